What follows belongs to an exercise in optimizing a design on an open flow for small area, a short achievable clock period and few clock cycles; a production flow would make more cautious choices. RTL that was checked went through simulation tests only; none was proved equivalent to the original. The runs stand in the order in which they began. Some may have run side by side, so a run need not build on the results above it, and the first need not be the original design. Some runs may be left out. An edit can pass the tests and still lose a function that they never use. The RTL of runs 1 to 9, 14 to 18, 27 and 29 was laid out without a check of its function. Power and IR drop assume default switching activity.

===== config.mk =====
export PLATFORM = sky130hd
export DESIGN_NAME = signed_right_shift_mplier
export DESIGN_NICKNAME = signed_right_shift_mplier
export VERILOG_FILES = /design/flow/design.v
export SDC_FILE = /design/flow/constraint.sdc
export NUM_CORES = 4
export LEC_CHECK = 0
export CAP_MARGIN = 20
export CORE_MARGIN = 2
export CORE_UTILIZATION = 40
export SLEW_MARGIN = 20

===== constraint.sdc =====
create_clock -name core_clock -period 5.0 [get_ports {clk}]
set_input_delay 1.0000 -clock core_clock [delete_from_list [all_inputs] [get_ports {clk}]]
set_output_delay 1.0000 -clock core_clock [all_outputs]
set_load 0.01 [all_outputs]

===== design.v =====
module signed_right_shift_mplier #(
    parameter N = 32
)(
    input                 clk,
    input                 rst_n,       
    input    [N-1:0]      mcand,
    input    [N-1:0]      mplier,
    output   [2*N-1:0]    product,
    output                done 
);
    reg signed  [2*N-1:0]         partial_product;
    reg signed  [N:0]             mcand_reg;
    reg signed  [N:0]             mplier_reg;
    reg         [$clog2(N):0]     counter;
    reg  [N:0]  mux_out;
    reg  [N:0]  sum;
    reg         cout;
    always @(*) begin
        case (mplier_reg[1:0])   
          2'b00 , 2'b11 :   mux_out = 0;
          2'b01         :   mux_out = mcand_reg;
          default       :   mux_out = ~mcand_reg + 1;   
        endcase
        {cout,sum} = partial_product[2*N-1:N-1] + mux_out;
    end
    reg LSB;
    always @(posedge clk) begin
        if (!rst_n) begin
            partial_product <= 0;
            counter         <= 0;
            LSB             <= 0;
            mcand_reg       <= {mcand[N-1],mcand};
            mplier_reg      <= {mplier,1'b0};
        end else begin
            partial_product <= {sum[N], sum, partial_product[N-2:1]};
            LSB             <= (counter== N-1) ? partial_product[0] : LSB;
            counter         <= counter + 1;
            mplier_reg      <= mplier_reg >>> 1;
        end
    end
        assign done = (counter == N);
        assign product = {partial_product[2*N-2:0],LSB};
endmodule

===== run.sh =====
#!/bin/bash
# synth_recipe.tcl (not shown) runs the flow's synth.tcl, then flattens the netlist and writes it again
# the make line also repeats each setting of config.mk as NAME=value (left out here)
make -C /OpenROAD-flow-scripts/flow DESIGN_CONFIG=/design/flow/config.mk WORK_HOME=/design/flow/orfs CLKGATE_MAP_FILE= SYNTH_SCRIPT=/design/flow/synth_recipe.tcl finish

==> impl_metrics.csv, run 1 <==
group,metric,value,unit
status,status,"timing/DRC/antenna clean",
pwr,p_seq_frac,0.370,
synth,postSynthCellCount,726,
sta,hold_ws,0.453,ns
synth,post_synth.cell_area_avg,9.31,µm²
synth,synth_async_sr_flop_share,0,
sta,rsz0062_at_grt,"false",
sta,post-route-period-util,0.877,
grt,first_global_vias,5605,
synth,count_of_flip_flops_with_a_built_in_enable_after_synthesis,33,
pwr,power.share.combinational,0.298,
critical_path,critical_path_required,5.36,ns
critical_path,worst_r2r_startpoint,"mcand_reg[10]",
pwr,power.density_cell_area,419,mW/mm²
drt,num_vias,5771,
drt,drt-vias-per-instance,5.35,
floorplanning,floorplan.initialDensity,0.409,
clock_tree,clock_latency,0.42,ns
synth,synth.ff_latch_count,135,
critical_path,critical_path_arrival,4.74,ns
clock_tree,cts_tree,"done",
sta,fin_skew,0.0143,ns
place,routabilityCongestion,0.912,
drt,avgRoutedWirePerCell,16.1,µm
floorplanning,rows,47,
synth,synthTopCellsByArea,"dfxtp_1 30%, edfxtp_1 15%, ha_1 6.7%",
pwr,p_clk_frac,0.332,
final_layout,number_of_nets_in_the_finished_design,948,
drt,drtAntennaViolNets,0,
drt,drtPass1Iterations,5,
place,placed_area,0.00824,mm²
sta,hold_viol,0,
sta,final-max-slew-violation-count,0,
worst_hold_path,holdPathStages,1,
pwr,power_switching,1250,µW
clock_tree,postCtsResizedCells,0,
place,dpl.hpwl,13000,µm
floorplanning,num_io_pins,131,
synth,post_synth_num_cell_types,56,
grt,grt-ovfl-total,0,
floorplanning,design.die.area,0.0180,mm²
final_layout,p_r_area_growth_vs_syn,30.8,%
worst_hold_path,min_from,"mplier_reg[31]",
final_layout,final_core_util,0.535,
synth,synth_top_cell_area_share,0.302,
final_layout,layout-drive-gt1-share,0.0944,
drt,route.final.wire_length,17400,µm
synth,yosysSeqAreaShare,0.449,
worst_hold_path,hold-path-endpoint,"mplier_reg[30]",
clock_tree,worst_setup_hold_path_clk_slew,0.06,ns
critical_path,r2r_setup_slack,0.62,ns
final_layout,n_antenna_cell,0,
sta,final-setup-viol-count,0,
critical_path,setup.worst_path.class,"flip-flop to flip-flop",
sta,totalNegativeSetupSlack,0,ns
final_layout,largest_reg_flops,63,
clock_tree,post-cts-setup-buffers,0,
synth,synth_area,0.00676,mm²
critical_path,endpoint_kind,"flip-flop",
critical_path,r2r-end,"partial_product[60]",
clock_tree,clock_buffers_created_by_tritoncts,17,
drt,dr.first_iter.drc_count,275,
pwr,p_int,2450,µW
clock_tree,postCtsHoldBufs,0,
clock_tree,clkSinkCount,135,
grt,total_grt_usage,0.194,
sta,top_achievable_clock_speed,0.228,GHz
synth,synth_area_leader_cell,"dfxtp_1",
pwr,power.leakage,0.00337,µW
grt,antenna_found_initial,0,
floorplanning,core,0.0165,mm²
critical_path,highest_net_fanout_along_the_worst_path,7,
final_layout,final_standard_cell_area_without_fillers,0.00884,mm²
synth,yosys_most_used_dff,"dfxtp_1",
grt,first_pass_grt_wire_length,27600,µm
drt,post_route_drc,0,
pwr,switching_part_of_the_total_power,0.339,
place,portBuffers,130,
pwr,ir_drop,0.280,mV
sta,worst_slew_pin_slew,0.965,ns
clock_tree,clk_root_buffer_cell,"clkbuf_16",
floorplanning,chipHeight,134,µm
job,max-cap-violations,0,
clock_tree,htree_levels,4,
critical_path,start_kind,"flip-flop",
sta,slew_headroom,0.356,
pwr,finalPower,3700,µW
sta,post-route-min-period,4.38,ns
floorplanning,die_boundary_width,134,µm
worst_hold_path,hp-class,"flip-flop to flip-flop",
clock_tree,cts_max_path_buffers,2,
critical_path,worstRegToRegCells,14,
grt,grt_start_max_net_pins,84,
synth,yosys_warnings,1,
==> worst max-delay path by stage <==
stage                   from                   to  slack (ns)  cells past startpoint
2_1_floorplan  mcand_reg[10]  partial_product[60]        0.93                     17
3_3_place_gp   mcand_reg[10]  partial_product[60]        0.80                     14
3_5_place_dp   mcand_reg[10]  partial_product[60]        0.67                     14
4_1_cts        mcand_reg[10]  partial_product[60]        0.63                     14
5_1_grt        mcand_reg[10]  partial_product[60]        0.28                     14
6_report       mcand_reg[10]  partial_product[60]        0.62                     14
==> kinds of logic (layout without fill, tap and decap cells) <==
kind of cell | Yosys count | count (layout) | synth area share
xor gates and xnor gates | 23 | 23 | 0.0298
adders and majority gates | 37 | 37 | 0.0696
DFF | 135 | 135 | 0.449
AOI/OAI and AO/OA | 180 | 180 | 0.164
muxes | 40 | 40 | 0.0650
buffers and inverters | 56 | 188 | 0.0320
and+or+nand+nor | 255 | 255 | 0.191
==> power by group through the flow <==
stage	sequential [µW]	combinational, µW	clock (µW)
after floorplan	1400	651	0
after global placement	1390	1090	0
after detailed placement	1390	1100	0
after CTS	1370	1100	1260
after global routing	1390	1220	1320
final	1370	1100	1230
==> cells in the mapped netlist, types with 2 or more instances <==
cell type	n
o31ai_1	14
edfxtp_1	33
or4_1	2
ha_1	36
a21o_1	3
o21a_1	7
nor2_1	49
and3_1	4
buf_2	2
or2_2	2
nand2_1	70
o21bai_1	8
mux2i_1	9
xnor2_1	9
nor3_1	22
dfxtp_1	102
a22o_1	2
inv_1	19
buf_1	3
a211o_1	3
a211oi_1	5
o41ai_1	2
nand4_1	13
o211ai_1	11
xor2_1	14
or3_1	6
nand3_1	17
o21ai_0	70
nand2b_1	9
clkbuf_1	31
nor4_1	10
mux2_2	31
a21oi_1	37
and2_1	37
a31oi_1	8
and4_1	2
nor2b_1	5
==> final cells by class <==
type                    count  area (µm²)
flip-flops and latches    135        3030
fillers                  1516        7680
well taps                 220         275
repair buffers            137        1350
multi-input cells         535        3510
inverters                  19        71.3
clock buffers              17         425
clock inverters            15         178
==> critical path, stage by stage, from the launching register on <==
cell	delay, ns
edfxtp_1	0.47
or3_1	0.47
or3b_1	0.50
or2_4	0.32
or3_4	0.38
o31ai_4	0.24
o21ai_0	0.14
ha_1	0.42
nand2_1	0.11
o21ai_0	0.37
a21oi_1	0.12
o211ai_1	0.25
o2111ai_1	0.18
a211o_1	0.32
nand2_1	0.06
==> metal layers <==
| layer | up-vias | global-route usage | part of all wire |
|---|---|---|---|
| met4 | 0 | 0.0674 | 0.012 |
| li1 | 2868 | - | - |
| met1 | 2691 | 0.241 | 0.44 |
| met3 | 16 | 0.0703 | 0.083 |
| met2 | 196 | 0.313 | 0.46 |
| met5 | - | 0 | 0 |
==> per-stage QoR <==
step / setup WS, ns / std cells
after global routing: 0.284 / 1078
after detailed placement: 0.669 / 1046
after CTS: 0.634 / 1078
after global placement: 0.798 / 1046
after floorplan: 0.930 / 726
final: 0.615 / 1078
==> cell usage in the layout, fill, tap and decap left out, types with 2 or more instances in the layout <==
master | Yosys | routed
edfxtp_1 | 33 | 33
inv_6 | 0 | 3
nand4_1 | 13 | 13
and4_1 | 2 | 2
clkinv_8 | 0 | 5
a211oi_1 | 5 | 5
nor2b_1 | 5 | 5
inv_8 | 0 | 5
o41ai_1 | 2 | 2
o21ai_0 | 70 | 70
or3_1 | 6 | 6
or2_2 | 2 | 2
mux2i_1 | 9 | 9
dfxtp_1 | 102 | 102
o21a_1 | 7 | 7
and2_1 | 37 | 37
inv_1 | 19 | 18
buf_4 | 1 | 7
nor4_1 | 10 | 10
o211ai_1 | 11 | 11
nor3_1 | 22 | 22
mux2_2 | 31 | 31
nor2_1 | 49 | 49
a22o_1 | 2 | 2
clkbuf_16 | 0 | 17
a31oi_1 | 8 | 8
xnor2_1 | 9 | 9
a21oi_1 | 37 | 37
or4_1 | 2 | 2
nand2b_1 | 9 | 9
and3_1 | 4 | 4
nand3_1 | 17 | 17
clkdlybuf4s50_1 | 0 | 129
o31ai_1 | 14 | 14
nand2_1 | 70 | 70
a211o_1 | 3 | 3
o21bai_1 | 8 | 8
a21o_1 | 3 | 3
ha_1 | 36 | 36
xor2_1 | 14 | 14
==> inputs of run 2 (changes only) <==
==> design.v (replaced) <==
module signed_right_shift_mplier #(
    parameter N = 32
)(
    input                 clk,
    input                 rst_n,       
    input    [N-1:0]      mcand,
    input    [N-1:0]      mplier,
    output   [2*N-1:0]    product,
    output                done
);
    reg  [31:0] mc;           
    reg  [31:0] pl;           
    reg  [3:0]  e_one, e_two, e_neg;   
    reg  [32:0] S, C;         
    reg  [7:0]  sl, cl;       
    reg         cin;          
    reg  [31:0] ph;           
    reg         first;        
    reg  [2:0]  cnt;
    function [11:0] benc(input [8:0] b);
        integer k;
        reg x2, x1, x0;
        begin
            for (k = 0; k < 4; k = k + 1) begin
                x2 = b[2*k+2]; x1 = b[2*k+1]; x0 = b[2*k];
                benc[k]     = x1 ^ x0;                               
                benc[4+k]   = (x2 & ~x1 & ~x0) | (~x2 & x1 & x0);    
                benc[8+k]   = x2;                                    
            end
        end
    endfunction
    wire [11:0] enc_start = benc({mplier[7:0], 1'b0});
    wire [11:0] enc_next  = benc(pl[15:7]);
    wire [32:0] mx  = {mc[31], mc};
    wire [32:0] mx2 = {mc, 1'b0};
    wire [32:0] pp0, pp1, pp2, pp3;
    wire [32:0] sel0 = ({33{e_one[0]}} & mx) | ({33{e_two[0]}} & mx2);
    wire [32:0] sel1 = ({33{e_one[1]}} & mx) | ({33{e_two[1]}} & mx2);
    wire [32:0] sel2 = ({33{e_one[2]}} & mx) | ({33{e_two[2]}} & mx2);
    wire [32:0] sel3 = ({33{e_one[3]}} & mx) | ({33{e_two[3]}} & mx2);
    assign pp0 = (sel0 ^ {33{e_neg[0]}}) ^ {1'b1, 32'b0};
    assign pp1 = (sel1 ^ {33{e_neg[1]}}) ^ {1'b1, 32'b0};
    assign pp2 = (sel2 ^ {33{e_neg[2]}}) ^ {1'b1, 32'b0};
    assign pp3 = (sel3 ^ {33{e_neg[3]}}) ^ {1'b1, 32'b0};
    wire [32:0] negs;
    genvar g;
    generate
        for (g = 0; g < 33; g = g + 1) begin : g_negs
            if (g % 2 == 0 && g < 31) begin : g_e
                assign negs[g] = pl[g+1];
            end else begin : g_o
                assign negs[g] = 1'b0;
            end
        end
    endgenerate
    wire [32:0] hs = first ? negs : S;
    wire [32:0] hc = first ? {1'b1, 32'b0} : C;
    wire hs0_ = hs[4] ^ hc[4];
    wire hc0_ = hs[4] & hc[4];
    wire fs0 = hs[5] ^ hc[5] ^ pp0[5];
    wire fc0 = (hs[5] & hc[5]) | (hs[5] & pp0[5]) | (hc[5] & pp0[5]);
    wire fs1 = hs[6] ^ hc[6] ^ pp0[6];
    wire fc1 = (hs[6] & hc[6]) | (hs[6] & pp0[6]) | (hc[6] & pp0[6]);
    wire hs1_ = pp1[4] ^ pp2[2];
    wire hc1_ = pp1[4] & pp2[2];
    wire fs2 = hs[7] ^ hc[7] ^ pp0[7];
    wire fc2 = (hs[7] & hc[7]) | (hs[7] & pp0[7]) | (hc[7] & pp0[7]);
    wire fs3 = pp1[5] ^ pp2[3] ^ pp3[1];
    wire fc3 = (pp1[5] & pp2[3]) | (pp1[5] & pp3[1]) | (pp2[3] & pp3[1]);
    wire fs4 = hs[8] ^ hc[8] ^ pp0[8];
    wire fc4 = (hs[8] & hc[8]) | (hs[8] & pp0[8]) | (hc[8] & pp0[8]);
    wire fs5 = pp1[6] ^ pp2[4] ^ pp3[2];
    wire fc5 = (pp1[6] & pp2[4]) | (pp1[6] & pp3[2]) | (pp2[4] & pp3[2]);
    wire fs6 = hs[9] ^ hc[9] ^ pp0[9];
    wire fc6 = (hs[9] & hc[9]) | (hs[9] & pp0[9]) | (hc[9] & pp0[9]);
    wire fs7 = pp1[7] ^ pp2[5] ^ pp3[3];
    wire fc7 = (pp1[7] & pp2[5]) | (pp1[7] & pp3[3]) | (pp2[5] & pp3[3]);
    wire fs8 = hs[10] ^ hc[10] ^ pp0[10];
    wire fc8 = (hs[10] & hc[10]) | (hs[10] & pp0[10]) | (hc[10] & pp0[10]);
    wire fs9 = pp1[8] ^ pp2[6] ^ pp3[4];
    wire fc9 = (pp1[8] & pp2[6]) | (pp1[8] & pp3[4]) | (pp2[6] & pp3[4]);
    wire fs10 = hs[11] ^ hc[11] ^ pp0[11];
    wire fc10 = (hs[11] & hc[11]) | (hs[11] & pp0[11]) | (hc[11] & pp0[11]);
    wire fs11 = pp1[9] ^ pp2[7] ^ pp3[5];
    wire fc11 = (pp1[9] & pp2[7]) | (pp1[9] & pp3[5]) | (pp2[7] & pp3[5]);
    wire fs12 = hs[12] ^ hc[12] ^ pp0[12];
    wire fc12 = (hs[12] & hc[12]) | (hs[12] & pp0[12]) | (hc[12] & pp0[12]);
    wire fs13 = pp1[10] ^ pp2[8] ^ pp3[6];
    wire fc13 = (pp1[10] & pp2[8]) | (pp1[10] & pp3[6]) | (pp2[8] & pp3[6]);
    wire fs14 = hs[13] ^ hc[13] ^ pp0[13];
    wire fc14 = (hs[13] & hc[13]) | (hs[13] & pp0[13]) | (hc[13] & pp0[13]);
    wire fs15 = pp1[11] ^ pp2[9] ^ pp3[7];
    wire fc15 = (pp1[11] & pp2[9]) | (pp1[11] & pp3[7]) | (pp2[9] & pp3[7]);
    wire fs16 = hs[14] ^ hc[14] ^ pp0[14];
    wire fc16 = (hs[14] & hc[14]) | (hs[14] & pp0[14]) | (hc[14] & pp0[14]);
    wire fs17 = pp1[12] ^ pp2[10] ^ pp3[8];
    wire fc17 = (pp1[12] & pp2[10]) | (pp1[12] & pp3[8]) | (pp2[10] & pp3[8]);
    wire fs18 = hs[15] ^ hc[15] ^ pp0[15];
    wire fc18 = (hs[15] & hc[15]) | (hs[15] & pp0[15]) | (hc[15] & pp0[15]);
    wire fs19 = pp1[13] ^ pp2[11] ^ pp3[9];
    wire fc19 = (pp1[13] & pp2[11]) | (pp1[13] & pp3[9]) | (pp2[11] & pp3[9]);
    wire fs20 = hs[16] ^ hc[16] ^ pp0[16];
    wire fc20 = (hs[16] & hc[16]) | (hs[16] & pp0[16]) | (hc[16] & pp0[16]);
    wire fs21 = pp1[14] ^ pp2[12] ^ pp3[10];
    wire fc21 = (pp1[14] & pp2[12]) | (pp1[14] & pp3[10]) | (pp2[12] & pp3[10]);
    wire fs22 = hs[17] ^ hc[17] ^ pp0[17];
    wire fc22 = (hs[17] & hc[17]) | (hs[17] & pp0[17]) | (hc[17] & pp0[17]);
    wire fs23 = pp1[15] ^ pp2[13] ^ pp3[11];
    wire fc23 = (pp1[15] & pp2[13]) | (pp1[15] & pp3[11]) | (pp2[13] & pp3[11]);
    wire fs24 = hs[18] ^ hc[18] ^ pp0[18];
    wire fc24 = (hs[18] & hc[18]) | (hs[18] & pp0[18]) | (hc[18] & pp0[18]);
    wire fs25 = pp1[16] ^ pp2[14] ^ pp3[12];
    wire fc25 = (pp1[16] & pp2[14]) | (pp1[16] & pp3[12]) | (pp2[14] & pp3[12]);
    wire fs26 = hs[19] ^ hc[19] ^ pp0[19];
    wire fc26 = (hs[19] & hc[19]) | (hs[19] & pp0[19]) | (hc[19] & pp0[19]);
    wire fs27 = pp1[17] ^ pp2[15] ^ pp3[13];
    wire fc27 = (pp1[17] & pp2[15]) | (pp1[17] & pp3[13]) | (pp2[15] & pp3[13]);
    wire fs28 = hs[20] ^ hc[20] ^ pp0[20];
    wire fc28 = (hs[20] & hc[20]) | (hs[20] & pp0[20]) | (hc[20] & pp0[20]);
    wire fs29 = pp1[18] ^ pp2[16] ^ pp3[14];
    wire fc29 = (pp1[18] & pp2[16]) | (pp1[18] & pp3[14]) | (pp2[16] & pp3[14]);
    wire fs30 = hs[21] ^ hc[21] ^ pp0[21];
    wire fc30 = (hs[21] & hc[21]) | (hs[21] & pp0[21]) | (hc[21] & pp0[21]);
    wire fs31 = pp1[19] ^ pp2[17] ^ pp3[15];
    wire fc31 = (pp1[19] & pp2[17]) | (pp1[19] & pp3[15]) | (pp2[17] & pp3[15]);
    wire fs32 = hs[22] ^ hc[22] ^ pp0[22];
    wire fc32 = (hs[22] & hc[22]) | (hs[22] & pp0[22]) | (hc[22] & pp0[22]);
    wire fs33 = pp1[20] ^ pp2[18] ^ pp3[16];
    wire fc33 = (pp1[20] & pp2[18]) | (pp1[20] & pp3[16]) | (pp2[18] & pp3[16]);
    wire fs34 = hs[23] ^ hc[23] ^ pp0[23];
    wire fc34 = (hs[23] & hc[23]) | (hs[23] & pp0[23]) | (hc[23] & pp0[23]);
    wire fs35 = pp1[21] ^ pp2[19] ^ pp3[17];
    wire fc35 = (pp1[21] & pp2[19]) | (pp1[21] & pp3[17]) | (pp2[19] & pp3[17]);
    wire fs36 = hs[24] ^ hc[24] ^ pp0[24];
    wire fc36 = (hs[24] & hc[24]) | (hs[24] & pp0[24]) | (hc[24] & pp0[24]);
    wire fs37 = pp1[22] ^ pp2[20] ^ pp3[18];
    wire fc37 = (pp1[22] & pp2[20]) | (pp1[22] & pp3[18]) | (pp2[20] & pp3[18]);
    wire fs38 = hs[25] ^ hc[25] ^ pp0[25];
    wire fc38 = (hs[25] & hc[25]) | (hs[25] & pp0[25]) | (hc[25] & pp0[25]);
    wire fs39 = pp1[23] ^ pp2[21] ^ pp3[19];
    wire fc39 = (pp1[23] & pp2[21]) | (pp1[23] & pp3[19]) | (pp2[21] & pp3[19]);
    wire fs40 = hs[26] ^ hc[26] ^ pp0[26];
    wire fc40 = (hs[26] & hc[26]) | (hs[26] & pp0[26]) | (hc[26] & pp0[26]);
    wire fs41 = pp1[24] ^ pp2[22] ^ pp3[20];
    wire fc41 = (pp1[24] & pp2[22]) | (pp1[24] & pp3[20]) | (pp2[22] & pp3[20]);
    wire fs42 = hs[27] ^ hc[27] ^ pp0[27];
    wire fc42 = (hs[27] & hc[27]) | (hs[27] & pp0[27]) | (hc[27] & pp0[27]);
    wire fs43 = pp1[25] ^ pp2[23] ^ pp3[21];
    wire fc43 = (pp1[25] & pp2[23]) | (pp1[25] & pp3[21]) | (pp2[23] & pp3[21]);
    wire fs44 = hs[28] ^ hc[28] ^ pp0[28];
    wire fc44 = (hs[28] & hc[28]) | (hs[28] & pp0[28]) | (hc[28] & pp0[28]);
    wire fs45 = pp1[26] ^ pp2[24] ^ pp3[22];
    wire fc45 = (pp1[26] & pp2[24]) | (pp1[26] & pp3[22]) | (pp2[24] & pp3[22]);
    wire fs46 = hs[29] ^ hc[29] ^ pp0[29];
    wire fc46 = (hs[29] & hc[29]) | (hs[29] & pp0[29]) | (hc[29] & pp0[29]);
    wire fs47 = pp1[27] ^ pp2[25] ^ pp3[23];
    wire fc47 = (pp1[27] & pp2[25]) | (pp1[27] & pp3[23]) | (pp2[25] & pp3[23]);
    wire fs48 = hs[30] ^ hc[30] ^ pp0[30];
    wire fc48 = (hs[30] & hc[30]) | (hs[30] & pp0[30]) | (hc[30] & pp0[30]);
    wire fs49 = pp1[28] ^ pp2[26] ^ pp3[24];
    wire fc49 = (pp1[28] & pp2[26]) | (pp1[28] & pp3[24]) | (pp2[26] & pp3[24]);
    wire fs50 = hs[31] ^ hc[31] ^ pp0[31];
    wire fc50 = (hs[31] & hc[31]) | (hs[31] & pp0[31]) | (hc[31] & pp0[31]);
    wire fs51 = pp1[29] ^ pp2[27] ^ pp3[25];
    wire fc51 = (pp1[29] & pp2[27]) | (pp1[29] & pp3[25]) | (pp2[27] & pp3[25]);
    wire fs52 = hs[32] ^ hc[32] ^ pp0[32];
    wire fc52 = (hs[32] & hc[32]) | (hs[32] & pp0[32]) | (hc[32] & pp0[32]);
    wire fs53 = pp1[30] ^ pp2[28] ^ pp3[26];
    wire fc53 = (pp1[30] & pp2[28]) | (pp1[30] & pp3[26]) | (pp2[28] & pp3[26]);
    wire fs54 = 1'b1 ^ pp1[31] ^ pp2[29];
    wire fc54 = (1'b1 & pp1[31]) | (1'b1 & pp2[29]) | (pp1[31] & pp2[29]);
    wire hs2_ = hs[2] ^ hc[2];
    wire hc2_ = hs[2] & hc[2];
    wire fs55 = hs[3] ^ hc[3] ^ pp0[3];
    wire fc55 = (hs[3] & hc[3]) | (hs[3] & pp0[3]) | (hc[3] & pp0[3]);
    wire fs56 = hs0_ ^ pp0[4] ^ pp1[2];
    wire fc56 = (hs0_ & pp0[4]) | (hs0_ & pp1[2]) | (pp0[4] & pp1[2]);
    wire fs57 = hc0_ ^ pp1[3] ^ pp2[1];
    wire fc57 = (hc0_ & pp1[3]) | (hc0_ & pp2[1]) | (pp1[3] & pp2[1]);
    wire fs58 = pp3[0] ^ hs1_ ^ fc0;
    wire fc58 = (pp3[0] & hs1_) | (pp3[0] & fc0) | (hs1_ & fc0);
    wire fs59 = hc1_ ^ fc1 ^ fs2;
    wire fc59 = (hc1_ & fc1) | (hc1_ & fs2) | (fc1 & fs2);
    wire fs60 = fc2 ^ fc3 ^ fs4;
    wire fc60 = (fc2 & fc3) | (fc2 & fs4) | (fc3 & fs4);
    wire fs61 = fc4 ^ fc5 ^ fs6;
    wire fc61 = (fc4 & fc5) | (fc4 & fs6) | (fc5 & fs6);
    wire fs62 = fc6 ^ fc7 ^ fs8;
    wire fc62 = (fc6 & fc7) | (fc6 & fs8) | (fc7 & fs8);
    wire fs63 = fc8 ^ fc9 ^ fs10;
    wire fc63 = (fc8 & fc9) | (fc8 & fs10) | (fc9 & fs10);
    wire fs64 = fc10 ^ fc11 ^ fs12;
    wire fc64 = (fc10 & fc11) | (fc10 & fs12) | (fc11 & fs12);
    wire fs65 = fc12 ^ fc13 ^ fs14;
    wire fc65 = (fc12 & fc13) | (fc12 & fs14) | (fc13 & fs14);
    wire fs66 = fc14 ^ fc15 ^ fs16;
    wire fc66 = (fc14 & fc15) | (fc14 & fs16) | (fc15 & fs16);
    wire fs67 = fc16 ^ fc17 ^ fs18;
    wire fc67 = (fc16 & fc17) | (fc16 & fs18) | (fc17 & fs18);
    wire fs68 = fc18 ^ fc19 ^ fs20;
    wire fc68 = (fc18 & fc19) | (fc18 & fs20) | (fc19 & fs20);
    wire fs69 = fc20 ^ fc21 ^ fs22;
    wire fc69 = (fc20 & fc21) | (fc20 & fs22) | (fc21 & fs22);
    wire fs70 = fc22 ^ fc23 ^ fs24;
    wire fc70 = (fc22 & fc23) | (fc22 & fs24) | (fc23 & fs24);
    wire fs71 = fc24 ^ fc25 ^ fs26;
    wire fc71 = (fc24 & fc25) | (fc24 & fs26) | (fc25 & fs26);
    wire fs72 = fc26 ^ fc27 ^ fs28;
    wire fc72 = (fc26 & fc27) | (fc26 & fs28) | (fc27 & fs28);
    wire fs73 = fc28 ^ fc29 ^ fs30;
    wire fc73 = (fc28 & fc29) | (fc28 & fs30) | (fc29 & fs30);
    wire fs74 = fc30 ^ fc31 ^ fs32;
    wire fc74 = (fc30 & fc31) | (fc30 & fs32) | (fc31 & fs32);
    wire fs75 = fc32 ^ fc33 ^ fs34;
    wire fc75 = (fc32 & fc33) | (fc32 & fs34) | (fc33 & fs34);
    wire fs76 = fc34 ^ fc35 ^ fs36;
    wire fc76 = (fc34 & fc35) | (fc34 & fs36) | (fc35 & fs36);
    wire fs77 = fc36 ^ fc37 ^ fs38;
    wire fc77 = (fc36 & fc37) | (fc36 & fs38) | (fc37 & fs38);
    wire fs78 = fc38 ^ fc39 ^ fs40;
    wire fc78 = (fc38 & fc39) | (fc38 & fs40) | (fc39 & fs40);
    wire fs79 = fc40 ^ fc41 ^ fs42;
    wire fc79 = (fc40 & fc41) | (fc40 & fs42) | (fc41 & fs42);
    wire fs80 = fc42 ^ fc43 ^ fs44;
    wire fc80 = (fc42 & fc43) | (fc42 & fs44) | (fc43 & fs44);
    wire fs81 = fc44 ^ fc45 ^ fs46;
    wire fc81 = (fc44 & fc45) | (fc44 & fs46) | (fc45 & fs46);
    wire fs82 = fc46 ^ fc47 ^ fs48;
    wire fc82 = (fc46 & fc47) | (fc46 & fs48) | (fc47 & fs48);
    wire fs83 = fc48 ^ fc49 ^ fs50;
    wire fc83 = (fc48 & fc49) | (fc48 & fs50) | (fc49 & fs50);
    wire fs84 = fc50 ^ fc51 ^ fs52;
    wire fc84 = (fc50 & fc51) | (fc50 & fs52) | (fc51 & fs52);
    wire fs85 = pp3[27] ^ fc52 ^ fc53;
    wire fc85 = (pp3[27] & fc52) | (pp3[27] & fc53) | (fc52 & fc53);
    wire fs86 = pp1[32] ^ pp2[30] ^ pp3[28];
    wire fc86 = (pp1[32] & pp2[30]) | (pp1[32] & pp3[28]) | (pp2[30] & pp3[28]);
    wire hs3_ = 1'b1 ^ pp2[31];
    wire hc3_ = 1'b1 & pp2[31];
    wire hs4_ = hs[0] ^ hc[0];
    wire hc4_ = hs[0] & hc[0];
    wire fs87 = hs[1] ^ hc[1] ^ pp0[1];
    wire fc87 = (hs[1] & hc[1]) | (hs[1] & pp0[1]) | (hc[1] & pp0[1]);
    wire fs88 = hs2_ ^ pp0[2] ^ pp1[0];
    wire fc88 = (hs2_ & pp0[2]) | (hs2_ & pp1[0]) | (pp0[2] & pp1[0]);
    wire fs89 = hc2_ ^ pp1[1] ^ fs55;
    wire fc89 = (hc2_ & pp1[1]) | (hc2_ & fs55) | (pp1[1] & fs55);
    wire fs90 = pp2[0] ^ fc55 ^ fs56;
    wire fc90 = (pp2[0] & fc55) | (pp2[0] & fs56) | (fc55 & fs56);
    wire fs91 = fc56 ^ fs0 ^ fs57;
    wire fc91 = (fc56 & fs0) | (fc56 & fs57) | (fs0 & fs57);
    wire fs92 = fc57 ^ fs1 ^ fs58;
    wire fc92 = (fc57 & fs1) | (fc57 & fs58) | (fs1 & fs58);
    wire fs93 = fs3 ^ fc58 ^ fs59;
    wire fc93 = (fs3 & fc58) | (fs3 & fs59) | (fc58 & fs59);
    wire fs94 = fs5 ^ fc59 ^ fs60;
    wire fc94 = (fs5 & fc59) | (fs5 & fs60) | (fc59 & fs60);
    wire fs95 = fs7 ^ fc60 ^ fs61;
    wire fc95 = (fs7 & fc60) | (fs7 & fs61) | (fc60 & fs61);
    wire fs96 = fs9 ^ fc61 ^ fs62;
    wire fc96 = (fs9 & fc61) | (fs9 & fs62) | (fc61 & fs62);
    wire fs97 = fs11 ^ fc62 ^ fs63;
    wire fc97 = (fs11 & fc62) | (fs11 & fs63) | (fc62 & fs63);
    wire fs98 = fs13 ^ fc63 ^ fs64;
    wire fc98 = (fs13 & fc63) | (fs13 & fs64) | (fc63 & fs64);
    wire fs99 = fs15 ^ fc64 ^ fs65;
    wire fc99 = (fs15 & fc64) | (fs15 & fs65) | (fc64 & fs65);
    wire fs100 = fs17 ^ fc65 ^ fs66;
    wire fc100 = (fs17 & fc65) | (fs17 & fs66) | (fc65 & fs66);
    wire fs101 = fs19 ^ fc66 ^ fs67;
    wire fc101 = (fs19 & fc66) | (fs19 & fs67) | (fc66 & fs67);
    wire fs102 = fs21 ^ fc67 ^ fs68;
    wire fc102 = (fs21 & fc67) | (fs21 & fs68) | (fc67 & fs68);
    wire fs103 = fs23 ^ fc68 ^ fs69;
    wire fc103 = (fs23 & fc68) | (fs23 & fs69) | (fc68 & fs69);
    wire fs104 = fs25 ^ fc69 ^ fs70;
    wire fc104 = (fs25 & fc69) | (fs25 & fs70) | (fc69 & fs70);
    wire fs105 = fs27 ^ fc70 ^ fs71;
    wire fc105 = (fs27 & fc70) | (fs27 & fs71) | (fc70 & fs71);
    wire fs106 = fs29 ^ fc71 ^ fs72;
    wire fc106 = (fs29 & fc71) | (fs29 & fs72) | (fc71 & fs72);
    wire fs107 = fs31 ^ fc72 ^ fs73;
    wire fc107 = (fs31 & fc72) | (fs31 & fs73) | (fc72 & fs73);
    wire fs108 = fs33 ^ fc73 ^ fs74;
    wire fc108 = (fs33 & fc73) | (fs33 & fs74) | (fc73 & fs74);
    wire fs109 = fs35 ^ fc74 ^ fs75;
    wire fc109 = (fs35 & fc74) | (fs35 & fs75) | (fc74 & fs75);
    wire fs110 = fs37 ^ fc75 ^ fs76;
    wire fc110 = (fs37 & fc75) | (fs37 & fs76) | (fc75 & fs76);
    wire fs111 = fs39 ^ fc76 ^ fs77;
    wire fc111 = (fs39 & fc76) | (fs39 & fs77) | (fc76 & fs77);
    wire fs112 = fs41 ^ fc77 ^ fs78;
    wire fc112 = (fs41 & fc77) | (fs41 & fs78) | (fc77 & fs78);
    wire fs113 = fs43 ^ fc78 ^ fs79;
    wire fc113 = (fs43 & fc78) | (fs43 & fs79) | (fc78 & fs79);
    wire fs114 = fs45 ^ fc79 ^ fs80;
    wire fc114 = (fs45 & fc79) | (fs45 & fs80) | (fc79 & fs80);
    wire fs115 = fs47 ^ fc80 ^ fs81;
    wire fc115 = (fs47 & fc80) | (fs47 & fs81) | (fc80 & fs81);
    wire fs116 = fs49 ^ fc81 ^ fs82;
    wire fc116 = (fs49 & fc81) | (fs49 & fs82) | (fc81 & fs82);
    wire fs117 = fs51 ^ fc82 ^ fs83;
    wire fc117 = (fs51 & fc82) | (fs51 & fs83) | (fc82 & fs83);
    wire fs118 = fs53 ^ fc83 ^ fs84;
    wire fc118 = (fs53 & fc83) | (fs53 & fs84) | (fc83 & fs84);
    wire fs119 = fs54 ^ fs85 ^ fc84;
    wire fc119 = (fs54 & fs85) | (fs54 & fc84) | (fs85 & fc84);
    wire fs120 = fc54 ^ fs86 ^ fc85;
    wire fc120 = (fc54 & fs86) | (fc54 & fc85) | (fs86 & fc85);
    wire fs121 = pp3[29] ^ hs3_ ^ fc86;
    wire fc121 = (pp3[29] & hs3_) | (pp3[29] & fc86) | (hs3_ & fc86);
    wire fs122 = pp2[32] ^ pp3[30] ^ hc3_;
    wire fc122 = (pp2[32] & pp3[30]) | (pp2[32] & hc3_) | (pp3[30] & hc3_);
    wire hs5_ = 1'b1 ^ pp3[31];
    wire hc5_ = 1'b1 & pp3[31];
    wire [40:0] cs_s = {1'b0, 1'b1, pp3[32], hs5_, fs122, fs121, fs120, fs119, fs118, fs117, fs116, fs115, fs114, fs113, fs112, fs111, fs110, fs109, fs108, fs107, fs106, fs105, fs104, fs103, fs102, fs101, fs100, fs99, fs98, fs97, fs96, fs95, fs94, fs93, fs92, fs91, fs90, fs89, fs88, fs87, pp0[0]};
    wire [40:0] cs_c = {1'b0, 1'b0, hc5_, fc122, fc121, fc120, fc119, fc118, fc117, fc116, fc115, fc114, fc113, fc112, fc111, fc110, fc109, fc108, fc107, fc106, fc105, fc104, fc103, fc102, fc101, fc100, fc99, fc98, fc97, fc96, fc95, fc94, fc93, fc92, fc91, fc90, fc89, fc88, fc87, hc4_, hs4_};
    wire [39:0] fsum = {S[31:0], sl} + {C[31:0], cl} + {39'b0, cin};
    wire        cout = fsum[8] ^ S[0] ^ C[0];
    always @(posedge clk) begin
        first <= ~rst_n;
        if (!rst_n) begin
            mc    <= mcand;
            pl    <= mplier;
            e_one <= enc_start[3:0];
            e_two <= enc_start[7:4];
            e_neg <= enc_start[11:8];
            cnt   <= 3'd0;
        end else begin
            pl    <= {fsum[7:0], pl[31:8]};
            e_one <= enc_next[3:0];
            e_two <= enc_next[7:4];
            e_neg <= enc_next[11:8];
            cnt   <= cnt + 3'd1;
        end
        S   <= cs_s[40:8];
        C   <= cs_c[40:8];
        sl  <= cs_s[7:0];
        cl  <= cs_c[7:0];
        cin <= first ? 1'b0 : cout;
        ph  <= fsum[39:8];
    end
    assign product = {ph, pl};
    assign done    = (cnt == 3'd5);
endmodule
==> impl_metrics.csv, run 2 <==
group,metric,value,unit
synth,ys_top_cells_by_count,"155 x dfxtp_1, 130 x inv_1, 124 x a22oi_1",
synth,post_synth.cell_area_avg,10.3,µm²
clock_tree,post-cts-setup-buffers,0,
floorplanning,chipHeight,183,µm
synth,yosys_most_used_dff,"dfxtp_1",
synth,synthTopCellsByArea,"dfxtp_1 24%, fa_1 19%, xor2_1 8.1%",
worst_hold_path,hp-class,"flip-flop to flip-flop",
critical_path,r2r-end,"S[1]",
clock_tree,htree_levels,4,
grt,busiest_layer,"met2",
clock_tree,clkSinkCount,187,
worst_hold_path,min_from,"cnt[0]",
sta,post-route-period-util,0.651,
sta,totalNegativeSetupSlack,0,ns
grt,grt_start_max_net_pins,49,
synth,synth_async_sr_flop_share,0,
clock_tree,cts_max_path_buffers,2,
place,portBuffers,130,
critical_path,start_kind,"flip-flop",
synth,post-synth-top-count-cell,"dfxtp_1",
critical_path,setup.worst_path.class,"flip-flop to flip-flop",
floorplanning,die_boundary_width,183,µm
critical_path,critical_path_required,5.32,ns
final_layout,p_r_area_growth_vs_syn,16.5,%
grt,gr-usage-met1,0.298,
floorplanning,core,0.0316,mm²
drt,post_route_drc,0,
grt,met2_demand_to_capacity_share_in_global_routing,0.332,
grt,grt-ovfl-total,0,
drt,num_vias,9072,
worst_hold_path,hold-path-endpoint,"cnt[0]",
floorplanning,floorplan.initialDensity,0.406,
sta,final-setup-viol-count,0,
critical_path,endpoint_kind,"flip-flop",
floorplanning,rows,65,
grt,gr-usage-met3,0.0359,
synth,yosysSeqAreaShare,0.317,
pwr,power.density_cell_area,789,mW/mm²
critical_path,critical_path_arrival,3.57,ns
drt,avgRoutedWirePerCell,20.2,µm
critical_path,highest_net_fanout_along_the_worst_path,26,
floorplanning,num_io_pins,131,
critical_path,worst_r2r_startpoint,"e_one[0]",
synth,synth_top_cell_area_share,0.242,
sta,rsz0062_at_grt,"false",
clock_tree,postCtsHoldBufs,0,
critical_path,worst_setup_sp,"e_one[0]",
final_layout,layout.cells.most_common,"dfxtp_1",
critical_path,worstRegToRegCells,7,
sta,top_achievable_clock_speed,0.307,GHz
clock_tree,clk_root_buffer_cell,"clkbuf_16",
status,status,"timing/DRC/antenna clean",
clock_tree,clock_latency,0.46,ns
final_layout,layout-drive-gt1-share,0.0819,
grt,first_pass_grt_wire_length,53800,µm
grt,total_grt_usage,0.211,
final_layout,number_of_nets_in_the_finished_design,1541,
place,routabilityCongestion,0.884,
sta,post-route-min-period,3.25,ns
sta,final-max-slew-violation-count,0,
drt,dr.first_iter.drc_count,628,
drt,route.final.wire_length,34700,µm
final_layout,most-common-layout-cells,"150 x dfxtp_1, 130 x inv_1, 129 x clkdlybuf4s50_1, 124 x a22oi_1, 122 x fa_1",
synth,synth_area_leader_cell,"dfxtp_1",
job,max-cap-violations,0,
clock_tree,cts_tree,"done",
place,dpl.hpwl,26500,µm
synth,synth.ff_latch_count,187,
grt,antenna_found_initial,1,
synth,count_of_flip_flops_with_a_built_in_enable_after_synthesis,32,
synth,yosys_warnings,1,
drt,drt-vias-per-instance,5.27,
pwr,power.leakage,0.00630,µW
grt,first_global_vias,9283,
clock_tree,clock_buffers_created_by_tritoncts,17,
drt,drtPass1Iterations,7,
drt,drtAntennaViolNets,0,
sta,hold_viol,0,
clock_tree,worst_setup_hold_path_clk_slew,0.08,ns
synth,synth_area,0.0128,mm²
critical_path,r2r_setup_slack,1.75,ns
sta,slew_headroom,0.255,
pwr,ir_drop,0.365,mV
floorplanning,design.die.area,0.0335,mm²
final_layout,final_cell_count_no_fill,1722,
synth,postSynthCellCount,1241,
sta,worst_slew_pin_slew,1.12,ns
sta,fin_skew,0.0169,ns
worst_hold_path,holdPathStages,1,
place,place.detailed.instances,1689,
synth,post_synth_num_cell_types,67,
clock_tree,postCtsResizedCells,0,
-- run 2: through the flow --
stage          cell area, µm²  hold slack, ns  worst slack, ns  utilization  power [µW]
2_1_floorplan           12800           0.406             2.00            -        7860
3_3_place_gp            14300           0.422             1.87        0.453       10100
3_5_place_dp            14300           0.424             1.80        0.453       10300
4_1_cts                 14900           0.444             1.47        0.473       11800
5_1_grt                 14900           0.470             1.59        0.473       12900
6_report                14900           0.441             1.75        0.474       11800
-- run 2: critical path, cell delays in order, from the launching register on --
cell and delay [ns]:
dfxtp_1 1.01, a22oi_1 0.20, xnor2_1 0.20, fa_1 0.57, inv_1 0.06, fa_1 0.53
inv_1 0.05, fa_1 0.49
-- run 2: cell families after synthesis --
group / after synthesis / share of synthesized area
AOI/OAI and AO/OA: 263 / 0.148
buffers and inverters: 230 / 0.0730
DFF: 187 / 0.317
xor gates and xnor gates: 177 / 0.121
adders and majority gates: 169 / 0.236
and+or+nand+nor: 169 / 0.0654
muxes: 46 / 0.0391
-- run 2: metal layers --
layer | vias to the layer above | wire (µm)
met4 | 0 | 842
met2 | 285 | 15900
met3 | 43 | 1710
met5 | - | 0
li1 | 4267 | -
met1 | 4477 | 16300
-- run 2: power breakdown --
part / leakage, µW / switching [µW] / internal (µW)
registers: 0.00162 / 592 / 2300
clock network: 0.000310 / 721 / 737
logic: 0.00437 / 4190 / 3240
total: 0.00630 / 5510 / 6280
-- run 2: final cells by class --
cell class,count,area [µm²]
repair buffers,145,1410
inverters,131,492
diodes,1,2.50
flip-flops and latches,187,4070
clock buffers,17,425
clock inverters,15,213
fillers,3026,16600
multi-input cells,824,7830
well taps,402,503
-- run 2: worst max path at each step --
stage / endpoint / slack [ns]
finish: S[1] / 1.75
global route: S[3] / 1.59
CTS: product[7] / 1.47
detailed placement: S[3] / 1.80
global placement: S[1] / 1.87
floorplan: S[11] / 2.00
==> inputs of run 3 (changes only) <==
--- a/config.mk
+++ b/config.mk
@@ -5,7 +5,9 @@
 export SDC_FILE = /design/flow/constraint.sdc
 export NUM_CORES = 4
 export LEC_CHECK = 0
+export ABC_CLOCK_PERIOD_IN_PS = 2000
 export CAP_MARGIN = 20
 export CORE_MARGIN = 2
 export CORE_UTILIZATION = 40
+export SETUP_SLACK_MARGIN = 2.8
 export SLEW_MARGIN = 20
==> impl_metrics.csv, run 3 <==
group,metric,value,unit
drt,drtAntennaViolNets,0,
place,dpl.hpwl,25300,µm
clock_tree,postCtsHoldBufs,0,
final_layout,number_of_nets_in_the_finished_design,1697,
clock_tree,clkSinkCount,187,
sta,post-route-period-util,0.550,
grt,total_grt_usage,0.230,
pwr,ir_drop,0.337,mV
sta,hold_viol,0,
sta,fin_skew,0.0100,ns
final_layout,layout.cells.most_common,"dfxtp_1",
synth,synth_top_cell_area_share,0.242,
synth,post_synth_num_cell_types,67,
final_layout,layout-drive-gt1-share,0.340,
synth,yosys_warnings,1,
critical_path,setup.worst_path.class,"flip-flop to flip-flop",
critical_path,start_kind,"flip-flop",
place,portBuffers,130,
synth,synthTopCellsByArea,"dfxtp_1 24%, fa_1 19%, xor2_1 8.1%",
critical_path,critical_path_arrival,3.13,ns
grt,met2_demand_to_capacity_share_in_global_routing,0.353,
critical_path,highest_net_fanout_along_the_worst_path,3,
grt,first_global_vias,10200,
grt,gr-usage-met3,0.0485,
floorplanning,rows,65,
pwr,finalPower,13300,µW
floorplanning,num_io_pins,131,
sta,post-route-min-period,2.75,ns
pwr,power_switching,5950,µW
pwr,p_int,7360,µW
sta,final-setup-viol-count,0,
clock_tree,clock_latency,0.45,ns
sta,rsz0062_at_grt,"true",
synth,count_of_flip_flops_with_a_built_in_enable_after_synthesis,32,
grt,antenna_found_initial,0,
job,max-cap-violations,0,
pwr,p_seq_frac,0.210,
critical_path,worst_r2r_startpoint,"sl[0]",
synth,synth_area_leader_cell,"dfxtp_1",
clock_tree,cts_max_path_buffers,2,
place,routabilityCongestion,0.870,
sta,totalNegativeSetupSlack,0,ns
grt,busiest_layer,"met2",
critical_path,critical_path_required,5.38,ns
synth,yosysSeqAreaShare,0.317,
synth,ys_top_cells_by_count,"155 x dfxtp_1, 130 x inv_1, 124 x a22oi_1",
sta,slew_headroom,0.587,
pwr,power.share.combinational,0.671,
status,status,"timing/DRC/antenna clean",
floorplanning,die_boundary_width,183,µm
clock_tree,clk_root_buffer_cell,"clkbuf_16",
pwr,switching_part_of_the_total_power,0.447,
clock_tree,htree_levels,4,
grt,grt_start_max_net_pins,50,
final_layout,most-common-layout-cells,"126 x dfxtp_1, 106 x xor2_1, 97 x buf_4, 95 x inv_1, 69 x a22oi_1",
synth,post_synth.cell_area_avg,10.3,µm²
synth,synth.ff_latch_count,187,
drt,avgRoutedWirePerCell,20.5,µm
floorplanning,core,0.0316,mm²
synth,yosys_most_used_dff,"dfxtp_1",
sta,worst_slew_pin_slew,0.619,ns
pwr,power.leakage,0.00743,µW
worst_hold_path,min_from,"cnt[0]",
worst_hold_path,holdPathStages,1,
final_layout,final_core_util,0.555,
drt,drtPass1Iterations,6,
pwr,power.density_cell_area,760,mW/mm²
synth,synth_async_sr_flop_share,0,
critical_path,worstRegToRegCells,11,
clock_tree,worst_setup_hold_path_clk_slew,0.08,ns
grt,grt-ovfl-total,0,
floorplanning,design.die.area,0.0335,mm²
grt,gr-usage-met1,0.325,
critical_path,endpoint_kind,"flip-flop",
floorplanning,floorplan.initialDensity,0.406,
drt,num_vias,10000,
clock_tree,cts_tree,"done",
final_layout,p_r_area_growth_vs_syn,36.7,%
critical_path,r2r-end,"ph[30]",
floorplanning,chipHeight,183,µm
final_layout,n_antenna_cell,0,
pwr,p_clk_frac,0.119,
drt,route.final.wire_length,38500,µm
drt,dr.first_iter.drc_count,834,
sta,top_achievable_clock_speed,0.363,GHz
clock_tree,clock_buffers_created_by_tritoncts,17,
synth,synth_area,0.0128,mm²
drt,drt-vias-per-instance,5.34,
grt,first_pass_grt_wire_length,58800,µm
synth,post-synth-top-count-cell,"dfxtp_1",
sta,final-max-slew-violation-count,0,
synth,postSynthCellCount,1241,
critical_path,r2r_setup_slack,2.25,ns
worst_hold_path,hp-class,"flip-flop to flip-flop",
worst_hold_path,hold-path-endpoint,"cnt[0]",
drt,post_route_drc,0,
==> run 3: changes by cell type in the layout (fill, tap and decap cells not counted), moves of 49 or more <==
cell             delta
fa_1               -65
buf_4              +82
a22oi_1            -55
buf_6              +49
a22oi_2            +55
dlygate4sd2_1      +63
fa_2               +65
clkdlybuf4s50_1    -65
==> run 3: metal layers <==
| metal | routed length (µm) | vias up |
|---|---|---|
| met5 | 0 | - |
| met4 | 1080 | 0 |
| met3 | 2830 | 65 |
| met2 | 17300 | 403 |
| met1 | 17300 | 4977 |
| li1 | - | 4581 |
==> run 3: final cells by class <==
| type | count | area [µm²] |
|---|---|---|
| Timing Repair inverter | 1 | 7.51 |
| Inverter | 131 | 500 |
| Tap cell | 402 | 503 |
| Multi-Input combinational cell | 824 | 8710 |
| Sequential cell | 187 | 4140 |
| Clock inverter | 13 | 221 |
| Fill cell | 2668 | 14000 |
| Clock buffer | 19 | 455 |
| Timing Repair Buffer | 300 | 2990 |
==> run 3: power by group through the flow <==
stage	Sequential (µW)	Combinational (µW)	Clock [µW]
CTS	2790	8220	1610
global route	2850	9890	1670
finish	2800	8930	1590
global placement	2930	7150	0
detailed placement	2930	7340	0
floorplan	2660	5350	0
==> run 3: kinds of logic (layout without fill, tap and decap cells) <==
family / Yosys count / after routing / share of synthesized area
AO/OA/AOI/OAI: 263 / 263 / 0.148
XOR/XNOR: 177 / 177 / 0.121
adder cells (fa/ha/maj): 169 / 169 / 0.236
buffers and inverters: 230 / 464 / 0.0730
flip-flops: 187 / 187 / 0.317
multiplexers: 46 / 46 / 0.0391
AND/OR/NAND/NOR: 169 / 169 / 0.0654
==> run 3: through the flow <==
step	hold WS [ns]	cell area (µm²)	cells	worst slack, ns
detailed placement	0.429	14400	1687	1.72
finish	0.448	17500	1877	2.25
global route	0.478	17500	1877	2.10
global placement	0.420	14400	1687	1.79
CTS	0.449	16900	1844	2.22
floorplan	0.406	13300	1241	2.42
==> run 3: repair_timing <==
item                       in CTS  in global routing
pin swaps                     135                109
resized for setup             303                 91
cloned                          4                  1
setup endpoints to repair     200                112
buffers inserted              121                 32
hold endpoints to repair        0                  0
==> run 3: critical path: stages (launching register included) <==
cell and delay (ns):
dfxtp_2 0.32, fa_2 0.39, fa_2 0.35, a21o_1 0.20, a221oi_4 0.33, or3_4 0.20
a21oi_4 0.07, buf_6 0.14, o21ai_4 0.20, o21bai_4 0.09, a221oi_2 0.25, xnor2_1 0.14
==> run 3: worst max path at each step <==
stage,startpoint,to,slack (ns),cells after the start
after floorplan,e_one[0],S[7],2.42,9
after global placement,e_one[0],S[15],1.79,8
after detailed placement,e_two[1],S[19],1.72,6
after CTS,cin,ph[20],2.22,10
after global routing,sl[0],ph[20],2.10,10
final,sl[0],ph[30],2.25,11
==> inputs of run 4 (changes only) <==
==> design.v (replaced) <==
module signed_right_shift_mplier #(
    parameter N = 32
)(
    input                 clk,
    input                 rst_n,       
    input    [N-1:0]      mcand,
    input    [N-1:0]      mplier,
    output   [2*N-1:0]    product,
    output                done
);
    reg  [31:0] mc;           
    reg  [31:0] pl;           
    reg  [3:0]  e_one, e_two, e_neg;   
    reg  [32:0] S, C;         
    reg  [7:0]  sl, cl;       
    reg         cin;          
    reg  [31:0] ph;           
    reg         first;        
    reg  [2:0]  cnt;
    function [11:0] benc(input [8:0] b);
        integer k;
        reg x2, x1, x0;
        begin
            for (k = 0; k < 4; k = k + 1) begin
                x2 = b[2*k+2]; x1 = b[2*k+1]; x0 = b[2*k];
                benc[k]     = x1 ^ x0;                               
                benc[4+k]   = (x2 & ~x1 & ~x0) | (~x2 & x1 & x0);    
                benc[8+k]   = x2;                                    
            end
        end
    endfunction
    wire [11:0] enc_start = benc({mplier[7:0], 1'b0});
    wire [11:0] enc_next  = benc(pl[15:7]);
    wire [32:0] mx  = {mc[31], mc};
    wire [32:0] mx2 = {mc, 1'b0};
    wire [32:0] pp0, pp1, pp2, pp3;
    wire [32:0] sel0 = ({33{e_one[0]}} & mx) | ({33{e_two[0]}} & mx2);
    wire [32:0] sel1 = ({33{e_one[1]}} & mx) | ({33{e_two[1]}} & mx2);
    wire [32:0] sel2 = ({33{e_one[2]}} & mx) | ({33{e_two[2]}} & mx2);
    wire [32:0] sel3 = ({33{e_one[3]}} & mx) | ({33{e_two[3]}} & mx2);
    assign pp0 = (sel0 ^ {33{e_neg[0]}}) ^ {1'b1, 32'b0};
    assign pp1 = (sel1 ^ {33{e_neg[1]}}) ^ {1'b1, 32'b0};
    assign pp2 = (sel2 ^ {33{e_neg[2]}}) ^ {1'b1, 32'b0};
    assign pp3 = (sel3 ^ {33{e_neg[3]}}) ^ {1'b1, 32'b0};
    wire [32:0] negs;
    genvar g;
    generate
        for (g = 0; g < 33; g = g + 1) begin : g_negs
            if (g % 2 == 0 && g < 31) begin : g_e
                assign negs[g] = pl[g+1];
            end else begin : g_o
                assign negs[g] = 1'b0;
            end
        end
    endgenerate
    wire [32:0] hs = first ? negs : S;
    wire [32:0] hc = first ? {1'b1, 32'b0} : C;
    wire hs0_ = hs[4] ^ hc[4];
    wire hc0_ = hs[4] & hc[4];
    wire fs0, fc0;
    csa_fa u_fa0 (.a(hs[5]), .b(hc[5]), .c(pp0[5]), .s(fs0), .co(fc0));
    wire fs1, fc1;
    csa_fa u_fa1 (.a(hs[6]), .b(hc[6]), .c(pp0[6]), .s(fs1), .co(fc1));
    wire hs1_ = pp1[4] ^ pp2[2];
    wire hc1_ = pp1[4] & pp2[2];
    wire fs2, fc2;
    csa_fa u_fa2 (.a(hs[7]), .b(hc[7]), .c(pp0[7]), .s(fs2), .co(fc2));
    wire fs3, fc3;
    csa_fa u_fa3 (.a(pp1[5]), .b(pp2[3]), .c(pp3[1]), .s(fs3), .co(fc3));
    wire fs4, fc4;
    csa_fa u_fa4 (.a(hs[8]), .b(hc[8]), .c(pp0[8]), .s(fs4), .co(fc4));
    wire fs5, fc5;
    csa_fa u_fa5 (.a(pp1[6]), .b(pp2[4]), .c(pp3[2]), .s(fs5), .co(fc5));
    wire fs6, fc6;
    csa_fa u_fa6 (.a(hs[9]), .b(hc[9]), .c(pp0[9]), .s(fs6), .co(fc6));
    wire fs7, fc7;
    csa_fa u_fa7 (.a(pp1[7]), .b(pp2[5]), .c(pp3[3]), .s(fs7), .co(fc7));
    wire fs8, fc8;
    csa_fa u_fa8 (.a(hs[10]), .b(hc[10]), .c(pp0[10]), .s(fs8), .co(fc8));
    wire fs9, fc9;
    csa_fa u_fa9 (.a(pp1[8]), .b(pp2[6]), .c(pp3[4]), .s(fs9), .co(fc9));
    wire fs10, fc10;
    csa_fa u_fa10 (.a(hs[11]), .b(hc[11]), .c(pp0[11]), .s(fs10), .co(fc10));
    wire fs11, fc11;
    csa_fa u_fa11 (.a(pp1[9]), .b(pp2[7]), .c(pp3[5]), .s(fs11), .co(fc11));
    wire fs12, fc12;
    csa_fa u_fa12 (.a(hs[12]), .b(hc[12]), .c(pp0[12]), .s(fs12), .co(fc12));
    wire fs13, fc13;
    csa_fa u_fa13 (.a(pp1[10]), .b(pp2[8]), .c(pp3[6]), .s(fs13), .co(fc13));
    wire fs14, fc14;
    csa_fa u_fa14 (.a(hs[13]), .b(hc[13]), .c(pp0[13]), .s(fs14), .co(fc14));
    wire fs15, fc15;
    csa_fa u_fa15 (.a(pp1[11]), .b(pp2[9]), .c(pp3[7]), .s(fs15), .co(fc15));
    wire fs16, fc16;
    csa_fa u_fa16 (.a(hs[14]), .b(hc[14]), .c(pp0[14]), .s(fs16), .co(fc16));
    wire fs17, fc17;
    csa_fa u_fa17 (.a(pp1[12]), .b(pp2[10]), .c(pp3[8]), .s(fs17), .co(fc17));
    wire fs18, fc18;
    csa_fa u_fa18 (.a(hs[15]), .b(hc[15]), .c(pp0[15]), .s(fs18), .co(fc18));
    wire fs19, fc19;
    csa_fa u_fa19 (.a(pp1[13]), .b(pp2[11]), .c(pp3[9]), .s(fs19), .co(fc19));
    wire fs20, fc20;
    csa_fa u_fa20 (.a(hs[16]), .b(hc[16]), .c(pp0[16]), .s(fs20), .co(fc20));
    wire fs21, fc21;
    csa_fa u_fa21 (.a(pp1[14]), .b(pp2[12]), .c(pp3[10]), .s(fs21), .co(fc21));
    wire fs22, fc22;
    csa_fa u_fa22 (.a(hs[17]), .b(hc[17]), .c(pp0[17]), .s(fs22), .co(fc22));
    wire fs23, fc23;
    csa_fa u_fa23 (.a(pp1[15]), .b(pp2[13]), .c(pp3[11]), .s(fs23), .co(fc23));
    wire fs24, fc24;
    csa_fa u_fa24 (.a(hs[18]), .b(hc[18]), .c(pp0[18]), .s(fs24), .co(fc24));
    wire fs25, fc25;
    csa_fa u_fa25 (.a(pp1[16]), .b(pp2[14]), .c(pp3[12]), .s(fs25), .co(fc25));
    wire fs26, fc26;
    csa_fa u_fa26 (.a(hs[19]), .b(hc[19]), .c(pp0[19]), .s(fs26), .co(fc26));
    wire fs27, fc27;
    csa_fa u_fa27 (.a(pp1[17]), .b(pp2[15]), .c(pp3[13]), .s(fs27), .co(fc27));
    wire fs28, fc28;
    csa_fa u_fa28 (.a(hs[20]), .b(hc[20]), .c(pp0[20]), .s(fs28), .co(fc28));
    wire fs29, fc29;
    csa_fa u_fa29 (.a(pp1[18]), .b(pp2[16]), .c(pp3[14]), .s(fs29), .co(fc29));
    wire fs30, fc30;
    csa_fa u_fa30 (.a(hs[21]), .b(hc[21]), .c(pp0[21]), .s(fs30), .co(fc30));
    wire fs31, fc31;
    csa_fa u_fa31 (.a(pp1[19]), .b(pp2[17]), .c(pp3[15]), .s(fs31), .co(fc31));
    wire fs32, fc32;
    csa_fa u_fa32 (.a(hs[22]), .b(hc[22]), .c(pp0[22]), .s(fs32), .co(fc32));
    wire fs33, fc33;
    csa_fa u_fa33 (.a(pp1[20]), .b(pp2[18]), .c(pp3[16]), .s(fs33), .co(fc33));
    wire fs34, fc34;
    csa_fa u_fa34 (.a(hs[23]), .b(hc[23]), .c(pp0[23]), .s(fs34), .co(fc34));
    wire fs35, fc35;
    csa_fa u_fa35 (.a(pp1[21]), .b(pp2[19]), .c(pp3[17]), .s(fs35), .co(fc35));
    wire fs36, fc36;
    csa_fa u_fa36 (.a(hs[24]), .b(hc[24]), .c(pp0[24]), .s(fs36), .co(fc36));
    wire fs37, fc37;
    csa_fa u_fa37 (.a(pp1[22]), .b(pp2[20]), .c(pp3[18]), .s(fs37), .co(fc37));
    wire fs38, fc38;
    csa_fa u_fa38 (.a(hs[25]), .b(hc[25]), .c(pp0[25]), .s(fs38), .co(fc38));
    wire fs39, fc39;
    csa_fa u_fa39 (.a(pp1[23]), .b(pp2[21]), .c(pp3[19]), .s(fs39), .co(fc39));
    wire fs40, fc40;
    csa_fa u_fa40 (.a(hs[26]), .b(hc[26]), .c(pp0[26]), .s(fs40), .co(fc40));
    wire fs41, fc41;
    csa_fa u_fa41 (.a(pp1[24]), .b(pp2[22]), .c(pp3[20]), .s(fs41), .co(fc41));
    wire fs42, fc42;
    csa_fa u_fa42 (.a(hs[27]), .b(hc[27]), .c(pp0[27]), .s(fs42), .co(fc42));
    wire fs43, fc43;
    csa_fa u_fa43 (.a(pp1[25]), .b(pp2[23]), .c(pp3[21]), .s(fs43), .co(fc43));
    wire fs44, fc44;
    csa_fa u_fa44 (.a(hs[28]), .b(hc[28]), .c(pp0[28]), .s(fs44), .co(fc44));
    wire fs45, fc45;
    csa_fa u_fa45 (.a(pp1[26]), .b(pp2[24]), .c(pp3[22]), .s(fs45), .co(fc45));
    wire fs46, fc46;
    csa_fa u_fa46 (.a(hs[29]), .b(hc[29]), .c(pp0[29]), .s(fs46), .co(fc46));
    wire fs47, fc47;
    csa_fa u_fa47 (.a(pp1[27]), .b(pp2[25]), .c(pp3[23]), .s(fs47), .co(fc47));
    wire fs48, fc48;
    csa_fa u_fa48 (.a(hs[30]), .b(hc[30]), .c(pp0[30]), .s(fs48), .co(fc48));
    wire fs49, fc49;
    csa_fa u_fa49 (.a(pp1[28]), .b(pp2[26]), .c(pp3[24]), .s(fs49), .co(fc49));
    wire fs50, fc50;
    csa_fa u_fa50 (.a(hs[31]), .b(hc[31]), .c(pp0[31]), .s(fs50), .co(fc50));
    wire fs51, fc51;
    csa_fa u_fa51 (.a(pp1[29]), .b(pp2[27]), .c(pp3[25]), .s(fs51), .co(fc51));
    wire fs52, fc52;
    csa_fa u_fa52 (.a(hs[32]), .b(hc[32]), .c(pp0[32]), .s(fs52), .co(fc52));
    wire fs53, fc53;
    csa_fa u_fa53 (.a(pp1[30]), .b(pp2[28]), .c(pp3[26]), .s(fs53), .co(fc53));
    wire fs54 = ~(pp1[31] ^ pp2[29]);
    wire fc54 = pp1[31] | pp2[29];
    wire hs2_ = hs[2] ^ hc[2];
    wire hc2_ = hs[2] & hc[2];
    wire fs55, fc55;
    csa_fa u_fa55 (.a(hs[3]), .b(hc[3]), .c(pp0[3]), .s(fs55), .co(fc55));
    wire fs56, fc56;
    csa_fa u_fa56 (.a(hs0_), .b(pp0[4]), .c(pp1[2]), .s(fs56), .co(fc56));
    wire fs57, fc57;
    csa_fa u_fa57 (.a(hc0_), .b(pp1[3]), .c(pp2[1]), .s(fs57), .co(fc57));
    wire fs58, fc58;
    csa_fa u_fa58 (.a(pp3[0]), .b(hs1_), .c(fc0), .s(fs58), .co(fc58));
    wire fs59, fc59;
    csa_fa u_fa59 (.a(hc1_), .b(fc1), .c(fs2), .s(fs59), .co(fc59));
    wire fs60, fc60;
    csa_fa u_fa60 (.a(fc2), .b(fc3), .c(fs4), .s(fs60), .co(fc60));
    wire fs61, fc61;
    csa_fa u_fa61 (.a(fc4), .b(fc5), .c(fs6), .s(fs61), .co(fc61));
    wire fs62, fc62;
    csa_fa u_fa62 (.a(fc6), .b(fc7), .c(fs8), .s(fs62), .co(fc62));
    wire fs63, fc63;
    csa_fa u_fa63 (.a(fc8), .b(fc9), .c(fs10), .s(fs63), .co(fc63));
    wire fs64, fc64;
    csa_fa u_fa64 (.a(fc10), .b(fc11), .c(fs12), .s(fs64), .co(fc64));
    wire fs65, fc65;
    csa_fa u_fa65 (.a(fc12), .b(fc13), .c(fs14), .s(fs65), .co(fc65));
    wire fs66, fc66;
    csa_fa u_fa66 (.a(fc14), .b(fc15), .c(fs16), .s(fs66), .co(fc66));
    wire fs67, fc67;
    csa_fa u_fa67 (.a(fc16), .b(fc17), .c(fs18), .s(fs67), .co(fc67));
    wire fs68, fc68;
    csa_fa u_fa68 (.a(fc18), .b(fc19), .c(fs20), .s(fs68), .co(fc68));
    wire fs69, fc69;
    csa_fa u_fa69 (.a(fc20), .b(fc21), .c(fs22), .s(fs69), .co(fc69));
    wire fs70, fc70;
    csa_fa u_fa70 (.a(fc22), .b(fc23), .c(fs24), .s(fs70), .co(fc70));
    wire fs71, fc71;
    csa_fa u_fa71 (.a(fc24), .b(fc25), .c(fs26), .s(fs71), .co(fc71));
    wire fs72, fc72;
    csa_fa u_fa72 (.a(fc26), .b(fc27), .c(fs28), .s(fs72), .co(fc72));
    wire fs73, fc73;
    csa_fa u_fa73 (.a(fc28), .b(fc29), .c(fs30), .s(fs73), .co(fc73));
    wire fs74, fc74;
    csa_fa u_fa74 (.a(fc30), .b(fc31), .c(fs32), .s(fs74), .co(fc74));
    wire fs75, fc75;
    csa_fa u_fa75 (.a(fc32), .b(fc33), .c(fs34), .s(fs75), .co(fc75));
    wire fs76, fc76;
    csa_fa u_fa76 (.a(fc34), .b(fc35), .c(fs36), .s(fs76), .co(fc76));
    wire fs77, fc77;
    csa_fa u_fa77 (.a(fc36), .b(fc37), .c(fs38), .s(fs77), .co(fc77));
    wire fs78, fc78;
    csa_fa u_fa78 (.a(fc38), .b(fc39), .c(fs40), .s(fs78), .co(fc78));
    wire fs79, fc79;
    csa_fa u_fa79 (.a(fc40), .b(fc41), .c(fs42), .s(fs79), .co(fc79));
    wire fs80, fc80;
    csa_fa u_fa80 (.a(fc42), .b(fc43), .c(fs44), .s(fs80), .co(fc80));
    wire fs81, fc81;
    csa_fa u_fa81 (.a(fc44), .b(fc45), .c(fs46), .s(fs81), .co(fc81));
    wire fs82, fc82;
    csa_fa u_fa82 (.a(fc46), .b(fc47), .c(fs48), .s(fs82), .co(fc82));
    wire fs83, fc83;
    csa_fa u_fa83 (.a(fc48), .b(fc49), .c(fs50), .s(fs83), .co(fc83));
    wire fs84, fc84;
    csa_fa u_fa84 (.a(fc50), .b(fc51), .c(fs52), .s(fs84), .co(fc84));
    wire fs85, fc85;
    csa_fa u_fa85 (.a(pp3[27]), .b(fc52), .c(fc53), .s(fs85), .co(fc85));
    wire fs86, fc86;
    csa_fa u_fa86 (.a(pp1[32]), .b(pp2[30]), .c(pp3[28]), .s(fs86), .co(fc86));
    wire hs3_ = 1'b1 ^ pp2[31];
    wire hc3_ = 1'b1 & pp2[31];
    wire hs4_ = hs[0] ^ hc[0];
    wire hc4_ = hs[0] & hc[0];
    wire fs87, fc87;
    csa_fa u_fa87 (.a(hs[1]), .b(hc[1]), .c(pp0[1]), .s(fs87), .co(fc87));
    wire fs88, fc88;
    csa_fa u_fa88 (.a(hs2_), .b(pp0[2]), .c(pp1[0]), .s(fs88), .co(fc88));
    wire fs89, fc89;
    csa_fa u_fa89 (.a(hc2_), .b(pp1[1]), .c(fs55), .s(fs89), .co(fc89));
    wire fs90, fc90;
    csa_fa u_fa90 (.a(pp2[0]), .b(fc55), .c(fs56), .s(fs90), .co(fc90));
    wire fs91, fc91;
    csa_fa u_fa91 (.a(fc56), .b(fs0), .c(fs57), .s(fs91), .co(fc91));
    wire fs92, fc92;
    csa_fa u_fa92 (.a(fc57), .b(fs1), .c(fs58), .s(fs92), .co(fc92));
    wire fs93, fc93;
    csa_fa u_fa93 (.a(fs3), .b(fc58), .c(fs59), .s(fs93), .co(fc93));
    wire fs94, fc94;
    csa_fa u_fa94 (.a(fs5), .b(fc59), .c(fs60), .s(fs94), .co(fc94));
    wire fs95, fc95;
    csa_fa u_fa95 (.a(fs7), .b(fc60), .c(fs61), .s(fs95), .co(fc95));
    wire fs96, fc96;
    csa_fa u_fa96 (.a(fs9), .b(fc61), .c(fs62), .s(fs96), .co(fc96));
    wire fs97, fc97;
    csa_fa u_fa97 (.a(fs11), .b(fc62), .c(fs63), .s(fs97), .co(fc97));
    wire fs98, fc98;
    csa_fa u_fa98 (.a(fs13), .b(fc63), .c(fs64), .s(fs98), .co(fc98));
    wire fs99, fc99;
    csa_fa u_fa99 (.a(fs15), .b(fc64), .c(fs65), .s(fs99), .co(fc99));
    wire fs100, fc100;
    csa_fa u_fa100 (.a(fs17), .b(fc65), .c(fs66), .s(fs100), .co(fc100));
    wire fs101, fc101;
    csa_fa u_fa101 (.a(fs19), .b(fc66), .c(fs67), .s(fs101), .co(fc101));
    wire fs102, fc102;
    csa_fa u_fa102 (.a(fs21), .b(fc67), .c(fs68), .s(fs102), .co(fc102));
    wire fs103, fc103;
    csa_fa u_fa103 (.a(fs23), .b(fc68), .c(fs69), .s(fs103), .co(fc103));
    wire fs104, fc104;
    csa_fa u_fa104 (.a(fs25), .b(fc69), .c(fs70), .s(fs104), .co(fc104));
    wire fs105, fc105;
    csa_fa u_fa105 (.a(fs27), .b(fc70), .c(fs71), .s(fs105), .co(fc105));
    wire fs106, fc106;
    csa_fa u_fa106 (.a(fs29), .b(fc71), .c(fs72), .s(fs106), .co(fc106));
    wire fs107, fc107;
    csa_fa u_fa107 (.a(fs31), .b(fc72), .c(fs73), .s(fs107), .co(fc107));
    wire fs108, fc108;
    csa_fa u_fa108 (.a(fs33), .b(fc73), .c(fs74), .s(fs108), .co(fc108));
    wire fs109, fc109;
    csa_fa u_fa109 (.a(fs35), .b(fc74), .c(fs75), .s(fs109), .co(fc109));
    wire fs110, fc110;
    csa_fa u_fa110 (.a(fs37), .b(fc75), .c(fs76), .s(fs110), .co(fc110));
    wire fs111, fc111;
    csa_fa u_fa111 (.a(fs39), .b(fc76), .c(fs77), .s(fs111), .co(fc111));
    wire fs112, fc112;
    csa_fa u_fa112 (.a(fs41), .b(fc77), .c(fs78), .s(fs112), .co(fc112));
    wire fs113, fc113;
    csa_fa u_fa113 (.a(fs43), .b(fc78), .c(fs79), .s(fs113), .co(fc113));
    wire fs114, fc114;
    csa_fa u_fa114 (.a(fs45), .b(fc79), .c(fs80), .s(fs114), .co(fc114));
    wire fs115, fc115;
    csa_fa u_fa115 (.a(fs47), .b(fc80), .c(fs81), .s(fs115), .co(fc115));
    wire fs116, fc116;
    csa_fa u_fa116 (.a(fs49), .b(fc81), .c(fs82), .s(fs116), .co(fc116));
    wire fs117, fc117;
    csa_fa u_fa117 (.a(fs51), .b(fc82), .c(fs83), .s(fs117), .co(fc117));
    wire fs118, fc118;
    csa_fa u_fa118 (.a(fs53), .b(fc83), .c(fs84), .s(fs118), .co(fc118));
    wire fs119, fc119;
    csa_fa u_fa119 (.a(fs54), .b(fs85), .c(fc84), .s(fs119), .co(fc119));
    wire fs120, fc120;
    csa_fa u_fa120 (.a(fc54), .b(fs86), .c(fc85), .s(fs120), .co(fc120));
    wire fs121, fc121;
    csa_fa u_fa121 (.a(pp3[29]), .b(hs3_), .c(fc86), .s(fs121), .co(fc121));
    wire fs122, fc122;
    csa_fa u_fa122 (.a(pp2[32]), .b(pp3[30]), .c(hc3_), .s(fs122), .co(fc122));
    wire hs5_ = 1'b1 ^ pp3[31];
    wire hc5_ = 1'b1 & pp3[31];
    wire [40:0] cs_s = {1'b0, 1'b1, pp3[32], hs5_, fs122, fs121, fs120, fs119, fs118, fs117, fs116, fs115, fs114, fs113, fs112, fs111, fs110, fs109, fs108, fs107, fs106, fs105, fs104, fs103, fs102, fs101, fs100, fs99, fs98, fs97, fs96, fs95, fs94, fs93, fs92, fs91, fs90, fs89, fs88, fs87, pp0[0]};
    wire [40:0] cs_c = {1'b0, 1'b0, hc5_, fc122, fc121, fc120, fc119, fc118, fc117, fc116, fc115, fc114, fc113, fc112, fc111, fc110, fc109, fc108, fc107, fc106, fc105, fc104, fc103, fc102, fc101, fc100, fc99, fc98, fc97, fc96, fc95, fc94, fc93, fc92, fc91, fc90, fc89, fc88, fc87, hc4_, hs4_};
    wire [39:0] fsum = {S[31:0], sl} + {C[31:0], cl} + {39'b0, cin};
    wire        cout = fsum[8] ^ S[0] ^ C[0];
    always @(posedge clk) begin
        first <= ~rst_n;
        if (!rst_n) begin
            mc    <= mcand;
            pl    <= mplier;
            e_one <= enc_start[3:0];
            e_two <= enc_start[7:4];
            e_neg <= enc_start[11:8];
            cnt   <= 3'd0;
        end else begin
            pl    <= {fsum[7:0], pl[31:8]};
            e_one <= enc_next[3:0];
            e_two <= enc_next[7:4];
            e_neg <= enc_next[11:8];
            cnt   <= cnt + 3'd1;
        end
        S   <= cs_s[40:8];
        C   <= cs_c[40:8];
        sl  <= cs_s[7:0];
        cl  <= cs_c[7:0];
        cin <= first ? 1'b0 : cout;
        ph  <= fsum[39:8];
    end
    assign product = {ph, pl};
    assign done    = (cnt == 3'd5);
endmodule
module csa_fa (
    input  a,
    input  b,
    input  c,
    output s,
    output co
);
    assign s  = a ^ b ^ c;
    assign co = (a & b) | (a & c) | (b & c);
endmodule
--- a/config.mk
+++ b/config.mk
@@ -5,9 +5,9 @@
 export SDC_FILE = /design/flow/constraint.sdc
 export NUM_CORES = 4
 export LEC_CHECK = 0
-export ABC_CLOCK_PERIOD_IN_PS = 2000
 export CAP_MARGIN = 20
 export CORE_MARGIN = 2
 export CORE_UTILIZATION = 40
-export SETUP_SLACK_MARGIN = 2.8
+export SETUP_SLACK_MARGIN = 2.5
 export SLEW_MARGIN = 20
+export SYNTH_HIERARCHICAL = 1
==> impl_metrics.csv, run 4 <==
group,metric,value,unit
place,routabilityCongestion,0.843,
floorplanning,chipHeight,180,µm
floorplanning,design.die.area,0.0326,mm²
critical_path,critical_path_required,5.36,ns
synth,ys_top_cells_by_count,"155 x dfxtp_1, 153 x xnor2_1, 126 x a22oi_1",
grt,grt_start_max_net_pins,49,
job,max-cap-violations,0,
grt,first_global_vias,9538,
synth,synth_area,0.0125,mm²
drt,drtPass1Iterations,5,
final_layout,p_r_area_growth_vs_syn,33.2,%
synth,postSynthCellCount,1135,
place,portBuffers,130,
grt,total_grt_usage,0.218,
place,place.detailed.instances,1580,
worst_hold_path,hp-class,"flip-flop to flip-flop",
final_layout,number_of_nets_in_the_finished_design,1552,
clock_tree,clkSinkCount,187,
synth,synth_area_leader_cell,"dfxtp_1",
drt,drt-vias-per-instance,5.43,
critical_path,setup.worst_path.class,"flip-flop to flip-flop",
place,dpl.hpwl,24600,µm
status,status,"timing/DRC/antenna clean",
sta,final-max-slew-violation-count,0,
pwr,finalPower,12600,µW
floorplanning,floorplan.initialDensity,0.407,
clock_tree,clk_root_buffer_cell,"clkbuf_16",
floorplanning,num_io_pins,131,
drt,avgRoutedWirePerCell,21.0,µm
drt,num_vias,9370,
drt,drtAntennaViolNets,0,
synth,yosysSeqAreaShare,0.326,
critical_path,worstPathCellList,"fa_2 > fa_2 > a21o_1 > a221oi_4 > o21ai_4 > a31oi_4 > o21a_1 > o21ai_2 > a211oi_2",
critical_path,worst_path_max_delay_cell,"fa_2",
sta,slew_headroom,0.362,
clock_tree,clock_latency,0.45,ns
critical_path,cp_slowest_stage_delay,0.40,ns
drt,post_route_drc,0,
critical_path,endpoint_kind,"flip-flop",
sta,fin_skew,0.0111,ns
sta,totalNegativeSetupSlack,0,ns
critical_path,critical-path-top-cell-by-count,"fa_2",
floorplanning,die_boundary_width,180,µm
worst_hold_path,min_from,"cnt[0]",
final_layout,n_antenna_cell,0,
critical_path,worst_r2r_startpoint,"sl[0]",
clock_tree,cts_max_path_buffers,2,
synth,synth_async_sr_flop_share,0,
sta,hold_viol,0,
synth,post_synth.cell_area_avg,11.0,µm²
drt,route.final.wire_length,36200,µm
grt,antenna_found_initial,0,
pwr,power.leakage,0.00642,µW
final_layout,most-common-layout-cells,"139 x xnor2_1, 126 x clkdlybuf4s50_1, 123 x dfxtp_1, 88 x buf_4, 82 x fa_1",
clock_tree,cts_tree,"done",
final_layout,layout.cells.most_common,"xnor2_1",
critical_path,cp_num_buf_inv,0,
sta,post-route-period-util,0.520,
final_layout,final_core_util,0.542,
clock_tree,postCtsHoldBufs,0,
synth,post_synth_num_cell_types,60,
synth,count_of_flip_flops_with_a_built_in_enable_after_synthesis,32,
sta,post-route-min-period,2.60,ns
sta,hold_ws,0.431,ns
synth,synth.ff_latch_count,187,
synth,synth_top_cell_area_share,0.249,
critical_path,start_kind,"flip-flop",
sta,rsz0062_at_grt,"true",
sta,worst_slew_pin_slew,0.958,ns
pwr,power.density_cell_area,758,mW/mm²
critical_path,worst_setup_sp,"sl[0]",
synth,synthTopCellsByArea,"dfxtp_1 25%, fa_1 20%, xnor2_1 11%",
critical_path,critical_path_arrival,2.96,ns
floorplanning,rows,64,
grt,first_pass_grt_wire_length,55300,µm
clock_tree,clock_buffers_created_by_tritoncts,17,
synth,yosys_warnings,7,
pwr,ir_drop,0.269,mV
critical_path,critical-path-top-delay-family,"compound AO/OA/AOI/OAI gates",
sta,top_achievable_clock_speed,0.385,GHz
clock_tree,worst_setup_hold_path_clk_slew,0.08,ns
floorplanning,core,0.0306,mm²
clock_tree,htree_levels,4,
final_layout,layout-drive-gt1-share,0.298,
final_layout,final_cell_count_no_fill,1726,
grt,grt-ovfl-total,0,
drt,dr.first_iter.drc_count,559,
critical_path,highest_net_fanout_along_the_worst_path,3,
synth,yosys_most_used_dff,"dfxtp_1",
sta,final-setup-viol-count,0,
synth,post-synth-top-count-cell,"dfxtp_1",
==> run 4: cell count changes after synthesis, sizes merged, moves of 4 or more <==
cell   delta
mux2     +14
nand3     +4
nor2b    +16
nand4     -4
mux2i    -13
inv     -111
a31oi     +6
nor2      -5
xnor2    +94
xor2     -93
nand2    -12
==> run 4: routing by layer <==
metal | global-route usage | vias up | routed length (µm)
met5 | 0 | - | 0
met4 | 0.0671 | 0 | 1020
met3 | 0.0519 | 70 | 2770
met2 | 0.325 | 402 | 15800
met1 | 0.314 | 4582 | 16700
li1 | - | 4316 | -
==> run 4: report_power, final <==
part	internal, µW	total, µW	switching, µW
Combinational	4030	8400	4370
Clock	706	1370	664
Sequential	2320	2810	486
==> run 4: path summary, 6_finish.rpt <==
check        cells past startpoint      to  slack, ns
min reg2reg                      1  cnt[0]       0.43
max                              9  ph[24]       2.40
max reg2reg                      9  ph[24]       2.40
min                              1  cnt[0]       0.43
==> run 4: final cells by class <==
cell class              instances  area [µm²]
flip-flops and latches        187        4140
well taps                     396         495
multi-input cells             835        8690
fillers                      2605       14000
repair buffers                257        2610
clock inverters                15         150
clock buffers                  17         425
inverters                      19        71.3
==> run 4: repair_timing <==
item,in CTS,in global routing
cloned,0,2
gates resized for setup,102,135
pin swaps,32,60
buffers inserted,67,45
endpoints found under the setup margin,99,75
==> run 4: stage by stage <==
stage | setup slack [ns] | instance area (µm²)
after detailed placement | 1.82 | 14000
after CTS | 2.34 | 15600
after global placement | 1.78 | 14000
after floorplan | 2.50 | 12600
final | 2.40 | 16600
after global routing | 2.29 | 16600
==> run 4: cells by family (layout without fill, tap and decap cells) <==
group / count (synthesis) / after routing / share of synthesized area
muxes: 47 / 47 / 0.0425
and+or+nand+nor: 166 / 166 / 0.0688
AOI/OAI and AO/OA: 273 / 273 / 0.154
adders and majority gates: 169 / 169 / 0.245
buffers and inverters: 114 / 308 / 0.0382
xor gates and xnor gates: 178 / 178 / 0.125
DFF: 187 / 187 / 0.326
other: 1 / 2 / 0.000301
==> run 4: Yosys stat by module, one instance, submodules excluded <==
| module | cells | flops+latches |
|---|---|---|
| csa_fa | 1 | 0 |
| signed_right_shift_mplier | 1013 | 187 |
==> inputs of run 5 (changes only) <==
--- a/config.mk
+++ b/config.mk
@@ -8,6 +8,5 @@
 export CAP_MARGIN = 20
 export CORE_MARGIN = 2
 export CORE_UTILIZATION = 40
-export SETUP_SLACK_MARGIN = 2.5
 export SLEW_MARGIN = 20
 export SYNTH_HIERARCHICAL = 1
==> impl_metrics.csv, run 5 <==
group,metric,value,unit
status,status,"timing/DRC/antenna clean",
synth,yosys_warnings,7,
sta,final-setup-viol-count,0,
floorplanning,rows,64,
drt,route.final.wire_length,32600,µm
sta,hold_viol,0,
floorplanning,chipHeight,180,µm
grt,grt_start_max_net_pins,51,
synth,count_of_flip_flops_with_a_built_in_enable_after_synthesis,32,
worst_hold_path,min_from,"cnt[0]",
final_layout,most-common-layout-cells,"153 x xnor2_1, 143 x dfxtp_1, 129 x clkdlybuf4s50_1, 126 x a22oi_1, 124 x fa_1",
synth,synth_area,0.0125,mm²
sta,post-route-period-util,0.603,
drt,post_route_drc,0,
final_layout,final-seq-area,0.00409,mm²
synth,synthTopCellsByArea,"dfxtp_1 25%, fa_1 20%, xnor2_1 11%",
synth,post_synthesis_share_of_cell_area_spent_on_full_adders_half_adders_and_majority_gates,0.245,
synth,yosys_most_used_dff,"dfxtp_1",
worst_hold_path,hp-class,"flip-flop to flip-flop",
clock_tree,clk_root_buffer_cell,"clkbuf_16",
sta,final.setup.worst_slack,1.99,ns
final_layout,number_of_nets_in_the_finished_design,1437,
sta,worst_slew_pin_slew,0.960,ns
floorplanning,design.die.area,0.0326,mm²
final_layout,n_antenna_cell,0,
clock_tree,post-cts-setup-buffers,0,
synth,post-synth-top-count-cell,"dfxtp_1",
clock_tree,clock_buffers_created_by_tritoncts,17,
clock_tree,worst_setup_hold_path_clk_slew,0.07,ns
synth,postSynthCellCount,1135,
synth,synth.ff_latch_count,187,
critical_path,highest_net_fanout_along_the_worst_path,4,
grt,first_pass_grt_wire_length,51700,µm
sta,rsz0062_at_grt,"false",
critical_path,worst_r2r_startpoint,"sl[0]",
clock_tree,clkSinkCount,187,
place,dpl.hpwl,24700,µm
critical_path,critical_path_arrival,3.37,ns
place,place_ws,1.87,ns
floorplanning,num_io_pins,131,
critical_path,worstRegToRegCells,9,
synth,largest_family_of_logic_cells_by_synthesized_area,"adder cells",
final_layout,multi_input_area,0.00792,mm²
critical_path,critical_path_required,5.36,ns
sta,slew_headroom,0.360,
grt,grt-ovfl-total,0,
drt,drtAntennaViolNets,0,
worst_hold_path,holdPathStages,1,
place,portBuffers,130,
critical_path,endpoint_kind,"flip-flop",
final_layout,final_core_util,0.474,
floorplanning,die_boundary_width,180,µm
job,max-cap-violations,0,
synth,synth_area_leader_cell,"dfxtp_1",
synth,synth_compound_area_frac,0.154,
place,routabilityCongestion,0.831,
drt,drtPass1Iterations,7,
floorplanning,floorplan.initialDensity,0.407,
sta,fin_skew,0.0140,ns
clock_tree,htree_levels,4,
sta,hold_ws,0.460,ns
sta,post-route-min-period,3.01,ns
grt,antenna_found_initial,0,
pwr,power.density_cell_area,780,mW/mm²
synth,post_synth_num_cell_types,60,
floorplanning,core,0.0306,mm²
synth,yosysSeqAreaShare,0.326,
clock_tree,postCtsHoldBufs,0,
worst_hold_path,hold-path-endpoint,"cnt[0]",
pwr,power.leakage,0.00555,µW
synth,ys_top_cells_by_count,"155 x dfxtp_1, 153 x xnor2_1, 126 x a22oi_1",
clock_tree,cts_tree,"done",
grt,first_global_vias,9002,
sta,final-max-slew-violation-count,0,
critical_path,start_kind,"flip-flop",
synth,post_synth_xor_area_fraction,0.125,
critical_path,r2r_setup_slack,1.99,ns
critical_path,r2r-end,"ph[24]",
sta,totalNegativeSetupSlack,0,ns
synth,synth_top_cell_area_share,0.249,
drt,avgRoutedWirePerCell,20.3,µm
clock_tree,cts_max_path_buffers,2,
sta,top_achievable_clock_speed,0.332,GHz
final_layout,layout-drive-gt1-share,0.0947,
grt,total_grt_usage,0.204,
clock_tree,postCtsResizedCells,0,
synth,post_synth.cell_area_avg,11.0,µm²
synth,yosys.area_share.simple,0.0688,
final_layout,p_r_area_growth_vs_syn,16.5,%
drt,drt-vias-per-instance,5.41,
critical_path,setup.worst_path.class,"flip-flop to flip-flop",
drt,dr.first_iter.drc_count,598,
synth,synth_async_sr_flop_share,0,
final_layout,layout.filler_cells,2838,
pwr,ir_drop,0.301,mV
final_layout,layout.cells.most_common,"xnor2_1",
synth,synthMuxAreaShare,0.0425,
clock_tree,clock_latency,0.45,ns
drt,num_vias,8711,
[run 5: cell families after synthesis]
family,after synthesis
simple gates,166
flops,187
compound gates,273
fa+ha+maj,169
buf+inv,114
xor+xnor,178
other cells,1
mux,47
[run 5: where the power goes]
group / switching, µW / internal (µW) / total [µW]
registers: 647 / 2310 / 2950
clock network: 621 / 655 / 1280
logic: 3740 / 3340 / 7080
[run 5: critical path, cell delays in order (launching register included)]
cell,delay [ns]
dfxtp_1,0.32
fa_1,0.46
fa_1,0.42
a21o_1,0.24
a221oi_2,0.35
o21ai_2,0.15
a31oi_2,0.34
o21a_1,0.24
o21ai_0,0.15
a211oi_1,0.26
[run 5: metrics by stage]
step                total power, µW  instances  instance area [µm²]
global route                  12400       1611                14500
detailed placement            10000       1579                14000
global placement               9880       1578                13900
floorplan                      7750       1136                12500
CTS                           11400       1611                14500
finish                        11300       1611                14500
[run 5: worst max-delay path by stage]
stage	start	end	slack, ns	depth (start not counted)
after floorplan	first	S[11]	2.10	6
after global routing	sl[0]	ph[24]	1.83	9
after global placement	e_one[0]	S[8]	1.73	5
after CTS	e_neg[2]	product[5]	1.67	1
after detailed placement	first	S[20]	1.87	4
final	sl[0]	ph[24]	1.99	9
[run 5: modules after synthesis (local to each module, per instance)]
module,times used,cells
csa_fa,122,1
signed_right_shift_mplier,1,1013
[run 5: area by class of cell]
class | count | share of cell area
Multi-Input combinational cell | 835 | 0.546
Tap cell | 396 | 0.0342
Timing Repair Buffer | 142 | 0.0961
Clock buffer | 21 | 0.0311
Clock inverter | 11 | 0.00612
Inverter | 19 | 0.00492
Sequential cell | 187 | 0.282
[run 5: layer usage]
layer / up-vias / GRT usage / wire length, µm
met5: - / 0 / 0
met4: 0 / 0.0629 / 646
met3: 34 / 0.0473 / 2300
met2: 327 / 0.289 / 13600
met1: 4269 / 0.307 / 16100
li1: 4081 / - / -
==> inputs of run 6 (changes only) <==
--- a/design.v
+++ b/design.v
@@ -237,85 +237,85 @@
     csa_fa u_fa86 (.a(pp1[32]), .b(pp2[30]), .c(pp3[28]), .s(fs86), .co(fc86));
     wire hs3_ = 1'b1 ^ pp2[31];
     wire hc3_ = 1'b1 & pp2[31];
-    wire hs4_ = hs[0] ^ hc[0];
-    wire hc4_ = hs[0] & hc[0];
     wire fs87, fc87;
-    csa_fa u_fa87 (.a(hs[1]), .b(hc[1]), .c(pp0[1]), .s(fs87), .co(fc87));
+    csa_fa u_fa87 (.a(hs[0]), .b(hc[0]), .c(pp0[0]), .s(fs87), .co(fc87));
     wire fs88, fc88;
-    csa_fa u_fa88 (.a(hs2_), .b(pp0[2]), .c(pp1[0]), .s(fs88), .co(fc88));
+    csa_fa u_fa88 (.a(hs[1]), .b(hc[1]), .c(pp0[1]), .s(fs88), .co(fc88));
     wire fs89, fc89;
-    csa_fa u_fa89 (.a(hc2_), .b(pp1[1]), .c(fs55), .s(fs89), .co(fc89));
+    csa_fa u_fa89 (.a(hs2_), .b(pp0[2]), .c(pp1[0]), .s(fs89), .co(fc89));
     wire fs90, fc90;
-    csa_fa u_fa90 (.a(pp2[0]), .b(fc55), .c(fs56), .s(fs90), .co(fc90));
+    csa_fa u_fa90 (.a(hc2_), .b(pp1[1]), .c(fs55), .s(fs90), .co(fc90));
     wire fs91, fc91;
-    csa_fa u_fa91 (.a(fc56), .b(fs0), .c(fs57), .s(fs91), .co(fc91));
+    csa_fa u_fa91 (.a(pp2[0]), .b(fc55), .c(fs56), .s(fs91), .co(fc91));
     wire fs92, fc92;
-    csa_fa u_fa92 (.a(fc57), .b(fs1), .c(fs58), .s(fs92), .co(fc92));
+    csa_fa u_fa92 (.a(fc56), .b(fs0), .c(fs57), .s(fs92), .co(fc92));
     wire fs93, fc93;
-    csa_fa u_fa93 (.a(fs3), .b(fc58), .c(fs59), .s(fs93), .co(fc93));
+    csa_fa u_fa93 (.a(fc57), .b(fs1), .c(fs58), .s(fs93), .co(fc93));
     wire fs94, fc94;
-    csa_fa u_fa94 (.a(fs5), .b(fc59), .c(fs60), .s(fs94), .co(fc94));
+    csa_fa u_fa94 (.a(fs3), .b(fc58), .c(fs59), .s(fs94), .co(fc94));
     wire fs95, fc95;
-    csa_fa u_fa95 (.a(fs7), .b(fc60), .c(fs61), .s(fs95), .co(fc95));
+    csa_fa u_fa95 (.a(fs5), .b(fc59), .c(fs60), .s(fs95), .co(fc95));
     wire fs96, fc96;
-    csa_fa u_fa96 (.a(fs9), .b(fc61), .c(fs62), .s(fs96), .co(fc96));
+    csa_fa u_fa96 (.a(fs7), .b(fc60), .c(fs61), .s(fs96), .co(fc96));
     wire fs97, fc97;
-    csa_fa u_fa97 (.a(fs11), .b(fc62), .c(fs63), .s(fs97), .co(fc97));
+    csa_fa u_fa97 (.a(fs9), .b(fc61), .c(fs62), .s(fs97), .co(fc97));
     wire fs98, fc98;
-    csa_fa u_fa98 (.a(fs13), .b(fc63), .c(fs64), .s(fs98), .co(fc98));
+    csa_fa u_fa98 (.a(fs11), .b(fc62), .c(fs63), .s(fs98), .co(fc98));
     wire fs99, fc99;
-    csa_fa u_fa99 (.a(fs15), .b(fc64), .c(fs65), .s(fs99), .co(fc99));
+    csa_fa u_fa99 (.a(fs13), .b(fc63), .c(fs64), .s(fs99), .co(fc99));
     wire fs100, fc100;
-    csa_fa u_fa100 (.a(fs17), .b(fc65), .c(fs66), .s(fs100), .co(fc100));
+    csa_fa u_fa100 (.a(fs15), .b(fc64), .c(fs65), .s(fs100), .co(fc100));
     wire fs101, fc101;
-    csa_fa u_fa101 (.a(fs19), .b(fc66), .c(fs67), .s(fs101), .co(fc101));
+    csa_fa u_fa101 (.a(fs17), .b(fc65), .c(fs66), .s(fs101), .co(fc101));
     wire fs102, fc102;
-    csa_fa u_fa102 (.a(fs21), .b(fc67), .c(fs68), .s(fs102), .co(fc102));
+    csa_fa u_fa102 (.a(fs19), .b(fc66), .c(fs67), .s(fs102), .co(fc102));
     wire fs103, fc103;
-    csa_fa u_fa103 (.a(fs23), .b(fc68), .c(fs69), .s(fs103), .co(fc103));
+    csa_fa u_fa103 (.a(fs21), .b(fc67), .c(fs68), .s(fs103), .co(fc103));
     wire fs104, fc104;
-    csa_fa u_fa104 (.a(fs25), .b(fc69), .c(fs70), .s(fs104), .co(fc104));
+    csa_fa u_fa104 (.a(fs23), .b(fc68), .c(fs69), .s(fs104), .co(fc104));
     wire fs105, fc105;
-    csa_fa u_fa105 (.a(fs27), .b(fc70), .c(fs71), .s(fs105), .co(fc105));
+    csa_fa u_fa105 (.a(fs25), .b(fc69), .c(fs70), .s(fs105), .co(fc105));
     wire fs106, fc106;
-    csa_fa u_fa106 (.a(fs29), .b(fc71), .c(fs72), .s(fs106), .co(fc106));
+    csa_fa u_fa106 (.a(fs27), .b(fc70), .c(fs71), .s(fs106), .co(fc106));
     wire fs107, fc107;
-    csa_fa u_fa107 (.a(fs31), .b(fc72), .c(fs73), .s(fs107), .co(fc107));
+    csa_fa u_fa107 (.a(fs29), .b(fc71), .c(fs72), .s(fs107), .co(fc107));
     wire fs108, fc108;
-    csa_fa u_fa108 (.a(fs33), .b(fc73), .c(fs74), .s(fs108), .co(fc108));
+    csa_fa u_fa108 (.a(fs31), .b(fc72), .c(fs73), .s(fs108), .co(fc108));
     wire fs109, fc109;
-    csa_fa u_fa109 (.a(fs35), .b(fc74), .c(fs75), .s(fs109), .co(fc109));
+    csa_fa u_fa109 (.a(fs33), .b(fc73), .c(fs74), .s(fs109), .co(fc109));
     wire fs110, fc110;
-    csa_fa u_fa110 (.a(fs37), .b(fc75), .c(fs76), .s(fs110), .co(fc110));
+    csa_fa u_fa110 (.a(fs35), .b(fc74), .c(fs75), .s(fs110), .co(fc110));
     wire fs111, fc111;
-    csa_fa u_fa111 (.a(fs39), .b(fc76), .c(fs77), .s(fs111), .co(fc111));
+    csa_fa u_fa111 (.a(fs37), .b(fc75), .c(fs76), .s(fs111), .co(fc111));
     wire fs112, fc112;
-    csa_fa u_fa112 (.a(fs41), .b(fc77), .c(fs78), .s(fs112), .co(fc112));
+    csa_fa u_fa112 (.a(fs39), .b(fc76), .c(fs77), .s(fs112), .co(fc112));
     wire fs113, fc113;
-    csa_fa u_fa113 (.a(fs43), .b(fc78), .c(fs79), .s(fs113), .co(fc113));
+    csa_fa u_fa113 (.a(fs41), .b(fc77), .c(fs78), .s(fs113), .co(fc113));
     wire fs114, fc114;
-    csa_fa u_fa114 (.a(fs45), .b(fc79), .c(fs80), .s(fs114), .co(fc114));
+    csa_fa u_fa114 (.a(fs43), .b(fc78), .c(fs79), .s(fs114), .co(fc114));
     wire fs115, fc115;
-    csa_fa u_fa115 (.a(fs47), .b(fc80), .c(fs81), .s(fs115), .co(fc115));
+    csa_fa u_fa115 (.a(fs45), .b(fc79), .c(fs80), .s(fs115), .co(fc115));
     wire fs116, fc116;
-    csa_fa u_fa116 (.a(fs49), .b(fc81), .c(fs82), .s(fs116), .co(fc116));
+    csa_fa u_fa116 (.a(fs47), .b(fc80), .c(fs81), .s(fs116), .co(fc116));
     wire fs117, fc117;
-    csa_fa u_fa117 (.a(fs51), .b(fc82), .c(fs83), .s(fs117), .co(fc117));
+    csa_fa u_fa117 (.a(fs49), .b(fc81), .c(fs82), .s(fs117), .co(fc117));
     wire fs118, fc118;
-    csa_fa u_fa118 (.a(fs53), .b(fc83), .c(fs84), .s(fs118), .co(fc118));
+    csa_fa u_fa118 (.a(fs51), .b(fc82), .c(fs83), .s(fs118), .co(fc118));
     wire fs119, fc119;
-    csa_fa u_fa119 (.a(fs54), .b(fs85), .c(fc84), .s(fs119), .co(fc119));
+    csa_fa u_fa119 (.a(fs53), .b(fc83), .c(fs84), .s(fs119), .co(fc119));
     wire fs120, fc120;
-    csa_fa u_fa120 (.a(fc54), .b(fs86), .c(fc85), .s(fs120), .co(fc120));
+    csa_fa u_fa120 (.a(fs54), .b(fs85), .c(fc84), .s(fs120), .co(fc120));
     wire fs121, fc121;
-    csa_fa u_fa121 (.a(pp3[29]), .b(hs3_), .c(fc86), .s(fs121), .co(fc121));
+    csa_fa u_fa121 (.a(fc54), .b(fs86), .c(fc85), .s(fs121), .co(fc121));
     wire fs122, fc122;
-    csa_fa u_fa122 (.a(pp2[32]), .b(pp3[30]), .c(hc3_), .s(fs122), .co(fc122));
-    wire hs5_ = 1'b1 ^ pp3[31];
-    wire hc5_ = 1'b1 & pp3[31];
-    wire [40:0] cs_s = {1'b0, 1'b1, pp3[32], hs5_, fs122, fs121, fs120, fs119, fs118, fs117, fs116, fs115, fs114, fs113, fs112, fs111, fs110, fs109, fs108, fs107, fs106, fs105, fs104, fs103, fs102, fs101, fs100, fs99, fs98, fs97, fs96, fs95, fs94, fs93, fs92, fs91, fs90, fs89, fs88, fs87, pp0[0]};
-    wire [40:0] cs_c = {1'b0, 1'b0, hc5_, fc122, fc121, fc120, fc119, fc118, fc117, fc116, fc115, fc114, fc113, fc112, fc111, fc110, fc109, fc108, fc107, fc106, fc105, fc104, fc103, fc102, fc101, fc100, fc99, fc98, fc97, fc96, fc95, fc94, fc93, fc92, fc91, fc90, fc89, fc88, fc87, hc4_, hs4_};
-    wire [39:0] fsum = {S[31:0], sl} + {C[31:0], cl} + {39'b0, cin};
+    csa_fa u_fa122 (.a(pp3[29]), .b(hs3_), .c(fc86), .s(fs122), .co(fc122));
+    wire fs123, fc123;
+    csa_fa u_fa123 (.a(pp2[32]), .b(pp3[30]), .c(hc3_), .s(fs123), .co(fc123));
+    wire hs4_ = 1'b1 ^ pp3[31];
+    wire hc4_ = 1'b1 & pp3[31];
+    wire [40:0] cs_s = {1'b0, 1'b1, pp3[32], hs4_, fs123, fs122, fs121, fs120, fs119, fs118, fs117, fs116, fs115, fs114, fs113, fs112, fs111, fs110, fs109, fs108, fs107, fs106, fs105, fs104, fs103, fs102, fs101, fs100, fs99, fs98, fs97, fs96, fs95, fs94, fs93, fs92, fs91, fs90, fs89, fs88, fs87};
+    wire [40:0] cs_c = {1'b0, 1'b0, hc4_, fc123, fc122, fc121, fc120, fc119, fc118, fc117, fc116, fc115, fc114, fc113, fc112, fc111, fc110, fc109, fc108, fc107, fc106, fc105, fc104, fc103, fc102, fc101, fc100, fc99, fc98, fc97, fc96, fc95, fc94, fc93, fc92, fc91, fc90, fc89, fc88, fc87, 1'b0};
+    wire [39:0] fsum = {S[31:0], sl} + {C[31:0], cl[7:1], cin};
     wire        cout = fsum[8] ^ S[0] ^ C[0];
     always @(posedge clk) begin
         first <= ~rst_n;
==> flow/run.sh (new file) <==
#!/bin/bash
# Standard ORFS layout, but with small buffers on the ports instead of the
# delay cells buffer_ports picks by default.  Each tool's output is logged
# by ORFS under orfs/logs; make's own output goes to flow_make.log.
set -euo pipefail
export BUFFER_PORTS_ARGS="-buffer_cell sky130_fd_sc_hd__buf_1"
bash standard.sh > flow_make.log 2>&1
==> standard.sh (new file) <==
#!/bin/bash
# synth_recipe.tcl (not shown) runs the flow's synth.tcl, then flattens the netlist and writes it again
# the make line also repeats each setting of config.mk as NAME=value (left out here)
make -C /OpenROAD-flow-scripts/flow DESIGN_CONFIG=/design/flow/config.mk WORK_HOME=/design/flow/orfs CLKGATE_MAP_FILE= SYNTH_SCRIPT=/design/flow/synth_recipe.tcl "${@:-finish}"
--- a/config.mk
+++ b/config.mk
@@ -8,5 +8,6 @@
 export CAP_MARGIN = 20
 export CORE_MARGIN = 2
 export CORE_UTILIZATION = 40
+export SETUP_SLACK_MARGIN = 2.5
 export SLEW_MARGIN = 20
 export SYNTH_HIERARCHICAL = 1
removed: run.sh
==> impl_metrics.csv, run 6 <==
group,metric,value,unit
sta,hold_viol,0,
final_layout,most-common-layout-cells,"147 x xnor2_1, 139 x dfxtp_1, 129 x buf_1, 109 x fa_1, 89 x a22oi_1",
sta,final-max-slew-violation-count,0,
critical_path,highest_net_fanout_along_the_worst_path,7,
pwr,p_seq_frac,0.229,
grt,total_grt_usage,0.223,
clock_tree,cts_tree,"done",
grt,first_pass_grt_wire_length,55500,µm
final_layout,n_antenna_cell,0,
place,placed_area,0.0131,mm²
synth,synth_area,0.0125,mm²
clock_tree,clkSinkCount,186,
critical_path,start_kind,"flip-flop",
pwr,p_int,6650,µW
sta,top_achievable_clock_speed,0.391,GHz
critical_path,r2r-end,"S[16]",
pwr,power_switching,5530,µW
drt,post_route_drc,0,
clock_tree,htree_levels,4,
floorplanning,die_boundary_width,181,µm
sta,final-setup-viol-count,0,
clock_tree,clk_root_buffer_cell,"clkbuf_16",
synth,synth.ff_latch_count,186,
status,status,"timing/DRC/antenna clean",
synth,post_synth.cell_area_avg,10.8,µm²
place,dpl.hpwl,25300,µm
synth,synth_area_leader_cell,"dfxtp_1",
grt,first_global_vias,9443,
drt,route.final.wire_length,36300,µm
pwr,p_clk_frac,0.114,
worst_hold_path,holdPathStages,1,
synth,post_synth_num_cell_types,60,
grt,grt-ovfl-total,0,
final_layout,p_r_area_growth_vs_syn,21.8,%
sta,fin_skew,0.0120,ns
final_layout,layout.cells.most_common,"xnor2_1",
synth,postSynthCellCount,1150,
pwr,power.leakage,0.00577,µW
final_layout,layout-drive-gt1-share,0.223,
pwr,switching_part_of_the_total_power,0.454,
floorplanning,chipHeight,181,µm
critical_path,r2r_setup_slack,2.44,ns
grt,antenna_found_initial,0,
synth,synthTopCellsByArea,"dfxtp_1 25%, fa_1 20%, xnor2_1 11%",
sta,rsz0062_at_grt,"true",
clock_tree,cts_max_path_buffers,2,
clock_tree,worst_setup_hold_path_clk_slew,0.08,ns
drt,num_vias,9461,
synth,yosysSeqAreaShare,0.324,
final_layout,final_standard_cell_area_without_fillers,0.0152,mm²
pwr,power.share.combinational,0.657,
drt,drtAntennaViolNets,0,
floorplanning,num_io_pins,131,
drt,drtPass1Iterations,5,
drt,dr.first_iter.drc_count,812,
pwr,ir_drop,0.252,mV
sta,slew_headroom,0.625,
synth,yosys_most_used_dff,"dfxtp_1",
synth,synth_async_sr_flop_share,0,
critical_path,setup.worst_path.class,"flip-flop to flip-flop",
sta,totalNegativeSetupSlack,0,ns
drt,avgRoutedWirePerCell,21.2,µm
critical_path,worstRegToRegCells,6,
critical_path,worst_r2r_startpoint,"mc[17]",
sta,post-route-period-util,0.512,
place,portBuffers,130,
floorplanning,design.die.area,0.0326,mm²
job,max-cap-violations,0,
clock_tree,clock_latency,0.45,ns
final_layout,number_of_nets_in_the_finished_design,1536,
synth,synth_top_cell_area_share,0.247,
place,routabilityCongestion,0.899,
synth,ys_top_cells_by_count,"154 x dfxtp_1, 154 x xnor2_1, 125 x a22oi_1",
synth,yosys_warnings,7,
drt,drt-vias-per-instance,5.53,
worst_hold_path,hp-class,"flip-flop to flip-flop",
critical_path,critical_path_arrival,2.88,ns
grt,grt_start_max_net_pins,48,
worst_hold_path,hold-path-endpoint,"cnt[0]",
critical_path,endpoint_kind,"flip-flop",
pwr,power.density_cell_area,802,mW/mm²
floorplanning,floorplan.initialDensity,0.406,
clock_tree,postCtsHoldBufs,0,
critical_path,critical_path_required,5.32,ns
synth,count_of_flip_flops_with_a_built_in_enable_after_synthesis,32,
clock_tree,clock_buffers_created_by_tritoncts,17,
floorplanning,rows,64,
worst_hold_path,min_from,"cnt[0]",
sta,post-route-min-period,2.56,ns
sta,worst_slew_pin_slew,0.554,ns
floorplanning,core,0.0307,mm²
run 6: cell count changes in the layout (fill, tap and decap cells not counted), moves of 15 or more:
cell,delta
buf_1,+129
clkdlybuf4s50_1,-129
buf_4,+66
a22oi_1,-37
a22oi_2,+36
fa_1,-15
fa_2,+15
run 6: worst max path at each step:
stage               depth (start not counted)  endpoint     start
floorplan                                   7      S[0]  e_one[2]
global placement                            5     S[21]  e_one[2]
detailed placement                          6      S[1]  e_one[3]
CTS                                         9    ph[30]      S[3]
global route                                6     S[16]    mc[17]
finish                                      6     S[16]    mc[17]
run 6: modules after synthesis (local to each module, per instance):
module,area [µm²],times used
csa_fa,20.0,123
signed_right_shift_mplier,10000,1
run 6: per-layer routing:
layer	vias up	GRT usage	wire [µm]
li1	4308	-	-
met3	63	0.0598	2900
met4	0	0.0810	1250
met2	415	0.343	16300
met5	-	0	0
met1	4675	0.303	15800
run 6: cell families (layout without fill, tap and decap cells):
group | count (synthesis) | after routing | share of synthesized area
buf+inv | 120 | 283 | 0.0401
fa+ha+maj | 169 | 169 | 0.244
other cells | 1 | 2 | 0.000301
mux | 44 | 44 | 0.0397
compound gates | 281 | 281 | 0.155
xor+xnor | 173 | 173 | 0.123
simple gates | 176 | 176 | 0.0733
flops | 186 | 186 | 0.324
run 6: stage by stage:
step / util / worst slack [ns] / hold WS [ns] / cells / total power (µW)
global route: 0.495 / 2.39 / 0.503 / 1710 / 13200
floorplan: - / 2.50 / 0.421 / 1151 / 7830
detailed placement: 0.428 / 1.84 / 0.443 / 1587 / 9980
CTS: 0.478 / 2.48 / 0.461 / 1682 / 11900
finish: 0.495 / 2.44 / 0.454 / 1710 / 12200
global placement: 0.428 / 1.85 / 0.434 / 1587 / 9840
run 6: power by group through the flow:
stage / logic [µW] / clock network (µW) / registers [µW]
floorplan: 5190 / 0 / 2640
global placement: 6890 / 0 / 2950
detailed placement: 7030 / 0 / 2950
CTS: 7670 / 1430 / 2810
global route: 8890 / 1480 / 2850
finish: 8000 / 1390 / 2790
run 6: layout make-up:
cell class              instances  area (µm²)
fillers                      2787       15500
inverters                      17        63.8
clock buffers                  18         450
repair buffers                234        1510
flip-flops and latches        186        4100
well taps                     396         495
clock inverters                14         145
multi-input cells             845        8430
run 6: critical path, cell delays in order (launching register included):
cell and delay [ns]:
edfxtp_1 0.54, buf_4 0.20, a22oi_2 0.19, xnor2_1 0.12
fa_1 0.41, fa_1 0.53, fa_1 0.44
run 6: timing repair:
item                                   4_1_cts  5_1_grt
pin swaps                                   13       21
setup endpoints to repair                   89       58
endpoints found under the hold margin        0        0
setup buffers                               63       28
resized for setup                           78       62
==> inputs of run 7 (changes only) <==
==> run.sh (new file) <==
#!/bin/bash
# synth_recipe.tcl (not shown) runs the flow's synth.tcl, then flattens the netlist and writes it again
# the make line also repeats each setting of config.mk as NAME=value (left out here)
make -C /OpenROAD-flow-scripts/flow DESIGN_CONFIG=/design/flow/config.mk WORK_HOME=/design/flow/orfs CLKGATE_MAP_FILE= SYNTH_SCRIPT=/design/flow/synth_recipe.tcl finish
removed: flow/run.sh
removed: standard.sh
==> impl_metrics.csv, run 7 <==
group,metric,value,unit
sta,final-setup-viol-count,0,
synth,synth_top_cell_area_share,0.247,
sta,totalNegativeSetupSlack,0,ns
sta,top_achievable_clock_speed,0.382,GHz
job,max-cap-violations,0,
sta,final-max-slew-violation-count,0,
pwr,ir_drop,0.274,mV
clock_tree,clkSinkCount,186,
pwr,power.density_cell_area,762,mW/mm²
critical_path,r2r-end,"S[8]",
floorplanning,floorplan.initialDensity,0.406,
grt,gr-usage-met1,0.320,
grt,first_global_vias,9665,
drt,dr.first_iter.drc_count,959,
grt,grt-ovfl-total,0,
clock_tree,cts_tree,"done",
clock_tree,clock_buffers_created_by_tritoncts,17,
sta,fin_skew,0.0111,ns
clock_tree,worst_setup_hold_path_clk_slew,0.08,ns
drt,route.final.wire_length,38400,µm
critical_path,worst_r2r_startpoint,"first",
place,dpl.hpwl,25400,µm
sta,post-route-min-period,2.62,ns
final_layout,p_r_area_growth_vs_syn,33.6,%
final_layout,layout.cells.most_common,"xnor2_1",
worst_hold_path,min_from,"cnt[0]",
floorplanning,die_boundary_width,181,µm
drt,avgRoutedWirePerCell,22.2,µm
sta,rsz0062_at_grt,"true",
synth,synthTopCellsByArea,"dfxtp_1 25%, fa_1 20%, xnor2_1 11%",
final_layout,most-common-layout-cells,"135 x xnor2_1, 127 x clkdlybuf4s50_1, 115 x dfxtp_1, 85 x buf_4, 81 x a22oi_1",
sta,worst_slew_pin_slew,0.558,ns
critical_path,critical_path_required,5.39,ns
grt,first_pass_grt_wire_length,57200,µm
place,portBuffers,130,
pwr,finalPower,12700,µW
drt,num_vias,9640,
worst_hold_path,hp-class,"flip-flop to flip-flop",
grt,met2_demand_to_capacity_share_in_global_routing,0.360,
synth,synth.ff_latch_count,186,
status,status,"timing/DRC/antenna clean",
place,routabilityCongestion,0.894,
floorplanning,chipHeight,181,µm
worst_hold_path,hold-path-endpoint,"cnt[0]",
clock_tree,postCtsHoldBufs,0,
grt,busiest_layer,"met2",
clock_tree,clk_root_buffer_cell,"clkbuf_16",
drt,drtAntennaViolNets,0,
synth,yosysSeqAreaShare,0.324,
worst_hold_path,holdPathStages,1,
synth,post_synth_num_cell_types,60,
critical_path,worstRegToRegCells,6,
critical_path,start_kind,"flip-flop",
final_layout,layout-drive-gt1-share,0.309,
grt,total_grt_usage,0.231,
clock_tree,clock_latency,0.45,ns
grt,gr-usage-met3,0.0420,
clock_tree,cts_max_path_buffers,2,
critical_path,r2r_setup_slack,2.38,ns
floorplanning,rows,64,
floorplanning,design.die.area,0.0326,mm²
synth,post_synth.cell_area_avg,10.8,µm²
sta,post-route-period-util,0.524,
sta,hold_viol,0,
grt,antenna_found_initial,1,
critical_path,endpoint_kind,"flip-flop",
synth,synth_async_sr_flop_share,0,
drt,drt-vias-per-instance,5.57,
synth,postSynthCellCount,1150,
critical_path,critical_path_arrival,3.01,ns
synth,synth_area_leader_cell,"dfxtp_1",
synth,count_of_flip_flops_with_a_built_in_enable_after_synthesis,32,
grt,grt_start_max_net_pins,48,
synth,synth_area,0.0125,mm²
pwr,power.leakage,0.00641,µW
final_layout,n_antenna_cell,0,
synth,yosys_warnings,7,
synth,ys_top_cells_by_count,"154 x dfxtp_1, 154 x xnor2_1, 125 x a22oi_1",
floorplanning,core,0.0307,mm²
critical_path,setup.worst_path.class,"flip-flop to flip-flop",
floorplanning,num_io_pins,131,
sta,slew_headroom,0.628,
synth,yosys_most_used_dff,"dfxtp_1",
clock_tree,htree_levels,4,
drt,post_route_drc,0,
final_layout,number_of_nets_in_the_finished_design,1558,
drt,drtPass1Iterations,6,
critical_path,highest_net_fanout_along_the_worst_path,5,
[run 7: worst max-delay path: stages (launching register included)]
cell,delay (ns)
dfxtp_4,0.43
buf_6,0.13
buf_16,0.11
mux2_4,0.30
fa_2,0.60
fa_2,0.45
fa_2,0.52
[run 7: per-module statistics from Yosys (local to each module, per instance)]
module	flops+latches	cells
csa_fa	0	1
signed_right_shift_mplier	186	1027
[run 7: per-stage QoR]
step,util,hold slack [ns],instance area [µm²],setup slack [ns],cells
3_3_place_gp,0.454,0.433,13900,1.83,1586
4_1_cts,0.515,0.427,15800,2.42,1691
6_report,0.543,0.424,16700,2.38,1732
3_5_place_dp,0.454,0.445,13900,1.75,1586
5_1_grt,0.543,0.431,16700,2.35,1732
2_1_floorplan,-,0.421,12500,2.50,1151
[run 7: area by class of cell]
| cell class | instances | area [µm²] |
|---|---|---|
| fill | 2549 | 14000 |
| multi-input combinational | 845 | 8760 |
| sequential | 186 | 4140 |
| timing repair buffer | 256 | 2640 |
| tap | 396 | 495 |
| clock buffer | 19 | 453 |
| clock inverter | 13 | 106 |
| inverter | 17 | 66.3 |
[run 7: report_power, final]
part	switching (µW)	internal, µW
Clock	648	675
Sequential	508	2320
Combinational	4400	4150
[run 7: worst max path at each step]
stage | from | to | slack, ns
global placement | e_one[0] | S[19] | 1.83
global route | S[8] | ph[30] | 2.35
CTS | first | S[22] | 2.42
finish | first | S[8] | 2.38
detailed placement | e_one[0] | S[8] | 1.75
floorplan | e_one[2] | S[0] | 2.50
[run 7: layer usage]
metal / vias to the layer above / wire (µm)
met2: 430 / 17600
li1: 4349 / -
met3: 84 / 2920
met1: 4777 / 16500
met4: 0 / 1350
met5: - / 0
[run 7: cells by family after synthesis]
kind of cell	Yosys count	synth area share
xor gates and xnor gates	173	0.123
buffers and inverters	120	0.0401
other	1	0.000301
muxes	44	0.0397
adders and majority gates	169	0.244
DFF	186	0.324
AOI/OAI and AO/OA	281	0.155
and+or+nand+nor	176	0.0733
[run 7: timing repair]
action                     CTS  global route
setup endpoints to repair  103            68
pin swaps                   48            69
cloned                       3             1
buffers inserted            70            40
resized for setup          144           130
hold endpoints to repair     0             0
==> inputs of run 8 (changes only) <==
==> flow/run.sh (new file) <==
#!/bin/bash
# Standard ORFS layout, but with small buffers on the ports instead of the
# delay cells buffer_ports picks by default.  Each tool's output is logged
# by ORFS under orfs/logs; make's own output goes to flow_make.log.
set -euo pipefail
export BUFFER_PORTS_ARGS="-buffer_cell sky130_fd_sc_hd__buf_1"
bash standard.sh > flow_make.log 2>&1
==> standard.sh (new file) <==
#!/bin/bash
# synth_recipe.tcl (not shown) runs the flow's synth.tcl, then flattens the netlist and writes it again
# the make line also repeats each setting of config.mk as NAME=value (left out here)
make -C /OpenROAD-flow-scripts/flow DESIGN_CONFIG=/design/flow/config.mk WORK_HOME=/design/flow/orfs CLKGATE_MAP_FILE= SYNTH_SCRIPT=/design/flow/synth_recipe.tcl "${@:-finish}"
--- a/config.mk
+++ b/config.mk
@@ -8,6 +8,6 @@
 export CAP_MARGIN = 20
 export CORE_MARGIN = 2
 export CORE_UTILIZATION = 40
-export SETUP_SLACK_MARGIN = 2.5
+export SETUP_SLACK_MARGIN = 3.0
 export SLEW_MARGIN = 20
 export SYNTH_HIERARCHICAL = 1
removed: run.sh
==> impl_metrics.csv, run 8 <==
group,metric,value,unit
synth,postSynthCellCount,1150,
drt,drtPass1Iterations,6,
floorplanning,chipHeight,181,µm
place,dpl.hpwl,25400,µm
sta,final.setup.worst_slack,2.43,ns
place,place.detailed.instances,1588,
critical_path,critical_path_arrival,2.90,ns
final_layout,number_of_nets_in_the_finished_design,1594,
sta,slew_headroom,0.627,
clock_tree,clk_root_buffer_cell,"clkbuf_16",
sta,worst_slew_pin_slew,0.559,ns
pwr,finalPower,13700,µW
status,status,"timing/DRC/antenna clean",
synth,synth_area_leader_cell,"dfxtp_1",
final_layout,layout.cells.most_common,"xnor2_1",
synth,synthTopCellsByArea,"dfxtp_1 25%, fa_1 20%, xnor2_1 11%",
clock_tree,clock_buffers_created_by_tritoncts,17,
grt,first_global_vias,10100,
critical_path,setup.worst_path.class,"flip-flop to flip-flop",
place,portBuffers,130,
synth,synth_area,0.0125,mm²
floorplanning,design.die.area,0.0326,mm²
sta,hold_viol,0,
critical_path,start_kind,"flip-flop",
synth,synth.ff_latch_count,186,
synth,post_synth.cell_area_avg,10.8,µm²
floorplanning,die_boundary_width,181,µm
final_layout,final_cell_count_no_fill,1768,
critical_path,endpoint_kind,"flip-flop",
synth,synth_top_cell_area_share,0.247,
grt,gr-usage-met3,0.0546,
pwr,ir_drop,0.286,mV
drt,drtAntennaViolNets,0,
drt,num_vias,10100,
clock_tree,worst_setup_hold_path_clk_slew,0.08,ns
sta,final-max-slew-violation-count,0,
critical_path,highest_net_fanout_along_the_worst_path,8,
grt,total_grt_usage,0.243,
drt,drt-vias-per-instance,5.68,
drt,avgRoutedWirePerCell,22.9,µm
clock_tree,postCtsHoldBufs,0,
synth,post_synth_num_cell_types,60,
synth,synth_async_sr_flop_share,0,
place,routabilityCongestion,0.879,
final_layout,most-common-layout-cells,"122 x xnor2_1, 110 x buf_1, 105 x dfxtp_1, 98 x buf_4, 80 x fa_2",
synth,ys_top_cells_by_count,"154 x dfxtp_1, 154 x xnor2_1, 125 x a22oi_1",
clock_tree,clkSinkCount,186,
worst_hold_path,hp-class,"flip-flop to flip-flop",
clock_tree,clock_latency,0.45,ns
grt,grt-ovfl-total,0,
critical_path,r2r_setup_slack,2.43,ns
sta,fin_skew,0.0122,ns
sta,rsz0062_at_grt,"true",
final_layout,final_core_util,0.556,
synth,yosysSeqAreaShare,0.324,
sta,post-route-min-period,2.57,ns
grt,met2_demand_to_capacity_share_in_global_routing,0.377,
grt,first_pass_grt_wire_length,60200,µm
drt,dr.first_iter.drc_count,745,
synth,yosys_warnings,7,
sta,totalNegativeSetupSlack,0,ns
job,max-cap-violations,0,
grt,grt_start_max_net_pins,48,
floorplanning,num_io_pins,131,
drt,post_route_drc,0,
floorplanning,floorplan.initialDensity,0.406,
clock_tree,cts_max_path_buffers,2,
clock_tree,cts_tree,"done",
critical_path,critical_path_required,5.33,ns
pwr,power.density_cell_area,803,mW/mm²
pwr,power.leakage,0.00650,µW
sta,post-route-period-util,0.514,
final_layout,layout-drive-gt1-share,0.418,
clock_tree,htree_levels,4,
sta,final-setup-viol-count,0,
final_layout,n_antenna_cell,0,
floorplanning,rows,64,
synth,count_of_flip_flops_with_a_built_in_enable_after_synthesis,32,
floorplanning,core,0.0307,mm²
grt,antenna_found_initial,0,
grt,busiest_layer,"met2",
sta,top_achievable_clock_speed,0.389,GHz
grt,gr-usage-met1,0.323,
drt,route.final.wire_length,40500,µm
final_layout,p_r_area_growth_vs_syn,36.7,%
place,place_ws,1.76,ns
synth,yosys_most_used_dff,"dfxtp_1",
==> run 8: layout make-up <==
| type | instances | area, µm² |
|---|---|---|
| fillers | 2551 | 13600 |
| multi-input cells | 845 | 9320 |
| flip-flops and latches | 186 | 4180 |
| repair buffers | 292 | 2390 |
| well taps | 396 | 495 |
| clock buffers | 19 | 443 |
| clock inverters | 13 | 150 |
| inverters | 17 | 66.3 |
==> run 8: power by group <==
| group | switching (µW) | total [µW] | internal [µW] |
|---|---|---|---|
| Combinational | 4850 | 9420 | 4570 |
| Sequential | 526 | 2870 | 2340 |
| Clock | 672 | 1400 | 725 |
==> run 8: per-module statistics from Yosys (local to each module, per instance) <==
module                     cell area, µm²  copies in the design  cells inside
signed_right_shift_mplier           10000                     1          1027
csa_fa                               20.0                   123             1
==> run 8: logic make-up after synthesis <==
family,Yosys count,synth area share
AO/OA/AOI/OAI,281,0.155
flip-flops,186,0.324
AND/OR/NAND/NOR,176,0.0733
XOR/XNOR,173,0.123
adder cells (fa/ha/maj),169,0.244
buffers and inverters,120,0.0401
multiplexers,44,0.0397
other,1,0.000301
==> run 8: what timing repair did <==
item | CTS | global route
setup endpoints to repair | 165 | 123
pin swaps | 77 | 66
cloned | 6 | 4
gates resized for setup | 293 | 122
setup buffers | 106 | 32
==> run 8: per-layer routing <==
layer,vias up,part of all wire
met4,0,0.042
met1,5009,0.41
li1,4427,-
met3,93,0.087
met2,522,0.46
met5,-,0
==> run 8: critical path: stages (launching register included) <==
cell,delay (ns)
dfxtp_4,0.47
buf_12,0.18
a22oi_2,0.08
xnor2_2,0.16
fa_2,0.63
fa_2,0.47
fa_1,0.45
==> run 8: path summary, 6_finish.rpt <==
kind | startpoint | to | depth (start not counted)
hold reg to reg | cnt[0] | cnt[0] | 1
setup reg to reg | e_two[0] | S[1] | 6
setup / recovery | e_two[0] | S[1] | 6
hold / removal | cnt[0] | cnt[0] | 1
==> run 8: stage by stage <==
step | hold WS [ns] | area [µm²]
floorplan | 0.421 | 12900
global placement | 0.432 | 13400
detailed placement | 0.444 | 13400
CTS | 0.461 | 16200
global route | 0.473 | 17000
finish | 0.454 | 17000
==> inputs of run 9 (changes only) <==
==> flow/run.sh (replaced) <==
#!/bin/bash
# Standard ORFS layout with two cell choices changed: small buffers on the
# ports instead of the delay cells buffer_ports picks by default, and no
# full/half-adder cells (ADDER_MAP_FILE empty), so abc maps the carry-save
# tree to XOR gates.  ORFS logs each tool under orfs/logs; make's own output
# goes to flow_make.log.
set -euo pipefail
export BUFFER_PORTS_ARGS="-buffer_cell sky130_fd_sc_hd__buf_1"
export ADDER_MAP_FILE=
bash standard.sh > flow_make.log 2>&1
--- a/config.mk
+++ b/config.mk
@@ -8,6 +8,6 @@
 export CAP_MARGIN = 20
 export CORE_MARGIN = 2
 export CORE_UTILIZATION = 40
-export SETUP_SLACK_MARGIN = 3.0
+export SETUP_SLACK_MARGIN = 2.5
 export SLEW_MARGIN = 20
-export SYNTH_HIERARCHICAL = 1
+export SYNTH_HIERARCHICAL = 0
==> impl_metrics.csv, run 9 <==
group,metric,value,unit
critical_path,cp_slowest_stage_delay,0.33,ns
floorplanning,die_boundary_width,184,µm
critical_path,endpoint_kind,"flip-flop",
clock_tree,htree_levels,4,
critical_path,critical-path-top-delay-family,"adder cells",
synth,post-synth-top-count-cell,"xnor2_1",
grt,grt-ovfl-total,0,
synth,yosys_most_used_dff,"dfxtp_1",
final_layout,n_antenna_cell,0,
sta,final-setup-viol-count,0,
sta,totalNegativeSetupSlack,0,ns
sta,post-route-period-util,0.518,
sta,hold_viol,0,
grt,first_global_vias,9914,
place,place_ws,1.87,ns
pwr,p_int,7090,µW
grt,total_grt_usage,0.215,
final_layout,final-seq-area,0.00412,mm²
drt,route.final.wire_length,37000,µm
synth,synth_area_leader_cell,"xnor2_1",
synth,synth_area,0.0130,mm²
floorplanning,design.die.area,0.0340,mm²
synth,postSynthCellCount,1481,
critical_path,critical-path-top-cell-by-count,"maj3_2",
status,status,"timing/DRC/antenna clean",
place,portBuffers,130,
sta,hold_ws,0.476,ns
critical_path,wp_depth,10,
drt,avgRoutedWirePerCell,18.4,µm
drt,drtPass1Iterations,5,
grt,grt_start_max_net_pins,49,
worst_hold_path,holdPathStages,1,
pwr,power.density_cell_area,893,mW/mm²
pwr,power.leakage,0.00511,µW
sta,rsz0062_at_grt,"true",
synth,ys_top_cells_by_count,"353 x xnor2_1, 154 x dfxtp_1, 126 x a22oi_1",
sta,top_achievable_clock_speed,0.386,GHz
pwr,power.share.combinational,0.651,
sta,final-max-slew-violation-count,0,
sta,fin_skew,0.0139,ns
clock_tree,cts_max_path_buffers,2,
clock_tree,postCtsHoldBufs,0,
final_layout,p_r_area_growth_vs_syn,14.9,%
synth,synth_async_sr_flop_share,0,
synth,yosys_warnings,1,
clock_tree,clock_latency,0.47,ns
floorplanning,chipHeight,184,µm
critical_path,worstPathCellList,"and2_4 > maj3_2 > maj3_2 > maj3_2 > and2_1 > o21a_1 > a311oi_2 > o21ai_2 > maj3_2 > xnor2_1",
clock_tree,worst_setup_hold_path_clk_slew,0.07,ns
pwr,p_clk_frac,0.102,
final_layout,layout.filler_cells,3108,
synth,post_synth_num_cell_types,65,
sta,slew_headroom,0.387,
floorplanning,rows,66,
sta,worst_slew_pin_slew,0.920,ns
place,routabilityCongestion,0.894,
final_layout,layout.cells.most_common,"xnor2_1",
drt,post_route_drc,0,
critical_path,start_kind,"flip-flop",
pwr,switching_part_of_the_total_power,0.469,
floorplanning,floorplan.initialDensity,0.403,
synth,yosysSeqAreaShare,0.311,
grt,first_pass_grt_wire_length,55900,µm
sta,final.setup.worst_slack,2.41,ns
drt,drt-vias-per-instance,5.37,
pwr,ir_drop,0.345,mV
synth,count_of_flip_flops_with_a_built_in_enable_after_synthesis,32,
final_layout,layout-drive-gt1-share,0.129,
critical_path,worst_path_max_delay_cell,"dfxtp_2",
place,dpl.hpwl,27300,µm
synth,synth_top_cell_area_share,0.238,
synth,synthTopCellsByArea,"xnor2_1 24%, dfxtp_1 24%, edfxtp_1 7.4%",
sta,post-route-min-period,2.59,ns
critical_path,setup.worst_path.class,"flip-flop to flip-flop",
synth,post_synth.cell_area_avg,8.79,µm²
floorplanning,num_io_pins,131,
critical_path,cp_num_buf_inv,0,
critical_path,critical_path_required,5.34,ns
pwr,power_switching,6250,µW
critical_path,worstRegToRegCells,10,
drt,dr.first_iter.drc_count,922,
grt,antenna_found_initial,0,
critical_path,highest_net_fanout_along_the_worst_path,4,
synth,synth.ff_latch_count,186,
final_layout,number_of_nets_in_the_finished_design,1619,
worst_hold_path,hp-class,"flip-flop to flip-flop",
clock_tree,clk_root_buffer_cell,"clkbuf_16",
drt,num_vias,10800,
clock_tree,clkSinkCount,186,
drt,drtAntennaViolNets,0,
job,max-cap-violations,0,
floorplanning,core,0.0323,mm²
clock_tree,cts_tree,"done",
final_layout,most-common-layout-cells,"336 x xnor2_1, 129 x buf_1, 125 x a22oi_1, 111 x dfxtp_1, 111 x nor2_1",
clock_tree,clock_buffers_created_by_tritoncts,17,
pwr,p_seq_frac,0.247,
final_layout,multi_input_area,0.00890,mm²
critical_path,critical_path_arrival,2.93,ns
-- run 9: cell count changes in the layout (fill, tap and decap cells not counted), moves of 44 or more --
cell,previous run,this run
xnor2_1,122,336
maj3_1,0,87
fa_2,80,0
buf_4,98,21
nor2_1,36,111
nand2_1,36,102
a22oi_1,69,125
a22oi_2,56,1
a21oi_1,35,85
xor2_1,18,68
fa_1,44,0
-- run 9: worst paths after layout --
kind / start / to / slack, ns
setup / recovery: S[15] / ph[29] / 2.41
hold / removal: cnt[0] / cnt[0] / 0.48
setup reg to reg: S[15] / ph[29] / 2.41
hold reg to reg: cnt[0] / cnt[0] / 0.48
-- run 9: layer usage --
layer  vias to the layer above  global-route usage  routed length (µm)
met4                         0              0.0694                 694
li1                       5269                   -                   -
met1                      5104               0.330               18300
met2                       382               0.297               15000
met3                        33              0.0411                2970
met5                         -                   0                   0
-- run 9: area by class of cell --
| cell class | count | area share |
|---|---|---|
| multi-input combinational | 1176 | 0.595 |
| sequential | 186 | 0.276 |
| timing repair buffer | 158 | 0.0494 |
| tap | 442 | 0.0370 |
| clock buffer | 17 | 0.0284 |
| clock inverter | 15 | 0.0105 |
| inverter | 14 | 0.00368 |
-- run 9: timing repair --
item / 4_1_cts / 5_1_grt
pin swaps: 14 / 6
setup endpoints to repair: 75 / 33
buffers inserted: 11 / 4
gates resized for setup: 70 / 54
-- run 9: power groups by stage --
stage	Clock, µW	Sequential (µW)	Combinational [µW]
5_1_grt	1450	3390	9450
3_5_place_dp	0	3180	8000
6_report	1360	3300	8690
2_1_floorplan	0	2830	6520
4_1_cts	1390	3220	8420
3_3_place_gp	0	3170	7940
-- run 9: worst register-to-register path: stages (launching register included) --
cell      delay, ns
dfxtp_2        0.33
and2_4         0.16
maj3_2         0.30
maj3_2         0.30
maj3_2         0.30
and2_1         0.14
o21a_1         0.18
a311oi_2       0.20
o21ai_2        0.12
maj3_2         0.31
xnor2_1        0.12
-- run 9: cells by family (layout without fill, tap and decap cells) --
family / count (synthesis) / count (layout) / synth area share
xor+xnor: 423 / 423 / 0.285
compound gates: 336 / 336 / 0.166
simple gates: 287 / 287 / 0.0969
flops: 186 / 186 / 0.311
buf+inv: 119 / 204 / 0.0387
fa+ha+maj: 97 / 97 / 0.0752
mux: 33 / 33 / 0.0280
-- run 9: through the flow --
step	util	cells	power [µW]	area, µm²
floorplan	-	1481	9350	13000
global placement	0.425	1961	11100	13700
detailed placement	0.425	1961	11200	13700
CTS	0.456	2004	13000	14700
global route	0.463	2008	14300	15000
finish	0.463	2008	13300	15000
==> inputs of run 10 (changes only) <==
--- a/design.v
+++ b/design.v
@@ -315,8 +315,252 @@
     wire hc4_ = 1'b1 & pp3[31];
     wire [40:0] cs_s = {1'b0, 1'b1, pp3[32], hs4_, fs123, fs122, fs121, fs120, fs119, fs118, fs117, fs116, fs115, fs114, fs113, fs112, fs111, fs110, fs109, fs108, fs107, fs106, fs105, fs104, fs103, fs102, fs101, fs100, fs99, fs98, fs97, fs96, fs95, fs94, fs93, fs92, fs91, fs90, fs89, fs88, fs87};
     wire [40:0] cs_c = {1'b0, 1'b0, hc4_, fc123, fc122, fc121, fc120, fc119, fc118, fc117, fc116, fc115, fc114, fc113, fc112, fc111, fc110, fc109, fc108, fc107, fc106, fc105, fc104, fc103, fc102, fc101, fc100, fc99, fc98, fc97, fc96, fc95, fc94, fc93, fc92, fc91, fc90, fc89, fc88, fc87, 1'b0};
-    wire [39:0] fsum = {S[31:0], sl} + {C[31:0], cl[7:1], cin};
-    wire        cout = fsum[8] ^ S[0] ^ C[0];
+    wire [39:0] fa_a = {S[31:0], sl};
+    wire [39:0] fa_b = {C[31:0], cl[7:1], cin};
+    wire [39:0] pg_g = fa_a & fa_b;
+    wire [39:0] pg_p = fa_a ^ fa_b;
+    wire sk_g0_1;
+    pfx_gray u_sk0 (.gh(pg_g[1]), .ph(pg_p[1]), .gl(pg_g[0]), .g(sk_g0_1));
+    wire sk_g0_3, sk_p0_3;
+    pfx_black u_sk1 (.gh(pg_g[3]), .ph(pg_p[3]), .gl(pg_g[2]), .pl(pg_p[2]), .g(sk_g0_3), .p(sk_p0_3));
+    wire sk_g0_5, sk_p0_5;
+    pfx_black u_sk2 (.gh(pg_g[5]), .ph(pg_p[5]), .gl(pg_g[4]), .pl(pg_p[4]), .g(sk_g0_5), .p(sk_p0_5));
+    wire sk_g0_7, sk_p0_7;
+    pfx_black u_sk3 (.gh(pg_g[7]), .ph(pg_p[7]), .gl(pg_g[6]), .pl(pg_p[6]), .g(sk_g0_7), .p(sk_p0_7));
+    wire sk_g0_9, sk_p0_9;
+    pfx_black u_sk4 (.gh(pg_g[9]), .ph(pg_p[9]), .gl(pg_g[8]), .pl(pg_p[8]), .g(sk_g0_9), .p(sk_p0_9));
+    wire sk_g0_11, sk_p0_11;
+    pfx_black u_sk5 (.gh(pg_g[11]), .ph(pg_p[11]), .gl(pg_g[10]), .pl(pg_p[10]), .g(sk_g0_11), .p(sk_p0_11));
+    wire sk_g0_13, sk_p0_13;
+    pfx_black u_sk6 (.gh(pg_g[13]), .ph(pg_p[13]), .gl(pg_g[12]), .pl(pg_p[12]), .g(sk_g0_13), .p(sk_p0_13));
+    wire sk_g0_15, sk_p0_15;
+    pfx_black u_sk7 (.gh(pg_g[15]), .ph(pg_p[15]), .gl(pg_g[14]), .pl(pg_p[14]), .g(sk_g0_15), .p(sk_p0_15));
+    wire sk_g0_17, sk_p0_17;
+    pfx_black u_sk8 (.gh(pg_g[17]), .ph(pg_p[17]), .gl(pg_g[16]), .pl(pg_p[16]), .g(sk_g0_17), .p(sk_p0_17));
+    wire sk_g0_19, sk_p0_19;
+    pfx_black u_sk9 (.gh(pg_g[19]), .ph(pg_p[19]), .gl(pg_g[18]), .pl(pg_p[18]), .g(sk_g0_19), .p(sk_p0_19));
+    wire sk_g0_21, sk_p0_21;
+    pfx_black u_sk10 (.gh(pg_g[21]), .ph(pg_p[21]), .gl(pg_g[20]), .pl(pg_p[20]), .g(sk_g0_21), .p(sk_p0_21));
+    wire sk_g0_23, sk_p0_23;
+    pfx_black u_sk11 (.gh(pg_g[23]), .ph(pg_p[23]), .gl(pg_g[22]), .pl(pg_p[22]), .g(sk_g0_23), .p(sk_p0_23));
+    wire sk_g0_25, sk_p0_25;
+    pfx_black u_sk12 (.gh(pg_g[25]), .ph(pg_p[25]), .gl(pg_g[24]), .pl(pg_p[24]), .g(sk_g0_25), .p(sk_p0_25));
+    wire sk_g0_27, sk_p0_27;
+    pfx_black u_sk13 (.gh(pg_g[27]), .ph(pg_p[27]), .gl(pg_g[26]), .pl(pg_p[26]), .g(sk_g0_27), .p(sk_p0_27));
+    wire sk_g0_29, sk_p0_29;
+    pfx_black u_sk14 (.gh(pg_g[29]), .ph(pg_p[29]), .gl(pg_g[28]), .pl(pg_p[28]), .g(sk_g0_29), .p(sk_p0_29));
+    wire sk_g0_31, sk_p0_31;
+    pfx_black u_sk15 (.gh(pg_g[31]), .ph(pg_p[31]), .gl(pg_g[30]), .pl(pg_p[30]), .g(sk_g0_31), .p(sk_p0_31));
+    wire sk_g0_33, sk_p0_33;
+    pfx_black u_sk16 (.gh(pg_g[33]), .ph(pg_p[33]), .gl(pg_g[32]), .pl(pg_p[32]), .g(sk_g0_33), .p(sk_p0_33));
+    wire sk_g0_35, sk_p0_35;
+    pfx_black u_sk17 (.gh(pg_g[35]), .ph(pg_p[35]), .gl(pg_g[34]), .pl(pg_p[34]), .g(sk_g0_35), .p(sk_p0_35));
+    wire sk_g0_37, sk_p0_37;
+    pfx_black u_sk18 (.gh(pg_g[37]), .ph(pg_p[37]), .gl(pg_g[36]), .pl(pg_p[36]), .g(sk_g0_37), .p(sk_p0_37));
+    wire sk_g0_39, sk_p0_39;
+    pfx_black u_sk19 (.gh(pg_g[39]), .ph(pg_p[39]), .gl(pg_g[38]), .pl(pg_p[38]), .g(sk_g0_39), .p(sk_p0_39));
+    wire sk_g1_2;
+    pfx_gray u_sk20 (.gh(pg_g[2]), .ph(pg_p[2]), .gl(sk_g0_1), .g(sk_g1_2));
+    wire sk_g1_3;
+    pfx_gray u_sk21 (.gh(sk_g0_3), .ph(sk_p0_3), .gl(sk_g0_1), .g(sk_g1_3));
+    wire sk_g1_6, sk_p1_6;
+    pfx_black u_sk22 (.gh(pg_g[6]), .ph(pg_p[6]), .gl(sk_g0_5), .pl(sk_p0_5), .g(sk_g1_6), .p(sk_p1_6));
+    wire sk_g1_7, sk_p1_7;
+    pfx_black u_sk23 (.gh(sk_g0_7), .ph(sk_p0_7), .gl(sk_g0_5), .pl(sk_p0_5), .g(sk_g1_7), .p(sk_p1_7));
+    wire sk_g1_10, sk_p1_10;
+    pfx_black u_sk24 (.gh(pg_g[10]), .ph(pg_p[10]), .gl(sk_g0_9), .pl(sk_p0_9), .g(sk_g1_10), .p(sk_p1_10));
+    wire sk_g1_11, sk_p1_11;
+    pfx_black u_sk25 (.gh(sk_g0_11), .ph(sk_p0_11), .gl(sk_g0_9), .pl(sk_p0_9), .g(sk_g1_11), .p(sk_p1_11));
+    wire sk_g1_14, sk_p1_14;
+    pfx_black u_sk26 (.gh(pg_g[14]), .ph(pg_p[14]), .gl(sk_g0_13), .pl(sk_p0_13), .g(sk_g1_14), .p(sk_p1_14));
+    wire sk_g1_15, sk_p1_15;
+    pfx_black u_sk27 (.gh(sk_g0_15), .ph(sk_p0_15), .gl(sk_g0_13), .pl(sk_p0_13), .g(sk_g1_15), .p(sk_p1_15));
+    wire sk_g1_18, sk_p1_18;
+    pfx_black u_sk28 (.gh(pg_g[18]), .ph(pg_p[18]), .gl(sk_g0_17), .pl(sk_p0_17), .g(sk_g1_18), .p(sk_p1_18));
+    wire sk_g1_19, sk_p1_19;
+    pfx_black u_sk29 (.gh(sk_g0_19), .ph(sk_p0_19), .gl(sk_g0_17), .pl(sk_p0_17), .g(sk_g1_19), .p(sk_p1_19));
+    wire sk_g1_22, sk_p1_22;
+    pfx_black u_sk30 (.gh(pg_g[22]), .ph(pg_p[22]), .gl(sk_g0_21), .pl(sk_p0_21), .g(sk_g1_22), .p(sk_p1_22));
+    wire sk_g1_23, sk_p1_23;
+    pfx_black u_sk31 (.gh(sk_g0_23), .ph(sk_p0_23), .gl(sk_g0_21), .pl(sk_p0_21), .g(sk_g1_23), .p(sk_p1_23));
+    wire sk_g1_26, sk_p1_26;
+    pfx_black u_sk32 (.gh(pg_g[26]), .ph(pg_p[26]), .gl(sk_g0_25), .pl(sk_p0_25), .g(sk_g1_26), .p(sk_p1_26));
+    wire sk_g1_27, sk_p1_27;
+    pfx_black u_sk33 (.gh(sk_g0_27), .ph(sk_p0_27), .gl(sk_g0_25), .pl(sk_p0_25), .g(sk_g1_27), .p(sk_p1_27));
+    wire sk_g1_30, sk_p1_30;
+    pfx_black u_sk34 (.gh(pg_g[30]), .ph(pg_p[30]), .gl(sk_g0_29), .pl(sk_p0_29), .g(sk_g1_30), .p(sk_p1_30));
+    wire sk_g1_31, sk_p1_31;
+    pfx_black u_sk35 (.gh(sk_g0_31), .ph(sk_p0_31), .gl(sk_g0_29), .pl(sk_p0_29), .g(sk_g1_31), .p(sk_p1_31));
+    wire sk_g1_34, sk_p1_34;
+    pfx_black u_sk36 (.gh(pg_g[34]), .ph(pg_p[34]), .gl(sk_g0_33), .pl(sk_p0_33), .g(sk_g1_34), .p(sk_p1_34));
+    wire sk_g1_35, sk_p1_35;
+    pfx_black u_sk37 (.gh(sk_g0_35), .ph(sk_p0_35), .gl(sk_g0_33), .pl(sk_p0_33), .g(sk_g1_35), .p(sk_p1_35));
+    wire sk_g1_38, sk_p1_38;
+    pfx_black u_sk38 (.gh(pg_g[38]), .ph(pg_p[38]), .gl(sk_g0_37), .pl(sk_p0_37), .g(sk_g1_38), .p(sk_p1_38));
+    wire sk_g1_39, sk_p1_39;
+    pfx_black u_sk39 (.gh(sk_g0_39), .ph(sk_p0_39), .gl(sk_g0_37), .pl(sk_p0_37), .g(sk_g1_39), .p(sk_p1_39));
+    wire sk_g2_4;
+    pfx_gray u_sk40 (.gh(pg_g[4]), .ph(pg_p[4]), .gl(sk_g1_3), .g(sk_g2_4));
+    wire sk_g2_5;
+    pfx_gray u_sk41 (.gh(sk_g0_5), .ph(sk_p0_5), .gl(sk_g1_3), .g(sk_g2_5));
+    wire sk_g2_6;
+    pfx_gray u_sk42 (.gh(sk_g1_6), .ph(sk_p1_6), .gl(sk_g1_3), .g(sk_g2_6));
+    wire sk_g2_7;
+    pfx_gray u_sk43 (.gh(sk_g1_7), .ph(sk_p1_7), .gl(sk_g1_3), .g(sk_g2_7));
+    wire sk_g2_12, sk_p2_12;
+    pfx_black u_sk44 (.gh(pg_g[12]), .ph(pg_p[12]), .gl(sk_g1_11), .pl(sk_p1_11), .g(sk_g2_12), .p(sk_p2_12));
+    wire sk_g2_13, sk_p2_13;
+    pfx_black u_sk45 (.gh(sk_g0_13), .ph(sk_p0_13), .gl(sk_g1_11), .pl(sk_p1_11), .g(sk_g2_13), .p(sk_p2_13));
+    wire sk_g2_14, sk_p2_14;
+    pfx_black u_sk46 (.gh(sk_g1_14), .ph(sk_p1_14), .gl(sk_g1_11), .pl(sk_p1_11), .g(sk_g2_14), .p(sk_p2_14));
+    wire sk_g2_15, sk_p2_15;
+    pfx_black u_sk47 (.gh(sk_g1_15), .ph(sk_p1_15), .gl(sk_g1_11), .pl(sk_p1_11), .g(sk_g2_15), .p(sk_p2_15));
+    wire sk_g2_20, sk_p2_20;
+    pfx_black u_sk48 (.gh(pg_g[20]), .ph(pg_p[20]), .gl(sk_g1_19), .pl(sk_p1_19), .g(sk_g2_20), .p(sk_p2_20));
+    wire sk_g2_21, sk_p2_21;
+    pfx_black u_sk49 (.gh(sk_g0_21), .ph(sk_p0_21), .gl(sk_g1_19), .pl(sk_p1_19), .g(sk_g2_21), .p(sk_p2_21));
+    wire sk_g2_22, sk_p2_22;
+    pfx_black u_sk50 (.gh(sk_g1_22), .ph(sk_p1_22), .gl(sk_g1_19), .pl(sk_p1_19), .g(sk_g2_22), .p(sk_p2_22));
+    wire sk_g2_23, sk_p2_23;
+    pfx_black u_sk51 (.gh(sk_g1_23), .ph(sk_p1_23), .gl(sk_g1_19), .pl(sk_p1_19), .g(sk_g2_23), .p(sk_p2_23));
+    wire sk_g2_28, sk_p2_28;
+    pfx_black u_sk52 (.gh(pg_g[28]), .ph(pg_p[28]), .gl(sk_g1_27), .pl(sk_p1_27), .g(sk_g2_28), .p(sk_p2_28));
+    wire sk_g2_29, sk_p2_29;
+    pfx_black u_sk53 (.gh(sk_g0_29), .ph(sk_p0_29), .gl(sk_g1_27), .pl(sk_p1_27), .g(sk_g2_29), .p(sk_p2_29));
+    wire sk_g2_30, sk_p2_30;
+    pfx_black u_sk54 (.gh(sk_g1_30), .ph(sk_p1_30), .gl(sk_g1_27), .pl(sk_p1_27), .g(sk_g2_30), .p(sk_p2_30));
+    wire sk_g2_31, sk_p2_31;
+    pfx_black u_sk55 (.gh(sk_g1_31), .ph(sk_p1_31), .gl(sk_g1_27), .pl(sk_p1_27), .g(sk_g2_31), .p(sk_p2_31));
+    wire sk_g2_36, sk_p2_36;
+    pfx_black u_sk56 (.gh(pg_g[36]), .ph(pg_p[36]), .gl(sk_g1_35), .pl(sk_p1_35), .g(sk_g2_36), .p(sk_p2_36));
+    wire sk_g2_37, sk_p2_37;
+    pfx_black u_sk57 (.gh(sk_g0_37), .ph(sk_p0_37), .gl(sk_g1_35), .pl(sk_p1_35), .g(sk_g2_37), .p(sk_p2_37));
+    wire sk_g2_38, sk_p2_38;
+    pfx_black u_sk58 (.gh(sk_g1_38), .ph(sk_p1_38), .gl(sk_g1_35), .pl(sk_p1_35), .g(sk_g2_38), .p(sk_p2_38));
+    wire sk_g2_39, sk_p2_39;
+    pfx_black u_sk59 (.gh(sk_g1_39), .ph(sk_p1_39), .gl(sk_g1_35), .pl(sk_p1_35), .g(sk_g2_39), .p(sk_p2_39));
+    wire sk_g3_8;
+    pfx_gray u_sk60 (.gh(pg_g[8]), .ph(pg_p[8]), .gl(sk_g2_7), .g(sk_g3_8));
+    wire sk_g3_9;
+    pfx_gray u_sk61 (.gh(sk_g0_9), .ph(sk_p0_9), .gl(sk_g2_7), .g(sk_g3_9));
+    wire sk_g3_10;
+    pfx_gray u_sk62 (.gh(sk_g1_10), .ph(sk_p1_10), .gl(sk_g2_7), .g(sk_g3_10));
+    wire sk_g3_11;
+    pfx_gray u_sk63 (.gh(sk_g1_11), .ph(sk_p1_11), .gl(sk_g2_7), .g(sk_g3_11));
+    wire sk_g3_12;
+    pfx_gray u_sk64 (.gh(sk_g2_12), .ph(sk_p2_12), .gl(sk_g2_7), .g(sk_g3_12));
+    wire sk_g3_13;
+    pfx_gray u_sk65 (.gh(sk_g2_13), .ph(sk_p2_13), .gl(sk_g2_7), .g(sk_g3_13));
+    wire sk_g3_14;
+    pfx_gray u_sk66 (.gh(sk_g2_14), .ph(sk_p2_14), .gl(sk_g2_7), .g(sk_g3_14));
+    wire sk_g3_15;
+    pfx_gray u_sk67 (.gh(sk_g2_15), .ph(sk_p2_15), .gl(sk_g2_7), .g(sk_g3_15));
+    wire sk_g3_24, sk_p3_24;
+    pfx_black u_sk68 (.gh(pg_g[24]), .ph(pg_p[24]), .gl(sk_g2_23), .pl(sk_p2_23), .g(sk_g3_24), .p(sk_p3_24));
+    wire sk_g3_25, sk_p3_25;
+    pfx_black u_sk69 (.gh(sk_g0_25), .ph(sk_p0_25), .gl(sk_g2_23), .pl(sk_p2_23), .g(sk_g3_25), .p(sk_p3_25));
+    wire sk_g3_26, sk_p3_26;
+    pfx_black u_sk70 (.gh(sk_g1_26), .ph(sk_p1_26), .gl(sk_g2_23), .pl(sk_p2_23), .g(sk_g3_26), .p(sk_p3_26));
+    wire sk_g3_27, sk_p3_27;
+    pfx_black u_sk71 (.gh(sk_g1_27), .ph(sk_p1_27), .gl(sk_g2_23), .pl(sk_p2_23), .g(sk_g3_27), .p(sk_p3_27));
+    wire sk_g3_28, sk_p3_28;
+    pfx_black u_sk72 (.gh(sk_g2_28), .ph(sk_p2_28), .gl(sk_g2_23), .pl(sk_p2_23), .g(sk_g3_28), .p(sk_p3_28));
+    wire sk_g3_29, sk_p3_29;
+    pfx_black u_sk73 (.gh(sk_g2_29), .ph(sk_p2_29), .gl(sk_g2_23), .pl(sk_p2_23), .g(sk_g3_29), .p(sk_p3_29));
+    wire sk_g3_30, sk_p3_30;
+    pfx_black u_sk74 (.gh(sk_g2_30), .ph(sk_p2_30), .gl(sk_g2_23), .pl(sk_p2_23), .g(sk_g3_30), .p(sk_p3_30));
+    wire sk_g3_31, sk_p3_31;
+    pfx_black u_sk75 (.gh(sk_g2_31), .ph(sk_p2_31), .gl(sk_g2_23), .pl(sk_p2_23), .g(sk_g3_31), .p(sk_p3_31));
+    wire sk_g4_16;
+    pfx_gray u_sk76 (.gh(pg_g[16]), .ph(pg_p[16]), .gl(sk_g3_15), .g(sk_g4_16));
+    wire sk_g4_17;
+    pfx_gray u_sk77 (.gh(sk_g0_17), .ph(sk_p0_17), .gl(sk_g3_15), .g(sk_g4_17));
+    wire sk_g4_18;
+    pfx_gray u_sk78 (.gh(sk_g1_18), .ph(sk_p1_18), .gl(sk_g3_15), .g(sk_g4_18));
+    wire sk_g4_19;
+    pfx_gray u_sk79 (.gh(sk_g1_19), .ph(sk_p1_19), .gl(sk_g3_15), .g(sk_g4_19));
+    wire sk_g4_20;
+    pfx_gray u_sk80 (.gh(sk_g2_20), .ph(sk_p2_20), .gl(sk_g3_15), .g(sk_g4_20));
+    wire sk_g4_21;
+    pfx_gray u_sk81 (.gh(sk_g2_21), .ph(sk_p2_21), .gl(sk_g3_15), .g(sk_g4_21));
+    wire sk_g4_22;
+    pfx_gray u_sk82 (.gh(sk_g2_22), .ph(sk_p2_22), .gl(sk_g3_15), .g(sk_g4_22));
+    wire sk_g4_23;
+    pfx_gray u_sk83 (.gh(sk_g2_23), .ph(sk_p2_23), .gl(sk_g3_15), .g(sk_g4_23));
+    wire sk_g4_24;
+    pfx_gray u_sk84 (.gh(sk_g3_24), .ph(sk_p3_24), .gl(sk_g3_15), .g(sk_g4_24));
+    wire sk_g4_25;
+    pfx_gray u_sk85 (.gh(sk_g3_25), .ph(sk_p3_25), .gl(sk_g3_15), .g(sk_g4_25));
+    wire sk_g4_26;
+    pfx_gray u_sk86 (.gh(sk_g3_26), .ph(sk_p3_26), .gl(sk_g3_15), .g(sk_g4_26));
+    wire sk_g4_27;
+    pfx_gray u_sk87 (.gh(sk_g3_27), .ph(sk_p3_27), .gl(sk_g3_15), .g(sk_g4_27));
+    wire sk_g4_28;
+    pfx_gray u_sk88 (.gh(sk_g3_28), .ph(sk_p3_28), .gl(sk_g3_15), .g(sk_g4_28));
+    wire sk_g4_29;
+    pfx_gray u_sk89 (.gh(sk_g3_29), .ph(sk_p3_29), .gl(sk_g3_15), .g(sk_g4_29));
+    wire sk_g4_30;
+    pfx_gray u_sk90 (.gh(sk_g3_30), .ph(sk_p3_30), .gl(sk_g3_15), .g(sk_g4_30));
+    wire sk_g4_31;
+    pfx_gray u_sk91 (.gh(sk_g3_31), .ph(sk_p3_31), .gl(sk_g3_15), .g(sk_g4_31));
+    wire sk_g5_32;
+    pfx_gray u_sk92 (.gh(pg_g[32]), .ph(pg_p[32]), .gl(sk_g4_31), .g(sk_g5_32));
+    wire sk_g5_33;
+    pfx_gray u_sk93 (.gh(sk_g0_33), .ph(sk_p0_33), .gl(sk_g4_31), .g(sk_g5_33));
+    wire sk_g5_34;
+    pfx_gray u_sk94 (.gh(sk_g1_34), .ph(sk_p1_34), .gl(sk_g4_31), .g(sk_g5_34));
+    wire sk_g5_35;
+    pfx_gray u_sk95 (.gh(sk_g1_35), .ph(sk_p1_35), .gl(sk_g4_31), .g(sk_g5_35));
+    wire sk_g5_36;
+    pfx_gray u_sk96 (.gh(sk_g2_36), .ph(sk_p2_36), .gl(sk_g4_31), .g(sk_g5_36));
+    wire sk_g5_37;
+    pfx_gray u_sk97 (.gh(sk_g2_37), .ph(sk_p2_37), .gl(sk_g4_31), .g(sk_g5_37));
+    wire sk_g5_38;
+    pfx_gray u_sk98 (.gh(sk_g2_38), .ph(sk_p2_38), .gl(sk_g4_31), .g(sk_g5_38));
+    wire sk_g5_39;
+    pfx_gray u_sk99 (.gh(sk_g2_39), .ph(sk_p2_39), .gl(sk_g4_31), .g(sk_g5_39));
+    wire [39:0] fsum;
+    assign fsum[0] = pg_p[0];
+    assign fsum[1] = pg_p[1] ^ pg_g[0];
+    assign fsum[2] = pg_p[2] ^ sk_g0_1;
+    assign fsum[3] = pg_p[3] ^ sk_g1_2;
+    assign fsum[4] = pg_p[4] ^ sk_g1_3;
+    assign fsum[5] = pg_p[5] ^ sk_g2_4;
+    assign fsum[6] = pg_p[6] ^ sk_g2_5;
+    assign fsum[7] = pg_p[7] ^ sk_g2_6;
+    assign fsum[8] = pg_p[8] ^ sk_g2_7;
+    assign fsum[9] = pg_p[9] ^ sk_g3_8;
+    assign fsum[10] = pg_p[10] ^ sk_g3_9;
+    assign fsum[11] = pg_p[11] ^ sk_g3_10;
+    assign fsum[12] = pg_p[12] ^ sk_g3_11;
+    assign fsum[13] = pg_p[13] ^ sk_g3_12;
+    assign fsum[14] = pg_p[14] ^ sk_g3_13;
+    assign fsum[15] = pg_p[15] ^ sk_g3_14;
+    assign fsum[16] = pg_p[16] ^ sk_g3_15;
+    assign fsum[17] = pg_p[17] ^ sk_g4_16;
+    assign fsum[18] = pg_p[18] ^ sk_g4_17;
+    assign fsum[19] = pg_p[19] ^ sk_g4_18;
+    assign fsum[20] = pg_p[20] ^ sk_g4_19;
+    assign fsum[21] = pg_p[21] ^ sk_g4_20;
+    assign fsum[22] = pg_p[22] ^ sk_g4_21;
+    assign fsum[23] = pg_p[23] ^ sk_g4_22;
+    assign fsum[24] = pg_p[24] ^ sk_g4_23;
+    assign fsum[25] = pg_p[25] ^ sk_g4_24;
+    assign fsum[26] = pg_p[26] ^ sk_g4_25;
+    assign fsum[27] = pg_p[27] ^ sk_g4_26;
+    assign fsum[28] = pg_p[28] ^ sk_g4_27;
+    assign fsum[29] = pg_p[29] ^ sk_g4_28;
+    assign fsum[30] = pg_p[30] ^ sk_g4_29;
+    assign fsum[31] = pg_p[31] ^ sk_g4_30;
+    assign fsum[32] = pg_p[32] ^ sk_g4_31;
+    assign fsum[33] = pg_p[33] ^ sk_g5_32;
+    assign fsum[34] = pg_p[34] ^ sk_g5_33;
+    assign fsum[35] = pg_p[35] ^ sk_g5_34;
+    assign fsum[36] = pg_p[36] ^ sk_g5_35;
+    assign fsum[37] = pg_p[37] ^ sk_g5_36;
+    assign fsum[38] = pg_p[38] ^ sk_g5_37;
+    assign fsum[39] = pg_p[39] ^ sk_g5_38;
+    wire cout = sk_g2_7;
     always @(posedge clk) begin
         first <= ~rst_n;
         if (!rst_n) begin
@@ -343,6 +587,25 @@
     assign product = {ph, pl};
     assign done    = (cnt == 3'd5);
 endmodule
+module pfx_black (
+    input  gh,
+    input  ph,
+    input  gl,
+    input  pl,
+    output g,
+    output p
+);
+    assign g = gh | (ph & gl);
+    assign p = ph & pl;
+endmodule
+module pfx_gray (
+    input  gh,
+    input  ph,
+    input  gl,
+    output g
+);
+    assign g = gh | (ph & gl);
+endmodule
 module csa_fa (
     input  a,
     input  b,
--- a/config.mk
+++ b/config.mk
@@ -10,4 +10,4 @@
 export CORE_UTILIZATION = 40
 export SETUP_SLACK_MARGIN = 2.5
 export SLEW_MARGIN = 20
-export SYNTH_HIERARCHICAL = 0
+export SYNTH_HIERARCHICAL = 1
==> impl_metrics.csv, run 10 <==
group,metric,value,unit
worst_hold_path,hp-class,"flip-flop to flip-flop",
place,portBuffers,130,
synth,synth_top_cell_area_share,0.221,
synth,count_of_flip_flops_with_a_built_in_enable_after_synthesis,32,
synth,synthTopCellsByArea,"dfxtp_1 22%, xor3_1 21%, maj3_1 8.8%",
floorplanning,rows,68,
floorplanning,chipHeight,191,µm
clock_tree,cts_max_path_buffers,2,
synth,postSynthCellCount,1206,
final_layout,layout-drive-gt1-share,0.0909,
clock_tree,postCtsHoldBufs,0,
drt,drt-vias-per-instance,5.27,
floorplanning,core,0.0345,mm²
pwr,p_int,8060,µW
synth,yosys.area_share.simple,0.0780,
final_layout,p_r_area_growth_vs_syn,10.8,%
floorplanning,design.die.area,0.0364,mm²
grt,antenna_found_initial,0,
place,placed_area,0.0147,mm²
critical_path,setup.worst_path.class,"flip-flop to flip-flop",
pwr,power.leakage,0.00670,µW
final_layout,final_cell_count_no_fill,1764,
pwr,p_seq_frac,0.226,
grt,first_global_vias,9182,
sta,top_achievable_clock_speed,0.406,GHz
synth,synth_compound_area_frac,0.127,
synth,post-synth-top-count-cell,"dfxtp_1",
synth,post_synth.cell_area_avg,11.6,µm²
critical_path,worst_path_max_delay_cell,"dfxtp_4",
sta,final-setup-viol-count,0,
clock_tree,clock_buffers_created_by_tritoncts,17,
pwr,ir_drop,0.427,mV
final_layout,most-common-layout-cells,"144 x dfxtp_1, 134 x xnor2_1, 129 x buf_1, 123 x maj3_1, 123 x xor3_1",
grt,grt-ovfl-total,0,
synth,yosys_most_used_dff,"dfxtp_1",
clock_tree,clkSinkCount,186,
final_layout,final_core_util,0.448,
critical_path,worstPathCellList,"buf_6 > mux2_2 > xor3_1 > maj3_1 > xor3_1",
critical_path,critical_path_arrival,2.78,ns
pwr,power_switching,4850,µW
drt,drtPass1Iterations,5,
sta,final-max-slew-violation-count,0,
drt,route.final.wire_length,35300,µm
clock_tree,htree_levels,4,
synth,post_synth_xor_area_fraction,0.348,
synth,yosys_warnings,7,
sta,worst_slew_pin_slew,1.05,ns
place,routabilityCongestion,0.799,
critical_path,highest_net_fanout_along_the_worst_path,18,
synth,synth.ff_latch_count,186,
sta,post-route-period-util,0.493,
status,status,"timing/DRC/antenna clean",
place,dpl.hpwl,25700,µm
sta,post-route-min-period,2.46,ns
job,max-cap-violations,0,
drt,post_route_drc,0,
final_layout,final_standard_cell_area_without_fillers,0.0154,mm²
synth,synth_async_sr_flop_share,0,
sta,fin_skew,0.0118,ns
place,place.detailed.instances,1723,
grt,grt_start_max_net_pins,48,
critical_path,endpoint_kind,"flip-flop",
synth,synth_area,0.0139,mm²
drt,dr.first_iter.drc_count,536,
pwr,power.share.combinational,0.670,
synth,post_synthesis_share_of_cell_area_spent_on_full_adders_half_adders_and_majority_gates,0.0883,
pwr,power.density_cell_area,836,mW/mm²
final_layout,n_antenna_cell,0,
synth,synth_area_leader_cell,"dfxtp_1",
sta,slew_headroom,0.299,
synth,yosysSeqAreaShare,0.290,
sta,hold_viol,0,
synth,largest_family_of_logic_cells_by_synthesized_area,"XOR/XNOR gates",
pwr,switching_part_of_the_total_power,0.376,
grt,total_grt_usage,0.196,
drt,num_vias,9299,
critical_path,start_kind,"flip-flop",
final_layout,layout.cells.most_common,"dfxtp_1",
critical_path,critical-path-top-cell-by-count,"xor3_1",
final_layout,number_of_nets_in_the_finished_design,1362,
floorplanning,num_io_pins,131,
synth,ys_top_cells_by_count,"154 x dfxtp_1, 134 x xnor2_1, 123 x maj3_1, 123 x xor3_1, 121 x a22oi_1",
floorplanning,floorplan.initialDensity,0.405,
synth,synthMuxAreaShare,0.0364,
clock_tree,cts_tree,"done",
grt,first_pass_grt_wire_length,53700,µm
critical_path,critical_path_required,5.31,ns
synth,post_synth_num_cell_types,34,
sta,totalNegativeSetupSlack,0,ns
floorplanning,die_boundary_width,191,µm
clock_tree,clock_latency,0.45,ns
drt,drtAntennaViolNets,0,
clock_tree,worst_setup_hold_path_clk_slew,0.08,ns
pwr,p_clk_frac,0.104,
drt,avgRoutedWirePerCell,20.0,µm
sta,rsz0062_at_grt,"true",
clock_tree,clk_root_buffer_cell,"clkbuf_16",
critical_path,cp_slowest_stage_delay,0.45,ns
## run 10: Yosys stat by module (local to each module, per instance)
module / cells inside / cell area (µm²)
pfx_black: 2 / 13.8
signed_right_shift_mplier: 806 / 8700
csa_fa: 2 / 33.8
pfx_gray: 1 / 7.51
## run 10: area by class of cell
class,count,area (µm²)
flip-flops and latches,186,4080
repair buffers,154,734
fillers,3270,19000
well taps,455,569
multi-input cells,932,9470
clock buffers,19,443
clock inverters,13,129
inverters,5,18.8
## run 10: through the flow
stage	hold slack (ns)	setup slack (ns)	power (µW)
after detailed placement	0.444	2.07	11500
after global placement	0.431	2.10	11400
after CTS	0.461	2.47	13000
after floorplan	0.418	2.54	9860
final	0.458	2.54	12900
after global routing	0.505	2.46	13800
## run 10: final timing paths
kind	startpoint	to	slack [ns]	cells past startpoint
hold reg to reg	cnt[0]	cnt[0]	0.46	1
setup / recovery	first	S[17]	2.54	5
hold / removal	cnt[0]	cnt[0]	0.46	1
setup reg to reg	first	S[17]	2.54	5
## run 10: worst max-delay path: cells and delay by family, from the launching register on
| family | cells | cell delay, ns |
|---|---|---|
| mux | 1 | 0.38 |
| fa+ha+maj | 1 | 0.41 |
| buf+inv | 1 | 0.22 |
| flops | 1 | 0.45 |
| xor+xnor | 2 | 0.86 |
## run 10: cell families after synthesis
group | count (synthesis)
AOI/OAI and AO/OA | 237
xor gates and xnor gates | 343
adders and majority gates | 123
buffers and inverters | 91
DFF | 186
muxes | 45
other | 1
and+or+nand+nor | 180
## run 10: layer usage
metal	wire length [µm]	global-route usage	part of all wire
met5	0	0	0
met4	1040	0.0763	0.029
met3	1660	0.0337	0.047
met2	16700	0.323	0.47
met1	15900	0.256	0.45
## run 10: power groups by stage
| stage | clock (µW) | sequential, µW | combinational [µW] |
|---|---|---|---|
| finish | 1350 | 2910 | 8650 |
| global route | 1450 | 2990 | 9380 |
| CTS | 1390 | 2940 | 8660 |
| detailed placement | 0 | 2970 | 8570 |
| global placement | 0 | 2970 | 8480 |
| floorplan | 0 | 2700 | 7160 |
## run 10: what timing repair did
item | in CTS | in global routing
endpoints found under the setup margin | 81 | 62
cloned | 0 | 0
buffers inserted | 4 | 5
resized for setup | 20 | 9
Testbench counts for the RTL of run 10, summed over its fixed seeds: cycles 48,000.
==> inputs of run 11 (changes only) <==
--- a/config.mk
+++ b/config.mk
@@ -8,6 +8,6 @@
 export CAP_MARGIN = 20
 export CORE_MARGIN = 2
 export CORE_UTILIZATION = 40
-export SETUP_SLACK_MARGIN = 2.5
+export SETUP_SLACK_MARGIN = 3.0
 export SLEW_MARGIN = 20
 export SYNTH_HIERARCHICAL = 1
==> impl_metrics.csv, run 11 <==
group,metric,value,unit
synth,yosys_warnings,7,
clock_tree,clkSinkCount,186,
worst_hold_path,hold-path-endpoint,"pl[22]",
critical_path,worstPathCellList,"buf_4 > a22oi_2 > xnor2_2 > maj3_2 > maj3_2 > xor3_1",
drt,drtAntennaViolNets,0,
synth,synth_top_cell_area_share,0.221,
synth,post-synth-top-count-cell,"dfxtp_1",
clock_tree,cts_tree,"done",
place,portBuffers,130,
sta,post-route-min-period,2.28,ns
pwr,power.density_cell_area,793,mW/mm²
critical_path,start_kind,"flip-flop",
critical_path,highest_net_fanout_along_the_worst_path,6,
job,max-cap-violations,0,
drt,num_vias,10100,
drt,avgRoutedWirePerCell,21.4,µm
worst_hold_path,holdPathStages,1,
sta,worst_slew_pin_slew,0.584,ns
grt,grt_start_max_net_pins,48,
grt,grt-ovfl-total,0,
synth,yosys_most_used_dff,"dfxtp_1",
synth,count_of_flip_flops_with_a_built_in_enable_after_synthesis,32,
synth,synth_async_sr_flop_share,0,
grt,antenna_found_initial,0,
final_layout,final_core_util,0.552,
critical_path,worst_path_max_delay_cell,"edfxtp_1",
worst_hold_path,hp-class,"flip-flop to flip-flop",
sta,top_achievable_clock_speed,0.438,GHz
floorplanning,chipHeight,191,µm
floorplanning,rows,68,
floorplanning,floorplan.initialDensity,0.405,
grt,first_global_vias,10200,
place,dpl.hpwl,26200,µm
synth,synth_area,0.0139,mm²
place,routabilityCongestion,0.827,
synth,post_synth_num_cell_types,34,
final_layout,most-common-layout-cells,"120 x buf_4, 116 x xor3_1, 111 x maj3_2, 110 x dfxtp_1, 102 x buf_1",
critical_path,worstRegToRegCells,6,
floorplanning,num_io_pins,131,
critical_path,cp_slowest_stage_delay,0.57,ns
sta,post-route-period-util,0.456,
drt,post_route_drc,0,
final_layout,layout.filler_cells,2907,
clock_tree,clk_root_buffer_cell,"clkbuf_16",
final_layout,number_of_nets_in_the_finished_design,1533,
sta,final-setup-viol-count,0,
critical_path,critical_path_required,5.33,ns
critical_path,worst_r2r_startpoint,"mc[27]",
drt,route.final.wire_length,41400,µm
critical_path,critical-path-top-cell-by-count,"maj3_2",
drt,drt-vias-per-instance,5.24,
synth,post_synth.cell_area_avg,11.6,µm²
sta,hold_viol,0,
critical_path,endpoint_kind,"flip-flop",
sta,fin_skew,0.0194,ns
grt,first_pass_grt_wire_length,61600,µm
clock_tree,htree_levels,4,
final_layout,multi_input_area,0.0109,mm²
sta,totalNegativeSetupSlack,0,ns
clock_tree,clock_latency,0.47,ns
sta,final-max-slew-violation-count,0,
status,status,"timing/DRC/antenna clean",
synth,postSynthCellCount,1206,
floorplanning,die_boundary_width,191,µm
drt,dr.first_iter.drc_count,578,
sta,slew_headroom,0.611,
clock_tree,worst_setup_hold_path_clk_slew,0.08,ns
synth,yosysSeqAreaShare,0.290,
critical_path,setup.worst_path.class,"flip-flop to flip-flop",
clock_tree,clock_buffers_created_by_tritoncts,17,
final_layout,layout-drive-gt1-share,0.461,
final_layout,final-seq-area,0.00417,mm²
critical_path,r2r_setup_slack,2.72,ns
clock_tree,cts_max_path_buffers,2,
synth,synthTopCellsByArea,"dfxtp_1 22%, xor3_1 21%, maj3_1 8.8%",
final_layout,layout.cells.most_common,"buf_4",
drt,drtPass1Iterations,7,
grt,total_grt_usage,0.227,
sta,rsz0062_at_grt,"true",
final_layout,n_antenna_cell,0,
pwr,ir_drop,0.478,mV
critical_path,r2r-end,"S[24]",
synth,synth.ff_latch_count,186,
floorplanning,design.die.area,0.0364,mm²
synth,ys_top_cells_by_count,"154 x dfxtp_1, 134 x xnor2_1, 123 x maj3_1, 123 x xor3_1, 121 x a22oi_1",
pwr,finalPower,15100,µW
floorplanning,core,0.0345,mm²
synth,synth_area_leader_cell,"dfxtp_1",
final_layout,p_r_area_growth_vs_syn,36.5,%
pwr,power.leakage,0.00854,µW
worst_hold_path,min_from,"pl[30]",
critical_path,critical_path_arrival,2.61,ns
run 11: repair_timing:
item / in CTS / in global routing
hold buffers: 0 / 0
pin swaps: 105 / 75
gates resized for setup: 250 / 103
setup buffers: 147 / 29
gates cloned: 7 / 2
endpoints found under the setup margin: 158 / 106
run 11: Yosys stat by module, one instance, submodules excluded:
| module | flops+latches | times used |
|---|---|---|
| signed_right_shift_mplier | 186 | 1 |
| csa_fa | 0 | 123 |
| pfx_black | 0 | 58 |
| pfx_gray | 0 | 38 |
run 11: logic make-up (layout without fill, tap and decap cells):
logic type / Yosys count / count (layout) / synth area share
other: 1 / 4 / 0.000269
flip-flops: 186 / 186 / 0.290
adder cells (fa/ha/maj): 123 / 123 / 0.0883
multiplexers: 45 / 45 / 0.0364
XOR/XNOR: 343 / 343 / 0.348
buffers and inverters: 91 / 362 / 0.0324
AND/OR/NAND/NOR: 180 / 180 / 0.0780
AO/OA/AOI/OAI: 237 / 237 / 0.127
run 11: layout make-up:
| class | count | area share |
|---|---|---|
| inverter | 5 | 0.00164 |
| tap | 455 | 0.0299 |
| clock inverter | 14 | 0.00894 |
| clock buffer | 18 | 0.0226 |
| sequential | 186 | 0.219 |
| timing repair buffer | 325 | 0.146 |
| multi-input combinational | 932 | 0.571 |
run 11: per-layer routing:
layer	GRT usage	vias to the layer above	part of all wire
met5	0	-	0
met4	0.0689	0	0.024
met3	0.0324	50	0.045
met2	0.393	241	0.49
met1	0.292	5059	0.44
li1	-	4792	-
run 11: worst max-delay path by stage:
stage          startpoint     to  slack, ns  cells past startpoint
5_1_grt            mc[27]  S[24]       2.69                      6
4_1_cts             first  C[14]       2.77                      6
3_3_place_gp     e_two[0]  sl[7]       1.92                      6
3_5_place_dp     e_two[0]  sl[7]       1.88                      6
6_report           mc[27]  S[24]       2.72                      6
2_1_floorplan    e_one[0]   C[0]       2.89                      7
run 11: critical path, delay by kind of cell (launching register included):
kind,cells,cell delay (ns)
fa+ha+maj,2,0.66
xor+xnor,2,0.53
flops,1,0.57
compound gates,1,0.16
buf+inv,1,0.22
run 11: power breakdown:
group	internal, µW	switching [µW]
clock network	720	708
logic	6520	4220
registers	2330	583
total	9570	5510
run 11: through the flow:
stage,worst slack [ns],hold slack [ns],instances,instance area [µm²]
floorplan,2.89,0.418,1209,14800
global placement,1.92,0.430,1718,15300
detailed placement,1.88,0.438,1718,15300
CTS,2.77,0.498,1904,18300
global route,2.69,0.523,1935,19000
finish,2.72,0.498,1935,19000
==> inputs of run 12 (changes only) <==
==> flow/run.sh (replaced) <==
#!/bin/bash
# Standard ORFS layout, but with small buffers on the ports instead of the
# delay cells buffer_ports picks by default.  Each tool's output is logged
# by ORFS under orfs/logs; make's own output goes to flow_make.log.
set -euo pipefail
export BUFFER_PORTS_ARGS="-buffer_cell sky130_fd_sc_hd__buf_1"
bash standard.sh > flow_make.log 2>&1
--- a/config.mk
+++ b/config.mk
@@ -8,6 +8,5 @@
 export CAP_MARGIN = 20
 export CORE_MARGIN = 2
 export CORE_UTILIZATION = 40
-export SETUP_SLACK_MARGIN = 3.0
 export SLEW_MARGIN = 20
 export SYNTH_HIERARCHICAL = 1
==> impl_metrics.csv, run 12 <==
group,metric,value,unit
status,status,"timing/DRC/antenna clean",
pwr,p_seq_frac,0.272,
critical_path,worstRegToRegCells,4,
synth,yosysSeqAreaShare,0.328,
synth,synth_area_leader_cell,"dfxtp_1",
pwr,ir_drop,0.382,mV
floorplanning,chipHeight,180,µm
sta,final-setup-viol-count,0,
critical_path,highest_net_fanout_along_the_worst_path,49,
final_layout,final-seq-area,0.00405,mm²
clock_tree,htree_levels,4,
pwr,power_switching,4500,µW
clock_tree,cts_tree,"done",
critical_path,r2r-end,"S[7]",
sta,top_achievable_clock_speed,0.328,GHz
synth,synthTopCellsByArea,"dfxtp_1 25%, fa_1 20%, xnor2_1 9.7%",
worst_hold_path,hp-class,"flip-flop to flip-flop",
place,routabilityCongestion,0.862,
critical_path,critical_path_required,5.33,ns
floorplanning,floorplan.initialDensity,0.405,
pwr,power.density_cell_area,770,mW/mm²
final_layout,layout-drive-gt1-share,0.0911,
drt,num_vias,8093,
final_layout,layout.filler_cells,2874,
pwr,switching_part_of_the_total_power,0.432,
synth,yosys_most_used_dff,"dfxtp_1",
critical_path,r2r_setup_slack,1.95,ns
sta,post-route-min-period,3.05,ns
synth,count_of_flip_flops_with_a_built_in_enable_after_synthesis,32,
clock_tree,clock_latency,0.47,ns
drt,post_route_drc,0,
sta,post-route-period-util,0.610,
drt,route.final.wire_length,31000,µm
floorplanning,design.die.area,0.0322,mm²
drt,drtPass1Iterations,6,
final_layout,layout.cells.most_common,"dfxtp_1",
drt,drtAntennaViolNets,0,
synth,synth_top_cell_area_share,0.250,
grt,first_pass_grt_wire_length,48900,µm
pwr,power.leakage,0.00559,µW
clock_tree,postCtsResizedCells,0,
pwr,p_int,5910,µW
grt,antenna_found_initial,0,
critical_path,critical_path_arrival,3.38,ns
synth,postSynthCellCount,1052,
synth,synth_async_sr_flop_share,0,
job,max-cap-violations,0,
floorplanning,core,0.0304,mm²
grt,grt-ovfl-total,0,
synth,post-synth-top-count-cell,"dfxtp_1",
clock_tree,post-cts-setup-buffers,0,
critical_path,worst_r2r_startpoint,"first",
floorplanning,die_boundary_width,180,µm
grt,total_grt_usage,0.196,
worst_hold_path,min_from,"cnt[0]",
sta,slew_headroom,0.240,
final_layout,most-common-layout-cells,"148 x dfxtp_1, 136 x xnor2_1, 129 x buf_1, 123 x fa_1, 114 x a22oi_1",
final_layout,number_of_nets_in_the_finished_design,1362,
grt,first_global_vias,8519,
clock_tree,postCtsHoldBufs,0,
sta,final-max-slew-violation-count,0,
synth,synth.ff_latch_count,186,
clock_tree,clock_buffers_created_by_tritoncts,17,
drt,avgRoutedWirePerCell,20.1,µm
pwr,power.share.combinational,0.591,
drt,drt-vias-per-instance,5.27,
final_layout,final_core_util,0.444,
synth,yosys_warnings,7,
final_layout,p_r_area_growth_vs_syn,9.67,%
floorplanning,rows,64,
synth,post_synth_num_cell_types,34,
critical_path,setup.worst_path.class,"flip-flop to flip-flop",
synth,ys_top_cells_by_count,"154 x dfxtp_1, 136 x xnor2_1, 123 x fa_1",
synth,synth_area,0.0123,mm²
sta,worst_slew_pin_slew,1.14,ns
floorplanning,num_io_pins,131,
sta,fin_skew,0.0187,ns
grt,grt_start_max_net_pins,54,
drt,dr.first_iter.drc_count,631,
clock_tree,cts_max_path_buffers,2,
clock_tree,clkSinkCount,186,
clock_tree,worst_setup_hold_path_clk_slew,0.08,ns
sta,hold_viol,0,
pwr,p_clk_frac,0.137,
final_layout,n_antenna_cell,0,
clock_tree,clk_root_buffer_cell,"clkbuf_16",
worst_hold_path,hold-path-endpoint,"cnt[0]",
place,portBuffers,130,
worst_hold_path,holdPathStages,1,
critical_path,start_kind,"flip-flop",
sta,hold_ws,0.449,ns
critical_path,endpoint_kind,"flip-flop",
final_layout,multi_input_area,0.00771,mm²
place,dpl.hpwl,22600,µm
synth,post_synth.cell_area_avg,11.7,µm²
sta,rsz0062_at_grt,"false",
sta,totalNegativeSetupSlack,0,ns
## run 12: changes by cell type in the layout (fill, tap and decap cells not counted), moves of 90 or more
cell     delta
buf_4     -106
a22oi_2    -90
maj3_2    -111
a22oi_1    +90
fa_1      +123
xor3_1    -116
## run 12: power groups by stage
stage	sequential [µW]	combinational (µW)	clock, µW
floorplan	2630	4660	0
global placement	2880	5980	0
detailed placement	2870	6160	0
CTS	2840	6230	1460
global route	2900	7000	1510
finish	2830	6150	1420
## run 12: critical path: stages, from the launching register on
cell	delay (ns)
dfxtp_2	1.01
mux2_2	0.45
fa_1	0.45
fa_1	0.57
fa_1	0.44
## run 12: worst max-delay path by stage
stage          startpoint    end  slack, ns  cells past startpoint
3_5_place_dp        first   S[7]       1.94                      4
3_3_place_gp        first  S[20]       1.96                      4
6_report            first   S[7]       1.95                      4
4_1_cts             first   S[7]       1.94                      4
5_1_grt             first  S[13]       1.83                      4
2_1_floorplan       first  S[21]       2.43                      6
## run 12: routing by layer
layer / vias to the layer above / GRT usage / part of all wire
li1: 3752 / - / -
met4: 0 / 0.0657 / 0.021
met1: 4065 / 0.258 / 0.45
met5: - / 0 / 0
met2: 231 / 0.329 / 0.49
met3: 45 / 0.0292 / 0.043
## run 12: cell families (layout without fill, tap and decap cells)
kind of cell | count (synthesis) | in the layout | share of synthesized area
AO/OA/AOI/OAI | 241 | 241 | 0.148
flip-flops | 186 | 186 | 0.328
XOR/XNOR | 178 | 178 | 0.126
adder cells (fa/ha/maj) | 168 | 168 | 0.245
AND/OR/NAND/NOR | 142 | 142 | 0.0691
buffers and inverters | 96 | 184 | 0.0463
multiplexers | 40 | 40 | 0.0365
other | 1 | 2 | 0.000304
## run 12: per-module statistics from Yosys (local to each module, per instance)
module	cells	flops+latches
csa_fa	1	0
pfx_black	2	0
pfx_gray	1	0
signed_right_shift_mplier	775	186
## run 12: stage by stage
step / cells / total power, µW / setup WS, ns / cell area (µm²)
finish: 1537 / 10400 / 1.95 / 13500
global route: 1537 / 11400 / 1.83 / 13500
floorplan: 1053 / 7290 / 2.43 / 12300
detailed placement: 1505 / 9030 / 1.94 / 12900
global placement: 1505 / 8860 / 1.96 / 12900
CTS: 1537 / 10500 / 1.94 / 13500
## run 12: area by class of cell
cell class | instances | share of cell area
tap | 396 | 0.0367
clock inverter | 15 | 0.0151
multi-input combinational | 771 | 0.571
clock buffer | 17 | 0.0315
inverter | 8 | 0.00222
timing repair buffer | 144 | 0.0440
sequential | 186 | 0.300
==> inputs of run 13 (changes only) <==
--- a/config.mk
+++ b/config.mk
@@ -8,5 +8,6 @@
 export CAP_MARGIN = 20
 export CORE_MARGIN = 2
 export CORE_UTILIZATION = 40
+export SETUP_SLACK_MARGIN = 2.5
 export SLEW_MARGIN = 20
 export SYNTH_HIERARCHICAL = 1
==> impl_metrics.csv, run 13 <==
group,metric,value,unit
status,status,"timing/DRC/antenna clean",
synth,post_synth_num_cell_types,34,
final_layout,n_antenna_cell,0,
floorplanning,rows,64,
clock_tree,clk_root_buffer_cell,"clkbuf_16",
clock_tree,clock_buffers_created_by_tritoncts,17,
place,routabilityCongestion,0.845,
worst_hold_path,min_from,"cnt[0]",
sta,fin_skew,0.0173,ns
drt,post_route_drc,0,
synth,ys_top_cells_by_count,"154 x dfxtp_1, 136 x xnor2_1, 123 x fa_1",
synth,yosys_warnings,7,
critical_path,critical_path_required,5.33,ns
critical_path,endpoint_kind,"flip-flop",
floorplanning,die_boundary_width,180,µm
final_layout,final_core_util,0.486,
sta,rsz0062_at_grt,"true",
job,max-cap-violations,0,
pwr,power.leakage,0.00613,µW
synth,synthTopCellsByArea,"dfxtp_1 25%, fa_1 20%, xnor2_1 9.7%",
sta,slew_headroom,0.571,
pwr,power.density_cell_area,738,mW/mm²
final_layout,most-common-layout-cells,"144 x dfxtp_1, 129 x buf_1, 125 x xnor2_1, 101 x fa_1, 94 x a21o_1",
final_layout,layout.cells.most_common,"dfxtp_1",
sta,totalNegativeSetupSlack,0,ns
final_layout,number_of_nets_in_the_finished_design,1430,
synth,post_synth.cell_area_avg,11.7,µm²
sta,post-route-min-period,2.57,ns
critical_path,worst_r2r_startpoint,"mc[28]",
floorplanning,chipHeight,180,µm
critical_path,r2r_setup_slack,2.43,ns
clock_tree,cts_max_path_buffers,2,
clock_tree,htree_levels,4,
worst_hold_path,holdPathStages,1,
sta,hold_viol,0,
synth,postSynthCellCount,1052,
grt,first_global_vias,8914,
worst_hold_path,hold-path-endpoint,"cnt[0]",
drt,num_vias,8490,
floorplanning,design.die.area,0.0322,mm²
clock_tree,worst_setup_hold_path_clk_slew,0.08,ns
pwr,ir_drop,0.367,mV
critical_path,critical_path_arrival,2.91,ns
synth,yosys_most_used_dff,"dfxtp_1",
grt,antenna_found_initial,0,
critical_path,start_kind,"flip-flop",
drt,drt-vias-per-instance,5.29,
drt,dr.first_iter.drc_count,672,
synth,post-synth-top-count-cell,"dfxtp_1",
final_layout,final_cell_count_no_fill,1605,
grt,first_pass_grt_wire_length,51500,µm
critical_path,r2r-end,"S[20]",
synth,synth_top_cell_area_share,0.250,
place,portBuffers,130,
synth,yosysSeqAreaShare,0.328,
grt,total_grt_usage,0.206,
drt,drtAntennaViolNets,0,
place,dpl.hpwl,22600,µm
clock_tree,clock_latency,0.46,ns
pwr,finalPower,10900,µW
drt,drtPass1Iterations,5,
final_layout,layout-drive-gt1-share,0.221,
place,place_ws,1.87,ns
floorplanning,floorplan.initialDensity,0.405,
synth,synth_area,0.0123,mm²
synth,synth_area_leader_cell,"dfxtp_1",
synth,count_of_flip_flops_with_a_built_in_enable_after_synthesis,32,
final_layout,p_r_area_growth_vs_syn,20.0,%
critical_path,highest_net_fanout_along_the_worst_path,7,
drt,route.final.wire_length,33300,µm
place,place.detailed.instances,1505,
sta,top_achievable_clock_speed,0.389,GHz
sta,worst_slew_pin_slew,0.644,ns
sta,final-max-slew-violation-count,0,
floorplanning,num_io_pins,131,
clock_tree,clkSinkCount,186,
clock_tree,postCtsHoldBufs,0,
drt,avgRoutedWirePerCell,20.8,µm
synth,synth.ff_latch_count,186,
grt,grt-ovfl-total,0,
grt,grt_start_max_net_pins,41,
synth,synth_async_sr_flop_share,0,
sta,final-setup-viol-count,0,
sta,final.setup.worst_slack,2.43,ns
sta,post-route-period-util,0.514,
critical_path,worstRegToRegCells,5,
clock_tree,cts_tree,"done",
worst_hold_path,hp-class,"flip-flop to flip-flop",
critical_path,setup.worst_path.class,"flip-flop to flip-flop",
floorplanning,core,0.0304,mm²
[run 13: modules after synthesis (local to each module, per instance)]
module | cells | flops+latches | cell area [µm²]
signed_right_shift_mplier | 775 | 186 | 8780
csa_fa | 1 | 0 | 20.0
pfx_black | 2 | 0 | 13.8
pfx_gray | 1 | 0 | 7.51
[run 13: area by class of cell]
type                       count  area (µm²)
fill                        2786       15600
clock buffer                  17         425
tap                          396         495
clock inverter                15         189
multi-input combinational    771        8150
timing repair buffer         212        1420
sequential                   186        4070
inverter                       8        32.5
[run 13: kinds of logic after synthesis]
kind of cell / share of synthesized area
flip-flops: 0.328
other: 0.000304
AO/OA/AOI/OAI: 0.148
XOR/XNOR: 0.126
multiplexers: 0.0365
adder cells (fa/ha/maj): 0.245
AND/OR/NAND/NOR: 0.0691
buffers and inverters: 0.0463
[run 13: stage by stage]
step / hold slack [ns] / cell area, µm²
final: 0.439 / 14800
after floorplan: 0.406 / 12300
after detailed placement: 0.426 / 12900
after global routing: 0.483 / 14800
after global placement: 0.420 / 12900
after CTS: 0.444 / 14100
[run 13: worst max path at each step]
stage | endpoint | depth (start not counted) | startpoint | slack [ns]
final | S[20] | 5 | mc[28] | 2.43
after global routing | S[18] | 5 | mc[23] | 2.36
after CTS | S[16] | 5 | mc[23] | 2.46
after detailed placement | S[16] | 5 | first | 1.87
after global placement | S[20] | 5 | first | 1.88
after floorplan | S[11] | 6 | first | 2.51
[run 13: worst max-delay path, stage by stage (launching register included)]
cell      delay (ns)
edfxtp_1        0.54
a22oi_2         0.29
xnor2_2         0.15
fa_1            0.47
fa_1            0.56
fa_2            0.44
[run 13: report_power, final]
group	switching [µW]	internal, µW
Clock	728	686
Sequential	435	2290
Combinational	3500	3270
Total	4660	6250
[run 13: per-layer routing]
| layer | wire (µm) | vias to the layer above | global-route usage |
|---|---|---|---|
| met5 | 0 | - | 0 |
| met4 | 686 | 0 | 0.0680 |
| met3 | 1880 | 46 | 0.0405 |
| met2 | 16300 | 265 | 0.345 |
| met1 | 14500 | 4276 | 0.269 |
| li1 | - | 3903 | - |
[run 13: repair_timing]
| item | in CTS | in global routing |
|---|---|---|
| endpoints found under the setup margin | 71 | 86 |
| gates cloned | 2 | 2 |
| buffers inserted | 33 | 31 |
| pin swaps | 8 | 32 |
| gates resized for setup | 60 | 93 |
==> inputs of run 14 (changes only) <==
--- a/design.v
+++ b/design.v
@@ -15,7 +15,9 @@
     reg  [7:0]  sl, cl;       
     reg         cin;          
     reg  [31:0] ph;           
+    reg  [3:0]  e_onen, e_twon, e_negn;   
     reg         first;        
+    reg         firstn;       
     reg  [2:0]  cnt;
     function [11:0] benc(input [8:0] b);
         integer k;
@@ -33,15 +35,20 @@
     wire [11:0] enc_next  = benc(pl[15:7]);
     wire [32:0] mx  = {mc[31], mc};
     wire [32:0] mx2 = {mc, 1'b0};
+    wire [3:0]  one_h = ~e_onen, two_h = ~e_twon, neg_h = ~e_negn;
     wire [32:0] pp0, pp1, pp2, pp3;
-    wire [32:0] sel0 = ({33{e_one[0]}} & mx) | ({33{e_two[0]}} & mx2);
-    wire [32:0] sel1 = ({33{e_one[1]}} & mx) | ({33{e_two[1]}} & mx2);
-    wire [32:0] sel2 = ({33{e_one[2]}} & mx) | ({33{e_two[2]}} & mx2);
-    wire [32:0] sel3 = ({33{e_one[3]}} & mx) | ({33{e_two[3]}} & mx2);
-    assign pp0 = (sel0 ^ {33{e_neg[0]}}) ^ {1'b1, 32'b0};
-    assign pp1 = (sel1 ^ {33{e_neg[1]}}) ^ {1'b1, 32'b0};
-    assign pp2 = (sel2 ^ {33{e_neg[2]}}) ^ {1'b1, 32'b0};
-    assign pp3 = (sel3 ^ {33{e_neg[3]}}) ^ {1'b1, 32'b0};
+    wire [32:0] sel0 = {({16{one_h[0]}} & mx[32:17]) | ({16{two_h[0]}} & mx2[32:17]),
+                        ({17{e_one[0]}} & mx[16:0]) | ({17{e_two[0]}} & mx2[16:0])};
+    wire [32:0] sel1 = {({16{one_h[1]}} & mx[32:17]) | ({16{two_h[1]}} & mx2[32:17]),
+                        ({17{e_one[1]}} & mx[16:0]) | ({17{e_two[1]}} & mx2[16:0])};
+    wire [32:0] sel2 = {({16{one_h[2]}} & mx[32:17]) | ({16{two_h[2]}} & mx2[32:17]),
+                        ({17{e_one[2]}} & mx[16:0]) | ({17{e_two[2]}} & mx2[16:0])};
+    wire [32:0] sel3 = {({16{one_h[3]}} & mx[32:17]) | ({16{two_h[3]}} & mx2[32:17]),
+                        ({17{e_one[3]}} & mx[16:0]) | ({17{e_two[3]}} & mx2[16:0])};
+    assign pp0 = (sel0 ^ {{16{neg_h[0]}}, {17{e_neg[0]}}}) ^ {1'b1, 32'b0};
+    assign pp1 = (sel1 ^ {{16{neg_h[1]}}, {17{e_neg[1]}}}) ^ {1'b1, 32'b0};
+    assign pp2 = (sel2 ^ {{16{neg_h[2]}}, {17{e_neg[2]}}}) ^ {1'b1, 32'b0};
+    assign pp3 = (sel3 ^ {{16{neg_h[3]}}, {17{e_neg[3]}}}) ^ {1'b1, 32'b0};
     wire [32:0] negs;
     genvar g;
     generate
@@ -53,8 +60,9 @@
             end
         end
     endgenerate
-    wire [32:0] hs = first ? negs : S;
-    wire [32:0] hc = first ? {1'b1, 32'b0} : C;
+    wire        first_h = ~firstn;
+    wire [32:0] hs = {first_h ? negs[32:17] : S[32:17], first ? negs[16:0] : S[16:0]};
+    wire [32:0] hc = {first_h ? {1'b1, 15'b0} : C[32:17], first ? 17'b0 : C[16:0]};
     wire hs0_ = hs[4] ^ hc[4];
     wire hc0_ = hs[4] & hc[4];
     wire fs0, fc0;
@@ -562,19 +570,26 @@
     assign fsum[39] = pg_p[39] ^ sk_g5_38;
     wire cout = sk_g2_7;
     always @(posedge clk) begin
-        first <= ~rst_n;
+        first  <= ~rst_n;
+        firstn <= rst_n;
         if (!rst_n) begin
             mc    <= mcand;
             pl    <= mplier;
             e_one <= enc_start[3:0];
             e_two <= enc_start[7:4];
             e_neg <= enc_start[11:8];
+            e_onen <= ~enc_start[3:0];
+            e_twon <= ~enc_start[7:4];
+            e_negn <= ~enc_start[11:8];
             cnt   <= 3'd0;
         end else begin
             pl    <= {fsum[7:0], pl[31:8]};
             e_one <= enc_next[3:0];
             e_two <= enc_next[7:4];
             e_neg <= enc_next[11:8];
+            e_onen <= ~enc_next[3:0];
+            e_twon <= ~enc_next[7:4];
+            e_negn <= ~enc_next[11:8];
             cnt   <= cnt + 3'd1;
         end
         S   <= cs_s[40:8];
==> impl_metrics.csv, run 14 <==
group,metric,value,unit
status,status,"timing/DRC/antenna clean",
critical_path,highest_net_fanout_along_the_worst_path,8,
synth,synth_async_sr_flop_share,0,
sta,hold_ws,0.454,ns
clock_tree,htree_levels,4,
clock_tree,cts_tree,"done",
drt,avgRoutedWirePerCell,19.0,µm
drt,drt-vias-per-instance,5.11,
grt,antenna_found_initial,0,
synth,synth_top_cell_area_share,0.267,
final_layout,layout.cells.most_common,"dfxtp_1",
pwr,power.density_cell_area,748,mW/mm²
drt,dr.first_iter.drc_count,610,
final_layout,most-common-layout-cells,"144 x dfxtp_1, 140 x xnor2_1, 129 x buf_1, 117 x fa_1, 94 x a21o_1",
sta,fin_skew,0.0122,ns
drt,route.final.wire_length,30900,µm
pwr,power.leakage,0.00595,µW
critical_path,worst_path_max_delay_cell,"edfxtp_1",
synth,yosys_warnings,7,
floorplanning,rows,64,
synth,synth_area_leader_cell,"dfxtp_1",
critical_path,critical_path_required,5.34,ns
synth,post-synth-top-count-cell,"dfxtp_1",
floorplanning,num_io_pins,131,
sta,top_achievable_clock_speed,0.400,GHz
clock_tree,postCtsHoldBufs,0,
grt,first_global_vias,8470,
final_layout,layout-drive-gt1-share,0.155,
worst_hold_path,hp-class,"flip-flop to flip-flop",
sta,post-route-min-period,2.50,ns
final_layout,final-seq-area,0.00437,mm²
floorplanning,chipHeight,181,µm
sta,slew_headroom,0.540,
synth,yosys_most_used_dff,"dfxtp_1",
job,max-cap-violations,0,
synth,synthTopCellsByArea,"dfxtp_1 27%, fa_1 20%, xnor2_1 9.9%",
floorplanning,floorplan.initialDensity,0.408,
drt,drtPass1Iterations,5,
clock_tree,clock_buffers_created_by_tritoncts,17,
sta,rsz0062_at_grt,"true",
sta,final-max-slew-violation-count,0,
grt,grt-ovfl-total,0,
grt,grt_start_max_net_pins,35,
drt,num_vias,8288,
clock_tree,clkSinkCount,199,
critical_path,r2r_setup_slack,2.50,ns
place,dpl.hpwl,23000,µm
critical_path,critical_path_arrival,2.83,ns
synth,postSynthCellCount,1090,
synth,synth_area,0.0125,mm²
synth,yosysSeqAreaShare,0.344,
critical_path,cp_slowest_stage_delay,0.53,ns
final_layout,n_antenna_cell,0,
grt,total_grt_usage,0.189,
synth,synth.ff_latch_count,199,
critical_path,worstPathCellList,"a22oi_2 > xnor2_2 > fa_1 > fa_1 > fa_1",
sta,final-setup-viol-count,0,
synth,ys_top_cells_by_count,"167 x dfxtp_1, 142 x xnor2_1, 123 x fa_1",
drt,post_route_drc,0,
floorplanning,core,0.0307,mm²
final_layout,number_of_nets_in_the_finished_design,1448,
synth,count_of_flip_flops_with_a_built_in_enable_after_synthesis,32,
floorplanning,die_boundary_width,181,µm
sta,worst_slew_pin_slew,0.690,ns
critical_path,endpoint_kind,"flip-flop",
synth,post_synth_num_cell_types,36,
clock_tree,cts_max_path_buffers,2,
final_layout,p_r_area_growth_vs_syn,14.3,%
clock_tree,clk_root_buffer_cell,"clkbuf_16",
final_layout,multi_input_area,0.00782,mm²
synth,post_synth.cell_area_avg,11.5,µm²
place,portBuffers,130,
final_layout,layout.filler_cells,2843,
floorplanning,design.die.area,0.0327,mm²
sta,post-route-period-util,0.499,
sta,totalNegativeSetupSlack,0,ns
clock_tree,worst_setup_hold_path_clk_slew,0.08,ns
critical_path,setup.worst_path.class,"flip-flop to flip-flop",
clock_tree,clock_latency,0.45,ns
grt,first_pass_grt_wire_length,48000,µm
critical_path,start_kind,"flip-flop",
critical_path,critical-path-top-cell-by-count,"fa_1",
drt,drtAntennaViolNets,0,
sta,hold_viol,0,
place,routabilityCongestion,0.868,
pwr,ir_drop,0.269,mV
-- run 14: changes by cell type after synthesis, sizes merged, moves of 7 or more --
cell | previous run | this run
a22oi | 124 | 64
and2 | 59 | 81
buf | 57 | 48
dfxtp | 154 | 167
inv | 8 | 26
nand2 | 10 | 18
nor2b | 47 | 28
o21a | 0 | 7
o22ai | 0 | 60
-- run 14: report_power, final --
part | total, µW | switching, µW | internal (µW)
combinational | 6250 | 3190 | 3060
clock | 1450 | 689 | 764
sequential | 3000 | 580 | 2420
total | 10700 | 4460 | 6250
-- run 14: cell families (layout without fill, tap and decap cells) --
family | after synthesis | in the layout | share of synthesized area
compound gates | 249 | 249 | 0.141
xor+xnor | 180 | 180 | 0.126
fa+ha+maj | 168 | 168 | 0.242
buf+inv | 104 | 240 | 0.0414
flops | 199 | 199 | 0.344
mux | 39 | 39 | 0.0349
other cells | 1 | 2 | 0.000300
simple gates | 150 | 150 | 0.0709
-- run 14: routing by layer --
layer | global-route usage | vias up | part of all wire
li1 | - | 3971 | -
met1 | 0.269 | 4073 | 0.47
met2 | 0.291 | 210 | 0.46
met3 | 0.0373 | 34 | 0.048
met4 | 0.0545 | 0 | 0.018
met5 | 0 | - | 0
-- run 14: cell type report --
class,count,share of cell area
repair buffers,182,0.0623
inverters,26,0.00744
flip-flops and latches,199,0.306
clock inverters,14,0.0130
multi-input cells,788,0.547
well taps,396,0.0346
clock buffers,18,0.0300
-- run 14: critical path, delay by kind of cell (launching register included) --
kind,cells,cell delay [ns]
compound gates,1,0.32
xor+xnor,1,0.16
fa+ha+maj,3,1.38
flops,1,0.53
-- run 14: final timing paths --
check	endpoint	cells after the start	startpoint
setup / recovery	S[7]	5	mc[15]
hold / removal	cnt[0]	1	cnt[0]
setup reg to reg	S[7]	5	mc[15]
hold reg to reg	cnt[0]	1	cnt[0]
-- run 14: stage by stage --
step	std cells	power, µW	worst slack [ns]	area [µm²]	utilization
2_1_floorplan	1091	7340	2.52	12500	-
3_3_place_gp	1546	8870	2.03	13100	0.428
3_5_place_dp	1546	9090	1.96	13100	0.428
4_1_cts	1585	10700	2.51	13900	0.453
5_1_grt	1623	11700	2.40	14300	0.466
6_report	1623	10700	2.50	14300	0.466
-- run 14: repair_timing --
| action | in CTS | in global routing |
|---|---|---|
| gates resized for setup | 45 | 44 |
| pin swaps | 1 | 17 |
| buffers inserted | 7 | 38 |
| setup endpoints to repair | 77 | 43 |
-- run 14: Yosys stat by module, one instance, submodules excluded --
module / flops+latches / area (µm²) / cells / copies in the design
signed_right_shift_mplier: 199 / 8970 / 813 / 1
csa_fa: 0 / 20.0 / 1 / 123
pfx_black: 0 / 13.8 / 2 / 58
pfx_gray: 0 / 7.51 / 1 / 38
==> inputs of run 15 (changes only) <==
==> flow/run.sh (replaced) <==
#!/bin/bash
# Standard ORFS layout with two cell choices changed: small buffers on the
# ports instead of the delay cells buffer_ports picks by default, and no
# full/half-adder cells (ADDER_MAP_FILE empty), so abc maps the carry-save
# tree to XOR gates.  ORFS logs each tool under orfs/logs; make's own output
# goes to flow_make.log.
set -euo pipefail
export BUFFER_PORTS_ARGS="-buffer_cell sky130_fd_sc_hd__buf_1"
export ADDER_MAP_FILE=
bash standard.sh > flow_make.log 2>&1
==> impl_metrics.csv, run 15 <==
group,metric,value,unit
synth,synth_area,0.0143,mm²
floorplanning,rows,69,
critical_path,start_kind,"flip-flop",
pwr,power.density_cell_area,842,mW/mm²
sta,post-route-period-util,0.488,
sta,hold_ws,0.456,ns
critical_path,highest_net_fanout_along_the_worst_path,25,
synth,post_synth_num_cell_types,38,
synth,yosys_most_used_dff,"dfxtp_1",
clock_tree,post-cts-setup-buffers,0,
sta,final.setup.worst_slack,2.56,ns
place,placed_area,0.0150,mm²
clock_tree,clkSinkCount,199,
sta,worst_slew_pin_slew,0.857,ns
job,max-cap-violations,0,
status,status,"timing/DRC/antenna clean",
final_layout,number_of_nets_in_the_finished_design,1394,
drt,drtPass1Iterations,6,
final_layout,final_core_util,0.444,
critical_path,endpoint_kind,"flip-flop",
critical_path,worstRegToRegCells,5,
drt,drt-vias-per-instance,5.20,
place,portBuffers,130,
pwr,ir_drop,0.372,mV
final_layout,n_antenna_cell,0,
drt,route.final.wire_length,35100,µm
final_layout,p_r_area_growth_vs_syn,10.1,%
sta,fin_skew,0.0166,ns
synth,synth_async_sr_flop_share,0,
synth,synth_area_leader_cell,"dfxtp_1",
floorplanning,num_io_pins,131,
drt,post_route_drc,0,
drt,dr.first_iter.drc_count,554,
grt,grt-ovfl-total,0,
sta,post-route-min-period,2.44,ns
sta,slew_headroom,0.428,
sta,final-max-slew-violation-count,0,
drt,drtAntennaViolNets,0,
clock_tree,clock_latency,0.46,ns
synth,yosys_warnings,7,
synth,post_synth.cell_area_avg,11.4,µm²
clock_tree,clk_root_buffer_cell,"clkbuf_16",
floorplanning,chipHeight,193,µm
floorplanning,die_boundary_width,193,µm
clock_tree,clock_buffers_created_by_tritoncts,17,
worst_hold_path,holdPathStages,1,
synth,synthTopCellsByArea,"dfxtp_1 23%, xor3_1 21%, maj3_1 8.6%",
synth,ys_top_cells_by_count,"167 x dfxtp_1, 136 x xnor2_1, 123 x maj3_1, 123 x xor3_1, 120 x and2_1",
synth,post-synth-top-count-cell,"dfxtp_1",
floorplanning,design.die.area,0.0372,mm²
grt,antenna_found_initial,0,
critical_path,critical_path_required,5.34,ns
sta,hold_viol,0,
synth,synth.ff_latch_count,199,
grt,first_pass_grt_wire_length,54600,µm
place,place_ws,2.11,ns
clock_tree,cts_max_path_buffers,2,
synth,yosysSeqAreaShare,0.302,
sta,top_achievable_clock_speed,0.410,GHz
grt,grt_start_max_net_pins,53,
sta,final-setup-viol-count,0,
grt,first_global_vias,9357,
final_layout,final_standard_cell_area_without_fillers,0.0157,mm²
worst_hold_path,hp-class,"flip-flop to flip-flop",
sta,totalNegativeSetupSlack,0,ns
clock_tree,cts_tree,"done",
final_layout,most-common-layout-cells,"145 x dfxtp_1, 135 x xnor2_1, 129 x buf_1, 123 x maj3_1, 123 x xor3_1",
sta,rsz0062_at_grt,"false",
final_layout,layout.cells.most_common,"dfxtp_1",
critical_path,setup.worst_path.class,"flip-flop to flip-flop",
place,dpl.hpwl,26800,µm
synth,count_of_flip_flops_with_a_built_in_enable_after_synthesis,32,
clock_tree,postCtsHoldBufs,0,
clock_tree,htree_levels,4,
final_layout,layout.filler_cells,3354,
final_layout,layout-drive-gt1-share,0.0738,
grt,total_grt_usage,0.196,
place,routabilityCongestion,0.817,
critical_path,critical_path_arrival,2.78,ns
floorplanning,floorplan.initialDensity,0.404,
clock_tree,worst_setup_hold_path_clk_slew,0.08,ns
synth,postSynthCellCount,1247,
drt,avgRoutedWirePerCell,19.5,µm
pwr,power.leakage,0.00687,µW
drt,num_vias,9368,
floorplanning,core,0.0353,mm²
synth,synth_top_cell_area_share,0.235,
==> run 15: Yosys stat by module (local to each module, per instance) <==
module,copies in the design,cells,cell area (µm²)
pfx_gray,38,1,7.51
pfx_black,58,2,13.8
signed_right_shift_mplier,1,847,9020
csa_fa,123,2,33.8
==> run 15: path summary, 6_finish.rpt <==
path | start | end | slack [ns]
worst max-delay path | first | S[1] | 2.56
worst min-delay path | cnt[0] | cnt[0] | 0.46
worst max register to register | first | S[1] | 2.56
worst min register to register | cnt[0] | cnt[0] | 0.46
==> run 15: worst max-delay path, stage by stage, from the launching register on <==
cell and delay (ns):
dfxtp_4 0.53, buf_4 0.24, mux2_1 0.37, xor3_1 0.41, maj3_1 0.39, xor3_1 0.36
==> run 15: cell type report <==
type / instances / area, µm² / area share
multi-input cells: 944 / 9490 / 0.605
flip-flops and latches: 199 / 4330 / 0.276
inverters: 29 / 111 / 0.00710
well taps: 461 / 577 / 0.0368
clock buffers: 18 / 450 / 0.0287
clock inverters: 14 / 190 / 0.0121
repair buffers: 137 / 542 / 0.0345
==> run 15: stage by stage <==
step / total power (µW) / instances
floorplan: 9990 / 1250
global placement: 11600 / 1770
detailed placement: 11700 / 1770
CTS: 13300 / 1802
global route: 14200 / 1802
finish: 13200 / 1802
==> run 15: logic make-up (layout without fill, tap and decap cells) <==
group	after synthesis	in the layout	synth area share
compound gates	239	239	0.121
xor+xnor	343	343	0.341
fa+ha+maj	123	123	0.0864
buf+inv	107	198	0.0362
flops	199	199	0.302
mux	45	45	0.0353
other cells	1	4	0.000263
simple gates	190	190	0.0779
==> run 15: power breakdown <==
part / internal (µW) / switching, µW / leakage, µW
clock: 725 / 762 / 0.000311
sequential: 2420 / 708 / 0.00172
combinational: 5040 / 3560 / 0.00483
==> run 15: layer usage <==
metal  routed length [µm]  track usage  part of all wire  vias up
li1                     -            -                 -     4536
met1                16000        0.259              0.46     4616
met2                17000        0.331              0.48      186
met3                 1500       0.0356             0.043       30
met4                  561       0.0461             0.016        0
met5                    0            0                 0        -
==> run 15: repair_timing <==
item	in CTS	in global routing
cloned	0	0
resized for setup	16	15
setup endpoints to repair	68	59
==> inputs of run 16 (changes only) <==
==> flow/run.sh (replaced) <==
#!/bin/bash
# Standard ORFS layout, but with small buffers on the ports instead of the
# delay cells buffer_ports picks by default.  Each tool's output is logged
# by ORFS under orfs/logs; make's own output goes to flow_make.log.
set -euo pipefail
export BUFFER_PORTS_ARGS="-buffer_cell sky130_fd_sc_hd__buf_1"
bash standard.sh > flow_make.log 2>&1
--- a/config.mk
+++ b/config.mk
@@ -7,7 +7,8 @@
 export LEC_CHECK = 0
 export CAP_MARGIN = 20
 export CORE_MARGIN = 2
-export CORE_UTILIZATION = 40
+export CORE_UTILIZATION = 65
+export PLACE_DENSITY = 0.75
 export SETUP_SLACK_MARGIN = 2.5
 export SLEW_MARGIN = 20
 export SYNTH_HIERARCHICAL = 1
==> impl_metrics.csv, run 16 <==
group,metric,value,unit
drt,avgRoutedWirePerCell,20.4,µm
sta,totalNegativeSetupSlack,0,ns
place,dpl.hpwl,21500,µm
synth,yosys_warnings,7,
synth,synth_area_leader_cell,"dfxtp_1",
final_layout,multi_input_area,0.00787,mm²
drt,dr.first_iter.drc_count,714,
place,routabilityCongestion,0.876,
synth,yosysSeqAreaShare,0.344,
final_layout,final-seq-area,0.00438,mm²
sta,final-max-slew-violation-count,0,
final_layout,p_r_area_growth_vs_syn,11.7,%
floorplanning,rows,50,
synth,count_of_flip_flops_with_a_built_in_enable_after_synthesis,32,
pwr,ir_drop,0.426,mV
floorplanning,core,0.0188,mm²
floorplanning,die_boundary_width,143,µm
critical_path,endpoint_kind,"flip-flop",
floorplanning,floorplan.initialDensity,0.667,
sta,final-setup-viol-count,0,
sta,slew_headroom,0.535,
clock_tree,cts_tree,"done",
synth,post_synth_num_cell_types,36,
sta,hold_viol,0,
critical_path,critical-path-top-cell-by-count,"fa_1",
synth,yosys.area_share.simple,0.0709,
synth,post_synth.cell_area_avg,11.5,µm²
synth,ys_top_cells_by_count,"167 x dfxtp_1, 142 x xnor2_1, 123 x fa_1",
synth,postSynthCellCount,1090,
grt,first_pass_grt_wire_length,46200,µm
final_layout,final_standard_cell_area_without_fillers,0.0140,mm²
place,placed_area,0.0129,mm²
drt,drtAntennaViolNets,0,
drt,num_vias,8607,
final_layout,number_of_nets_in_the_finished_design,1428,
clock_tree,clk_root_buffer_cell,"clkbuf_16",
final_layout,layout.filler_cells,1280,
sta,top_achievable_clock_speed,0.395,GHz
drt,post_route_drc,0,
floorplanning,chipHeight,143,µm
synth,post-synth-top-count-cell,"dfxtp_1",
final_layout,layout-drive-gt1-share,0.148,
clock_tree,clock_buffers_created_by_tritoncts,17,
synth,synth_top_cell_area_share,0.267,
floorplanning,num_io_pins,131,
synth,yosys_most_used_dff,"dfxtp_1",
clock_tree,cts_max_path_buffers,2,
sta,post-route-period-util,0.506,
worst_hold_path,hp-class,"flip-flop to flip-flop",
pwr,power.density_cell_area,753,mW/mm²
grt,antenna_found_initial,2,
critical_path,setup.worst_path.class,"flip-flop to flip-flop",
status,status,"timing/DRC/antenna clean",
sta,rsz0062_at_grt,"true",
clock_tree,clock_latency,0.44,ns
synth,synthMuxAreaShare,0.0349,
synth,post_synthesis_share_of_cell_area_spent_on_full_adders_half_adders_and_majority_gates,0.242,
synth,post_synth_xor_area_fraction,0.126,
grt,grt-ovfl-total,0,
critical_path,worst_path_max_delay_cell,"fa_1",
clock_tree,postCtsHoldBufs,0,
place,portBuffers,130,
critical_path,worstPathCellList,"buf_4 > a22oi_2 > xnor2_1 > fa_1 > fa_1 > fa_1",
sta,fin_skew,0.0131,ns
drt,route.final.wire_length,29500,µm
critical_path,start_kind,"flip-flop",
pwr,power.leakage,0.00583,µW
clock_tree,worst_setup_hold_path_clk_slew,0.08,ns
sta,hold_ws,0.459,ns
critical_path,critical_path_arrival,2.85,ns
sta,post-route-min-period,2.53,ns
drt,drt-vias-per-instance,5.96,
synth,synth_area,0.0125,mm²
final_layout,layout.cells.most_common,"dfxtp_1",
synth,synth.ff_latch_count,199,
grt,total_grt_usage,0.301,
floorplanning,design.die.area,0.0204,mm²
grt,grt_start_max_net_pins,33,
sta,worst_slew_pin_slew,0.697,ns
synth,synthTopCellsByArea,"dfxtp_1 27%, fa_1 20%, xnor2_1 9.9%",
critical_path,cp_slowest_stage_delay,0.55,ns
clock_tree,clkSinkCount,199,
critical_path,critical_path_required,5.32,ns
synth,synth_async_sr_flop_share,0,
clock_tree,htree_levels,4,
final_layout,most-common-layout-cells,"142 x dfxtp_1, 139 x xnor2_1, 129 x buf_1, 113 x fa_1, 94 x a21o_1",
critical_path,highest_net_fanout_along_the_worst_path,4,
grt,first_global_vias,8441,
drt,drtPass1Iterations,5,
synth,synth_compound_area_frac,0.141,
job,max-cap-violations,0,
synth,largest_family_of_logic_cells_by_synthesized_area,"adder cells",
run 16: cell types whose count changed after synthesis, moves of 8 or more:
cell / before / now
fa_1: 0 / 123
maj3_1: 123 / 0
xor3_1: 123 / 0
ha_1: 0 / 45
xor2_1: 83 / 38
and2_1: 120 / 81
mux2_1: 24 / 0
buf_2: 51 / 32
mux2_2: 18 / 37
clkbuf_2: 9 / 19
inv_2: 8 / 0
nand2_1: 26 / 18
run 16: worst paths after layout:
path	startpoint	end	slack, ns	depth (start not counted)
worst min-delay path	cnt[0]	cnt[0]	0.46	1
worst min register to register	cnt[0]	cnt[0]	0.46	1
worst max register to register	mc[16]	S[8]	2.47	6
worst max-delay path	mc[16]	S[8]	2.47	6
run 16: logic make-up (layout without fill, tap and decap cells):
logic type	Yosys count	after routing
XOR/XNOR	180	180
other	1	4
adder cells (fa/ha/maj)	168	168
buffers and inverters	104	220
AND/OR/NAND/NOR	150	150
flip-flops	199	199
multiplexers	39	39
AO/OA/AOI/OAI	249	249
run 16: Yosys stat by module (local to each module, per instance):
module	area, µm²	cells	flip-flops and latches
signed_right_shift_mplier	8970	813	199
pfx_black	13.8	2	0
pfx_gray	7.51	1	0
csa_fa	20.0	1	0
run 16: cell type report:
cell class	instances	area share
Tap cell	234	0.0209
Clock inverter	14	0.0105
Multi-Input combinational cell	788	0.563
Inverter	26	0.00815
Sequential cell	199	0.313
Antenna cell	2	0.000358
Clock buffer	18	0.0307
Timing Repair Buffer	162	0.0535
run 16: repair_timing:
item / 4_1_cts / 5_1_grt
resized for setup: 55 / 49
setup buffers: 9 / 16
endpoints found under the setup margin: 70 / 47
pin swaps: 0 / 14
endpoints found under the hold margin: 0 / 0
run 16: per-stage QoR:
step / total power, µW / setup WS (ns) / utilization / cells
CTS: 10400 / 2.45 / 0.729 / 1425
floorplan: 7340 / 2.52 / - / 1091
detailed placement: 8970 / 2.03 / 0.689 / 1384
global placement: 8730 / 2.11 / 0.689 / 1384
global route: 11400 / 2.40 / 0.745 / 1442
finish: 10500 / 2.47 / 0.745 / 1443
run 16: where the power goes:
group	switching (µW)	total (µW)	internal, µW	leakage [µW]
Combinational	3130	6130	3000	0.00384
Sequential	621	3040	2420	0.00173
Clock	652	1350	700	0.000269
Total	4400	10500	6120	0.00583
run 16: per-layer routing:
metal | track usage | wire (µm) | vias up
li1 | - | - | 3937
met1 | 0.440 | 13200 | 4178
met2 | 0.442 | 12800 | 439
met3 | 0.0758 | 2780 | 53
met4 | 0.0995 | 732 | 0
met5 | 0 | 0 | -
run 16: critical path, delay by kind of cell (launching register included):
kind                     cells  cell delay (ns)
flip-flops                   1             0.45
XOR/XNOR                     1             0.11
buffers and inverters        1             0.19
adder cells (fa/ha/maj)      3             1.51
AO/OA/AOI/OAI                1             0.16
==> inputs of run 17 (changes only) <==
--- a/config.mk
+++ b/config.mk
@@ -7,8 +7,8 @@
 export LEC_CHECK = 0
 export CAP_MARGIN = 20
 export CORE_MARGIN = 2
-export CORE_UTILIZATION = 65
-export PLACE_DENSITY = 0.75
+export CORE_UTILIZATION = 40
+export CTS_BUF_LIST = sky130_fd_sc_hd__clkbuf_4 sky130_fd_sc_hd__clkbuf_8
 export SETUP_SLACK_MARGIN = 2.5
 export SLEW_MARGIN = 20
 export SYNTH_HIERARCHICAL = 1
==> impl_metrics.csv, run 17 <==
group,metric,value,unit
sta,rsz0062_at_grt,"true",
floorplanning,num_io_pins,131,
final_layout,n_antenna_cell,0,
synth,yosys_most_used_dff,"dfxtp_1",
drt,post_route_drc,0,
drt,dr.first_iter.drc_count,635,
synth,yosysSeqAreaShare,0.344,
pwr,power.leakage,0.00582,µW
final_layout,final_core_util,0.458,
clock_tree,cts_max_path_buffers,2,
sta,totalNegativeSetupSlack,0,ns
final_layout,layout.filler_cells,2868,
critical_path,cp_slowest_stage_delay,0.56,ns
critical_path,critical-path-top-delay-family,"adder cells",
sta,post-route-period-util,0.503,
floorplanning,core,0.0307,mm²
drt,drtAntennaViolNets,0,
synth,post-synth-top-count-cell,"dfxtp_1",
synth,synth_async_sr_flop_share,0,
clock_tree,worst_setup_hold_path_clk_slew,0.11,ns
worst_hold_path,holdPathStages,1,
final_layout,number_of_nets_in_the_finished_design,1436,
critical_path,endpoint_kind,"flip-flop",
sta,top_achievable_clock_speed,0.398,GHz
clock_tree,clk_root_buffer_cell,"clkbuf_8",
pwr,power_switching,4400,µW
floorplanning,rows,64,
grt,total_grt_usage,0.188,
place,portBuffers,130,
final_layout,p_r_area_growth_vs_syn,12.3,%
sta,final-max-slew-violation-count,0,
sta,fin_skew,0.0201,ns
synth,post_synth_num_cell_types,36,
synth,yosys_warnings,7,
pwr,p_clk_frac,0.109,
sta,worst_slew_pin_slew,0.686,ns
clock_tree,clkSinkCount,199,
critical_path,start_kind,"flip-flop",
critical_path,cp_num_buf_inv,0,
pwr,p_int,5920,µW
place,dpl.hpwl,23000,µm
synth,synth_top_cell_area_share,0.267,
worst_hold_path,hp-class,"flip-flop to flip-flop",
job,max-cap-violations,0,
critical_path,critical-path-top-cell-by-count,"fa_1",
critical_path,worst_path_max_delay_cell,"edfxtp_1",
floorplanning,die_boundary_width,181,µm
floorplanning,floorplan.initialDensity,0.408,
synth,ys_top_cells_by_count,"167 x dfxtp_1, 142 x xnor2_1, 123 x fa_1",
final_layout,most-common-layout-cells,"144 x dfxtp_1, 139 x xnor2_1, 129 x buf_1, 115 x fa_1, 94 x a21o_1",
clock_tree,htree_levels,4,
worst_hold_path,min_from,"cnt[0]",
sta,final-setup-viol-count,0,
floorplanning,design.die.area,0.0327,mm²
synth,postSynthCellCount,1090,
critical_path,r2r-end,"S[5]",
critical_path,worst_r2r_startpoint,"mc[13]",
clock_tree,postCtsHoldBufs,0,
critical_path,worstRegToRegCells,5,
pwr,power.share.combinational,0.601,
floorplanning,chipHeight,181,µm
grt,first_pass_grt_wire_length,47700,µm
pwr,switching_part_of_the_total_power,0.426,
critical_path,r2r_setup_slack,2.49,ns
final_layout,layout.cells.most_common,"dfxtp_1",
synth,post_synth.cell_area_avg,11.5,µm²
drt,avgRoutedWirePerCell,18.9,µm
synth,synthTopCellsByArea,"dfxtp_1 27%, fa_1 20%, xnor2_1 9.9%",
critical_path,wp_depth,5,
critical_path,critical_path_required,5.39,ns
grt,antenna_found_initial,0,
synth,count_of_flip_flops_with_a_built_in_enable_after_synthesis,32,
grt,grt-ovfl-total,0,
drt,num_vias,8281,
critical_path,highest_net_fanout_along_the_worst_path,8,
clock_tree,cts_tree,"done",
status,status,"timing/DRC/antenna clean",
sta,slew_headroom,0.542,
final_layout,layout-drive-gt1-share,0.150,
worst_hold_path,hold-path-endpoint,"cnt[0]",
clock_tree,clock_buffers_created_by_tritoncts,17,
sta,post-route-min-period,2.51,ns
pwr,power.density_cell_area,735,mW/mm²
synth,synth_area,0.0125,mm²
synth,synth_area_leader_cell,"dfxtp_1",
critical_path,worst_setup_sp,"mc[13]",
pwr,ir_drop,0.226,mV
place,routabilityCongestion,0.868,
drt,drt-vias-per-instance,5.14,
drt,drtPass1Iterations,5,
clock_tree,clock_latency,0.51,ns
sta,hold_viol,0,
grt,grt_start_max_net_pins,35,
critical_path,worstPathCellList,"a22oi_1 > xnor2_1 > fa_1 > fa_1 > fa_1",
critical_path,setup.worst_path.class,"flip-flop to flip-flop",
critical_path,critical_path_arrival,2.90,ns
pwr,p_seq_frac,0.290,
drt,route.final.wire_length,30500,µm
synth,synth.ff_latch_count,199,
grt,first_global_vias,8411,
[run 17: changes by cell type in the layout (fill, tap and decap cells not counted), moves of 3 or more]
cell,delta
inv_8,+3
clkbuf_16,-17
dfxtp_2,-3
inv_4,-3
clkinvlp_4,-3
inv_2,+3
clkbuf_8,+17
buf_4,+8
[run 17: worst max path at each step]
stage / endpoint
finish: S[5]
global route: S[6]
CTS: S[25]
detailed placement: S[17]
global placement: S[23]
floorplan: S[1]
[run 17: timing repair]
item / in CTS / in global routing
setup endpoints to repair: 77 / 46
setup buffers: 8 / 25
gates resized for setup: 45 / 49
endpoints found under the hold margin: 0 / 0
pin swaps: 1 / 13
[run 17: layer usage]
metal  vias up  global-route usage  wire length [µm]
li1       3935                   -                 -
met1      4074               0.268             14400
met2       227               0.286             13800
met3        45              0.0403              1600
met4         0              0.0600               706
met5         -                   0                 0
[run 17: stage by stage]
stage / worst slack (ns) / power, µW / instance area [µm²] / hold slack [ns] / instances
3_5_place_dp: 1.96 / 9090 / 13100 / 0.441 / 1546
4_1_cts: 2.51 / 10300 / 13700 / 0.468 / 1586
2_1_floorplan: 2.52 / 7340 / 12500 / 0.406 / 1091
5_1_grt: 2.45 / 11400 / 14100 / 0.486 / 1611
6_report: 2.49 / 10300 / 14100 / 0.462 / 1611
3_3_place_gp: 2.03 / 8870 / 13100 / 0.422 / 1546
[run 17: cell type report]
class,instances,area (µm²),area share
Multi-Input combinational cell,788,7830,0.557
Sequential cell,199,4380,0.311
Timing Repair Buffer,170,813,0.0579
Tap cell,396,495,0.0353
Clock buffer,18,241,0.0172
Clock inverter,14,186,0.0133
Inverter,26,106,0.00757
[run 17: worst reg2reg max path, delay by kind of cell, from the launching register on]
kind / cells / cell delay, ns
fa+ha+maj: 3 / 1.39
flops: 1 / 0.56
compound gates: 1 / 0.30
xor+xnor: 1 / 0.17
[run 17: logic make-up after synthesis]
family / count (synthesis) / synth area share
muxes: 39 / 0.0349
DFF: 199 / 0.344
xor gates and xnor gates: 180 / 0.126
other: 1 / 0.000300
buffers and inverters: 104 / 0.0414
AOI/OAI and AO/OA: 249 / 0.141
adders and majority gates: 168 / 0.242
and+or+nand+nor: 150 / 0.0709
[run 17: per-module statistics from Yosys (local to each module, per instance)]
module | times used | flip-flops and latches | cells inside
pfx_gray | 38 | 0 | 1
signed_right_shift_mplier | 1 | 199 | 813
csa_fa | 123 | 0 | 1
pfx_black | 58 | 0 | 2
[run 17: power groups by stage]
stage                     logic [µW]  registers, µW  clock network (µW)
final                           6200           2990                1130
after global routing            7080           3060                1230
after CTS                       6160           3000                1160
after detailed placement        6050           3040                   0
after global placement          5830           3040                   0
after floorplan                 4590           2750                   0
==> inputs of run 18 (changes only) <==
--- a/config.mk
+++ b/config.mk
@@ -9,6 +9,6 @@
 export CORE_MARGIN = 2
 export CORE_UTILIZATION = 40
 export CTS_BUF_LIST = sky130_fd_sc_hd__clkbuf_4 sky130_fd_sc_hd__clkbuf_8
-export SETUP_SLACK_MARGIN = 2.5
+export SETUP_SLACK_MARGIN = 2.3
 export SLEW_MARGIN = 20
 export SYNTH_HIERARCHICAL = 1
==> impl_metrics.csv, run 18 <==
group,metric,value,unit
drt,drtAntennaViolNets,0,
status,status,"timing/DRC/antenna clean",
clock_tree,clkSinkCount,199,
clock_tree,cts_tree,"done",
drt,drtPass1Iterations,7,
drt,drt-vias-per-instance,5.16,
final_layout,layout.filler_cells,2915,
synth,post_synth_num_cell_types,36,
floorplanning,num_io_pins,131,
floorplanning,rows,64,
critical_path,worstPathCellList,"inv_1 > o22ai_1 > xnor2_1 > fa_1 > fa_1 > fa_1",
critical_path,cp_num_buf_inv,1,
place,portBuffers,130,
final_layout,final_standard_cell_area_without_fillers,0.0136,mm²
drt,dr.first_iter.drc_count,690,
critical_path,cp_slowest_stage_delay,0.53,ns
critical_path,endpoint_kind,"flip-flop",
final_layout,layout-drive-gt1-share,0.0919,
synth,yosys_warnings,7,
sta,hold_viol,0,
sta,post-route-min-period,2.60,ns
critical_path,critical_path_required,5.38,ns
final_layout,n_antenna_cell,0,
final_layout,most-common-layout-cells,"145 x dfxtp_1, 142 x xnor2_1, 129 x buf_1, 123 x fa_1, 94 x a21o_1",
sta,rsz0062_at_grt,"false",
synth,synthTopCellsByArea,"dfxtp_1 27%, fa_1 20%, xnor2_1 9.9%",
floorplanning,chipHeight,181,µm
floorplanning,die_boundary_width,181,µm
grt,first_pass_grt_wire_length,47200,µm
synth,synth.ff_latch_count,199,
pwr,power.density_cell_area,745,mW/mm²
floorplanning,core,0.0307,mm²
synth,yosys_most_used_dff,"dfxtp_1",
sta,slew_headroom,0.559,
sta,top_achievable_clock_speed,0.384,GHz
synth,synth_area,0.0125,mm²
critical_path,setup.worst_path.class,"flip-flop to flip-flop",
final_layout,layout.cells.most_common,"dfxtp_1",
sta,fin_skew,0.0133,ns
drt,post_route_drc,0,
place,routabilityCongestion,0.877,
sta,worst_slew_pin_slew,0.662,ns
synth,count_of_flip_flops_with_a_built_in_enable_after_synthesis,32,
drt,num_vias,8164,
clock_tree,htree_levels,4,
pwr,ir_drop,0.213,mV
critical_path,highest_net_fanout_along_the_worst_path,8,
sta,final-max-slew-violation-count,0,
sta,final.setup.worst_slack,2.40,ns
sta,totalNegativeSetupSlack,0,ns
critical_path,critical_path_arrival,2.98,ns
place,dpl.hpwl,23200,µm
sta,final-setup-viol-count,0,
final_layout,number_of_nets_in_the_finished_design,1407,
pwr,power.leakage,0.00567,µW
floorplanning,design.die.area,0.0327,mm²
clock_tree,clock_latency,0.50,ns
final_layout,p_r_area_growth_vs_syn,9.03,%
synth,postSynthCellCount,1090,
grt,total_grt_usage,0.187,
place,place_ws,1.96,ns
clock_tree,cts_max_path_buffers,2,
sta,post-route-period-util,0.521,
synth,synth_top_cell_area_share,0.267,
synth,yosysSeqAreaShare,0.344,
synth,ys_top_cells_by_count,"167 x dfxtp_1, 142 x xnor2_1, 123 x fa_1",
job,max-cap-violations,0,
synth,synth_async_sr_flop_share,0,
drt,route.final.wire_length,30300,µm
clock_tree,worst_setup_hold_path_clk_slew,0.12,ns
place,placed_area,0.0131,mm²
clock_tree,postCtsHoldBufs,0,
worst_hold_path,hp-class,"flip-flop to flip-flop",
clock_tree,clk_root_buffer_cell,"clkbuf_8",
clock_tree,clock_buffers_created_by_tritoncts,17,
critical_path,start_kind,"flip-flop",
critical_path,critical-path-top-cell-by-count,"fa_1",
critical_path,worstRegToRegCells,6,
sta,hold_ws,0.455,ns
critical_path,worst_path_max_delay_cell,"fa_1",
grt,antenna_found_initial,0,
critical_path,critical-path-top-delay-family,"adder cells",
synth,post_synth.cell_area_avg,11.5,µm²
critical_path,wp_depth,6,
floorplanning,floorplan.initialDensity,0.408,
grt,grt_start_max_net_pins,63,
drt,avgRoutedWirePerCell,19.1,µm
grt,grt-ovfl-total,0,
synth,synth_area_leader_cell,"dfxtp_1",
worst_hold_path,holdPathStages,1,
synth,post-synth-top-count-cell,"dfxtp_1",
grt,first_global_vias,8265,
==> run 18: changes by cell type in the layout (fill, tap and decap cells not counted), moves of 15 or more <==
| cell | change |
|---|---|
| inv_1 | +17 |
| buf_4 | -25 |
| a22oi_1 | +15 |
| a22oi_2 | -15 |
| dfxtp_4 | -15 |
==> run 18: modules after synthesis, one instance, submodules excluded <==
module                     times used  flip-flops and latches  cell area, µm²
pfx_gray                           38                       0            7.51
signed_right_shift_mplier           1                     199            8970
pfx_black                          58                       0            13.8
csa_fa                            123                       0            20.0
==> run 18: per-stage QoR <==
| stage | util | power [µW] | std cells |
|---|---|---|---|
| after floorplan | - | 7340 | 1091 |
| after global placement | 0.428 | 8890 | 1547 |
| after detailed placement | 0.428 | 9060 | 1547 |
| after CTS | 0.443 | 10300 | 1579 |
| after global routing | 0.445 | 11100 | 1582 |
| final | 0.445 | 10200 | 1582 |
==> run 18: cells by family (layout without fill, tap and decap cells) <==
family / after synthesis / after routing / synth area share
AO/OA/AOI/OAI: 249 / 249 / 0.141
flip-flops: 199 / 199 / 0.344
XOR/XNOR: 180 / 180 / 0.126
adder cells (fa/ha/maj): 168 / 168 / 0.242
AND/OR/NAND/NOR: 150 / 150 / 0.0709
buffers and inverters: 104 / 199 / 0.0414
multiplexers: 39 / 39 / 0.0349
other: 1 / 2 / 0.000300
==> run 18: path summary, 6_finish.rpt <==
path	startpoint	endpoint	slack [ns]
worst min register to register	cnt[0]	cnt[0]	0.45
worst min-delay path	cnt[0]	cnt[0]	0.45
worst max register to register	mc[30]	S[22]	2.40
worst max-delay path	mc[30]	S[22]	2.40
==> run 18: power by group <==
part           leakage, µW  switching (µW)  total, µW  internal, µW
Combinational      0.00373            3130       6060          2930
Sequential         0.00172             578       2990          2410
Clock             0.000217             684       1120           433
==> run 18: area by class of cell <==
class                   count  area, µm²  share of cell area
multi-input cells         788       7710               0.565
flip-flops and latches    199       4340               0.318
repair buffers            141        572              0.0419
well taps                 396        495              0.0363
clock buffers              17        234              0.0172
clock inverters            15        196              0.0144
inverters                  26       97.6             0.00715
==> run 18: worst reg2reg max path: stages, from the launching register on <==
cell and delay (ns):
edfxtp_1 0.37, inv_1 0.23, o22ai_1 0.15, xnor2_1 0.28, fa_1 0.50, fa_1 0.53, fa_1 0.43
==> run 18: layer usage <==
layer  wire [µm]  global-route usage  vias to the layer above  share of wire
met2       13500               0.284                      251           0.45
met5           0                   0                        -              0
met4         623              0.0623                        0          0.021
met3        1630              0.0337                       34          0.054
met1       14500               0.268                     3992           0.48
li1            -                   -                     3887              -
==> run 18: timing repair <==
action,CTS,global route
resized for setup,18,11
pin swaps,0,1
setup endpoints to repair,58,47
gates cloned,0,0
setup buffers,0,3
==> inputs of run 19 (changes only) <==
--- a/design.v
+++ b/design.v
@@ -628,6 +628,15 @@
     output s,
     output co
 );
-    assign s  = a ^ b ^ c;
+    wire t;
+    csa_xor u_x (.a(a), .b(b), .y(t));
+    assign s  = t ^ c;
     assign co = (a & b) | (a & c) | (b & c);
 endmodule
+module csa_xor (
+    input  a,
+    input  b,
+    output y
+);
+    assign y = a ^ b;
+endmodule
--- a/config.mk
+++ b/config.mk
@@ -8,7 +8,6 @@
 export CAP_MARGIN = 20
 export CORE_MARGIN = 2
 export CORE_UTILIZATION = 40
-export CTS_BUF_LIST = sky130_fd_sc_hd__clkbuf_4 sky130_fd_sc_hd__clkbuf_8
-export SETUP_SLACK_MARGIN = 2.3
+export SETUP_SLACK_MARGIN = 2.5
 export SLEW_MARGIN = 20
 export SYNTH_HIERARCHICAL = 1
==> impl_metrics.csv, run 19 <==
group,metric,value,unit
clock_tree,clock_buffers_created_by_tritoncts,17,
synth,synth.ff_latch_count,199,
clock_tree,clock_latency,0.45,ns
sta,totalNegativeSetupSlack,0,ns
final_layout,most-common-layout-cells,"284 x xor2_1, 150 x dfxtp_1, 142 x xnor2_1, 129 x buf_1, 123 x maj3_2",
drt,drt-vias-per-instance,5.09,
sta,hold_viol,0,
sta,top_achievable_clock_speed,0.407,GHz
floorplanning,num_io_pins,131,
critical_path,r2r_setup_slack,2.61,ns
grt,first_pass_grt_wire_length,52700,µm
job,max-cap-violations,0,
clock_tree,clkSinkCount,199,
clock_tree,cts_tree,"done",
critical_path,cp_slowest_stage_delay,0.75,ns
grt,grt_start_max_net_pins,64,
place,placed_area,0.0143,mm²
sta,rsz0062_at_grt,"false",
status,status,"timing/DRC/antenna clean",
sta,post-route-min-period,2.45,ns
drt,drtPass1Iterations,5,
sta,post-route-period-util,0.491,
synth,post-synth-top-count-cell,"xor2_1",
final_layout,final_cell_count_no_fill,1880,
grt,first_global_vias,9416,
critical_path,critical-path-top-delay-family,"flip-flops",
sta,final-max-slew-violation-count,0,
grt,grt-ovfl-total,0,
pwr,power.density_cell_area,810,mW/mm²
pwr,power.leakage,0.00635,µW
critical_path,highest_net_fanout_along_the_worst_path,19,
critical_path,endpoint_kind,"primary output",
synth,post_synthesis_share_of_cell_area_spent_on_full_adders_half_adders_and_majority_gates,0.143,
floorplanning,chipHeight,188,µm
pwr,p_clk_frac,0.116,
grt,antenna_found_initial,0,
place,dpl.hpwl,25600,µm
synth,yosys.area_share.simple,0.0653,
pwr,power.share.combinational,0.635,
floorplanning,floorplan.initialDensity,0.405,
final_layout,final_standard_cell_area_without_fillers,0.0149,mm²
synth,yosys_warnings,7,
drt,dr.first_iter.drc_count,637,
synth,synth_top_cell_area_share,0.246,
floorplanning,design.die.area,0.0355,mm²
synth,largest_family_of_logic_cells_by_synthesized_area,"XOR/XNOR gates",
sta,final-setup-viol-count,0,
synth,post_synth_xor_area_fraction,0.275,
final_layout,layout-drive-gt1-share,0.157,
critical_path,start_kind,"flip-flop",
floorplanning,die_boundary_width,188,µm
sta,slew_headroom,0.523,
clock_tree,clk_root_buffer_cell,"clkbuf_16",
final_layout,layout.cells.most_common,"xor2_1",
synth,yosys_most_used_dff,"dfxtp_1",
critical_path,worst_path_max_delay_cell,"dfxtp_2",
floorplanning,rows,67,
sta,hold_ws,0.456,ns
synth,post_synth.cell_area_avg,10.2,µm²
synth,count_of_flip_flops_with_a_built_in_enable_after_synthesis,32,
sta,fin_skew,0.0108,ns
pwr,p_int,6720,µW
critical_path,wp_depth,1,
final_layout,p_r_area_growth_vs_syn,9.91,%
floorplanning,core,0.0335,mm²
drt,route.final.wire_length,33000,µm
pwr,ir_drop,0.390,mV
pwr,power_switching,5370,µW
critical_path,critical_path_required,4.00,ns
synth,synth_area_leader_cell,"dfxtp_1",
sta,worst_slew_pin_slew,0.715,ns
synth,synthTopCellsByArea,"dfxtp_1 25%, xor2_1 18%, maj3_2 10%",
critical_path,critical_path_arrival,1.45,ns
clock_tree,htree_levels,4,
critical_path,setup.worst_path.class,"flip-flop to primary output",
clock_tree,cts_max_path_buffers,2,
synth,yosysSeqAreaShare,0.317,
synth,synth_compound_area_frac,0.130,
drt,avgRoutedWirePerCell,17.5,µm
place,portBuffers,130,
clock_tree,postCtsHoldBufs,0,
synth,post_synth_num_cell_types,36,
synth,synth_area,0.0136,mm²
clock_tree,worst_setup_hold_path_clk_slew,0.08,ns
critical_path,worstRegToRegCells,8,
pwr,switching_part_of_the_total_power,0.444,
synth,synth_async_sr_flop_share,0,
drt,drtAntennaViolNets,0,
worst_hold_path,hp-class,"flip-flop to flip-flop",
drt,post_route_drc,0,
grt,total_grt_usage,0.190,
place,routabilityCongestion,0.818,
drt,num_vias,9571,
pwr,p_seq_frac,0.249,
final_layout,number_of_nets_in_the_finished_design,1529,
critical_path,cp_num_buf_inv,1,
synth,ys_top_cells_by_count,"284 x xor2_1, 167 x dfxtp_1, 142 x xnor2_1",
synth,synthMuxAreaShare,0.0321,
place,place.detailed.instances,1845,
synth,postSynthCellCount,1336,
critical_path,worstPathCellList,"buf_1",
worst_hold_path,holdPathStages,1,
[run 19: cell count changes after synthesis, sizes merged]
cell and delta:
maj3 +123, xor2 +246, fa -123
[run 19: layout make-up]
type / instances / area [µm²]
clock inverter: 14 / 170
clock buffer: 18 / 429
antenna: 1 / 2.50
inverter: 26 / 101
multi-input combinational: 1036 / 8790
tap: 448 / 561
fill: 3263 / 18600
sequential: 199 / 4330
timing repair buffer: 138 / 549
[run 19: worst paths after layout]
| check | to | from |
|---|---|---|
| min reg2reg | cnt[0] | cnt[0] |
| max | product[5] | e_neg[2] |
| max reg2reg | ph[29] | cl[1] |
| min | cnt[0] | cnt[0] |
[run 19: repair_timing]
item,CTS,global route
cloned,0,0
hold endpoints to repair,0,0
gates resized for setup,7,17
endpoints found under the setup margin,49,60
setup buffers,0,2
[run 19: layer usage]
layer  vias up  global-route usage  part of all wire
met5         -                   0                 0
met2       216               0.289              0.44
li1       4755                   -                 -
met4         0              0.0535             0.017
met1      4576               0.277              0.50
met3        24              0.0305             0.043
[run 19: modules after synthesis, one instance, submodules excluded]
module | flip-flops and latches | cell area (µm²) | cells inside
csa_fa | 0 | 20.0 | 2
csa_xor | 0 | 8.76 | 1
pfx_black | 0 | 13.8 | 2
pfx_gray | 0 | 7.51 | 1
signed_right_shift_mplier | 199 | 8970 | 813
[run 19: logic make-up (layout without fill, tap and decap cells)]
family	Yosys count	in the layout
XOR/XNOR	426	426
AO/OA/AOI/OAI	249	249
flip-flops	199	199
adder cells (fa/ha/maj)	168	168
AND/OR/NAND/NOR	150	150
buffers and inverters	104	196
multiplexers	39	39
other	1	5
[run 19: through the flow]
| step | setup WS [ns] | power (µW) | utilization |
|---|---|---|---|
| 6_report | 2.55 | 12100 | 0.445 |
| 5_1_grt | 2.50 | 13200 | 0.445 |
| 4_1_cts | 2.52 | 12200 | 0.444 |
| 3_5_place_dp | 2.07 | 10700 | 0.426 |
| 3_3_place_gp | 2.18 | 10600 | 0.426 |
| 2_1_floorplan | 2.62 | 9060 | - |
[run 19: power groups by stage]
stage,Clock [µW],Combinational (µW),Sequential [µW]
floorplan,0,6310,2750
global placement,0,7530,3050
detailed placement,0,7660,3050
CTS,1440,7710,3020
global route,1510,8560,3090
finish,1400,7680,3020
Testbench counts for the RTL of run 19, summed over its fixed seeds: cycles 48,000.
==> inputs of run 20 (changes only) <==
--- a/config.mk
+++ b/config.mk
@@ -8,6 +8,6 @@
 export CAP_MARGIN = 20
 export CORE_MARGIN = 2
 export CORE_UTILIZATION = 40
-export SETUP_SLACK_MARGIN = 2.5
+export SETUP_SLACK_MARGIN = 3.2
 export SLEW_MARGIN = 20
 export SYNTH_HIERARCHICAL = 1
==> impl_metrics.csv, run 20 <==
group,metric,value,unit
clock_tree,clkSinkCount,199,
critical_path,worst_path_max_delay_cell,"dfxtp_2",
sta,final-setup-viol-count,0,
grt,first_global_vias,10500,
critical_path,cp_num_buf_inv,2,
clock_tree,cts_tree,"done",
sta,post-route-period-util,0.447,
drt,num_vias,10700,
drt,post_route_drc,0,
critical_path,r2r_setup_slack,2.82,ns
critical_path,wp_depth,4,
critical_path,worstPathCellList,"inv_2 > ha_4 > and2_4 > buf_6",
drt,drt-vias-per-instance,5.19,
synth,post_synth.cell_area_avg,10.2,µm²
place,routabilityCongestion,0.807,
final_layout,number_of_nets_in_the_finished_design,1718,
synth,ys_top_cells_by_count,"284 x xor2_1, 167 x dfxtp_1, 142 x xnor2_1",
drt,route.final.wire_length,39900,µm
synth,postSynthCellCount,1336,
place,portBuffers,130,
sta,hold_viol,0,
synth,synth.ff_latch_count,199,
synth,synth_area_leader_cell,"dfxtp_1",
sta,final.setup.worst_slack,2.77,ns
synth,yosys_warnings,7,
drt,dr.first_iter.drc_count,647,
synth,count_of_flip_flops_with_a_built_in_enable_after_synthesis,32,
critical_path,critical_path_required,4.00,ns
worst_hold_path,holdPathStages,1,
floorplanning,chipHeight,188,µm
clock_tree,clock_latency,0.47,ns
place,place_ws,2.46,ns
critical_path,highest_net_fanout_along_the_worst_path,2,
status,status,"timing/DRC/antenna clean",
clock_tree,postCtsHoldBufs,0,
sta,final-max-slew-violation-count,0,
critical_path,setup.worst_path.class,"flip-flop to primary output",
floorplanning,core,0.0335,mm²
floorplanning,die_boundary_width,188,µm
drt,drtAntennaViolNets,0,
worst_hold_path,hp-class,"flip-flop to flip-flop",
worst_hold_path,min_from,"cnt[0]",
grt,antenna_found_initial,1,
sta,post-route-min-period,2.23,ns
critical_path,worst_setup_sp,"cnt[1]",
sta,rsz0062_at_grt,"true",
pwr,power.leakage,0.00848,µW
final_layout,most-common-layout-cells,"261 x xor2_1, 134 x buf_4, 123 x maj3_2, 93 x a21o_1, 86 x dfxtp_1",
critical_path,cp_slowest_stage_delay,0.34,ns
final_layout,p_r_area_growth_vs_syn,45.0,%
clock_tree,worst_setup_hold_path_clk_slew,0.08,ns
drt,avgRoutedWirePerCell,19.3,µm
grt,total_grt_usage,0.216,
sta,totalNegativeSetupSlack,0,ns
critical_path,worstRegToRegCells,7,
floorplanning,floorplan.initialDensity,0.405,
place,dpl.hpwl,25600,µm
pwr,ir_drop,0.391,mV
synth,post_synth_num_cell_types,36,
clock_tree,cts_max_path_buffers,2,
pwr,power.density_cell_area,749,mW/mm²
sta,worst_slew_pin_slew,0.537,ns
synth,synth_area,0.0136,mm²
synth,synthTopCellsByArea,"dfxtp_1 25%, xor2_1 18%, maj3_2 10%",
grt,grt_start_max_net_pins,63,
synth,post-synth-top-count-cell,"xor2_1",
sta,fin_skew,0.0100,ns
clock_tree,clock_buffers_created_by_tritoncts,17,
critical_path,endpoint_kind,"primary output",
final_layout,n_antenna_cell,0,
grt,first_pass_grt_wire_length,59300,µm
final_layout,layout-drive-gt1-share,0.512,
clock_tree,clk_root_buffer_cell,"clkbuf_16",
clock_tree,htree_levels,4,
critical_path,critical-path-top-delay-family,"flip-flops",
critical_path,critical_path_arrival,1.23,ns
job,max-cap-violations,0,
final_layout,layout.cells.most_common,"xor2_1",
synth,yosys_most_used_dff,"dfxtp_1",
grt,grt-ovfl-total,0,
floorplanning,rows,67,
synth,synth_async_sr_flop_share,0,
sta,top_achievable_clock_speed,0.448,GHz
synth,synth_top_cell_area_share,0.246,
floorplanning,design.die.area,0.0355,mm²
drt,drtPass1Iterations,5,
sta,slew_headroom,0.642,
synth,yosysSeqAreaShare,0.317,
floorplanning,num_io_pins,131,
critical_path,worst_r2r_startpoint,"mc[2]",
critical_path,start_kind,"flip-flop",
## run 20: cell counts after synthesis
Identical to the previous run, type by type.
## run 20: kinds of logic (layout without fill, tap and decap cells)
kind of cell	after synthesis	count (layout)	synth area share
xor+xnor	426	426	0.275
compound gates	249	249	0.130
buf+inv	104	385	0.0381
flops	199	199	0.317
fa+ha+maj	168	168	0.143
other cells	1	4	0.000276
mux	39	39	0.0321
simple gates	150	150	0.0653
## run 20: report_power, final
part | leakage, µW | switching, µW | total [µW] | internal, µW
Combinational | 0.00644 | 4860 | 10200 | 5300
Clock | 0.000302 | 767 | 1500 | 732
Sequential | 0.00174 | 625 | 3110 | 2480
## run 20: path summary, 6_finish.rpt
kind,end
max,done
min,cnt[0]
max reg2reg,C[1]
min reg2reg,cnt[0]
## run 20: what timing repair did
action / CTS / global route
cloned: 5 / 1
setup endpoints to repair: 207 / 165
setup buffers: 131 / 53
resized for setup: 351 / 162
pin swaps: 169 / 131
## run 20: per-module statistics from Yosys (local to each module, per instance)
module	flip-flops and latches	cell area, µm²	cells inside
pfx_black	0	13.8	2
csa_fa	0	20.0	2
signed_right_shift_mplier	199	8970	813
csa_xor	0	8.76	1
pfx_gray	0	7.51	1
## run 20: area by class of cell
cell class	instances	area, µm²
fillers	2673	13800
multi-input cells	1036	11000
flip-flops and latches	199	4510
repair buffers	326	2870
well taps	448	561
clock buffers	17	425
clock inverters	15	201
inverters	26	164
repair inverters	1	7.51
## run 20: per-stage QoR
step	power [µW]	hold slack [ns]	utilization	instance area (µm²)	cells
global route	15800	0.477	0.588	19700	2068
finish	14800	0.469	0.588	19700	2068
CTS	13700	0.502	0.547	18300	2014
floorplan	9430	0.421	-	14800	1339
detailed placement	10900	0.454	0.449	15100	1846
global placement	10800	0.433	0.449	15100	1846
## run 20: layer usage
layer / part of all wire / up-vias / GRT usage
li1: - / 5143 / -
met2: 0.45 / 298 / 0.333
met4: 0.021 / 0 / 0.0643
met3: 0.052 / 43 / 0.0373
met5: 0 / - / 0
met1: 0.47 / 5242 / 0.310
==> inputs of run 21 (changes only) <==
--- a/config.mk
+++ b/config.mk
@@ -8,6 +8,6 @@
 export CAP_MARGIN = 20
 export CORE_MARGIN = 2
 export CORE_UTILIZATION = 40
-export SETUP_SLACK_MARGIN = 3.2
+export SETUP_SLACK_MARGIN = 3.0
 export SLEW_MARGIN = 20
 export SYNTH_HIERARCHICAL = 1
==> impl_metrics.csv, run 21 <==
group,metric,value,unit
floorplanning,die_boundary_width,188,µm
pwr,p_int,8030,µW
final_layout,layout-drive-gt1-share,0.448,
grt,grt_start_max_net_pins,63,
pwr,switching_part_of_the_total_power,0.430,
sta,post-route-min-period,2.24,ns
worst_hold_path,hp-class,"flip-flop to flip-flop",
sta,worst_slew_pin_slew,0.798,ns
critical_path,critical-path-top-delay-family,"flip-flops",
pwr,power.share.combinational,0.683,
clock_tree,cts_tree,"done",
drt,drt-vias-per-instance,5.23,
sta,top_achievable_clock_speed,0.446,GHz
critical_path,endpoint_kind,"primary output",
critical_path,worst_setup_sp,"cnt[1]",
pwr,power.leakage,0.00803,µW
critical_path,r2r-end,"S[9]",
drt,route.final.wire_length,40300,µm
pwr,power_switching,6050,µW
synth,post_synth.cell_area_avg,10.2,µm²
status,status,"timing/DRC/antenna clean",
clock_tree,worst_setup_hold_path_clk_slew,0.08,ns
final_layout,p_r_area_growth_vs_syn,37.7,%
floorplanning,chipHeight,188,µm
grt,first_pass_grt_wire_length,55800,µm
drt,avgRoutedWirePerCell,19.5,µm
clock_tree,clock_buffers_created_by_tritoncts,17,
job,max-cap-violations,0,
pwr,p_seq_frac,0.215,
critical_path,highest_net_fanout_along_the_worst_path,2,
synth,synth.ff_latch_count,199,
critical_path,worstPathCellList,"inv_2 > ha_4 > and2_4 > buf_6",
critical_path,start_kind,"flip-flop",
drt,num_vias,10800,
drt,drtPass1Iterations,6,
floorplanning,floorplan.initialDensity,0.405,
drt,post_route_drc,0,
sta,totalNegativeSetupSlack,0,ns
worst_hold_path,min_from,"cnt[0]",
grt,total_grt_usage,0.202,
synth,post-synth-top-count-cell,"xor2_1",
final_layout,n_antenna_cell,0,
pwr,power.density_cell_area,753,mW/mm²
pwr,ir_drop,0.398,mV
place,portBuffers,130,
grt,first_global_vias,10000,
critical_path,r2r_setup_slack,2.81,ns
floorplanning,rows,67,
synth,yosys_most_used_dff,"dfxtp_1",
synth,synth_async_sr_flop_share,0,
synth,synth_top_cell_area_share,0.246,
sta,hold_viol,0,
clock_tree,clk_root_buffer_cell,"clkbuf_16",
final_layout,number_of_nets_in_the_finished_design,1713,
place,dpl.hpwl,25200,µm
critical_path,critical_path.endpoint,"done",
synth,synthTopCellsByArea,"dfxtp_1 25%, xor2_1 18%, maj3_2 10%",
sta,final-max-slew-violation-count,0,
sta,fin_skew,0.0140,ns
sta,final-setup-viol-count,0,
synth,postSynthCellCount,1336,
clock_tree,htree_levels,4,
synth,yosysSeqAreaShare,0.317,
sta,post-route-period-util,0.449,
sta,hold_ws,0.448,ns
pwr,p_clk_frac,0.102,
sta,rsz0062_at_grt,"true",
synth,ys_top_cells_by_count,"284 x xor2_1, 167 x dfxtp_1, 142 x xnor2_1",
final_layout,layout.cells.most_common,"xor2_1",
sta,slew_headroom,0.467,
floorplanning,core,0.0335,mm²
synth,count_of_flip_flops_with_a_built_in_enable_after_synthesis,32,
place,routabilityCongestion,0.834,
critical_path,critical_path_arrival,1.24,ns
floorplanning,design.die.area,0.0355,mm²
synth,synth_area_leader_cell,"dfxtp_1",
grt,antenna_found_initial,0,
synth,yosys_warnings,7,
clock_tree,clkSinkCount,199,
critical_path,cp_num_buf_inv,2,
critical_path,setup.worst_path.class,"flip-flop to primary output",
critical_path,worstRegToRegCells,7,
drt,drtAntennaViolNets,0,
synth,synth_area,0.0136,mm²
final_layout,layout.filler_cells,2773,
critical_path,wp_depth,4,
critical_path,worst_path_max_delay_cell,"dfxtp_2",
drt,dr.first_iter.drc_count,784,
synth,post_synth_num_cell_types,36,
critical_path,cp_slowest_stage_delay,0.34,ns
clock_tree,cts_max_path_buffers,2,
critical_path,worst_r2r_startpoint,"mc[14]",
grt,grt-ovfl-total,0,
floorplanning,num_io_pins,131,
final_layout,most-common-layout-cells,"248 x xor2_1, 135 x buf_4, 123 x maj3_2, 115 x dfxtp_1, 101 x buf_1",
clock_tree,clock_latency,0.46,ns
critical_path,critical_path_required,4.00,ns
## run 21: cell counts after synthesis
No cell type changed its count.
## run 21: logic make-up (layout without fill, tap and decap cells)
logic type / after synthesis / after routing / synth area share
adders and majority gates: 168 / 168 / 0.143
other: 1 / 4 / 0.000276
DFF: 199 / 199 / 0.317
AOI/OAI and AO/OA: 249 / 249 / 0.130
muxes: 39 / 39 / 0.0321
and+or+nand+nor: 150 / 150 / 0.0653
buffers and inverters: 104 / 380 / 0.0381
xor gates and xnor gates: 426 / 426 / 0.275
## run 21: stage by stage
step | area, µm² | total power [µW] | utilization | worst slack [ns] | std cells
final | 18700 | 14100 | 0.558 | 2.76 | 2063
after global routing | 18700 | 15100 | 0.558 | 2.70 | 2063
after CTS | 16700 | 13000 | 0.498 | 2.74 | 1975
after detailed placement | 14300 | 10600 | 0.426 | 2.48 | 1843
after global placement | 14300 | 10500 | 0.426 | 2.40 | 1843
after floorplan | 13700 | 9110 | - | 2.85 | 1339
## run 21: modules after synthesis, one instance, submodules excluded
module / copies in the design / cells / flip-flops and latches / cell area, µm²
pfx_black: 58 / 2 / 0 / 13.8
csa_xor: 123 / 1 / 0 / 8.76
pfx_gray: 38 / 1 / 0 / 7.51
signed_right_shift_mplier: 1 / 813 / 199 / 8970
csa_fa: 123 / 2 / 0 / 20.0
## run 21: per-layer routing
layer | vias up | routed length [µm] | global-route usage
li1 | 5103 | - | -
met1 | 5261 | 17300 | 0.265
met2 | 358 | 19300 | 0.329
met3 | 74 | 2360 | 0.0488
met4 | 0 | 1240 | 0.0655
met5 | - | 0 | 0
## run 21: cell type report
class | count | area (µm²) | area share
multi-input cells | 1036 | 10500 | 0.562
flip-flops and latches | 199 | 4470 | 0.239
repair buffers | 322 | 2400 | 0.128
well taps | 448 | 561 | 0.0300
clock buffers | 18 | 439 | 0.0235
clock inverters | 14 | 174 | 0.00930
inverters | 26 | 144 | 0.00769
## run 21: timing repair
item,4_1_cts,5_1_grt
pin swaps,83,168
gates resized for setup,273,219
setup endpoints to repair,109,106
hold buffers,0,0
setup buffers,97,88
endpoints found under the hold margin,0,0
gates cloned,3,0
## run 21: worst register-to-register path: stages (launching register included)
cell      delay [ns]
edfxtp_1        0.51
buf_6           0.17
a22oi_2         0.17
xnor2_2         0.13
maj3_2          0.35
maj3_2          0.36
xor2_2          0.19
xor2_1          0.19
## run 21: how the worst min path moves through the flow
| stage | cells after the start | slack [ns] | endpoint |
|---|---|---|---|
| after floorplan | 1 | 0.41 | cnt[0] |
| after global placement | 1 | 0.42 | cnt[0] |
| after detailed placement | 1 | 0.43 | cnt[0] |
| after CTS | 1 | 0.47 | cnt[0] |
| after global routing | 1 | 0.47 | cnt[0] |
| final | 1 | 0.45 | cnt[0] |
## run 21: power groups by stage
| stage | combinational (µW) | sequential (µW) | clock, µW |
|---|---|---|---|
| after floorplan | 6360 | 2750 | 0 |
| after global placement | 7470 | 3030 | 0 |
| after detailed placement | 7610 | 3040 | 0 |
| after CTS | 8540 | 3000 | 1470 |
| after global routing | 10400 | 3100 | 1530 |
| final | 9620 | 3030 | 1440 |
==> inputs of run 22 (changes only) <==
--- a/design.v
+++ b/design.v
@@ -19,6 +19,7 @@
     reg         first;        
     reg         firstn;       
     reg  [2:0]  cnt;
+    reg         done_r;
     function [11:0] benc(input [8:0] b);
         integer k;
         reg x2, x1, x0;
@@ -582,6 +583,7 @@
             e_twon <= ~enc_start[7:4];
             e_negn <= ~enc_start[11:8];
             cnt   <= 3'd0;
+            done_r <= 1'b0;
         end else begin
             pl    <= {fsum[7:0], pl[31:8]};
             e_one <= enc_next[3:0];
@@ -591,6 +593,7 @@
             e_twon <= ~enc_next[7:4];
             e_negn <= ~enc_next[11:8];
             cnt   <= cnt + 3'd1;
+            done_r <= (cnt == 3'd4);
         end
         S   <= cs_s[40:8];
         C   <= cs_c[40:8];
@@ -600,7 +603,7 @@
         ph  <= fsum[39:8];
     end
     assign product = {ph, pl};
-    assign done    = (cnt == 3'd5);
+    assign done    = done_r;
 endmodule
 module pfx_black (
     input  gh,
--- a/config.mk
+++ b/config.mk
@@ -8,6 +8,6 @@
 export CAP_MARGIN = 20
 export CORE_MARGIN = 2
 export CORE_UTILIZATION = 40
-export SETUP_SLACK_MARGIN = 3.0
+export SETUP_SLACK_MARGIN = 2.6
 export SLEW_MARGIN = 20
 export SYNTH_HIERARCHICAL = 1
==> impl_metrics.csv, run 22 <==
group,metric,value,unit
worst_hold_path,hp-class,"flip-flop to flip-flop",
place,routabilityCongestion,0.841,
grt,first_pass_grt_wire_length,51300,µm
drt,topRoutingLayerUsed,"met4",
clock_tree,cts_max_path_buffers,2,
grt,grt_start_max_net_pins,65,
sta,hold_ws,0.440,ns
final_layout,p_r_area_growth_vs_syn,11.2,%
job,max-cap-violations,0,
grt,first_global_vias,9064,
status,status,"timing/DRC/antenna clean",
sta,top_achievable_clock_speed,0.428,GHz
place,portBuffers,130,
grt,antenna_found_initial,0,
sta,post-route-min-period,2.33,ns
synth,yosys_warnings,7,
floorplanning,floorplan.initialDensity,0.406,
grt,total_grt_usage,0.186,
synth,post-synth-top-count-cell,"xor2_1",
synth,synth_area_leader_cell,"dfxtp_1",
place,dpl.hpwl,25100,µm
final_layout,layout.filler_cells,3277,
drt,drtAntennaViolNets,0,
drt,dr.first_iter.drc_count,635,
drt,met3RoutedLength,1480,µm
floorplanning,die_boundary_width,188,µm
floorplanning,design.die.area,0.0355,mm²
critical_path,start_kind,"flip-flop",
floorplanning,core,0.0335,mm²
synth,yosys_most_used_dff,"dfxtp_1",
drt,route.final.wire_length,33000,µm
final_layout,number_of_nets_in_the_finished_design,1544,
worst_hold_path,holdPathStages,1,
drt,wl_met1,17000,µm
final_layout,most-common-layout-cells,"284 x xor2_1, 143 x dfxtp_1, 141 x xnor2_1, 129 x buf_1, 123 x maj3_2",
critical_path,endpoint_kind,"primary output",
synth,post_synth_num_cell_types,37,
sta,totalNegativeSetupSlack,0,ns
synth,ys_top_cells_by_count,"284 x xor2_1, 168 x dfxtp_1, 142 x xnor2_1",
clock_tree,htree_levels,4,
sta,fin_skew,0.0123,ns
synth,synthTopCellsByArea,"dfxtp_1 25%, xor2_1 18%, maj3_2 10%",
sta,rsz0062_at_grt,"false",
synth,postSynthCellCount,1338,
clock_tree,clkSinkCount,200,
clock_tree,clock_latency,0.45,ns
clock_tree,postCtsHoldBufs,0,
floorplanning,num_io_pins,131,
sta,final.setup.worst_slack,2.67,ns
final_layout,n_antenna_cell,0,
pwr,ir_drop,0.373,mV
synth,synth.ff_latch_count,200,
pwr,power.leakage,0.00644,µW
drt,post_route_drc,0,
critical_path,critical_path_required,4.00,ns
critical_path,highest_net_fanout_along_the_worst_path,22,
final_layout,layout.cells.most_common,"xor2_1",
critical_path,worstRegToRegCells,9,
final_layout,final_core_util,0.452,
sta,final-setup-viol-count,0,
pwr,finalPower,12400,µW
critical_path,setup.worst_path.class,"flip-flop to primary output",
final_layout,layout-drive-gt1-share,0.174,
synth,synth_top_cell_area_share,0.247,
drt,num_vias,9613,
drt,met2_wirelength,14000,µm
synth,synth_async_sr_flop_share,0,
place,place_ws,2.21,ns
floorplanning,chipHeight,188,µm
critical_path,critical_path_arrival,1.33,ns
synth,yosysSeqAreaShare,0.318,
sta,final-max-slew-violation-count,0,
drt,drtPass1Iterations,5,
drt,avgRoutedWirePerCell,17.4,µm
synth,count_of_flip_flops_with_a_built_in_enable_after_synthesis,32,
clock_tree,clock_buffers_created_by_tritoncts,17,
clock_tree,clk_root_buffer_cell,"clkbuf_16",
clock_tree,worst_setup_hold_path_clk_slew,0.08,ns
sta,post-route-period-util,0.467,
sta,hold_viol,0,
clock_tree,cts_tree,"done",
synth,synth_area,0.0136,mm²
drt,drt-vias-per-instance,5.08,
floorplanning,rows,67,
synth,post_synth.cell_area_avg,10.2,µm²
pwr,power.density_cell_area,817,mW/mm²
grt,grt-ovfl-total,0,
sta,slew_headroom,0.549,
sta,worst_slew_pin_slew,0.676,ns
==> run 22: cell count changes in the layout (fill, tap and decap cells not counted), moves of 28 or more <==
cell     change
buf_6       -50
dfxtp_1     +28
xnor2_1     +60
dfxtp_4     -39
buf_4      -117
xor2_1      +36
a22oi_2     -56
a22oi_1     +56
xor2_2      -36
xnor2_2     -59
buf_1       +28
o22ai_1     +32
==> run 22: metal layers <==
layer,vias up,global-route usage
met3,22,0.0292
met5,-,0
met2,235,0.271
met4,0,0.0535
met1,4559,0.279
li1,4797,-
==> run 22: cell type report <==
| cell class | instances | area (µm²) | share of cell area |
|---|---|---|---|
| clock buffer | 18 | 439 | 0.0290 |
| clock inverter | 14 | 146 | 0.00967 |
| inverter | 27 | 101 | 0.00669 |
| multi-input combinational | 1036 | 8860 | 0.585 |
| sequential | 200 | 4360 | 0.288 |
| tap | 448 | 561 | 0.0370 |
| timing repair buffer | 151 | 676 | 0.0446 |
==> run 22: worst max-delay path: stages (launching register included) <==
cell and delay [ns]:
dfxtp_1 0.32, buf_4 0.37, buf_1 0.20
==> run 22: what timing repair did <==
action                                  4_1_cts  5_1_grt
buffers inserted                              3       11
hold endpoints to repair                      0        0
gates cloned                                  0        1
resized for setup                            19       23
pin swaps                                     3        8
endpoints found under the setup margin       72       60
==> run 22: worst paths after layout <==
kind / startpoint / endpoint / slack, ns
max: pl[7] / product[7] / 2.67
min: cnt[0] / cnt[0] / 0.44
max reg2reg: sl[1] / ph[29] / 2.68
min reg2reg: cnt[0] / cnt[0] / 0.44
==> run 22: cells by family (layout without fill, tap and decap cells) <==
group                      after synthesis  after routing  share of synthesized area
xor gates and xnor gates               426            426                      0.274
AOI/OAI and AO/OA                      250            250                      0.130
DFF                                    200            200                      0.318
adders and majority gates              168            168                      0.143
and+or+nand+nor                        149            149                     0.0644
buffers and inverters                  105            210                     0.0390
muxes                                   39             39                     0.0321
other                                    1              4                   0.000275
==> run 22: per-stage QoR <==
step / instance area, µm² / instances
floorplan: 13600 / 1341
global placement: 14300 / 1847
detailed placement: 14300 / 1847
CTS: 15000 / 1882
global route: 15100 / 1894
finish: 15100 / 1894
==> run 22: report_power, final <==
part	internal [µW]	total (µW)	switching [µW]
combinational	3870	7930	4070
sequential	2430	3030	608
clock	684	1400	721
total	6980	12400	5400
==> run 22: per-module statistics from Yosys (local to each module, per instance) <==
module	area, µm²	copies in the design	cells inside	flops+latches
csa_fa	20.0	123	2	0
signed_right_shift_mplier	8990	1	815	200
pfx_black	13.8	58	2	0
csa_xor	8.76	123	1	0
pfx_gray	7.51	38	1	0
Testbench counts for the RTL of run 22, summed over its fixed seeds: cycles 48,000.
==> inputs of run 23 (changes only) <==
--- a/config.mk
+++ b/config.mk
@@ -8,6 +8,6 @@
 export CAP_MARGIN = 20
 export CORE_MARGIN = 2
 export CORE_UTILIZATION = 40
-export SETUP_SLACK_MARGIN = 2.6
+export SETUP_SLACK_MARGIN = 2.8
 export SLEW_MARGIN = 20
 export SYNTH_HIERARCHICAL = 1
==> impl_metrics.csv, run 23 <==
group,metric,value,unit
sta,slew_headroom,0.471,
synth,post_synth_num_cell_types,37,
synth,postSynthCellCount,1338,
floorplanning,num_io_pins,131,
grt,total_grt_usage,0.191,
synth,yosys_warnings,7,
drt,route.final.wire_length,34000,µm
drt,drt-vias-per-instance,5.12,
clock_tree,clkSinkCount,200,
grt,first_pass_grt_wire_length,53000,µm
final_layout,layout-drive-gt1-share,0.224,
critical_path,cp_slowest_stage_delay,0.49,ns
clock_tree,clk_root_buffer_cell,"clkbuf_16",
floorplanning,core,0.0335,mm²
final_layout,number_of_nets_in_the_finished_design,1562,
sta,totalNegativeSetupSlack,0,ns
critical_path,start_kind,"flip-flop",
clock_tree,worst_setup_hold_path_clk_slew,0.08,ns
critical_path,worstRegToRegCells,7,
clock_tree,clock_latency,0.46,ns
critical_path,wp_depth,7,
pwr,power.density_cell_area,805,mW/mm²
synth,synth.ff_latch_count,200,
synth,synthTopCellsByArea,"dfxtp_1 25%, xor2_1 18%, maj3_2 10%",
floorplanning,design.die.area,0.0355,mm²
sta,hold_viol,0,
synth,synth_area,0.0136,mm²
critical_path,worst_r2r_startpoint,"mc[31]",
floorplanning,chipHeight,188,µm
place,dpl.hpwl,25100,µm
worst_hold_path,min_from,"cnt[0]",
sta,post-route-period-util,0.436,
grt,grt-ovfl-total,0,
synth,yosysSeqAreaShare,0.318,
drt,post_route_drc,0,
floorplanning,floorplan.initialDensity,0.406,
clock_tree,cts_max_path_buffers,2,
clock_tree,clock_buffers_created_by_tritoncts,17,
status,status,"timing/DRC/antenna clean",
clock_tree,htree_levels,4,
sta,rsz0062_at_grt,"true",
drt,avgRoutedWirePerCell,17.8,µm
critical_path,worstPathCellList,"inv_1 > o22ai_1 > xnor2_2 > maj3_2 > xor2_1 > xor2_2 > maj3_2",
critical_path,r2r-end,"C[25]",
sta,final-max-slew-violation-count,0,
final_layout,final-seq-area,0.00441,mm²
grt,grt_start_max_net_pins,65,
sta,final-setup-viol-count,0,
sta,final.setup.worst_slack,2.82,ns
synth,post-synth-top-count-cell,"xor2_1",
critical_path,critical_path_required,5.34,ns
grt,first_global_vias,9540,
critical_path,critical-path-top-cell-by-count,"maj3_2",
sta,worst_slew_pin_slew,0.792,ns
critical_path,worst_path_max_delay_cell,"edfxtp_1",
place,place_ws,2.43,ns
drt,num_vias,9804,
synth,yosys_most_used_dff,"dfxtp_1",
synth,synth_top_cell_area_share,0.247,
place,routabilityCongestion,0.829,
critical_path,highest_net_fanout_along_the_worst_path,5,
sta,post-route-min-period,2.18,ns
critical_path,r2r_setup_slack,2.82,ns
synth,post_synth.cell_area_avg,10.2,µm²
critical_path,critical_path_arrival,2.52,ns
critical_path,endpoint_kind,"flip-flop",
worst_hold_path,hp-class,"flip-flop to flip-flop",
drt,dr.first_iter.drc_count,602,
drt,drtPass1Iterations,5,
worst_hold_path,hold-path-endpoint,"cnt[0]",
drt,drtAntennaViolNets,0,
synth,count_of_flip_flops_with_a_built_in_enable_after_synthesis,32,
floorplanning,die_boundary_width,188,µm
final_layout,layout.cells.most_common,"xor2_1",
critical_path,critical-path-top-delay-family,"adder cells",
final_layout,multi_input_area,0.00913,mm²
sta,top_achievable_clock_speed,0.459,GHz
worst_hold_path,holdPathStages,1,
final_layout,layout.filler_cells,3225,
synth,ys_top_cells_by_count,"284 x xor2_1, 168 x dfxtp_1, 142 x xnor2_1",
critical_path,cp_num_buf_inv,1,
sta,fin_skew,0.0126,ns
pwr,power.leakage,0.00662,µW
job,max-cap-violations,0,
place,portBuffers,130,
critical_path,setup.worst_path.class,"flip-flop to flip-flop",
grt,antenna_found_initial,0,
pwr,ir_drop,0.354,mV
floorplanning,rows,67,
final_layout,p_r_area_growth_vs_syn,15.3,%
clock_tree,cts_tree,"done",
synth,synth_async_sr_flop_share,0,
synth,synth_area_leader_cell,"dfxtp_1",
final_layout,most-common-layout-cells,"276 x xor2_1, 133 x xnor2_1, 130 x dfxtp_1, 128 x buf_1, 123 x maj3_2",
[run 23: cell counts after synthesis]
No cell type changed its count.
[run 23: what timing repair did]
action                                  4_1_cts  5_1_grt
cloned                                        1        1
endpoints found under the setup margin       97       61
resized for setup                            54       67
pin swaps                                    10        9
buffers inserted                             13       20
hold buffers                                  0        0
[run 23: cells by family (layout without fill, tap and decap cells)]
family | Yosys count | after routing | synth area share
AOI/OAI and AO/OA | 250 | 250 | 0.130
xor gates and xnor gates | 426 | 426 | 0.274
adders and majority gates | 168 | 168 | 0.143
buffers and inverters | 105 | 228 | 0.0390
DFF | 200 | 200 | 0.318
muxes | 39 | 39 | 0.0321
other | 1 | 5 | 0.000275
and+or+nand+nor | 149 | 149 | 0.0644
[run 23: per-layer routing]
metal  vias to the layer above  track usage  share of wire  routed length, µm
met5                         -            0              0                  0
met2                       237        0.291           0.44              14900
li1                       4821            -              -                  -
met1                      4714        0.272           0.50              17000
met4                         0       0.0613          0.019                646
met3                        32       0.0335          0.043               1470
[run 23: where the power goes]
group	switching (µW)	leakage (µW)	total (µW)	internal (µW)
registers	645	0.00173	3080	2440
logic	4130	0.00458	8120	3980
clock network	726	0.000305	1440	712
[run 23: final cells by class]
cell class / instances / area share
well taps: 448 / 0.0357
clock inverters: 14 / 0.0113
flip-flops and latches: 200 / 0.281
inverters: 27 / 0.00669
repair buffers: 169 / 0.0554
diodes: 1 / 0.000159
multi-input cells: 1036 / 0.581
clock buffers: 18 / 0.0287
[run 23: Yosys stat by module, one instance, submodules excluded]
module                     flops+latches  times used
csa_xor                                0         123
csa_fa                                 0         123
signed_right_shift_mplier            200           1
pfx_black                              0          58
pfx_gray                               0          38
[run 23: through the flow]
step | util | power, µW | hold slack (ns) | instances | area (µm²)
final | 0.468 | 12600 | 0.438 | 1913 | 15700
after CTS | 0.453 | 12400 | 0.449 | 1891 | 15200
after floorplan | - | 9090 | 0.402 | 1341 | 13600
after global routing | 0.468 | 13700 | 0.462 | 1912 | 15700
after global placement | 0.426 | 10500 | 0.414 | 1845 | 14300
after detailed placement | 0.426 | 10600 | 0.431 | 1845 | 14300
[run 23: worst max path at each step]
stage / start / to / slack, ns
finish: mc[31] / C[25] / 2.82
global route: mc[31] / C[25] / 2.73
CTS: e_neg[2] / product[5] / 2.72
detailed placement: cl[1] / ph[29] / 2.43
global placement: cl[1] / ph[29] / 2.43
floorplan: cl[1] / ph[28] / 2.81
==> inputs of run 24 (changes only) <==
--- a/design.v
+++ b/design.v
@@ -19,7 +19,6 @@
     reg         first;        
     reg         firstn;       
     reg  [2:0]  cnt;
-    reg         done_r;
     function [11:0] benc(input [8:0] b);
         integer k;
         reg x2, x1, x0;
@@ -583,7 +582,6 @@
             e_twon <= ~enc_start[7:4];
             e_negn <= ~enc_start[11:8];
             cnt   <= 3'd0;
-            done_r <= 1'b0;
         end else begin
             pl    <= {fsum[7:0], pl[31:8]};
             e_one <= enc_next[3:0];
@@ -593,7 +591,6 @@
             e_twon <= ~enc_next[7:4];
             e_negn <= ~enc_next[11:8];
             cnt   <= cnt + 3'd1;
-            done_r <= (cnt == 3'd4);
         end
         S   <= cs_s[40:8];
         C   <= cs_c[40:8];
@@ -603,7 +600,7 @@
         ph  <= fsum[39:8];
     end
     assign product = {ph, pl};
-    assign done    = done_r;
+    assign done    = (cnt == 3'd5);
 endmodule
 module pfx_black (
     input  gh,
==> impl_metrics.csv, run 24 <==
group,metric,value,unit
clock_tree,htree_levels,4,
clock_tree,clkSinkCount,199,
worst_hold_path,hp-class,"flip-flop to flip-flop",
pwr,power.leakage,0.00657,µW
synth,yosys_warnings,7,
critical_path,start_kind,"flip-flop",
synth,yosysSeqAreaShare,0.317,
sta,rsz0062_at_grt,"true",
clock_tree,worst_setup_hold_path_clk_slew,0.08,ns
synth,synth_area_leader_cell,"dfxtp_1",
synth,yosys_most_used_dff,"dfxtp_1",
place,place_ws,2.44,ns
drt,dr.first_iter.drc_count,577,
grt,first_global_vias,9134,
final_layout,layout.cells.most_common,"xor2_1",
sta,final.setup.worst_slack,2.79,ns
floorplanning,rows,67,
pwr,ir_drop,0.347,mV
critical_path,endpoint_kind,"primary output",
sta,totalNegativeSetupSlack,0,ns
drt,drtPass1Iterations,6,
critical_path,critical_path_required,4.00,ns
final_layout,layout.filler_cells,3218,
place,routabilityCongestion,0.831,
floorplanning,chipHeight,188,µm
floorplanning,num_io_pins,131,
synth,post-synth-top-count-cell,"xor2_1",
critical_path,worst_setup_sp,"cnt[1]",
clock_tree,clock_latency,0.46,ns
final_layout,p_r_area_growth_vs_syn,15.1,%
sta,fin_skew,0.0138,ns
synth,ys_top_cells_by_count,"284 x xor2_1, 167 x dfxtp_1, 142 x xnor2_1",
floorplanning,core,0.0335,mm²
clock_tree,clk_root_buffer_cell,"clkbuf_16",
grt,grt-ovfl-total,0,
status,status,"timing/DRC/antenna clean",
drt,drtAntennaViolNets,0,
sta,top_achievable_clock_speed,0.452,GHz
clock_tree,clock_buffers_created_by_tritoncts,17,
sta,worst_slew_pin_slew,0.801,ns
synth,synth_top_cell_area_share,0.246,
clock_tree,cts_max_path_buffers,2,
floorplanning,floorplan.initialDensity,0.405,
floorplanning,die_boundary_width,188,µm
grt,first_pass_grt_wire_length,51200,µm
critical_path,worst_r2r_startpoint,"cl[1]",
drt,post_route_drc,0,
synth,synth_async_sr_flop_share,0,
place,placed_area,0.0143,mm²
grt,antenna_found_initial,1,
worst_hold_path,min_from,"cnt[0]",
synth,post_synth.cell_area_avg,10.2,µm²
synth,count_of_flip_flops_with_a_built_in_enable_after_synthesis,32,
final_layout,n_antenna_cell,0,
sta,slew_headroom,0.465,
place,portBuffers,130,
critical_path,highest_net_fanout_along_the_worst_path,2,
clock_tree,postCtsHoldBufs,0,
clock_tree,cts_tree,"done",
synth,postSynthCellCount,1336,
pwr,power.density_cell_area,804,mW/mm²
sta,hold_ws,0.446,ns
critical_path,critical_path.endpoint,"done",
drt,drt-vias-per-instance,5.06,
drt,avgRoutedWirePerCell,17.4,µm
sta,post-route-period-util,0.443,
final_layout,number_of_nets_in_the_finished_design,1558,
final_layout,final_standard_cell_area_without_fillers,0.0156,mm²
synth,synth_area,0.0136,mm²
synth,post_synth_num_cell_types,36,
grt,grt_start_max_net_pins,63,
sta,final-setup-viol-count,0,
floorplanning,design.die.area,0.0355,mm²
synth,synthTopCellsByArea,"dfxtp_1 25%, xor2_1 18%, maj3_2 10%",
grt,total_grt_usage,0.185,
sta,post-route-min-period,2.21,ns
critical_path,worstRegToRegCells,8,
job,max-cap-violations,0,
sta,final-max-slew-violation-count,0,
final_layout,most-common-layout-cells,"280 x xor2_1, 134 x xnor2_1, 127 x buf_1, 126 x dfxtp_1, 123 x maj3_2",
critical_path,r2r_setup_slack,2.83,ns
final_layout,layout-drive-gt1-share,0.229,
drt,route.final.wire_length,33200,µm
drt,num_vias,9654,
critical_path,r2r-end,"ph[30]",
synth,synth.ff_latch_count,199,
sta,hold_viol,0,
critical_path,critical_path_arrival,1.21,ns
place,dpl.hpwl,24900,µm
critical_path,setup.worst_path.class,"flip-flop to primary output",
[run 24: cells by family after synthesis]
group           after synthesis  synth area share
compound gates              249             0.130
flops                       199             0.317
mux                          39            0.0321
xor+xnor                    426             0.275
fa+ha+maj                   168             0.143
buf+inv                     104            0.0381
simple gates                150            0.0653
other cells                   1          0.000276
[run 24: repair_timing]
item	4_1_cts	5_1_grt
pin swaps	10	21
gates cloned	0	0
endpoints found under the setup margin	96	60
hold endpoints to repair	0	0
gates resized for setup	50	81
buffers inserted	12	20
[run 24: worst min path at each step]
stage,endpoint,depth (start not counted)
finish,cnt[0],1
CTS,cnt[0],1
floorplan,cnt[0],1
global route,cnt[0],1
detailed placement,cnt[0],1
global placement,cnt[0],1
[run 24: area by class of cell]
type	count	area [µm²]	share of cell area
Clock buffer	17	425	0.0272
Clock inverter	15	194	0.0124
Inverter	26	101	0.00648
Multi-Input combinational cell	1036	9150	0.585
Sequential cell	199	4400	0.281
Tap cell	448	561	0.0358
Timing Repair Buffer	167	817	0.0522
[run 24: where the power goes]
part / leakage [µW] / internal, µW / switching [µW]
sequential: 0.00173 / 2430 / 630
clock: 0.000300 / 689 / 748
combinational: 0.00455 / 4020 / 4060
total: 0.00657 / 7140 / 5440
[run 24: critical path, stage by stage (launching register included)]
cell	delay [ns]
dfxtp_2	0.34
inv_2	0.04
ha_4	0.14
and2_4	0.13
buf_6	0.11
[run 24: layer usage]
layer | vias to the layer above | global-route usage | part of all wire
met1 | 4573 | 0.257 | 0.47
met3 | 28 | 0.0391 | 0.052
met4 | 2 | 0.0562 | 0.019
met2 | 235 | 0.286 | 0.45
met5 | - | 0 | 0.00030
li1 | 4816 | - | -
[run 24: modules after synthesis, one instance, submodules excluded]
module | flops+latches | cells inside
pfx_gray | 0 | 1
csa_fa | 0 | 2
csa_xor | 0 | 1
pfx_black | 0 | 2
signed_right_shift_mplier | 199 | 813
[run 24: stage by stage]
step / power (µW) / util / cells
after global placement: 10500 / 0.426 / 1844
after floorplan: 9080 / - / 1339
after detailed placement: 10600 / 0.426 / 1844
final: 12600 / 0.467 / 1908
after global routing: 13600 / 0.467 / 1908
after CTS: 12300 / 0.450 / 1888
Testbench counts for the RTL of run 24, summed over its fixed seeds: cycles 48,000.
==> inputs of run 25 (changes only) <==
--- a/design.v
+++ b/design.v
@@ -19,6 +19,7 @@
     reg         first;        
     reg         firstn;       
     reg  [2:0]  cnt;
+    reg         done_r;
     function [11:0] benc(input [8:0] b);
         integer k;
         reg x2, x1, x0;
@@ -582,6 +583,7 @@
             e_twon <= ~enc_start[7:4];
             e_negn <= ~enc_start[11:8];
             cnt   <= 3'd0;
+            done_r <= 1'b0;
         end else begin
             pl    <= {fsum[7:0], pl[31:8]};
             e_one <= enc_next[3:0];
@@ -591,6 +593,7 @@
             e_twon <= ~enc_next[7:4];
             e_negn <= ~enc_next[11:8];
             cnt   <= cnt + 3'd1;
+            done_r <= (cnt == 3'd4);
         end
         S   <= cs_s[40:8];
         C   <= cs_c[40:8];
@@ -600,7 +603,7 @@
         ph  <= fsum[39:8];
     end
     assign product = {ph, pl};
-    assign done    = (cnt == 3'd5);
+    assign done    = done_r;
 endmodule
 module pfx_black (
     input  gh,
--- a/config.mk
+++ b/config.mk
@@ -8,6 +8,8 @@
 export CAP_MARGIN = 20
 export CORE_MARGIN = 2
 export CORE_UTILIZATION = 40
+export CTS_BUF_LIST = sky130_fd_sc_hd__clkbuf_8
+export CTS_CLUSTER_SIZE = 30
 export SETUP_SLACK_MARGIN = 2.8
 export SLEW_MARGIN = 20
 export SYNTH_HIERARCHICAL = 1
==> impl_metrics.csv, run 25 <==
group,metric,value,unit
status,status,"timing/DRC/antenna clean",
synth,yosys_warnings,7,
synth,yosys_most_used_dff,"dfxtp_1",
sta,hold_viol,0,
sta,final-max-slew-violation-count,0,
sta,rsz0062_at_grt,"true",
sta,top_achievable_clock_speed,0.460,GHz
clock_tree,cts_tree,"done",
clock_tree,postCtsHoldBufs,0,
floorplanning,floorplan.initialDensity,0.406,
synth,synth.ff_latch_count,200,
synth,synth_top_cell_area_share,0.247,
critical_path,highest_net_fanout_along_the_worst_path,8,
floorplanning,num_io_pins,131,
sta,fin_skew,0.0144,ns
grt,antenna_found_initial,1,
floorplanning,design.die.area,0.0355,mm²
floorplanning,core,0.0335,mm²
place,routabilityCongestion,0.829,
drt,avgRoutedWirePerCell,17.8,µm
synth,synth_area_leader_cell,"dfxtp_1",
critical_path,endpoint_kind,"flip-flop",
drt,drtAntennaViolNets,0,
drt,drt-vias-per-instance,5.14,
clock_tree,cts_max_path_buffers,2,
clock_tree,htree_levels,4,
synth,count_of_flip_flops_with_a_built_in_enable_after_synthesis,32,
synth,synthTopCellsByArea,"dfxtp_1 25%, xor2_1 18%, maj3_2 10%",
synth,ys_top_cells_by_count,"284 x xor2_1, 168 x dfxtp_1, 142 x xnor2_1",
floorplanning,chipHeight,188,µm
sta,worst_slew_pin_slew,0.801,ns
sta,post-route-period-util,0.435,
final_layout,layout.cells.most_common,"xor2_1",
synth,synth_async_sr_flop_share,0,
final_layout,most-common-layout-cells,"272 x xor2_1, 136 x xnor2_1, 127 x buf_1, 123 x dfxtp_1, 123 x maj3_2",
critical_path,critical_path_required,5.39,ns
grt,total_grt_usage,0.191,
synth,yosysSeqAreaShare,0.318,
place,place.detailed.instances,1845,
clock_tree,worst_setup_hold_path_clk_slew,0.11,ns
drt,post_route_drc,0,
place,portBuffers,130,
critical_path,setup.worst_path.class,"flip-flop to flip-flop",
job,max-cap-violations,0,
synth,post-synth-top-count-cell,"xor2_1",
clock_tree,clk_root_buffer_cell,"clkbuf_8",
final_layout,layout-drive-gt1-share,0.239,
drt,dr.first_iter.drc_count,492,
critical_path,critical_path_arrival,2.57,ns
drt,route.final.wire_length,34300,µm
sta,totalNegativeSetupSlack,0,ns
final_layout,n_antenna_cell,0,
pwr,power.leakage,0.00659,µW
worst_hold_path,hp-class,"flip-flop to flip-flop",
grt,grt_start_max_net_pins,65,
clock_tree,clock_latency,0.51,ns
floorplanning,rows,67,
clock_tree,clkSinkCount,200,
grt,first_pass_grt_wire_length,53000,µm
sta,final-setup-viol-count,0,
grt,grt-ovfl-total,0,
pwr,power.density_cell_area,790,mW/mm²
final_layout,p_r_area_growth_vs_syn,14.9,%
pwr,ir_drop,0.294,mV
drt,drtPass1Iterations,5,
sta,slew_headroom,0.465,
drt,num_vias,9904,
place,placed_area,0.0143,mm²
synth,synth_area,0.0136,mm²
critical_path,start_kind,"flip-flop",
synth,post_synth_num_cell_types,37,
final_layout,final_cell_count_no_fill,1925,
synth,post_synth.cell_area_avg,10.2,µm²
grt,first_global_vias,9567,
clock_tree,clock_buffers_created_by_tritoncts,17,
final_layout,final_standard_cell_area_without_fillers,0.0156,mm²
synth,postSynthCellCount,1338,
floorplanning,die_boundary_width,188,µm
sta,post-route-min-period,2.17,ns
final_layout,number_of_nets_in_the_finished_design,1575,
place,dpl.hpwl,25100,µm
## run 25: logic make-up (layout without fill, tap and decap cells)
logic type	Yosys count	count (layout)	synth area share
compound gates	250	250	0.130
simple gates	149	149	0.0644
mux	39	39	0.0321
buf+inv	105	241	0.0390
xor+xnor	426	426	0.274
fa+ha+maj	168	168	0.143
flops	200	200	0.318
other cells	1	4	0.000275
## run 25: power breakdown
part	internal [µW]	switching (µW)	total (µW)	leakage, µW
Sequential	2450	638	3090	0.00174
Clock	437	682	1120	0.000219
Combinational	4000	4150	8160	0.00463
## run 25: layer usage
layer | wire length (µm) | global-route usage | vias to the layer above
li1 | - | - | 4840
met4 | 791 | 0.0652 | 0
met2 | 15000 | 0.289 | 250
met1 | 16700 | 0.269 | 4774
met3 | 1760 | 0.0378 | 40
met5 | 0 | 0 | -
## run 25: per-stage QoR
| step | worst slack [ns] | hold slack, ns | util | total power (µW) |
|---|---|---|---|---|
| final | 2.83 | 0.446 | 0.467 | 12400 |
| after global routing | 2.72 | 0.471 | 0.467 | 13400 |
| after CTS | 2.63 | 0.458 | 0.448 | 12100 |
| after detailed placement | 2.43 | 0.431 | 0.426 | 10600 |
| after global placement | 2.43 | 0.414 | 0.426 | 10500 |
| after floorplan | 2.81 | 0.402 | - | 9090 |
## run 25: path summary, 6_finish.rpt
check | startpoint | end | slack (ns) | cells past startpoint
worst min register to register | cnt[0] | cnt[0] | 0.45 | 1
worst max-delay path | cl[1] | ph[29] | 2.83 | 8
worst min-delay path | cnt[0] | cnt[0] | 0.45 | 1
worst max register to register | cl[1] | ph[29] | 2.83 | 8
## run 25: modules after synthesis, one instance, submodules excluded
module                     cells  copies in the design  flops+latches
pfx_black                      2                    58              0
signed_right_shift_mplier    815                     1            200
csa_fa                         2                   123              0
pfx_gray                       1                    38              0
csa_xor                        1                   123              0
## run 25: final cells by class
cell class              count  area (µm²)
inverters                  27         105
clock inverters            15         208
fillers                  3237       17900
well taps                 448         561
multi-input cells        1036        9130
clock buffers              17         234
repair buffers            182         966
flip-flops and latches    200        4440
## run 25: critical path, cell delays in order (launching register included)
cell,delay (ns)
dfxtp_1,0.32
ha_1,0.30
a21o_1,0.18
a21o_4,0.23
a21o_4,0.23
a21o_4,0.24
a21o_4,0.25
a21o_1,0.17
xor2_1,0.14
## run 25: what timing repair did
| item | CTS | global route |
|---|---|---|
| resized for setup | 68 | 76 |
| setup buffers | 16 | 30 |
| endpoints found under the setup margin | 102 | 63 |
| pin swaps | 11 | 14 |
| gates cloned | 1 | 1 |
Testbench counts for the RTL of run 25, summed over its fixed seeds: cycles 48,000.
==> inputs of run 26 (changes only) <==
--- a/config.mk
+++ b/config.mk
@@ -8,8 +8,7 @@
 export CAP_MARGIN = 20
 export CORE_MARGIN = 2
 export CORE_UTILIZATION = 40
-export CTS_BUF_LIST = sky130_fd_sc_hd__clkbuf_8
-export CTS_CLUSTER_SIZE = 30
+export CTS_CLUSTER_SIZE = 40
 export SETUP_SLACK_MARGIN = 2.8
 export SLEW_MARGIN = 20
 export SYNTH_HIERARCHICAL = 1
==> impl_metrics.csv, run 26 <==
group,metric,value,unit
status,status,"timing/DRC/antenna clean",
sta,final-setup-viol-count,0,
drt,avgRoutedWirePerCell,17.8,µm
pwr,ir_drop,0.354,mV
grt,met2_demand_to_capacity_share_in_global_routing,0.291,
synth,count_of_flip_flops_with_a_built_in_enable_after_synthesis,32,
grt,first_pass_grt_wire_length,53000,µm
floorplanning,floorplan.initialDensity,0.406,
synth,post-synth-top-count-cell,"xor2_1",
drt,drtAntennaViolNets,0,
final_layout,p_r_area_growth_vs_syn,15.3,%
clock_tree,clk_root_buffer_cell,"clkbuf_16",
drt,post_route_drc,0,
final_layout,layout.cells.most_common,"xor2_1",
synth,post_synth_num_cell_types,37,
critical_path,endpoint_kind,"flip-flop",
synth,synth_area,0.0136,mm²
grt,first_global_vias,9540,
sta,final.setup.worst_slack,2.82,ns
floorplanning,design.die.area,0.0355,mm²
synth,synth_area_leader_cell,"dfxtp_1",
pwr,power.density_cell_area,805,mW/mm²
clock_tree,worst_setup_hold_path_clk_slew,0.08,ns
synth,synth_async_sr_flop_share,0,
sta,rsz0062_at_grt,"true",
place,placed_area,0.0143,mm²
floorplanning,die_boundary_width,188,µm
grt,gr-usage-met3,0.0335,
grt,grt_start_max_net_pins,65,
sta,worst_slew_pin_slew,0.792,ns
sta,fin_skew,0.0126,ns
drt,dr.first_iter.drc_count,602,
critical_path,highest_net_fanout_along_the_worst_path,5,
final_layout,layout.filler_cells,3225,
synth,synth.ff_latch_count,200,
critical_path,critical_path_arrival,2.52,ns
critical_path,critical-path-top-cell-by-count,"maj3_2",
clock_tree,clock_buffers_created_by_tritoncts,17,
critical_path,setup.worst_path.class,"flip-flop to flip-flop",
grt,total_grt_usage,0.191,
place,place_ws,2.43,ns
synth,yosysSeqAreaShare,0.318,
floorplanning,num_io_pins,131,
critical_path,worstRegToRegCells,7,
clock_tree,clock_latency,0.46,ns
critical_path,start_kind,"flip-flop",
synth,synth_top_cell_area_share,0.247,
final_layout,final_standard_cell_area_without_fillers,0.0157,mm²
sta,post-route-period-util,0.436,
critical_path,worst_r2r_startpoint,"mc[31]",
sta,top_achievable_clock_speed,0.459,GHz
critical_path,critical_path_required,5.34,ns
critical_path,worstPathCellList,"inv_1 > o22ai_1 > xnor2_2 > maj3_2 > xor2_1 > xor2_2 > maj3_2",
pwr,finalPower,12600,µW
grt,busiest_layer,"met2",
drt,drtPass1Iterations,5,
grt,gr-usage-met1,0.272,
clock_tree,clkSinkCount,200,
synth,post_synth.cell_area_avg,10.2,µm²
final_layout,layout-drive-gt1-share,0.224,
sta,slew_headroom,0.471,
grt,antenna_found_initial,0,
critical_path,cp_slowest_stage_delay,0.49,ns
final_layout,number_of_nets_in_the_finished_design,1562,
floorplanning,chipHeight,188,µm
floorplanning,rows,67,
synth,yosys_most_used_dff,"dfxtp_1",
worst_hold_path,min_from,"cnt[0]",
critical_path,worst_setup_sp,"mc[31]",
place,portBuffers,130,
sta,hold_viol,0,
drt,route.final.wire_length,34000,µm
drt,drt-vias-per-instance,5.12,
sta,post-route-min-period,2.18,ns
clock_tree,cts_max_path_buffers,2,
drt,num_vias,9804,
clock_tree,htree_levels,4,
grt,grt-ovfl-total,0,
synth,postSynthCellCount,1338,
worst_hold_path,holdPathStages,1,
sta,totalNegativeSetupSlack,0,ns
job,max-cap-violations,0,
place,routabilityCongestion,0.829,
synth,yosys_warnings,7,
synth,synthTopCellsByArea,"dfxtp_1 25%, xor2_1 18%, maj3_2 10%",
floorplanning,core,0.0335,mm²
synth,ys_top_cells_by_count,"284 x xor2_1, 168 x dfxtp_1, 142 x xnor2_1",
clock_tree,cts_tree,"done",
pwr,power.leakage,0.00662,µW
place,dpl.hpwl,25100,µm
final_layout,most-common-layout-cells,"276 x xor2_1, 133 x xnor2_1, 130 x dfxtp_1, 128 x buf_1, 123 x maj3_2",
sta,final-max-slew-violation-count,0,
worst_hold_path,hp-class,"flip-flop to flip-flop",
critical_path,worst_path_max_delay_cell,"edfxtp_1",
[run 26: per-layer routing]
| layer | up-vias | part of all wire |
|---|---|---|
| li1 | 4821 | - |
| met1 | 4714 | 0.50 |
| met2 | 237 | 0.44 |
| met3 | 32 | 0.043 |
| met4 | 0 | 0.019 |
| met5 | - | 0 |
[run 26: timing repair]
action / 4_1_cts / 5_1_grt
gates cloned: 1 / 1
endpoints found under the setup margin: 97 / 61
resized for setup: 54 / 67
hold buffers: 0 / 0
buffers inserted: 13 / 20
pin swaps: 10 / 9
[run 26: final cells by class]
cell class | count | area [µm²] | area share
Multi-Input combinational cell | 1036 | 9130 | 0.581
Sequential cell | 200 | 4410 | 0.281
Timing Repair Buffer | 169 | 870 | 0.0554
Tap cell | 448 | 561 | 0.0357
Clock buffer | 18 | 450 | 0.0287
Clock inverter | 14 | 178 | 0.0113
Inverter | 27 | 105 | 0.00669
Antenna cell | 1 | 2.50 | 0.000159
[run 26: metrics by stage]
stage	instances	util	hold slack (ns)
6_report	1913	0.468	0.438
5_1_grt	1912	0.468	0.462
4_1_cts	1891	0.453	0.449
3_5_place_dp	1845	0.426	0.431
3_3_place_gp	1845	0.426	0.414
2_1_floorplan	1341	-	0.402
[run 26: final timing paths]
check	slack (ns)	end
min	0.44	cnt[0]
max	2.82	C[25]
max reg2reg	2.82	C[25]
min reg2reg	0.44	cnt[0]
[run 26: cells by family after synthesis]
logic type,synth area share
XOR/XNOR,0.274
adder cells (fa/ha/maj),0.143
AND/OR/NAND/NOR,0.0644
buffers and inverters,0.0390
AO/OA/AOI/OAI,0.130
other,0.000275
flip-flops,0.318
multiplexers,0.0321
[run 26: modules after synthesis (local to each module, per instance)]
module	flip-flops and latches	cells	area [µm²]
csa_fa	0	2	20.0
csa_xor	0	1	8.76
signed_right_shift_mplier	200	815	8990
pfx_gray	0	1	7.51
pfx_black	0	2	13.8
[run 26: critical path: cells and delay by family (launching register included)]
| family | cells | cell delay (ns) |
|---|---|---|
| AOI/OAI and AO/OA | 1 | 0.28 |
| xor gates and xnor gates | 3 | 0.49 |
| adders and majority gates | 2 | 0.65 |
| buffers and inverters | 1 | 0.15 |
| DFF | 1 | 0.49 |
[run 26: report_power, final]
group          internal [µW]  total, µW  switching (µW)
Combinational           3980       8120            4130
Clock                    712       1440             726
Sequential              2440       3080             645
==> inputs of run 27 (changes only) <==
--- a/design.v
+++ b/design.v
@@ -67,115 +67,115 @@
     wire hs0_ = hs[4] ^ hc[4];
     wire hc0_ = hs[4] & hc[4];
     wire fs0, fc0;
-    csa_fa u_fa0 (.a(hs[5]), .b(hc[5]), .c(pp0[5]), .s(fs0), .co(fc0));
+    csa_fac u_fa0 (.a(hs[5]), .b(hc[5]), .c(pp0[5]), .s(fs0), .co(fc0));
     wire fs1, fc1;
-    csa_fa u_fa1 (.a(hs[6]), .b(hc[6]), .c(pp0[6]), .s(fs1), .co(fc1));
+    csa_fac u_fa1 (.a(hs[6]), .b(hc[6]), .c(pp0[6]), .s(fs1), .co(fc1));
     wire hs1_ = pp1[4] ^ pp2[2];
     wire hc1_ = pp1[4] & pp2[2];
     wire fs2, fc2;
-    csa_fa u_fa2 (.a(hs[7]), .b(hc[7]), .c(pp0[7]), .s(fs2), .co(fc2));
+    csa_fac u_fa2 (.a(hs[7]), .b(hc[7]), .c(pp0[7]), .s(fs2), .co(fc2));
     wire fs3, fc3;
-    csa_fa u_fa3 (.a(pp1[5]), .b(pp2[3]), .c(pp3[1]), .s(fs3), .co(fc3));
+    csa_fac u_fa3 (.a(pp1[5]), .b(pp2[3]), .c(pp3[1]), .s(fs3), .co(fc3));
     wire fs4, fc4;
-    csa_fa u_fa4 (.a(hs[8]), .b(hc[8]), .c(pp0[8]), .s(fs4), .co(fc4));
+    csa_fac u_fa4 (.a(hs[8]), .b(hc[8]), .c(pp0[8]), .s(fs4), .co(fc4));
     wire fs5, fc5;
-    csa_fa u_fa5 (.a(pp1[6]), .b(pp2[4]), .c(pp3[2]), .s(fs5), .co(fc5));
+    csa_fac u_fa5 (.a(pp1[6]), .b(pp2[4]), .c(pp3[2]), .s(fs5), .co(fc5));
     wire fs6, fc6;
-    csa_fa u_fa6 (.a(hs[9]), .b(hc[9]), .c(pp0[9]), .s(fs6), .co(fc6));
+    csa_fac u_fa6 (.a(hs[9]), .b(hc[9]), .c(pp0[9]), .s(fs6), .co(fc6));
     wire fs7, fc7;
-    csa_fa u_fa7 (.a(pp1[7]), .b(pp2[5]), .c(pp3[3]), .s(fs7), .co(fc7));
+    csa_fac u_fa7 (.a(pp1[7]), .b(pp2[5]), .c(pp3[3]), .s(fs7), .co(fc7));
     wire fs8, fc8;
-    csa_fa u_fa8 (.a(hs[10]), .b(hc[10]), .c(pp0[10]), .s(fs8), .co(fc8));
+    csa_fac u_fa8 (.a(hs[10]), .b(hc[10]), .c(pp0[10]), .s(fs8), .co(fc8));
     wire fs9, fc9;
-    csa_fa u_fa9 (.a(pp1[8]), .b(pp2[6]), .c(pp3[4]), .s(fs9), .co(fc9));
+    csa_fac u_fa9 (.a(pp1[8]), .b(pp2[6]), .c(pp3[4]), .s(fs9), .co(fc9));
     wire fs10, fc10;
-    csa_fa u_fa10 (.a(hs[11]), .b(hc[11]), .c(pp0[11]), .s(fs10), .co(fc10));
+    csa_fac u_fa10 (.a(hs[11]), .b(hc[11]), .c(pp0[11]), .s(fs10), .co(fc10));
     wire fs11, fc11;
-    csa_fa u_fa11 (.a(pp1[9]), .b(pp2[7]), .c(pp3[5]), .s(fs11), .co(fc11));
+    csa_fac u_fa11 (.a(pp1[9]), .b(pp2[7]), .c(pp3[5]), .s(fs11), .co(fc11));
     wire fs12, fc12;
-    csa_fa u_fa12 (.a(hs[12]), .b(hc[12]), .c(pp0[12]), .s(fs12), .co(fc12));
+    csa_fac u_fa12 (.a(hs[12]), .b(hc[12]), .c(pp0[12]), .s(fs12), .co(fc12));
     wire fs13, fc13;
-    csa_fa u_fa13 (.a(pp1[10]), .b(pp2[8]), .c(pp3[6]), .s(fs13), .co(fc13));
+    csa_fac u_fa13 (.a(pp1[10]), .b(pp2[8]), .c(pp3[6]), .s(fs13), .co(fc13));
     wire fs14, fc14;
-    csa_fa u_fa14 (.a(hs[13]), .b(hc[13]), .c(pp0[13]), .s(fs14), .co(fc14));
+    csa_fac u_fa14 (.a(hs[13]), .b(hc[13]), .c(pp0[13]), .s(fs14), .co(fc14));
     wire fs15, fc15;
-    csa_fa u_fa15 (.a(pp1[11]), .b(pp2[9]), .c(pp3[7]), .s(fs15), .co(fc15));
+    csa_fac u_fa15 (.a(pp1[11]), .b(pp2[9]), .c(pp3[7]), .s(fs15), .co(fc15));
     wire fs16, fc16;
-    csa_fa u_fa16 (.a(hs[14]), .b(hc[14]), .c(pp0[14]), .s(fs16), .co(fc16));
+    csa_fac u_fa16 (.a(hs[14]), .b(hc[14]), .c(pp0[14]), .s(fs16), .co(fc16));
     wire fs17, fc17;
-    csa_fa u_fa17 (.a(pp1[12]), .b(pp2[10]), .c(pp3[8]), .s(fs17), .co(fc17));
+    csa_fac u_fa17 (.a(pp1[12]), .b(pp2[10]), .c(pp3[8]), .s(fs17), .co(fc17));
     wire fs18, fc18;
-    csa_fa u_fa18 (.a(hs[15]), .b(hc[15]), .c(pp0[15]), .s(fs18), .co(fc18));
+    csa_fac u_fa18 (.a(hs[15]), .b(hc[15]), .c(pp0[15]), .s(fs18), .co(fc18));
     wire fs19, fc19;
-    csa_fa u_fa19 (.a(pp1[13]), .b(pp2[11]), .c(pp3[9]), .s(fs19), .co(fc19));
+    csa_fac u_fa19 (.a(pp1[13]), .b(pp2[11]), .c(pp3[9]), .s(fs19), .co(fc19));
     wire fs20, fc20;
-    csa_fa u_fa20 (.a(hs[16]), .b(hc[16]), .c(pp0[16]), .s(fs20), .co(fc20));
+    csa_fac u_fa20 (.a(hs[16]), .b(hc[16]), .c(pp0[16]), .s(fs20), .co(fc20));
     wire fs21, fc21;
-    csa_fa u_fa21 (.a(pp1[14]), .b(pp2[12]), .c(pp3[10]), .s(fs21), .co(fc21));
+    csa_fac u_fa21 (.a(pp1[14]), .b(pp2[12]), .c(pp3[10]), .s(fs21), .co(fc21));
     wire fs22, fc22;
-    csa_fa u_fa22 (.a(hs[17]), .b(hc[17]), .c(pp0[17]), .s(fs22), .co(fc22));
+    csa_fac u_fa22 (.a(hs[17]), .b(hc[17]), .c(pp0[17]), .s(fs22), .co(fc22));
     wire fs23, fc23;
-    csa_fa u_fa23 (.a(pp1[15]), .b(pp2[13]), .c(pp3[11]), .s(fs23), .co(fc23));
+    csa_fac u_fa23 (.a(pp1[15]), .b(pp2[13]), .c(pp3[11]), .s(fs23), .co(fc23));
     wire fs24, fc24;
-    csa_fa u_fa24 (.a(hs[18]), .b(hc[18]), .c(pp0[18]), .s(fs24), .co(fc24));
+    csa_fac u_fa24 (.a(hs[18]), .b(hc[18]), .c(pp0[18]), .s(fs24), .co(fc24));
     wire fs25, fc25;
-    csa_fa u_fa25 (.a(pp1[16]), .b(pp2[14]), .c(pp3[12]), .s(fs25), .co(fc25));
+    csa_fac u_fa25 (.a(pp1[16]), .b(pp2[14]), .c(pp3[12]), .s(fs25), .co(fc25));
     wire fs26, fc26;
-    csa_fa u_fa26 (.a(hs[19]), .b(hc[19]), .c(pp0[19]), .s(fs26), .co(fc26));
+    csa_fac u_fa26 (.a(hs[19]), .b(hc[19]), .c(pp0[19]), .s(fs26), .co(fc26));
     wire fs27, fc27;
-    csa_fa u_fa27 (.a(pp1[17]), .b(pp2[15]), .c(pp3[13]), .s(fs27), .co(fc27));
+    csa_fac u_fa27 (.a(pp1[17]), .b(pp2[15]), .c(pp3[13]), .s(fs27), .co(fc27));
     wire fs28, fc28;
-    csa_fa u_fa28 (.a(hs[20]), .b(hc[20]), .c(pp0[20]), .s(fs28), .co(fc28));
+    csa_fac u_fa28 (.a(hs[20]), .b(hc[20]), .c(pp0[20]), .s(fs28), .co(fc28));
     wire fs29, fc29;
-    csa_fa u_fa29 (.a(pp1[18]), .b(pp2[16]), .c(pp3[14]), .s(fs29), .co(fc29));
+    csa_fac u_fa29 (.a(pp1[18]), .b(pp2[16]), .c(pp3[14]), .s(fs29), .co(fc29));
     wire fs30, fc30;
-    csa_fa u_fa30 (.a(hs[21]), .b(hc[21]), .c(pp0[21]), .s(fs30), .co(fc30));
+    csa_fac u_fa30 (.a(hs[21]), .b(hc[21]), .c(pp0[21]), .s(fs30), .co(fc30));
     wire fs31, fc31;
-    csa_fa u_fa31 (.a(pp1[19]), .b(pp2[17]), .c(pp3[15]), .s(fs31), .co(fc31));
+    csa_fac u_fa31 (.a(pp1[19]), .b(pp2[17]), .c(pp3[15]), .s(fs31), .co(fc31));
     wire fs32, fc32;
-    csa_fa u_fa32 (.a(hs[22]), .b(hc[22]), .c(pp0[22]), .s(fs32), .co(fc32));
+    csa_fac u_fa32 (.a(hs[22]), .b(hc[22]), .c(pp0[22]), .s(fs32), .co(fc32));
     wire fs33, fc33;
-    csa_fa u_fa33 (.a(pp1[20]), .b(pp2[18]), .c(pp3[16]), .s(fs33), .co(fc33));
+    csa_fac u_fa33 (.a(pp1[20]), .b(pp2[18]), .c(pp3[16]), .s(fs33), .co(fc33));
     wire fs34, fc34;
-    csa_fa u_fa34 (.a(hs[23]), .b(hc[23]), .c(pp0[23]), .s(fs34), .co(fc34));
+    csa_fac u_fa34 (.a(hs[23]), .b(hc[23]), .c(pp0[23]), .s(fs34), .co(fc34));
     wire fs35, fc35;
-    csa_fa u_fa35 (.a(pp1[21]), .b(pp2[19]), .c(pp3[17]), .s(fs35), .co(fc35));
+    csa_fac u_fa35 (.a(pp1[21]), .b(pp2[19]), .c(pp3[17]), .s(fs35), .co(fc35));
     wire fs36, fc36;
-    csa_fa u_fa36 (.a(hs[24]), .b(hc[24]), .c(pp0[24]), .s(fs36), .co(fc36));
+    csa_fac u_fa36 (.a(hs[24]), .b(hc[24]), .c(pp0[24]), .s(fs36), .co(fc36));
     wire fs37, fc37;
-    csa_fa u_fa37 (.a(pp1[22]), .b(pp2[20]), .c(pp3[18]), .s(fs37), .co(fc37));
+    csa_fac u_fa37 (.a(pp1[22]), .b(pp2[20]), .c(pp3[18]), .s(fs37), .co(fc37));
     wire fs38, fc38;
-    csa_fa u_fa38 (.a(hs[25]), .b(hc[25]), .c(pp0[25]), .s(fs38), .co(fc38));
+    csa_fac u_fa38 (.a(hs[25]), .b(hc[25]), .c(pp0[25]), .s(fs38), .co(fc38));
     wire fs39, fc39;
-    csa_fa u_fa39 (.a(pp1[23]), .b(pp2[21]), .c(pp3[19]), .s(fs39), .co(fc39));
+    csa_fac u_fa39 (.a(pp1[23]), .b(pp2[21]), .c(pp3[19]), .s(fs39), .co(fc39));
     wire fs40, fc40;
-    csa_fa u_fa40 (.a(hs[26]), .b(hc[26]), .c(pp0[26]), .s(fs40), .co(fc40));
+    csa_fac u_fa40 (.a(hs[26]), .b(hc[26]), .c(pp0[26]), .s(fs40), .co(fc40));
     wire fs41, fc41;
-    csa_fa u_fa41 (.a(pp1[24]), .b(pp2[22]), .c(pp3[20]), .s(fs41), .co(fc41));
+    csa_fac u_fa41 (.a(pp1[24]), .b(pp2[22]), .c(pp3[20]), .s(fs41), .co(fc41));
     wire fs42, fc42;
-    csa_fa u_fa42 (.a(hs[27]), .b(hc[27]), .c(pp0[27]), .s(fs42), .co(fc42));
+    csa_fac u_fa42 (.a(hs[27]), .b(hc[27]), .c(pp0[27]), .s(fs42), .co(fc42));
     wire fs43, fc43;
-    csa_fa u_fa43 (.a(pp1[25]), .b(pp2[23]), .c(pp3[21]), .s(fs43), .co(fc43));
+    csa_fac u_fa43 (.a(pp1[25]), .b(pp2[23]), .c(pp3[21]), .s(fs43), .co(fc43));
     wire fs44, fc44;
-    csa_fa u_fa44 (.a(hs[28]), .b(hc[28]), .c(pp0[28]), .s(fs44), .co(fc44));
+    csa_fac u_fa44 (.a(hs[28]), .b(hc[28]), .c(pp0[28]), .s(fs44), .co(fc44));
     wire fs45, fc45;
-    csa_fa u_fa45 (.a(pp1[26]), .b(pp2[24]), .c(pp3[22]), .s(fs45), .co(fc45));
+    csa_fac u_fa45 (.a(pp1[26]), .b(pp2[24]), .c(pp3[22]), .s(fs45), .co(fc45));
     wire fs46, fc46;
-    csa_fa u_fa46 (.a(hs[29]), .b(hc[29]), .c(pp0[29]), .s(fs46), .co(fc46));
+    csa_fac u_fa46 (.a(hs[29]), .b(hc[29]), .c(pp0[29]), .s(fs46), .co(fc46));
     wire fs47, fc47;
-    csa_fa u_fa47 (.a(pp1[27]), .b(pp2[25]), .c(pp3[23]), .s(fs47), .co(fc47));
+    csa_fac u_fa47 (.a(pp1[27]), .b(pp2[25]), .c(pp3[23]), .s(fs47), .co(fc47));
     wire fs48, fc48;
-    csa_fa u_fa48 (.a(hs[30]), .b(hc[30]), .c(pp0[30]), .s(fs48), .co(fc48));
+    csa_fac u_fa48 (.a(hs[30]), .b(hc[30]), .c(pp0[30]), .s(fs48), .co(fc48));
     wire fs49, fc49;
-    csa_fa u_fa49 (.a(pp1[28]), .b(pp2[26]), .c(pp3[24]), .s(fs49), .co(fc49));
+    csa_fac u_fa49 (.a(pp1[28]), .b(pp2[26]), .c(pp3[24]), .s(fs49), .co(fc49));
     wire fs50, fc50;
-    csa_fa u_fa50 (.a(hs[31]), .b(hc[31]), .c(pp0[31]), .s(fs50), .co(fc50));
+    csa_fac u_fa50 (.a(hs[31]), .b(hc[31]), .c(pp0[31]), .s(fs50), .co(fc50));
     wire fs51, fc51;
-    csa_fa u_fa51 (.a(pp1[29]), .b(pp2[27]), .c(pp3[25]), .s(fs51), .co(fc51));
+    csa_fac u_fa51 (.a(pp1[29]), .b(pp2[27]), .c(pp3[25]), .s(fs51), .co(fc51));
     wire fs52, fc52;
-    csa_fa u_fa52 (.a(hs[32]), .b(hc[32]), .c(pp0[32]), .s(fs52), .co(fc52));
+    csa_fac u_fa52 (.a(hs[32]), .b(hc[32]), .c(pp0[32]), .s(fs52), .co(fc52));
     wire fs53, fc53;
-    csa_fa u_fa53 (.a(pp1[30]), .b(pp2[28]), .c(pp3[26]), .s(fs53), .co(fc53));
+    csa_fac u_fa53 (.a(pp1[30]), .b(pp2[28]), .c(pp3[26]), .s(fs53), .co(fc53));
     wire fs54 = ~(pp1[31] ^ pp2[29]);
     wire fc54 = pp1[31] | pp2[29];
     wire hs2_ = hs[2] ^ hc[2];
@@ -636,6 +636,16 @@
     assign s  = t ^ c;
     assign co = (a & b) | (a & c) | (b & c);
 endmodule
+module csa_fac (
+    input  a,
+    input  b,
+    input  c,
+    output s,
+    output co
+);
+    assign s  = a ^ b ^ c;
+    assign co = (a & b) | (a & c) | (b & c);
+endmodule
 module csa_xor (
     input  a,
     input  b,
--- a/config.mk
+++ b/config.mk
@@ -8,7 +8,6 @@
 export CAP_MARGIN = 20
 export CORE_MARGIN = 2
 export CORE_UTILIZATION = 40
-export CTS_CLUSTER_SIZE = 40
 export SETUP_SLACK_MARGIN = 2.8
 export SLEW_MARGIN = 20
 export SYNTH_HIERARCHICAL = 1
==> impl_metrics.csv, run 27 <==
group,metric,value,unit
status,status,"timing/DRC/antenna clean",
synth,count_of_flip_flops_with_a_built_in_enable_after_synthesis,32,
clock_tree,clock_latency,0.45,ns
floorplanning,chipHeight,185,µm
synth,synth.ff_latch_count,200,
pwr,power.leakage,0.00693,µW
drt,route.final.wire_length,35700,µm
critical_path,worst_path_max_delay_cell,"edfxtp_1",
floorplanning,core,0.0325,mm²
place,routabilityCongestion,0.875,
job,max-cap-violations,0,
synth,yosysSeqAreaShare,0.329,
clock_tree,postCtsHoldBufs,0,
sta,totalNegativeSetupSlack,0,ns
floorplanning,num_io_pins,131,
synth,synthTopCellsByArea,"dfxtp_1 26%, xor2_1 12%, xnor2_1 9.5%",
critical_path,critical-path-top-delay-family,"adder cells",
final_layout,multi_input_area,0.00907,mm²
critical_path,worstRegToRegCells,6,
pwr,finalPower,13000,µW
clock_tree,clk_root_buffer_cell,"clkbuf_16",
final_layout,layout.cells.most_common,"xor2_1",
synth,synth_async_sr_flop_share,0,
critical_path,start_kind,"flip-flop",
clock_tree,cts_tree,"done",
synth,ys_top_cells_by_count,"176 x xor2_1, 168 x dfxtp_1, 142 x xnor2_1",
floorplanning,rows,66,
grt,total_grt_usage,0.198,
final_layout,n_antenna_cell,0,
sta,post-route-min-period,2.30,ns
floorplanning,design.die.area,0.0343,mm²
synth,yosys_warnings,7,
sta,post-route-period-util,0.459,
sta,worst_slew_pin_slew,0.726,ns
critical_path,setup.worst_path.class,"flip-flop to flip-flop",
critical_path,worstPathCellList,"buf_6 > a22oi_2 > xnor2_2 > fa_1 > maj3_2 > maj3_2",
critical_path,cp_num_buf_inv,1,
sta,slew_headroom,0.516,
place,portBuffers,130,
pwr,power.density_cell_area,787,mW/mm²
drt,drtPass1Iterations,5,
critical_path,critical-path-top-cell-by-count,"maj3_2",
sta,rsz0062_at_grt,"true",
grt,grt-ovfl-total,0,
sta,final-setup-viol-count,0,
synth,postSynthCellCount,1230,
critical_path,endpoint_kind,"flip-flop",
floorplanning,die_boundary_width,185,µm
sta,fin_skew,0.0171,ns
synth,synth_area,0.0131,mm²
critical_path,wp_depth,6,
clock_tree,clkSinkCount,200,
clock_tree,worst_setup_hold_path_clk_slew,0.08,ns
drt,dr.first_iter.drc_count,825,
grt,first_pass_grt_wire_length,51500,µm
clock_tree,clock_buffers_created_by_tritoncts,17,
place,dpl.hpwl,24000,µm
pwr,ir_drop,0.282,mV
drt,post_route_drc,0,
grt,antenna_found_initial,0,
drt,drt-vias-per-instance,5.19,
critical_path,critical_path_arrival,2.63,ns
critical_path,cp_slowest_stage_delay,0.50,ns
critical_path,highest_net_fanout_along_the_worst_path,3,
final_layout,layout.filler_cells,2866,
clock_tree,cts_max_path_buffers,2,
synth,yosys_most_used_dff,"dfxtp_1",
grt,grt_start_max_net_pins,67,
critical_path,critical_path_required,5.34,ns
synth,synth_top_cell_area_share,0.256,
sta,hold_viol,0,
synth,post-synth-top-count-cell,"xor2_1",
sta,top_achievable_clock_speed,0.436,GHz
drt,avgRoutedWirePerCell,18.9,µm
sta,final-max-slew-violation-count,0,
drt,drtAntennaViolNets,0,
final_layout,layout-drive-gt1-share,0.311,
final_layout,final-seq-area,0.00442,mm²
synth,synth_area_leader_cell,"dfxtp_1",
final_layout,most-common-layout-cells,"167 x xor2_1, 134 x dfxtp_1, 127 x buf_1, 119 x xnor2_1, 109 x buf_4",
synth,post_synth_num_cell_types,38,
synth,post_synth.cell_area_avg,10.7,µm²
final_layout,number_of_nets_in_the_finished_design,1601,
final_layout,p_r_area_growth_vs_syn,25.4,%
worst_hold_path,hp-class,"flip-flop to flip-flop",
worst_hold_path,holdPathStages,1,
floorplanning,floorplan.initialDensity,0.405,
clock_tree,htree_levels,4,
grt,first_global_vias,9080,
drt,num_vias,9813,
[run 27: timing repair]
action,in CTS,in global routing
gates resized for setup,107,138
pin swaps,29,118
cloned,3,1
buffers inserted,54,71
endpoints found under the setup margin,134,75
[run 27: cells by family (layout without fill, tap and decap cells)]
group	after synthesis	in the layout	synth area share
AO/OA/AOI/OAI	250	250	0.134
XOR/XNOR	318	318	0.212
adder cells (fa/ha/maj)	168	168	0.184
buffers and inverters	105	323	0.0404
flip-flops	200	200	0.329
multiplexers	39	39	0.0332
other	1	2	0.000285
AND/OR/NAND/NOR	149	149	0.0667
[run 27: final cells by class]
| class | count | share of cell area |
|---|---|---|
| Multi-Input combinational cell | 926 | 0.550 |
| Sequential cell | 200 | 0.268 |
| Clock buffer | 21 | 0.0292 |
| Timing Repair Buffer | 263 | 0.103 |
| Inverter | 27 | 0.00789 |
| Clock inverter | 11 | 0.00759 |
| Tap cell | 442 | 0.0336 |
| Timing Repair inverter | 1 | 0.000455 |
[run 27: final timing paths]
path / slack [ns] / startpoint / end
min: 0.44 / cnt[0] / cnt[0]
max reg2reg: 2.70 / mc[12] / C[6]
min reg2reg: 0.44 / cnt[0] / cnt[0]
max: 2.70 / mc[12] / C[6]
[run 27: metal layers]
| layer | GRT usage | part of all wire |
|---|---|---|
| met5 | 0 | 0 |
| met4 | 0.0502 | 0.019 |
| met3 | 0.0348 | 0.067 |
| met2 | 0.311 | 0.46 |
| met1 | 0.280 | 0.46 |
[run 27: worst reg2reg max path: stages, from the launching register on]
cell      delay (ns)
edfxtp_1        0.50
buf_6           0.18
a22oi_2         0.21
xnor2_2         0.15
fa_1            0.48
maj3_2          0.36
maj3_2          0.32
[run 27: Yosys stat by module (local to each module, per instance)]
module,area (µm²),copies in the design,flip-flops and latches,cells inside
csa_fa,20.0,69,0,2
csa_fac,20.0,54,0,1
csa_xor,8.76,69,0,1
pfx_black,13.8,58,0,2
pfx_gray,7.51,38,0,1
signed_right_shift_mplier,8990,1,200,815
[run 27: power breakdown]
group / total (µW) / switching (µW) / internal (µW) / leakage (µW)
Sequential: 3040 / 605 / 2440 / 0.00174
Combinational: 8490 / 4140 / 4350 / 0.00490
Clock: 1430 / 702 / 725 / 0.000294
Total: 13000 / 5450 / 7510 / 0.00693
[run 27: through the flow]
stage	std cells	instance area (µm²)	setup slack [ns]	hold slack, ns	util
3_5_place_dp	1730	13800	1.78	0.425	0.425
5_1_grt	1891	16500	2.65	0.470	0.508
3_3_place_gp	1730	13800	1.89	0.416	0.425
4_1_cts	1819	15200	2.75	0.442	0.468
2_1_floorplan	1231	13200	2.81	0.402	-
6_report	1891	16500	2.70	0.437	0.508
==> inputs of run 28 (changes only) <==
==> design.v: back to that of run 22 <==
--- a/config.mk
+++ b/config.mk
@@ -7,7 +7,9 @@
 export LEC_CHECK = 0
 export CAP_MARGIN = 20
 export CORE_MARGIN = 2
-export CORE_UTILIZATION = 40
+export CORE_UTILIZATION = 60
+export GPL_TIMING_DRIVEN = 1
+export PLACE_DENSITY = 0.7
 export SETUP_SLACK_MARGIN = 2.8
 export SLEW_MARGIN = 20
 export SYNTH_HIERARCHICAL = 1
==> impl_metrics.csv, run 28 <==
group,metric,value,unit
floorplanning,rows,55,
synth,post_synth.cell_area_avg,10.2,µm²
critical_path,endpoint_kind,"flip-flop",
synth,post-synth-top-count-cell,"xor2_1",
grt,gr-usage-met3,0.0479,
synth,synth.ff_latch_count,200,
critical_path,worst_path_max_delay_cell,"edfxtp_1",
grt,met2_demand_to_capacity_share_in_global_routing,0.416,
critical_path,critical-path-top-delay-family,"XOR/XNOR gates",
grt,grt_start_max_net_pins,65,
place,routabilityCongestion,0.854,
critical_path,critical_path_required,5.33,ns
pwr,power.density_cell_area,815,mW/mm²
synth,largest_family_of_logic_cells_by_synthesized_area,"XOR/XNOR gates",
place,placed_area,0.0141,mm²
floorplanning,num_io_pins,131,
critical_path,highest_net_fanout_along_the_worst_path,8,
synth,postSynthCellCount,1338,
drt,num_vias,9937,
sta,rsz0062_at_grt,"true",
sta,hold_viol,0,
drt,dr.first_iter.drc_count,739,
drt,drtAntennaViolNets,0,
grt,first_pass_grt_wire_length,50500,µm
sta,totalNegativeSetupSlack,0,ns
final_layout,layout.cells.most_common,"xor2_1",
synth,synth_area,0.0136,mm²
floorplanning,chipHeight,155,µm
clock_tree,clock_buffers_created_by_tritoncts,17,
floorplanning,design.die.area,0.0239,mm²
grt,antenna_found_initial,0,
critical_path,critical_path_arrival,2.51,ns
critical_path,start_kind,"flip-flop",
synth,ys_top_cells_by_count,"284 x xor2_1, 168 x dfxtp_1, 142 x xnor2_1",
synth,synth_area_leader_cell,"dfxtp_1",
critical_path,worst_r2r_startpoint,"mc[9]",
pwr,power.leakage,0.00652,µW
sta,final.setup.worst_slack,2.82,ns
critical_path,critical_path.endpoint,"C[3]",
final_layout,most-common-layout-cells,"281 x xor2_1, 134 x dfxtp_1, 132 x xnor2_1, 127 x buf_1, 123 x maj3_2",
final_layout,number_of_nets_in_the_finished_design,1549,
synth,yosys_warnings,7,
pwr,finalPower,12500,µW
drt,drtPass1Iterations,5,
drt,route.final.wire_length,32600,µm
critical_path,r2r-end,"C[3]",
final_layout,n_antenna_cell,0,
synth,yosys_most_used_dff,"dfxtp_1",
grt,total_grt_usage,0.268,
final_layout,layout-drive-gt1-share,0.219,
pwr,ir_drop,0.356,mV
grt,first_global_vias,9413,
sta,final-setup-viol-count,0,
final_layout,final_cell_count_no_fill,1736,
synth,yosysSeqAreaShare,0.318,
place,place.detailed.instances,1682,
clock_tree,clkSinkCount,200,
critical_path,worstPathCellList,"a22oi_1 > xnor2_1 > maj3_2 > xor2_1 > xor2_2 > maj3_2",
synth,synth_async_sr_flop_share,0,
clock_tree,clk_root_buffer_cell,"clkbuf_16",
synth,post_synth_num_cell_types,37,
critical_path,wp_depth,6,
place,place_ws,2.37,ns
critical_path,worst_setup_sp,"mc[9]",
sta,fin_skew,0.0120,ns
clock_tree,postCtsHoldBufs,0,
place,dpl.hpwl,23300,µm
sta,slew_headroom,0.423,
final_layout,final_standard_cell_area_without_fillers,0.0154,mm²
critical_path,cp_slowest_stage_delay,0.57,ns
sta,worst_slew_pin_slew,0.863,ns
final_layout,final-seq-area,0.00440,mm²
critical_path,critical-path-top-cell-by-count,"maj3_2",
final_layout,multi_input_area,0.00915,mm²
sta,post-route-period-util,0.435,
synth,synth_compound_area_frac,0.130,
synth,post_synthesis_share_of_cell_area_spent_on_full_adders_half_adders_and_majority_gates,0.143,
clock_tree,cts_tree,"done",
floorplanning,core,0.0224,mm²
floorplanning,floorplan.initialDensity,0.607,
worst_hold_path,hp-class,"flip-flop to flip-flop",
clock_tree,htree_levels,4,
place,portBuffers,130,
critical_path,setup.worst_path.class,"flip-flop to flip-flop",
synth,post_synth_xor_area_fraction,0.274,
worst_hold_path,holdPathStages,1,
status,status,"timing/DRC/antenna clean",
critical_path,cp_num_buf_inv,0,
critical_path,r2r_setup_slack,2.82,ns
synth,synthMuxAreaShare,0.0321,
synth,synthTopCellsByArea,"dfxtp_1 25%, xor2_1 18%, maj3_2 10%",
clock_tree,worst_setup_hold_path_clk_slew,0.08,ns
synth,count_of_flip_flops_with_a_built_in_enable_after_synthesis,32,
clock_tree,cts_max_path_buffers,2,
synth,synth_top_cell_area_share,0.247,
floorplanning,die_boundary_width,155,µm
drt,post_route_drc,0,
final_layout,p_r_area_growth_vs_syn,12.7,%
grt,gr-usage-met1,0.389,
sta,final-max-slew-violation-count,0,
clock_tree,clock_latency,0.44,ns
synth,yosys.area_share.simple,0.0644,
grt,busiest_layer,"met2",
sta,post-route-min-period,2.18,ns
grt,grt-ovfl-total,0,
final_layout,layout.filler_cells,1769,
drt,avgRoutedWirePerCell,18.8,µm
drt,drt-vias-per-instance,5.72,
critical_path,worstRegToRegCells,6,
sta,top_achievable_clock_speed,0.459,GHz
job,max-cap-violations,0,
==> run 28: worst reg2reg max path, cell delays in order, from the launching register on <==
cell	delay, ns
edfxtp_1	0.57
a22oi_1	0.18
xnor2_1	0.31
maj3_2	0.32
xor2_1	0.24
xor2_2	0.14
maj3_2	0.31
==> run 28: area by class of cell <==
cell class	count	area share
Clock buffer	18	0.0286
Clock inverter	14	0.0103
Inverter	27	0.00701
Multi-Input combinational cell	1036	0.596
Sequential cell	200	0.286
Tap cell	285	0.0232
Timing Repair Buffer	156	0.0482
==> run 28: stage by stage <==
| stage | util | hold slack, ns |
|---|---|---|
| 4_1_cts | 0.668 | 0.448 |
| 3_5_place_dp | 0.628 | 0.429 |
| 3_3_place_gp | 0.628 | 0.417 |
| 6_report | 0.684 | 0.446 |
| 5_1_grt | 0.684 | 0.455 |
| 2_1_floorplan | - | 0.402 |
==> run 28: power by group <==
group / switching (µW) / leakage [µW] / internal [µW] / total (µW)
Clock: 698 / 0.000289 / 684 / 1380
Combinational: 4080 / 0.00450 / 3950 / 8030
Sequential: 657 / 0.00173 / 2430 / 3090
Total: 5440 / 0.00652 / 7070 / 12500
==> run 28: modules after synthesis (local to each module, per instance) <==
module / area (µm²) / flops+latches / copies in the design / cells
csa_fa: 20.0 / 0 / 123 / 2
csa_xor: 8.76 / 0 / 123 / 1
pfx_black: 13.8 / 0 / 58 / 2
signed_right_shift_mplier: 8990 / 200 / 1 / 815
pfx_gray: 7.51 / 0 / 38 / 1
==> run 28: how the worst min path moves through the flow <==
stage / startpoint / to / slack [ns]
floorplan: cnt[0] / cnt[0] / 0.40
global placement: cnt[0] / cnt[0] / 0.42
detailed placement: cnt[0] / cnt[0] / 0.43
CTS: cnt[0] / cnt[0] / 0.45
global route: cnt[0] / cnt[0] / 0.46
finish: cnt[0] / cnt[0] / 0.45
==> run 28: what timing repair did <==
action / in CTS / in global routing
setup buffers: 16 / 6
pin swaps: 14 / 8
endpoints found under the hold margin: 0 / 0
setup endpoints to repair: 93 / 56
resized for setup: 53 / 65
==> run 28: cell families (layout without fill, tap and decap cells) <==
family,Yosys count,count (layout)
muxes,39,39
and+or+nand+nor,149,149
DFF,200,200
other,1,4
AOI/OAI and AO/OA,250,250
xor gates and xnor gates,426,426
adders and majority gates,168,168
buffers and inverters,105,215
==> run 28: metal layers <==
layer	wire length (µm)	part of all wire
met1	15600	0.48
met2	14400	0.44
met3	2120	0.065
met4	511	0.016
met5	0	0
Testbench counts for the RTL of run 28, summed over its fixed seeds: cycles 48,000.
==> inputs of run 29 (changes only) <==
--- a/design.v
+++ b/design.v
@@ -15,9 +15,7 @@
     reg  [7:0]  sl, cl;       
     reg         cin;          
     reg  [31:0] ph;           
-    reg  [3:0]  e_onen, e_twon, e_negn;   
     reg         first;        
-    reg         firstn;       
     reg  [2:0]  cnt;
     reg         done_r;
     function [11:0] benc(input [8:0] b);
@@ -36,7 +34,7 @@
     wire [11:0] enc_next  = benc(pl[15:7]);
     wire [32:0] mx  = {mc[31], mc};
     wire [32:0] mx2 = {mc, 1'b0};
-    wire [3:0]  one_h = ~e_onen, two_h = ~e_twon, neg_h = ~e_negn;
+    wire [3:0]  one_h = e_one, two_h = e_two, neg_h = e_neg;
     wire [32:0] pp0, pp1, pp2, pp3;
     wire [32:0] sel0 = {({16{one_h[0]}} & mx[32:17]) | ({16{two_h[0]}} & mx2[32:17]),
                         ({17{e_one[0]}} & mx[16:0]) | ({17{e_two[0]}} & mx2[16:0])};
@@ -61,7 +59,7 @@
             end
         end
     endgenerate
-    wire        first_h = ~firstn;
+    wire        first_h = first;
     wire [32:0] hs = {first_h ? negs[32:17] : S[32:17], first ? negs[16:0] : S[16:0]};
     wire [32:0] hc = {first_h ? {1'b1, 15'b0} : C[32:17], first ? 17'b0 : C[16:0]};
     wire hs0_ = hs[4] ^ hc[4];
@@ -572,16 +570,12 @@
     wire cout = sk_g2_7;
     always @(posedge clk) begin
         first  <= ~rst_n;
-        firstn <= rst_n;
         if (!rst_n) begin
             mc    <= mcand;
             pl    <= mplier;
             e_one <= enc_start[3:0];
             e_two <= enc_start[7:4];
             e_neg <= enc_start[11:8];
-            e_onen <= ~enc_start[3:0];
-            e_twon <= ~enc_start[7:4];
-            e_negn <= ~enc_start[11:8];
             cnt   <= 3'd0;
             done_r <= 1'b0;
         end else begin
@@ -589,9 +583,6 @@
             e_one <= enc_next[3:0];
             e_two <= enc_next[7:4];
             e_neg <= enc_next[11:8];
-            e_onen <= ~enc_next[3:0];
-            e_twon <= ~enc_next[7:4];
-            e_negn <= ~enc_next[11:8];
             cnt   <= cnt + 3'd1;
             done_r <= (cnt == 3'd4);
         end
--- a/config.mk
+++ b/config.mk
@@ -8,7 +8,6 @@
 export CAP_MARGIN = 20
 export CORE_MARGIN = 2
 export CORE_UTILIZATION = 60
-export GPL_TIMING_DRIVEN = 1
 export PLACE_DENSITY = 0.7
 export SETUP_SLACK_MARGIN = 2.8
 export SLEW_MARGIN = 20
==> impl_metrics.csv, run 29 <==
group,metric,value,unit
synth,post_synth_num_cell_types,34,
final_layout,layout.cells.most_common,"xor2_1",
floorplanning,rows,54,
floorplanning,core,0.0219,mm²
synth,synth.ff_latch_count,187,
clock_tree,cts_max_path_buffers,2,
pwr,power.density_cell_area,826,mW/mm²
synth,yosys_most_used_dff,"dfxtp_1",
pwr,power.share.combinational,0.671,
place,portBuffers,130,
synth,count_of_flip_flops_with_a_built_in_enable_after_synthesis,32,
drt,post_route_drc,0,
synth,yosys_warnings,7,
sta,fin_skew,0.0137,ns
sta,post-route-min-period,2.22,ns
floorplanning,floorplan.initialDensity,0.614,
sta,slew_headroom,0.435,
final_layout,layout-drive-gt1-share,0.256,
drt,num_vias,10100,
sta,final-setup-viol-count,0,
synth,postSynthCellCount,1301,
floorplanning,die_boundary_width,154,µm
final_layout,final_standard_cell_area_without_fillers,0.0158,mm²
drt,dr.first_iter.drc_count,755,
sta,totalNegativeSetupSlack,0,ns
synth,synth_area,0.0134,mm²
place,place.detailed.instances,1640,
drt,drt-vias-per-instance,5.83,
pwr,p_seq_frac,0.216,
drt,avgRoutedWirePerCell,20.5,µm
critical_path,setup.worst_path.class,"flip-flop to flip-flop",
pwr,power.leakage,0.00670,µW
final_layout,number_of_nets_in_the_finished_design,1545,
clock_tree,clk_root_buffer_cell,"clkbuf_16",
sta,worst_slew_pin_slew,0.845,ns
clock_tree,clock_buffers_created_by_tritoncts,17,
place,routabilityCongestion,0.850,
synth,synth_async_sr_flop_share,0,
grt,first_global_vias,9778,
worst_hold_path,hp-class,"flip-flop to flip-flop",
place,placed_area,0.0139,mm²
clock_tree,clkSinkCount,187,
drt,drtPass1Iterations,5,
floorplanning,num_io_pins,131,
pwr,switching_part_of_the_total_power,0.443,
pwr,power_switching,5770,µW
synth,yosysSeqAreaShare,0.302,
clock_tree,clock_latency,0.44,ns
synth,synthTopCellsByArea,"dfxtp_1 23%, xor2_1 19%, maj3_2 10%",
synth,synth_top_cell_area_share,0.231,
clock_tree,worst_setup_hold_path_clk_slew,0.09,ns
place,dpl.hpwl,23500,µm
job,max-cap-violations,0,
floorplanning,chipHeight,154,µm
floorplanning,design.die.area,0.0236,mm²
synth,post_synth.cell_area_avg,10.3,µm²
critical_path,critical_path_arrival,2.54,ns
pwr,p_clk_frac,0.112,
grt,total_grt_usage,0.284,
final_layout,final_cell_count_no_fill,1727,
sta,post-route-period-util,0.445,
status,status,"timing/DRC/antenna clean",
pwr,p_int,7260,µW
clock_tree,cts_tree,"done",
critical_path,highest_net_fanout_along_the_worst_path,7,
synth,post-synth-top-count-cell,"xor2_1",
grt,grt_start_max_net_pins,55,
sta,rsz0062_at_grt,"true",
final_layout,final_core_util,0.721,
grt,grt-ovfl-total,0,
grt,first_pass_grt_wire_length,52900,µm
synth,ys_top_cells_by_count,"288 x xor2_1, 155 x dfxtp_1, 136 x xnor2_1",
sta,top_achievable_clock_speed,0.450,GHz
critical_path,endpoint_kind,"flip-flop",
grt,antenna_found_initial,0,
pwr,ir_drop,0.420,mV
drt,route.final.wire_length,35500,µm
synth,synth_area_leader_cell,"dfxtp_1",
critical_path,critical_path_required,5.31,ns
sta,final-max-slew-violation-count,0,
final_layout,p_r_area_growth_vs_syn,17.5,%
sta,hold_viol,0,
drt,drtAntennaViolNets,0,
final_layout,most-common-layout-cells,"273 x xor2_1, 133 x dfxtp_1, 126 x buf_1, 123 x xnor2_1, 123 x maj3_2",
final_layout,n_antenna_cell,0,
pwr,finalPower,13000,µW
clock_tree,htree_levels,4,
critical_path,start_kind,"flip-flop",
==> run 29: cell types whose count changed in the layout (fill, tap and decap cells not counted), sizes merged, moves of 13 or more <==
cell | before | now
nor2b | 28 | 48
and2 | 81 | 59
o22ai | 61 | 0
a22oi | 64 | 124
buf | 153 | 193
dfxtp | 168 | 155
inv | 31 | 14
==> run 29: path summary, 6_finish.rpt <==
path,startpoint,end,slack (ns),cells past startpoint
hold / removal,cnt[0],cnt[0],0.45,1
setup reg to reg,mc[20],S[17],2.78,7
setup / recovery,mc[20],S[17],2.78,7
hold reg to reg,cnt[0],cnt[0],0.45,1
==> run 29: per-stage QoR <==
| step | setup slack (ns) | hold slack [ns] |
|---|---|---|
| 5_1_grt | 2.73 | 0.479 |
| 6_report | 2.78 | 0.446 |
| 4_1_cts | 2.80 | 0.454 |
| 2_1_floorplan | 2.81 | 0.402 |
| 3_5_place_dp | 2.14 | 0.434 |
| 3_3_place_gp | 2.20 | 0.420 |
==> run 29: final cells by class <==
class	count	area, µm²
inverters	9	37.5
well taps	280	350
clock buffers	18	450
repair buffers	198	1280
flip-flops and latches	187	4110
clock inverters	14	206
fillers	1660	6100
multi-input cells	1021	9350
==> run 29: modules after synthesis, one instance, submodules excluded <==
| module | copies in the design | cell area (µm²) | cells |
|---|---|---|---|
| signed_right_shift_mplier | 1 | 8810 | 778 |
| pfx_gray | 38 | 7.51 | 1 |
| csa_xor | 123 | 8.76 | 1 |
| csa_fa | 123 | 20.0 | 2 |
| pfx_black | 58 | 13.8 | 2 |
==> run 29: logic make-up after synthesis <==
kind of cell               synth area share
adders and majority gates             0.145
AOI/OAI and AO/OA                     0.136
muxes                                0.0335
xor gates and xnor gates              0.276
DFF                                   0.302
buffers and inverters                0.0432
and+or+nand+nor                      0.0635
other                              0.000279
==> run 29: timing repair <==
action                     in CTS  in global routing
setup endpoints to repair      97                 65
cloned                          1                  4
pin swaps                      14                 29
hold buffers                    0                  0
resized for setup              51                 87
setup buffers                  24                 26
==> run 29: metal layers <==
layer | up-vias | global-route usage | part of all wire
met2 | 330 | 0.474 | 0.48
li1 | 4745 | - | -
met1 | 4922 | 0.374 | 0.44
met4 | 0 | 0.100 | 0.033
met3 | 68 | 0.0443 | 0.053
met5 | - | 0 | 0
==> run 29: power groups by stage <==
stage	logic [µW]	registers, µW	clock network, µW
2_1_floorplan	6380	2630	0
3_3_place_gp	7550	2830	0
3_5_place_dp	7750	2810	0
4_1_cts	8180	2760	1490
5_1_grt	9530	2870	1550
6_report	8750	2820	1460
==> run 29: critical path, cell delays in order (launching register included) <==
cell	delay, ns
edfxtp_1	0.56
buf_6	0.20
a22oi_2	0.15
xnor2_1	0.13
maj3_2	0.37
maj3_2	0.35
xor2_1	0.18
xor2_1	0.17
==> inputs of run 30 (changes only) <==
--- a/design.v
+++ b/design.v
@@ -15,7 +15,9 @@
     reg  [7:0]  sl, cl;       
     reg         cin;          
     reg  [31:0] ph;           
+    reg  [3:0]  e_onen, e_twon, e_negn;   
     reg         first;        
+    reg         firstn;       
     reg  [2:0]  cnt;
     reg         done_r;
     function [11:0] benc(input [8:0] b);
@@ -34,7 +36,7 @@
     wire [11:0] enc_next  = benc(pl[15:7]);
     wire [32:0] mx  = {mc[31], mc};
     wire [32:0] mx2 = {mc, 1'b0};
-    wire [3:0]  one_h = e_one, two_h = e_two, neg_h = e_neg;
+    wire [3:0]  one_h = ~e_onen, two_h = ~e_twon, neg_h = ~e_negn;
     wire [32:0] pp0, pp1, pp2, pp3;
     wire [32:0] sel0 = {({16{one_h[0]}} & mx[32:17]) | ({16{two_h[0]}} & mx2[32:17]),
                         ({17{e_one[0]}} & mx[16:0]) | ({17{e_two[0]}} & mx2[16:0])};
@@ -59,7 +61,7 @@
             end
         end
     endgenerate
-    wire        first_h = first;
+    wire        first_h = ~firstn;
     wire [32:0] hs = {first_h ? negs[32:17] : S[32:17], first ? negs[16:0] : S[16:0]};
     wire [32:0] hc = {first_h ? {1'b1, 15'b0} : C[32:17], first ? 17'b0 : C[16:0]};
     wire hs0_ = hs[4] ^ hc[4];
@@ -570,12 +572,16 @@
     wire cout = sk_g2_7;
     always @(posedge clk) begin
         first  <= ~rst_n;
+        firstn <= rst_n;
         if (!rst_n) begin
             mc    <= mcand;
             pl    <= mplier;
             e_one <= enc_start[3:0];
             e_two <= enc_start[7:4];
             e_neg <= enc_start[11:8];
+            e_onen <= ~enc_start[3:0];
+            e_twon <= ~enc_start[7:4];
+            e_negn <= ~enc_start[11:8];
             cnt   <= 3'd0;
             done_r <= 1'b0;
         end else begin
@@ -583,6 +589,9 @@
             e_one <= enc_next[3:0];
             e_two <= enc_next[7:4];
             e_neg <= enc_next[11:8];
+            e_onen <= ~enc_next[3:0];
+            e_twon <= ~enc_next[7:4];
+            e_negn <= ~enc_next[11:8];
             cnt   <= cnt + 3'd1;
             done_r <= (cnt == 3'd4);
         end
--- a/config.mk
+++ b/config.mk
@@ -9,6 +9,6 @@
 export CORE_MARGIN = 2
 export CORE_UTILIZATION = 60
 export PLACE_DENSITY = 0.7
-export SETUP_SLACK_MARGIN = 2.8
+export SETUP_SLACK_MARGIN = 2.85
 export SLEW_MARGIN = 20
 export SYNTH_HIERARCHICAL = 1
==> impl_metrics.csv, run 30 <==
group,metric,value,unit
critical_path,worst_path_max_delay_cell,"edfxtp_1",
clock_tree,htree_levels,4,
sta,fin_skew,0.0130,ns
place,portBuffers,130,
final_layout,most-common-layout-cells,"282 x xor2_1, 128 x buf_1, 125 x xnor2_1, 123 x maj3_2, 118 x dfxtp_1",
sta,hold_ws,0.442,ns
pwr,p_int,7220,µW
clock_tree,clock_latency,0.45,ns
drt,avgRoutedWirePerCell,18.8,µm
synth,yosys_warnings,7,
critical_path,critical_path_arrival,2.58,ns
sta,post-route-period-util,0.438,
synth,synth_area,0.0136,mm²
floorplanning,floorplan.initialDensity,0.607,
grt,first_global_vias,9450,
sta,worst_slew_pin_slew,0.834,ns
synth,yosys_most_used_dff,"dfxtp_1",
clock_tree,postCtsHoldBufs,0,
place,routabilityCongestion,0.875,
drt,drtAntennaViolNets,0,
grt,antenna_found_initial,2,
synth,postSynthCellCount,1338,
clock_tree,clk_root_buffer_cell,"clkbuf_16",
sta,final-setup-viol-count,0,
grt,met2_demand_to_capacity_share_in_global_routing,0.413,
pwr,power_switching,5440,µW
clock_tree,clock_buffers_created_by_tritoncts,17,
grt,gr-usage-met3,0.0555,
grt,gr-usage-met1,0.380,
grt,busiest_layer,"met2",
sta,hold_viol,0,
synth,synth_area_leader_cell,"dfxtp_1",
synth,synth.ff_latch_count,200,
drt,dr.first_iter.drc_count,853,
final_layout,layout-drive-gt1-share,0.249,
synth,post-synth-top-count-cell,"xor2_1",
drt,drt-vias-per-instance,5.70,
pwr,power.share.combinational,0.641,
synth,synthTopCellsByArea,"dfxtp_1 25%, xor2_1 18%, maj3_2 10%",
drt,route.final.wire_length,33000,µm
floorplanning,num_io_pins,131,
critical_path,critical_path_required,5.39,ns
synth,post_synth.cell_area_avg,10.2,µm²
floorplanning,rows,55,
sta,rsz0062_at_grt,"true",
critical_path,endpoint_kind,"flip-flop",
pwr,switching_part_of_the_total_power,0.430,
final_layout,number_of_nets_in_the_finished_design,1567,
clock_tree,worst_setup_hold_path_clk_slew,0.08,ns
critical_path,start_kind,"flip-flop",
worst_hold_path,hp-class,"flip-flop to flip-flop",
critical_path,highest_net_fanout_along_the_worst_path,8,
pwr,ir_drop,0.383,mV
critical_path,setup.worst_path.class,"flip-flop to flip-flop",
synth,post_synth_num_cell_types,37,
drt,num_vias,9990,
final_layout,p_r_area_growth_vs_syn,14.9,%
floorplanning,core,0.0224,mm²
pwr,power.density_cell_area,809,mW/mm²
sta,top_achievable_clock_speed,0.457,GHz
critical_path,cp_num_buf_inv,0,
pwr,p_seq_frac,0.245,
grt,grt_start_max_net_pins,65,
place,placed_area,0.0141,mm²
critical_path,critical-path-top-delay-family,"XOR/XNOR gates",
sta,totalNegativeSetupSlack,0,ns
final_layout,layout.cells.most_common,"xor2_1",
synth,yosysSeqAreaShare,0.318,
status,status,"timing/DRC/antenna clean",
floorplanning,die_boundary_width,155,µm
floorplanning,chipHeight,155,µm
synth,count_of_flip_flops_with_a_built_in_enable_after_synthesis,32,
grt,first_pass_grt_wire_length,50500,µm
sta,final-max-slew-violation-count,0,
drt,post_route_drc,0,
grt,total_grt_usage,0.268,
critical_path,worstPathCellList,"a22oi_1 > xnor2_1 > maj3_2 > xor2_1 > xor2_1 > maj3_2",
synth,synth_top_cell_area_share,0.247,
grt,grt-ovfl-total,0,
clock_tree,cts_max_path_buffers,2,
synth,synth_async_sr_flop_share,0,
final_layout,final_standard_cell_area_without_fillers,0.0156,mm²
job,max-cap-violations,0,
drt,drtPass1Iterations,6,
pwr,p_clk_frac,0.114,
final_layout,n_antenna_cell,0,
sta,post-route-min-period,2.19,ns
critical_path,cp_slowest_stage_delay,0.55,ns
clock_tree,cts_tree,"done",
pwr,power.leakage,0.00666,µW
clock_tree,clkSinkCount,200,
sta,slew_headroom,0.443,
synth,ys_top_cells_by_count,"284 x xor2_1, 168 x dfxtp_1, 142 x xnor2_1",
floorplanning,design.die.area,0.0239,mm²
place,dpl.hpwl,23400,µm
==> run 30: power groups by stage <==
stage	clock network [µW]	registers, µW	logic [µW]
after floorplan	0	2760	6360
after global placement	0	3050	7350
after detailed placement	0	3040	7480
after CTS	1470	3030	7860
after global routing	1530	3150	8930
final	1440	3100	8120
==> run 30: cells by family (layout without fill, tap and decap cells) <==
| group | count (synthesis) | count (layout) | synth area share |
|---|---|---|---|
| other | 1 | 4 | 0.000275 |
| XOR/XNOR | 426 | 426 | 0.274 |
| AO/OA/AOI/OAI | 250 | 250 | 0.130 |
| multiplexers | 39 | 39 | 0.0321 |
| flip-flops | 200 | 200 | 0.318 |
| adder cells (fa/ha/maj) | 168 | 168 | 0.143 |
| AND/OR/NAND/NOR | 149 | 149 | 0.0644 |
| buffers and inverters | 105 | 233 | 0.0390 |
==> run 30: through the flow <==
stage               power (µW)  setup WS (ns)   util  instances
floorplan                 9110           2.85      -       1341
CTS                      12400           2.78  0.674       1736
global route             13600           2.73  0.697       1754
finish                   12700           2.81  0.697       1754
global placement         10400           2.42  0.628       1681
detailed placement       10500           2.40  0.628       1681
==> run 30: repair_timing <==
action                     in CTS  in global routing
buffers inserted               23                 18
setup endpoints to repair      97                 73
gates resized for setup        65                 86
pin swaps                      18                 21
==> run 30: layout make-up <==
cell class | count | area, µm²
inverters | 27 | 105
fillers | 1747 | 6790
multi-input cells | 1036 | 9250
clock inverters | 14 | 183
flip-flops and latches | 200 | 4440
clock buffers | 18 | 439
repair buffers | 174 | 863
well taps | 285 | 357
==> run 30: path summary, 6_finish.rpt <==
path / depth (start not counted) / endpoint / from / slack [ns]
worst max-delay path: 6 / C[4] / mc[9] / 2.81
worst min-delay path: 1 / cnt[0] / cnt[0] / 0.44
worst max register to register: 6 / C[4] / mc[9] / 2.81
worst min register to register: 1 / cnt[0] / cnt[0] / 0.44
==> run 30: per-layer routing <==
metal / share of wire / routed length (µm)
met5: 0 / 0
met4: 0.021 / 681
met3: 0.071 / 2340
met2: 0.45 / 14800
met1: 0.46 / 15200
==> run 30: modules after synthesis, one instance, submodules excluded <==
module	cells inside	times used	cell area (µm²)	flops+latches
csa_fa	2	123	20.0	0
signed_right_shift_mplier	815	1	8990	200
pfx_gray	1	38	7.51	0
csa_xor	1	123	8.76	0
pfx_black	2	58	13.8	0
Testbench counts for the RTL of run 30, summed over its fixed seeds: cycles 48,000.
==> inputs of run 31 (changes only) <==
--- a/config.mk
+++ b/config.mk
@@ -7,8 +7,8 @@
 export LEC_CHECK = 0
 export CAP_MARGIN = 20
 export CORE_MARGIN = 2
-export CORE_UTILIZATION = 60
-export PLACE_DENSITY = 0.7
-export SETUP_SLACK_MARGIN = 2.85
+export CORE_UTILIZATION = 70
+export PLACE_DENSITY = 0.8
+export SETUP_SLACK_MARGIN = 2.8
 export SLEW_MARGIN = 20
 export SYNTH_HIERARCHICAL = 1
==> impl_metrics.csv, run 31 <==
group,metric,value,unit
status,status,"timing/DRC/antenna clean",
worst_hold_path,min_from,"cnt[0]",
synth,post_synth.cell_area_avg,10.2,µm²
critical_path,critical-path-top-delay-family,"XOR/XNOR gates",
synth,yosys_most_used_dff,"dfxtp_1",
critical_path,critical_path_required,5.39,ns
floorplanning,core,0.0193,mm²
place,routabilityCongestion,0.893,
sta,post-route-min-period,2.18,ns
critical_path,worst_path_max_delay_cell,"edfxtp_1",
final_layout,n_antenna_cell,0,
critical_path,setup.worst_path.class,"flip-flop to flip-flop",
drt,drt-vias-per-instance,5.93,
pwr,ir_drop,0.381,mV
drt,drtPass1Iterations,8,
critical_path,worstRegToRegCells,6,
synth,synth_top_cell_area_share,0.247,
critical_path,cp_num_buf_inv,0,
clock_tree,clkSinkCount,200,
floorplanning,chipHeight,143,µm
pwr,power.leakage,0.00657,µW
clock_tree,cts_tree,"done",
clock_tree,htree_levels,4,
critical_path,start_kind,"flip-flop",
floorplanning,floorplan.initialDensity,0.707,
synth,synthTopCellsByArea,"dfxtp_1 25%, xor2_1 18%, maj3_2 10%",
grt,first_global_vias,9494,
grt,grt_start_max_net_pins,65,
sta,post-route-period-util,0.437,
place,portBuffers,130,
synth,synth_async_sr_flop_share,0,
sta,hold_viol,0,
synth,post-synth-top-count-cell,"xor2_1",
grt,grt-ovfl-total,0,
critical_path,worstPathCellList,"a22oi_1 > xnor2_1 > maj3_2 > xor2_1 > xor2_1 > maj3_2",
drt,post_route_drc,0,
drt,dr.first_iter.drc_count,765,
critical_path,worst_r2r_startpoint,"mc[3]",
clock_tree,cts_max_path_buffers,2,
floorplanning,rows,51,
worst_hold_path,hp-class,"flip-flop to flip-flop",
critical_path,highest_net_fanout_along_the_worst_path,7,
floorplanning,num_io_pins,131,
sta,hold_ws,0.443,ns
critical_path,endpoint_kind,"flip-flop",
clock_tree,postCtsHoldBufs,0,
final_layout,layout-drive-gt1-share,0.213,
clock_tree,clk_root_buffer_cell,"clkbuf_16",
final_layout,number_of_nets_in_the_finished_design,1561,
job,max-cap-violations,0,
synth,post_synth_num_cell_types,37,
worst_hold_path,hold-path-endpoint,"cnt[0]",
grt,total_grt_usage,0.312,
pwr,finalPower,12600,µW
synth,ys_top_cells_by_count,"284 x xor2_1, 168 x dfxtp_1, 142 x xnor2_1",
pwr,power.density_cell_area,821,mW/mm²
place,dpl.hpwl,23200,µm
sta,top_achievable_clock_speed,0.458,GHz
critical_path,r2r_setup_slack,2.82,ns
critical_path,cp_slowest_stage_delay,0.52,ns
synth,synth_area,0.0136,mm²
synth,synth.ff_latch_count,200,
synth,synth_area_leader_cell,"dfxtp_1",
sta,rsz0062_at_grt,"true",
synth,yosysSeqAreaShare,0.318,
sta,worst_slew_pin_slew,0.793,ns
floorplanning,design.die.area,0.0206,mm²
drt,route.final.wire_length,33400,µm
clock_tree,worst_setup_hold_path_clk_slew,0.08,ns
sta,fin_skew,0.0175,ns
synth,postSynthCellCount,1338,
grt,first_pass_grt_wire_length,50000,µm
synth,count_of_flip_flops_with_a_built_in_enable_after_synthesis,32,
sta,final-setup-viol-count,0,
final_layout,layout.cells.most_common,"xor2_1",
sta,final-max-slew-violation-count,0,
clock_tree,clock_buffers_created_by_tritoncts,17,
drt,drtAntennaViolNets,0,
sta,totalNegativeSetupSlack,0,ns
sta,slew_headroom,0.470,
clock_tree,clock_latency,0.45,ns
synth,yosys_warnings,7,
final_layout,most-common-layout-cells,"281 x xor2_1, 137 x dfxtp_1, 136 x xnor2_1, 128 x buf_1, 123 x maj3_2",
drt,avgRoutedWirePerCell,19.3,µm
final_layout,p_r_area_growth_vs_syn,12.5,%
worst_hold_path,holdPathStages,1,
floorplanning,die_boundary_width,143,µm
critical_path,r2r-end,"C[3]",
critical_path,critical_path_arrival,2.57,ns
grt,antenna_found_initial,0,
drt,num_vias,10200,
[run 31: modules after synthesis (local to each module, per instance)]
| module | flip-flops and latches | cell area [µm²] | cells | times used |
|---|---|---|---|---|
| signed_right_shift_mplier | 200 | 8990 | 815 | 1 |
| csa_xor | 0 | 8.76 | 1 | 123 |
| pfx_gray | 0 | 7.51 | 1 | 38 |
| pfx_black | 0 | 13.8 | 2 | 58 |
| csa_fa | 0 | 20.0 | 2 | 123 |
[run 31: final cells by class]
class                           instances  area, µm²
Inverter                               27        105
Clock inverter                         15        181
Fill cell                            1261       3950
Timing Repair Buffer                  168        825
Sequential cell                       200       4390
Multi-Input combinational cell       1036       9060
Tap cell                              265        332
Clock buffer                           17        425
[run 31: how the worst max path moves through the flow]
| stage | startpoint | end | slack [ns] | depth (start not counted) |
|---|---|---|---|---|
| floorplan | cl[1] | ph[28] | 2.81 | 8 |
| CTS | e_neg[0] | product[1] | 2.72 | 1 |
| global placement | e_neg[2] | S[3] | 2.50 | 5 |
| global route | mc[3] | C[3] | 2.70 | 6 |
| detailed placement | firstn | S[19] | 2.43 | 6 |
| finish | mc[3] | C[3] | 2.82 | 6 |
[run 31: layer usage]
| layer | wire, µm | track usage |
|---|---|---|
| met5 | 0 | 0 |
| met4 | 652 | 0.0759 |
| met3 | 2700 | 0.0636 |
| met2 | 15500 | 0.502 |
| met1 | 14600 | 0.431 |
[run 31: logic make-up after synthesis]
logic type | count (synthesis) | share of synthesized area
other | 1 | 0.000275
and+or+nand+nor | 149 | 0.0644
adders and majority gates | 168 | 0.143
xor gates and xnor gates | 426 | 0.274
AOI/OAI and AO/OA | 250 | 0.130
DFF | 200 | 0.318
muxes | 39 | 0.0321
buffers and inverters | 105 | 0.0390
[run 31: report_power, final]
part           internal, µW  switching (µW)  total [µW]
clock                   719             692        1410
combinational          3950            4160        8110
sequential             2430             626        3060
[run 31: through the flow]
| stage | instance area [µm²] | setup slack (ns) | std cells | util |
|---|---|---|---|---|
| 6_report | 15300 | 2.82 | 1728 | 0.795 |
| 4_1_cts | 14900 | 2.72 | 1709 | 0.772 |
| 3_5_place_dp | 14100 | 2.43 | 1661 | 0.729 |
| 3_3_place_gp | 14100 | 2.50 | 1661 | 0.729 |
| 2_1_floorplan | 13600 | 2.81 | 1341 | - |
| 5_1_grt | 15300 | 2.70 | 1728 | 0.795 |
[run 31: what timing repair did]
action,4_1_cts,5_1_grt
pin swaps,11,10
resized for setup,43,54
gates cloned,0,1
setup buffers,16,18
endpoints found under the setup margin,90,55
==> inputs of run 32 (changes only) <==
--- a/config.mk
+++ b/config.mk
@@ -7,8 +7,8 @@
 export LEC_CHECK = 0
 export CAP_MARGIN = 20
 export CORE_MARGIN = 2
-export CORE_UTILIZATION = 70
-export PLACE_DENSITY = 0.8
+export CORE_UTILIZATION = 60
+export PLACE_DENSITY = 0.7
 export SETUP_SLACK_MARGIN = 2.8
 export SLEW_MARGIN = 20
 export SYNTH_HIERARCHICAL = 1
==> impl_metrics.csv, run 32 <==
group,metric,value,unit
final_layout,layout.filler_cells,1769,
critical_path,cp_num_buf_inv,0,
worst_hold_path,hp-class,"flip-flop to flip-flop",
synth,post-synth-top-count-cell,"xor2_1",
sta,hold_ws,0.446,ns
floorplanning,design.die.area,0.0239,mm²
pwr,power_switching,5440,µW
sta,worst_slew_pin_slew,0.863,ns
drt,drtAntennaViolNets,0,
pwr,finalPower,12500,µW
pwr,power.density_cell_area,815,mW/mm²
clock_tree,clkSinkCount,200,
synth,synth_async_sr_flop_share,0,
synth,yosys_warnings,7,
pwr,switching_part_of_the_total_power,0.435,
grt,grt_start_max_net_pins,65,
critical_path,critical-path-top-cell-by-count,"maj3_2",
sta,hold_viol,0,
sta,fin_skew,0.0120,ns
final_layout,p_r_area_growth_vs_syn,12.7,%
floorplanning,floorplan.initialDensity,0.607,
synth,synth_area_leader_cell,"dfxtp_1",
critical_path,critical_path_arrival,2.51,ns
critical_path,cp_slowest_stage_delay,0.57,ns
place,dpl.hpwl,23300,µm
critical_path,highest_net_fanout_along_the_worst_path,8,
critical_path,worst_setup_sp,"mc[9]",
grt,busiest_layer,"met2",
sta,post-route-min-period,2.18,ns
clock_tree,cts_tree,"done",
clock_tree,clock_buffers_created_by_tritoncts,17,
synth,synth_top_cell_area_share,0.247,
final_layout,most-common-layout-cells,"281 x xor2_1, 134 x dfxtp_1, 132 x xnor2_1, 127 x buf_1, 123 x maj3_2",
synth,post_synth_num_cell_types,37,
floorplanning,core,0.0224,mm²
sta,final.setup.worst_slack,2.82,ns
clock_tree,postCtsHoldBufs,0,
drt,drt-vias-per-instance,5.72,
synth,yosys_most_used_dff,"dfxtp_1",
final_layout,layout.cells.most_common,"xor2_1",
grt,met2_demand_to_capacity_share_in_global_routing,0.416,
worst_hold_path,min_from,"cnt[0]",
synth,ys_top_cells_by_count,"284 x xor2_1, 168 x dfxtp_1, 142 x xnor2_1",
clock_tree,cts_max_path_buffers,2,
critical_path,critical-path-top-delay-family,"XOR/XNOR gates",
floorplanning,num_io_pins,131,
pwr,power.leakage,0.00652,µW
final_layout,layout-drive-gt1-share,0.219,
sta,slew_headroom,0.423,
synth,post_synth.cell_area_avg,10.2,µm²
sta,rsz0062_at_grt,"true",
critical_path,setup.worst_path.class,"flip-flop to flip-flop",
grt,first_global_vias,9413,
synth,count_of_flip_flops_with_a_built_in_enable_after_synthesis,32,
place,portBuffers,130,
critical_path,worstPathCellList,"a22oi_1 > xnor2_1 > maj3_2 > xor2_1 > xor2_2 > maj3_2",
synth,synth_area,0.0136,mm²
drt,post_route_drc,0,
floorplanning,rows,55,
synth,synth.ff_latch_count,200,
grt,antenna_found_initial,0,
grt,gr-usage-met3,0.0479,
floorplanning,die_boundary_width,155,µm
place,placed_area,0.0141,mm²
drt,drtPass1Iterations,5,
status,status,"timing/DRC/antenna clean",
grt,grt-ovfl-total,0,
grt,first_pass_grt_wire_length,50500,µm
sta,top_achievable_clock_speed,0.459,GHz
clock_tree,clock_latency,0.44,ns
sta,totalNegativeSetupSlack,0,ns
pwr,ir_drop,0.356,mV
synth,postSynthCellCount,1338,
sta,post-route-period-util,0.435,
clock_tree,worst_setup_hold_path_clk_slew,0.08,ns
floorplanning,chipHeight,155,µm
place,place_ws,2.37,ns
drt,dr.first_iter.drc_count,739,
grt,gr-usage-met1,0.389,
final_layout,number_of_nets_in_the_finished_design,1549,
sta,final-max-slew-violation-count,0,
pwr,p_clk_frac,0.111,
pwr,power.share.combinational,0.642,
drt,route.final.wire_length,32600,µm
critical_path,critical_path_required,5.33,ns
pwr,p_seq_frac,0.247,
drt,avgRoutedWirePerCell,18.8,µm
grt,total_grt_usage,0.268,
pwr,p_int,7070,µW
job,max-cap-violations,0,
place,routabilityCongestion,0.854,
critical_path,start_kind,"flip-flop",
final_layout,n_antenna_cell,0,
critical_path,worst_r2r_startpoint,"mc[9]",
synth,synthTopCellsByArea,"dfxtp_1 25%, xor2_1 18%, maj3_2 10%",
clock_tree,clk_root_buffer_cell,"clkbuf_16",
synth,yosysSeqAreaShare,0.318,
clock_tree,htree_levels,4,
final_layout,final_standard_cell_area_without_fillers,0.0154,mm²
critical_path,endpoint_kind,"flip-flop",
drt,num_vias,9937,
critical_path,worst_path_max_delay_cell,"edfxtp_1",
sta,final-setup-viol-count,0,
-- run 32: per-stage QoR --
step,utilization,instances
6_report,0.684,1736
5_1_grt,0.684,1736
4_1_cts,0.668,1730
3_5_place_dp,0.628,1682
3_3_place_gp,0.628,1682
2_1_floorplan,-,1341
-- run 32: layer usage --
| layer | vias to the layer above | part of all wire |
|---|---|---|
| li1 | 4791 | - |
| met4 | 0 | 0.016 |
| met1 | 4743 | 0.48 |
| met2 | 368 | 0.44 |
| met3 | 35 | 0.065 |
| met5 | - | 0 |
-- run 32: layout make-up --
type / count / area [µm²] / area share
clock inverter: 14 / 158 / 0.0103
multi-input combinational: 1036 / 9150 / 0.596
inverter: 27 / 108 / 0.00701
timing repair buffer: 156 / 739 / 0.0482
tap: 285 / 357 / 0.0232
clock buffer: 18 / 439 / 0.0286
sequential: 200 / 4400 / 0.286
-- run 32: final timing paths --
| path | to | slack (ns) | depth (start not counted) |
|---|---|---|---|
| setup / recovery | C[3] | 2.82 | 6 |
| hold / removal | cnt[0] | 0.45 | 1 |
| setup reg to reg | C[3] | 2.82 | 6 |
| hold reg to reg | cnt[0] | 0.45 | 1 |
-- run 32: per-module statistics from Yosys, one instance, submodules excluded --
module | times used | cells inside
signed_right_shift_mplier | 1 | 815
pfx_gray | 38 | 1
csa_fa | 123 | 2
pfx_black | 58 | 2
csa_xor | 123 | 1
-- run 32: cell families (layout without fill, tap and decap cells) --
| logic type | count (synthesis) | count (layout) | share of synthesized area |
|---|---|---|---|
| simple gates | 149 | 149 | 0.0644 |
| other cells | 1 | 4 | 0.000275 |
| xor+xnor | 426 | 426 | 0.274 |
| compound gates | 250 | 250 | 0.130 |
| fa+ha+maj | 168 | 168 | 0.143 |
| flops | 200 | 200 | 0.318 |
| mux | 39 | 39 | 0.0321 |
| buf+inv | 105 | 215 | 0.0390 |
-- run 32: timing repair --
| action | CTS | global route |
|---|---|---|
| gates resized for setup | 53 | 65 |
| pin swaps | 14 | 8 |
| setup buffers | 16 | 6 |
| setup endpoints to repair | 93 | 56 |
-- run 32: power groups by stage --
stage               combinational (µW)  clock [µW]  sequential (µW)
CTS                               7840        1410             3020
finish                            8030        1380             3090
global route                      8800        1460             3150
floorplan                         6330           0             2760
global placement                  7310           0             3040
detailed placement                7470           0             3030
==> inputs of run 33 (changes only) <==
--- a/config.mk
+++ b/config.mk
@@ -8,6 +8,7 @@
 export CAP_MARGIN = 20
 export CORE_MARGIN = 2
 export CORE_UTILIZATION = 60
+export CTS_CLUSTER_DIAMETER = 50
 export PLACE_DENSITY = 0.7
 export SETUP_SLACK_MARGIN = 2.8
 export SLEW_MARGIN = 20
==> impl_metrics.csv, run 33 <==
group,metric,value,unit
grt,first_global_vias,9413,
grt,antenna_found_initial,0,
critical_path,critical_path_required,5.33,ns
drt,avgRoutedWirePerCell,18.8,µm
synth,synth_top_cell_area_share,0.247,
critical_path,worst_path_max_delay_cell,"edfxtp_1",
clock_tree,worst_setup_hold_path_clk_slew,0.08,ns
critical_path,highest_net_fanout_along_the_worst_path,8,
pwr,p_int,7070,µW
drt,route.final.wire_length,32600,µm
floorplanning,chipHeight,155,µm
synth,post-synth-top-count-cell,"xor2_1",
sta,post-route-min-period,2.18,ns
clock_tree,cts_tree,"done",
synth,yosys_warnings,7,
sta,final-max-slew-violation-count,0,
pwr,ir_drop,0.356,mV
place,dpl.hpwl,23300,µm
clock_tree,clock_latency,0.44,ns
pwr,power_switching,5440,µW
synth,synth.ff_latch_count,200,
drt,dr.first_iter.drc_count,739,
sta,slew_headroom,0.423,
grt,total_grt_usage,0.268,
synth,synth_async_sr_flop_share,0,
status,status,"timing/DRC/antenna clean",
final_layout,number_of_nets_in_the_finished_design,1549,
grt,grt-ovfl-total,0,
sta,rsz0062_at_grt,"true",
drt,post_route_drc,0,
drt,drt-vias-per-instance,5.72,
final_layout,p_r_area_growth_vs_syn,12.7,%
critical_path,start_kind,"flip-flop",
pwr,p_seq_frac,0.247,
synth,ys_top_cells_by_count,"284 x xor2_1, 168 x dfxtp_1, 142 x xnor2_1",
drt,drtAntennaViolNets,0,
floorplanning,design.die.area,0.0239,mm²
synth,count_of_flip_flops_with_a_built_in_enable_after_synthesis,32,
drt,num_vias,9937,
final_layout,n_antenna_cell,0,
critical_path,critical-path-top-cell-by-count,"maj3_2",
sta,post-route-period-util,0.435,
pwr,switching_part_of_the_total_power,0.435,
synth,synth_area_leader_cell,"dfxtp_1",
sta,final.setup.worst_slack,2.82,ns
critical_path,cp_num_buf_inv,0,
place,portBuffers,130,
synth,yosysSeqAreaShare,0.318,
final_layout,layout.filler_cells,1769,
floorplanning,core,0.0224,mm²
critical_path,critical-path-top-delay-family,"XOR/XNOR gates",
worst_hold_path,hp-class,"flip-flop to flip-flop",
clock_tree,htree_levels,4,
final_layout,most-common-layout-cells,"281 x xor2_1, 134 x dfxtp_1, 132 x xnor2_1, 127 x buf_1, 123 x maj3_2",
critical_path,worstPathCellList,"a22oi_1 > xnor2_1 > maj3_2 > xor2_1 > xor2_2 > maj3_2",
synth,postSynthCellCount,1338,
sta,final-setup-viol-count,0,
final_layout,layout.cells.most_common,"xor2_1",
pwr,power.leakage,0.00652,µW
sta,worst_slew_pin_slew,0.863,ns
clock_tree,clock_buffers_created_by_tritoncts,17,
critical_path,cp_slowest_stage_delay,0.57,ns
place,place_ws,2.37,ns
sta,hold_viol,0,
critical_path,setup.worst_path.class,"flip-flop to flip-flop",
place,routabilityCongestion,0.854,
grt,grt_start_max_net_pins,65,
grt,first_pass_grt_wire_length,50500,µm
clock_tree,clk_root_buffer_cell,"clkbuf_16",
pwr,power.density_cell_area,815,mW/mm²
drt,drtPass1Iterations,5,
floorplanning,rows,55,
pwr,p_clk_frac,0.111,
clock_tree,clkSinkCount,200,
floorplanning,die_boundary_width,155,µm
synth,post_synth.cell_area_avg,10.2,µm²
synth,post_synth_num_cell_types,37,
final_layout,layout-drive-gt1-share,0.219,
critical_path,critical_path_arrival,2.51,ns
synth,synth_area,0.0136,mm²
sta,totalNegativeSetupSlack,0,ns
synth,yosys_most_used_dff,"dfxtp_1",
clock_tree,cts_max_path_buffers,2,
synth,synthTopCellsByArea,"dfxtp_1 25%, xor2_1 18%, maj3_2 10%",
job,max-cap-violations,0,
critical_path,endpoint_kind,"flip-flop",
sta,top_achievable_clock_speed,0.459,GHz
floorplanning,floorplan.initialDensity,0.607,
pwr,power.share.combinational,0.642,
floorplanning,num_io_pins,131,
sta,fin_skew,0.0120,ns
==> run 33: path summary, 6_finish.rpt <==
check | slack, ns | cells past startpoint | startpoint | to
setup / recovery | 2.82 | 6 | mc[9] | C[3]
hold / removal | 0.45 | 1 | cnt[0] | cnt[0]
setup reg to reg | 2.82 | 6 | mc[9] | C[3]
hold reg to reg | 0.45 | 1 | cnt[0] | cnt[0]
==> run 33: power by group through the flow <==
stage,registers (µW),logic (µW),clock network [µW]
after floorplan,2760,6330,0
after global placement,3040,7310,0
after detailed placement,3030,7470,0
after CTS,3020,7840,1410
after global routing,3150,8800,1460
final,3090,8030,1380
==> run 33: metal layers <==
metal,wire length [µm],part of all wire,track usage
met3,2120,0.065,0.0479
met4,511,0.016,0.0648
met1,15600,0.48,0.389
met2,14400,0.44,0.416
met5,0,0,0
==> run 33: modules after synthesis (local to each module, per instance) <==
module | times used | area (µm²) | flops+latches | cells
csa_fa | 123 | 20.0 | 0 | 2
csa_xor | 123 | 8.76 | 0 | 1
pfx_black | 58 | 13.8 | 0 | 2
pfx_gray | 38 | 7.51 | 0 | 1
signed_right_shift_mplier | 1 | 8990 | 200 | 815
==> run 33: worst register-to-register path, cell delays in order, from the launching register on <==
cell and delay (ns):
edfxtp_1 0.57, a22oi_1 0.18, xnor2_1 0.31, maj3_2 0.32, xor2_1 0.24, xor2_2 0.14
maj3_2 0.31
==> run 33: cell type report <==
cell class,instances,area [µm²],area share
Clock buffer,18,439,0.0286
Multi-Input combinational cell,1036,9150,0.596
Sequential cell,200,4400,0.286
Timing Repair Buffer,156,739,0.0482
Tap cell,285,357,0.0232
Inverter,27,108,0.00701
Clock inverter,14,158,0.0103
==> run 33: cells by family (layout without fill, tap and decap cells) <==
logic type      count (synthesis)  in the layout  share of synthesized area
xor+xnor                      426            426                      0.274
compound gates                250            250                      0.130
flops                         200            200                      0.318
fa+ha+maj                     168            168                      0.143
simple gates                  149            149                     0.0644
buf+inv                       105            215                     0.0390
mux                            39             39                     0.0321
other cells                     1              4                   0.000275
==> run 33: repair_timing <==
item,4_1_cts,5_1_grt
pin swaps,14,8
hold buffers,0,0
setup endpoints to repair,93,56
buffers inserted,16,6
gates resized for setup,53,65
==> run 33: through the flow <==
step                      instance area, µm²  hold WS (ns)  cells  total power [µW]   util
after global routing                   15400         0.455   1736             13400  0.684
after detailed placement               14100         0.429   1682             10500  0.628
final                                  15400         0.446   1736             12500  0.684
after global placement                 14100         0.417   1682             10300  0.628
after floorplan                        13600         0.402   1341              9090      -
after CTS                              15000         0.448   1730             12300  0.668

## what the ideal ports hide
The results above use ideal ports. As a check the final layouts listed here were re-extracted and re-timed, cells and wires unchanged. Step 1, drivers: a clkbuf_16 drives clk and a buf_2 each remaining input, both assumed. Step 2 adds t to the input delays and takes it off the output delays; t is the mean of the earliest and latest rising clock arrival at the registers after step 1. Input paths then give back, and output paths get back, about the clock's delay inside the block. Three values: ideal, step 1, step 2; two values: the first two.
run	t, ns	setup WS [ns]	hold slack, ns	clock arrival spread, ns	cell pins on the clock port's net
run 1	0.458	0.615 / 0.615 / 0.615	0.453 / 0.453 / 0.453	0.018 / 0.017	1
run 2	0.502	1.746 / 1.698 / 1.746	0.441 / 0.441 / 0.441	0.017 / 0.017	1
run 3	0.489	2.248 / 2.248 / 2.248	0.448 / 0.448 / 0.448	0.013 / 0.013	1
run 4	0.495	2.401 / 2.401 / 2.334	0.431 / 0.431 / 0.431	0.012 / 0.013	1
run 5	0.491	1.987 / 1.987 / 1.987	0.460 / 0.460 / 0.460	0.014 / 0.014	1
run 6	0.493	2.440 / 2.440 / 2.394	0.454 / 0.454 / 0.454	0.013 / 0.012	1
run 7	0.498	2.379 / 2.379 / 2.379	0.424 / 0.424 / 0.424	0.013 / 0.012	1
run 8	0.497	2.430 / 2.430 / 2.430	0.454 / 0.454 / 0.454	0.012 / 0.012	1
run 9	0.510	2.411 / 2.411 / 2.249	0.476 / 0.476 / 0.476	0.014 / 0.014	1
run 10	0.498	2.535 / 2.535 / 2.300	0.458 / 0.458 / 0.458	0.012 / 0.012	1
run 11	0.511	2.719 / 2.719 / 2.639	0.498 / 0.498 / 0.498	0.019 / 0.020	1
run 12	0.506	1.950 / 1.935 / 1.950	0.449 / 0.449 / 0.449	0.019 / 0.019	1
run 13	0.498	2.428 / 2.428 / 2.309	0.439 / 0.439 / 0.439	0.018 / 0.018	1
run 14	0.493	2.503 / 2.503 / 2.446	0.454 / 0.454 / 0.454	0.013 / 0.013	1
run 15	0.504	2.562 / 2.562 / 2.297	0.456 / 0.456 / 0.456	0.016 / 0.017	1
run 16	0.483	2.468 / 2.468 / 2.468	0.459 / 0.459 / 0.459	0.013 / 0.013	1
run 17	0.543	2.485 / 2.485 / 2.169	0.462 / 0.462 / 0.462	0.020 / 0.020	1
run 18	0.540	2.396 / 2.372 / 2.396	0.455 / 0.455 / 0.455	0.013 / 0.014	1
run 19	0.497	2.546 / 2.496 / 2.440	0.456 / 0.456 / 0.456	0.013 / 0.013	1
run 20	0.514	2.767 / 2.714 / 2.797	0.469 / 0.469 / 0.469	0.010 / 0.011	1
run 21	0.508	2.757 / 2.707 / 2.633	0.448 / 0.448 / 0.448	0.015 / 0.016	1
run 22	0.493	2.666 / 2.621 / 2.597	0.440 / 0.440 / 0.440	0.013 / 0.013	1
run 23	0.498	2.819 / 2.805 / 2.588	0.438 / 0.438 / 0.438	0.012 / 0.013	1
run 24	0.505	2.785 / 2.734 / 2.608	0.446 / 0.446 / 0.446	0.014 / 0.014	1
run 25	0.544	2.826 / 2.812 / 2.597	0.446 / 0.446 / 0.446	0.014 / 0.014	1
run 26	0.498	2.819 / 2.805 / 2.588	0.438 / 0.438 / 0.438	0.012 / 0.013	1
run 27	0.489	2.704 / 2.704 / 2.516	0.437 / 0.437 / 0.437	0.017 / 0.017	1
run 28	0.484	2.823 / 2.787 / 2.514	0.446 / 0.446 / 0.446	0.013 / 0.013	1
run 29	0.484	2.775 / 2.775 / 2.587	0.446 / 0.446 / 0.446	0.015 / 0.015	1
run 30	0.482	2.810 / 2.810 / 2.554	0.442 / 0.442 / 0.442	0.013 / 0.013	1
run 31	0.486	2.816 / 2.776 / 2.577	0.443 / 0.443 / 0.443	0.017 / 0.017	1
run 32	0.484	2.823 / 2.787 / 2.514	0.446 / 0.446 / 0.446	0.013 / 0.013	1
run 33	0.484	2.823 / 2.787 / 2.514	0.446 / 0.446 / 0.446	0.013 / 0.013	1
After both steps setup and hold are still met in every run listed. For run 17, which loses most, drivers alone change the setup slack by 0.000 ns; drivers and shift together by -0.316 ns.
